This design comes from an exercise in tuning for small area, a short achievable clock period and few clock cycles on the open sky130 flow, not from production work. Where RTL was checked, it was by simulation tests only, not by an equivalence proof against the original. Order is by start time. A run may have started before the one above it ended, and the first run may already hold edits. Some runs may be left out. An edit can pass the tests and still lose a function that they never use. The RTL of runs 2 to 6 was laid out without a check of its function. Power figures rest on the tool's default switching activity, not on a simulated workload.

$ cat flow/config.mk
export PLATFORM = sky130hd
export DESIGN_NAME = P_Liu
export DESIGN_NICKNAME = P_Liu
export VERILOG_FILES = /design/flow/design.v
export SDC_FILE = /design/flow/constraint.sdc
export NUM_CORES = 4
export LEC_CHECK = 0
export CAP_MARGIN = 20
export CORE_MARGIN = 2
export CORE_UTILIZATION = 40
export SLEW_MARGIN = 20
$ cat flow/run.sh
#!/bin/bash
# synth_recipe.tcl (not shown) runs the flow's synth.tcl, then flattens the netlist and writes it again
# the make line also repeats each setting of config.mk as NAME=value (left out here)
make -C /OpenROAD-flow-scripts/flow DESIGN_CONFIG=/design/flow/config.mk WORK_HOME=/design/flow/orfs CLKGATE_MAP_FILE= SYNTH_SCRIPT=/design/flow/synth_recipe.tcl finish
$ cat flow/design.v
module C_ALU (op, in0, in1, dout);
	input [2:0] op;
	input [15:0] in0;
	input [15:0] in1;
	output reg [15:0] dout;
	always @ * begin
		case(op)
			3'b000: dout = in0+in1;
			3'b001: dout = in0&in1;
			3'b010: dout = in0|in1;
			3'b011: dout = in0^in1;
			3'b100: dout = in0-in1;
			3'b101: dout = ~(in0&in1);
			3'b110: dout = ~(in0|in1);
			3'b111: dout = ~(in0^in1);
		endcase
	end
endmodule
module C_Comparator (op, in0, in1, out);
	input [1:0] op;
	input [15:0] in0;
	input [15:0] in1;
	output reg out;
	always @ * begin
		out = 0;
		case (op)
			default: if(in0 == in1) out = 1'b1;		
			2'b01: if(in0 < in1) out = 1'b1;
			2'b10: if (in0 != in1) out = 1'b1;
			2'b11: if (in0 >= in1) out = 1'b1;
		endcase
	end
endmodule
module C_Immediate (instruction, immediate);
	input [15:0] instruction;
	output reg [15:0] immediate;
	always @ * begin
		case (instruction [15:13])
			3'b000:
				immediate = {{8{instruction[10]}}, instruction[10:3]};  
			3'b001:
				case (instruction [12])
					1'b0: immediate = {{10{instruction[11]}}, instruction[11:6]};  
					default: immediate = {{5{instruction[9]}}, instruction[9:0], 1'b0};  
				endcase
			3'b010:
				immediate = {{6{instruction[11]}}, instruction[11:3], 1'b0};  
			3'b011:
				immediate = {{5{instruction[9]}}, instruction[9:0], 1'b0};  
			default: immediate = {{8{instruction[12]}}, instruction[12:6], 1'b0};  
		endcase
	end
endmodule
module C_Mux_3 (sel, in0, in1, in2, in3, in4, in5, in6, in7, out);
   parameter BITS = 1;
	input [2:0] sel;
	input [BITS-1:0] in0;
	input [BITS-1:0] in1;
	input [BITS-1:0] in2;
	input [BITS-1:0] in3;
	input [BITS-1:0] in4;
	input [BITS-1:0] in5;
	input [BITS-1:0] in6;
	input [BITS-1:0] in7;
	output reg [BITS-1:0] out;
	always @ * begin
		case (sel)
			default : out = in0;
			3'b001 : out = in1;
			3'b010 : out = in2;
			3'b011 : out = in3;
			3'b100 : out = in4;
			3'b101 : out = in5;
			3'b110 : out = in6;
			3'b111 : out = in7;
		endcase
	end
endmodule
module C_Decoder_3 (dis, sel, out0, out1, out2, out3, out4, out5, out6, out7);
	input dis;
	input [2:0] sel;
	output reg out0;
	output reg out1;
	output reg out2;
	output reg out3;
	output reg out4;
	output reg out5;
	output reg out6;
	output reg out7;
	always @ (dis or sel)
	begin
		case ({dis, sel})
			4'b0000 : {out7, out6, out5, out4, out3, out2, out1, out0} = 8'b0000_0001;
			4'b0001 : {out7, out6, out5, out4, out3, out2, out1, out0} = 8'b0000_0010;
			4'b0010 : {out7, out6, out5, out4, out3, out2, out1, out0} = 8'b0000_0100;
			4'b0011 : {out7, out6, out5, out4, out3, out2, out1, out0} = 8'b0000_1000;
			4'b0100 : {out7, out6, out5, out4, out3, out2, out1, out0} = 8'b0001_0000;
			4'b0101 : {out7, out6, out5, out4, out3, out2, out1, out0} = 8'b0010_0000;
			4'b0110 : {out7, out6, out5, out4, out3, out2, out1, out0} = 8'b0100_0000;
			4'b0111 : {out7, out6, out5, out4, out3, out2, out1, out0} = 8'b1000_0000;
			default : {out7, out6, out5, out4, out3, out2, out1, out0} = 8'b0000_0000;
		endcase
	end
endmodule
module C_Register (clk, rst, save, in, out);
	parameter BITS = 16;
	input clk;
	input rst;
	input save;
	input [BITS-1:0] in;
	output reg [BITS-1:0] out;
	always @ (posedge clk, posedge rst) begin
	   if (rst)
			out <= {BITS{1'b0}};
		else if (save)
			out <= in;
	end
endmodule
module C_SHIFT (immediate, in0, out);
	input signed [4:0] immediate;
	input [15:0] in0;
	output reg [15:0] out;
	always @(*) begin
		if (immediate < 0) begin
			out = in0 >> -immediate;  
		end else begin
			out = in0 << immediate;
		end
	end
endmodule
module L_Control (
	input [15:0] in,
	output reg [1:0] ALUInput1Select,
	output reg [1:0] ALUInput2Select,
	output reg [2:0] ALUOp,
	output reg [1:0] PCOutSelect,
	output reg [0:0] SPOutSelect,
	output reg [0:0] RAOutSelect,
	output reg [1:0] MemoryAddrSelect,
	output reg [0:0] MemoryOutSelect,
	output reg [2:0] RegisterOutSelect,
	output reg [4:0] shiftAmount,
	output reg registerWrite,
	output reg spWrite,
	output reg raWrite,
	output reg memoryWrite,
	output reg outputLineWrite,
	output reg forcePCAlternate  
);
	always @ * begin
		ALUInput1Select = 0;
		ALUInput2Select = 0;
		ALUOp = 0;
		RegisterOutSelect = 0;
		SPOutSelect = 0;
		PCOutSelect = 0;
		RAOutSelect = 0;
		MemoryAddrSelect = 0;
		MemoryOutSelect = 0;
		shiftAmount = 0;
		registerWrite = 0;
		spWrite = 0;
		raWrite = 0;
		memoryWrite = 0;
		outputLineWrite = 0;
		forcePCAlternate = 0;
		case (in [15:13])
			3'b000:
				case (in [12])
					1'b0:
						begin
							ALUInput1Select = 2;
							ALUInput2Select = 1;
							ALUOp	= in[11:9];
							registerWrite = 1;
							RegisterOutSelect = 1;
						end
					default:
						begin
							case (in[11])
								1'b0:
									begin
										RegisterOutSelect = 2;
										PCOutSelect = 0;
										registerWrite = 1;
										spWrite = 0;
										raWrite = 0;
										memoryWrite = 0;
										forcePCAlternate = 0;
									end
								default:
									begin
										RegisterOutSelect = 3;
										PCOutSelect = 0;
										registerWrite = 1;
										spWrite = 0;
										raWrite = 0;
										memoryWrite = 0;
										forcePCAlternate = 0;
									end
							endcase
						end
				endcase
			3'b001:
				case (in[12])
					1'b0:
						begin
							ALUInput1Select = 2;
							ALUInput2Select = 0;
							ALUOp = 0;
							RegisterOutSelect = 1;
							PCOutSelect = 0;
							registerWrite = 1;
							spWrite = 0;
							raWrite = 0;
							memoryWrite = 0;
							forcePCAlternate = 0;
						end
					default:
						case (in[11])
							1'b0:
									begin
										RegisterOutSelect = 4;
										PCOutSelect = 0;
										shiftAmount = in[10:6]; 
										registerWrite = 1;
										spWrite = 0;
										raWrite = 0;
										memoryWrite = 0;
										forcePCAlternate = 0;
									end
							default:
								case (in[10])
									1'b0:
										begin
											ALUInput1Select = 1;
											ALUInput2Select = 0;
											ALUOp = 0;
											SPOutSelect = 0;
											PCOutSelect = 2;
											RAOutSelect = 0;
											MemoryAddrSelect = 2;
											registerWrite = 0;
											spWrite = 1;
											raWrite = 1;
											memoryWrite = 0;
											forcePCAlternate = 1;
										end
									1'b1:
									begin
										ALUInput1Select = 0;
										ALUInput2Select = 0;
										ALUOp = 0;
										PCOutSelect = 1;
										RAOutSelect = 1;
										MemoryAddrSelect = 1;
										MemoryOutSelect = 1;
										registerWrite = 0;
										spWrite = 0;
										raWrite = 1;
										memoryWrite = 1;
										forcePCAlternate = 1;
									end
									default: ;
								endcase
						endcase
				endcase
			3'b010:
				case (in [12])
					1'b0:
						begin
							ALUInput1Select = 1;
							ALUInput2Select = 0;
							ALUOp = 0;
							RegisterOutSelect = 0;
							PCOutSelect = 0;
							MemoryAddrSelect = 2;
							MemoryOutSelect = 0;
							registerWrite = 0;
							spWrite = 0;
							raWrite = 0;
							memoryWrite = 1;
							forcePCAlternate = 0;
						end
					default: 
						begin
							ALUInput1Select = 1;
							ALUInput2Select = 0;
							ALUOp = 0;
							RegisterOutSelect = 0;
							PCOutSelect = 0;
							MemoryAddrSelect = 2;
							registerWrite = 1;
							spWrite = 0;
							raWrite = 0;
							memoryWrite = 0;
							forcePCAlternate = 0;
						end
				endcase
			3'b011:
				case (in [12:10])
					3'b100 :
						case (in [9:6])
							4'b0010:
								begin
									PCOutSelect = 0;
									MemoryAddrSelect = 0;
									MemoryOutSelect = 0;
									registerWrite = 0;
									spWrite = 0;
									raWrite = 0;
									memoryWrite = 1;
									forcePCAlternate = 0;
								end
							4'b0011:
								begin
									RegisterOutSelect = 0;
									PCOutSelect = 0;
									MemoryAddrSelect = 0;
									registerWrite = 1;
									spWrite = 0;
									raWrite = 0;
									memoryWrite = 0;
									forcePCAlternate = 0;
								end
							default :
								case (in [5:3])
									3'b000:
										begin
											RegisterOutSelect = 7;
											PCOutSelect = 0;
											registerWrite = 1;
											spWrite = 0;
											raWrite = 0;
											memoryWrite = 0;
											forcePCAlternate = 0;
										end
									default:
										begin
											PCOutSelect = 0;
											registerWrite = 0;
											spWrite = 0;
											raWrite = 0;
											memoryWrite = 0;
											outputLineWrite = 1;
											forcePCAlternate = 0;
										end
								endcase
						endcase
					3'b101 :
						case (in [9:3])
							7'b0000000:
									begin
										RegisterOutSelect = 5;
										PCOutSelect = 0;
										registerWrite = 1;
										spWrite = 0;
										raWrite = 0;
										memoryWrite = 0;
										forcePCAlternate = 0;
									end
							7'b0100000:
									begin
										ALUInput1Select = 1;
										ALUInput2Select = 2;
										ALUOp = 0;
										SPOutSelect = 0;
										PCOutSelect = 0;
										registerWrite = 0;
										spWrite = 1;
										raWrite = 0;
										memoryWrite = 0;
										forcePCAlternate = 0;
									end
							7'b0100001:
									begin
										SPOutSelect = 1;
										PCOutSelect = 0;
										registerWrite = 0;
										spWrite = 1;
										raWrite = 0;
										memoryWrite = 0;
										forcePCAlternate = 0;
									end
							7'b1000000:
									begin
										RegisterOutSelect = 6;
										PCOutSelect = 0;
										registerWrite = 1;
										spWrite = 0;
										raWrite = 0;
										memoryWrite = 0;
										forcePCAlternate = 0;
									end
							7'b1100000:
									begin
										ALUInput1Select = 0;
										ALUInput2Select = 2;
										ALUOp = 0;
										PCOutSelect = 1;
										shiftAmount = 0;
										registerWrite = 0;
										spWrite = 0;
										raWrite = 0;
										memoryWrite = 0;
										forcePCAlternate = 1;
									end
							default:
									begin
										PCOutSelect = 3;
										registerWrite = 0;
										spWrite = 0;
										raWrite = 0;
										memoryWrite = 0;
										forcePCAlternate = 1;
									end
						endcase
					3'b110 :
						begin
							ALUInput1Select = 1;
							ALUInput2Select = 0;
							ALUOp = 0;
							SPOutSelect = 0;
							PCOutSelect = 0;
							registerWrite = 0;
							spWrite = 1;
							raWrite = 0;
							memoryWrite = 0;
							forcePCAlternate = 0;
						end
					default:
						begin
							ALUInput1Select = 0;
							ALUInput2Select = 0;
							ALUOp = 0;
							RegisterOutSelect = 0;
							SPOutSelect = 0;
							PCOutSelect = 1;
							registerWrite = 0;
							spWrite = 0;
							raWrite = 0;
							memoryWrite = 0;
							forcePCAlternate = 1;
						end
				endcase
			default:
				begin
					ALUInput1Select = 0;
					ALUInput2Select = 0;
					ALUOp = 0;
					PCOutSelect = 1;
					registerWrite = 0;
					spWrite = 0;
					raWrite = 0;
					memoryWrite = 0;
					forcePCAlternate = 0;
				end
		endcase
	end
endmodule
module L_Register_File(sel0, sel1, sel2, in, writeDisable, clk, rst, out0, out1, out2);
	input [2:0] sel0;
	input [2:0] sel1;
	input [2:0] sel2;
	input writeDisable;
	input clk;
	input rst;
	input [15:0] in;
	output [15:0] out0;
	output [15:0] out1;
	output [15:0] out2;
	wire x0WriteEnable;
	wire x1WriteEnable;
	wire x2WriteEnable;
	wire x3WriteEnable;
	wire x4WriteEnable;
	wire x5WriteEnable;
	wire x6WriteEnable;
	wire x7WriteEnable;
	wire [15:0] x0Value;
	wire [15:0] x1Value;
	wire [15:0] x2Value;
	wire [15:0] x3Value;
	wire [15:0] x4Value;
	wire [15:0] x5Value;
	wire [15:0] x6Value;
	wire [15:0] x7Value;
	C_Decoder_3 REGISTER_WRITE_SELECT (.dis(writeDisable), .sel(sel0), .out0(x0WriteEnable), .out1(x1WriteEnable), .out2(x2WriteEnable), .out3(x3WriteEnable), .out4(x4WriteEnable), .out5(x5WriteEnable), .out6(x6WriteEnable), .out7(x7WriteEnable));
	C_Register # (.BITS(16)) REGISTER_x0 (.clk(clk), .rst(rst), .save(x0WriteEnable), .in(in), .out(x0Value));
	C_Register # (.BITS(16)) REGISTER_x1 (.clk(clk), .rst(rst), .save(x1WriteEnable), .in(in), .out(x1Value));
	C_Register # (.BITS(16)) REGISTER_x2 (.clk(clk), .rst(rst), .save(x2WriteEnable), .in(in), .out(x2Value));
	C_Register # (.BITS(16)) REGISTER_x3 (.clk(clk), .rst(rst), .save(x3WriteEnable), .in(in), .out(x3Value));
	C_Register # (.BITS(16)) REGISTER_x4 (.clk(clk), .rst(rst), .save(x4WriteEnable), .in(in), .out(x4Value));
	C_Register # (.BITS(16)) REGISTER_x5 (.clk(clk), .rst(rst), .save(x5WriteEnable), .in(in), .out(x5Value));
	C_Register # (.BITS(16)) REGISTER_x6 (.clk(clk), .rst(rst), .save(x6WriteEnable), .in(in), .out(x6Value));
	C_Register # (.BITS(16)) REGISTER_x7 (.clk(clk), .rst(rst), .save(x7WriteEnable), .in(in), .out(x7Value));
	C_Mux_3 # (.BITS(16)) REGISTER_MUX_0 (.sel(sel0), .in0(x0Value), .in1(x1Value), .in2(x2Value), .in3(x3Value), .in4(x4Value), .in5(x5Value), .in6(x6Value), .in7(x7Value), .out(out0));
	C_Mux_3 # (.BITS(16)) REGISTER_MUX_1 (.sel(sel1), .in0(x0Value), .in1(x1Value), .in2(x2Value), .in3(x3Value), .in4(x4Value), .in5(x5Value), .in6(x6Value), .in7(x7Value), .out(out1));
	C_Mux_3 # (.BITS(16)) REGISTER_MUX_2 (.sel(sel2), .in0(x0Value), .in1(x1Value), .in2(x2Value), .in3(x3Value), .in4(x4Value), .in5(x5Value), .in6(x6Value), .in7(x7Value), .out(out2));
endmodule
module L_Value_Selection (
	input [15:0] inputLine,
	input [15:0] in0,
	input [15:0] in1,
	input [15:0] in2,
	input [15:0] spIn,
	input [15:0] pcIn,
	input [15:0] raIn,
	input [15:0] memoryIn,
	input [15:0] immediate,
	output reg [15:0] out,
	output reg [15:0] spOut,
	output reg [15:0] pcOut,
	output reg [15:0] raOut,
	output reg [15:0] memoryAddress,
	output reg [15:0] memoryOut,
	input [1:0] ALUInput1Select,
	input [1:0] ALUInput2Select,
	input [2:0] ALUOp,
	input [1:0] CompOp,
	input [1:0] PCOutSelect,
	input [0:0] SPOutSelect,
	input [0:0] RAOutSelect,
	input [1:0] MemoryAddrSelect,
	input [0:0] MemoryOutSelect,
	input [2:0] RegisterOutSelect,
	input [4:0] shiftAmount,
	input forcePCAlternate
);
	wire [15:0] pcIncrementValue;
	assign pcIncrementValue = pcIn + 2;
	reg [15:0] ALUInput1;
	reg [15:0] ALUInput2;
	wire [15:0] ALUOut;
	C_ALU ALU (.op(ALUOp), .in0(ALUInput1), .in1(ALUInput2), .dout(ALUOut));
	wire [15:0] shiftOut;
	C_SHIFT SHIFTER (.immediate(shiftAmount), .in0(in1), .out(shiftOut));
	wire comparatorSelect;
	C_Comparator COMPARE (.op(CompOp), .in0(in0), .in1(in1), .out(comparatorSelect));
	always @ * begin
		case (ALUInput1Select)
			2'b00: ALUInput1 <= pcIn;
			2'b01: ALUInput1 <= spIn;
			default: ALUInput1 <= in1;
		endcase
		case (ALUInput2Select)
			2'b00: ALUInput2 <= immediate;
			2'b01: ALUInput2 <= in2;
			default: ALUInput2 <= in0;
		endcase
		case (PCOutSelect & {2{forcePCAlternate | comparatorSelect}})
			default: pcOut <= pcIncrementValue;
			2'b01: pcOut <= ALUOut;
			2'b10: pcOut <= raIn;
			2'b11: pcOut <= in0;
		endcase
		case (SPOutSelect)
			1'b0: spOut <= ALUOut;
			default: spOut <= in0;
		endcase
		case (RAOutSelect)
			1'b0: raOut <= memoryIn;
			default: raOut <= pcIncrementValue;
		endcase
		case (MemoryOutSelect)
			1'b0: memoryOut <= in0;
			default: memoryOut <= raIn;
		endcase
		case (MemoryAddrSelect)
			2'b00: memoryAddress <= in1;
			2'b01: memoryAddress <= spIn;
			default: memoryAddress <= ALUOut;
		endcase
		case (RegisterOutSelect)
			3'b000: out <= memoryIn;
			3'b001: out <= ALUOut;
			3'b010: out <= {immediate[7:0], in0[7:0]};
			3'b011: out <= immediate;
			3'b100: out <= shiftOut;
			3'b101: out <= spIn;
			3'b110: out <= pcIn;
			default: out <= inputLine;
		endcase
	end
endmodule
module L_Logical_Sector (
	input [15:0] instruction,
	input [15:0] inputLine,
	output reg [15:0] outputLine,
	output outputLineWrite,
	input [15:0] in0,
	input [15:0] in1,
	input [15:0] in2,
	input [15:0] spIn,
	input [15:0] pcIn,
	input [15:0] raIn,
	input [15:0] memoryIn,
	output [15:0] out,
	output [15:0] spOut,
	output [15:0] pcOut,
	output [15:0] raOut,
	output [15:0] memoryAddress,
	output [15:0] memoryOut,
	output registerWrite,
	output spWrite,
	output raWrite,
	output memoryWrite
);
	wire [1:0] ALUInput1Select;
	wire [1:0] ALUInput2Select;
	wire [2:0] ALUOp;
	wire [1:0] CompOp;
	wire [1:0] PCOutSelect;
	wire [0:0] SPOutSelect;
	wire [0:0] RAOutSelect;
	wire [1:0] MemoryAddrSelect;
	wire [0:0] MemoryOutSelect;
	wire [2:0] RegisterOutSelect;
	wire [4:0] shiftAmount;
	wire [15:0] immediate;
	wire forcePCAlternate;
	L_Value_Selection VALUE_ROUTING (
		.inputLine(inputLine),
		.in0(in0),
		.in1(in1),
		.in2(in2),
		.spIn(spIn),
		.pcIn(pcIn),
		.raIn(raIn),
		.memoryIn(memoryIn),
		.immediate(immediate),
		.out(out),
		.spOut(spOut),
		.pcOut(pcOut),
		.raOut(raOut),
		.memoryAddress(memoryAddress),
		.memoryOut(memoryOut),
		.ALUInput1Select(ALUInput1Select),
		.ALUInput2Select(ALUInput2Select),
		.ALUOp(ALUOp),
		.CompOp(instruction[14:13]),
		.PCOutSelect(PCOutSelect),
		.SPOutSelect(SPOutSelect),
		.RAOutSelect(RAOutSelect),
		.MemoryAddrSelect(MemoryAddrSelect),
		.MemoryOutSelect(MemoryOutSelect),
		.RegisterOutSelect(RegisterOutSelect),
		.shiftAmount(shiftAmount),
		.forcePCAlternate(forcePCAlternate)
	);
	L_Control CONTROL_GENERATOR (
		.in(instruction),
		.ALUInput1Select(ALUInput1Select),
		.ALUInput2Select(ALUInput2Select),
		.ALUOp(ALUOp),
		.PCOutSelect(PCOutSelect),
		.SPOutSelect(SPOutSelect),
		.RAOutSelect(RAOutSelect),
		.MemoryAddrSelect(MemoryAddrSelect),
		.MemoryOutSelect(MemoryOutSelect),
		.RegisterOutSelect(RegisterOutSelect),
		.shiftAmount(shiftAmount),
		.registerWrite(registerWrite),
		.spWrite(spWrite),
		.raWrite(raWrite),
		.memoryWrite(memoryWrite),
		.outputLineWrite(outputLineWrite),
		.forcePCAlternate(forcePCAlternate)
	);
	C_Immediate IMMEDIATE_GENERATOR (
		.instruction(instruction),
		.immediate(immediate)
	);
	always @ * begin
		case (outputLineWrite)
			1'b0: outputLine = 0;
			default: outputLine = in0;
		endcase
	end
endmodule
module P_Liu (
	input clk,
	input rst,	
	input [15:0] inputLine,
	output [15:0] outputLine,
	output outputLineWrite,
	output [9:0] imem_addr,
	input [15:0] imem_rdata,
	output [9:0] dmem_addr,
	output [15:0] dmem_wdata,
	output dmem_we,
	input [15:0] dmem_rdata
);
	wire [15:0] instruction;
	wire [15:0] RegisterOut0;
	wire [15:0] RegisterOut1;
	wire [15:0] RegisterOut2;
	wire [15:0] registerDataInBus;
	wire [15:0] spDataInBus;
	wire [15:0] pcDataInBus;
	wire [15:0] raDataInBus;
	wire [15:0] memoryAddress;
	wire [15:0] memoryDataInBus;
	wire GPRegisterWriteDisable;
	wire GPRegisterWriteEnable;
	assign GPRegisterWriteDisable = ~GPRegisterWriteEnable;
	wire spWriteEnable;
	wire raWriteEnable;
	wire memoryWriteEnable;
	wire [15:0] spValue;
	wire [15:0] pcValue;
	wire [15:0] raValue;
	wire [15:0] memoryValue;
	L_Register_File REGISTER_FILE (
		.sel0(instruction[2:0]),
		.sel1(instruction[5:3]),
		.sel2(instruction[8:6]),
		.writeDisable(GPRegisterWriteDisable),
		.in(registerDataInBus),
		.clk(clk),
		.rst(rst),
		.out0(RegisterOut0),
		.out1(RegisterOut1),
		.out2(RegisterOut2)
	);
	C_Register # (.BITS(16)) REGISTER_sp (
		.clk(clk),
		.rst(rst),
		.save(spWriteEnable),
		.in(spDataInBus),
		.out(spValue)
	);
	C_Register # (.BITS(16)) REGISTER_pc (
		.clk(clk),
		.rst(rst),
		.save(1'b1),
		.in(pcDataInBus),
		.out(pcValue)
	);
	C_Register # (.BITS(16)) REGISTER_ra (
		.clk(clk),
		.rst(rst),
		.save(raWriteEnable),
		.in(raDataInBus),
		.out(raValue)
	);
	assign instruction = imem_rdata;
	assign memoryValue = dmem_rdata;
	assign imem_addr = rst ? 10'd0 : pcDataInBus[10:1];
	assign dmem_addr = memoryAddress[10:1];
	assign dmem_wdata = memoryDataInBus;
	assign dmem_we = memoryWriteEnable;
	L_Logical_Sector Logic (
		.instruction(instruction),
		.inputLine(inputLine),
		.outputLine(outputLine),
		.outputLineWrite(outputLineWrite),
		.in0(RegisterOut0),
		.in1(RegisterOut1),
		.in2(RegisterOut2),
		.spIn(spValue),
		.pcIn(pcValue),
		.raIn(raValue),
		.memoryIn(memoryValue),
		.out(registerDataInBus),
		.spOut(spDataInBus),
		.pcOut(pcDataInBus),
		.raOut(raDataInBus),
		.memoryAddress(memoryAddress),
		.memoryOut(memoryDataInBus),
		.registerWrite(GPRegisterWriteEnable),
		.spWrite(spWriteEnable),
		.raWrite(raWriteEnable),
		.memoryWrite(memoryWriteEnable)
	);
endmodule
$ cat flow/constraint.sdc
create_clock -name core_clock -period 11.0 [get_ports {clk}]
set_input_delay 2.2000 -clock core_clock [delete_from_list [all_inputs] [get_ports {clk}]]
set_output_delay 2.2000 -clock core_clock [all_outputs]
set_load 0.01 [all_outputs]
==> results of run 1 <==
metrics by stage:
| stage | hold slack [ns] | util | area (um2) |
|---|---|---|---|
| 6_report | 0.522 | 0.462 | 20400 |
| 5_1_grt | 0.551 | 0.462 | 20400 |
| 4_1_cts | 0.525 | 0.462 | 20400 |
| 3_5_place_dp | 0.506 | 0.448 | 19800 |
| 3_3_place_gp | 0.489 | 0.448 | 19800 |
| 2_1_floorplan | 0.462 | - | 17900 |
power breakdown:
group          switching (mW)  total (mW)  internal, mW
Combinational            1.27        2.09         0.827
Sequential              0.294        1.14         0.849
Clock                   0.358       0.674         0.316
Total                    1.92        3.91          1.99
layout make-up:
class | count | area (um2) | area share
clock inverters | 14 | 176 | 0.00863
diodes | 1 | 2.50 | 0.000122
repair buffers | 235 | 1990 | 0.0973
well taps | 592 | 741 | 0.0362
inverters | 100 | 380 | 0.0186
multi-input cells | 1833 | 12300 | 0.602
clock buffers | 18 | 439 | 0.0215
flip-flops and latches | 176 | 4400 | 0.215
state kept, by name (all words and copies together) (netlist names):
| name | flops |
|---|---|
| REGISTER_sp.out | 16 |
| REGISTER_FILE.REGISTER_x7.out | 16 |
| REGISTER_FILE.REGISTER_x3.out | 16 |
| REGISTER_FILE.REGISTER_x6.out | 16 |
| REGISTER_FILE.REGISTER_x2.out | 16 |
| REGISTER_FILE.REGISTER_x5.out | 16 |
| REGISTER_FILE.REGISTER_x4.out | 16 |
| REGISTER_FILE.REGISTER_x1.out | 16 |
| REGISTER_pc.out | 16 |
| REGISTER_FILE.REGISTER_x0.out | 16 |
| REGISTER_ra.out | 16 |
layer usage:
metal  vias up  share of wire  GRT usage
li1       8604              -          -
met1      9541           0.41      0.518
met2      1282           0.43      0.582
met3       276           0.11     0.0985
met4         4          0.057      0.186
met5         -        0.00026          0
cells by family (layout without fill, tap and decap cells):
family	after synthesis	after routing	synth area share
compound gates	762	762	0.302
flops	176	176	0.246
fa+ha+maj	68	68	0.0480
other cells	0	1	0
buf+inv	273	367	0.0677
mux	160	160	0.103
xor+xnor	64	64	0.0324
simple gates	779	779	0.201
critical path: stages:
cell                              delay, ns
sky130_fd_sc_hd__clkdlybuf4s50_1       0.68
sky130_fd_sc_hd__buf_4                 0.37
sky130_fd_sc_hd__and3b_1               0.33
sky130_fd_sc_hd__and2_4                0.23
sky130_fd_sc_hd__a21oi_1               0.73
sky130_fd_sc_hd__o221a_2               0.39
sky130_fd_sc_hd__inv_1                 0.08
sky130_fd_sc_hd__ha_1                  0.25
sky130_fd_sc_hd__fa_1                  0.43
sky130_fd_sc_hd__nor2b_1               0.12
sky130_fd_sc_hd__o21ai_0               0.14
sky130_fd_sc_hd__a21boi_0              0.31
sky130_fd_sc_hd__or2_2                 0.18
sky130_fd_sc_hd__a41o_1                0.19
sky130_fd_sc_hd__xnor2_1               0.06
sky130_fd_sc_hd__o21ai_0               0.54
sky130_fd_sc_hd__o31ai_1               0.20
sky130_fd_sc_hd__o22ai_1               0.20
sky130_fd_sc_hd__clkdlybuf4s50_1       0.57
how the worst min path moves through the flow:
stage	start	end	cells after the start
finish	REGISTER_ra.out[6]$_DFFE_PP0P_	REGISTER_ra.out[6]$_DFFE_PP0P_	2
global route	REGISTER_ra.out[6]$_DFFE_PP0P_	REGISTER_ra.out[6]$_DFFE_PP0P_	2
CTS	REGISTER_ra.out[6]$_DFFE_PP0P_	REGISTER_ra.out[6]$_DFFE_PP0P_	2
detailed placement	REGISTER_ra.out[14]$_DFFE_PP0P_	REGISTER_ra.out[14]$_DFFE_PP0P_	2
global placement	REGISTER_ra.out[12]$_DFFE_PP0P_	REGISTER_ra.out[12]$_DFFE_PP0P_	2
floorplan	REGISTER_FILE.REGISTER_x2.out[11]$_DFFE_PP0P_	REGISTER_FILE.REGISTER_x2.out[11]$_DFFE_PP0P_	2
synthesized netlist by cell type, types with 17 or more instances:
cell                       count  share of area
sky130_fd_sc_hd__nand2_1     308          0.065
sky130_fd_sc_hd__nor2_1      210          0.044
sky130_fd_sc_hd__dfrtp_1     176           0.25
sky130_fd_sc_hd__o21ai_0     168          0.047
sky130_fd_sc_hd__mux2i_1     120          0.067
sky130_fd_sc_hd__a21oi_1     115          0.032
sky130_fd_sc_hd__clkbuf_1     89          0.019
sky130_fd_sc_hd__inv_1        88          0.018
sky130_fd_sc_hd__ha_1         67          0.047
sky130_fd_sc_hd__o21ai_1      52          0.015
sky130_fd_sc_hd__o31ai_1      52          0.022
sky130_fd_sc_hd__buf_2        47          0.013
sky130_fd_sc_hd__xnor2_1      45          0.022
sky130_fd_sc_hd__nor2b_1      43          0.015
sky130_fd_sc_hd__o22ai_1      43          0.015
sky130_fd_sc_hd__a221oi_1     37          0.018
sky130_fd_sc_hd__nand3_1      37          0.010
sky130_fd_sc_hd__nor3_1       32         0.0090
sky130_fd_sc_hd__a22oi_1      28          0.012
sky130_fd_sc_hd__o221ai_1     25          0.012
sky130_fd_sc_hd__nand2b_1     23         0.0080
sky130_fd_sc_hd__a211oi_1     21         0.0088
sky130_fd_sc_hd__xor2_1       18         0.0088
sky130_fd_sc_hd__a221o_1      17         0.0095
sky130_fd_sc_hd__and2_1       17         0.0059
sky130_fd_sc_hd__nand3b_1     17         0.0071
==> summary.log, run 1 <==
[logic_synthesis] commonest register cell after synthesis sky130_fd_sc_hd__dfrtp_1
[detailed_routing] average detailed-routed wire length per instance 30.7 um
[logic_synthesis] Mapped Nets 2400
[final_layout] fin nets 2481
[detailed_routing] Antenna Nets Post-Route 0
[detailed_routing] DRC errors left 0
[critical_path] CP Capture Type output port
[flow_run] max-capacitance violation count 0
[placed_design] dpl hpwl 70.4 mm
[floorplanning] die height 215 um
[pwr] Max rail drop VDD 107 uV
[critical_path] Crit Path Class input pin to output port
[timing] setup clock skew after layout 0.0188 ns
[global_route] remaining global-route overflow 0
[critical_path] Arrival @ worst endpoint 8.21 ns
[clocking] buffer levels on the longest clock path 2
[clocking] number of instances resized during post-cts repair 0
[timing] final count of negative-setup-slack endpoints 0
[logic_synthesis] average size of a mapped cell 7.84 um2
[detailed_routing] via density per instance 6.64
[detailed_routing] TritonRoute pass-1 iters 7
[critical_path] reg-to-reg critical path endpoint REGISTER_FILE.REGISTER_x2.out[13]$_DFFE_PP0P_
[clocking] clk sink count 176
[global_route] number of antenna violations at the first check in global routing 2
[critical_path] setup slack on the worst flop-to-flop path 4.59 ns
[detailed_routing] total via count in the routed design 19700
[clocking] hold buffer count at cts 0
[clocking] Clock H-tree levels 4
[placed_design] pre-CTS setup slack 0.735 ns
[timing] setup repair after global routing missed its margin no
[timing] max_slew headroom 0.213
[pwr] total chip power 3.91 mW
[critical_path] Worst EP required 8.80 ns
[floorplanning] Die Width 215 um
[timing] transition time at the pin with the least slew margin 1.17 ns
[floorplanning] number of top-level pins 104
[final_layout] area added between synthesis and finish 14.3%
[clocking] clock transition at the registers of the reported paths 0.08 ns
[final_layout] final standard cell count with taps included and fillers excluded 2969
[timing] clock period minus final worst setup slack 10.41 ns
[timing] setup_tns 0 ns
[placed_design] placer congestion estimate 1.06
[detailed_routing] routed wire length 91.0 mm
[floorplanning] initial standard-cell utilization of the core 0.404
[pwr] leakage power total 8.65 nW
[placed_design] total placed cells including tap cells 2936
[floorplanning] placeable core area 44200 um2
[timing] number of hold violations in the final report 0
[global_route] first-pass GRT wire length 132 mm
[logic_synthesis] mapped cell area 17900 um2
[timing] Worst Setup Slack, final 0.594 ns
[logic_synthesis] post-synthesis cell count 2282
[pwr] power per cell area 191 nW/um2
[logic_synthesis] synthesis-stage register bit count 176
[placed_design] Buffers on Ports 103
[detailed_routing] Starting DRT DRC Count 2860
[logic_synthesis] count of unique library cells instantiated by Yosys 109
[global_route] aggregate global-route resource usage 0.387
[timing] Peak Freq 0.0961 GHz
[final_layout] most common cell after layout, fill and taps aside sky130_fd_sc_hd__nand2_1
[logic_synthesis] synthesis warning total 10
[clocking] TritonCTS clock tree built
[clocking] clk latency of the worst-skew pair 0.52 ns
[min_path] worst min-delay path class flip-flop to flip-flop
[final_layout] fillers 4470
[logic_synthesis] count of flip-flops with a built-in enable after synthesis 0
[logic_synthesis] share of synthesized flip-flops with an asynchronous set or reset 1.00
[timing] final clock period utilization by the worst path 0.946
[global_route] maximum number of pins on one net before global-route repair 85
[critical_path] end of the critical path imem_addr[7]
[final_layout] leading cell types in the layout, fill and taps excluded sky130_fd_sc_hd__nand2_1, sky130_fd_sc_hd__nor2_1, sky130_fd_sc_hd__dfrtp_1
[timing] final max-slew violation count 0
[floorplanning] total die area 46400 um2
[critical_path] type of element launching the critical path input pin
[critical_path] number of cell instances on the worst register-to-register path 19
[critical_path] source of the critical timing path imem_rdata[13]
[final_layout] fraction of final layout cells sized beyond drive strength 1 0.124
[logic_synthesis] register area share after synthesis 0.246
[run_status] result of the run timing/DRC/antenna clean
[critical_path] maximum fanout along the worst path 21
[clocking] total clock buffers created by CTS 17
[global_route] via count of the first global-routing pass 18500
[clocking] number of buffers inserted to repair setup after CTS 0
[critical_path] Worst R2R Start REGISTER_FILE.REGISTER_x7.out[1]$_DFFE_PP0P_
[clocking] clock root cell sky130_fd_sc_hd__clkbuf_16
[floorplanning] cell row count 77
Testbench counts, summed over its fixed seeds: cycles 47,249.
==> run 2, diff against run 1 <==
==> flow/design.v (replaced) <==
module P_Liu (
	input clk,
	input rst,
	input [15:0] inputLine,
	output [15:0] outputLine,
	output outputLineWrite,
	output [9:0] imem_addr,
	input [15:0] imem_rdata,
	output [9:0] dmem_addr,
	output [15:0] dmem_wdata,
	output dmem_we,
	input [15:0] dmem_rdata
);
	reg [9:0] fa;         
	reg dv;               
	reg [15:0] ir;        
	reg [2:0] ira;        
	reg xv;               
	reg lph;              
	reg [9:0] maddr;      
	reg mwe;              
	reg [15:0] wdr;       
	reg owr;              
	reg [15:0] sp, ra, pc;
	reg [15:0] x0, x1, x2, x3, x4, x5, x6, x7;
	assign imem_addr = fa;
	assign dmem_addr = maddr;
	assign dmem_we = mwe;
	assign dmem_wdata = wdr;
	assign outputLine = wdr;
	assign outputLineWrite = owr;
	wire [15:0] iw = imem_rdata;
	wire d_load = (iw[15:12] == 4'b0101) | (iw[15:6] == 10'b0111000011) |
	              (iw[15:10] == 6'b001110);
	wire [2:0] d_ra = (iw[15:12] == 4'b0000) ? iw[8:6] : iw[2:0];
	wire [2:0] rd  = ir[2:0];
	wire [2:0] rs1 = ir[5:3];
	wire i_alu   = ir[15:12] == 4'b0000;
	wire i_lu    = ir[15:11] == 5'b00010;
	wire i_ll    = ir[15:11] == 5'b00011;
	wire i_addi  = ir[15:12] == 4'b0010;
	wire i_shift = ir[15:11] == 5'b00110;
	wire i_ret   = ir[15:10] == 6'b001110;
	wire i_jump  = ir[15:10] == 6'b001111;
	wire i_strsp = ir[15:12] == 4'b0100;
	wire i_rtvsp = ir[15:12] == 4'b0101;
	wire g_io    = ir[15:10] == 6'b011100;
	wire i_str   = g_io & (ir[9:6] == 4'b0010);
	wire i_rtv   = g_io & (ir[9:6] == 4'b0011);
	wire g_rw    = g_io & (ir[9:7] != 3'b001);
	wire i_read  = g_rw & (ir[5:3] == 3'b000);
	wire i_write = g_rw & (ir[5:3] != 3'b000);
	wire g_sp    = ir[15:10] == 6'b011101;
	wire i_getsp = g_sp & (ir[9:3] == 7'b0000000);
	wire i_chgsp = g_sp & (ir[9:3] == 7'b0100000);
	wire i_setsp = g_sp & (ir[9:3] == 7'b0100001);
	wire i_getpc = g_sp & (ir[9:3] == 7'b1000000);
	wire i_chgpc = g_sp & (ir[9:3] == 7'b1100000);
	wire i_setpc = g_sp & ~i_getsp & ~i_chgsp & ~i_setsp & ~i_getpc & ~i_chgpc;
	wire i_chgspi = ir[15:10] == 6'b011110;
	wire i_chgpci = (ir[15:10] == 6'b011111) | (ir[15:12] == 4'b0110);
	wire i_br    = ir[15];
	wire i_load  = i_rtvsp | i_rtv | i_ret;
	wire i_store = i_strsp | i_str | i_jump;
	reg [15:0] A, B;
	always @* begin
		case (ira)
			3'd0: A = x0; 3'd1: A = x1; 3'd2: A = x2; 3'd3: A = x3;
			3'd4: A = x4; 3'd5: A = x5; 3'd6: A = x6; default: A = x7;
		endcase
		case (rs1)
			3'd0: B = x0; 3'd1: B = x1; 3'd2: B = x2; 3'd3: B = x3;
			3'd4: B = x4; 3'd5: B = x5; 3'd6: B = x6; default: B = x7;
		endcase
	end
	wire [2:0] aop = ir[11:9];
	wire use_sp = i_chgsp | i_chgspi | i_ret | i_strsp | i_rtvsp;
	wire [15:0] imm6   = {{10{ir[11]}}, ir[11:6]};
	wire [15:0] imm9s  = {{6{ir[11]}}, ir[11:3], 1'b0};
	wire [15:0] imm10s = {{5{ir[9]}}, ir[9:0], 1'b0};
	wire [15:0] imm7s  = {{8{ir[12]}}, ir[12:6], 1'b0};
	wire [15:0] ain1 = use_sp ? sp : (i_chgpc ? pc : B);
	wire a_inv = i_br | (i_alu & aop[2]);
	wire a_imm = i_addi | i_chgspi | i_ret | i_strsp | i_rtvsp;
	wire [15:0] immA = i_addi ? imm6 : ((i_strsp | i_rtvsp) ? imm9s : imm10s);
	wire [15:0] ain2 = a_imm ? immA : (A ^ {16{a_inv}});
	wire a_cin = i_alu & aop[2];
	wire [16:0] asum = {1'b0, ain1} + {1'b0, ain2} + {16'd0, a_cin};
	wire [15:0] sum = asum[15:0];
	wire lt = asum[16];
	wire [15:0] xab = A ^ B;
	wire eq = ~|xab;
	reg cond;
	always @* begin
		case (ir[14:13])
			2'b00: cond = eq;
			2'b01: cond = lt;
			2'b10: cond = ~eq;
			default: cond = ~lt;
		endcase
	end
	reg [15:0] lg;
	always @* begin
		case (aop[1:0])
			2'b01: lg = B & A;
			2'b10: lg = B | A;
			default: lg = xab;
		endcase
	end
	wire [15:0] alu_out = (aop[1:0] == 2'b00) ? sum : (lg ^ {16{aop[2]}});
	wire [3:0] sk = ir[9:6];
	wire [31:0] rot2 = {B, B} << sk;
	wire [15:0] rot = rot2[31:16];
	wire [15:0] lowm = ~(16'hFFFF << sk);
	wire [15:0] sh = rot & (ir[10] ? lowm : ~lowm);
	wire [15:0] pc2 = pc + 16'd2;
	wire [15:0] pcadd = pc + (i_br ? imm7s : imm10s);
	reg [15:0] wdata;
	always @* begin
		if (lph) wdata = dmem_rdata;
		else if (i_alu) wdata = alu_out;
		else if (i_addi) wdata = sum;
		else if (i_shift) wdata = sh;
		else if (i_lu) wdata = {ir[10:3], A[7:0]};
		else if (i_ll) wdata = {{8{ir[10]}}, ir[10:3]};
		else if (i_getsp) wdata = sp;
		else if (i_getpc) wdata = pc;
		else wdata = inputLine;
	end
	wire xdone = xv & (~i_load | lph);
	wire gpr_we = xdone & (i_alu | i_lu | i_ll | i_addi | i_shift | i_rtvsp |
	                       i_rtv | i_read | i_getsp | i_getpc);
	wire sp_we = xdone & (i_chgsp | i_chgspi | i_ret | i_setsp);
	wire ra_we = xdone & (i_jump | i_ret);
	wire taken = i_jump | i_chgpci | (i_br & cond) | i_setpc | i_chgpc;
	reg [15:0] npc;
	always @* begin
		if (i_ret) npc = ra;
		else if (i_setpc) npc = A;
		else if (i_chgpc) npc = sum;
		else if (taken) npc = pcadd;
		else npc = pc2;
	end
	wire redir = xv & ((~i_load & taken) | (i_ret & ~lph));
	wire capture = ~(xv & i_load & ~lph);
	always @(posedge clk or posedge rst) begin
		if (rst) begin
			fa <= 10'd0;
			dv <= 1'b0;
			xv <= 1'b0;
			lph <= 1'b0;
			mwe <= 1'b0;
			owr <= 1'b0;
		end else begin
			if (redir) begin
				fa <= npc[10:1];
				dv <= 1'b0;
			end else if (dv & d_load) begin
				dv <= 1'b0;
			end else begin
				fa <= fa + 10'd1;
				dv <= 1'b1;
			end
			if (capture) xv <= dv & ~redir;
			lph <= xv & i_load & ~lph;
			mwe <= xv & i_store;
			owr <= xv & i_write;
		end
	end
	always @(posedge clk) begin
		if (capture) begin
			ir <= iw;
			ira <= d_ra;
		end
		maddr <= (i_str | i_rtv) ? B[10:1] : (i_jump ? sp[10:1] : sum[10:1]);
		wdr <= i_jump ? ra : A;
	end
	always @(posedge clk or posedge rst) begin
		if (rst) begin
			pc <= 16'd0;
			sp <= 16'd0;
			ra <= 16'd0;
		end else begin
			if (xdone) pc <= npc;
			if (sp_we) sp <= i_setsp ? A : sum;
			if (ra_we) ra <= i_ret ? dmem_rdata : pc2;
		end
	end
	always @(posedge clk or posedge rst) begin
		if (rst) begin
			x0 <= 16'd0; x1 <= 16'd0; x2 <= 16'd0; x3 <= 16'd0;
			x4 <= 16'd0; x5 <= 16'd0; x6 <= 16'd0; x7 <= 16'd0;
		end else if (gpr_we) begin
			case (rd)
				3'd0: x0 <= wdata; 3'd1: x1 <= wdata;
				3'd2: x2 <= wdata; 3'd3: x3 <= wdata;
				3'd4: x4 <= wdata; 3'd5: x5 <= wdata;
				3'd6: x6 <= wdata; default: x7 <= wdata;
			endcase
		end
	end
endmodule
==> run 2 against run 1 <==
- still clean on timing, DRC and antenna
- die area is 5.2% higher
- final cell count decreased by 3.3%
- largest power group unchanged
- power is 58% higher
- sequential power up 44%
- first-iteration DRC count shrank 11%
==> summary.log, run 2 <==
[critical_path] type of element launching the critical path flip-flop
[floorplanning] number of top-level pins 104
[clocking] hold buffer count at cts 0
[placed_design] placer congestion estimate 1.06
[logic_synthesis] post-synthesis cell count 2192
[pwr] Max rail drop VDD 164 uV
[clocking] buffer levels on the longest clock path 3
[timing] final max-slew violation count 0
[timing] setup repair after global routing missed its margin no
[detailed_routing] total via count in the routed design 18400
[critical_path] cell repeated most along the worst path sky130_fd_sc_hd__fa_1
[critical_path] Slowest Stage Delay on Critical Path 0.82 ns
[clocking] total clock buffers created by CTS 29
[logic_synthesis] most used standard cells in the synthesized netlist sky130_fd_sc_hd__nand2_1, sky130_fd_sc_hd__nor2_1, sky130_fd_sc_hd__dfrtp_1
[timing] clock period minus final worst setup slack 6.98 ns
[final_layout] n_diodes 0
[critical_path] CP Capture Type flip-flop
[timing] final count of negative-setup-slack endpoints 0
[floorplanning] placeable core area 46500 um2
[logic_synthesis] share of synthesized flip-flops with an asynchronous set or reset 0.809
[run_status] result of the run timing/DRC/antenna clean
[timing] max_slew headroom 0.228
[critical_path] Cell Chain, Critical Path or3_1, nor2_1, a21oi_4, xor2_1, a22oi_1, fa_1, inv_1, fa_1, a211oi_1, o21bai_1, a21oi_1, o21a_1, mux2i_1, nand2_1, o21ai_1, mux2_2, a31oi_1
[clocking] Clock H-tree levels 1
[detailed_routing] routed wire length 84.5 mm
[critical_path] cell with the largest stage delay on the worst path sky130_fd_sc_hd__o21ai_1
[logic_synthesis] synthesis-stage register bit count 236
[global_route] most used routing layer in global routing met2
[critical_path] Crit Path Class flip-flop to flip-flop
[global_route] global routing met2 resource utilization 0.520
[logic_synthesis] count of unique library cells instantiated by Yosys 108
[final_layout] fraction of final layout cells sized beyond drive strength 1 0.157
[floorplanning] die height 221 um
[detailed_routing] DRC errors left 0
[final_layout] fin nets 2361
[logic_synthesis] Mapped Nets 2311
[floorplanning] total die area 48800 um2
[detailed_routing] TritonRoute pass-1 iters 6
[logic_synthesis] synthesis warning total 1
[pwr] power per cell area 287 nW/um2
[placed_design] dpl hpwl 62.4 mm
[timing] final clock period utilization by the worst path 0.634
[logic_synthesis] leading post-synthesis cells by cell area sky130_fd_sc_hd__dfrtp_1, sky130_fd_sc_hd__mux2_2, sky130_fd_sc_hd__o21ai_0
[detailed_routing] via density per instance 6.42
[floorplanning] cell row count 79
[logic_synthesis] count of flip-flops with a built-in enable after synthesis 19
[global_route] GR met3 Demand/Resource 0.0625
[clocking] number of instances resized during post-cts repair 0
[global_route] number of antenna violations at the first check in global routing 0
[clocking] TritonCTS clock tree built
[logic_synthesis] top cell type's share of synthesized area 0.254
[floorplanning] Die Width 221 um
[placed_design] Buffers on Ports 103
[critical_path] maximum fanout along the worst path 18
[final_layout] area added between synthesis and finish 14.2%
[placed_design] pre-CTS setup slack 4.12 ns
[global_route] routing usage on met1 0.435
[clocking] clk sink count 236
[logic_synthesis] commonest register cell after synthesis sky130_fd_sc_hd__dfrtp_1
[timing] setup_tns 0 ns
[min_path] worst min-delay path class flip-flop to flip-flop
[timing] Peak Freq 0.143 GHz
[detailed_routing] average detailed-routed wire length per instance 29.4 um
[critical_path] Arrival @ worst endpoint 7.48 ns
[final_layout] most common cell after layout, fill and taps aside sky130_fd_sc_hd__nand2_1
[detailed_routing] Antenna Nets Post-Route 0
[logic_synthesis] register area share after synthesis 0.312
[timing] transition time at the pin with the least slew margin 1.15 ns
[logic_synthesis] cell with the most instances after synthesis sky130_fd_sc_hd__nand2_1
[floorplanning] initial standard-cell utilization of the core 0.405
[critical_path] Worst EP required 11.51 ns
[logic_synthesis] average size of a mapped cell 8.59 um2
[timing] number of hold violations in the final report 0
[clocking] clk latency of the worst-skew pair 0.60 ns
[global_route] aggregate global-route resource usage 0.335
[global_route] remaining global-route overflow 0
[timing] Worst Setup Slack, final 4.02 ns
[global_route] via count of the first global-routing pass 17600
[logic_synthesis] library cell with the largest summed area after synthesis sky130_fd_sc_hd__dfrtp_1
[flow_run] max-capacitance violation count 0
[timing] setup clock skew after layout 0.0181 ns
[clocking] number of buffers inserted to repair setup after CTS 0
[clocking] clock root cell sky130_fd_sc_hd__clkbuf_16
[final_layout] leading cell types in the layout, fill and taps excluded sky130_fd_sc_hd__nand2_1, sky130_fd_sc_hd__nor2_1, sky130_fd_sc_hd__dfrtp_1
[logic_synthesis] mapped cell area 18800 um2
[pwr] leakage power total 8.99 nW
[final_layout] fillers 4590
[global_route] maximum number of pins on one net before global-route repair 127
[global_route] first-pass GRT wire length 123 mm
[clocking] clock transition at the registers of the reported paths 0.07 ns
[detailed_routing] Starting DRT DRC Count 2556
[run 2: cell types whose count changed after synthesis, sizes merged, moves of 19 or more]
cell    delta
nor2b     -25
a221oi    -29
mux2i     -30
nand2     -83
dfxtp     +26
o22ai     -19
edfxtp    +19
o31ai     -38
o21ai     -21
buf       -23
mux2     +114
a21oi     +37
[run 2: final cells by class]
class / instances / area (um2) / area share
multi-input cells: 1708 / 11900 / 0.556
clock inverters: 18 / 164 / 0.00762
flip-flops and latches: 236 / 5870 / 0.273
repair buffers: 180 / 1610 / 0.0748
inverters: 87 / 334 / 0.0155
clock buffers: 36 / 815 / 0.0379
well taps: 607 / 759 / 0.0353
[run 2: cell families (layout without fill, tap and decap cells)]
logic type      count (synthesis)  in the layout  share of synthesized area
fa+ha+maj                      69             69                     0.0471
mux                           244            244                      0.150
buf+inv                       248            321                     0.0572
simple gates                  657            657                      0.164
flops                         236            236                      0.312
xor+xnor                       77             77                     0.0358
compound gates                661            661                      0.235
[run 2: final timing paths]
kind | start | end | slack, ns | depth (start not counted)
max | ir[12]$_DFFE_PN_ | fa[2]$_DFFE_PP0P_ | 4.02 | 17
min | x6[15]$_DFFE_PP0P_ | x6[15]$_DFFE_PP0P_ | 0.52 | 1
max reg2reg | ir[12]$_DFFE_PN_ | fa[2]$_DFFE_PP0P_ | 4.02 | 17
min reg2reg | x6[15]$_DFFE_PP0P_ | x6[15]$_DFFE_PP0P_ | 0.52 | 1
max in group asynchronous | rst | ra[3]$_DFFE_PP0P_ | 7.32 | 3
min in group asynchronous | rst | x1[5]$_DFFE_PP0P_ | 2.23 | 2
[run 2: per-stage QoR]
stage / util / instance area [um2] / cells / total power [mW] / hold slack, ns
2_1_floorplan: - / 18800 / 2192 / 3.67 / 0.447
3_3_place_gp: 0.441 / 20500 / 2818 / 5.02 / 0.484
3_5_place_dp: 0.441 / 20500 / 2818 / 5.06 / 0.497
4_1_cts: 0.462 / 21500 / 2872 / 6.06 / 0.511
5_1_grt: 0.463 / 21500 / 2872 / 6.47 / 0.526
6_report: 0.463 / 21500 / 2872 / 6.18 / 0.515
[run 2: critical path, delay by kind of cell, from the launching register on]
kind,cells,cell delay [ns]
AOI/OAI and AO/OA,8,2.76
and+or+nand+nor,3,1.67
muxes,2,0.74
adders and majority gates,2,0.73
DFF,1,0.67
xor gates and xnor gates,1,0.22
buffers and inverters,1,0.07
[run 2: layer usage]
layer	part of all wire	wire [um]	vias to the layer above
met2	0.44	36800	1085
met1	0.40	33900	9016
met3	0.093	7900	242
met4	0.070	5910	0
li1	-	-	8096
met5	0	0	-
[run 2: power by group]
group	total, mW	switching (mW)	internal (mW)	leakage (nW)
Sequential	1.64	0.370	1.27	2.74
Clock	0.981	0.408	0.573	0.472
Combinational	3.55	2.16	1.39	5.77
Total	6.18	2.94	3.24	8.99
==> run 3, diff against run 2 <==
--- a/flow/config.mk
+++ b/flow/config.mk
@@ -9,3 +9,4 @@
 export CORE_MARGIN = 2
 export CORE_UTILIZATION = 40
+export SETUP_SLACK_MARGIN = 5
 export SLEW_MARGIN = 20
==> run 3 against run 2 <==
- synthesized cell count unchanged
- largest power group unchanged
- count of clock-buffer cells in the layout increased by 4
- worst hold slack got worse by 0.011 ns
- final cell count increased by 0.42%
- area after synthesis unchanged
- largest cell class unchanged
- global-route usage increased by 4.3 points
- via count increased by 1.9%
- clock power increased by 13%
- setup slack improved by 1.1 ns
- register-to-register slack improved by 1.1 ns
- first-iteration DRC count decreased by 12%
==> summary.log, run 3 <==
[global_route] first-pass GRT wire length 135 mm
[final_layout] fin nets 2369
[floorplanning] die height 221 um
[floorplanning] initial standard-cell utilization of the core 0.405
[timing] clock period minus final worst setup slack 5.84 ns
[detailed_routing] TritonRoute pass-1 iters 8
[global_route] via count of the first global-routing pass 18000
[timing] transition time at the pin with the least slew margin 1.15 ns
[detailed_routing] routed wire length 94.5 mm
[final_layout] end-of-flow core utilization 0.471
[final_layout] fraction of final layout cells sized beyond drive strength 1 0.171
[min_path] worst min-delay path class flip-flop to flip-flop
[logic_synthesis] leading post-synthesis cells by cell area sky130_fd_sc_hd__dfrtp_1, sky130_fd_sc_hd__mux2_2, sky130_fd_sc_hd__o21ai_0
[placed_design] dpl hpwl 71.5 mm
[detailed_routing] total via count in the routed design 18800
[logic_synthesis] post-synthesis cell count 2192
[detailed_routing] Starting DRT DRC Count 2257
[clocking] clock root cell sky130_fd_sc_hd__clkbuf_16
[timing] number of hold violations in the final report 0
[pwr] total chip power 6.47 mW
[global_route] maximum number of pins on one net before global-route repair 173
[timing] Peak Freq 0.171 GHz
[logic_synthesis] most used standard cells in the synthesized netlist sky130_fd_sc_hd__nand2_1, sky130_fd_sc_hd__nor2_1, sky130_fd_sc_hd__dfrtp_1
[logic_synthesis] mapped cell area 18800 um2
[flow_run] max-capacitance violation count 0
[critical_path] Crit Path Class flip-flop to flip-flop
[logic_synthesis] count of flip-flops with a built-in enable after synthesis 19
[timing] setup clock skew after layout 0.0171 ns
[floorplanning] cell row count 79
[logic_synthesis] Mapped Nets 2311
[final_layout] most common cell after layout, fill and taps aside sky130_fd_sc_hd__nand2_1
[floorplanning] total die area 48800 um2
[floorplanning] placeable core area 46500 um2
[placed_design] placer congestion estimate 1.01
[pwr] leakage power total 9.14 nW
[timing] final clock period utilization by the worst path 0.530
[timing] max_slew headroom 0.232
[detailed_routing] via density per instance 6.52
[placed_design] Buffers on Ports 103
[logic_synthesis] commonest register cell after synthesis sky130_fd_sc_hd__dfrtp_1
[final_layout] area added between synthesis and finish 16.2%
[final_layout] leading cell types in the layout, fill and taps excluded sky130_fd_sc_hd__nand2_1, sky130_fd_sc_hd__nor2_1, sky130_fd_sc_hd__dfrtp_1
[pwr] power per cell area 296 nW/um2
[clocking] TritonCTS clock tree built
[critical_path] maximum fanout along the worst path 48
[clocking] clk latency of the worst-skew pair 0.61 ns
[clocking] clk sink count 236
[logic_synthesis] cell with the most instances after synthesis sky130_fd_sc_hd__nand2_1
[timing] setup repair after global routing missed its margin no
[run_status] result of the run timing/DRC/antenna clean
[floorplanning] Die Width 221 um
[detailed_routing] Met1 Wirelength 38.1 mm
[logic_synthesis] register area share after synthesis 0.312
[logic_synthesis] count of unique library cells instantiated by Yosys 108
[logic_synthesis] synthesis warning total 1
[detailed_routing] highest signal layer in the routed design met5
[logic_synthesis] average size of a mapped cell 8.59 um2
[global_route] remaining global-route overflow 0
[floorplanning] number of top-level pins 104
[timing] final count of negative-setup-slack endpoints 0
[logic_synthesis] share of synthesized flip-flops with an asynchronous set or reset 0.809
[logic_synthesis] top cell type's share of synthesized area 0.254
[pwr] Max rail drop VDD 189 uV
[global_route] number of antenna violations at the first check in global routing 2
[critical_path] Arrival @ worst endpoint 6.32 ns
[clocking] clock transition at the registers of the reported paths 0.06 ns
[placed_design] total placed cells including tap cells 2812
[final_layout] final standard cell count with taps included and fillers excluded 2884
[detailed_routing] wire length on met2 42.5 mm
[critical_path] Worst EP required 11.49 ns
[clocking] hold buffer count at cts 0
[clocking] Clock H-tree levels 1
[clocking] buffer levels on the longest clock path 3
[clocking] total clock buffers created by CTS 30
[detailed_routing] Antenna Nets Post-Route 0
[critical_path] type of element launching the critical path flip-flop
[timing] setup_tns 0 ns
[logic_synthesis] library cell with the largest summed area after synthesis sky130_fd_sc_hd__dfrtp_1
[global_route] aggregate global-route resource usage 0.378
[timing] final max-slew violation count 0
[detailed_routing] length of routed met3 wiring 7.34 mm
[detailed_routing] average detailed-routed wire length per instance 32.8 um
[detailed_routing] DRC errors left 0
[critical_path] CP Capture Type flip-flop
[logic_synthesis] synthesis-stage register bit count 236
run 3: cell counts after synthesis:
Identical to the previous run, type by type.
run 3: path summary, 6_finish.rpt:
| kind | start | to | slack (ns) | cells past startpoint |
|---|---|---|---|---|
| worst min register to register | ra[15]$_DFFE_PP0P_ | wdr[15]$_DFF_P_ | 0.50 | 2 |
| worst max-delay path | ira[2]$_DFFE_PN_ | fa[6]$_DFFE_PP0P_ | 5.16 | 19 |
| worst min-delay path | ra[15]$_DFFE_PP0P_ | wdr[15]$_DFF_P_ | 0.50 | 2 |
| min in group asynchronous | rst | x2[13]$_DFFE_PP0P_ | 2.02 | 2 |
| worst max register to register | ira[2]$_DFFE_PN_ | fa[6]$_DFFE_PP0P_ | 5.16 | 19 |
| max in group asynchronous | rst | ra[15]$_DFFE_PP0P_ | 7.54 | 4 |
run 3: timing repair:
action / CTS / global route
setup endpoints to repair: 93 / 83
setup buffers: 6 / 5
gates resized for setup: 20 / 18
hold endpoints to repair: 0 / 0
pin swaps: 2 / 2
cloned: 1 / 0
run 3: cell families (layout without fill, tap and decap cells):
family,Yosys count,count (layout),share of synthesized area
DFF,236,236,0.312
other,0,3,0
buffers and inverters,248,330,0.0572
AOI/OAI and AO/OA,661,661,0.235
xor gates and xnor gates,77,77,0.0358
adders and majority gates,69,69,0.0471
muxes,244,244,0.150
and+or+nand+nor,657,657,0.164
run 3: area by class of cell:
cell class | instances | area (um2)
diodes | 3 | 7.51
clock buffers | 40 | 871
repair inverters | 1 | 5.00
fillers | 4562 | 24600
well taps | 607 | 759
multi-input cells | 1708 | 12100
clock inverters | 16 | 243
flip-flops and latches | 236 | 5870
inverters | 87 | 335
repair buffers | 186 | 1730
run 3: power by group:
part           internal [mW]  switching [mW]  leakage (nW)
Combinational           1.41            2.22          5.85
Clock                  0.676           0.434         0.544
Sequential              1.27           0.451          2.74
Total                   3.36            3.11          9.14
run 3: critical path, cell delays in order (launching register included):
cell                        delay, ns
sky130_fd_sc_hd__edfxtp_1        0.32
sky130_fd_sc_hd__buf_4           0.44
sky130_fd_sc_hd__nor3b_1         0.75
sky130_fd_sc_hd__o2bb2ai_1       0.19
sky130_fd_sc_hd__o31ai_1         0.09
sky130_fd_sc_hd__buf_4           0.20
sky130_fd_sc_hd__xor2_1          0.17
sky130_fd_sc_hd__a22oi_1         0.24
sky130_fd_sc_hd__fa_1            0.33
sky130_fd_sc_hd__inv_1           0.09
sky130_fd_sc_hd__fa_1            0.48
sky130_fd_sc_hd__a211oi_1        0.32
sky130_fd_sc_hd__o21bai_1        0.19
sky130_fd_sc_hd__a21oi_2         0.28
sky130_fd_sc_hd__o21a_1          0.23
sky130_fd_sc_hd__mux2i_2         0.37
sky130_fd_sc_hd__nand2_4         0.25
sky130_fd_sc_hd__o21ai_4         0.24
sky130_fd_sc_hd__buf_12          0.14
sky130_fd_sc_hd__mux2_2          0.32
run 3: per-stage QoR:
stage	cell area, um2	hold slack, ns	worst slack [ns]
finish	21900	0.504	5.16
floorplan	18800	0.447	5.75
CTS	21700	0.507	4.90
detailed placement	20500	0.494	3.75
global route	21900	0.542	5.00
global placement	20500	0.485	3.81
run 3: per-layer routing:
layer,GRT usage,up-vias
li1,-,8132
met1,0.493,9279
met2,0.600,1112
met3,0.0506,267
met4,0.220,2
met5,0,-
==> run 4, diff against run 3 <==
--- a/flow/design.v
+++ b/flow/design.v
@@ -176,27 +176,18 @@
 		wdr <= i_jump ? ra : A;
 	end
-	always @(posedge clk or posedge rst) begin
-		if (rst) begin
-			pc <= 16'd0;
-			sp <= 16'd0;
-			ra <= 16'd0;
-		end else begin
-			if (xdone) pc <= npc;
-			if (sp_we) sp <= i_setsp ? A : sum;
-			if (ra_we) ra <= i_ret ? dmem_rdata : pc2;
-		end
-	end
-	always @(posedge clk or posedge rst) begin
-		if (rst) begin
-			x0 <= 16'd0; x1 <= 16'd0; x2 <= 16'd0; x3 <= 16'd0;
-			x4 <= 16'd0; x5 <= 16'd0; x6 <= 16'd0; x7 <= 16'd0;
-		end else if (gpr_we) begin
-			case (rd)
-				3'd0: x0 <= wdata; 3'd1: x1 <= wdata;
-				3'd2: x2 <= wdata; 3'd3: x3 <= wdata;
-				3'd4: x4 <= wdata; 3'd5: x5 <= wdata;
-				3'd6: x6 <= wdata; default: x7 <= wdata;
-			endcase
-		end
+	wire [15:0] wd = rst ? 16'd0 : wdata;
+	wire [7:0] rf_we = {8{rst}} | ({8{gpr_we}} & (8'd1 << rd));
+	always @(posedge clk) begin
+		if (rst | xdone) pc <= rst ? 16'd0 : npc;
+		if (rst | sp_we) sp <= rst ? 16'd0 : (i_setsp ? A : sum);
+		if (rst | ra_we) ra <= rst ? 16'd0 : (i_ret ? dmem_rdata : pc2);
+		if (rf_we[0]) x0 <= wd;
+		if (rf_we[1]) x1 <= wd;
+		if (rf_we[2]) x2 <= wd;
+		if (rf_we[3]) x3 <= wd;
+		if (rf_we[4]) x4 <= wd;
+		if (rf_we[5]) x5 <= wd;
+		if (rf_we[6]) x6 <= wd;
+		if (rf_we[7]) x7 <= wd;
 	end
 endmodule
==> run 4 against run 3 <==
- die area decreased by 4.3%
- sequential share of layout area increased by 5.6 points
- count of clock-buffer cells in the layout decreased by 11
- combinational power decreased by 36%
==> summary.log, run 4 <==
[logic_synthesis] post-synthesis cell count 1953
[timing] final clock period utilization by the worst path 0.532
[pwr] Max rail drop VDD 174 uV
[final_layout] area added between synthesis and finish 15.8%
[critical_path] Crit Path Class flip-flop to flip-flop
[clocking] hold buffer count at cts 0
[critical_path] CP Capture Type flip-flop
[detailed_routing] Starting DRT DRC Count 2057
[detailed_routing] via density per instance 6.60
[clocking] buffer levels on the longest clock path 3
[timing] setup clock skew after layout 0.0315 ns
[flow_run] max-capacitance violation count 0
[floorplanning] initial standard-cell utilization of the core 0.406
[placed_design] total placed cells including tap cells 2560
[final_layout] fin nets 2130
[pwr] power per cell area 228 nW/um2
[critical_path] Arrival @ worst endpoint 6.08 ns
[clocking] clk sink count 236
[global_route] first-pass GRT wire length 115 mm
[logic_synthesis] leading post-synthesis cells by cell area sky130_fd_sc_hd__edfxtp_1, sky130_fd_sc_hd__nor2_1, sky130_fd_sc_hd__ha_1
[logic_synthesis] top cell type's share of synthesized area 0.325
[clocking] clock root cell sky130_fd_sc_hd__clkbuf_16
[critical_path] maximum fanout along the worst path 16
[logic_synthesis] Mapped Nets 2072
[timing] transition time at the pin with the least slew margin 1.22 ns
[final_layout] fraction of final layout cells sized beyond drive strength 1 0.132
[global_route] remaining global-route overflow 0
[floorplanning] number of top-level pins 104
[timing] Peak Freq 0.171 GHz
[logic_synthesis] count of unique library cells instantiated by Yosys 98
[detailed_routing] routed wire length 80.2 mm
[timing] final max-slew violation count 0
[final_layout] final standard cell count with taps included and fillers excluded 2624
[logic_synthesis] most used standard cells in the synthesized netlist sky130_fd_sc_hd__nor2_1, sky130_fd_sc_hd__edfxtp_1, sky130_fd_sc_hd__nand2_1
[logic_synthesis] share of synthesized flip-flops with an asynchronous set or reset 0.0636
[global_route] maximum number of pins on one net before global-route repair 54
[final_layout] most common cell after layout, fill and taps aside sky130_fd_sc_hd__nor2_1
[placed_design] Buffers on Ports 103
[timing] max_slew headroom 0.182
[global_route] via count of the first global-routing pass 16100
[clocking] clk latency of the worst-skew pair 0.61 ns
[detailed_routing] Antenna Nets Post-Route 0
[timing] final count of negative-setup-slack endpoints 0
[floorplanning] placeable core area 44300 um2
[critical_path] Worst EP required 11.23 ns
[floorplanning] total die area 46700 um2
[detailed_routing] total via count in the routed design 17300
[clocking] Clock H-tree levels 1
[floorplanning] die height 216 um
[run_status] result of the run timing/DRC/antenna clean
[logic_synthesis] average size of a mapped cell 9.21 um2
[timing] hold slack final 0.493 ns
[floorplanning] Die Width 216 um
[logic_synthesis] library cell with the largest summed area after synthesis sky130_fd_sc_hd__edfxtp_1
[global_route] aggregate global-route resource usage 0.335
[clocking] clock transition at the registers of the reported paths 0.07 ns
[detailed_routing] average detailed-routed wire length per instance 30.6 um
[logic_synthesis] register area share after synthesis 0.375
[pwr] total chip power 4.75 mW
[floorplanning] cell row count 77
[detailed_routing] DRC errors left 0
[logic_synthesis] commonest register cell after synthesis sky130_fd_sc_hd__edfxtp_1
[final_layout] leading cell types in the layout, fill and taps excluded sky130_fd_sc_hd__nor2_1, sky130_fd_sc_hd__edfxtp_1, sky130_fd_sc_hd__nand2_1
[logic_synthesis] mapped cell area 18000 um2
[placed_design] placer congestion estimate 1.05
[timing] setup repair after global routing missed its margin no
[logic_synthesis] count of flip-flops with a built-in enable after synthesis 195
[pwr] leakage power total 7.82 nW
[timing] setup_tns 0 ns
[timing] number of hold violations in the final report 0
[placed_design] dpl hpwl 59.9 mm
[min_path] worst min-delay path class flip-flop to flip-flop
[detailed_routing] TritonRoute pass-1 iters 8
[logic_synthesis] cell with the most instances after synthesis sky130_fd_sc_hd__nor2_1
[logic_synthesis] synthesis-stage register bit count 236
[logic_synthesis] synthesis warning total 1
[timing] clock period minus final worst setup slack 5.85 ns
[global_route] number of antenna violations at the first check in global routing 6
[critical_path] type of element launching the critical path flip-flop
[clocking] TritonCTS clock tree built
[clocking] total clock buffers created by CTS 27
[run 4: critical path: stages (launching register included)]
cell                       delay (ns)
sky130_fd_sc_hd__edfxtp_1        0.53
sky130_fd_sc_hd__buf_4           0.22
sky130_fd_sc_hd__or3_1           0.68
sky130_fd_sc_hd__nor2_4          0.33
sky130_fd_sc_hd__a21oi_2         0.08
sky130_fd_sc_hd__buf_4           0.25
sky130_fd_sc_hd__xor2_1          0.17
sky130_fd_sc_hd__o21ai_0         0.35
sky130_fd_sc_hd__ha_1            0.30
sky130_fd_sc_hd__nor2b_1         0.14
sky130_fd_sc_hd__o31a_1          0.28
sky130_fd_sc_hd__a21oi_1         0.68
sky130_fd_sc_hd__a22oi_1         0.27
sky130_fd_sc_hd__o2111a_1        0.23
sky130_fd_sc_hd__a221oi_1        0.93
[run 4: cell families (layout without fill, tap and decap cells)]
| logic type | Yosys count | in the layout | share of synthesized area |
|---|---|---|---|
| adder cells (fa/ha/maj) | 69 | 69 | 0.0492 |
| flip-flops | 236 | 236 | 0.375 |
| buffers and inverters | 236 | 314 | 0.0596 |
| AND/OR/NAND/NOR | 593 | 593 | 0.152 |
| AO/OA/AOI/OAI | 618 | 618 | 0.235 |
| XOR/XNOR | 78 | 78 | 0.0380 |
| multiplexers | 123 | 123 | 0.0917 |
| other | 0 | 1 | 0 |
[run 4: through the flow]
step                instance area [um2]  utilization  worst slack (ns)
floorplan                         18000            -              5.43
global placement                  19600        0.442              4.51
detailed placement                19600        0.442              4.47
CTS                               20600        0.466              5.01
global route                      20800        0.470              5.04
finish                            20800        0.470              5.15
[run 4: where the power goes]
| group | internal [mW] | switching (mW) |
|---|---|---|
| clock | 0.596 | 0.407 |
| combinational | 0.874 | 1.46 |
| sequential | 1.21 | 0.206 |
| total | 2.68 | 2.08 |
[run 4: final cells by class]
cell class                 count  area, um2
inverter                      82        308
fill                        4288      23500
antenna                        1       2.50
multi-input combinational   1481      10400
sequential                   236       6750
clock inverter                20        287
clock buffer                  29        683
timing repair buffer         183       1650
tap                          592        741
[run 4: worst paths after layout]
path | slack, ns | cells past startpoint | from | end
worst min-delay path | 0.49 | 2 | ra[7]$_SDFFCE_PP0P_ | wdr[7]$_DFF_P_
max in group asynchronous | 8.70 | 3 | rst | fa[6]$_DFFE_PP0P_
worst max-delay path | 5.15 | 14 | ir[14]$_DFFE_PN_ | x6[3]$_DFFE_PP_
min in group asynchronous | 1.95 | 3 | rst | mwe$_DFF_PP0_
worst min register to register | 0.49 | 2 | ra[7]$_SDFFCE_PP0P_ | wdr[7]$_DFF_P_
worst max register to register | 5.15 | 14 | ir[14]$_DFFE_PN_ | x6[3]$_DFFE_PP_
[run 4: metal layers]
layer / track usage / share of wire / vias to the layer above
met3: 0.0559 / 0.093 / 217
met5: 0 / 0.00051 / -
met2: 0.514 / 0.44 / 1028
met4: 0.169 / 0.058 / 6
met1: 0.458 / 0.41 / 8551
li1: - / - / 7512
[run 4: timing repair]
action / in CTS / in global routing
gates resized for setup: 12 / 27
hold endpoints to repair: 0 / 0
setup endpoints to repair: 90 / 147
pin swaps: 1 / 4
buffers inserted: 3 / 11
==> run 5, diff against run 4 <==
==> flow/flow/run.sh (new file) <==
#!/bin/bash
# Standard ORFS layout, with timing repair asked to leave a larger setup
# margin than the 11 ns clock needs, so that the achieved period shrinks.
set -euo pipefail
bash standard.sh SETUP_SLACK_MARGIN=6 finish > standard_make.log 2>&1
==> flow/standard.sh (new file) <==
#!/bin/bash
# synth_recipe.tcl (not shown) runs the flow's synth.tcl, then flattens the netlist and writes it again
# the make line also repeats each setting of config.mk as NAME=value (left out here)
make -C /OpenROAD-flow-scripts/flow DESIGN_CONFIG=/design/flow/config.mk WORK_HOME=/design/flow/orfs CLKGATE_MAP_FILE= SYNTH_SCRIPT=/design/flow/synth_recipe.tcl "${@:-finish}"
--- a/flow/config.mk
+++ b/flow/config.mk
@@ -9,4 +9,3 @@
 export CORE_MARGIN = 2
 export CORE_UTILIZATION = 40
-export SETUP_SLACK_MARGIN = 5
 export SLEW_MARGIN = 20
removed: flow/run.sh
==> run 5 against run 4 <==
- still clean
- count of clock-buffer cells in the layout up 4
- sequential cell count unchanged
- core utilization increased by 3.5 points
- first-iteration DRC count is 21% higher
- synthesized cell count unchanged
- critical path depth is 4 higher
- routed wire length increased by 5.7%
- critical path type unchanged
- highest routed layer unchanged
==> summary.log, run 5 <==
[global_route] number of antenna violations at the first check in global routing 2
[pwr] total chip power 4.98 mW
[logic_synthesis] most used standard cells in the synthesized netlist sky130_fd_sc_hd__nor2_1, sky130_fd_sc_hd__edfxtp_1, sky130_fd_sc_hd__nand2_1
[logic_synthesis] mapped cell area 18000 um2
[final_layout] leading cell types in the layout, fill and taps excluded sky130_fd_sc_hd__nor2_1, sky130_fd_sc_hd__edfxtp_1, sky130_fd_sc_hd__nand2_1
[timing] Peak Freq 0.198 GHz
[timing] setup_tns 0 ns
[clocking] buffer levels on the longest clock path 3
[detailed_routing] via density per instance 6.66
[global_route] first-pass GRT wire length 120 mm
[timing] final clock period utilization by the worst path 0.460
[critical_path] Crit Path Class flip-flop to flip-flop
[logic_synthesis] synthesis warning total 1
[detailed_routing] Starting DRT DRC Count 2498
[clocking] Clock H-tree levels 1
[logic_synthesis] top cell type's share of synthesized area 0.325
[timing] final max-slew violation count 0
[floorplanning] Die Width 216 um
[placed_design] Buffers on Ports 103
[clocking] TritonCTS clock tree built
[logic_synthesis] leading post-synthesis cells by cell area sky130_fd_sc_hd__edfxtp_1, sky130_fd_sc_hd__nor2_1, sky130_fd_sc_hd__ha_1
[clocking] hold buffer count at cts 0
[detailed_routing] average detailed-routed wire length per instance 31.5 um
[critical_path] Worst EP required 11.36 ns
[timing] setup clock skew after layout 0.0410 ns
[clocking] total clock buffers created by CTS 27
[placed_design] placed inst area 19600 um2
[timing] setup repair after global routing missed its margin yes
[final_layout] end-of-flow core utilization 0.505
[logic_synthesis] count of unique library cells instantiated by Yosys 98
[clocking] clk latency of the worst-skew pair 0.61 ns
[logic_synthesis] average size of a mapped cell 9.21 um2
[clocking] clk sink count 236
[timing] max_slew headroom 0.315
[timing] number of hold violations in the final report 0
[timing] final count of negative-setup-slack endpoints 0
[floorplanning] number of top-level pins 104
[final_layout] fin nets 2201
[logic_synthesis] commonest register cell after synthesis sky130_fd_sc_hd__edfxtp_1
[clocking] clock root cell sky130_fd_sc_hd__clkbuf_16
[floorplanning] cell row count 77
[detailed_routing] Antenna Nets Post-Route 0
[floorplanning] placeable core area 44300 um2
[critical_path] CP Capture Type flip-flop
[global_route] aggregate global-route resource usage 0.349
[placed_design] placer congestion estimate 1.02
[logic_synthesis] library cell with the largest summed area after synthesis sky130_fd_sc_hd__edfxtp_1
[detailed_routing] DRC errors left 0
[floorplanning] total die area 46700 um2
[clocking] clock transition at the registers of the reported paths 0.06 ns
[final_layout] area added between synthesis and finish 24.4%
[final_layout] most common cell after layout, fill and taps aside sky130_fd_sc_hd__nor2_1
[placed_design] dpl hpwl 59.4 mm
[timing] Worst Setup Slack, final 5.94 ns
[logic_synthesis] Mapped Nets 2072
[logic_synthesis] cell with the most instances after synthesis sky130_fd_sc_hd__nor2_1
[placed_design] total placed cells including tap cells 2557
[final_layout] area occupied by multi-input gates 11100 um2
[detailed_routing] routed wire length 84.8 mm
[global_route] maximum number of pins on one net before global-route repair 58
[final_layout] final standard cell count with taps included and fillers excluded 2696
[min_path] worst min-delay path class flip-flop to flip-flop
[critical_path] Arrival @ worst endpoint 5.42 ns
[timing] hold slack final 0.500 ns
[final_layout] fillers 4173
[timing] clock period minus final worst setup slack 5.06 ns
[run_status] result of the run timing/DRC/antenna clean
[detailed_routing] TritonRoute pass-1 iters 8
[logic_synthesis] share of synthesized flip-flops with an asynchronous set or reset 0.0636
[logic_synthesis] register area share after synthesis 0.375
[pwr] leakage power total 8.41 nW
[placed_design] pre-CTS setup slack 4.62 ns
[logic_synthesis] post-synthesis cell count 1953
[floorplanning] initial standard-cell utilization of the core 0.406
[logic_synthesis] synthesis-stage register bit count 236
[flow_run] max-capacitance violation count 0
[pwr] Max rail drop VDD 140 uV
[logic_synthesis] count of flip-flops with a built-in enable after synthesis 195
[final_layout] fraction of final layout cells sized beyond drive strength 1 0.206
[timing] transition time at the pin with the least slew margin 1.03 ns
[global_route] remaining global-route overflow 0
[detailed_routing] total via count in the routed design 17900
[critical_path] maximum fanout along the worst path 21
[final_layout] sequential cell area in the final layout 6750 um2
[pwr] power per cell area 222 nW/um2
[floorplanning] die height 216 um
[final_layout] Non-Filler Cell Area, Final 22400 um2
[global_route] via count of the first global-routing pass 16600
[critical_path] type of element launching the critical path flip-flop
-- run 5: kinds of logic after synthesis --
group,Yosys count,synth area share
AO/OA/AOI/OAI,618,0.235
AND/OR/NAND/NOR,593,0.152
buffers and inverters,236,0.0596
flip-flops,236,0.375
multiplexers,123,0.0917
XOR/XNOR,78,0.0380
adder cells (fa/ha/maj),69,0.0492
-- run 5: final cells by class --
class	instances	area share
Sequential cell	236	0.302
Tap cell	592	0.0331
Inverter	82	0.0142
Clock buffer	33	0.0326
Antenna cell	1	0.000112
Timing Repair Buffer	253	0.116
Multi-Input combinational cell	1482	0.495
Clock inverter	17	0.00693
-- run 5: path summary, 6_finish.rpt --
path	startpoint	to	slack, ns	depth (start not counted)
max	ir[3]$_DFFE_PN_	pc[9]$_SDFFCE_PP0P_	5.94	18
min	dv$_DFF_PP0_	xv$_DFFE_PP0N_	0.50	2
max reg2reg	ir[3]$_DFFE_PN_	pc[9]$_SDFFCE_PP0P_	5.94	18
min reg2reg	dv$_DFF_PP0_	xv$_DFFE_PP0N_	0.50	2
max in group asynchronous	rst	lph$_DFF_PP0_	8.36	4
min in group asynchronous	rst	fa[4]$_DFFE_PP0P_	2.24	4
-- run 5: timing repair --
action,4_1_cts,5_1_grt
buffers inserted,49,28
resized for setup,93,112
pin swaps,23,42
cloned,8,2
endpoints found under the setup margin,174,156
-- run 5: critical path, cell delays in order, from the launching register on --
cell                        delay [ns]
sky130_fd_sc_hd__edfxtp_1         0.45
sky130_fd_sc_hd__buf_12           0.17
sky130_fd_sc_hd__or3_4            0.38
sky130_fd_sc_hd__or4_4            0.48
sky130_fd_sc_hd__nor2_4           0.17
sky130_fd_sc_hd__buf_6            0.14
sky130_fd_sc_hd__bufbuf_16        0.34
sky130_fd_sc_hd__a21oi_1          0.09
sky130_fd_sc_hd__a21oi_1          0.20
sky130_fd_sc_hd__ha_2             0.36
sky130_fd_sc_hd__a21oi_1          0.22
sky130_fd_sc_hd__nand3b_1         0.14
sky130_fd_sc_hd__a31oi_1          0.17
sky130_fd_sc_hd__or4_4            0.53
sky130_fd_sc_hd__buf_4            0.18
sky130_fd_sc_hd__a311oi_1         0.32
sky130_fd_sc_hd__a211o_1          0.20
sky130_fd_sc_hd__a31oi_4          0.11
sky130_fd_sc_hd__and2_1           0.18
-- run 5: routing by layer --
layer  vias to the layer above  track usage  share of wire
met4                         2        0.174          0.060
li1                       7651            -              -
met2                      1222        0.533           0.43
met5                         -            0        0.00012
met1                      8820        0.474           0.40
met3                       250       0.0681           0.11
-- run 5: where the power goes --
part	total [mW]	internal (mW)	switching, mW
sequential	1.42	1.21	0.210
clock	0.919	0.521	0.398
combinational	2.64	1.08	1.56
==> run 6, diff against run 5 <==
--- a/flow/design.v
+++ b/flow/design.v
@@ -15,5 +15,6 @@
 	reg dv;               
 	reg [15:0] ir;        
-	reg [2:0] ira;        
+	reg [8:0] sa;         
+	reg [9:0] sb;         
 	reg xv;               
 	reg lph;              
@@ -33,7 +34,15 @@
 	wire d_load = (iw[15:12] == 4'b0101) | (iw[15:6] == 10'b0111000011) |
 	              (iw[15:10] == 6'b001110);
-	wire [2:0] d_ra = (iw[15:12] == 4'b0000) ? iw[8:6] : iw[2:0];
+	wire d_a_rs2 = iw[15:12] == 4'b0000;
+	wire d_a_ra  = iw[15:11] == 5'b00111;
+	wire [2:0] d_ra = d_a_rs2 ? iw[8:6] : iw[2:0];
+	wire [8:0] d_sa = d_a_ra ? 9'h100 : {1'b0, 8'd1 << d_ra};
+	wire d_g_sp = iw[15:10] == 6'b011101;
+	wire d_b_sp = (d_g_sp & ((iw[9:3] == 7'b0100000) | (iw[9:3] == 7'b0000000))) |
+	              (iw[15:10] == 6'b011110) | (iw[15:11] == 5'b00111) |
+	              (iw[15:13] == 3'b010);
+	wire d_b_pc = d_g_sp & ((iw[9:3] == 7'b1100000) | (iw[9:3] == 7'b1000000));
+	wire [9:0] d_sb = d_b_sp ? 10'h100 : (d_b_pc ? 10'h200 : {2'b00, 8'd1 << iw[5:3]});
 	wire [2:0] rd  = ir[2:0];
-	wire [2:0] rs1 = ir[5:3];
 	wire i_alu   = ir[15:12] == 4'b0000;
 	wire i_lu    = ir[15:11] == 5'b00010;
@@ -63,32 +72,24 @@
 	wire i_load  = i_rtvsp | i_rtv | i_ret;
 	wire i_store = i_strsp | i_str | i_jump;
-	reg [15:0] A, B;
-	always @* begin
-		case (ira)
-			3'd0: A = x0; 3'd1: A = x1; 3'd2: A = x2; 3'd3: A = x3;
-			3'd4: A = x4; 3'd5: A = x5; 3'd6: A = x6; default: A = x7;
-		endcase
-		case (rs1)
-			3'd0: B = x0; 3'd1: B = x1; 3'd2: B = x2; 3'd3: B = x3;
-			3'd4: B = x4; 3'd5: B = x5; 3'd6: B = x6; default: B = x7;
-		endcase
-	end
+	wire [15:0] A = ({16{sa[0]}} & x0) | ({16{sa[1]}} & x1) | ({16{sa[2]}} & x2) |
+	                ({16{sa[3]}} & x3) | ({16{sa[4]}} & x4) | ({16{sa[5]}} & x5) |
+	                ({16{sa[6]}} & x6) | ({16{sa[7]}} & x7) | ({16{sa[8]}} & ra);
+	wire [15:0] B = ({16{sb[0]}} & x0) | ({16{sb[1]}} & x1) | ({16{sb[2]}} & x2) |
+	                ({16{sb[3]}} & x3) | ({16{sb[4]}} & x4) | ({16{sb[5]}} & x5) |
+	                ({16{sb[6]}} & x6) | ({16{sb[7]}} & x7) | ({16{sb[8]}} & sp) |
+	                ({16{sb[9]}} & pc);
 	wire [2:0] aop = ir[11:9];
-	wire use_sp = i_chgsp | i_chgspi | i_ret | i_strsp | i_rtvsp;
 	wire [15:0] imm6   = {{10{ir[11]}}, ir[11:6]};
 	wire [15:0] imm9s  = {{6{ir[11]}}, ir[11:3], 1'b0};
 	wire [15:0] imm10s = {{5{ir[9]}}, ir[9:0], 1'b0};
 	wire [15:0] imm7s  = {{8{ir[12]}}, ir[12:6], 1'b0};
-	wire [15:0] ain1 = use_sp ? sp : (i_chgpc ? pc : B);
-	wire a_inv = i_br | (i_alu & aop[2]);
+	wire a_sub = i_alu & aop[2];
 	wire a_imm = i_addi | i_chgspi | i_ret | i_strsp | i_rtvsp;
 	wire [15:0] immA = i_addi ? imm6 : ((i_strsp | i_rtvsp) ? imm9s : imm10s);
-	wire [15:0] ain2 = a_imm ? immA : (A ^ {16{a_inv}});
-	wire a_cin = i_alu & aop[2];
-	wire [16:0] asum = {1'b0, ain1} + {1'b0, ain2} + {16'd0, a_cin};
-	wire [15:0] sum = asum[15:0];
-	wire lt = asum[16];
+	wire [15:0] ain2 = a_imm ? immA : (A ^ {16{a_sub}});
+	wire [15:0] sum = B + ain2 + {15'd0, a_sub};
 	wire [15:0] xab = A ^ B;
 	wire eq = ~|xab;
+	wire lt = A < B;
 	reg cond;
 	always @* begin
@@ -108,5 +109,4 @@
 		endcase
 	end
-	wire [15:0] alu_out = (aop[1:0] == 2'b00) ? sum : (lg ^ {16{aop[2]}});
 	wire [3:0] sk = ir[9:6];
 	wire [31:0] rot2 = {B, B} << sk;
@@ -116,16 +116,22 @@
 	wire [15:0] pc2 = pc + 16'd2;
 	wire [15:0] pcadd = pc + (i_br ? imm7s : imm10s);
-	reg [15:0] wdata;
-	always @* begin
-		if (lph) wdata = dmem_rdata;
-		else if (i_alu) wdata = alu_out;
-		else if (i_addi) wdata = sum;
-		else if (i_shift) wdata = sh;
-		else if (i_lu) wdata = {ir[10:3], A[7:0]};
-		else if (i_ll) wdata = {{8{ir[10]}}, ir[10:3]};
-		else if (i_getsp) wdata = sp;
-		else if (i_getpc) wdata = pc;
-		else wdata = inputLine;
-	end
+	wire nr = ~rst;
+	wire s_mem = nr & lph;
+	wire s_add = nr & ~lph & ((i_alu & (aop[1:0] == 2'b00)) | i_addi);
+	wire s_log = nr & ~lph & i_alu & (aop[1:0] != 2'b00);
+	wire s_sh  = nr & ~lph & i_shift;
+	wire s_lu  = nr & ~lph & i_lu;
+	wire s_ll  = nr & ~lph & i_ll;
+	wire s_b   = nr & ~lph & (i_getsp | i_getpc);
+	wire s_in  = nr & ~lph & i_read;
+	wire [15:0] wdata =
+		({16{s_mem}} & dmem_rdata) |
+		({16{s_add}} & sum) |
+		({16{s_log}} & (lg ^ {16{aop[2]}})) |
+		({16{s_sh}} & sh) |
+		({16{s_lu}} & {ir[10:3], A[7:0]}) |
+		({16{s_ll}} & {{8{ir[10]}}, ir[10:3]}) |
+		({16{s_b}} & B) |
+		({16{s_in}} & inputLine);
 	wire xdone = xv & (~i_load | lph);
 	wire gpr_we = xdone & (i_alu | i_lu | i_ll | i_addi | i_shift | i_rtvsp |
@@ -134,12 +140,5 @@
 	wire ra_we = xdone & (i_jump | i_ret);
 	wire taken = i_jump | i_chgpci | (i_br & cond) | i_setpc | i_chgpc;
-	reg [15:0] npc;
-	always @* begin
-		if (i_ret) npc = ra;
-		else if (i_setpc) npc = A;
-		else if (i_chgpc) npc = sum;
-		else if (taken) npc = pcadd;
-		else npc = pc2;
-	end
+	wire [15:0] tgt = (i_ret | i_setpc) ? A : (i_chgpc ? sum : pcadd);
 	wire redir = xv & ((~i_load & taken) | (i_ret & ~lph));
 	wire capture = ~(xv & i_load & ~lph);
@@ -154,5 +153,5 @@
 		end else begin
 			if (redir) begin
-				fa <= npc[10:1];
+				fa <= tgt[10:1];
 				dv <= 1'b0;
 			end else if (dv & d_load) begin
@@ -171,23 +170,23 @@
 		if (capture) begin
 			ir <= iw;
-			ira <= d_ra;
+			sa <= d_sa;
+			sb <= d_sb;
 		end
-		maddr <= (i_str | i_rtv) ? B[10:1] : (i_jump ? sp[10:1] : sum[10:1]);
-		wdr <= i_jump ? ra : A;
+		maddr <= (i_str | i_rtv | i_jump) ? B[10:1] : sum[10:1];
+		wdr <= A;
 	end
-	wire [15:0] wd = rst ? 16'd0 : wdata;
 	wire [7:0] rf_we = {8{rst}} | ({8{gpr_we}} & (8'd1 << rd));
 	always @(posedge clk) begin
-		if (rst | xdone) pc <= rst ? 16'd0 : npc;
-		if (rst | sp_we) sp <= rst ? 16'd0 : (i_setsp ? A : sum);
-		if (rst | ra_we) ra <= rst ? 16'd0 : (i_ret ? dmem_rdata : pc2);
-		if (rf_we[0]) x0 <= wd;
-		if (rf_we[1]) x1 <= wd;
-		if (rf_we[2]) x2 <= wd;
-		if (rf_we[3]) x3 <= wd;
-		if (rf_we[4]) x4 <= wd;
-		if (rf_we[5]) x5 <= wd;
-		if (rf_we[6]) x6 <= wd;
-		if (rf_we[7]) x7 <= wd;
+		if (rst | xdone) pc <= {16{nr}} & ((i_ret | taken) ? tgt : pc2);
+		if (rst | sp_we) sp <= {16{nr}} & (i_setsp ? A : sum);
+		if (rst | ra_we) ra <= {16{nr}} & (i_ret ? dmem_rdata : pc2);
+		if (rf_we[0]) x0 <= wdata;
+		if (rf_we[1]) x1 <= wdata;
+		if (rf_we[2]) x2 <= wdata;
+		if (rf_we[3]) x3 <= wdata;
+		if (rf_we[4]) x4 <= wdata;
+		if (rf_we[5]) x5 <= wdata;
+		if (rf_we[6]) x6 <= wdata;
+		if (rf_we[7]) x7 <= wdata;
 	end
 endmodule
==> run 6 against run 5 <==
- still clean on timing, DRC and antenna
- sequential power grew 3%
- register-to-register slack gained 0.20 ns
- final cell count shrank 16%
- via count shrank 15%
- synthesized cell count shrank 17%
- critical endpoint is now x3[13]$_DFFE_PP_
- largest cell class unchanged
==> summary.log, run 6 <==
[logic_synthesis] average size of a mapped cell 10.1 um2
[timing] transition time at the pin with the least slew margin 1.19 ns
[pwr] internal power 2.72 mW
[logic_synthesis] count of unique library cells instantiated by Yosys 101
[critical_path] Worst EP required 11.25 ns
[pwr] Flop pwr share 0.310
[clocking] Clock H-tree levels 1
[timing] Peak Freq 0.206 GHz
[placed_design] total placed cells including tap cells 2182
[flow_run] max-capacitance violation count 0
[logic_synthesis] most used standard cells in the synthesized netlist sky130_fd_sc_hd__edfxtp_1, sky130_fd_sc_hd__nor2_1, sky130_fd_sc_hd__a21oi_1, sky130_fd_sc_hd__nand2_1, sky130_fd_sc_hd__ha_1
[logic_synthesis] cell with the most instances after synthesis sky130_fd_sc_hd__edfxtp_1
[final_layout] leading cell types in the layout, fill and taps excluded sky130_fd_sc_hd__edfxtp_1, sky130_fd_sc_hd__nor2_1, sky130_fd_sc_hd__nand2_1
[timing] setup_tns 0 ns
[global_route] via count of the first global-routing pass 14100
[detailed_routing] Starting DRT DRC Count 2584
[timing] final max-slew violation count 0
[logic_synthesis] mapped cell area 16500 um2
[logic_synthesis] commonest register cell after synthesis sky130_fd_sc_hd__edfxtp_1
[final_layout] fraction of final layout cells sized beyond drive strength 1 0.128
[logic_synthesis] count of flip-flops with a built-in enable after synthesis 211
[pwr] part of the power in the clock network 0.212
[logic_synthesis] post-synthesis cell count 1630
[global_route] aggregate global-route resource usage 0.301
[logic_synthesis] synthesis-stage register bit count 252
[logic_synthesis] top cell type's share of synthesized area 0.384
[critical_path] CP Capture Type flip-flop
[logic_synthesis] register area share after synthesis 0.439
[critical_path] Arrival @ worst endpoint 5.11 ns
[timing] number of hold violations in the final report 0
[final_layout] area added between synthesis and finish 17.7%
[run_status] result of the run timing/DRC/antenna clean
[detailed_routing] Antenna Nets Post-Route 0
[pwr] Max rail drop VDD 116 uV
[detailed_routing] total via count in the routed design 15300
[logic_synthesis] synthesis warning total 1
[logic_synthesis] library cell with the largest summed area after synthesis sky130_fd_sc_hd__edfxtp_1
[detailed_routing] DRC errors left 0
[placed_design] placer congestion estimate 1.06
[timing] final clock period utilization by the worst path 0.442
[final_layout] final standard cell count with taps included and fillers excluded 2255
[min_path] worst min-delay path class flip-flop to flip-flop
[timing] max_slew headroom 0.205
[logic_synthesis] leading post-synthesis cells by cell area sky130_fd_sc_hd__edfxtp_1, sky130_fd_sc_hd__ha_1, sky130_fd_sc_hd__a21oi_1
[detailed_routing] TritonRoute pass-1 iters 7
[pwr] leakage power total 7.32 nW
[global_route] remaining global-route overflow 0
[floorplanning] cell row count 74
[timing] setup clock skew after layout 0.0176 ns
[clocking] clk latency of the worst-skew pair 0.58 ns
[pwr] power per cell area 243 nW/um2
[clocking] total clock buffers created by CTS 29
[global_route] number of antenna violations at the first check in global routing 0
[placed_design] dpl hpwl 48.5 mm
[clocking] clk sink count 252
[placed_design] Buffers on Ports 103
[final_layout] most common cell after layout, fill and taps aside sky130_fd_sc_hd__edfxtp_1
[timing] Worst Setup Slack, final 6.14 ns
[critical_path] Crit Path Class flip-flop to flip-flop
[timing] clock period minus final worst setup slack 4.86 ns
[detailed_routing] average detailed-routed wire length per instance 29.8 um
[clocking] clock root cell sky130_fd_sc_hd__clkbuf_16
[floorplanning] total die area 42900 um2
[floorplanning] Die Width 207 um
[clocking] clock transition at the registers of the reported paths 0.06 ns
[global_route] first-pass GRT wire length 96.8 mm
[floorplanning] initial standard-cell utilization of the core 0.405
[floorplanning] number of top-level pins 104
[final_layout] Non-Filler Cell Area, Final 19400 um2
[detailed_routing] via density per instance 6.76
[critical_path] maximum fanout along the worst path 14
[clocking] buffer levels on the longest clock path 3
[clocking] hold buffer count at cts 0
[timing] final count of negative-setup-slack endpoints 0
[critical_path] type of element launching the critical path flip-flop
[logic_synthesis] Mapped Nets 1764
[global_route] maximum number of pins on one net before global-route repair 51
[timing] setup repair after global routing missed its margin no
[floorplanning] die height 207 um
[clocking] TritonCTS clock tree built
[pwr] switching power 2.00 mW
[pwr] share of power burned in combinational logic 0.478
[placed_design] pre-CTS setup slack 5.22 ns
[floorplanning] placeable core area 40700 um2
[logic_synthesis] share of synthesized flip-flops with an asynchronous set or reset 0.0595
[detailed_routing] routed wire length 67.2 mm
[pwr] Switching Share 0.424
[final_layout] fin nets 1836
[placed_design] placed inst area 18100 um2
-- run 6: cell count changes after synthesis, sizes merged, moves of 31 or more --
cell	previous run	this run
nor2	233	127
a21oi	141	110
mux2	35	4
mux2i	58	18
o21ai	130	74
nand2	165	111
a22oi	9	72
-- run 6: final timing paths --
path,startpoint,endpoint,slack [ns],cells past startpoint
worst max-delay path,sa[6]$_SDFFCE_PP0N_,x3[13]$_DFFE_PP_,6.14,15
worst min-delay path,dv$_DFF_PP0_,xv$_DFFE_PP0N_,0.52,2
worst max register to register,sa[6]$_SDFFCE_PP0N_,x3[13]$_DFFE_PP_,6.14,15
worst min register to register,dv$_DFF_PP0_,xv$_DFFE_PP0N_,0.52,2
max in group asynchronous,rst,fa[8]$_DFFE_PP0P_,8.40,4
min in group asynchronous,rst,fa[2]$_DFFE_PP0P_,1.92,3
-- run 6: worst max-delay path, cell delays in order (launching register included) --
cell                        delay (ns)
sky130_fd_sc_hd__edfxtp_1         0.51
sky130_fd_sc_hd__buf_4            0.28
sky130_fd_sc_hd__a22o_1           0.22
sky130_fd_sc_hd__a221oi_1         0.27
sky130_fd_sc_hd__nand3_2          0.24
sky130_fd_sc_hd__xor2_1           0.21
sky130_fd_sc_hd__a211oi_2         0.33
sky130_fd_sc_hd__ha_1             0.28
sky130_fd_sc_hd__a21o_1           0.16
sky130_fd_sc_hd__a21o_1           0.19
sky130_fd_sc_hd__a21o_1           0.24
sky130_fd_sc_hd__a2111oi_4        0.55
sky130_fd_sc_hd__o41a_1           0.34
sky130_fd_sc_hd__o21bai_1         0.15
sky130_fd_sc_hd__xnor2_2          0.29
sky130_fd_sc_hd__o2111ai_4        0.27
-- run 6: cell type report --
| class | count | area [um2] |
|---|---|---|
| clock buffers | 32 | 737 |
| multi-input cells | 1155 | 8590 |
| inverters | 82 | 310 |
| flip-flops and latches | 252 | 7230 |
| fillers | 3837 | 21300 |
| diodes | 1 | 2.50 |
| well taps | 532 | 666 |
| repair buffers | 182 | 1630 |
| clock inverters | 19 | 238 |
-- run 6: through the flow --
step / utilization / hold slack [ns] / power (mW)
final: 0.476 / 0.515 / 4.72
after global routing: 0.476 / 0.575 / 4.90
after CTS: 0.471 / 0.522 / 4.58
after detailed placement: 0.443 / 0.498 / 3.55
after global placement: 0.443 / 0.506 / 3.54
after floorplan: - / 0.439 / 2.74
-- run 6: power by group through the flow --
stage               logic [mW]  clock network, mW  registers (mW)
global placement          2.06                  0            1.47
finish                    2.26               1.00            1.46
global route              2.38               1.05            1.48
detailed placement        2.07                  0            1.47
floorplan                 1.32                  0            1.42
CTS                       2.12               1.01            1.46
-- run 6: logic make-up (layout without fill, tap and decap cells) --
group / count (synthesis) / count (layout) / synth area share
compound gates: 515 / 515 / 0.225
simple gates: 438 / 438 / 0.133
flops: 252 / 252 / 0.439
buf+inv: 223 / 315 / 0.0594
fa+ha+maj: 85 / 85 / 0.0657
xor+xnor: 79 / 79 / 0.0420
mux: 38 / 38 / 0.0363
other cells: 0 / 1 / 0
-- run 6: per-layer routing --
metal,GRT usage,vias up,routed length (um)
met5,0,-,0
met4,0.137,0,3510
met3,0.0713,193,8770
met2,0.440,1256,28400
met1,0.424,7398,26500
li1,-,6404,-
-- run 6: what timing repair did --
action | 4_1_cts | 5_1_grt
pin swaps | 2 | 4
endpoints found under the setup margin | 131 | 99
gates resized for setup | 18 | 19
gates cloned | 0 | 0
setup buffers | 8 | 13
==> run 7, diff against run 6 <==
--- a/flow/design.v
+++ b/flow/design.v
@@ -18,4 +18,5 @@
 	reg [9:0] sb;         
 	reg xv;               
+	reg xp;               
 	reg lph;              
 	reg [9:0] maddr;      
@@ -44,4 +45,9 @@
 	wire d_b_pc = d_g_sp & ((iw[9:3] == 7'b1100000) | (iw[9:3] == 7'b1000000));
 	wire [9:0] d_sb = d_b_sp ? 10'h100 : (d_b_pc ? 10'h200 : {2'b00, 8'd1 << iw[5:3]});
+	wire d_far = (iw[15:10] == 6'b001111) | (iw[15:10] == 6'b011111) |
+	             (iw[15:12] == 4'b0110);
+	wire d_pred = d_far | (iw[15] & iw[12]);
+	wire [9:0] d_off = d_far ? iw[9:0] : {{3{iw[12]}}, iw[12:6]};
+	wire [9:0] d_tgt = pc[10:1] + d_off + {9'd0, xv};
 	wire [2:0] rd  = ir[2:0];
 	wire i_alu   = ir[15:12] == 4'b0000;
@@ -141,5 +147,6 @@
 	wire taken = i_jump | i_chgpci | (i_br & cond) | i_setpc | i_chgpc;
 	wire [15:0] tgt = (i_ret | i_setpc) ? A : (i_chgpc ? sum : pcadd);
-	wire redir = xv & ((~i_load & taken) | (i_ret & ~lph));
+	wire redir = xv & ((~i_load & (taken ^ xp)) | (i_ret & ~lph));
+	wire [9:0] rtgt = (taken | i_ret) ? tgt[10:1] : pc2[10:1];
 	wire capture = ~(xv & i_load & ~lph);
 	always @(posedge clk or posedge rst) begin
@@ -153,5 +160,8 @@
 		end else begin
 			if (redir) begin
-				fa <= tgt[10:1];
+				fa <= rtgt;
+				dv <= 1'b0;
+			end else if (dv & d_pred) begin
+				fa <= d_tgt;
 				dv <= 1'b0;
 			end else if (dv & d_load) begin
@@ -172,4 +182,5 @@
 			sa <= d_sa;
 			sb <= d_sb;
+			xp <= d_pred;
 		end
 		maddr <= (i_str | i_rtv | i_jump) ? B[10:1] : sum[10:1];
==> flow/flow/run.sh (replaced) <==
#!/bin/bash
# Standard ORFS layout, with timing repair asked to leave a larger setup
# margin than the 11 ns clock needs, so that the achieved period shrinks.
set -euo pipefail
bash standard.sh SETUP_SLACK_MARGIN=7 finish > standard_make.log 2>&1
==> run 7 against run 6 <==
- still clean on timing, DRC and antenna
- core utilization is 4.8 points higher
- synthesized cell count up 6.2%
- non-clock buffer count up 110
- worst hold slack improved by 0.051 ns
- power is 16% higher
- largest power group unchanged
- highest routed layer unchanged
==> summary.log, run 7 <==
[run_status] result of the run timing/DRC/antenna clean
[logic_synthesis] synthesis warning total 1
[critical_path] Slowest Stage Delay on Critical Path 0.48 ns
[final_layout] final standard cell count with taps included and fillers excluded 2482
[logic_synthesis] synthesis-stage register bit count 253
[detailed_routing] average detailed-routed wire length per instance 29.3 um
[min_path] worst min-delay path class flip-flop to flip-flop
[pwr] share of power burned in combinational logic 0.547
[timing] max_slew headroom 0.377
[detailed_routing] via density per instance 6.53
[flow_run] max-capacitance violation count 0
[critical_path] type of element launching the critical path flip-flop
[timing] setup repair after global routing missed its margin yes
[global_route] first-pass GRT wire length 104 mm
[logic_synthesis] count of flip-flops with a built-in enable after synthesis 212
[pwr] internal power 3.18 mW
[floorplanning] Die Width 210 um
[global_route] remaining global-route overflow 0
[timing] Peak Freq 0.217 GHz
[critical_path] reg-to-reg critical path endpoint pc[10]$_DFFE_PP_
[logic_synthesis] commonest register cell after synthesis sky130_fd_sc_hd__edfxtp_1
[timing] setup clock skew after layout 0.0505 ns
[final_layout] area added between synthesis and finish 29.7%
[clocking] clock transition at the registers of the reported paths 0.06 ns
[final_layout] fraction of final layout cells sized beyond drive strength 1 0.239
[critical_path] Worst R2R Start sb[7]$_SDFFCE_PP0N_
[logic_synthesis] top cell type's share of synthesized area 0.375
[min_path] critical hold path startpoint dv$_DFF_PP0_
[floorplanning] initial standard-cell utilization of the core 0.404
[placed_design] placer congestion estimate 0.989
[logic_synthesis] average size of a mapped cell 9.80 um2
[floorplanning] cell row count 75
[final_layout] most common cell after layout, fill and taps aside sky130_fd_sc_hd__edfxtp_1
[pwr] switching power 2.28 mW
[pwr] Flop pwr share 0.270
[detailed_routing] routed wire length 72.6 mm
[clocking] total clock buffers created by CTS 29
[floorplanning] placeable core area 41900 um2
[timing] final clock period utilization by the worst path 0.418
[timing] number of hold violations in the final report 0
[global_route] number of antenna violations at the first check in global routing 0
[critical_path] Crit Path Class flip-flop to flip-flop
[logic_synthesis] cell with the most instances after synthesis sky130_fd_sc_hd__edfxtp_1
[pwr] Max rail drop VDD 135 uV
[detailed_routing] TritonRoute pass-1 iters 8
[clocking] hold buffer count at cts 0
[logic_synthesis] library cell with the largest summed area after synthesis sky130_fd_sc_hd__edfxtp_1
[pwr] leakage power total 8.48 nW
[min_path] Hold EP xv$_DFFE_PP0N_
[placed_design] dpl hpwl 49.4 mm
[final_layout] fin nets 2065
[critical_path] maximum fanout along the worst path 16
[final_layout] n_diodes 0
[timing] setup_tns 0 ns
[detailed_routing] total via count in the routed design 16200
[global_route] maximum number of pins on one net before global-route repair 51
[clocking] clk latency of the worst-skew pair 0.62 ns
[clocking] Clock H-tree levels 1
[logic_synthesis] share of synthesized flip-flops with an asynchronous set or reset 0.0593
[logic_synthesis] count of unique library cells instantiated by Yosys 82
[timing] final count of negative-setup-slack endpoints 0
[pwr] part of the power in the clock network 0.183
[detailed_routing] Starting DRT DRC Count 2284
[critical_path] setup slack on the worst flop-to-flop path 6.40 ns
[timing] transition time at the pin with the least slew margin 0.924 ns
[final_layout] end-of-flow core utilization 0.524
[timing] hold slack final 0.566 ns
[floorplanning] number of top-level pins 104
[logic_synthesis] post-synthesis cell count 1731
[clocking] clk sink count 253
[logic_synthesis] leading post-synthesis cells by cell area sky130_fd_sc_hd__edfxtp_1, sky130_fd_sc_hd__ha_1, sky130_fd_sc_hd__a22oi_1
[logic_synthesis] Mapped Nets 1876
[floorplanning] total die area 44100 um2
[global_route] via count of the first global-routing pass 15600
[floorplanning] die height 210 um
[critical_path] Worst EP required 11.37 ns
[placed_design] Buffers on Ports 103
[detailed_routing] Antenna Nets Post-Route 0
[logic_synthesis] mapped cell area 17000 um2
[logic_synthesis] most used standard cells in the synthesized netlist sky130_fd_sc_hd__edfxtp_1, sky130_fd_sc_hd__nor2_1, sky130_fd_sc_hd__a21oi_1
[logic_synthesis] register area share after synthesis 0.428
[timing] clock period minus final worst setup slack 4.60 ns
[detailed_routing] DRC errors left 0
[critical_path] number of cell instances on the worst register-to-register path 16
[critical_path] Arrival @ worst endpoint 4.97 ns
[timing] final max-slew violation count 0
[clocking] TritonCTS clock tree built
[clocking] buffer levels on the longest clock path 3
[min_path] hold path depth 1
[critical_path] Cell Chain, Critical Path buf_4, a22o_1, a221oi_1, and4_4, fa_2, inv_2, fa_2, a21o_1, a21oi_4, o21ai_2, a31o_2, a21oi_4, xor2_4, a221oi_2, o21ai_2, nor2_1
[critical_path] CP Capture Type flip-flop
[pwr] power per cell area 248 nW/um2
[final_layout] leading cell types in the layout, fill and taps excluded sky130_fd_sc_hd__edfxtp_1, sky130_fd_sc_hd__buf_4, sky130_fd_sc_hd__nor2_1
[clocking] clock root cell sky130_fd_sc_hd__clkbuf_16
[global_route] aggregate global-route resource usage 0.321
[placed_design] total placed cells including tap cells 2288
[critical_path] cell with the largest stage delay on the worst path sky130_fd_sc_hd__a221oi_1
[pwr] Switching Share 0.418
-- run 7: worst max-delay path, delay by kind of cell (launching register included) --
kind / cells / cell delay [ns]
buf+inv: 2 / 0.29
compound gates: 9 / 2.21
simple gates: 2 / 0.53
fa+ha+maj: 2 / 0.65
xor+xnor: 1 / 0.29
flops: 1 / 0.38
-- run 7: repair_timing --
action,CTS,global route
gates resized for setup,242,60
setup endpoints to repair,307,190
gates cloned,4,1
pin swaps,106,66
buffers inserted,103,31
-- run 7: power by group through the flow --
| stage | Sequential (mW) | Combinational (mW) | Clock (mW) |
|---|---|---|---|
| final | 1.47 | 2.99 | 1.00 |
| after global routing | 1.49 | 3.14 | 1.05 |
| after CTS | 1.47 | 2.72 | 1.01 |
| after detailed placement | 1.49 | 2.15 | 0 |
| after global placement | 1.49 | 2.14 | 0 |
| after floorplan | 1.43 | 1.40 | 0 |
-- run 7: cell type report --
cell class | count | area, um2
clock inverter | 16 | 196
timing repair buffer | 292 | 2670
multi-input combinational | 1268 | 10100
inverter | 75 | 298
tap | 539 | 674
timing repair inverter | 1 | 7.51
clock buffer | 38 | 759
fill | 3679 | 20000
sequential | 253 | 7260
-- run 7: kinds of logic after synthesis --
logic type,after synthesis,synth area share
flip-flops,253,0.428
adder cells (fa/ha/maj),95,0.0723
AND/OR/NAND/NOR,477,0.135
AO/OA/AOI/OAI,546,0.225
multiplexers,65,0.0436
buffers and inverters,213,0.0535
XOR/XNOR,82,0.0423
-- run 7: per-stage QoR --
| step | total power [mW] | setup WS, ns | area [um2] |
|---|---|---|---|
| after floorplan | 2.83 | 6.30 | 17100 |
| after global placement | 3.63 | 5.21 | 18600 |
| after detailed placement | 3.64 | 5.14 | 18600 |
| after CTS | 5.20 | 6.56 | 21400 |
| after global routing | 5.68 | 6.39 | 22000 |
| final | 5.46 | 6.40 | 22000 |
-- run 7: routing by layer --
metal | share of wire | routed length (um) | vias up | GRT usage
met4 | 0.066 | 4780 | 0 | 0.178
met1 | 0.39 | 28200 | 7807 | 0.429
met2 | 0.43 | 31500 | 1185 | 0.494
met5 | 0 | 0 | - | 0
met3 | 0.11 | 8070 | 221 | 0.0572
li1 | - | - | 6989 | -
-- run 7: how the worst max path moves through the flow --
stage                             start  cells past startpoint  slack [ns]                end
floorplan                imem_rdata[12]                     14        6.30  fa[9]$_DFFE_PP0P_
global placement         imem_rdata[12]                     14        5.21  fa[9]$_DFFE_PP0P_
detailed placement       imem_rdata[12]                     14        5.14  fa[9]$_DFFE_PP0P_
CTS                     sa[8]$_DFFE_PN_                     19        6.56   pc[10]$_DFFE_PP_
global route            sa[8]$_DFFE_PN_                     19        6.39   pc[10]$_DFFE_PP_
finish              sb[7]$_SDFFCE_PP0N_                     16        6.40   pc[10]$_DFFE_PP_
Testbench counts for the RTL of run 7, summed over its fixed seeds: cycles 59,843.
==> run 8, diff against run 7 <==
--- a/flow/design.v
+++ b/flow/design.v
@@ -90,12 +90,23 @@
 	wire [15:0] imm10s = {{5{ir[9]}}, ir[9:0], 1'b0};
 	wire [15:0] imm7s  = {{8{ir[12]}}, ir[12:6], 1'b0};
-	wire a_sub = i_alu & aop[2];
+	wire a_sub = i_alu & (aop == 3'b100);
 	wire a_imm = i_addi | i_chgspi | i_ret | i_strsp | i_rtvsp;
 	wire [15:0] immA = i_addi ? imm6 : ((i_strsp | i_rtvsp) ? imm9s : imm10s);
-	wire [15:0] ain2 = a_imm ? immA : (A ^ {16{a_sub}});
-	wire [15:0] sum = B + ain2 + {15'd0, a_sub};
-	wire [15:0] xab = A ^ B;
-	wire eq = ~|xab;
-	wire lt = A < B;
+	wire a_inv = a_sub | i_br;
+	wire [15:0] ain2 = a_imm ? immA : (A ^ {16{a_inv}});
+	wire [15:0] ap = B ^ ain2;
+	wire [15:0] ag = B & ain2;
+	wire [15:0] kg0 = {ag[15:1], ag[0] | (ap[0] & a_sub)};
+	wire [15:0] kp0 = ap;
+	wire [15:0] kg1 = kg0 | (kp0 & {kg0[14:0], 1'b0});
+	wire [15:0] kp1 = kp0 & {kp0[14:0], 1'b0};
+	wire [15:0] kg2 = kg1 | (kp1 & {kg1[13:0], 2'b0});
+	wire [15:0] kp2 = kp1 & {kp1[13:0], 2'b0};
+	wire [15:0] kg3 = kg2 | (kp2 & {kg2[11:0], 4'b0});
+	wire [15:0] kp3 = kp2 & {kp2[11:0], 4'b0};
+	wire [15:0] kg4 = kg3 | (kp3 & {kg3[7:0], 8'b0});
+	wire [15:0] sum = ap ^ {kg4[14:0], a_sub};
+	wire eq = &ap;
+	wire lt = kg4[15];
 	reg cond;
 	always @* begin
@@ -110,7 +121,7 @@
 	always @* begin
 		case (aop[1:0])
-			2'b01: lg = B & A;
-			2'b10: lg = B | A;
-			default: lg = xab;
+			2'b01: lg = ag;
+			2'b10: lg = ag | ap;
+			default: lg = ap;
 		endcase
 	end
==> flow/flow/run.sh (replaced) <==
#!/bin/bash
# Standard ORFS layout, with timing repair asked to leave a larger setup
# margin than the 11 ns clock needs, so that the achieved period shrinks.
set -euo pipefail
bash standard.sh SETUP_SLACK_MARGIN=6.5 finish > standard_make.log 2>&1
==> run 8 against run 7 <==
- area after synthesis fell by 2.0%
- setup slack barely moved
- register-to-register slack barely moved
- combinational power fell by 3%
- critical path type unchanged
==> summary.log, run 8 <==
[run_status] result of the run timing/DRC/antenna clean
[min_path] worst min-delay path class flip-flop to flip-flop
[clocking] total clock buffers created by CTS 29
[global_route] first-pass GRT wire length 105 mm
[clocking] TritonCTS clock tree built
[pwr] internal power 3.02 mW
[timing] hold slack final 0.662 ns
[critical_path] cell with the largest stage delay on the worst path sky130_fd_sc_hd__or4_4
[critical_path] Worst EP required 11.31 ns
[timing] number of hold violations in the final report 0
[critical_path] Crit Path Class flip-flop to flip-flop
[critical_path] maximum fanout along the worst path 7
[logic_synthesis] count of unique library cells instantiated by Yosys 81
[timing] setup_tns 0 ns
[detailed_routing] total via count in the routed design 16100
[floorplanning] number of top-level pins 104
[floorplanning] Die Width 208 um
[detailed_routing] average detailed-routed wire length per instance 31.0 um
[logic_synthesis] cell with the most instances after synthesis sky130_fd_sc_hd__edfxtp_1
[detailed_routing] Antenna Nets Post-Route 0
[floorplanning] die height 208 um
[global_route] GR met3 Demand/Resource 0.0626
[final_layout] end-of-flow core utilization 0.509
[pwr] Max rail drop VDD 150 uV
[clocking] clock transition at the registers of the reported paths 0.06 ns
[detailed_routing] DRC errors left 0
[final_layout] n_diodes 0
[detailed_routing] TritonRoute pass-1 iters 6
[critical_path] Arrival @ worst endpoint 4.91 ns
[final_layout] fillers 3789
[clocking] clock root cell sky130_fd_sc_hd__clkbuf_16
[timing] Worst Setup Slack, final 6.40 ns
[critical_path] Slowest Stage Delay on Critical Path 0.50 ns
[timing] max_slew headroom 0.337
[logic_synthesis] top cell type's share of synthesized area 0.383
[floorplanning] initial standard-cell utilization of the core 0.406
[timing] transition time at the pin with the least slew margin 0.984 ns
[floorplanning] cell row count 74
[placed_design] placer congestion estimate 0.998
[pwr] Flop pwr share 0.281
[critical_path] Cell Chain, Critical Path buf_12, buf_4, a222oi_1, nand3_1, a221oi_2, xor2_1, nor2_1, nor2_2, ha_4, nand4_1, or4_4, nor2_1, a32oi_1, and3_4, or2_4, mux2i_4, and2_1
[clocking] clk sink count 253
[timing] final clock period utilization by the worst path 0.418
[logic_synthesis] register area share after synthesis 0.437
[clocking] Clock H-tree levels 1
[global_route] global routing met2 resource utilization 0.491
[timing] setup clock skew after layout 0.0158 ns
[pwr] total chip power 5.38 mW
[logic_synthesis] post-synthesis cell count 1693
[logic_synthesis] count of flip-flops with a built-in enable after synthesis 212
[detailed_routing] routed wire length 74.6 mm
[logic_synthesis] share of synthesized flip-flops with an asynchronous set or reset 0.0593
[logic_synthesis] Mapped Nets 1807
[pwr] power per cell area 259 nW/um2
[timing] Peak Freq 0.217 GHz
[final_layout] fin nets 1969
[logic_synthesis] synthesis warning total 1
[logic_synthesis] commonest register cell after synthesis sky130_fd_sc_hd__edfxtp_1
[placed_design] dpl hpwl 52.7 mm
[detailed_routing] via density per instance 6.67
[timing] final count of negative-setup-slack endpoints 0
[logic_synthesis] average size of a mapped cell 9.82 um2
[timing] clock period minus final worst setup slack 4.60 ns
[global_route] most used routing layer in global routing met2
[logic_synthesis] synthesis-stage register bit count 253
[global_route] number of antenna violations at the first check in global routing 1
[timing] setup repair after global routing missed its margin yes
[final_layout] most common cell after layout, fill and taps aside sky130_fd_sc_hd__edfxtp_1
[global_route] maximum number of pins on one net before global-route repair 51
[final_layout] fraction of final layout cells sized beyond drive strength 1 0.198
[logic_synthesis] library cell with the largest summed area after synthesis sky130_fd_sc_hd__edfxtp_1
[critical_path] CP Capture Type flip-flop
[final_layout] leading cell types in the layout, fill and taps excluded sky130_fd_sc_hd__edfxtp_1, sky130_fd_sc_hd__buf_4, sky130_fd_sc_hd__nor2_1
[logic_synthesis] leading post-synthesis cells by cell area sky130_fd_sc_hd__edfxtp_1, sky130_fd_sc_hd__ha_1, sky130_fd_sc_hd__nor2_1
[clocking] hold buffer count at cts 0
[pwr] part of the power in the clock network 0.178
[placed_design] pre-CTS setup slack 4.96 ns
[placed_design] Buffers on Ports 103
[global_route] aggregate global-route resource usage 0.330
[detailed_routing] Starting DRT DRC Count 2276
[floorplanning] total die area 43200 um2
[global_route] routing usage on met1 0.453
[global_route] via count of the first global-routing pass 14900
[critical_path] type of element launching the critical path flip-flop
[final_layout] area added between synthesis and finish 25.1%
[timing] final max-slew violation count 0
[pwr] leakage power total 7.97 nW
[logic_synthesis] mapped cell area 16600 um2
[floorplanning] placeable core area 40900 um2
[clocking] clk latency of the worst-skew pair 0.56 ns
[critical_path] cell repeated most along the worst path sky130_fd_sc_hd__nor2_1
[pwr] switching power 2.36 mW
[pwr] Switching Share 0.439
[flow_run] max-capacitance violation count 0
[global_route] remaining global-route overflow 0
[logic_synthesis] most used standard cells in the synthesized netlist sky130_fd_sc_hd__edfxtp_1, sky130_fd_sc_hd__nor2_1, sky130_fd_sc_hd__nand2_1
[clocking] buffer levels on the longest clock path 3
[pwr] share of power burned in combinational logic 0.541
==> run 8: cell types whose count changed after synthesis, sizes merged, moves of 9 or more <==
cell / previous run / this run
ha: 90 / 59
a21oi: 119 / 93
a22oi: 82 / 62
a22o: 20 / 36
nand2: 119 / 133
inv: 72 / 82
mux4: 6 / 16
mux2i: 48 / 39
==> run 8: path summary, 6_finish.rpt <==
kind	from	to	slack [ns]	depth (start not counted)
max in group asynchronous	rst	mwe$_DFF_PP0_	8.48	4
hold / removal	fa[6]$_DFFE_PP0P_	fa[6]$_DFFE_PP0P_	0.66	2
setup reg to reg	sa[0]$_SDFFCE_PP0N_	pc[8]$_DFFE_PP_	6.40	17
min in group asynchronous	rst	fa[0]$_DFFE_PP0P_	2.13	4
setup / recovery	sa[0]$_SDFFCE_PP0N_	pc[8]$_DFFE_PP_	6.40	17
hold reg to reg	fa[6]$_DFFE_PP0P_	fa[6]$_DFFE_PP0P_	0.66	2
==> run 8: logic make-up (layout without fill, tap and decap cells) <==
group	Yosys count	count (layout)	synth area share
xor+xnor	81	81	0.0427
simple gates	488	488	0.142
flops	253	253	0.437
mux	59	59	0.0478
fa+ha+maj	64	64	0.0504
compound gates	523	523	0.223
buf+inv	225	409	0.0584
==> run 8: metal layers <==
metal  up-vias  wire, um
met5         -         0
met4         0      4920
met3       252      8550
met2      1188     31800
met1      7837     29400
li1       6798         -
==> run 8: power by group through the flow <==
stage,sequential [mW],clock (mW),combinational [mW]
after global routing,1.53,1.00,3.02
after detailed placement,1.53,0,2.39
after global placement,1.53,0,2.39
after floorplan,1.45,0,1.43
after CTS,1.50,0.963,2.60
final,1.52,0.957,2.91
==> run 8: what timing repair did <==
item / 4_1_cts / 5_1_grt
buffers inserted: 56 / 44
pin swaps: 23 / 28
resized for setup: 107 / 84
gates cloned: 0 / 4
endpoints found under the setup margin: 171 / 140
==> run 8: layout make-up <==
| type | instances | area (um2) | share of cell area |
|---|---|---|---|
| multi-input combinational | 1215 | 9140 | 0.439 |
| inverter | 83 | 329 | 0.0158 |
| tap | 532 | 666 | 0.0320 |
| clock inverter | 6 | 90.1 | 0.00433 |
| clock buffer | 47 | 843 | 0.0405 |
| sequential | 253 | 7260 | 0.349 |
| timing repair buffer | 273 | 2480 | 0.119 |
==> run 8: stage by stage <==
stage                     std cells  cell area [um2]
after global routing           2409            20800
after floorplan                1693            16700
after global placement         2249            18300
after CTS                      2359            20100
after detailed placement       2250            18300
final                          2409            20800
==> run 8: worst max-delay path, delay by kind of cell, from the launching register on <==
| family | cells | cell delay [ns] |
|---|---|---|
| and+or+nand+nor | 9 | 1.92 |
| xor gates and xnor gates | 1 | 0.12 |
| buffers and inverters | 2 | 0.32 |
| AOI/OAI and AO/OA | 3 | 0.99 |
| muxes | 1 | 0.23 |
| DFF | 1 | 0.44 |
| adders and majority gates | 1 | 0.33 |
Testbench counts for the RTL of run 8, summed over its fixed seeds: cycles 59,843.
==> run 9, diff against run 8 <==
==> flow/flow/run.sh (replaced) <==
#!/bin/bash
set -euo pipefail
bash standard.sh SETUP_SLACK_MARGIN=6.5 TNS_END_PERCENT=10 finish > standard_make.log 2>&1
==> run 9 against run 8 <==
- largest cell class unchanged
- sequential cell count is the same
- still clean on timing, DRC and antenna
- largest power group unchanged
- maximum frequency grew 0.28%
- final cell count fell by 1.4%
- non-clock buffer count shrank 35
- sequential share of layout area is 0.82 points higher
- clock skew fell by 0.0029 ns
- register-to-register slack is essentially flat
- sequential power barely moved
- highest routed layer unchanged
==> summary.log, run 9 <==
[critical_path] Crit path max-delay family simple AND/OR/NAND/NOR gates
[detailed_routing] TritonRoute pass-1 iters 8
[critical_path] Worst EP required 11.31 ns
[global_route] maximum number of pins on one net before global-route repair 51
[placed_design] dpl hpwl 52.7 mm
[timing] Peak Freq 0.218 GHz
[logic_synthesis] mapped cell area 16600 um2
[final_layout] leading cell types in the layout, fill and taps excluded sky130_fd_sc_hd__edfxtp_1, sky130_fd_sc_hd__nor2_1, sky130_fd_sc_hd__nand2_1
[floorplanning] number of top-level pins 104
[critical_path] maximum fanout along the worst path 22
[final_layout] fraction of final layout cells sized beyond drive strength 1 0.171
[detailed_routing] Starting DRT DRC Count 2464
[logic_synthesis] synthesis warning total 1
[timing] setup_tns 0 ns
[timing] Worst Setup Slack, final 6.41 ns
[final_layout] Non-Filler Cell Area, Final 20300 um2
[final_layout] area occupied by multi-input gates 9000 um2
[timing] final count of negative-setup-slack endpoints 0
[timing] setup clock skew after layout 0.0128 ns
[pwr] Max rail drop VDD 150 uV
[logic_synthesis] count of flip-flops with a built-in enable after synthesis 212
[logic_synthesis] register area share after synthesis 0.437
[critical_path] Cell Chain, Critical Path buf_8, inv_12, ha_4, and4_4, nor2_4, buf_6, buf_4, xor2_1, nor2_1, nor2_1, ha_4, nand4_1, or4_4, nor2_1, a32oi_1, and3_4, or2_4, mux2i_4, and2_1
[logic_synthesis] count of unique library cells instantiated by Yosys 81
[pwr] power per cell area 258 nW/um2
[global_route] remaining global-route overflow 0
[clocking] total clock buffers created by CTS 29
[placed_design] placed inst area 18300 um2
[detailed_routing] via density per instance 6.71
[critical_path] Slowest Stage Delay on Critical Path 0.62 ns
[floorplanning] Die Width 208 um
[global_route] aggregate global-route resource usage 0.330
[logic_synthesis] top cell type's share of synthesized area 0.383
[timing] transition time at the pin with the least slew margin 1.10 ns
[logic_synthesis] cell with the most instances after synthesis sky130_fd_sc_hd__edfxtp_1
[global_route] number of antenna violations at the first check in global routing 0
[floorplanning] placeable core area 40900 um2
[clocking] TritonCTS clock tree built
[timing] setup repair after global routing missed its margin yes
[min_path] worst min-delay path class flip-flop to flip-flop
[logic_synthesis] leading post-synthesis cells by cell area sky130_fd_sc_hd__edfxtp_1, sky130_fd_sc_hd__ha_1, sky130_fd_sc_hd__nor2_1
[logic_synthesis] post-synthesis cell count 1693
[global_route] via count of the first global-routing pass 14900
[logic_synthesis] average size of a mapped cell 9.82 um2
[final_layout] fin nets 1934
[placed_design] Buffers on Ports 103
[critical_path] type of element launching the critical path flip-flop
[logic_synthesis] library cell with the largest summed area after synthesis sky130_fd_sc_hd__edfxtp_1
[clocking] clk sink count 253
[timing] final clock period utilization by the worst path 0.417
[logic_synthesis] share of synthesized flip-flops with an asynchronous set or reset 0.0593
[clocking] clock transition at the registers of the reported paths 0.06 ns
[timing] final max-slew violation count 0
[critical_path] Crit Path Class flip-flop to flip-flop
[critical_path] CP Capture Type flip-flop
[detailed_routing] routed wire length 73.8 mm
[final_layout] sequential cell area in the final layout 7260 um2
[logic_synthesis] Mapped Nets 1807
[detailed_routing] Antenna Nets Post-Route 0
[detailed_routing] average detailed-routed wire length per instance 31.1 um
[placed_design] placer congestion estimate 0.998
[critical_path] CP bufs+invs 4
[global_route] first-pass GRT wire length 105 mm
[floorplanning] initial standard-cell utilization of the core 0.406
[critical_path] cell with the largest stage delay on the worst path sky130_fd_sc_hd__or4_4
[timing] clock period minus final worst setup slack 4.59 ns
[clocking] Clock H-tree levels 1
[floorplanning] cell row count 74
[logic_synthesis] synthesis-stage register bit count 253
[clocking] hold buffer count at cts 0
[final_layout] end-of-flow core utilization 0.497
[floorplanning] die height 208 um
[pwr] leakage power total 7.73 nW
[timing] max_slew headroom 0.262
[flow_run] max-capacitance violation count 0
[clocking] buffer levels on the longest clock path 3
[critical_path] cell repeated most along the worst path sky130_fd_sc_hd__nor2_1
[clocking] clock root cell sky130_fd_sc_hd__clkbuf_16
[floorplanning] total die area 43200 um2
[timing] hold slack final 0.666 ns
[logic_synthesis] commonest register cell after synthesis sky130_fd_sc_hd__edfxtp_1
[timing] number of hold violations in the final report 0
[detailed_routing] DRC errors left 0
[run_status] result of the run timing/DRC/antenna clean
[placed_design] pre-CTS setup slack 4.96 ns
[final_layout] most common cell after layout, fill and taps aside sky130_fd_sc_hd__edfxtp_1
[final_layout] area added between synthesis and finish 22.3%
[critical_path] Arrival @ worst endpoint 4.90 ns
[clocking] clk latency of the worst-skew pair 0.56 ns
[detailed_routing] total via count in the routed design 15900
[logic_synthesis] most used standard cells in the synthesized netlist sky130_fd_sc_hd__edfxtp_1, sky130_fd_sc_hd__nor2_1, sky130_fd_sc_hd__nand2_1
[final_layout] fillers 3810
## run 9: cell types whose count changed in the layout (fill, tap and decap cells not counted), sizes merged
cell           delta
dlymetal6s2s      -1
diode             +2
clkdlybuf4s15     +4
buf              -36
clkbuf            -3
clkdlybuf4s50     +1
## run 9: worst paths after layout
| check | slack [ns] | to | from | cells past startpoint |
|---|---|---|---|---|
| max in group asynchronous | 8.49 | xv$_DFFE_PP0N_ | rst | 4 |
| hold / removal | 0.67 | fa[6]$_DFFE_PP0P_ | fa[6]$_DFFE_PP0P_ | 2 |
| setup reg to reg | 6.41 | pc[8]$_DFFE_PP_ | ir[9]$_DFFE_PN_ | 19 |
| hold reg to reg | 0.67 | fa[6]$_DFFE_PP0P_ | fa[6]$_DFFE_PP0P_ | 2 |
| min in group asynchronous | 2.13 | fa[0]$_DFFE_PP0P_ | rst | 4 |
| setup / recovery | 6.41 | pc[8]$_DFFE_PP_ | ir[9]$_DFFE_PN_ | 19 |
## run 9: area by class of cell
cell class	count	share of cell area
multi-input cells	1215	0.443
flip-flops and latches	253	0.357
repair buffers	238	0.105
clock buffers	47	0.0415
well taps	532	0.0327
inverters	83	0.0162
clock inverters	6	0.00443
diodes	2	0.000246
## run 9: cell families (layout without fill, tap and decap cells)
group	Yosys count	count (layout)	share of synthesized area
AO/OA/AOI/OAI	523	523	0.223
XOR/XNOR	81	81	0.0427
flip-flops	253	253	0.437
AND/OR/NAND/NOR	488	488	0.142
buffers and inverters	225	374	0.0584
adder cells (fa/ha/maj)	64	64	0.0504
other	0	2	0
multiplexers	59	59	0.0478
## run 9: layer usage
metal	global-route usage	vias up	part of all wire
met2	0.492	1197	0.43
li1	-	6727	-
met3	0.0604	249	0.11
met5	0	-	0
met4	0.183	0	0.067
met1	0.454	7774	0.39
## run 9: metrics by stage
| stage | power, mW | instances |
|---|---|---|
| 2_1_floorplan | 2.88 | 1693 |
| 3_3_place_gp | 3.92 | 2249 |
| 3_5_place_dp | 3.92 | 2250 |
| 4_1_cts | 5.04 | 2356 |
| 5_1_grt | 5.43 | 2374 |
| 6_report | 5.25 | 2376 |
## run 9: worst register-to-register path, delay by kind of cell, from the launching register on
| family | cells | cell delay [ns] |
|---|---|---|
| fa+ha+maj | 2 | 0.52 |
| buf+inv | 4 | 0.70 |
| simple gates | 10 | 2.19 |
| xor+xnor | 1 | 0.15 |
| compound gates | 1 | 0.16 |
| mux | 1 | 0.23 |
| flops | 1 | 0.39 |
## run 9: repair_timing
action	in CTS	in global routing
resized for setup	95	38
buffers inserted	53	16
pin swaps	18	12
setup endpoints to repair	171	150
## run 9: where the power goes
group / switching, mW / internal (mW)
clock network: 0.387 / 0.570
registers: 0.217 / 1.30
logic: 1.70 / 1.08
==> run 10, diff against run 9 <==
--- a/flow/design.v
+++ b/flow/design.v
@@ -1,2 +1,26 @@
+module C_KSAdd #(parameter W = 16) (
+	input [W-1:0] a,
+	input [W-1:0] b,
+	input ci,
+	output [W-1:0] s,
+	output co
+);
+	wire [W-1:0] p = a ^ b;
+	wire [W-1:0] g0 = (a & b) | {{(W-1){1'b0}}, p[0] & ci};
+	reg [W-1:0] g, pp;
+	integer d, i;
+	always @* begin
+		g = g0;
+		pp = p;
+		for (d = 1; d < W; d = d * 2) begin
+			for (i = W - 1; i >= d; i = i - 1) begin
+				g[i] = g[i] | (pp[i] & g[i - d]);
+				pp[i] = pp[i] & pp[i - d];
+			end
+		end
+	end
+	assign s = p ^ {g[W-2:0], ci};
+	assign co = g[W-1];
+endmodule
 module P_Liu (
 	input clk,
@@ -49,5 +73,6 @@
 	wire d_pred = d_far | (iw[15] & iw[12]);
 	wire [9:0] d_off = d_far ? iw[9:0] : {{3{iw[12]}}, iw[12:6]};
-	wire [9:0] d_tgt = pc[10:1] + d_off + {9'd0, xv};
+	wire [9:0] d_tgt;
+	C_KSAdd #(.W(10)) DTGT (.a(pc[10:1]), .b(d_off), .ci(xv), .s(d_tgt), .co());
 	wire [2:0] rd  = ir[2:0];
 	wire i_alu   = ir[15:12] == 4'b0000;
@@ -131,6 +156,11 @@
 	wire [15:0] lowm = ~(16'hFFFF << sk);
 	wire [15:0] sh = rot & (ir[10] ? lowm : ~lowm);
-	wire [15:0] pc2 = pc + 16'd2;
-	wire [15:0] pcadd = pc + (i_br ? imm7s : imm10s);
+	wire [15:0] pc2;
+	C_KSAdd #(.W(15)) PC2 (.a(pc[15:1]), .b(15'd0), .ci(1'b1), .s(pc2[15:1]), .co());
+	assign pc2[0] = pc[0];
+	wire [15:0] pcadd;
+	C_KSAdd #(.W(15)) PCADD (.a(pc[15:1]), .b(i_br ? imm7s[15:1] : imm10s[15:1]), .ci(1'b0),
+		.s(pcadd[15:1]), .co());
+	assign pcadd[0] = pc[0];
 	wire nr = ~rst;
 	wire s_mem = nr & lph;
@@ -156,9 +186,28 @@
 	wire sp_we = xdone & (i_chgsp | i_chgspi | i_ret | i_setsp);
 	wire ra_we = xdone & (i_jump | i_ret);
-	wire taken = i_jump | i_chgpci | (i_br & cond) | i_setpc | i_chgpc;
-	wire [15:0] tgt = (i_ret | i_setpc) ? A : (i_chgpc ? sum : pcadd);
-	wire redir = xv & ((~i_load & (taken ^ xp)) | (i_ret & ~lph));
-	wire [9:0] rtgt = (taken | i_ret) ? tgt[10:1] : pc2[10:1];
+	wire btk = i_br & cond;
+	wire j_add = i_jump | i_chgpci | btk;
+	wire j_a = i_ret | i_setpc;
+	wire p_sum = nr & i_chgpc;
+	wire p_a = nr & j_a;
+	wire p_add = nr & j_add;
+	wire p_2 = nr & ~(i_chgpc | j_a | j_add);
+	wire [15:0] npc = ({16{p_sum}} & sum) | ({16{p_a}} & A) |
+	                  ({16{p_add}} & pcadd) | ({16{p_2}} & pc2);
+	wire r_sum = xv & i_chgpc;
+	wire r_a = xv & ((i_setpc) | (i_ret & ~lph));
+	wire r_add = xv & btk & ~xp;
+	wire r_2 = xv & i_br & ~cond & xp;
+	wire redir = r_sum | r_a | r_add | r_2;
 	wire capture = ~(xv & i_load & ~lph);
+	wire f_d = ~redir & dv & d_pred;
+	wire f_inc = ~redir & ~(dv & (d_pred | d_load));
+	wire f_hold = ~redir & dv & d_load;
+	wire [9:0] fa1;
+	C_KSAdd #(.W(10)) FA1 (.a(fa), .b(10'd0), .ci(1'b1), .s(fa1), .co());
+	wire [9:0] nfa = ({10{r_sum}} & sum[10:1]) | ({10{r_a}} & A[10:1]) |
+	                 ({10{r_add}} & pcadd[10:1]) | ({10{r_2}} & pc2[10:1]) |
+	                 ({10{f_d}} & d_tgt) | ({10{f_inc}} & fa1) |
+	                 ({10{f_hold}} & fa);
 	always @(posedge clk or posedge rst) begin
 		if (rst) begin
@@ -170,16 +219,6 @@
 			owr <= 1'b0;
 		end else begin
-			if (redir) begin
-				fa <= rtgt;
-				dv <= 1'b0;
-			end else if (dv & d_pred) begin
-				fa <= d_tgt;
-				dv <= 1'b0;
-			end else if (dv & d_load) begin
-				dv <= 1'b0;
-			end else begin
-				fa <= fa + 10'd1;
-				dv <= 1'b1;
-			end
+			fa <= nfa;
+			dv <= f_inc;
 			if (capture) xv <= dv & ~redir;
 			lph <= xv & i_load & ~lph;
@@ -200,7 +239,7 @@
 	wire [7:0] rf_we = {8{rst}} | ({8{gpr_we}} & (8'd1 << rd));
 	always @(posedge clk) begin
-		if (rst | xdone) pc <= {16{nr}} & ((i_ret | taken) ? tgt : pc2);
-		if (rst | sp_we) sp <= {16{nr}} & (i_setsp ? A : sum);
-		if (rst | ra_we) ra <= {16{nr}} & (i_ret ? dmem_rdata : pc2);
+		if (rst | xdone) pc <= npc;
+		if (rst | sp_we) sp <= ({16{nr & i_setsp}} & A) | ({16{nr & ~i_setsp}} & sum);
+		if (rst | ra_we) ra <= ({16{nr & i_ret}} & dmem_rdata) | ({16{nr & ~i_ret}} & pc2);
 		if (rf_we[0]) x0 <= wdata;
 		if (rf_we[1]) x1 <= wdata;
==> flow/flow/run.sh (replaced) <==
#!/bin/bash
set -euo pipefail
bash standard.sh SETUP_SLACK_MARGIN=7 TNS_END_PERCENT=10 finish > standard_make.log 2>&1
==> run 10 against run 9 <==
- final area up 2.3%
- area after synthesis down 0.11%
- clock power up 1%
- worst hold slack worse by 0.082 ns
- count of clock-buffer cells in the layout down 7
- maximum frequency up 1.0%
- sequential cell count unchanged
- synthesized cell count down 0.89%
- critical path type is now input pin to flip-flop
- still clean on timing, DRC and antenna
- core utilization up 1.2 points
- die area down 0.11%
- critical path depth down 8
==> summary.log, run 10 <==
[final_layout] most common cell after layout, fill and taps aside sky130_fd_sc_hd__edfxtp_1
[timing] Worst Setup Slack, final 6.46 ns
[run_status] result of the run timing/DRC/antenna clean
[pwr] Max rail drop VDD 129 uV
[min_path] worst min-delay path class flip-flop to flip-flop
[logic_synthesis] post-synthesis cell count 1678
[timing] max_slew headroom 0.287
[global_route] global routing met2 resource utilization 0.469
[detailed_routing] average detailed-routed wire length per instance 29.8 um
[global_route] first-pass GRT wire length 102 mm
[logic_synthesis] top cell type's share of synthesized area 0.383
[critical_path] Worst EP required 11.23 ns
[placed_design] dpl hpwl 49.0 mm
[global_route] routing usage on met1 0.446
[global_route] most used routing layer in global routing met2
[timing] transition time at the pin with the least slew margin 1.07 ns
[logic_synthesis] Mapped Nets 1792
[timing] clock period minus final worst setup slack 4.54 ns
[detailed_routing] TritonRoute pass-1 iters 6
[clocking] clk sink count 253
[pwr] Flop pwr share 0.288
[logic_synthesis] mapped cell area 16600 um2
[placed_design] Buffers on Ports 103
[critical_path] maximum fanout along the worst path 12
[logic_synthesis] share of synthesized flip-flops with an asynchronous set or reset 0.0593
[final_layout] area added between synthesis and finish 25.3%
[critical_path] cell with the largest stage delay on the worst path sky130_fd_sc_hd__a221oi_1
[critical_path] Crit Path Class input pin to flip-flop
[floorplanning] cell row count 74
[detailed_routing] Antenna Nets Post-Route 0
[timing] setup_tns 0 ns
[floorplanning] die height 208 um
[pwr] total chip power 5.17 mW
[floorplanning] initial standard-cell utilization of the core 0.406
[critical_path] type of element launching the critical path input pin
[pwr] leakage power total 7.93 nW
[clocking] clk latency of the worst-skew pair 0.57 ns
[global_route] aggregate global-route resource usage 0.319
[logic_synthesis] synthesis warning total 3
[flow_run] max-capacitance violation count 0
[clocking] Clock H-tree levels 1
[critical_path] setup slack on the worst flop-to-flop path 6.50 ns
[pwr] internal power 2.93 mW
[pwr] Switching Share 0.434
[detailed_routing] Starting DRT DRC Count 2638
[timing] setup clock skew after layout 0.0334 ns
[detailed_routing] DRC errors left 0
[logic_synthesis] count of flip-flops with a built-in enable after synthesis 212
[logic_synthesis] leading post-synthesis cells by cell area sky130_fd_sc_hd__edfxtp_1, sky130_fd_sc_hd__a22oi_1, sky130_fd_sc_hd__ha_1
[floorplanning] Die Width 208 um
[pwr] switching power 2.24 mW
[clocking] TritonCTS clock tree built
[critical_path] Arrival @ worst endpoint 4.77 ns
[clocking] total clock buffers created by CTS 29
[floorplanning] total die area 43200 um2
[critical_path] CP Capture Type flip-flop
[global_route] maximum number of pins on one net before global-route repair 40
[timing] number of hold violations in the final report 0
[critical_path] Slowest Stage Delay on Critical Path 0.36 ns
[detailed_routing] routed wire length 71.3 mm
[detailed_routing] via density per instance 6.66
[critical_path] Cell Chain, Critical Path buf_4, buf_12, nor2_1, and4b_1, buf_4, and3_2, a221oi_1, o21ai_0, a221oi_1, a21boi_0, o221ai_2
[floorplanning] number of top-level pins 104
[pwr] part of the power in the clock network 0.188
[detailed_routing] total via count in the routed design 15900
[final_layout] fin nets 1949
[logic_synthesis] count of unique library cells instantiated by Yosys 78
[logic_synthesis] register area share after synthesis 0.437
[floorplanning] placeable core area 40900 um2
[clocking] clock root cell sky130_fd_sc_hd__clkbuf_16
[timing] Peak Freq 0.220 GHz
[placed_design] placer congestion estimate 1.01
[placed_design] pre-CTS setup slack 5.27 ns
[global_route] GR met3 Demand/Resource 0.0652
[timing] setup repair after global routing missed its margin yes
[global_route] number of antenna violations at the first check in global routing 2
[clocking] buffer levels on the longest clock path 3
[logic_synthesis] cell with the most instances after synthesis sky130_fd_sc_hd__edfxtp_1
[timing] final clock period utilization by the worst path 0.413
[pwr] share of power burned in combinational logic 0.525
[logic_synthesis] library cell with the largest summed area after synthesis sky130_fd_sc_hd__edfxtp_1
[logic_synthesis] average size of a mapped cell 9.90 um2
[global_route] via count of the first global-routing pass 15200
[timing] final max-slew violation count 0
[final_layout] fraction of final layout cells sized beyond drive strength 1 0.201
[pwr] power per cell area 248 nW/um2
[clocking] clock transition at the registers of the reported paths 0.06 ns
[final_layout] leading cell types in the layout, fill and taps excluded sky130_fd_sc_hd__edfxtp_1, sky130_fd_sc_hd__nor2_1, sky130_fd_sc_hd__buf_4
[timing] final count of negative-setup-slack endpoints 0
[logic_synthesis] commonest register cell after synthesis sky130_fd_sc_hd__edfxtp_1
[global_route] remaining global-route overflow 0
[logic_synthesis] synthesis-stage register bit count 253
[logic_synthesis] most used standard cells in the synthesized netlist sky130_fd_sc_hd__edfxtp_1, sky130_fd_sc_hd__nor2_1, sky130_fd_sc_hd__nand2_1
==> run 10: final cells by class <==
cell class,instances,area (um2)
clock inverter,13,115
inverter,87,338
clock buffer,40,850
multi-input combinational,1209,9180
fill,3718,20100
sequential,253,7260
antenna,2,5.00
tap,532,666
timing repair buffer,255,2390
==> run 10: kinds of logic after synthesis <==
logic type	synth area share
buffers and inverters	0.0567
AO/OA/AOI/OAI	0.227
XOR/XNOR	0.0427
adder cells (fa/ha/maj)	0.0505
flip-flops	0.437
multiplexers	0.0426
AND/OR/NAND/NOR	0.144
==> run 10: stage by stage <==
step                area, um2  utilization  std cells  hold slack [ns]
global placement        18000        0.440       2209            0.555
finish                  20800        0.508       2391            0.584
detailed placement      18000        0.440       2209            0.553
floorplan               16800            -       1678            0.495
global route            20800        0.508       2390            0.623
CTS                     20500        0.502       2376            0.570
==> run 10: power by group through the flow <==
stage / logic [mW] / clock network, mW / registers [mW]
after floorplan: 1.40 / 0 / 1.44
after global placement: 2.19 / 0 / 1.53
after detailed placement: 2.18 / 0 / 1.53
after CTS: 2.54 / 0.982 / 1.48
after global routing: 2.85 / 1.02 / 1.50
final: 2.71 / 0.970 / 1.49
==> run 10: final timing paths <==
| check | end | cells after the start | start |
|---|---|---|---|
| setup / recovery | x4[13]$_DFFE_PP_ | 11 | rst |
| hold / removal | fa[5]$_DFF_PP0_ | 2 | fa[5]$_DFF_PP0_ |
| setup reg to reg | x6[4]$_DFFE_PP_ | 17 | sa[7]$_SDFFCE_PP0N_ |
| hold reg to reg | fa[5]$_DFF_PP0_ | 2 | fa[5]$_DFF_PP0_ |
| max in group asynchronous | fa[5]$_DFF_PP0_ | 3 | rst |
| min in group asynchronous | dv$_DFF_PP0_ | 3 | rst |
==> run 10: routing by layer <==
metal / vias up / wire length, um
met2: 1243 / 30000
met3: 246 / 8630
met4: 2 / 4290
li1: 6746 / -
met5: - / 13
met1: 7691 / 28300
==> run 10: worst max-delay path, delay by kind of cell <==
| kind | cells | cell delay [ns] |
|---|---|---|
| simple gates | 3 | 0.66 |
| compound gates | 5 | 1.36 |
| buf+inv | 3 | 0.53 |
==> run 10: repair_timing <==
item                       CTS  global route
setup buffers              108            13
setup endpoints to repair  203           186
hold endpoints to repair     0             0
resized for setup          141            28
hold buffers                 0             0
pin swaps                   38            18
gates cloned                 6             0
Testbench counts for the RTL of run 10, summed over its fixed seeds: cycles 59,843.
==> run 11, diff against run 10 <==
==> flow/flow/run.sh (replaced) <==
#!/bin/bash
set -euo pipefail
bash standard.sh SETUP_SLACK_MARGIN=7 TNS_END_PERCENT=10 \
  CAP_MARGIN=0 SLEW_MARGIN=0 \
  "CTS_BUF_LIST=sky130_fd_sc_hd__clkbuf_4 sky130_fd_sc_hd__clkbuf_8" \
  finish > standard_make.log 2>&1
==> run 11 against run 10 <==
- sequential cell count unchanged
- final area increased by 0.79%
- clock power decreased by 2.4%
- register-to-register slack got worse by 0.05 ns
- worst hold slack improved by 0.011 ns
- area after synthesis unchanged
- critical path depth unchanged
- sequential share of layout area decreased by 0.27 points
- combinational power increased by 3%
- count of clock-buffer cells in the layout increased by 23
==> summary.log, run 11 <==
[timing] final max-slew violation count 0
[clocking] clock root cell sky130_fd_sc_hd__clkbuf_8
[floorplanning] cell row count 74
[detailed_routing] DRC errors left 0
[pwr] power per cell area 249 nW/um2
[critical_path] maximum fanout along the worst path 48
[timing] hold slack final 0.594 ns
[timing] max_slew headroom 0.107
[final_layout] end-of-flow core utilization 0.513
[logic_synthesis] synthesis warning total 3
[timing] final clock period utilization by the worst path 0.422
[final_layout] most common cell after layout, fill and taps aside sky130_fd_sc_hd__edfxtp_1
[clocking] TritonCTS clock tree built
[logic_synthesis] count of flip-flops with a built-in enable after synthesis 212
[clocking] clk sink count 253
[critical_path] Worst R2R Start sa[8]$_DFFE_PN_
[clocking] total clock buffers created by CTS 45
[logic_synthesis] mapped cell area 16600 um2
[critical_path] type of element launching the critical path input pin
[logic_synthesis] count of unique library cells instantiated by Yosys 78
[logic_synthesis] average size of a mapped cell 9.90 um2
[timing] transition time at the pin with the least slew margin 1.33 ns
[floorplanning] die height 208 um
[final_layout] fin nets 1984
[pwr] switching power 2.30 mW
[timing] setup clock skew after layout 0.0583 ns
[timing] number of hold violations in the final report 0
[run_status] result of the run timing/DRC/antenna clean
[critical_path] Crit Path Class input pin to flip-flop
[logic_synthesis] share of synthesized flip-flops with an asynchronous set or reset 0.0593
[floorplanning] number of top-level pins 104
[critical_path] Worst EP required 11.29 ns
[timing] final count of negative-setup-slack endpoints 0
[detailed_routing] average detailed-routed wire length per instance 29.8 um
[logic_synthesis] library cell with the largest summed area after synthesis sky130_fd_sc_hd__edfxtp_1
[critical_path] number of cell instances on the worst register-to-register path 19
[detailed_routing] TritonRoute pass-1 iters 7
[floorplanning] total die area 43200 um2
[logic_synthesis] register area share after synthesis 0.437
[clocking] buffer levels on the longest clock path 3
[flow_run] max-capacitance violation count 0
[pwr] part of the power in the clock network 0.181
[global_route] via count of the first global-routing pass 15400
[pwr] share of power burned in combinational logic 0.533
[final_layout] fraction of final layout cells sized beyond drive strength 1 0.225
[detailed_routing] Starting DRT DRC Count 2438
[min_path] Hold EP fa[1]$_DFF_PP0_
[timing] setup repair after global routing missed its margin yes
[pwr] Max rail drop VDD 124 uV
[logic_synthesis] synthesis-stage register bit count 253
[critical_path] setup slack on the worst flop-to-flop path 6.45 ns
[logic_synthesis] leading post-synthesis cells by cell area sky130_fd_sc_hd__edfxtp_1, sky130_fd_sc_hd__a22oi_1, sky130_fd_sc_hd__ha_1
[floorplanning] Die Width 208 um
[timing] Peak Freq 0.215 GHz
[placed_design] dpl hpwl 49.0 mm
[logic_synthesis] commonest register cell after synthesis sky130_fd_sc_hd__edfxtp_1
[logic_synthesis] post-synthesis cell count 1678
[global_route] aggregate global-route resource usage 0.326
[floorplanning] initial standard-cell utilization of the core 0.406
[min_path] hold path depth 2
[detailed_routing] via density per instance 6.64
[clocking] clk latency of the worst-skew pair 0.66 ns
[placed_design] placer congestion estimate 1.01
[critical_path] reg-to-reg critical path endpoint fa[9]$_DFF_PP0_
[logic_synthesis] cell with the most instances after synthesis sky130_fd_sc_hd__edfxtp_1
[clocking] clock transition at the registers of the reported paths 0.06 ns
[timing] clock period minus final worst setup slack 4.65 ns
[pwr] leakage power total 8.04 nW
[floorplanning] placeable core area 40900 um2
[critical_path] Arrival @ worst endpoint 4.94 ns
[clocking] Clock H-tree levels 2
[pwr] internal power 2.93 mW
[placed_design] Buffers on Ports 103
[global_route] remaining global-route overflow 0
[logic_synthesis] most used standard cells in the synthesized netlist sky130_fd_sc_hd__edfxtp_1, sky130_fd_sc_hd__nor2_1, sky130_fd_sc_hd__nand2_1
[final_layout] area added between synthesis and finish 26.3%
[detailed_routing] total via count in the routed design 16200
[logic_synthesis] top cell type's share of synthesized area 0.383
[min_path] critical hold path startpoint fa[1]$_DFF_PP0_
[detailed_routing] routed wire length 72.7 mm
[detailed_routing] Antenna Nets Post-Route 0
[pwr] Flop pwr share 0.285
[global_route] number of antenna violations at the first check in global routing 1
[final_layout] leading cell types in the layout, fill and taps excluded sky130_fd_sc_hd__edfxtp_1, sky130_fd_sc_hd__buf_4, sky130_fd_sc_hd__nor2_1
[timing] setup_tns 0 ns
[critical_path] CP Capture Type flip-flop
[global_route] first-pass GRT wire length 104 mm
[global_route] maximum number of pins on one net before global-route repair 49
[min_path] worst min-delay path class flip-flop to flip-flop
[logic_synthesis] Mapped Nets 1792
[pwr] Switching Share 0.439
## run 11: cell counts after synthesis
Identical to the previous run, type by type.
## run 11: worst max-delay path by stage
stage / start / to / slack (ns) / cells past startpoint
global placement: ir[15]$_DFFE_PN_ / fa[8]$_DFF_PP0_ / 5.31 / 17
detailed placement: ir[13]$_DFFE_PN_ / fa[8]$_DFF_PP0_ / 5.27 / 16
CTS: sa[8]$_DFFE_PN_ / x4[2]$_DFFE_PP_ / 6.58 / 17
global route: sa[8]$_DFFE_PN_ / fa[2]$_DFF_PP0_ / 6.33 / 20
finish: rst / x0[13]$_DFFE_PP_ / 6.35 / 11
floorplan: imem_rdata[12] / fa[4]$_DFF_PP0_ / 6.35 / 14
## run 11: repair_timing
item / CTS / global route
hold buffers: 0 / 0
gates resized for setup: 167 / 31
hold endpoints to repair: 0 / 0
setup buffers: 124 / 17
gates cloned: 3 / 2
pin swaps: 58 / 27
endpoints found under the setup margin: 190 / 186
## run 11: area by class of cell
class	count	area, um2
antenna	3	7.51
clock buffer	63	767
clock inverter	20	188
fill	3734	19900
inverter	87	338
multi-input combinational	1209	9220
sequential	253	7260
tap	532	666
timing repair buffer	274	2520
## run 11: kinds of logic (layout without fill, tap and decap cells)
| kind of cell | count (synthesis) | after routing | share of synthesized area |
|---|---|---|---|
| flip-flops | 253 | 253 | 0.437 |
| other | 0 | 3 | 0 |
| AO/OA/AOI/OAI | 518 | 519 | 0.227 |
| adder cells (fa/ha/maj) | 64 | 64 | 0.0505 |
| XOR/XNOR | 81 | 81 | 0.0427 |
| buffers and inverters | 218 | 444 | 0.0567 |
| multiplexers | 47 | 47 | 0.0426 |
| AND/OR/NAND/NOR | 497 | 498 | 0.144 |
## run 11: through the flow
stage	power, mW	setup WS, ns	cells	instance area [um2]
detailed placement	3.72	5.27	2209	18000
CTS	5.02	6.58	2419	20700
global placement	3.72	5.31	2209	18000
finish	5.23	6.35	2441	21000
floorplan	2.83	6.35	1678	16800
global route	5.42	6.33	2439	21000
## run 11: power groups by stage
stage               clock [mW]  combinational (mW)  sequential, mW
detailed placement           0                2.18            1.53
floorplan                    0                1.40            1.44
CTS                      0.957                2.59            1.48
global placement             0                2.19            1.53
global route              1.00                2.91            1.50
finish                   0.947                2.79            1.49
## run 11: routing by layer
layer  GRT usage  part of all wire
met5           0                 0
met1       0.450              0.39
met2       0.479              0.42
met3      0.0770              0.13
met4       0.159             0.057
## run 11: critical path: stages
cell and delay [ns]:
sky130_fd_sc_hd__buf_2 0.10, sky130_fd_sc_hd__buf_12 0.24, sky130_fd_sc_hd__nor2_1 0.19, sky130_fd_sc_hd__and4b_1 0.24, sky130_fd_sc_hd__buf_4 0.20, sky130_fd_sc_hd__and3_1 0.31, sky130_fd_sc_hd__a221oi_1 0.26, sky130_fd_sc_hd__o21ai_0 0.14
sky130_fd_sc_hd__a221oi_1 0.38, sky130_fd_sc_hd__a21boi_0 0.36, sky130_fd_sc_hd__o221ai_2 0.29
==> run 12, diff against run 11 <==
--- a/flow/design.v
+++ b/flow/design.v
@@ -39,8 +39,11 @@
 	reg dv;               
 	reg [15:0] ir;        
-	reg [8:0] sa;         
-	reg [9:0] sb;         
+	reg [15:0] opa;       
+	reg [15:0] opb;       
+	reg fwa, fwb;         
+	reg [15:0] res;       
 	reg xv;               
 	reg xp;               
+	reg c_imm, c_sub, c_inv, c_addi, c_sp9;    
 	reg lph;              
 	reg [9:0] maddr;      
@@ -72,7 +75,14 @@
 	             (iw[15:12] == 4'b0110);
 	wire d_pred = d_far | (iw[15] & iw[12]);
-	wire [9:0] d_off = d_far ? iw[9:0] : {{3{iw[12]}}, iw[12:6]};
-	wire [9:0] d_tgt;
-	C_KSAdd #(.W(10)) DTGT (.a(pc[10:1]), .b(d_off), .ci(xv), .s(d_tgt), .co());
+	wire [9:0] d_tfar, d_tbr;
+	C_KSAdd #(.W(10)) DTFAR (.a(pc[10:1]), .b(iw[9:0]), .ci(xv), .s(d_tfar), .co());
+	C_KSAdd #(.W(10)) DTBR (.a(pc[10:1]), .b({{3{iw[12]}}, iw[12:6]}), .ci(xv), .s(d_tbr), .co());
+	wire [9:0] d_tgt = d_far ? d_tfar : d_tbr;
+	wire d_i_addi = iw[15:12] == 4'b0010;
+	wire d_i_sp9 = iw[15:13] == 3'b010;                       
+	wire d_a_imm = d_i_addi | d_i_sp9 | (iw[15:10] == 6'b011110) |   
+	               (iw[15:10] == 6'b001110);                         
+	wire d_a_sub = iw[15:9] == 7'b0000100;
+	wire d_a_inv = d_a_sub | iw[15];
 	wire [2:0] rd  = ir[2:0];
 	wire i_alu   = ir[15:12] == 4'b0000;
@@ -103,11 +113,6 @@
 	wire i_load  = i_rtvsp | i_rtv | i_ret;
 	wire i_store = i_strsp | i_str | i_jump;
-	wire [15:0] A = ({16{sa[0]}} & x0) | ({16{sa[1]}} & x1) | ({16{sa[2]}} & x2) |
-	                ({16{sa[3]}} & x3) | ({16{sa[4]}} & x4) | ({16{sa[5]}} & x5) |
-	                ({16{sa[6]}} & x6) | ({16{sa[7]}} & x7) | ({16{sa[8]}} & ra);
-	wire [15:0] B = ({16{sb[0]}} & x0) | ({16{sb[1]}} & x1) | ({16{sb[2]}} & x2) |
-	                ({16{sb[3]}} & x3) | ({16{sb[4]}} & x4) | ({16{sb[5]}} & x5) |
-	                ({16{sb[6]}} & x6) | ({16{sb[7]}} & x7) | ({16{sb[8]}} & sp) |
-	                ({16{sb[9]}} & pc);
+	wire [15:0] A = fwa ? res : opa;
+	wire [15:0] B = fwb ? res : opb;
 	wire [2:0] aop = ir[11:9];
 	wire [15:0] imm6   = {{10{ir[11]}}, ir[11:6]};
@@ -115,8 +120,8 @@
 	wire [15:0] imm10s = {{5{ir[9]}}, ir[9:0], 1'b0};
 	wire [15:0] imm7s  = {{8{ir[12]}}, ir[12:6], 1'b0};
-	wire a_sub = i_alu & (aop == 3'b100);
-	wire a_imm = i_addi | i_chgspi | i_ret | i_strsp | i_rtvsp;
-	wire [15:0] immA = i_addi ? imm6 : ((i_strsp | i_rtvsp) ? imm9s : imm10s);
-	wire a_inv = a_sub | i_br;
+	wire a_sub = c_sub;
+	wire a_imm = c_imm;
+	wire [15:0] immA = c_addi ? imm6 : (c_sp9 ? imm9s : imm10s);
+	wire a_inv = c_inv;
 	wire [15:0] ain2 = a_imm ? immA : (A ^ {16{a_inv}});
 	wire [15:0] ap = B ^ ain2;
@@ -157,5 +162,5 @@
 	wire [15:0] sh = rot & (ir[10] ? lowm : ~lowm);
 	wire [15:0] pc2;
-	C_KSAdd #(.W(15)) PC2 (.a(pc[15:1]), .b(15'd0), .ci(1'b1), .s(pc2[15:1]), .co());
+	C_KSAdd #(.W(15)) INC_PC (.a(pc[15:1]), .b(15'd0), .ci(1'b1), .s(pc2[15:1]), .co());
 	assign pc2[0] = pc[0];
 	wire [15:0] pcadd;
@@ -165,5 +170,6 @@
 	wire nr = ~rst;
 	wire s_mem = nr & lph;
-	wire s_add = nr & ~lph & ((i_alu & (aop[1:0] == 2'b00)) | i_addi);
+	wire s_add = nr & ~lph & ((i_alu & (aop[1:0] == 2'b00)) | i_addi | i_chgsp | i_chgspi);
+	wire s_a   = nr & ~lph & i_setsp;
 	wire s_log = nr & ~lph & i_alu & (aop[1:0] != 2'b00);
 	wire s_sh  = nr & ~lph & i_shift;
@@ -180,25 +186,41 @@
 		({16{s_ll}} & {{8{ir[10]}}, ir[10:3]}) |
 		({16{s_b}} & B) |
-		({16{s_in}} & inputLine);
+		({16{s_in}} & inputLine) |
+		({16{s_a}} & A);
 	wire xdone = xv & (~i_load | lph);
 	wire gpr_we = xdone & (i_alu | i_lu | i_ll | i_addi | i_shift | i_rtvsp |
 	                       i_rtv | i_read | i_getsp | i_getpc);
-	wire sp_we = xdone & (i_chgsp | i_chgspi | i_ret | i_setsp);
+	wire sp_fw = xv & (i_chgsp | i_chgspi | i_setsp);
+	wire sp_we = sp_fw | (xv & i_ret & ~lph);
 	wire ra_we = xdone & (i_jump | i_ret);
 	wire btk = i_br & cond;
 	wire j_add = i_jump | i_chgpci | btk;
-	wire j_a = i_ret | i_setpc;
 	wire p_sum = nr & i_chgpc;
-	wire p_a = nr & j_a;
+	wire p_a = nr & i_setpc;
+	wire p_ra = nr & i_ret;
 	wire p_add = nr & j_add;
-	wire p_2 = nr & ~(i_chgpc | j_a | j_add);
-	wire [15:0] npc = ({16{p_sum}} & sum) | ({16{p_a}} & A) |
+	wire p_2 = nr & ~(i_chgpc | i_setpc | i_ret | j_add);
+	wire [15:0] npc = ({16{p_sum}} & sum) | ({16{p_a}} & A) | ({16{p_ra}} & ra) |
 	                  ({16{p_add}} & pcadd) | ({16{p_2}} & pc2);
 	wire r_sum = xv & i_chgpc;
-	wire r_a = xv & ((i_setpc) | (i_ret & ~lph));
+	wire r_a = xv & i_setpc;
+	wire r_ra = xv & i_ret & ~lph;
 	wire r_add = xv & btk & ~xp;
 	wire r_2 = xv & i_br & ~cond & xp;
-	wire redir = r_sum | r_a | r_add | r_2;
+	wire redir = r_sum | r_a | r_ra | r_add | r_2;
 	wire capture = ~(xv & i_load & ~lph);
+	wire [15:0] pcd = xv ? pc2 : pc;
+	wire [15:0] d_a =
+		({16{d_sa[0]}} & x0) | ({16{d_sa[1]}} & x1) | ({16{d_sa[2]}} & x2) |
+		({16{d_sa[3]}} & x3) | ({16{d_sa[4]}} & x4) | ({16{d_sa[5]}} & x5) |
+		({16{d_sa[6]}} & x6) | ({16{d_sa[7]}} & x7) | ({16{d_sa[8]}} & ra);
+	wire [15:0] d_b =
+		({16{d_sb[0]}} & x0) | ({16{d_sb[1]}} & x1) | ({16{d_sb[2]}} & x2) |
+		({16{d_sb[3]}} & x3) | ({16{d_sb[4]}} & x4) | ({16{d_sb[5]}} & x5) |
+		({16{d_sb[6]}} & x6) | ({16{d_sb[7]}} & x7) | ({16{d_sb[8]}} & sp) |
+		({16{d_sb[9]}} & pcd);
+	wire [7:0] x_wr = {8{gpr_we}} & (8'd1 << rd);
+	wire d_fwa = |(d_sa[7:0] & x_wr);
+	wire d_fwb = (|(d_sb[7:0] & x_wr)) | (d_sb[8] & sp_fw);
 	wire f_d = ~redir & dv & d_pred;
 	wire f_inc = ~redir & ~(dv & (d_pred | d_load));
@@ -207,4 +229,5 @@
 	C_KSAdd #(.W(10)) FA1 (.a(fa), .b(10'd0), .ci(1'b1), .s(fa1), .co());
 	wire [9:0] nfa = ({10{r_sum}} & sum[10:1]) | ({10{r_a}} & A[10:1]) |
+	                 ({10{r_ra}} & ra[10:1]) |
 	                 ({10{r_add}} & pcadd[10:1]) | ({10{r_2}} & pc2[10:1]) |
 	                 ({10{f_d}} & d_tgt) | ({10{f_inc}} & fa1) |
@@ -230,9 +253,17 @@
 		if (capture) begin
 			ir <= iw;
-			sa <= d_sa;
-			sb <= d_sb;
 			xp <= d_pred;
+			c_imm <= d_a_imm;
+			c_sub <= d_a_sub;
+			c_inv <= d_a_inv;
+			c_addi <= d_i_addi;
+			c_sp9 <= d_i_sp9;
 		end
-		maddr <= (i_str | i_rtv | i_jump) ? B[10:1] : sum[10:1];
+		opa <= d_a;
+		opb <= d_b;
+		fwa <= d_fwa;
+		fwb <= d_fwb;
+		res <= wdata;
+		if (~lph) maddr <= (i_str | i_rtv | i_jump) ? B[10:1] : sum[10:1];
 		wdr <= A;
 	end
==> flow/flow/run.sh (replaced) <==
#!/bin/bash
set -euo pipefail
bash standard.sh SETUP_SLACK_MARGIN=7.3 TNS_END_PERCENT=10 finish > standard_make.log 2>&1
==> run 12 against run 11 <==
- clock power grew about 20%
- synthesized cell count grew 16%
- sequential share of layout area shrank 1.6 points
- still clean
- first-iteration DRC count grew 16%
- die area grew 12%
- maximum frequency grew 13%
- highest routed layer is now met5
- worst hold slack lost 0.12 ns
- sequential cell count grew 36
- via count grew 11%
==> summary.log, run 12 <==
[critical_path] Arrival @ worst endpoint 4.56 ns
[logic_synthesis] synthesis-stage register bit count 289
[final_layout] fin nets 2270
[timing] final count of negative-setup-slack endpoints 0
[placed_design] placer congestion estimate 1.05
[pwr] internal power 3.05 mW
[pwr] part of the power in the clock network 0.220
[logic_synthesis] share of synthesized flip-flops with an asynchronous set or reset 0.0519
[pwr] leakage power total 9.18 nW
[floorplanning] total die area 48500 um2
[logic_synthesis] commonest register cell after synthesis sky130_fd_sc_hd__edfxtp_1
[detailed_routing] Starting DRT DRC Count 2824
[detailed_routing] via density per instance 6.51
[timing] final max-slew violation count 0
[global_route] number of antenna violations at the first check in global routing 3
[logic_synthesis] leading post-synthesis cells by cell area sky130_fd_sc_hd__edfxtp_1, sky130_fd_sc_hd__dfxtp_1, sky130_fd_sc_hd__ha_1
[logic_synthesis] combinational family with the most area after synthesis compound AO/OA/AOI/OAI gates
[timing] setup repair after global routing missed its margin yes
[logic_synthesis] Post-Synth Adder-Cell Area 0.0523
[placed_design] pre-CTS setup slack 5.51 ns
[global_route] aggregate global-route resource usage 0.332
[final_layout] leading cell types in the layout, fill and taps excluded sky130_fd_sc_hd__edfxtp_1, sky130_fd_sc_hd__nand2_1, sky130_fd_sc_hd__buf_4
[clocking] clk sink count 289
[logic_synthesis] most used standard cells in the synthesized netlist sky130_fd_sc_hd__edfxtp_1, sky130_fd_sc_hd__nand2_1, sky130_fd_sc_hd__nor2_1
[timing] clock period minus final worst setup slack 4.11 ns
[detailed_routing] routed wire length 84.0 mm
[detailed_routing] average detailed-routed wire length per instance 30.2 um
[floorplanning] number of top-level pins 104
[global_route] remaining global-route overflow 0
[critical_path] CP Capture Type flip-flop
[logic_synthesis] multiplexer fraction of the synthesized cell area 0.0570
[global_route] via count of the first global-routing pass 16900
[clocking] clock root cell sky130_fd_sc_hd__clkbuf_16
[final_layout] most common cell after layout, fill and taps aside sky130_fd_sc_hd__edfxtp_1
[critical_path] Crit Path Class input pin to flip-flop
[clocking] Clock H-tree levels 2
[flow_run] max-capacitance violation count 0
[min_path] worst min-delay path class flip-flop to flip-flop
[pwr] Switching Share 0.413
[clocking] TritonCTS clock tree built
[logic_synthesis] count of unique library cells instantiated by Yosys 89
[logic_synthesis] mapped cell area 18700 um2
[floorplanning] die height 220 um
[timing] number of hold violations in the final report 0
[logic_synthesis] count of flip-flops with a built-in enable after synthesis 208
[logic_synthesis] library cell with the largest summed area after synthesis sky130_fd_sc_hd__edfxtp_1
[logic_synthesis] parity-gate share of the synthesized area counting xor and xnor cells 0.0478
[clocking] buffer levels on the longest clock path 3
[critical_path] Worst EP required 11.45 ns
[floorplanning] placeable core area 46400 um2
[critical_path] type of element launching the critical path input pin
[timing] Peak Freq 0.243 GHz
[final_layout] area added between synthesis and finish 28.6%
[floorplanning] Die Width 220 um
[timing] hold slack final 0.472 ns
[floorplanning] initial standard-cell utilization of the core 0.403
[timing] setup clock skew after layout 0.0239 ns
[pwr] share of power burned in combinational logic 0.462
[placed_design] dpl hpwl 57.4 mm
[logic_synthesis] synthesis warning total 3
[timing] final clock period utilization by the worst path 0.374
[logic_synthesis] top cell type's share of synthesized area 0.334
[logic_synthesis] average size of a mapped cell 9.61 um2
[final_layout] fraction of final layout cells sized beyond drive strength 1 0.227
[pwr] Max rail drop VDD 152 uV
[floorplanning] cell row count 79
[pwr] Flop pwr share 0.318
[clocking] clk latency of the worst-skew pair 0.58 ns
[detailed_routing] total via count in the routed design 18100
[pwr] switching power 2.15 mW
[placed_design] Buffers on Ports 103
[logic_synthesis] register area share after synthesis 0.425
[critical_path] maximum fanout along the worst path 4
[global_route] first-pass GRT wire length 117 mm
[global_route] maximum number of pins on one net before global-route repair 46
[logic_synthesis] cell with the most instances after synthesis sky130_fd_sc_hd__edfxtp_1
[logic_synthesis] post-synthesis cell count 1945
[timing] transition time at the pin with the least slew margin 1.03 ns
[clocking] hold buffer count at cts 0
[timing] max_slew headroom 0.307
[logic_synthesis] basic-gate share of the synthesized area counting and, or, nand and nor cells 0.137
[detailed_routing] Antenna Nets Post-Route 0
[timing] setup_tns 0 ns
[detailed_routing] DRC errors left 0
[logic_synthesis] post-synthesis compound-gate area fraction 0.231
[detailed_routing] TritonRoute pass-1 iters 9
[final_layout] n_diodes 0
[run_status] result of the run timing/DRC/antenna clean
[clocking] clock transition at the registers of the reported paths 0.06 ns
[logic_synthesis] Mapped Nets 2069
[pwr] power per cell area 216 nW/um2
[clocking] total clock buffers created by CTS 34
[timing] Worst Setup Slack, final 6.89 ns
-- run 12: changes by cell type after synthesis, sizes merged, moves of 19 or more --
cell,before,now
a22oi,99,74
o21ai,68,141
mux2i,20,55
xnor2,49,68
nand2,131,164
a21oi,86,108
dfxtp,26,66
mux2,9,43
clkbuf,73,93
buf,58,39
-- run 12: per-layer routing --
layer / GRT usage / vias to the layer above / part of all wire
met2: 0.503 / 1266 / 0.43
met3: 0.0826 / 298 / 0.12
met4: 0.181 / 4 / 0.065
met1: 0.437 / 8706 / 0.38
met5: 0 / - / 0.00033
li1: - / 7800 / -
-- run 12: area by class of cell --
class / instances / area [um2]
clock inverter: 17 / 181
multi-input combinational: 1434 / 10900
timing repair buffer: 292 / 2950
tap: 607 / 759
inverter: 94 / 389
sequential: 289 / 7950
timing repair inverter: 1 / 5.00
clock buffer: 44 / 908
fill: 4180 / 22300
-- run 12: final timing paths --
kind / cells past startpoint / start / slack (ns) / end
min in group asynchronous: 4 / rst / 1.88 / lph$_DFF_PP0_
hold reg to reg: 2 / sp[8]$_DFFE_PP_ / 0.47 / opb[8]$_DFF_P_
setup / recovery: 11 / imem_rdata[2] / 6.89 / fa[9]$_DFF_PP0_
setup reg to reg: 16 / fwa$_DFF_P_ / 6.91 / fa[5]$_DFF_PP0_
max in group asynchronous: 4 / rst / 8.85 / fa[1]$_DFF_PP0_
hold / removal: 2 / sp[8]$_DFFE_PP_ / 0.47 / opb[8]$_DFF_P_
-- run 12: cells by family after synthesis --
| group | after synthesis |
|---|---|
| compound gates | 618 |
| buf+inv | 226 |
| simple gates | 537 |
| xor+xnor | 102 |
| mux | 99 |
| fa+ha+maj | 74 |
| flops | 289 |
-- run 12: worst max-delay path, cell delays in order --
cell	delay (ns)
sky130_fd_sc_hd__dlygate4sd2_1	0.33
sky130_fd_sc_hd__ha_4	0.32
sky130_fd_sc_hd__nand3_1	0.11
sky130_fd_sc_hd__o2111ai_1	0.23
sky130_fd_sc_hd__o211ai_1	0.19
sky130_fd_sc_hd__o21ai_2	0.22
sky130_fd_sc_hd__xnor2_1	0.08
sky130_fd_sc_hd__mux2i_1	0.27
sky130_fd_sc_hd__xnor2_1	0.18
sky130_fd_sc_hd__a211oi_4	0.30
sky130_fd_sc_hd__nand4_1	0.12
-- run 12: through the flow --
| step | area, um2 | std cells | power [mW] | util |
|---|---|---|---|---|
| after floorplan | 18900 | 1945 | 2.83 | - |
| after global placement | 20500 | 2578 | 3.56 | 0.441 |
| after detailed placement | 20500 | 2578 | 3.58 | 0.441 |
| after CTS | 23000 | 2721 | 4.99 | 0.496 |
| after global routing | 24000 | 2778 | 5.41 | 0.519 |
| final | 24000 | 2778 | 5.20 | 0.519 |
-- run 12: power by group through the flow --
stage / logic (mW) / registers (mW) / clock network, mW
floorplan: 1.26 / 1.57 / 0
global placement: 1.91 / 1.65 / 0
detailed placement: 1.93 / 1.65 / 0
CTS: 2.20 / 1.64 / 1.15
global route: 2.55 / 1.67 / 1.19
finish: 2.40 / 1.65 / 1.14
-- run 12: timing repair --
action | in CTS | in global routing
pin swaps | 42 | 40
gates resized for setup | 187 | 152
gates cloned | 7 | 10
setup endpoints to repair | 319 | 357
buffers inserted | 75 | 47
Testbench counts for the RTL of run 12, summed over its fixed seeds: cycles 59,843.
==> run 13, diff against run 12 <==
--- a/flow/config.mk
+++ b/flow/config.mk
@@ -8,4 +8,4 @@
 export CAP_MARGIN = 20
 export CORE_MARGIN = 2
-export CORE_UTILIZATION = 40
+export CORE_UTILIZATION = 60
 export SLEW_MARGIN = 20
==> run 13 against run 12 <==
- first-iteration DRC count increased by 43%
- synthesized cell count unchanged
- combinational power up 3%
- maximum frequency decreased by 6.3%
- routed wire length increased by 0.94%
- final cell count decreased by 8.3%
- count of clock-buffer cells in the layout shrank 1
- critical endpoint is now x0[8]$_DFFE_PP_
- core utilization up 24 points
- sequential power hardly changed
- die area is 33% lower
- still clean
- area after synthesis unchanged
- final area down 3.4%
==> summary.log, run 13 <==
[final_layout] sequential cell area in the final layout 7950 um2
[timing] hold slack final 0.476 ns
[timing] Worst Setup Slack, final 6.61 ns
[logic_synthesis] cell with the most instances after synthesis sky130_fd_sc_hd__edfxtp_1
[clocking] total clock buffers created by CTS 31
[timing] final count of negative-setup-slack endpoints 0
[detailed_routing] average detailed-routed wire length per instance 33.3 um
[final_layout] fillers 2089
[clocking] clock transition at the registers of the reported paths 0.06 ns
[global_route] first-pass GRT wire length 119 mm
[global_route] aggregate global-route resource usage 0.495
[placed_design] Buffers on Ports 103
[floorplanning] cell row count 64
[clocking] clock root cell sky130_fd_sc_hd__clkbuf_16
[clocking] clk sink count 289
[logic_synthesis] Mapped Nets 2069
[logic_synthesis] mapped cell area 18700 um2
[timing] Peak Freq 0.228 GHz
[timing] setup_tns 0 ns
[clocking] TritonCTS clock tree built
[logic_synthesis] commonest register cell after synthesis sky130_fd_sc_hd__edfxtp_1
[clocking] hold buffer count at cts 0
[global_route] remaining global-route overflow 0
[floorplanning] total die area 32600 um2
[critical_path] Worst EP required 11.30 ns
[placed_design] pre-CTS setup slack 5.51 ns
[global_route] via count of the first global-routing pass 17800
[logic_synthesis] register area share after synthesis 0.425
[final_layout] area occupied by multi-input gates 10700 um2
[flow_run] max-capacitance violation count 0
[pwr] Max rail drop VDD 168 uV
[logic_synthesis] post-synthesis cell count 1945
[timing] setup clock skew after layout 0.0226 ns
[final_layout] fin nets 2243
[timing] final clock period utilization by the worst path 0.399
[logic_synthesis] count of flip-flops with a built-in enable after synthesis 208
[logic_synthesis] synthesis warning total 3
[timing] number of hold violations in the final report 0
[clocking] Clock H-tree levels 1
[global_route] number of antenna violations at the first check in global routing 4
[logic_synthesis] count of unique library cells instantiated by Yosys 89
[logic_synthesis] share of synthesized flip-flops with an asynchronous set or reset 0.0519
[critical_path] Worst R2R Start fwa$_DFF_P_
[detailed_routing] Starting DRT DRC Count 4050
[pwr] power per cell area 224 nW/um2
[logic_synthesis] library cell with the largest summed area after synthesis sky130_fd_sc_hd__edfxtp_1
[critical_path] Crit Path Class input pin to flip-flop
[logic_synthesis] leading post-synthesis cells by cell area sky130_fd_sc_hd__edfxtp_1, sky130_fd_sc_hd__dfxtp_1, sky130_fd_sc_hd__ha_1
[detailed_routing] via density per instance 7.69
[placed_design] total placed cells including tap cells 2373
[logic_synthesis] synthesis-stage register bit count 289
[final_layout] area added between synthesis and finish 24.3%
[critical_path] setup slack on the worst flop-to-flop path 6.66 ns
[pwr] leakage power total 8.92 nW
[critical_path] maximum fanout along the worst path 13
[timing] final max-slew violation count 0
[timing] max_slew headroom 0.287
[critical_path] reg-to-reg critical path endpoint fa[9]$_DFF_PP0_
[min_path] Hold EP opb[8]$_DFF_P_
[min_path] critical hold path startpoint sp[8]$_DFFE_PP_
[timing] transition time at the pin with the least slew margin 1.06 ns
[detailed_routing] TritonRoute pass-1 iters 13
[global_route] maximum number of pins on one net before global-route repair 42
[detailed_routing] DRC errors left 0
[floorplanning] placeable core area 30700 um2
[critical_path] Arrival @ worst endpoint 4.69 ns
[logic_synthesis] average size of a mapped cell 9.61 um2
[clocking] buffer levels on the longest clock path 3
[final_layout] final standard cell count with taps included and fillers excluded 2547
[detailed_routing] routed wire length 84.8 mm
[final_layout] fraction of final layout cells sized beyond drive strength 1 0.208
[floorplanning] initial standard-cell utilization of the core 0.609
[clocking] clk latency of the worst-skew pair 0.62 ns
[min_path] hold path depth 2
[final_layout] leading cell types in the layout, fill and taps excluded sky130_fd_sc_hd__edfxtp_1, sky130_fd_sc_hd__nand2_1, sky130_fd_sc_hd__nor2_1
[timing] setup repair after global routing missed its margin yes
[floorplanning] die height 181 um
[critical_path] number of cell instances on the worst register-to-register path 14
[final_layout] most common cell after layout, fill and taps aside sky130_fd_sc_hd__edfxtp_1
[logic_synthesis] most used standard cells in the synthesized netlist sky130_fd_sc_hd__edfxtp_1, sky130_fd_sc_hd__nand2_1, sky130_fd_sc_hd__nor2_1
[min_path] worst min-delay path class flip-flop to flip-flop
[critical_path] CP Capture Type flip-flop
[timing] clock period minus final worst setup slack 4.39 ns
[detailed_routing] total via count in the routed design 19600
[run_status] result of the run timing/DRC/antenna clean
[placed_design] placer congestion estimate 1.07
[floorplanning] Die Width 181 um
[floorplanning] number of top-level pins 104
[logic_synthesis] top cell type's share of synthesized area 0.334
[critical_path] type of element launching the critical path input pin
[placed_design] dpl hpwl 54.8 mm
[detailed_routing] Antenna Nets Post-Route 0
[run 13: cell counts after synthesis]
No cell type changed its count.
[run 13: worst max-delay path by stage]
| stage | slack [ns] | start | endpoint | cells past startpoint |
|---|---|---|---|---|
| 3_5_place_dp | 5.51 | imem_rdata[12] | opb[10]$_DFF_P_ | 9 |
| 5_1_grt | 6.65 | fwa$_DFF_P_ | fa[9]$_DFF_PP0_ | 17 |
| 2_1_floorplan | 7.00 | imem_rdata[6] | fa[8]$_DFF_PP0_ | 12 |
| 4_1_cts | 6.91 | fwa$_DFF_P_ | pc[15]$_DFFE_PP_ | 16 |
| 3_3_place_gp | 5.66 | imem_rdata[13] | opa[11]$_DFF_P_ | 9 |
| 6_report | 6.61 | rst | x0[8]$_DFFE_PP_ | 8 |
[run 13: final cells by class]
type | instances | area share
Antenna cell | 7 | 0.000754
Clock buffer | 43 | 0.0375
Clock inverter | 15 | 0.00689
Inverter | 94 | 0.0162
Multi-Input combinational cell | 1434 | 0.462
Sequential cell | 289 | 0.342
Tap cell | 396 | 0.0213
Timing Repair Buffer | 269 | 0.113
[run 13: repair_timing]
| item | CTS | global route |
|---|---|---|
| pin swaps | 30 | 35 |
| resized for setup | 174 | 75 |
| setup endpoints to repair | 290 | 385 |
| cloned | 10 | 2 |
| buffers inserted | 76 | 20 |
[run 13: cells by family (layout without fill, tap and decap cells)]
family | count (synthesis) | in the layout | share of synthesized area
AOI/OAI and AO/OA | 618 | 620 | 0.231
xor gates and xnor gates | 102 | 102 | 0.0478
adders and majority gates | 74 | 74 | 0.0523
buffers and inverters | 226 | 421 | 0.0504
DFF | 289 | 289 | 0.425
muxes | 99 | 99 | 0.0570
other | 0 | 7 | 0
and+or+nand+nor | 537 | 539 | 0.137
[run 13: worst max-delay path, cell delays in order]
cell	delay, ns
sky130_fd_sc_hd__buf_2	0.15
sky130_fd_sc_hd__buf_12	0.17
sky130_fd_sc_hd__nor2_4	0.14
sky130_fd_sc_hd__nand2_1	0.12
sky130_fd_sc_hd__or4_4	0.56
sky130_fd_sc_hd__o21ai_0	0.87
sky130_fd_sc_hd__a221oi_1	0.14
sky130_fd_sc_hd__o221ai_2	0.32
[run 13: metrics by stage]
step,cell area [um2],util,total power [mW]
after floorplan,18900,-,2.83
after global placement,20200,0.659,3.60
after detailed placement,20200,0.660,3.63
after CTS,22600,0.738,4.88
after global routing,23200,0.757,5.32
final,23200,0.757,5.21
[run 13: report_power, final]
| part | switching [mW] | total, mW | internal, mW |
|---|---|---|---|
| Combinational | 1.51 | 2.48 | 0.968 |
| Sequential | 0.226 | 1.65 | 1.42 |
| Clock | 0.479 | 1.08 | 0.605 |
[run 13: layer usage]
metal / vias to the layer above / part of all wire / global-route usage
li1: 7771 / - / -
met1: 9166 / 0.33 / 0.611
met2: 2047 / 0.41 / 0.714
met3: 607 / 0.17 / 0.185
met4: 6 / 0.098 / 0.348
met5: - / 0.0011 / 0.0163
==> run 14, diff against run 13 <==
==> flow/design.v: back to that of run 10 <==
==> flow/flow/run.sh (replaced) <==
#!/bin/bash
set -euo pipefail
bash standard.sh SETUP_SLACK_MARGIN=7 TNS_END_PERCENT=10 \
  "BUFFER_PORTS_ARGS=-buffer_cell sky130_fd_sc_hd__buf_2" \
  finish > standard_make.log 2>&1
--- a/flow/config.mk
+++ b/flow/config.mk
@@ -8,4 +8,4 @@
 export CAP_MARGIN = 20
 export CORE_MARGIN = 2
-export CORE_UTILIZATION = 60
+export CORE_UTILIZATION = 40
 export SLEW_MARGIN = 20
==> run 14 against run 13 <==
- power decreased by 0.56%
- sequential power decreased by about 10%
- highest routed layer is now met4
- critical endpoint is now x2[6]$_DFFE_PP_
- first-iteration DRC count decreased by 41%
- count of clock-buffer cells in the layout decreased by 4
- final cell count decreased by 5.9%
- clock power decreased by 11%
==> summary.log, run 14 <==
[timing] setup_tns 0 ns
[timing] setup clock skew after layout 0.0279 ns
[clocking] clk sink count 253
[floorplanning] total die area 43200 um2
[logic_synthesis] count of flip-flops with a built-in enable after synthesis 212
[global_route] remaining global-route overflow 0
[logic_synthesis] cell with the most instances after synthesis sky130_fd_sc_hd__edfxtp_1
[clocking] clock transition at the registers of the reported paths 0.06 ns
[critical_path] CP bufs+invs 2
[logic_synthesis] register area share after synthesis 0.437
[placed_design] pre-CTS setup slack 5.08 ns
[min_path] worst min-delay path class flip-flop to flip-flop
[clocking] buffer levels on the longest clock path 3
[detailed_routing] Starting DRT DRC Count 2405
[global_route] aggregate global-route resource usage 0.318
[timing] transition time at the pin with the least slew margin 1.32 ns
[critical_path] Slowest Stage Delay on Critical Path 0.94 ns
[pwr] leakage power total 7.97 nW
[critical_path] Crit path max-delay family simple AND/OR/NAND/NOR gates
[logic_synthesis] Mapped Nets 1792
[logic_synthesis] synthesis-stage register bit count 253
[floorplanning] placeable core area 40900 um2
[global_route] maximum number of pins on one net before global-route repair 49
[placed_design] Buffers on Ports 103
[detailed_routing] TritonRoute pass-1 iters 8
[timing] number of hold violations in the final report 0
[logic_synthesis] count of unique library cells instantiated by Yosys 78
[critical_path] Cell Chain, Critical Path buf_2, buf_12, nor2_1, nand2_1, nor3_1, a22oi_1, o21ai_0, nor2_1, o21ai_0
[clocking] total clock buffers created by CTS 28
[logic_synthesis] most used standard cells in the synthesized netlist sky130_fd_sc_hd__edfxtp_1, sky130_fd_sc_hd__nor2_1, sky130_fd_sc_hd__nand2_1
[global_route] number of antenna violations at the first check in global routing 1
[logic_synthesis] synthesis warning total 3
[final_layout] area added between synthesis and finish 23.0%
[timing] final max-slew violation count 0
[detailed_routing] average detailed-routed wire length per instance 29.6 um
[floorplanning] number of top-level pins 104
[clocking] clk latency of the worst-skew pair 0.58 ns
[detailed_routing] Antenna Nets Post-Route 0
[pwr] power per cell area 254 nW/um2
[logic_synthesis] top cell type's share of synthesized area 0.383
[critical_path] cell with the largest stage delay on the worst path sky130_fd_sc_hd__nor3_1
[timing] final clock period utilization by the worst path 0.420
[detailed_routing] routed wire length 70.9 mm
[detailed_routing] via density per instance 6.65
[detailed_routing] total via count in the routed design 15900
[logic_synthesis] library cell with the largest summed area after synthesis sky130_fd_sc_hd__edfxtp_1
[flow_run] max-capacitance violation count 0
[run_status] result of the run timing/DRC/antenna clean
[clocking] Clock H-tree levels 1
[logic_synthesis] share of synthesized flip-flops with an asynchronous set or reset 0.0593
[placed_design] placer congestion estimate 0.964
[final_layout] leading cell types in the layout, fill and taps excluded sky130_fd_sc_hd__edfxtp_1, sky130_fd_sc_hd__nor2_1, sky130_fd_sc_hd__nand2_1
[critical_path] CP Capture Type flip-flop
[logic_synthesis] leading post-synthesis cells by cell area sky130_fd_sc_hd__edfxtp_1, sky130_fd_sc_hd__a22oi_1, sky130_fd_sc_hd__ha_1
[global_route] via count of the first global-routing pass 15100
[placed_design] dpl hpwl 48.6 mm
[critical_path] maximum fanout along the worst path 49
[logic_synthesis] post-synthesis cell count 1678
[floorplanning] cell row count 74
[floorplanning] Die Width 208 um
[pwr] Max rail drop VDD 151 uV
[timing] setup repair after global routing missed its margin yes
[logic_synthesis] mapped cell area 16600 um2
[final_layout] fin nets 1955
[floorplanning] die height 208 um
[critical_path] Crit Path Class input pin to flip-flop
[timing] max_slew headroom 0.116
[timing] final count of negative-setup-slack endpoints 0
[logic_synthesis] average size of a mapped cell 9.90 um2
[final_layout] sequential cell area in the final layout 7260 um2
[timing] Worst Setup Slack, final 6.38 ns
[final_layout] most common cell after layout, fill and taps aside sky130_fd_sc_hd__edfxtp_1
[detailed_routing] DRC errors left 0
[clocking] clock root cell sky130_fd_sc_hd__clkbuf_16
[critical_path] Worst EP required 11.19 ns
[final_layout] fillers 3746
[timing] clock period minus final worst setup slack 4.62 ns
[clocking] TritonCTS clock tree built
[final_layout] area occupied by multi-input gates 9180 um2
[global_route] first-pass GRT wire length 102 mm
[critical_path] Arrival @ worst endpoint 4.81 ns
[logic_synthesis] commonest register cell after synthesis sky130_fd_sc_hd__edfxtp_1
[floorplanning] initial standard-cell utilization of the core 0.406
[final_layout] fraction of final layout cells sized beyond drive strength 1 0.247
[critical_path] type of element launching the critical path input pin
[timing] Peak Freq 0.216 GHz
==> run 14: worst reg2reg max path, stage by stage, from the launching register on <==
cell                       delay [ns]
sky130_fd_sc_hd__edfxtp_1        0.77
sky130_fd_sc_hd__a22oi_1         0.35
sky130_fd_sc_hd__nand4_1         0.62
sky130_fd_sc_hd__ha_1            0.68
sky130_fd_sc_hd__a21o_1          0.21
sky130_fd_sc_hd__nor3_1          0.18
sky130_fd_sc_hd__o211ai_1        0.22
sky130_fd_sc_hd__a31oi_1         0.31
sky130_fd_sc_hd__o21ai_0         0.11
sky130_fd_sc_hd__nor2b_1         0.22
sky130_fd_sc_hd__a221oi_1        0.33
sky130_fd_sc_hd__o21ai_2         0.22
==> run 14: routing by layer <==
| metal | part of all wire | wire, um | GRT usage |
|---|---|---|---|
| met1 | 0.39 | 27700 | 0.438 |
| met2 | 0.43 | 30200 | 0.478 |
| met3 | 0.12 | 8720 | 0.0643 |
| met4 | 0.059 | 4210 | 0.156 |
| met5 | 0 | 0 | 0 |
==> run 14: metrics by stage <==
stage / util / total power [mW] / hold slack, ns / area (um2) / instances
CTS: 0.494 / 5.03 / 0.557 / 20200 / 2386
detailed placement: 0.428 / 3.71 / 0.546 / 17500 / 2212
global placement: 0.428 / 3.71 / 0.550 / 17500 / 2212
finish: 0.499 / 5.19 / 0.565 / 20400 / 2396
global route: 0.499 / 5.37 / 0.592 / 20400 / 2395
floorplan: - / 2.83 / 0.495 / 16800 / 1678
==> run 14: worst paths after layout <==
kind	from	endpoint	slack, ns	cells after the start
min in group asynchronous	rst	fa[6]$_DFF_PP0_	2.08	3
worst min-delay path	fa[2]$_DFF_PP0_	fa[2]$_DFF_PP0_	0.56	1
worst max-delay path	rst	x2[6]$_DFFE_PP_	6.38	9
worst max register to register	sb[2]$_SDFFCE_PP0N_	x1[11]$_DFFE_PP_	6.46	11
worst min register to register	fa[2]$_DFF_PP0_	fa[2]$_DFF_PP0_	0.56	1
max in group asynchronous	rst	fa[8]$_DFF_PP0_	8.35	3
==> run 14: area by class of cell <==
| cell class | count | area share |
|---|---|---|
| Antenna cell | 1 | 0.000123 |
| Multi-Input combinational cell | 1212 | 0.450 |
| Timing Repair Buffer | 259 | 0.100 |
| Clock inverter | 13 | 0.00717 |
| Tap cell | 532 | 0.0326 |
| Sequential cell | 253 | 0.356 |
| Clock buffer | 39 | 0.0383 |
| Inverter | 87 | 0.0165 |
==> run 14: report_power, final <==
group / internal (mW) / total (mW) / leakage (nW) / switching (mW)
Combinational: 1.02 / 2.74 / 4.89 / 1.72
Clock: 0.566 / 0.962 / 0.452 / 0.396
Sequential: 1.29 / 1.48 / 2.63 / 0.188
==> run 14: cells by family (layout without fill, tap and decap cells) <==
family	Yosys count	in the layout	synth area share
XOR/XNOR	81	81	0.0427
multiplexers	47	47	0.0426
adder cells (fa/ha/maj)	64	64	0.0505
other	0	1	0
AND/OR/NAND/NOR	497	501	0.144
AO/OA/AOI/OAI	518	519	0.227
buffers and inverters	218	398	0.0567
flip-flops	253	253	0.437
==> run 14: repair_timing <==
action | CTS | global route
pin swaps | 70 | 32
cloned | 6 | 1
hold buffers | 0 | 0
endpoints found under the hold margin | 0 | 0
buffers inserted | 116 | 8
endpoints found under the setup margin | 195 | 184
resized for setup | 158 | 19
Testbench counts for the RTL of run 14, summed over its fixed seeds: cycles 59,843.
==> run 15, diff against run 14 <==
--- a/flow/design.v
+++ b/flow/design.v
@@ -48,4 +48,5 @@
 	reg [15:0] wdr;       
 	reg owr;              
+	reg rq;               
 	reg [15:0] sp, ra, pc;
 	reg [15:0] x0, x1, x2, x3, x4, x5, x6, x7;
@@ -163,5 +164,5 @@
 		.s(pcadd[15:1]), .co());
 	assign pcadd[0] = pc[0];
-	wire nr = ~rst;
+	wire nr = ~rq;
 	wire s_mem = nr & lph;
 	wire s_add = nr & ~lph & ((i_alu & (aop[1:0] == 2'b00)) | i_addi);
@@ -237,9 +238,10 @@
 		wdr <= A;
 	end
-	wire [7:0] rf_we = {8{rst}} | ({8{gpr_we}} & (8'd1 << rd));
+	always @(posedge clk) rq <= rst;
+	wire [7:0] rf_we = {8{rq}} | ({8{gpr_we}} & (8'd1 << rd));
 	always @(posedge clk) begin
-		if (rst | xdone) pc <= npc;
-		if (rst | sp_we) sp <= ({16{nr & i_setsp}} & A) | ({16{nr & ~i_setsp}} & sum);
-		if (rst | ra_we) ra <= ({16{nr & i_ret}} & dmem_rdata) | ({16{nr & ~i_ret}} & pc2);
+		if (rq | xdone) pc <= npc;
+		if (rq | sp_we) sp <= ({16{nr & i_setsp}} & A) | ({16{nr & ~i_setsp}} & sum);
+		if (rq | ra_we) ra <= ({16{nr & i_ret}} & dmem_rdata) | ({16{nr & ~i_ret}} & pc2);
 		if (rf_we[0]) x0 <= wdata;
 		if (rf_we[1]) x1 <= wdata;
==> run 15 against run 14 <==
- global-route usage shrank 0.50 points
- highest routed layer is now met5
- worst hold slack gained 0.062 ns
- core utilization shrank 0.53 points
- non-clock buffer count grew 3
- via count grew 0.19%
- first-iteration DRC count grew 11%
- die area is essentially flat
- critical endpoint is now fa[8]$_DFF_PP0_
- maximum frequency shrank 1.6%
- sequential share of layout area grew 0.48 points
- final cell count shrank 0.92%
- critical path depth grew 9
- still clean on timing, DRC and antenna
- area after synthesis is essentially flat
==> summary.log, run 15 <==
[global_route] via count of the first global-routing pass 14800
[clocking] Clock H-tree levels 1
[logic_synthesis] most used standard cells in the synthesized netlist sky130_fd_sc_hd__edfxtp_1, sky130_fd_sc_hd__nor2_1, sky130_fd_sc_hd__nand2_1
[logic_synthesis] multiplexer fraction of the synthesized cell area 0.0440
[timing] Peak Freq 0.213 GHz
[logic_synthesis] post-synthesis cell count 1656
[clocking] clk latency of the worst-skew pair 0.58 ns
[timing] final count of negative-setup-slack endpoints 0
[floorplanning] number of top-level pins 104
[timing] number of hold violations in the final report 0
[detailed_routing] via density per instance 6.73
[critical_path] CP Capture Type flip-flop
[detailed_routing] TritonRoute pass-1 iters 12
[logic_synthesis] register area share after synthesis 0.438
[clocking] clock root cell sky130_fd_sc_hd__clkbuf_16
[logic_synthesis] basic-gate share of the synthesized area counting and, or, nand and nor cells 0.136
[logic_synthesis] Mapped Nets 1770
[logic_synthesis] commonest register cell after synthesis sky130_fd_sc_hd__edfxtp_1
[logic_synthesis] cell with the most instances after synthesis sky130_fd_sc_hd__edfxtp_1
[final_layout] sequential cell area in the final layout 7280 um2
[floorplanning] initial standard-cell utilization of the core 0.406
[floorplanning] cell row count 74
[final_layout] area occupied by multi-input gates 9060 um2
[critical_path] Crit. path cell count 18
[critical_path] Cell Chain, Critical Path buf_4, buf_4, a22o_1, a221oi_1, nand3_2, xnor2_1, nor2_1, nor2_1, ha_1, and2_1, nand3_1, nor4_1, a221o_2, nor2_2, xnor2_2, nor3_1, a221o_1, or4b_1
[timing] setup clock skew after layout 0.0212 ns
[logic_synthesis] synthesis warning total 3
[detailed_routing] routed wire length 70.9 mm
[floorplanning] placeable core area 40900 um2
[flow_run] max-capacitance violation count 0
[global_route] first-pass GRT wire length 100 mm
[logic_synthesis] mapped cell area 16600 um2
[critical_path] cell with the largest stage delay on the worst path sky130_fd_sc_hd__or4b_1
[critical_path] Crit path max-delay family simple AND/OR/NAND/NOR gates
[critical_path] number of cell instances on the worst register-to-register path 18
[run_status] result of the run timing/DRC/antenna clean
[critical_path] Slowest Stage Delay on Critical Path 0.52 ns
[clocking] clock transition at the registers of the reported paths 0.06 ns
[critical_path] reg-to-reg critical path endpoint fa[8]$_DFF_PP0_
[logic_synthesis] average size of a mapped cell 10.0 um2
[global_route] aggregate global-route resource usage 0.313
[critical_path] Worst R2R Start sa[3]$_SDFFCE_PP0N_
[critical_path] Arrival @ worst endpoint 5.13 ns
[timing] transition time at the pin with the least slew margin 1.21 ns
[logic_synthesis] leading post-synthesis cells by cell area sky130_fd_sc_hd__edfxtp_1, sky130_fd_sc_hd__ha_1, sky130_fd_sc_hd__a22oi_1
[timing] setup repair after global routing missed its margin yes
[final_layout] fraction of final layout cells sized beyond drive strength 1 0.257
[critical_path] Worst EP required 11.43 ns
[global_route] maximum number of pins on one net before global-route repair 43
[logic_synthesis] combinational family with the most area after synthesis compound AO/OA/AOI/OAI gates
[floorplanning] die height 208 um
[timing] hold slack final 0.626 ns
[clocking] TritonCTS clock tree built
[floorplanning] Die Width 208 um
[logic_synthesis] parity-gate share of the synthesized area counting xor and xnor cells 0.0484
[logic_synthesis] post-synthesis compound-gate area fraction 0.229
[timing] max_slew headroom 0.186
[final_layout] fin nets 1933
[pwr] Max rail drop VDD 150 uV
[timing] final max-slew violation count 0
[critical_path] source of the critical timing path sa[3]$_SDFFCE_PP0N_
[placed_design] placer congestion estimate 1.01
[final_layout] n_diodes 0
[detailed_routing] Starting DRT DRC Count 2661
[logic_synthesis] share of synthesized flip-flops with an asynchronous set or reset 0.0591
[pwr] power per cell area 251 nW/um2
[global_route] remaining global-route overflow 0
[clocking] total clock buffers created by CTS 29
[final_layout] area added between synthesis and finish 21.6%
[critical_path] setup slack on the worst flop-to-flop path 6.30 ns
[placed_design] Buffers on Ports 103
[clocking] buffer levels on the longest clock path 3
[timing] setup_tns 0 ns
[min_path] worst min-delay path class flip-flop to flip-flop
[detailed_routing] Antenna Nets Post-Route 0
[logic_synthesis] library cell with the largest summed area after synthesis sky130_fd_sc_hd__edfxtp_1
[floorplanning] total die area 43200 um2
[logic_synthesis] Post-Synth Adder-Cell Area 0.0504
[critical_path] end of the critical path fa[8]$_DFF_PP0_
[placed_design] dpl hpwl 48.8 mm
[critical_path] CP bufs+invs 2
[logic_synthesis] count of unique library cells instantiated by Yosys 88
[final_layout] most common cell after layout, fill and taps aside sky130_fd_sc_hd__edfxtp_1
[clocking] clk sink count 254
[critical_path] maximum fanout along the worst path 6
[logic_synthesis] top cell type's share of synthesized area 0.383
[pwr] leakage power total 7.98 nW
[timing] clock period minus final worst setup slack 4.70 ns
[final_layout] fillers 3727
[detailed_routing] total via count in the routed design 16000
[timing] final clock period utilization by the worst path 0.427
[logic_synthesis] synthesis-stage register bit count 254
[critical_path] Crit Path Class flip-flop to flip-flop
[global_route] number of antenna violations at the first check in global routing 2
[pwr] total chip power 5.08 mW
[final_layout] leading cell types in the layout, fill and taps excluded sky130_fd_sc_hd__edfxtp_1, sky130_fd_sc_hd__buf_4, sky130_fd_sc_hd__nor2_1
[detailed_routing] DRC errors left 0
[detailed_routing] average detailed-routed wire length per instance 29.9 um
[logic_synthesis] count of flip-flops with a built-in enable after synthesis 212
[critical_path] type of element launching the critical path flip-flop
==> run 15: logic make-up (layout without fill, tap and decap cells) <==
kind of cell / Yosys count / after routing
buffers and inverters: 203 / 387
and+or+nand+nor: 464 / 466
DFF: 254 / 254
muxes: 55 / 55
adders and majority gates: 64 / 64
xor gates and xnor gates: 91 / 91
AOI/OAI and AO/OA: 525 / 525
==> run 15: worst min path at each step <==
stage	from	cells after the start	endpoint	slack, ns
3_5_place_dp	x3[15]$_DFFE_PP_	2	wdr[15]$_DFF_P_	0.60
5_1_grt	x3[15]$_DFFE_PP_	2	wdr[15]$_DFF_P_	0.66
6_report	x2[13]$_DFFE_PP_	2	wdr[13]$_DFF_P_	0.63
4_1_cts	x2[13]$_DFFE_PP_	2	wdr[13]$_DFF_P_	0.62
3_3_place_gp	x3[15]$_DFFE_PP_	2	wdr[15]$_DFF_P_	0.62
2_1_floorplan	x3[15]$_DFFE_PP_	2	wdr[15]$_DFF_P_	0.49
==> run 15: timing repair <==
action / 4_1_cts / 5_1_grt
hold buffers: 0 / 0
setup endpoints to repair: 192 / 175
hold endpoints to repair: 0 / 0
buffers inserted: 103 / 15
cloned: 2 / 2
resized for setup: 90 / 31
pin swaps: 26 / 16
==> run 15: per-stage QoR <==
stage | util | setup WS, ns | cells | area, um2
floorplan | - | 5.84 | 1656 | 16800
global placement | 0.431 | 5.36 | 2198 | 17600
detailed placement | 0.431 | 5.28 | 2198 | 17600
CTS | 0.486 | 6.33 | 2357 | 19900
global route | 0.494 | 6.15 | 2374 | 20200
finish | 0.494 | 6.30 | 2374 | 20200
==> run 15: area by class of cell <==
| type | count | area share |
|---|---|---|
| clock buffer | 35 | 0.0375 |
| sequential | 254 | 0.360 |
| clock inverter | 19 | 0.0116 |
| timing repair buffer | 262 | 0.0952 |
| tap | 532 | 0.0329 |
| multi-input combinational | 1201 | 0.448 |
| inverter | 71 | 0.0142 |
==> run 15: layer usage <==
metal / wire, um / global-route usage / up-vias / share of wire
met5: 13 / 0 / - / 0.00018
li1: - / - / 6685 / -
met1: 27500 / 0.430 / 7671 / 0.39
met3: 9280 / 0.0732 / 248 / 0.13
met2: 29300 / 0.457 / 1366 / 0.41
met4: 4860 / 0.169 / 2 / 0.069
==> run 15: worst register-to-register path: cells and delay by family (launching register included) <==
family / cells / cell delay, ns
DFF: 1 / 0.41
and+or+nand+nor: 9 / 1.71
AOI/OAI and AO/OA: 4 / 1.18
xor gates and xnor gates: 2 / 0.52
buffers and inverters: 2 / 0.34
adders and majority gates: 1 / 0.42
==> run 15: report_power, final <==
| part | leakage (nW) | internal, mW | total (mW) | switching, mW |
|---|---|---|---|---|
| clock network | 0.476 | 0.609 | 1.01 | 0.405 |
| registers | 2.64 | 1.30 | 1.51 | 0.206 |
| logic | 4.86 | 0.951 | 2.55 | 1.60 |
Testbench counts for the RTL of run 15, summed over its fixed seeds: cycles 59,843.
==> run 16, diff against run 15 <==
--- a/flow/design.v
+++ b/flow/design.v
@@ -43,4 +43,5 @@
 	reg xv;               
 	reg xp;               
+	reg c_imm, c_sub, c_inv, c_addi, c_sp9;    
 	reg lph;              
 	reg [9:0] maddr;      
@@ -70,10 +71,21 @@
 	wire d_b_pc = d_g_sp & ((iw[9:3] == 7'b1100000) | (iw[9:3] == 7'b1000000));
 	wire [9:0] d_sb = d_b_sp ? 10'h100 : (d_b_pc ? 10'h200 : {2'b00, 8'd1 << iw[5:3]});
+	wire [15:0] pc2;
+	C_KSAdd #(.W(15)) PC2 (.a(pc[15:1]), .b(15'd0), .ci(1'b1), .s(pc2[15:1]), .co());
+	assign pc2[0] = pc[0];
 	wire d_far = (iw[15:10] == 6'b001111) | (iw[15:10] == 6'b011111) |
 	             (iw[15:12] == 4'b0110);
 	wire d_pred = d_far | (iw[15] & iw[12]);
-	wire [9:0] d_off = d_far ? iw[9:0] : {{3{iw[12]}}, iw[12:6]};
-	wire [9:0] d_tgt;
-	C_KSAdd #(.W(10)) DTGT (.a(pc[10:1]), .b(d_off), .ci(xv), .s(d_tgt), .co());
+	wire [9:0] pcd = xv ? pc2[10:1] : pc[10:1];
+	wire [9:0] d_tfar, d_tbr;
+	C_KSAdd #(.W(10)) DTFAR (.a(pcd), .b(iw[9:0]), .ci(1'b0), .s(d_tfar), .co());
+	C_KSAdd #(.W(10)) DTBR (.a(pcd), .b({{3{iw[12]}}, iw[12:6]}), .ci(1'b0), .s(d_tbr), .co());
+	wire [9:0] d_tgt = d_far ? d_tfar : d_tbr;
+	wire d_i_addi = iw[15:12] == 4'b0010;
+	wire d_i_sp9 = iw[15:13] == 3'b010;                       
+	wire d_a_imm = d_i_addi | d_i_sp9 | (iw[15:10] == 6'b011110) |   
+	               (iw[15:10] == 6'b001110);                         
+	wire d_a_sub = iw[15:9] == 7'b0000100;
+	wire d_a_inv = d_a_sub | iw[15];
 	wire [2:0] rd  = ir[2:0];
 	wire i_alu   = ir[15:12] == 4'b0000;
@@ -116,8 +128,8 @@
 	wire [15:0] imm10s = {{5{ir[9]}}, ir[9:0], 1'b0};
 	wire [15:0] imm7s  = {{8{ir[12]}}, ir[12:6], 1'b0};
-	wire a_sub = i_alu & (aop == 3'b100);
-	wire a_imm = i_addi | i_chgspi | i_ret | i_strsp | i_rtvsp;
-	wire [15:0] immA = i_addi ? imm6 : ((i_strsp | i_rtvsp) ? imm9s : imm10s);
-	wire a_inv = a_sub | i_br;
+	wire a_sub = c_sub;
+	wire a_imm = c_imm;
+	wire [15:0] immA = c_addi ? imm6 : (c_sp9 ? imm9s : imm10s);
+	wire a_inv = c_inv;
 	wire [15:0] ain2 = a_imm ? immA : (A ^ {16{a_inv}});
 	wire [15:0] ap = B ^ ain2;
@@ -157,7 +169,4 @@
 	wire [15:0] lowm = ~(16'hFFFF << sk);
 	wire [15:0] sh = rot & (ir[10] ? lowm : ~lowm);
-	wire [15:0] pc2;
-	C_KSAdd #(.W(15)) PC2 (.a(pc[15:1]), .b(15'd0), .ci(1'b1), .s(pc2[15:1]), .co());
-	assign pc2[0] = pc[0];
 	wire [15:0] pcadd;
 	C_KSAdd #(.W(15)) PCADD (.a(pc[15:1]), .b(i_br ? imm7s[15:1] : imm10s[15:1]), .ci(1'b0),
@@ -234,4 +243,9 @@
 			sb <= d_sb;
 			xp <= d_pred;
+			c_imm <= d_a_imm;
+			c_sub <= d_a_sub;
+			c_inv <= d_a_inv;
+			c_addi <= d_i_addi;
+			c_sp9 <= d_i_sp9;
 		end
 		maddr <= (i_str | i_rtv | i_jump) ? B[10:1] : sum[10:1];
==> flow/flow/run.sh (replaced) <==
#!/bin/bash
set -euo pipefail
bash standard.sh SETUP_SLACK_MARGIN=7.3 TNS_END_PERCENT=10 \
  "BUFFER_PORTS_ARGS=-buffer_cell sky130_fd_sc_hd__buf_2" \
  finish > standard_make.log 2>&1
==> run 16 against run 15 <==
- still clean
- die area grew 4.5%
- maximum frequency increased by 4.7%
- first-iteration DRC count grew 9.3%
- clock power is 4% higher
- combinational power rose by 18%
- sequential cell count rose by 5
- via count up 4.2%
- critical path type unchanged
- largest power group unchanged
==> summary.log, run 16 <==
[timing] max_slew headroom 0.206
[timing] setup clock skew after layout 0.0294 ns
[detailed_routing] Antenna Nets Post-Route 0
[timing] final max-slew violation count 0
[global_route] via count of the first global-routing pass 15700
[critical_path] number of cell instances on the worst register-to-register path 12
[final_layout] leading cell types in the layout, fill and taps excluded sky130_fd_sc_hd__edfxtp_1, sky130_fd_sc_hd__buf_4, sky130_fd_sc_hd__nor2_1
[final_layout] n_diodes 0
[logic_synthesis] top cell type's share of synthesized area 0.375
[run_status] result of the run timing/DRC/antenna clean
[logic_synthesis] leading post-synthesis cells by cell area sky130_fd_sc_hd__edfxtp_1, sky130_fd_sc_hd__ha_1, sky130_fd_sc_hd__a22oi_1
[critical_path] type of element launching the critical path flip-flop
[floorplanning] initial standard-cell utilization of the core 0.404
[floorplanning] die height 212 um
[clocking] clock transition at the registers of the reported paths 0.06 ns
[placed_design] total placed cells including tap cells 2315
[global_route] aggregate global-route resource usage 0.335
[timing] setup_tns 0 ns
[timing] final clock period utilization by the worst path 0.408
[floorplanning] number of top-level pins 104
[critical_path] Crit Path Class flip-flop to flip-flop
[placed_design] placed inst area 18300 um2
[logic_synthesis] parity-gate share of the synthesized area counting xor and xnor cells 0.0487
[logic_synthesis] mapped cell area 17400 um2
[final_layout] area added between synthesis and finish 20.3%
[logic_synthesis] most used standard cells in the synthesized netlist sky130_fd_sc_hd__edfxtp_1, sky130_fd_sc_hd__nor2_1, sky130_fd_sc_hd__nand2_1
[logic_synthesis] Mapped Nets 1868
[logic_synthesis] combinational family with the most area after synthesis compound AO/OA/AOI/OAI gates
[detailed_routing] DRC errors left 0
[critical_path] maximum fanout along the worst path 8
[logic_synthesis] register area share after synthesis 0.428
[logic_synthesis] multiplexer fraction of the synthesized cell area 0.0434
[min_path] hold path depth 2
[pwr] total chip power 5.63 mW
[logic_synthesis] cell with the most instances after synthesis sky130_fd_sc_hd__edfxtp_1
[global_route] first-pass GRT wire length 109 mm
[clocking] Clock H-tree levels 1
[logic_synthesis] post-synthesis compound-gate area fraction 0.235
[clocking] TritonCTS clock tree built
[min_path] worst min-delay path class flip-flop to flip-flop
[timing] final count of negative-setup-slack endpoints 0
[timing] number of hold violations in the final report 0
[detailed_routing] routed wire length 76.2 mm
[critical_path] Worst EP required 11.23 ns
[logic_synthesis] average size of a mapped cell 9.96 um2
[logic_synthesis] synthesis warning total 3
[timing] setup repair after global routing missed its margin yes
[logic_synthesis] library cell with the largest summed area after synthesis sky130_fd_sc_hd__edfxtp_1
[clocking] clk latency of the worst-skew pair 0.60 ns
[global_route] remaining global-route overflow 0
[pwr] Max rail drop VDD 155 uV
[logic_synthesis] count of flip-flops with a built-in enable after synthesis 217
[detailed_routing] Met1 Wirelength 28.9 mm
[critical_path] CP Capture Type flip-flop
[floorplanning] total die area 45100 um2
[detailed_routing] Starting DRT DRC Count 2909
[logic_synthesis] share of synthesized flip-flops with an asynchronous set or reset 0.0579
[placed_design] placer congestion estimate 1.01
[logic_synthesis] synthesis-stage register bit count 259
[placed_design] Buffers on Ports 103
[detailed_routing] total via count in the routed design 16600
[timing] hold slack final 0.615 ns
[clocking] clk sink count 259
[pwr] leakage power total 8.22 nW
[logic_synthesis] post-synthesis cell count 1744
[global_route] maximum number of pins on one net before global-route repair 53
[logic_synthesis] commonest register cell after synthesis sky130_fd_sc_hd__edfxtp_1
[final_layout] fraction of final layout cells sized beyond drive strength 1 0.231
[detailed_routing] average detailed-routed wire length per instance 30.6 um
[detailed_routing] TritonRoute pass-1 iters 9
[detailed_routing] highest signal layer in the routed design met4
[floorplanning] cell row count 76
[global_route] number of antenna violations at the first check in global routing 0
[timing] clock period minus final worst setup slack 4.49 ns
[logic_synthesis] basic-gate share of the synthesized area counting and, or, nand and nor cells 0.133
[final_layout] most common cell after layout, fill and taps aside sky130_fd_sc_hd__edfxtp_1
[flow_run] max-capacitance violation count 0
[pwr] power per cell area 269 nW/um2
[clocking] total clock buffers created by CTS 30
[final_layout] fin nets 2002
[logic_synthesis] count of unique library cells instantiated by Yosys 89
[timing] transition time at the pin with the least slew margin 1.18 ns
[critical_path] Arrival @ worst endpoint 4.71 ns
[timing] Peak Freq 0.223 GHz
[detailed_routing] wire length on met2 31.9 mm
[floorplanning] placeable core area 43000 um2
[floorplanning] Die Width 212 um
[final_layout] Non-Filler Cell Area, Final 20900 um2
[clocking] clock root cell sky130_fd_sc_hd__clkbuf_16
[logic_synthesis] Post-Synth Adder-Cell Area 0.0554
[clocking] hold buffer count at cts 0
[clocking] buffer levels on the longest clock path 3
[final_layout] final standard cell count with taps included and fillers excluded 2487
[placed_design] dpl hpwl 52.4 mm
[detailed_routing] length of routed met3 wiring 9.82 mm
[final_layout] fillers 4002
[detailed_routing] via density per instance 6.69
run 16: changes by cell type after synthesis, moves of 15 or more:
cell,previous run,this run
sky130_fd_sc_hd__o21ai_0,90,62
sky130_fd_sc_hd__mux2i_1,28,54
sky130_fd_sc_hd__clkbuf_1,83,101
sky130_fd_sc_hd__a221oi_1,48,63
sky130_fd_sc_hd__o21a_1,3,28
sky130_fd_sc_hd__nand2_1,106,122
sky130_fd_sc_hd__nor2_1,149,127
run 16: what timing repair did:
action,CTS,global route
setup buffers,95,16
resized for setup,96,39
setup endpoints to repair,259,341
pin swaps,34,36
gates cloned,5,0
run 16: final timing paths:
path | slack, ns | end | from
max | 6.51 | x7[2]$_DFFE_PP_ | sa[7]$_SDFFCE_PP0N_
min | 0.62 | fa[1]$_DFF_PP0_ | fa[1]$_DFF_PP0_
max reg2reg | 6.51 | x7[2]$_DFFE_PP_ | sa[7]$_SDFFCE_PP0N_
min reg2reg | 0.62 | fa[1]$_DFF_PP0_ | fa[1]$_DFF_PP0_
max in group asynchronous | 8.83 | fa[7]$_DFF_PP0_ | rst
min in group asynchronous | 1.72 | owr$_DFF_PP0_ | rst
run 16: area by class of cell:
class	instances	area (um2)	share of cell area
multi-input combinational	1262	9750	0.467
sequential	259	7430	0.356
timing repair buffer	246	1650	0.0789
clock inverter	21	239	0.0114
tap	585	732	0.0350
clock buffer	35	790	0.0378
inverter	79	300	0.0144
run 16: metal layers:
metal,vias up,global-route usage
met4,0,0.199
met1,7966,0.451
met5,-,0
met3,289,0.0755
li1,6960,-
met2,1424,0.492
run 16: power by group:
part	leakage (nW)	internal [mW]	switching, mW
logic	5.03	1.12	1.88
clock network	0.496	0.610	0.441
registers	2.69	1.34	0.242
total	8.22	3.07	2.56
run 16: logic make-up (layout without fill, tap and decap cells):
logic type	count (synthesis)	after routing
xor gates and xnor gates	95	95
DFF	259	259
buffers and inverters	228	381
adders and majority gates	74	74
AOI/OAI and AO/OA	546	548
and+or+nand+nor	474	476
muxes	68	69
run 16: worst max-delay path, stage by stage, from the launching register on:
cell                       delay, ns
sky130_fd_sc_hd__edfxtp_1       0.50
sky130_fd_sc_hd__a222oi_1       0.37
sky130_fd_sc_hd__nand3_1        0.17
sky130_fd_sc_hd__a221oi_4       0.34
sky130_fd_sc_hd__xor2_1         0.13
sky130_fd_sc_hd__o21ai_2        0.19
sky130_fd_sc_hd__fa_2           0.24
sky130_fd_sc_hd__inv_2          0.04
sky130_fd_sc_hd__fa_2           0.41
sky130_fd_sc_hd__xnor2_1        0.36
sky130_fd_sc_hd__a222oi_1       0.47
sky130_fd_sc_hd__a21boi_1       0.47
sky130_fd_sc_hd__o211ai_1       0.41
run 16: per-stage QoR:
step / util / setup WS [ns]
3_3_place_gp: 0.425 / 5.66
6_report: 0.486 / 6.51
2_1_floorplan: - / 6.93
5_1_grt: 0.486 / 6.45
4_1_cts: 0.478 / 6.66
3_5_place_dp: 0.425 / 5.58
Testbench counts for the RTL of run 16, summed over its fixed seeds: cycles 59,843.
==> run 17, diff against run 16 <==
==> flow/design.v: back to that of run 10 <==
==> flow/flow/run.sh (replaced) <==
#!/bin/bash
set -euo pipefail
bash standard.sh SETUP_SLACK_MARGIN=6.5 TNS_END_PERCENT=10 \
  "BUFFER_PORTS_ARGS=-buffer_cell sky130_fd_sc_hd__buf_2" \
  finish > standard_make.log 2>&1
==> run 17 against run 16 <==
- worst hold slack lost 0.045 ns
- routed wire length shrank 9.5%
- sequential share of layout area grew 1.0 points
- final area shrank 5.1%
- area after synthesis shrank 4.4%
==> summary.log, run 17 <==
[final_layout] area occupied by multi-input gates 9010 um2
[final_layout] leading cell types in the layout, fill and taps excluded sky130_fd_sc_hd__edfxtp_1, sky130_fd_sc_hd__nor2_1, sky130_fd_sc_hd__nand2_1
[logic_synthesis] count of flip-flops with a built-in enable after synthesis 212
[global_route] via count of the first global-routing pass 14600
[global_route] number of antenna violations at the first check in global routing 1
[timing] final count of negative-setup-slack endpoints 0
[final_layout] fillers 3805
[detailed_routing] DRC errors left 0
[timing] setup repair after global routing missed its margin yes
[clocking] total clock buffers created by CTS 28
[global_route] first-pass GRT wire length 99.3 mm
[critical_path] Arrival @ worst endpoint 4.73 ns
[clocking] clk sink count 253
[timing] transition time at the pin with the least slew margin 1.05 ns
[logic_synthesis] post-synthesis cell count 1678
[final_layout] n_diodes 0
[pwr] total chip power 4.98 mW
[flow_run] max-capacitance violation count 0
[floorplanning] total die area 43200 um2
[final_layout] area added between synthesis and finish 19.4%
[clocking] clock transition at the registers of the reported paths 0.06 ns
[critical_path] type of element launching the critical path flip-flop
[critical_path] Crit Path Class flip-flop to flip-flop
[clocking] TritonCTS clock tree built
[detailed_routing] via density per instance 6.65
[timing] number of hold violations in the final report 0
[timing] clock period minus final worst setup slack 4.55 ns
[logic_synthesis] most used standard cells in the synthesized netlist sky130_fd_sc_hd__edfxtp_1, sky130_fd_sc_hd__nor2_1, sky130_fd_sc_hd__nand2_1
[timing] hold slack final 0.571 ns
[run_status] result of the run timing/DRC/antenna clean
[placed_design] placer congestion estimate 1.00
[final_layout] final standard cell count with taps included and fillers excluded 2364
[critical_path] number of cell instances on the worst register-to-register path 12
[global_route] aggregate global-route resource usage 0.308
[pwr] power per cell area 251 nW/um2
[floorplanning] cell row count 74
[floorplanning] placeable core area 40900 um2
[logic_synthesis] count of unique library cells instantiated by Yosys 78
[clocking] Clock H-tree levels 1
[min_path] worst min-delay path class flip-flop to flip-flop
[placed_design] total placed cells including tap cells 2211
[global_route] maximum number of pins on one net before global-route repair 49
[logic_synthesis] commonest register cell after synthesis sky130_fd_sc_hd__edfxtp_1
[detailed_routing] Starting DRT DRC Count 2312
[global_route] remaining global-route overflow 0
[pwr] Max rail drop VDD 139 uV
[timing] setup_tns 0 ns
[timing] max_slew headroom 0.299
[clocking] clock root cell sky130_fd_sc_hd__clkbuf_16
[logic_synthesis] synthesis-stage register bit count 253
[clocking] clk latency of the worst-skew pair 0.58 ns
[final_layout] sequential cell area in the final layout 7260 um2
[final_layout] fin nets 1925
[placed_design] Buffers on Ports 103
[detailed_routing] total via count in the routed design 15700
[floorplanning] initial standard-cell utilization of the core 0.406
[clocking] hold buffer count at cts 0
[detailed_routing] Antenna Nets Post-Route 0
[pwr] leakage power total 7.71 nW
[min_path] hold path depth 1
[critical_path] CP Capture Type flip-flop
[floorplanning] Die Width 208 um
[detailed_routing] TritonRoute pass-1 iters 10
[placed_design] dpl hpwl 48.7 mm
[logic_synthesis] library cell with the largest summed area after synthesis sky130_fd_sc_hd__edfxtp_1
[logic_synthesis] mapped cell area 16600 um2
[timing] final clock period utilization by the worst path 0.414
[final_layout] fraction of final layout cells sized beyond drive strength 1 0.231
[timing] setup clock skew after layout 0.0322 ns
[logic_synthesis] register area share after synthesis 0.437
[logic_synthesis] average size of a mapped cell 9.90 um2
[logic_synthesis] leading post-synthesis cells by cell area sky130_fd_sc_hd__edfxtp_1, sky130_fd_sc_hd__a22oi_1, sky130_fd_sc_hd__ha_1
[logic_synthesis] synthesis warning total 3
[floorplanning] die height 208 um
[logic_synthesis] share of synthesized flip-flops with an asynchronous set or reset 0.0593
[timing] final max-slew violation count 0
[critical_path] Worst EP required 11.18 ns
[detailed_routing] average detailed-routed wire length per instance 29.2 um
[timing] Peak Freq 0.220 GHz
[logic_synthesis] top cell type's share of synthesized area 0.383
[logic_synthesis] cell with the most instances after synthesis sky130_fd_sc_hd__edfxtp_1
[critical_path] maximum fanout along the worst path 16
[clocking] buffer levels on the longest clock path 3
[floorplanning] number of top-level pins 104
[detailed_routing] routed wire length 69.0 mm
[logic_synthesis] Mapped Nets 1792
[final_layout] most common cell after layout, fill and taps aside sky130_fd_sc_hd__edfxtp_1
## run 17: cell types whose count changed in the layout (fill, tap and decap cells not counted), moves of 11 or more
cell and change:
sky130_fd_sc_hd__buf_4 -17, sky130_fd_sc_hd__nand4_1 +15, sky130_fd_sc_hd__o21a_1 -17, sky130_fd_sc_hd__ha_1 -15
sky130_fd_sc_hd__a221o_1 +11, sky130_fd_sc_hd__a21oi_1 -14, sky130_fd_sc_hd__nor2b_1 -11, sky130_fd_sc_hd__mux4_2 +13
sky130_fd_sc_hd__a221oi_1 -12, sky130_fd_sc_hd__nor2_1 +18, sky130_fd_sc_hd__a22oi_1 +19, sky130_fd_sc_hd__mux2i_1 -33
## run 17: final cells by class
class                      instances  share of cell area
clock inverter                    14             0.00631
inverter                          87              0.0168
multi-input combinational       1209               0.454
sequential                       253               0.366
clock buffer                      37              0.0396
tap                              532              0.0336
timing repair buffer             232              0.0832
## run 17: routing by layer
| layer | GRT usage | wire [um] | vias up |
|---|---|---|---|
| li1 | - | - | 6701 |
| met5 | 0 | 0 | - |
| met4 | 0.146 | 4110 | 0 |
| met2 | 0.454 | 29400 | 1190 |
| met1 | 0.436 | 27600 | 7589 |
| met3 | 0.0573 | 7910 | 237 |
## run 17: path summary, 6_finish.rpt
check / startpoint / end / slack [ns]
hold reg to reg: fa[2]$_DFF_PP0_ / fa[2]$_DFF_PP0_ / 0.57
min in group asynchronous: rst / fa[9]$_DFF_PP0_ / 1.99
setup / recovery: sb[6]$_SDFFCE_PP0N_ / x7[4]$_DFFE_PP_ / 6.45
hold / removal: fa[2]$_DFF_PP0_ / fa[2]$_DFF_PP0_ / 0.57
setup reg to reg: sb[6]$_SDFFCE_PP0N_ / x7[4]$_DFFE_PP_ / 6.45
max in group asynchronous: rst / mwe$_DFF_PP0_ / 8.48
## run 17: per-stage QoR
step	setup WS, ns	utilization	cell area, um2
2_1_floorplan	6.35	-	16700
3_3_place_gp	5.17	0.427	17500
3_5_place_dp	5.08	0.427	17500
4_1_cts	6.34	0.474	19400
5_1_grt	6.37	0.485	19800
6_report	6.45	0.485	19800
## run 17: logic make-up after synthesis
kind of cell	Yosys count	share of synthesized area
AO/OA/AOI/OAI	518	0.227
AND/OR/NAND/NOR	497	0.144
flip-flops	253	0.437
buffers and inverters	218	0.0567
XOR/XNOR	81	0.0427
adder cells (fa/ha/maj)	64	0.0505
multiplexers	47	0.0426
## run 17: power by group
group	switching, mW	leakage [nW]	internal [mW]	total [mW]
Clock	0.399	0.446	0.546	0.945
Sequential	0.190	2.63	1.30	1.49
Combinational	1.62	4.64	0.924	2.55
Total	2.21	7.71	2.77	4.98
## run 17: critical path, cell delays in order, from the launching register on
cell and delay, ns:
sky130_fd_sc_hd__edfxtp_1 0.77, sky130_fd_sc_hd__a22oi_1 0.33, sky130_fd_sc_hd__nand4_1 0.49, sky130_fd_sc_hd__fa_2 0.61, sky130_fd_sc_hd__inv_1 0.10, sky130_fd_sc_hd__fa_2 0.24
sky130_fd_sc_hd__nand2b_4 0.15, sky130_fd_sc_hd__nand2b_1 0.06, sky130_fd_sc_hd__a21oi_1 0.22, sky130_fd_sc_hd__xor2_2 0.50, sky130_fd_sc_hd__o22ai_1 0.21, sky130_fd_sc_hd__a21oi_1 0.17
sky130_fd_sc_hd__o211ai_1 0.31
## run 17: timing repair
action	4_1_cts	5_1_grt
endpoints found under the setup margin	173	152
pin swaps	16	21
gates cloned	2	1
buffers inserted	75	24
gates resized for setup	76	52
Testbench counts for the RTL of run 17, summed over its fixed seeds: cycles 59,843.
==> run 18, diff against run 17 <==
==> flow/design.v: back to that of run 16 <==
==> run 18 against run 17 <==
- global-route usage grew 1.9 points
- non-clock buffer count decreased by 29
- core utilization fell by 1.5 points
- routed wire length up 7.9%
- combinational power increased by about 10%
- clock power rose by 15%
- via count up 3.2%
- sequential cell count rose by 6
==> summary.log, run 18 <==
[run_status] result of the run timing/DRC/antenna clean
[logic_synthesis] register area share after synthesis 0.428
[logic_synthesis] top cell type's share of synthesized area 0.375
[critical_path] CP bufs+invs 1
[critical_path] Slowest Stage Delay on Critical Path 1.01 ns
[timing] final max-slew violation count 0
[clocking] clock root cell sky130_fd_sc_hd__clkbuf_16
[timing] number of hold violations in the final report 0
[timing] setup clock skew after layout 0.0187 ns
[floorplanning] die height 212 um
[final_layout] fraction of final layout cells sized beyond drive strength 1 0.191
[critical_path] maximum fanout along the worst path 16
[global_route] aggregate global-route resource usage 0.327
[global_route] number of antenna violations at the first check in global routing 1
[clocking] total clock buffers created by CTS 30
[clocking] clk latency of the worst-skew pair 0.60 ns
[timing] max_slew headroom 0.122
[placed_design] placer congestion estimate 0.981
[final_layout] end-of-flow core utilization 0.469
[timing] clock period minus final worst setup slack 4.78 ns
[logic_synthesis] synthesis warning total 3
[logic_synthesis] commonest register cell after synthesis sky130_fd_sc_hd__edfxtp_1
[timing] final count of negative-setup-slack endpoints 0
[detailed_routing] total via count in the routed design 16200
[critical_path] Crit path max-delay family compound AO/OA/AOI/OAI gates
[final_layout] fin nets 1956
[placed_design] Buffers on Ports 103
[clocking] buffer levels on the longest clock path 3
[floorplanning] Die Width 212 um
[logic_synthesis] leading post-synthesis cells by cell area sky130_fd_sc_hd__edfxtp_1, sky130_fd_sc_hd__ha_1, sky130_fd_sc_hd__a22oi_1
[detailed_routing] TritonRoute pass-1 iters 8
[pwr] Max rail drop VDD 175 uV
[logic_synthesis] share of synthesized flip-flops with an asynchronous set or reset 0.0579
[pwr] leakage power total 7.90 nW
[critical_path] cell repeated most along the worst path sky130_fd_sc_hd__a221oi_1
[placed_design] dpl hpwl 52.8 mm
[flow_run] max-capacitance violation count 0
[critical_path] Cell Chain, Critical Path a22o_1, a221oi_1, and3_1, inv_1, ha_1, a21o_1, a21oi_1, xnor2_1, a221oi_1, nand3_1
[detailed_routing] DRC errors left 0
[floorplanning] initial standard-cell utilization of the core 0.404
[critical_path] cell with the largest stage delay on the worst path sky130_fd_sc_hd__xnor2_1
[floorplanning] total die area 45100 um2
[detailed_routing] average detailed-routed wire length per instance 30.5 um
[critical_path] Crit Path Class flip-flop to flip-flop
[timing] hold slack final 0.633 ns
[detailed_routing] Antenna Nets Post-Route 0
[critical_path] type of element launching the critical path flip-flop
[final_layout] n_diodes 0
[critical_path] number of cell instances on the worst register-to-register path 10
[clocking] clock transition at the registers of the reported paths 0.07 ns
[logic_synthesis] most used standard cells in the synthesized netlist sky130_fd_sc_hd__edfxtp_1, sky130_fd_sc_hd__nor2_1, sky130_fd_sc_hd__nand2_1
[pwr] power per cell area 272 nW/um2
[logic_synthesis] Mapped Nets 1868
[timing] Peak Freq 0.209 GHz
[critical_path] Worst EP required 11.33 ns
[timing] transition time at the pin with the least slew margin 1.31 ns
[floorplanning] cell row count 76
[clocking] Clock H-tree levels 1
[logic_synthesis] cell with the most instances after synthesis sky130_fd_sc_hd__edfxtp_1
[critical_path] setup slack on the worst flop-to-flop path 6.22 ns
[global_route] remaining global-route overflow 0
[detailed_routing] routed wire length 74.4 mm
[clocking] TritonCTS clock tree built
[logic_synthesis] post-synthesis cell count 1744
[critical_path] Worst R2R Start sb[8]$_SDFFCE_PP1N_
[min_path] hold path depth 2
[min_path] critical hold path startpoint fa[1]$_DFF_PP0_
[timing] setup_tns 0 ns
[critical_path] reg-to-reg critical path endpoint x2[3]$_DFFE_PP_
[final_layout] leading cell types in the layout, fill and taps excluded sky130_fd_sc_hd__edfxtp_1, sky130_fd_sc_hd__nor2_1, sky130_fd_sc_hd__nand2_1
[logic_synthesis] count of unique library cells instantiated by Yosys 89
[timing] final clock period utilization by the worst path 0.435
[critical_path] CP Capture Type flip-flop
[global_route] first-pass GRT wire length 107 mm
[logic_synthesis] library cell with the largest summed area after synthesis sky130_fd_sc_hd__edfxtp_1
[logic_synthesis] mapped cell area 17400 um2
[detailed_routing] via density per instance 6.64
[global_route] via count of the first global-routing pass 15100
[detailed_routing] Starting DRT DRC Count 2864
[final_layout] area added between synthesis and finish 16.1%
[final_layout] final standard cell count with taps included and fillers excluded 2441
[logic_synthesis] count of flip-flops with a built-in enable after synthesis 217
[clocking] clk sink count 259
[critical_path] Arrival @ worst endpoint 5.11 ns
[floorplanning] placeable core area 43000 um2
[final_layout] most common cell after layout, fill and taps aside sky130_fd_sc_hd__edfxtp_1
[logic_synthesis] average size of a mapped cell 9.96 um2
[min_path] worst min-delay path class flip-flop to flip-flop
[min_path] Hold EP fa[1]$_DFF_PP0_
[global_route] maximum number of pins on one net before global-route repair 52
[placed_design] total placed cells including tap cells 2320
[timing] setup repair after global routing missed its margin yes
[logic_synthesis] synthesis-stage register bit count 259
[floorplanning] number of top-level pins 104
[run 18: changes by cell type after synthesis, moves of 14 or more]
cell	previous run	this run
sky130_fd_sc_hd__nor2_1	150	127
sky130_fd_sc_hd__a221oi_1	47	63
sky130_fd_sc_hd__mux2i_1	20	54
sky130_fd_sc_hd__nand4_1	22	7
sky130_fd_sc_hd__clkbuf_1	73	101
sky130_fd_sc_hd__a21oi_1	85	99
sky130_fd_sc_hd__a22oi_1	99	80
sky130_fd_sc_hd__o21a_1	10	28
sky130_fd_sc_hd__buf_2	27	11
[run 18: logic make-up after synthesis]
group                    Yosys count  synth area share
AO/OA/AOI/OAI                    546             0.235
AND/OR/NAND/NOR                  474             0.133
buffers and inverters            228            0.0568
flip-flops                       259             0.428
adder cells (fa/ha/maj)           74            0.0554
XOR/XNOR                          95            0.0487
multiplexers                      68            0.0434
[run 18: timing repair]
action,CTS,global route
hold buffers,0,0
gates resized for setup,40,14
endpoints found under the setup margin,158,143
cloned,0,2
pin swaps,5,6
setup buffers,57,6
[run 18: worst reg2reg max path, stage by stage, from the launching register on]
cell and delay (ns):
sky130_fd_sc_hd__edfxtp_1 0.76, sky130_fd_sc_hd__a22o_1 0.35, sky130_fd_sc_hd__a221oi_1 0.20, sky130_fd_sc_hd__and3_1 0.50, sky130_fd_sc_hd__inv_1 0.17, sky130_fd_sc_hd__ha_1 0.34
sky130_fd_sc_hd__a21o_1 0.23, sky130_fd_sc_hd__a21oi_1 0.12, sky130_fd_sc_hd__xnor2_1 1.01, sky130_fd_sc_hd__a221oi_1 0.30, sky130_fd_sc_hd__nand3_1 0.51
[run 18: metrics by stage]
stage	area, um2	worst slack (ns)	total power [mW]
after floorplan	17400	6.59	3.07
after detailed placement	18200	5.40	4.09
after CTS	20000	6.37	5.31
after global placement	18200	5.44	4.08
after global routing	20200	6.30	5.67
final	20200	6.22	5.48
[run 18: worst max-delay path by stage]
stage	end	start	depth (start not counted)	slack [ns]
2_1_floorplan	pc[13]$_DFFE_PP_	sa[8]$_DFFE_PN_	17	6.59
3_3_place_gp	pc[13]$_DFFE_PP_	sa[0]$_SDFFCE_PP0N_	14	5.44
3_5_place_dp	pc[13]$_DFFE_PP_	sa[7]$_SDFFCE_PP0N_	17	5.40
4_1_cts	x4[13]$_DFFE_PP_	sa[8]$_DFFE_PN_	15	6.37
5_1_grt	pc[7]$_DFFE_PP_	sa[7]$_SDFFCE_PP0N_	18	6.30
6_report	x2[3]$_DFFE_PP_	sb[8]$_SDFFCE_PP1N_	10	6.22
[run 18: cell type report]
cell class,count,area [um2]
fill,4113,22800
multi-input combinational,1259,9280
sequential,259,7430
timing repair buffer,203,1350
clock buffer,32,768
tap,585,732
clock inverter,24,308
inverter,79,297
[run 18: power by group]
group          internal (mW)  switching, mW
logic                  0.991           1.82
registers               1.34          0.241
clock network          0.634          0.458
[run 18: layer usage]
| metal | vias up | track usage | share of wire |
|---|---|---|---|
| met5 | - | 0 | 0.00019 |
| met4 | 2 | 0.136 | 0.056 |
| met3 | 273 | 0.0715 | 0.12 |
| met2 | 1281 | 0.491 | 0.43 |
| met1 | 7804 | 0.455 | 0.40 |
| li1 | 6853 | - | - |
Testbench counts for the RTL of run 18, summed over its fixed seeds: cycles 59,843.
==> run 19, diff against run 18 <==
==> flow/design.v: back to that of run 15 <==
==> run 19 against run 18 <==
- still clean on timing, DRC and antenna
- global-route usage shrank 0.94 points
- die area is 4.3% lower
- sequential cell count fell by 5
- maximum frequency fell by 2.7%
- final cell count is 2.0% lower
- core utilization rose by 2.8 points
- routed wire length down 4.1%
- critical path depth grew 3
- critical path type unchanged
- critical endpoint is now x7[9]$_DFFE_PP_
- largest cell class unchanged
==> summary.log, run 19 <==
[timing] setup clock skew after layout 0.0186 ns
[placed_design] pre-CTS setup slack 4.56 ns
[clocking] clock transition at the registers of the reported paths 0.06 ns
[detailed_routing] Antenna Nets Post-Route 0
[min_path] critical hold path startpoint x1[15]$_DFFE_PP_
[floorplanning] total die area 43200 um2
[final_layout] sequential cell area in the final layout 7280 um2
[final_layout] area occupied by multi-input gates 9070 um2
[logic_synthesis] count of unique library cells instantiated by Yosys 88
[final_layout] fillers 3707
[placed_design] dpl hpwl 48.7 mm
[timing] number of hold violations in the final report 0
[final_layout] final standard cell count with taps included and fillers excluded 2392
[logic_synthesis] synthesis warning total 3
[critical_path] Arrival @ worst endpoint 5.33 ns
[detailed_routing] via density per instance 6.66
[floorplanning] placeable core area 40900 um2
[min_path] Hold EP wdr[15]$_DFF_P_
[critical_path] Cell Chain, Critical Path buf_4, a22o_1, a221oi_1, nand4_1, ha_1, a21o_1, a21oi_2, o21ai_0, a41oi_1, xnor2_1, a21oi_1, o21ai_0, buf_4
[timing] setup_tns 0 ns
[placed_design] total placed cells including tap cells 2208
[timing] max_slew headroom 0.177
[logic_synthesis] synthesis-stage register bit count 254
[logic_synthesis] share of synthesized flip-flops with an asynchronous set or reset 0.0591
[timing] final count of negative-setup-slack endpoints 0
[clocking] clock root cell sky130_fd_sc_hd__clkbuf_16
[critical_path] Slowest Stage Delay on Critical Path 0.84 ns
[critical_path] CP bufs+invs 2
[critical_path] Crit path max-delay family compound AO/OA/AOI/OAI gates
[logic_synthesis] cell with the most instances after synthesis sky130_fd_sc_hd__edfxtp_1
[timing] setup repair after global routing missed its margin yes
[critical_path] setup slack on the worst flop-to-flop path 6.08 ns
[final_layout] leading cell types in the layout, fill and taps excluded sky130_fd_sc_hd__edfxtp_1, sky130_fd_sc_hd__buf_4, sky130_fd_sc_hd__nor2_1
[timing] clock period minus final worst setup slack 4.92 ns
[detailed_routing] Starting DRT DRC Count 2383
[timing] Peak Freq 0.203 GHz
[logic_synthesis] average size of a mapped cell 10.0 um2
[final_layout] fraction of final layout cells sized beyond drive strength 1 0.263
[timing] Worst Setup Slack, final 6.08 ns
[critical_path] Crit. path cell count 13
[global_route] number of antenna violations at the first check in global routing 2
[logic_synthesis] mapped cell area 16600 um2
[clocking] clk latency of the worst-skew pair 0.57 ns
[final_layout] Non-Filler Cell Area, Final 20400 um2
[clocking] clk sink count 254
[global_route] via count of the first global-routing pass 14900
[clocking] buffer levels on the longest clock path 3
[detailed_routing] DRC errors left 0
[min_path] worst min-delay path class flip-flop to flip-flop
[detailed_routing] average detailed-routed wire length per instance 29.8 um
[logic_synthesis] library cell with the largest summed area after synthesis sky130_fd_sc_hd__edfxtp_1
[logic_synthesis] Mapped Nets 1770
[global_route] aggregate global-route resource usage 0.317
[final_layout] n_diodes 0
[final_layout] fin nets 1952
[floorplanning] number of top-level pins 104
[logic_synthesis] count of flip-flops with a built-in enable after synthesis 212
[critical_path] number of cell instances on the worst register-to-register path 13
[detailed_routing] TritonRoute pass-1 iters 8
[timing] hold slack final 0.630 ns
[clocking] Clock H-tree levels 1
[critical_path] Worst R2R Start sb[3]$_SDFFCE_PP0N_
[pwr] leakage power total 8.04 nW
[logic_synthesis] post-synthesis cell count 1656
[placed_design] Buffers on Ports 103
[critical_path] type of element launching the critical path flip-flop
[clocking] total clock buffers created by CTS 28
[floorplanning] initial standard-cell utilization of the core 0.406
[floorplanning] Die Width 208 um
[global_route] first-pass GRT wire length 102 mm
[timing] transition time at the pin with the least slew margin 1.22 ns
[critical_path] maximum fanout along the worst path 8
[logic_synthesis] most used standard cells in the synthesized netlist sky130_fd_sc_hd__edfxtp_1, sky130_fd_sc_hd__nor2_1, sky130_fd_sc_hd__nand2_1
[min_path] hold path depth 2
[detailed_routing] total via count in the routed design 15900
[critical_path] CP Capture Type flip-flop
[logic_synthesis] top cell type's share of synthesized area 0.383
[logic_synthesis] leading post-synthesis cells by cell area sky130_fd_sc_hd__edfxtp_1, sky130_fd_sc_hd__ha_1, sky130_fd_sc_hd__a22oi_1
[pwr] Max rail drop VDD 127 uV
[final_layout] area added between synthesis and finish 22.5%
[clocking] hold buffer count at cts 0
[floorplanning] die height 208 um
[global_route] remaining global-route overflow 0
[clocking] TritonCTS clock tree built
[logic_synthesis] commonest register cell after synthesis sky130_fd_sc_hd__edfxtp_1
[placed_design] placed inst area 17600 um2
[critical_path] reg-to-reg critical path endpoint x7[9]$_DFFE_PP_
[critical_path] Worst EP required 11.41 ns
[flow_run] max-capacitance violation count 0
[logic_synthesis] register area share after synthesis 0.438
[global_route] maximum number of pins on one net before global-route repair 43
[critical_path] Crit Path Class flip-flop to flip-flop
[critical_path] cell with the largest stage delay on the worst path sky130_fd_sc_hd__xnor2_1
[final_layout] most common cell after layout, fill and taps aside sky130_fd_sc_hd__edfxtp_1
[timing] final max-slew violation count 0
[timing] final clock period utilization by the worst path 0.447
[detailed_routing] routed wire length 71.4 mm
[floorplanning] cell row count 74
[pwr] power per cell area 250 nW/um2
[run_status] result of the run timing/DRC/antenna clean
[placed_design] placer congestion estimate 1.05
run 19: cell count changes after synthesis, sizes merged, moves of 16 or more:
cell	before	now
o21a	28	3
o21ai	63	97
clkbuf	102	84
nor2	127	150
a221oi	64	48
nand2	123	107
mux2i	54	28
run 19: logic make-up (layout without fill, tap and decap cells):
group | count (synthesis) | after routing | share of synthesized area
muxes | 55 | 55 | 0.0440
DFF | 254 | 254 | 0.438
AOI/OAI and AO/OA | 525 | 525 | 0.229
adders and majority gates | 64 | 64 | 0.0504
xor gates and xnor gates | 91 | 91 | 0.0484
and+or+nand+nor | 464 | 465 | 0.136
buffers and inverters | 203 | 406 | 0.0541
run 19: layout make-up:
| cell class | instances | share of cell area |
|---|---|---|
| Sequential cell | 254 | 0.358 |
| Multi-Input combinational cell | 1200 | 0.445 |
| Clock inverter | 19 | 0.00682 |
| Tap cell | 532 | 0.0327 |
| Inverter | 71 | 0.0136 |
| Timing Repair Buffer | 283 | 0.107 |
| Clock buffer | 33 | 0.0364 |
run 19: metrics by stage:
stage,util,total power [mW]
after detailed placement,0.431,3.68
after floorplan,-,2.84
after global placement,0.431,3.67
after global routing,0.498,5.24
final,0.498,5.08
after CTS,0.485,4.85
run 19: worst max-delay path by stage:
stage,start,end,slack (ns)
4_1_cts,imem_rdata[12],fa[8]$_DFF_PP0_,6.36
6_report,sb[3]$_SDFFCE_PP0N_,x7[9]$_DFFE_PP_,6.08
2_1_floorplan,imem_rdata[12],fa[8]$_DFF_PP0_,5.84
5_1_grt,imem_rdata[12],fa[8]$_DFF_PP0_,6.21
3_3_place_gp,ir[9]$_DFFE_PN_,pc[13]$_DFFE_PP_,4.64
3_5_place_dp,ir[9]$_DFFE_PN_,pc[13]$_DFFE_PP_,4.56
run 19: per-layer routing:
metal / share of wire / track usage
met1: 0.40 / 0.442
met2: 0.42 / 0.458
met3: 0.13 / 0.0759
met4: 0.060 / 0.162
met5: 0.00020 / 0
run 19: timing repair:
action / CTS / global route
endpoints found under the setup margin: 179 / 128
hold endpoints to repair: 0 / 0
buffers inserted: 97 / 31
gates cloned: 3 / 1
pin swaps: 30 / 37
resized for setup: 104 / 52
run 19: worst reg2reg max path, delay by kind of cell (launching register included):
kind / cells / cell delay, ns
xor+xnor: 1 / 0.84
fa+ha+maj: 1 / 0.62
flops: 1 / 0.35
compound gates: 8 / 1.91
simple gates: 1 / 0.60
buf+inv: 2 / 0.45
run 19: where the power goes:
part           internal, mW  switching, mW
Combinational          1.02           1.65
Clock                 0.524          0.396
Sequential             1.30          0.193
Total                  2.85           2.24
Testbench counts for the RTL of run 19, summed over its fixed seeds: cycles 59,843.
==> run 20, diff against run 19 <==
--- a/flow/design.v
+++ b/flow/design.v
@@ -48,5 +48,4 @@
 	reg [15:0] wdr;       
 	reg owr;              
-	reg rq;               
 	reg [15:0] sp, ra, pc;
 	reg [15:0] x0, x1, x2, x3, x4, x5, x6, x7;
@@ -164,5 +163,5 @@
 		.s(pcadd[15:1]), .co());
 	assign pcadd[0] = pc[0];
-	wire nr = ~rq;
+	wire nr = ~rst;
 	wire s_mem = nr & lph;
 	wire s_add = nr & ~lph & ((i_alu & (aop[1:0] == 2'b00)) | i_addi);
@@ -238,10 +237,9 @@
 		wdr <= A;
 	end
-	always @(posedge clk) rq <= rst;
-	wire [7:0] rf_we = {8{rq}} | ({8{gpr_we}} & (8'd1 << rd));
+	wire [7:0] rf_we = {8{rst}} | ({8{gpr_we}} & (8'd1 << rd));
 	always @(posedge clk) begin
-		if (rq | xdone) pc <= npc;
-		if (rq | sp_we) sp <= ({16{nr & i_setsp}} & A) | ({16{nr & ~i_setsp}} & sum);
-		if (rq | ra_we) ra <= ({16{nr & i_ret}} & dmem_rdata) | ({16{nr & ~i_ret}} & pc2);
+		if (rst | xdone) pc <= npc;
+		if (rst | sp_we) sp <= ({16{nr & i_setsp}} & A) | ({16{nr & ~i_setsp}} & sum);
+		if (rst | ra_we) ra <= ({16{nr & i_ret}} & dmem_rdata) | ({16{nr & ~i_ret}} & pc2);
 		if (rf_we[0]) x0 <= wdata;
 		if (rf_we[1]) x1 <= wdata;
==> flow/flow/run.sh (replaced) <==
#!/bin/bash
set -euo pipefail
bash standard.sh TNS_END_PERCENT=10 \
  "BUFFER_PORTS_ARGS=-buffer_cell sky130_fd_sc_hd__buf_2" \
  floorplan > standard_make_floorplan.log 2>&1
bash standard.sh SETUP_SLACK_MARGIN=6.5 TNS_END_PERCENT=10 \
  "BUFFER_PORTS_ARGS=-buffer_cell sky130_fd_sc_hd__buf_2" \
  finish > standard_make.log 2>&1
==> run 20 against run 19 <==
- largest cell class unchanged
- final cell count shrank 1.3%
- global-route usage shrank 0.57 points
- sequential cell count shrank 1
- count of clock-buffer cells in the layout grew 3
- critical path depth shrank 2
- via count shrank 0.67%
==> summary.log, run 20 <==
[logic_synthesis] count of unique library cells instantiated by Yosys 78
[pwr] Max rail drop VDD 136 uV
[logic_synthesis] count of flip-flops with a built-in enable after synthesis 212
[placed_design] Buffers on Ports 103
[clocking] buffer levels on the longest clock path 3
[clocking] clk sink count 253
[global_route] aggregate global-route resource usage 0.312
[floorplanning] total die area 43200 um2
[global_route] via count of the first global-routing pass 14900
[floorplanning] die height 208 um
[run_status] result of the run timing/DRC/antenna clean
[critical_path] Arrival @ worst endpoint 4.82 ns
[logic_synthesis] cell with the most instances after synthesis sky130_fd_sc_hd__edfxtp_1
[logic_synthesis] synthesis-stage register bit count 253
[global_route] first-pass GRT wire length 100 mm
[floorplanning] number of top-level pins 104
[critical_path] cell repeated most along the worst path sky130_fd_sc_hd__a221oi_1
[timing] setup clock skew after layout 0.0254 ns
[logic_synthesis] post-synthesis cell count 1678
[critical_path] maximum fanout along the worst path 48
[detailed_routing] via density per instance 6.70
[logic_synthesis] mapped cell area 16600 um2
[floorplanning] placeable core area 40900 um2
[clocking] clk latency of the worst-skew pair 0.57 ns
[clocking] clock root cell sky130_fd_sc_hd__clkbuf_16
[global_route] remaining global-route overflow 0
[timing] final clock period utilization by the worst path 0.415
[critical_path] Cell Chain, Critical Path buf_2, buf_12, nor2_1, and4b_1, buf_4, and3_1, a221oi_1, o21ai_0, a221oi_1, a21boi_1, o221ai_4
[logic_synthesis] top cell type's share of synthesized area 0.383
[logic_synthesis] share of synthesized flip-flops with an asynchronous set or reset 0.0593
[detailed_routing] routed wire length 70.0 mm
[global_route] maximum number of pins on one net before global-route repair 49
[critical_path] CP Capture Type flip-flop
[timing] setup repair after global routing missed its margin yes
[clocking] Clock H-tree levels 1
[logic_synthesis] library cell with the largest summed area after synthesis sky130_fd_sc_hd__edfxtp_1
[clocking] total clock buffers created by CTS 28
[pwr] power per cell area 249 nW/um2
[timing] number of hold violations in the final report 0
[critical_path] CP bufs+invs 3
[critical_path] Crit path max-delay family compound AO/OA/AOI/OAI gates
[detailed_routing] DRC errors left 0
[floorplanning] initial standard-cell utilization of the core 0.406
[floorplanning] Die Width 208 um
[min_path] worst min-delay path class flip-flop to flip-flop
[detailed_routing] Starting DRT DRC Count 2267
[logic_synthesis] average size of a mapped cell 9.90 um2
[timing] transition time at the pin with the least slew margin 1.12 ns
[logic_synthesis] register area share after synthesis 0.437
[logic_synthesis] synthesis warning total 3
[placed_design] dpl hpwl 48.4 mm
[detailed_routing] total via count in the routed design 15800
[detailed_routing] average detailed-routed wire length per instance 29.7 um
[critical_path] Worst EP required 11.25 ns
[critical_path] cell with the largest stage delay on the worst path sky130_fd_sc_hd__a221oi_1
[logic_synthesis] Mapped Nets 1792
[timing] clock period minus final worst setup slack 4.57 ns
[floorplanning] cell row count 74
[final_layout] most common cell after layout, fill and taps aside sky130_fd_sc_hd__edfxtp_1
[timing] max_slew headroom 0.256
[timing] Peak Freq 0.219 GHz
[final_layout] fin nets 1921
[pwr] total chip power 4.98 mW
[clocking] clock transition at the registers of the reported paths 0.06 ns
[critical_path] Slowest Stage Delay on Critical Path 0.37 ns
[final_layout] area added between synthesis and finish 20.3%
[logic_synthesis] commonest register cell after synthesis sky130_fd_sc_hd__edfxtp_1
[clocking] TritonCTS clock tree built
[critical_path] Crit Path Class input pin to flip-flop
[detailed_routing] TritonRoute pass-1 iters 6
[final_layout] leading cell types in the layout, fill and taps excluded sky130_fd_sc_hd__edfxtp_1, sky130_fd_sc_hd__nor2_1, sky130_fd_sc_hd__nand2_1
[timing] setup_tns 0 ns
[logic_synthesis] most used standard cells in the synthesized netlist sky130_fd_sc_hd__edfxtp_1, sky130_fd_sc_hd__nor2_1, sky130_fd_sc_hd__nand2_1
[critical_path] type of element launching the critical path input pin
[global_route] number of antenna violations at the first check in global routing 2
[timing] final count of negative-setup-slack endpoints 0
[flow_run] max-capacitance violation count 0
[pwr] leakage power total 7.78 nW
[logic_synthesis] leading post-synthesis cells by cell area sky130_fd_sc_hd__edfxtp_1, sky130_fd_sc_hd__a22oi_1, sky130_fd_sc_hd__ha_1
[final_layout] fraction of final layout cells sized beyond drive strength 1 0.236
[timing] final max-slew violation count 0
[detailed_routing] Antenna Nets Post-Route 0
[placed_design] placer congestion estimate 1.01
run 20: power breakdown:
group	switching [mW]	total, mW	internal [mW]
Combinational	1.61	2.55	0.940
Clock	0.403	0.947	0.544
Sequential	0.188	1.48	1.29
run 20: final cells by class:
cell class | count | area, um2
multi-input cells | 1208 | 9060
fillers | 3793 | 20900
flip-flops and latches | 253 | 7260
diodes | 1 | 2.50
well taps | 532 | 666
repair buffers | 229 | 1730
clock inverters | 16 | 129
inverters | 87 | 334
clock buffers | 36 | 805
run 20: what timing repair did:
action,4_1_cts,5_1_grt
pin swaps,22,41
setup buffers,65,19
cloned,3,3
hold buffers,0,0
setup endpoints to repair,179,138
gates resized for setup,97,71
run 20: final timing paths:
check,from,endpoint,slack [ns],cells past startpoint
setup / recovery,rst,x0[13]$_DFFE_PP_,6.43,11
hold / removal,fa[1]$_DFF_PP0_,fa[1]$_DFF_PP0_,0.56,2
setup reg to reg,ir[15]$_DFFE_PN_,fa[7]$_DFF_PP0_,6.48,19
hold reg to reg,fa[1]$_DFF_PP0_,fa[1]$_DFF_PP0_,0.56,2
max in group asynchronous,rst,fa[9]$_DFF_PP0_,8.39,3
min in group asynchronous,rst,lph$_DFF_PP0_,2.07,3
run 20: stage by stage:
stage | setup WS [ns] | std cells | area (um2) | util | hold slack (ns)
global placement | 4.80 | 2219 | 17500 | 0.427 | 0.542
global route | 6.34 | 2361 | 20000 | 0.488 | 0.582
finish | 6.43 | 2362 | 20000 | 0.488 | 0.560
detailed placement | 4.57 | 2219 | 17500 | 0.427 | 0.557
CTS | 6.42 | 2339 | 19400 | 0.475 | 0.565
floorplan | 5.79 | 1678 | 16600 | - | 0.517
run 20: layer usage:
metal  routed length, um  part of all wire  vias up  GRT usage
met2               29200              0.42     1300      0.451
met1               27300              0.39     7588      0.437
li1                    -                 -     6704          -
met4                4310             0.062        0      0.162
met3                9210              0.13      240     0.0682
met5                   0                 0        -          0
run 20: worst reg2reg max path: cells and delay by family (launching register included):
family                     cells  cell delay, ns
adders and majority gates      1            0.27
and+or+nand+nor                5            1.01
buffers and inverters          4            0.70
xor gates and xnor gates       1            0.14
DFF                            1            0.44
AOI/OAI and AO/OA              8            1.84
run 20: logic make-up after synthesis:
kind of cell,synth area share
xor gates and xnor gates,0.0427
muxes,0.0426
adders and majority gates,0.0505
DFF,0.437
AOI/OAI and AO/OA,0.227
buffers and inverters,0.0567
and+or+nand+nor,0.144
Testbench counts for the RTL of run 20, summed over its fixed seeds: cycles 59,843.
==> run 21, diff against run 20 <==
==> flow/flow/run.sh (replaced) <==
#!/bin/bash
set -euo pipefail
bash standard.sh SETUP_SLACK_MARGIN=6.5 TNS_END_PERCENT=5 \
  "BUFFER_PORTS_ARGS=-buffer_cell sky130_fd_sc_hd__buf_2" \
  finish > standard_make.log 2>&1
==> run 21 against run 20 <==
- still clean
- combinational power about the same
- die area stayed put
- sequential cell count stayed put
- power increased by 1.5%
- area after synthesis stayed put
- final area down 0.55%
- global-route usage increased by 0.14 points
- maximum frequency decreased by 0.38%
- final cell count hardly changed
- clock skew rose by 0.015 ns
- largest power group unchanged
- highest routed layer unchanged
==> summary.log, run 21 <==
[placed_design] dpl hpwl 48.9 mm
[logic_synthesis] leading post-synthesis cells by cell area sky130_fd_sc_hd__edfxtp_1, sky130_fd_sc_hd__a22oi_1, sky130_fd_sc_hd__ha_1
[clocking] hold buffer count at cts 0
[logic_synthesis] cell with the most instances after synthesis sky130_fd_sc_hd__edfxtp_1
[floorplanning] total die area 43200 um2
[critical_path] Cell Chain, Critical Path buf_6, nor2_1, and4b_1, and2_1, a22o_1, a221oi_1, o21ai_0, a21oi_1, o21ai_0
[detailed_routing] DRC errors left 0
[timing] transition time at the pin with the least slew margin 1.21 ns
[critical_path] cell repeated most along the worst path sky130_fd_sc_hd__o21ai_0
[timing] setup clock skew after layout 0.0408 ns
[timing] clock period minus final worst setup slack 4.59 ns
[final_layout] sequential cell area in the final layout 7260 um2
[pwr] power per cell area 254 nW/um2
[global_route] via count of the first global-routing pass 14700
[run_status] result of the run timing/DRC/antenna clean
[critical_path] type of element launching the critical path input pin
[logic_synthesis] most used standard cells in the synthesized netlist sky130_fd_sc_hd__edfxtp_1, sky130_fd_sc_hd__nor2_1, sky130_fd_sc_hd__nand2_1
[timing] final count of negative-setup-slack endpoints 0
[clocking] clk latency of the worst-skew pair 0.59 ns
[logic_synthesis] basic-gate share of the synthesized area counting and, or, nand and nor cells 0.144
[critical_path] source of the critical timing path rst
[critical_path] reg-to-reg critical path endpoint fa[7]$_DFF_PP0_
[timing] max_slew headroom 0.190
[floorplanning] cell row count 74
[detailed_routing] average detailed-routed wire length per instance 29.8 um
[timing] hold slack final 0.563 ns
[logic_synthesis] post-synthesis compound-gate area fraction 0.227
[final_layout] fin nets 1924
[final_layout] n_diodes 0
[placed_design] placer congestion estimate 0.981
[global_route] first-pass GRT wire length 100 mm
[global_route] maximum number of pins on one net before global-route repair 49
[logic_synthesis] combinational family with the most area after synthesis compound AO/OA/AOI/OAI gates
[global_route] aggregate global-route resource usage 0.313
[clocking] Clock H-tree levels 1
[flow_run] max-capacitance violation count 0
[critical_path] setup slack on the worst flop-to-flop path 6.48 ns
[logic_synthesis] commonest register cell after synthesis sky130_fd_sc_hd__edfxtp_1
[timing] number of hold violations in the final report 0
[logic_synthesis] count of flip-flops with a built-in enable after synthesis 212
[min_path] worst min-delay path class flip-flop to flip-flop
[logic_synthesis] count of unique library cells instantiated by Yosys 78
[final_layout] area occupied by multi-input gates 9040 um2
[detailed_routing] total via count in the routed design 15900
[logic_synthesis] Post-Synth Adder-Cell Area 0.0505
[detailed_routing] TritonRoute pass-1 iters 9
[detailed_routing] Starting DRT DRC Count 2654
[logic_synthesis] register area share after synthesis 0.437
[clocking] clk sink count 253
[logic_synthesis] post-synthesis cell count 1678
[detailed_routing] routed wire length 70.3 mm
[critical_path] Worst R2R Start sb[8]$_SDFFCE_PP1N_
[logic_synthesis] parity-gate share of the synthesized area counting xor and xnor cells 0.0427
[placed_design] total placed cells including tap cells 2213
[clocking] total clock buffers created by CTS 28
[critical_path] Crit Path Class input pin to flip-flop
[placed_design] Buffers on Ports 103
[min_path] critical hold path startpoint fa[5]$_DFF_PP0_
[logic_synthesis] multiplexer fraction of the synthesized cell area 0.0426
[critical_path] Worst EP required 11.17 ns
[pwr] leakage power total 7.77 nW
[critical_path] number of cell instances on the worst register-to-register path 12
[final_layout] fillers 3820
[final_layout] leading cell types in the layout, fill and taps excluded sky130_fd_sc_hd__edfxtp_1, sky130_fd_sc_hd__nor2_1, sky130_fd_sc_hd__nand2_1
[floorplanning] Die Width 208 um
[logic_synthesis] share of synthesized flip-flops with an asynchronous set or reset 0.0593
[timing] final clock period utilization by the worst path 0.417
[timing] setup_tns 0 ns
[logic_synthesis] average size of a mapped cell 9.90 um2
[pwr] Max rail drop VDD 141 uV
[detailed_routing] via density per instance 6.75
[timing] Peak Freq 0.218 GHz
[logic_synthesis] Mapped Nets 1792
[global_route] remaining global-route overflow 0
[timing] setup repair after global routing missed its margin yes
[logic_synthesis] synthesis warning total 3
[detailed_routing] Antenna Nets Post-Route 0
[global_route] number of antenna violations at the first check in global routing 2
[timing] final max-slew violation count 0
[logic_synthesis] mapped cell area 16600 um2
[logic_synthesis] library cell with the largest summed area after synthesis sky130_fd_sc_hd__edfxtp_1
[critical_path] Slowest Stage Delay on Critical Path 0.38 ns
[final_layout] area added between synthesis and finish 19.6%
[floorplanning] number of top-level pins 104
[final_layout] fraction of final layout cells sized beyond drive strength 1 0.232
[critical_path] CP Capture Type flip-flop
[clocking] clock transition at the registers of the reported paths 0.06 ns
[clocking] buffer levels on the longest clock path 3
[min_path] Hold EP fa[5]$_DFF_PP0_
[clocking] clock root cell sky130_fd_sc_hd__clkbuf_16
[critical_path] maximum fanout along the worst path 48
[logic_synthesis] synthesis-stage register bit count 253
[logic_synthesis] top cell type's share of synthesized area 0.383
[final_layout] final standard cell count with taps included and fillers excluded 2363
[critical_path] cell with the largest stage delay on the worst path sky130_fd_sc_hd__o21ai_0
[critical_path] Arrival @ worst endpoint 4.76 ns
[floorplanning] die height 208 um
[min_path] hold path depth 2
[clocking] TritonCTS clock tree built
[final_layout] most common cell after layout, fill and taps aside sky130_fd_sc_hd__edfxtp_1
[floorplanning] placeable core area 40900 um2
[floorplanning] initial standard-cell utilization of the core 0.406
[run 21: cell counts after synthesis]
Identical to the previous run, type by type.
[run 21: worst max-delay path by stage]
| stage | endpoint |
|---|---|
| 6_report | x0[0]$_DFFE_PP_ |
| 5_1_grt | fa[2]$_DFF_PP0_ |
| 4_1_cts | x3[11]$_DFFE_PP_ |
| 3_5_place_dp | fa[8]$_DFF_PP0_ |
| 3_3_place_gp | fa[8]$_DFF_PP0_ |
| 2_1_floorplan | fa[4]$_DFF_PP0_ |
[run 21: stage by stage]
step	utilization	cell area, um2	total power, mW	worst slack (ns)
after global routing	0.486	19900	5.23	6.36
after detailed placement	0.427	17500	3.68	5.06
final	0.486	19900	5.05	6.41
after global placement	0.427	17500	3.68	5.18
after floorplan	-	16700	2.82	6.35
after CTS	0.472	19300	4.81	6.33
[run 21: power breakdown]
| group | leakage, nW | switching, mW | internal, mW |
|---|---|---|---|
| combinational | 4.65 | 1.65 | 0.921 |
| clock | 0.488 | 0.402 | 0.602 |
| sequential | 2.63 | 0.188 | 1.29 |
[run 21: cells by family (layout without fill, tap and decap cells)]
family / after synthesis / after routing
flip-flops: 253 / 253
AO/OA/AOI/OAI: 518 / 519
adder cells (fa/ha/maj): 64 / 64
multiplexers: 47 / 47
buffers and inverters: 218 / 368
XOR/XNOR: 81 / 81
AND/OR/NAND/NOR: 497 / 499
[run 21: critical path, delay by kind of cell]
family | cells | cell delay (ns)
buffers and inverters | 1 | 0.33
and+or+nand+nor | 3 | 0.86
AOI/OAI and AO/OA | 5 | 1.34
[run 21: repair_timing]
action | in CTS | in global routing
hold endpoints to repair | 0 | 0
buffers inserted | 56 | 37
cloned | 5 | 0
gates resized for setup | 70 | 61
endpoints found under the setup margin | 172 | 135
pin swaps | 17 | 34
[run 21: cell type report]
type / count / area share
multi-input cells: 1210 / 0.455
flip-flops and latches: 253 / 0.365
repair buffers: 230 / 0.0803
clock buffers: 35 / 0.0397
well taps: 532 / 0.0335
inverters: 87 / 0.0168
clock inverters: 16 / 0.00951
[run 21: routing by layer]
metal	wire length, um	vias up	GRT usage
li1	-	6716	-
met1	27700	7721	0.437
met2	30000	1263	0.467
met3	8070	244	0.0499
met4	4640	0	0.166
met5	0	-	0
==> run 22, diff against run 21 <==
==> flow/flow/run.sh (replaced) <==
#!/bin/bash
set -euo pipefail
bash standard.sh SETUP_SLACK_MARGIN=6 TNS_END_PERCENT=10 \
  "BUFFER_PORTS_ARGS=-buffer_cell sky130_fd_sc_hd__buf_2" \
  finish > standard_make.log 2>&1
==> run 22 against run 21 <==
- final area fell by 5.1%
- combinational power is 9.3% lower
- non-clock buffer count fell by 51
- first-iteration DRC count is 8.1% lower
- worst hold slack improved by 0.030 ns
- critical path type is now flip-flop to flip-flop
- critical endpoint is now pc[13]$_DFFE_PP_
- largest cell class unchanged
- largest power group unchanged
- highest routed layer unchanged
==> summary.log, run 22 <==
[pwr] leakage power total 7.28 nW
[critical_path] Crit Path Class flip-flop to flip-flop
[critical_path] CP bufs+invs 0
[clocking] buffer levels on the longest clock path 3
[final_layout] leading cell types in the layout, fill and taps excluded sky130_fd_sc_hd__edfxtp_1, sky130_fd_sc_hd__nor2_1, sky130_fd_sc_hd__nand2_1
[timing] final max-slew violation count 0
[pwr] Max rail drop VDD 152 uV
[logic_synthesis] most used standard cells in the synthesized netlist sky130_fd_sc_hd__edfxtp_1, sky130_fd_sc_hd__nor2_1, sky130_fd_sc_hd__nand2_1
[timing] final clock period utilization by the worst path 0.451
[timing] setup repair after global routing missed its margin yes
[detailed_routing] routed wire length 68.9 mm
[final_layout] fraction of final layout cells sized beyond drive strength 1 0.168
[global_route] remaining global-route overflow 0
[clocking] Clock H-tree levels 1
[clocking] clock root cell sky130_fd_sc_hd__clkbuf_16
[logic_synthesis] count of unique library cells instantiated by Yosys 78
[timing] max_slew headroom 0.109
[global_route] first-pass GRT wire length 99.8 mm
[timing] hold slack final 0.593 ns
[detailed_routing] Antenna Nets Post-Route 0
[global_route] number of antenna violations at the first check in global routing 0
[logic_synthesis] register area share after synthesis 0.437
[placed_design] Buffers on Ports 103
[timing] clock period minus final worst setup slack 4.96 ns
[detailed_routing] average detailed-routed wire length per instance 29.9 um
[run_status] result of the run timing/DRC/antenna clean
[pwr] Flop pwr share 0.316
[logic_synthesis] leading post-synthesis cells by cell area sky130_fd_sc_hd__edfxtp_1, sky130_fd_sc_hd__a22oi_1, sky130_fd_sc_hd__ha_1
[global_route] maximum number of pins on one net before global-route repair 49
[critical_path] type of element launching the critical path flip-flop
[timing] number of hold violations in the final report 0
[critical_path] Cell Chain, Critical Path a22oi_1, nand3_1, xnor2_1, nand2_1, nand2_1, ha_1, o21a_1, nor2_1, a211oi_1, a211o_2, a31oi_4, or2_1, o221ai_1, o21bai_1
[detailed_routing] via density per instance 6.75
[detailed_routing] TritonRoute pass-1 iters 6
[logic_synthesis] commonest register cell after synthesis sky130_fd_sc_hd__edfxtp_1
[timing] Peak Freq 0.202 GHz
[critical_path] cell repeated most along the worst path sky130_fd_sc_hd__nand2_1
[placed_design] placer congestion estimate 1.06
[global_route] via count of the first global-routing pass 14600
[critical_path] Crit path max-delay family compound AO/OA/AOI/OAI gates
[logic_synthesis] share of synthesized flip-flops with an asynchronous set or reset 0.0593
[detailed_routing] DRC errors left 0
[flow_run] max-capacitance violation count 0
[logic_synthesis] Mapped Nets 1792
[pwr] Switching Share 0.448
[timing] setup clock skew after layout 0.0310 ns
[global_route] aggregate global-route resource usage 0.310
[final_layout] n_diodes 0
[detailed_routing] total via count in the routed design 15600
[detailed_routing] Starting DRT DRC Count 2439
[logic_synthesis] top cell type's share of synthesized area 0.383
[logic_synthesis] synthesis-stage register bit count 253
[final_layout] fin nets 1869
[timing] transition time at the pin with the least slew margin 1.32 ns
[clocking] TritonCTS clock tree built
[logic_synthesis] cell with the most instances after synthesis sky130_fd_sc_hd__edfxtp_1
[clocking] clock transition at the registers of the reported paths 0.07 ns
[floorplanning] die height 208 um
[placed_design] dpl hpwl 49.0 mm
[pwr] part of the power in the clock network 0.193
[critical_path] maximum fanout along the worst path 16
[pwr] power per cell area 251 nW/um2
[logic_synthesis] count of flip-flops with a built-in enable after synthesis 212
[critical_path] Arrival @ worst endpoint 5.27 ns
[logic_synthesis] mapped cell area 16600 um2
[floorplanning] Die Width 208 um
[critical_path] Slowest Stage Delay on Critical Path 0.79 ns
[logic_synthesis] average size of a mapped cell 9.90 um2
[timing] setup_tns 0 ns
[logic_synthesis] post-synthesis cell count 1678
[clocking] clk latency of the worst-skew pair 0.58 ns
[critical_path] cell with the largest stage delay on the worst path sky130_fd_sc_hd__edfxtp_1
[critical_path] Worst EP required 11.32 ns
[pwr] share of power burned in combinational logic 0.491
[critical_path] CP Capture Type flip-flop
[clocking] total clock buffers created by CTS 27
[floorplanning] cell row count 74
[clocking] clk sink count 253
[logic_synthesis] library cell with the largest summed area after synthesis sky130_fd_sc_hd__edfxtp_1
[timing] final count of negative-setup-slack endpoints 0
[pwr] switching power 2.12 mW
[final_layout] area added between synthesis and finish 13.6%
[floorplanning] placeable core area 40900 um2
[floorplanning] initial standard-cell utilization of the core 0.406
[floorplanning] number of top-level pins 104
[final_layout] most common cell after layout, fill and taps aside sky130_fd_sc_hd__edfxtp_1
[min_path] worst min-delay path class flip-flop to flip-flop
[logic_synthesis] synthesis warning total 3
[floorplanning] total die area 43200 um2
[pwr] internal power 2.62 mW
run 22: changes by cell type in the layout (fill, tap and decap cells not counted), moves of 6 or more:
cell / change
sky130_fd_sc_hd__nand3_2: -8
sky130_fd_sc_hd__a21oi_2: -7
sky130_fd_sc_hd__ha_1: +8
sky130_fd_sc_hd__buf_4: -47
sky130_fd_sc_hd__nand3_1: +9
sky130_fd_sc_hd__a21oi_1: +7
sky130_fd_sc_hd__clkbuf_1: +6
run 22: cell type report:
type | count | area (um2)
clock buffer | 37 | 723
clock inverter | 11 | 136
tap | 532 | 666
sequential | 253 | 7260
fill | 3862 | 22100
inverter | 87 | 334
timing repair buffer | 179 | 1130
multi-input combinational | 1207 | 8620
run 22: power groups by stage:
stage / registers (mW) / logic, mW / clock network, mW
5_1_grt: 1.52 / 2.45 / 0.952
4_1_cts: 1.49 / 2.21 / 0.919
2_1_floorplan: 1.44 / 1.38 / 0
3_5_place_dp: 1.53 / 2.13 / 0
3_3_place_gp: 1.53 / 2.13 / 0
6_report: 1.50 / 2.33 / 0.914
run 22: cells by family (layout without fill, tap and decap cells):
| kind of cell | Yosys count | count (layout) | synth area share |
|---|---|---|---|
| compound gates | 518 | 518 | 0.227 |
| xor+xnor | 81 | 81 | 0.0427 |
| fa+ha+maj | 64 | 64 | 0.0505 |
| buf+inv | 218 | 314 | 0.0567 |
| flops | 253 | 253 | 0.437 |
| mux | 47 | 47 | 0.0426 |
| simple gates | 497 | 497 | 0.144 |
run 22: worst paths after layout:
kind,start,to,slack (ns),cells after the start
setup / recovery,sa[0]$_SDFFCE_PP0N_,pc[13]$_DFFE_PP_,6.04,14
hold / removal,fa[5]$_DFF_PP0_,fa[5]$_DFF_PP0_,0.59,2
setup reg to reg,sa[0]$_SDFFCE_PP0N_,pc[13]$_DFFE_PP_,6.04,14
hold reg to reg,fa[5]$_DFF_PP0_,fa[5]$_DFF_PP0_,0.59,2
max in group asynchronous,rst,fa[9]$_DFF_PP0_,8.37,2
min in group asynchronous,rst,lph$_DFF_PP0_,2.10,2
run 22: repair_timing:
item | 4_1_cts | 5_1_grt
pin swaps | 4 | 3
setup buffers | 36 | 10
gates resized for setup | 25 | 22
setup endpoints to repair | 171 | 130
hold buffers | 0 | 0
run 22: tightest hold or removal path, stage by stage (launching register included):
cell and delay, ns:
sky130_fd_sc_hd__dfrtp_1 0.39, sky130_fd_sc_hd__o21ai_1 0.08, sky130_fd_sc_hd__nand3_1 0.08
run 22: metrics by stage:
step | instance area, um2 | setup WS, ns | util | instances | total power [mW]
detailed placement | 17400 | 4.54 | 0.426 | 2212 | 3.66
floorplan | 16600 | 6.01 | - | 1678 | 2.81
global placement | 17400 | 4.89 | 0.426 | 2212 | 3.65
finish | 18900 | 6.04 | 0.461 | 2306 | 4.74
global route | 18900 | 5.83 | 0.461 | 2306 | 4.92
CTS | 18700 | 5.95 | 0.456 | 2296 | 4.62
run 22: per-layer routing:
metal  wire, um  GRT usage  share of wire
met1      27100      0.423           0.39
met2      30200      0.475           0.44
met3       7930     0.0675           0.12
met4       3680      0.133          0.053
met5          0          0              0
==> run 23, diff against run 22 <==
==> flow/design.v: back to that of run 16 <==
==> flow/flow/run.sh (replaced) <==
#!/bin/bash
set -euo pipefail
bash standard.sh TNS_END_PERCENT=10 \
  "BUFFER_PORTS_ARGS=-buffer_cell sky130_fd_sc_hd__buf_2" \
  floorplan > standard_make_floorplan.log 2>&1
bash standard.sh SETUP_SLACK_MARGIN=6.5 TNS_END_PERCENT=10 \
  "BUFFER_PORTS_ARGS=-buffer_cell sky130_fd_sc_hd__buf_2" \
  finish > standard_make.log 2>&1
==> run 23 against run 22 <==
- highest routed layer is now met5
- clock skew decreased by 0.0028 ns
- sequential power increased by 3%
- power increased by 10%
- die area increased by 4.5%
- sequential cell count increased by 6
- final cell count increased by 6.9%
==> summary.log, run 23 <==
[run_status] result of the run timing/DRC/antenna clean
[critical_path] Worst R2R Start sa[7]$_SDFFCE_PP0N_
[detailed_routing] TritonRoute pass-1 iters 9
[pwr] share of power burned in combinational logic 0.532
[timing] setup clock skew after layout 0.0283 ns
[pwr] switching power 2.40 mW
[floorplanning] placeable core area 43000 um2
[min_path] worst min-delay path class flip-flop to flip-flop
[final_layout] area added between synthesis and finish 16.6%
[logic_synthesis] register area share after synthesis 0.428
[detailed_routing] total via count in the routed design 16400
[final_layout] fillers 4073
[clocking] clk sink count 259
[placed_design] placed inst area 18200 um2
[global_route] first-pass GRT wire length 104 mm
[floorplanning] die height 212 um
[floorplanning] total die area 45100 um2
[timing] final count of negative-setup-slack endpoints 0
[final_layout] leading cell types in the layout, fill and taps excluded sky130_fd_sc_hd__edfxtp_1, sky130_fd_sc_hd__nor2_1, sky130_fd_sc_hd__nand2_1
[floorplanning] Die Width 212 um
[logic_synthesis] cell with the most instances after synthesis sky130_fd_sc_hd__edfxtp_1
[critical_path] Worst EP required 11.24 ns
[min_path] critical hold path startpoint fa[1]$_DFF_PP0_
[critical_path] type of element launching the critical path flip-flop
[min_path] Hold EP fa[1]$_DFF_PP0_
[timing] clock period minus final worst setup slack 4.53 ns
[critical_path] maximum fanout along the worst path 8
[logic_synthesis] synthesis warning total 3
[floorplanning] cell row count 76
[logic_synthesis] library cell with the largest summed area after synthesis sky130_fd_sc_hd__edfxtp_1
[timing] hold slack final 0.638 ns
[flow_run] max-capacitance violation count 0
[timing] transition time at the pin with the least slew margin 1.20 ns
[logic_synthesis] mapped cell area 17400 um2
[clocking] clock transition at the registers of the reported paths 0.07 ns
[min_path] hold path depth 2
[logic_synthesis] synthesis-stage register bit count 259
[floorplanning] initial standard-cell utilization of the core 0.404
[critical_path] Crit Path Class flip-flop to flip-flop
[global_route] aggregate global-route resource usage 0.320
[logic_synthesis] leading post-synthesis cells by cell area sky130_fd_sc_hd__edfxtp_1, sky130_fd_sc_hd__ha_1, sky130_fd_sc_hd__a22oi_1
[pwr] Max rail drop VDD 149 uV
[final_layout] most common cell after layout, fill and taps aside sky130_fd_sc_hd__edfxtp_1
[clocking] total clock buffers created by CTS 28
[final_layout] final standard cell count with taps included and fillers excluded 2465
[logic_synthesis] count of flip-flops with a built-in enable after synthesis 217
[placed_design] total placed cells including tap cells 2319
[timing] number of hold violations in the final report 0
[placed_design] Buffers on Ports 103
[clocking] buffer levels on the longest clock path 3
[global_route] maximum number of pins on one net before global-route repair 52
[detailed_routing] DRC errors left 0
[logic_synthesis] count of unique library cells instantiated by Yosys 89
[pwr] total chip power 5.21 mW
[logic_synthesis] post-synthesis cell count 1744
[critical_path] number of cell instances on the worst register-to-register path 13
[logic_synthesis] Mapped Nets 1868
[detailed_routing] via density per instance 6.64
[clocking] TritonCTS clock tree built
[logic_synthesis] average size of a mapped cell 9.96 um2
[clocking] clock root cell sky130_fd_sc_hd__clkbuf_16
[final_layout] fin nets 1981
[final_layout] Non-Filler Cell Area, Final 20300 um2
[timing] final clock period utilization by the worst path 0.412
[pwr] internal power 2.81 mW
[timing] Worst Setup Slack, final 6.47 ns
[logic_synthesis] top cell type's share of synthesized area 0.375
[clocking] Clock H-tree levels 1
[final_layout] end-of-flow core utilization 0.471
[timing] Peak Freq 0.221 GHz
[placed_design] dpl hpwl 51.7 mm
[timing] setup repair after global routing missed its margin yes
[critical_path] Arrival @ worst endpoint 4.78 ns
[final_layout] fraction of final layout cells sized beyond drive strength 1 0.207
[global_route] remaining global-route overflow 0
[floorplanning] number of top-level pins 104
[placed_design] placer congestion estimate 1.01
[timing] setup_tns 0 ns
[global_route] via count of the first global-routing pass 15200
[pwr] Flop pwr share 0.297
[critical_path] setup slack on the worst flop-to-flop path 6.47 ns
[detailed_routing] routed wire length 73.8 mm
[pwr] leakage power total 7.94 nW
[detailed_routing] Starting DRT DRC Count 2432
[pwr] power per cell area 257 nW/um2
[clocking] clk latency of the worst-skew pair 0.59 ns
[critical_path] CP Capture Type flip-flop
[detailed_routing] average detailed-routed wire length per instance 29.9 um
[timing] max_slew headroom 0.202
[pwr] Switching Share 0.461
[timing] final max-slew violation count 0
[pwr] part of the power in the clock network 0.171
[detailed_routing] Antenna Nets Post-Route 0
[logic_synthesis] commonest register cell after synthesis sky130_fd_sc_hd__edfxtp_1
[critical_path] reg-to-reg critical path endpoint x6[2]$_DFFE_PP_
[logic_synthesis] share of synthesized flip-flops with an asynchronous set or reset 0.0579
[placed_design] pre-CTS setup slack 4.79 ns
[global_route] number of antenna violations at the first check in global routing 4
[logic_synthesis] most used standard cells in the synthesized netlist sky130_fd_sc_hd__edfxtp_1, sky130_fd_sc_hd__nor2_1, sky130_fd_sc_hd__nand2_1
run 23: cell types whose count changed in the layout (fill, tap and decap cells not counted), sizes merged, moves of 13 or more:
cell / change
a21oi: +13
nand4: -13
buf: +52
o21a: +18
mux2i: +34
a221o: -13
mux4: -13
a221oi: +13
a22oi: -19
nor2: -23
run 23: power groups by stage:
stage	registers [mW]	logic, mW	clock network (mW)
global route	1.56	2.92	0.933
finish	1.55	2.77	0.890
CTS	1.54	2.57	0.897
global placement	1.59	2.40	0
floorplan	1.48	1.59	0
detailed placement	1.59	2.41	0
run 23: cells by family (layout without fill, tap and decap cells):
logic type	after synthesis	in the layout	synth area share
muxes	68	68	0.0434
buffers and inverters	228	362	0.0568
xor gates and xnor gates	95	95	0.0487
adders and majority gates	74	74	0.0554
other	0	1	0
AOI/OAI and AO/OA	546	546	0.235
DFF	259	259	0.428
and+or+nand+nor	474	475	0.133
run 23: metal layers:
layer,routed length [um],vias to the layer above,track usage
met5,27,-,0
met4,4480,4,0.152
met3,8860,262,0.0743
met2,31300,1238,0.478
met1,29100,7954,0.437
li1,-,6913,-
run 23: timing repair:
| action | 4_1_cts | 5_1_grt |
|---|---|---|
| hold buffers | 0 | 0 |
| gates resized for setup | 40 | 46 |
| buffers inserted | 68 | 23 |
| gates cloned | 0 | 1 |
| endpoints found under the setup margin | 163 | 135 |
| pin swaps | 6 | 30 |
run 23: worst max-delay path by stage:
stage,from,to,slack (ns),depth (start not counted)
floorplan,sa[8]$_DFFE_PN_,pc[13]$_DFFE_PP_,6.46,17
global placement,sa[7]$_SDFFCE_PP0N_,fa[7]$_DFF_PP0_,4.97,16
detailed placement,sa[7]$_SDFFCE_PP0N_,fa[7]$_DFF_PP0_,4.79,16
CTS,x7[0]$_DFFE_PP_,x1[4]$_DFFE_PP_,6.41,15
global route,sa[4]$_SDFFCE_PP0N_,x0[15]$_DFFE_PP_,6.35,17
finish,sa[7]$_SDFFCE_PP0N_,x6[2]$_DFFE_PP_,6.47,13
run 23: area by class of cell:
class	count	area [um2]	share of cell area
antenna	1	2.50	0.000124
clock buffer	29	704	0.0348
sequential	259	7430	0.367
timing repair buffer	231	1560	0.0771
multi-input combinational	1258	9380	0.463
clock inverter	23	150	0.00741
inverter	79	300	0.0148
tap	585	732	0.0361
run 23: critical path, stage by stage, from the launching register on:
cell	delay, ns
sky130_fd_sc_hd__edfxtp_1	0.40
sky130_fd_sc_hd__a222oi_1	0.40
sky130_fd_sc_hd__nand3_1	0.17
sky130_fd_sc_hd__a221oi_4	0.35
sky130_fd_sc_hd__xor2_1	0.14
sky130_fd_sc_hd__o21ai_2	0.21
sky130_fd_sc_hd__fa_2	0.25
sky130_fd_sc_hd__inv_2	0.05
sky130_fd_sc_hd__fa_2	0.41
sky130_fd_sc_hd__buf_4	0.15
sky130_fd_sc_hd__xnor2_1	0.80
sky130_fd_sc_hd__a222oi_1	0.26
sky130_fd_sc_hd__a21boi_0	0.20
sky130_fd_sc_hd__o211ai_1	0.41
Testbench counts for the RTL of run 23, summed over its fixed seeds: cycles 59,843.
==> run 24, diff against run 23 <==
==> flow/design.v: back to that of run 10 <==
==> flow/flow/run.sh (replaced) <==
#!/bin/bash
set -euo pipefail
bash standard.sh SETUP_SLACK_MARGIN=6.8 TNS_END_PERCENT=10 \
  "BUFFER_PORTS_ARGS=-buffer_cell sky130_fd_sc_hd__buf_2" \
  finish > standard_make.log 2>&1
==> run 24 against run 23 <==
- still clean
- die area down 4.3%
- worst hold slack worse by 0.071 ns
- count of clock-buffer cells in the layout up 15
- non-clock buffer count rose by 21
- sequential share of layout area down 1.1 points
- routed wire length down 4.3%
- critical path depth rose by 5
- critical endpoint is now fa[4]$_DFF_PP0_
==> summary.log, run 24 <==
[run_status] result of the run timing/DRC/antenna clean
[logic_synthesis] Mapped Nets 1792
[timing] max_slew headroom 0.284
[pwr] part of the power in the clock network 0.201
[global_route] remaining global-route overflow 0
[final_layout] area occupied by multi-input gates 9240 um2
[logic_synthesis] register area share after synthesis 0.437
[global_route] number of antenna violations at the first check in global routing 2
[logic_synthesis] average size of a mapped cell 9.90 um2
[critical_path] Arrival @ worst endpoint 4.94 ns
[critical_path] Cell Chain, Critical Path buf_6, bufbuf_16, a222oi_1, nand3_2, xnor2_1, nor2_1, nor2_2, ha_4, a21oi_1, o21ai_1, a221o_2, a221oi_4, buf_6, a21oi_4, buf_6, or4_4, and4_4, o211ai_2
[final_layout] fraction of final layout cells sized beyond drive strength 1 0.252
[timing] final clock period utilization by the worst path 0.402
[critical_path] Worst EP required 11.52 ns
[timing] clock period minus final worst setup slack 4.42 ns
[pwr] Flop pwr share 0.284
[detailed_routing] total via count in the routed design 16100
[final_layout] fin nets 1946
[logic_synthesis] top cell type's share of synthesized area 0.383
[clocking] Clock H-tree levels 1
[logic_synthesis] share of synthesized flip-flops with an asynchronous set or reset 0.0593
[timing] final count of negative-setup-slack endpoints 0
[placed_design] dpl hpwl 48.1 mm
[clocking] clk sink count 253
[logic_synthesis] synthesis-stage register bit count 253
[detailed_routing] average detailed-routed wire length per instance 29.5 um
[critical_path] CP Capture Type flip-flop
[min_path] Hold EP fa[2]$_DFF_PP0_
[detailed_routing] Starting DRT DRC Count 2455
[floorplanning] Die Width 208 um
[placed_design] Buffers on Ports 103
[clocking] TritonCTS clock tree built
[pwr] switching power 2.28 mW
[floorplanning] initial standard-cell utilization of the core 0.406
[min_path] worst min-delay path class flip-flop to flip-flop
[global_route] maximum number of pins on one net before global-route repair 49
[critical_path] type of element launching the critical path flip-flop
[critical_path] setup slack on the worst flop-to-flop path 6.58 ns
[flow_run] max-capacitance violation count 0
[logic_synthesis] most used standard cells in the synthesized netlist sky130_fd_sc_hd__edfxtp_1, sky130_fd_sc_hd__nor2_1, sky130_fd_sc_hd__nand2_1
[logic_synthesis] count of flip-flops with a built-in enable after synthesis 212
[detailed_routing] Antenna Nets Post-Route 0
[pwr] internal power 2.94 mW
[final_layout] Non-Filler Cell Area, Final 20400 um2
[logic_synthesis] cell with the most instances after synthesis sky130_fd_sc_hd__edfxtp_1
[global_route] aggregate global-route resource usage 0.317
[placed_design] placed inst area 17500 um2
[floorplanning] number of top-level pins 104
[critical_path] reg-to-reg critical path endpoint fa[4]$_DFF_PP0_
[final_layout] sequential cell area in the final layout 7260 um2
[logic_synthesis] count of unique library cells instantiated by Yosys 78
[timing] hold slack final 0.567 ns
[min_path] critical hold path startpoint fa[2]$_DFF_PP0_
[placed_design] pre-CTS setup slack 4.94 ns
[floorplanning] cell row count 74
[clocking] total clock buffers created by CTS 30
[logic_synthesis] synthesis warning total 3
[timing] Worst Setup Slack, final 6.58 ns
[timing] transition time at the pin with the least slew margin 1.07 ns
[logic_synthesis] commonest register cell after synthesis sky130_fd_sc_hd__edfxtp_1
[critical_path] Slowest Stage Delay on Critical Path 0.53 ns
[pwr] total chip power 5.22 mW
[critical_path] number of cell instances on the worst register-to-register path 18
[floorplanning] die height 208 um
[global_route] first-pass GRT wire length 102 mm
[critical_path] Crit Path Class flip-flop to flip-flop
[detailed_routing] DRC errors left 0
[timing] final max-slew violation count 0
[floorplanning] placeable core area 40900 um2
[detailed_routing] via density per instance 6.73
[timing] setup repair after global routing missed its margin yes
[detailed_routing] routed wire length 70.6 mm
[critical_path] cell repeated most along the worst path sky130_fd_sc_hd__buf_6
[pwr] leakage power total 7.93 nW
[critical_path] maximum fanout along the worst path 8
[pwr] Switching Share 0.438
[global_route] via count of the first global-routing pass 15100
[pwr] share of power burned in combinational logic 0.515
[floorplanning] total die area 43200 um2
[min_path] hold path depth 1
[final_layout] most common cell after layout, fill and taps aside sky130_fd_sc_hd__edfxtp_1
[clocking] clock root cell sky130_fd_sc_hd__clkbuf_16
[clocking] buffer levels on the longest clock path 3
[timing] setup clock skew after layout 0.0168 ns
[logic_synthesis] post-synthesis cell count 1678
[final_layout] area added between synthesis and finish 22.8%
[detailed_routing] TritonRoute pass-1 iters 8
[critical_path] cell with the largest stage delay on the worst path sky130_fd_sc_hd__or4_4
[placed_design] placer congestion estimate 1.05
[timing] number of hold violations in the final report 0
[logic_synthesis] leading post-synthesis cells by cell area sky130_fd_sc_hd__edfxtp_1, sky130_fd_sc_hd__a22oi_1, sky130_fd_sc_hd__ha_1
[pwr] power per cell area 256 nW/um2
[final_layout] leading cell types in the layout, fill and taps excluded sky130_fd_sc_hd__edfxtp_1, sky130_fd_sc_hd__nor2_1, sky130_fd_sc_hd__buf_4
[clocking] clock transition at the registers of the reported paths 0.06 ns
[final_layout] fillers 3755
[pwr] Max rail drop VDD 161 uV
[logic_synthesis] mapped cell area 16600 um2
[logic_synthesis] library cell with the largest summed area after synthesis sky130_fd_sc_hd__edfxtp_1
[critical_path] Worst R2R Start sa[7]$_SDFFCE_PP0N_
[clocking] clk latency of the worst-skew pair 0.61 ns
[timing] Peak Freq 0.226 GHz
[timing] setup_tns 0 ns
run 24: power groups by stage:
stage	Combinational, mW	Sequential, mW	Clock, mW
after CTS	2.46	1.47	1.06
after global placement	2.10	1.51	0
after floorplan	1.39	1.44	0
after global routing	2.81	1.50	1.10
final	2.69	1.48	1.05
after detailed placement	2.11	1.51	0
run 24: worst max-delay path by stage:
stage,from,to,slack (ns),depth (start not counted)
final,sa[7]$_SDFFCE_PP0N_,fa[4]$_DFF_PP0_,6.58,18
after global routing,sa[7]$_SDFFCE_PP0N_,fa[6]$_DFF_PP0_,6.48,21
after CTS,imem_rdata[12],fa[4]$_DFF_PP0_,6.62,14
after floorplan,imem_rdata[12],fa[4]$_DFF_PP0_,6.35,14
after global placement,ir[9]$_DFFE_PN_,fa[8]$_DFF_PP0_,5.16,18
after detailed placement,ir[9]$_DFFE_PN_,fa[8]$_DFF_PP0_,4.94,18
run 24: metal layers:
layer  share of wire  wire length (um)  track usage  vias to the layer above
met5         0.00014                10            0                        -
met4           0.068              4820        0.178                        2
met3            0.13              8970       0.0731                      243
met2            0.41             28900        0.452                     1273
met1            0.40             27900        0.441                     7810
li1                -                 -            -                     6745
run 24: cells by family after synthesis:
| logic type | after synthesis | synth area share |
|---|---|---|
| flip-flops | 253 | 0.437 |
| XOR/XNOR | 81 | 0.0427 |
| buffers and inverters | 218 | 0.0567 |
| AO/OA/AOI/OAI | 518 | 0.227 |
| multiplexers | 47 | 0.0426 |
| AND/OR/NAND/NOR | 497 | 0.144 |
| adder cells (fa/ha/maj) | 64 | 0.0505 |
run 24: worst max-delay path: cells and delay by family, from the launching register on:
| kind | cells | cell delay, ns |
|---|---|---|
| AOI/OAI and AO/OA | 7 | 1.55 |
| and+or+nand+nor | 5 | 1.20 |
| buffers and inverters | 4 | 0.77 |
| DFF | 1 | 0.38 |
| adders and majority gates | 1 | 0.25 |
| xor gates and xnor gates | 1 | 0.20 |
run 24: repair_timing:
item	4_1_cts	5_1_grt
pin swaps	57	31
hold buffers	0	0
gates resized for setup	134	34
endpoints found under the setup margin	176	160
setup buffers	98	12
cloned	3	0
run 24: layout make-up:
class                           instances  area share
Multi-Input combinational cell       1208       0.453
Sequential cell                       253       0.356
Tap cell                              532      0.0326
Clock inverter                         12     0.00994
Timing Repair Buffer                  252      0.0911
Clock buffer                           44      0.0409
Inverter                               87      0.0164
Antenna cell                            1    0.000123
run 24: metrics by stage:
step / util / std cells
6_report: 0.498 / 2389
5_1_grt: 0.498 / 2388
4_1_cts: 0.490 / 2375
3_5_place_dp: 0.429 / 2218
3_3_place_gp: 0.429 / 2218
2_1_floorplan: - / 1678
Testbench counts for the RTL of run 24, summed over its fixed seeds: cycles 59,843.

==> static timing again, ports no longer ideal <==
The flow's constraints put no driver on any port. The routed layouts listed below were extracted and timed again, unchanged, in two steps. Step 1, drivers: a clkbuf_16 drives clk and a buf_2 each remaining input, both assumed. Step 2, shift: input delay + t, output delay - t, t = (earliest + latest rising clock arrival at the registers) / 2. This alone moves slack from input paths to output paths. Slacks: no drivers / after step 1 / after step 2; pairs: no drivers / after step 1.
run | t (ns) | setup slack, ns | hold slack, ns
run 1 | 0.577 | 0.594 / 0.572 / 0.572 | 0.522 / 0.522 / 0.522
run 2 | 0.651 | 4.022 / 4.022 / 4.022 | 0.515 / 0.515 / 0.515
run 3 | 0.663 | 5.165 / 5.165 / 5.165 | 0.504 / 0.504 / 0.504
run 4 | 0.652 | 5.147 / 5.147 / 5.147 | 0.493 / 0.493 / 0.493
run 5 | 0.649 | 5.942 / 5.942 / 5.661 | 0.500 / 0.500 / 0.500
run 6 | 0.625 | 6.137 / 6.137 / 5.731 | 0.515 / 0.515 / 0.515
run 7 | 0.658 | 6.401 / 6.401 / 6.039 | 0.566 / 0.566 / 0.566
run 8 | 0.615 | 6.401 / 6.401 / 5.962 | 0.662 / 0.662 / 0.662
run 9 | 0.611 | 6.414 / 6.414 / 5.842 | 0.666 / 0.666 / 0.666
run 10 | 0.619 | 6.461 / 6.494 / 5.876 | 0.584 / 0.584 / 0.584
run 11 | 0.685 | 6.354 / 6.386 / 5.701 | 0.594 / 0.594 / 0.594
run 12 | 0.624 | 6.888 / 6.910 / 6.304 | 0.472 / 0.472 / 0.472
run 13 | 0.657 | 6.610 / 6.645 / 5.988 | 0.476 / 0.476 / 0.476
run 14 | 0.618 | 6.377 / 6.415 / 5.797 | 0.565 / 0.565 / 0.565
run 15 | 0.629 | 6.303 / 6.303 / 5.717 | 0.626 / 0.626 / 0.626
run 16 | 0.639 | 6.515 / 6.515 / 6.110 | 0.615 / 0.615 / 0.615
run 17 | 0.625 | 6.450 / 6.450 / 5.945 | 0.571 / 0.571 / 0.571
run 18 | 0.651 | 6.217 / 6.217 / 6.110 | 0.633 / 0.633 / 0.633
run 19 | 0.614 | 6.083 / 6.083 / 5.751 | 0.630 / 0.630 / 0.630
run 20 | 0.611 | 6.430 / 6.462 / 5.851 | 0.560 / 0.560 / 0.560
run 21 | 0.623 | 6.413 / 6.434 / 5.811 | 0.563 / 0.563 / 0.563
run 22 | 0.615 | 6.044 / 6.044 / 5.522 | 0.593 / 0.593 / 0.593
run 23 | 0.637 | 6.468 / 6.468 / 6.218 | 0.638 / 0.638 / 0.638
run 24 | 0.657 | 6.578 / 6.578 / 5.990 | 0.567 / 0.567 / 0.567
After both steps every run listed still meets setup and hold. The setup slack of run 11, which loses most, moves by +0.032 ns with the drivers and by -0.653 ns with both steps.
